Source: an optimization exercise on an open RTL-to-GDS flow (aim: small area, a short achievable clock period and few clock cycles per item). Production flows keep margins and buffers that such runs may drop. At most, simulation tests tie the RTL to the original design; equivalence was not proved. The runs stand in the order in which they began. Some may have run side by side, so a run need not build on the results above it, and the first need not be the original design. Not every run is shown, and edits may drop behaviour that the tests do not exercise. For runs 1 to 10, 13 to 18, 26, 29 to 33, 36 and 38, only the layout was checked, not whether the RTL still works.

[flow/design.v]
module Mult (MultStart, out_A, out_B, rst, clk, HI, LOW, EndMult);
	input wire MultStart;
	input wire [31:0] out_A;
	input wire [31:0] out_B;
	output reg [31:0] HI;
	output reg [31:0] LOW;
	input wire rst;
	input wire clk;
	output reg EndMult;
	wire signed [63:0] p = $signed(out_A) * $signed(out_B);
	always @(posedge clk) begin
		{HI, LOW} <= p;
		EndMult <= ~rst & MultStart;
	end
endmodule
[flow/run.sh]
#!/bin/bash
# synth_recipe.tcl (not shown) runs the flow's synth.tcl, then flattens the netlist and writes it again
# the make line also repeats each setting of config.mk as NAME=value (left out here)
make -C /OpenROAD-flow-scripts/flow DESIGN_CONFIG=/design/flow/config.mk WORK_HOME=/design/flow/orfs CLKGATE_MAP_FILE= SYNTH_SCRIPT=/design/flow/synth_recipe.tcl finish
[flow/config.mk]
export PLATFORM = sky130hd
export DESIGN_NAME = Mult
export DESIGN_NICKNAME = Mult
export VERILOG_FILES = /design/flow/design.v
export SDC_FILE = /design/flow/constraint.sdc
export NUM_CORES = 4
export LEC_CHECK = 0
export CAP_MARGIN = 20
export CORE_MARGIN = 2
export CORE_UTILIZATION = 40
export SLEW_MARGIN = 20
[flow/constraint.sdc]
create_clock -name core_clock -period 6.5 [get_ports {clk}]
set_input_delay 1.3000 -clock core_clock [delete_from_list [all_inputs] [get_ports {clk}]]
set_output_delay 1.3000 -clock core_clock [all_outputs]
set_load 0.01 [all_outputs]
==> results of run 1 <==
==> through the flow <==
step,TNS (ns),cell area [µm²],instances,util
floorplan,-36.88,38200,3935,-
finish,-51.06,49900,5826,0.536
global route,-58.15,49900,5825,0.536
global placement,-93.70,44600,5598,0.479
detailed placement,-96.31,44600,5598,0.479
CTS,-52.33,48800,5793,0.524
==> logic make-up after synthesis <==
| logic type | after synthesis | synth area share |
|---|---|---|
| AOI/OAI and AO/OA | 209 | 0.0379 |
| and+or+nand+nor | 1162 | 0.156 |
| buffers and inverters | 1161 | 0.117 |
| adders and majority gates | 1266 | 0.638 |
| xor gates and xnor gates | 72 | 0.0168 |
| DFF | 65 | 0.0347 |
==> layout make-up <==
type,instances,share of cell area
Clock buffer,9,0.00451
Tap cell,1254,0.0314
Antenna cell,1,0.0000501
Inverter,952,0.0718
Timing Repair Buffer,829,0.184
Multi-Input combinational cell,2709,0.680
Sequential cell,65,0.0261
Clock inverter,7,0.00216
==> worst paths after layout <==
| check | endpoint | slack [ns] | depth (start not counted) |
|---|---|---|---|
| worst min-delay path | EndMult$_DFF_P_ | 1.48 | 2 |
| worst max-delay path | HI[26]$_DFF_P_ | -1.59 | 28 |
==> routing by layer <==
layer,wire length [µm],vias to the layer above,part of all wire,GRT usage
met5,47,-,0.00039,0
met4,7100,4,0.059,0.117
met3,6480,312,0.054,0.0313
met2,62800,938,0.52,0.462
met1,44200,15300,0.37,0.308
li1,-,12500,-,-
==> registers in the layout, indices dropped and copies added, names as in the netlist <==
name,cells
HI,32
LOW,32
EndMult,1
==> critical path: cells and delay by family <==
kind                       cells  cell delay (ns)
AOI/OAI and AO/OA              5             0.92
xor gates and xnor gates       1             0.15
adders and majority gates      9             4.41
buffers and inverters          8             0.79
and+or+nand+nor                5             0.77
==> cells in the final DEF (no fill, tap or decap), drive strengths merged, types with 3 or more instances in the layout <==
cell           synthesis  layout
and3                   9       9
and2                 515     515
clkbuf               198      23
clkdlybuf4s50          0      67
nand2                521     521
o22ai                  3       3
nand2b                15      15
nor3                   6       6
nor2b                  9       9
nand3                 10      10
dfxtp                 65      65
fa                  1082    1082
buf                   11     719
o21a                  13      13
bufbuf                 0      23
a21boi                 3       3
a21o                  27      27
xnor2                 42      42
nor2                  52      52
a31oi                  5       5
o21ai                 42      42
nand4                 10      10
and4                   3       3
xor2                  30      30
ha                   184     184
a21oi                 63      63
clkdlybuf4s15          0       3
a211oi                 9       9
clkinvlp               0       3
o21bai                10      10
o211ai                 7       7
or3                    5       5
inv                  952     954
==> timing repair <==
| item | CTS | global route |
|---|---|---|
| pin swaps | 239 | 216 |
| setup buffers | 128 | 42 |
| endpoints found under the setup margin | 55 | 54 |
| cloned | 54 | 3 |
| gates resized for setup | 639 | 355 |
==> results.py, run 1 <==
metrics = {
    "status": {
        "outcome": "finished with violations",
        "violatedChecks": "setup timing",
    },
    "detailed_routing": {
        "viasPerCell": 5.00,
        "via_count": 29100,
        "routedWlPerCell_um": 20.7,
        "antenna_left": 0,
        "tritonroute_pass_1_iters": 6,
        "drt_drc_violations_left": 0,
        "dr.first_iter.drc_count": 1605,
        "wirelength_mm": 121,
    },
    "setup_path": {
        "cp_max_fo": 7,
        "path_class": "in2reg",
        "slowest_delay_ns": 0.57,
        "critPathSlowestCell": "sky130_fd_sc_hd__fa_2",
        "start_kind": "primary input",
        "critical_path_arrival_ns": 8.37,
        "critical_path.endpoint_type": "flip-flop",
        "setup.worst_path.start": "out_B[11]",
        "timing.critical_path.required_ns": 6.77,
    },
    "logic_synthesis": {
        "synth.ff_latch_count": 65,
        "postSynth.asyncResetShare": 0,
        "synth_cell_type_count": 70,
        "cells_after_synthesis": 3935,
        "ys_flop_type": "sky130_fd_sc_hd__dfxtp_1",
        "post_synth_top_area_share": 0.577,
        "synth_warnings": 1,
        "syn_area_per_cell_um2": 9.54,
        "synth_area_leader_cell": "sky130_fd_sc_hd__fa_1",
        "synth_most_common_cell": "sky130_fd_sc_hd__fa_1",
        "synth.top_cells.by_area": "sky130_fd_sc_hd__fa_1 58%, sky130_fd_sc_hd__inv_1 9.5%, sky130_fd_sc_hd__and2_1 8.6%",
        "number_of_synthesized_flops_with_an_enable_pin": 0,
        "synth_area_um2": 37500,
        "synth_sequential_area_ratio": 0.0347,
        "synth.top_cells.by_count": "1082 x sky130_fd_sc_hd__fa_1, 952 x sky130_fd_sc_hd__inv_1, 521 x sky130_fd_sc_hd__nand2_1",
    },
    "grt": {
        "grt-ovfl-total": 0,
        "antenna_violations_before_repair": 6,
        "grt_pass1_wl_mm": 186,
        "first_global_vias": 32400,
        "grt_start_max_net_pins": 28,
        "track_usage": 0.257,
    },
    "layout": {
        "synthToLayoutAreaGrowth_pct": 33.0,
        "post_route_cells_drive_above_1_share": 0.284,
        "register_area_um2": 1300,
        "final.fill_count": 8212,
        "multi_input_logic_area_um2": 34000,
        "final_nets": 5899,
    },
    "sta": {
        "final.hold.worst_slack_ns": 1.48,
        "setup_violations": 51,
        "final_critical_path_setup_slack_ns": -1.59,
        "slew_viol_final": 0,
        "maxClockFrequency_ghz": 0.124,
        "timing_worst_slew_pin_value_ns": 0.429,
        "final-hold-violation-count": 0,
        "final.period_utilization": 1.25,
        "fin_crit_ns": 8.09,
        "grt_setup_unrepaired": "true",
        "timing.slew.headroom": 0.707,
    },
    "floorplanning": {
        "start_util": 0.403,
        "row_count": 112,
        "core-area_um2": 93200,
        "io_pins": 132,
        "dieArea_um2": 96300,
        "die_w_um": 310,
        "die_height_um": 310,
    },
    "cts": {
        "tritoncts": "done",
        "cts_made_buffers": 9,
        "ctsHtreeMaxLevel": 3,
        "cts_buffer_depth": 2,
        "ctsHoldBuffers": 0,
        "root_buffer_cell": "sky130_fd_sc_hd__clkbuf_16",
        "clock_transition_at_the_registers_of_the_reported_paths_ns": 0.06,
        "cts_sinks": 65,
    },
    "placed_design": {
        "io_buffer_count": 131,
        "global_placement_routability_congestion": 0.873,
        "pre_cts_slack_ns": -2.51,
        "detailed_place_hpwl_mm": 90.8,
    },
    "min_path": {
        "hold_sp": "rst",
        "worst_hold_path_class": "in2reg",
    },
    "job": {
        "max_cap_viol_count": 0,
    },
}
Power of run 1 is left out: the tool's default activity adds up to more than one toggle a clock period on the data nets, which glitch-free logic cannot reach.
==> run 2: changes to the inputs <==
==> flow/design.v (replaced) <==
module Mult (MultStart, out_A, out_B, rst, clk, HI, LOW, EndMult);
	input wire MultStart;
	input wire [31:0] out_A;
	input wire [31:0] out_B;
	output reg [31:0] HI;			 
	output reg [31:0] LOW;			 
	input wire rst;
	input wire clk;
	reg sinal;
	reg [65:0] A;
	reg [65:0] B;
	reg [65:0] negaA;
	reg [6:0] cont;
	output reg EndMult;
	always @(posedge clk) begin
		EndMult = 1'b0;
		if (rst) begin
			sinal = 0; A = 0; B = 0; negaA = 0; cont = 0;
		end else if (MultStart == 1'd1) begin
			if (cont == 7'd0) begin		 
				A = {out_A[31], out_A, 33'd0};			 
				negaA = {(~{out_A[31], out_A}) + 33'd1, 33'd0};	 
				B = {33'd0, out_B, 1'b0};	 
			end
			if (cont == 7'd32) begin		 
				HI = B [64:33];
				LOW = B [32:1];		 
				EndMult = 1'b1;
			end
			case (B[1:0])
				2'b01: begin
					B = B + A;		 
					sinal = B[65];		 
					B = (B >> 1);
				end
				2'b10: begin
					B = B + negaA;	 
					sinal = B[65];
					B = (B >> 1);
				end
				2'b00: begin			 
					sinal = B[65];		 
					B = (B >> 1);		 
				end
				2'b11: begin
					sinal = B[65];
					B = (B >> 1);
				end
			endcase
			B [65] = sinal;
			if (cont == 32) cont = 0;
			else cont = cont + 1;
		end  
	end		 
endmodule
==> run 2 against run 1 <==
Effect of this change: area after synthesis decreased by 46%; final cell count decreased by 42%; sequential share of layout area increased by 24 points; critical path type is now reg2reg; design area decreased by 54%; now clean on timing, DRC and antenna; flip-flop and latch count increased by 204; critical path depth decreased by 10; first-iteration DRC count increased by 14%; routed wire length decreased by 38%; die area decreased by 46%; hold slack got worse by 1.0 ns; critical endpoint is now B[49]$_SDFFE_PP0P_.
==> results.py, run 2 <==
metrics = {
    "detailed_routing": {
        "routedWlPerCell_um": 22.2,
        "antenna_left": 0,
        "wirelength_mm": 74.5,
        "tritonroute_pass_1_iters": 6,
        "viasPerCell": 5.92,
        "drt_drc_violations_left": 0,
        "via_count": 19900,
        "dr.first_iter.drc_count": 1831,
    },
    "cts": {
        "ctsHoldBuffers": 0,
        "clock_transition_at_the_registers_of_the_reported_paths_ns": 0.06,
        "clk-insertion-delay-late_ns": 0.57,
        "cts_made_buffers": 35,
        "ctsHtreeMaxLevel": 2,
        "root_buffer_cell": "sky130_fd_sc_hd__clkbuf_16",
        "postCtsResizedCells": 0,
        "cts_sinks": 269,
        "cts_buffer_depth": 3,
        "tritoncts": "done",
        "cts_setup_buffers": 0,
    },
    "floorplanning": {
        "row_count": 82,
        "io_pins": 132,
        "dieArea_um2": 52300,
        "core-area_um2": 50000,
        "die_height_um": 229,
        "die_w_um": 229,
        "start_util": 0.404,
    },
    "logic_synthesis": {
        "synth_cell_type_count": 91,
        "ys_flop_type": "sky130_fd_sc_hd__dfxtp_1",
        "post_synth_top_area_share": 0.203,
        "cells_after_synthesis": 2617,
        "synth_sequential_area_ratio": 0.298,
        "synth_area_um2": 20200,
        "syn_area_per_cell_um2": 7.72,
        "synth.top_cells.by_count": "484 x sky130_fd_sc_hd__nand2_1, 243 x sky130_fd_sc_hd__a21oi_1, 205 x sky130_fd_sc_hd__dfxtp_1",
        "synth_most_common_cell": "sky130_fd_sc_hd__nand2_1",
        "postSynth.asyncResetShare": 0,
        "synth.top_cells.by_area": "sky130_fd_sc_hd__dfxtp_1 20%, sky130_fd_sc_hd__edfxtp_1 9.5%, sky130_fd_sc_hd__nand2_1 9.0%",
        "synth.ff_latch_count": 269,
        "number_of_synthesized_flops_with_an_enable_pin": 64,
        "synth_area_leader_cell": "sky130_fd_sc_hd__dfxtp_1",
        "synth_warnings": 1,
    },
    "sta": {
        "final-hold-violation-count": 0,
        "sum_neg_setup_slack_ns": 0,
        "final.hold.worst_slack_ns": 0.454,
        "timing_worst_slew_pin_value_ns": 1.14,
        "timing.slew.headroom": 0.237,
        "slew_viol_final": 0,
        "grt_setup_unrepaired": "false",
        "maxClockFrequency_ghz": 0.171,
        "timing.clock.skew_ns": 0.0321,
        "final.period_utilization": 0.899,
        "setup_violations": 0,
        "fin_crit_ns": 5.84,
    },
    "layout": {
        "diodes": 0,
        "final_nets": 2855,
        "register_area_um2": 6030,
        "synthToLayoutAreaGrowth_pct": 14.1,
        "final_cell_count_no_fill": 3352,
        "final_cell_mix": "482 x sky130_fd_sc_hd__nand2_1, 243 x sky130_fd_sc_hd__a21oi_1, 205 x sky130_fd_sc_hd__dfxtp_1",
        "final_common_cell": "sky130_fd_sc_hd__nand2_1",
        "final.fill_count": 5012,
        "post_route_cells_drive_above_1_share": 0.0545,
        "post-route-util": 0.462,
        "multi_input_logic_area_um2": 13300,
    },
    "setup_path": {
        "critPathSlowestCell": "sky130_fd_sc_hd__a21oi_1",
        "cp_max_fo": 14,
        "path_class": "reg2reg",
        "critical_path_arrival_ns": 6.26,
        "start_kind": "flip-flop",
        "cp_cell_sequence": "inv_1 -> ha_1 -> nor2b_1 -> and2_4 -> mux2i_1 -> inv_1 -> fa_1 -> a21o_1 -> a221o_1 -> a21oi_1 -> o21ai_0 -> a21oi_1 -> o21bai_1 -> a21boi_0 -> buf_4 -> o31ai_1 -> xnor2_1 -> a2111oi_0",
        "critical_path.endpoint_type": "flip-flop",
        "slowest_delay_ns": 0.61,
        "timing.critical_path.required_ns": 6.92,
        "r2r_cells": 18,
    },
    "placed_design": {
        "global_placement_routability_congestion": 0.951,
        "detailed_place_hpwl_mm": 55.2,
        "io_buffer_count": 131,
        "placed_cells_incl_taps": 3288,
    },
    "grt": {
        "grt-ovfl-total": 0,
        "first_global_vias": 19000,
        "track_usage": 0.276,
        "antenna_violations_before_repair": 0,
        "grt_pass1_wl_mm": 114,
        "grt_start_max_net_pins": 65,
    },
    "job": {
        "max_cap_viol_count": 0,
    },
    "min_path": {
        "hold_path_depth": 2,
        "worst_hold_path_class": "reg2reg",
    },
    "status": {
        "outcome": "complete, no violations",
    },
}
-- run 2: worst paths after layout --
kind                                           start            endpoint  slack (ns)
worst min-delay path              A[33]$_SDFFE_PP0P_  A[33]$_SDFFE_PP0P_        0.45
worst max-delay path            cont[0]$_SDFFE_PP0P_  B[49]$_SDFFE_PP0P_        0.66
worst max register to register  cont[0]$_SDFFE_PP0P_  B[49]$_SDFFE_PP0P_        0.66
worst min register to register    A[33]$_SDFFE_PP0P_  A[33]$_SDFFE_PP0P_        0.45
-- run 2: layout make-up --
class / instances / share of cell area
well taps: 672 / 0.0365
clock buffers: 46 / 0.0406
flip-flops and latches: 269 / 0.261
repair buffers: 167 / 0.0689
inverters: 51 / 0.00830
multi-input cells: 2129 / 0.576
clock inverters: 18 / 0.00836
-- run 2: worst max-delay path: cells and delay by family, from the launching register on --
family / cells / cell delay (ns)
buffers and inverters: 3 / 0.50
flip-flops: 1 / 0.35
XOR/XNOR: 1 / 0.15
AO/OA/AOI/OAI: 9 / 2.82
adder cells (fa/ha/maj): 2 / 0.68
AND/OR/NAND/NOR: 2 / 0.74
multiplexers: 1 / 0.44
-- run 2: logic make-up after synthesis --
kind of cell | share of synthesized area
xor+xnor | 0.0602
mux | 0.0227
buf+inv | 0.0466
flops | 0.298
fa+ha+maj | 0.0843
simple gates | 0.253
compound gates | 0.235
-- run 2: layer usage --
layer,vias to the layer above,track usage,share of wire
li1,9474,-,-
met4,0,0.0917,0.031
met2,730,0.461,0.47
met5,-,0,0
met1,9541,0.369,0.44
met3,112,0.0306,0.062
-- run 2: through the flow --
| stage | worst slack, ns | instance area, µm² |
|---|---|---|
| 5_1_grt | 0.521 | 23100 |
| 6_report | 0.660 | 23100 |
| 2_1_floorplan | 1.43 | 20200 |
| 4_1_cts | 0.756 | 23100 |
| 3_5_place_dp | 0.470 | 21900 |
| 3_3_place_gp | 0.532 | 21900 |
Power of run 2 is not shown: the default activity estimate is doubtful for this run.
==> run 3: changes to the inputs <==
==> flow/design.v (replaced) <==
module Mult (MultStart, out_A, out_B, rst, clk, HI, LOW, EndMult);
	input wire MultStart;
	input wire [31:0] out_A;
	input wire [31:0] out_B;
	output wire [31:0] HI;
	output reg [31:0] LOW;
	input wire rst;
	input wire clk;
	output reg EndMult;
	reg [0:0] cnt;
	wire first = (cnt == 1'd0);
	always @(posedge clk) begin
		if (rst) begin
			cnt <= 1'd0;
			EndMult <= 1'b0;
		end else begin
			EndMult <= (cnt == 1'd1);
			if (!first || MultStart) cnt <= cnt + 1'd1;
		end
	end
	wire [16:0] bs;
	reg [16:0] bsr;
	always @(*) begin
		case (cnt)
		1'd0: bsr = {out_B[15:0], 1'b0};
		default: bsr = out_B[31:15];
		endcase
	end
	assign bs = bsr;
	wire [32:0] ax = {out_A[31], out_A};
	wire [32:0] ax1 = {out_A, 1'b0};
	wire neg0 = bs[2];
	wire one0 = bs[1] ^ bs[0];
	wire two0 = (bs[2] & ~bs[1] & ~bs[0]) | (~bs[2] & bs[1] & bs[0]);
	wire [32:0] pp0 = (({33{one0}} & ax) | ({33{two0}} & ax1)) ^ {33{neg0}};
	wire neg1 = bs[4];
	wire one1 = bs[3] ^ bs[2];
	wire two1 = (bs[4] & ~bs[3] & ~bs[2]) | (~bs[4] & bs[3] & bs[2]);
	wire [32:0] pp1 = (({33{one1}} & ax) | ({33{two1}} & ax1)) ^ {33{neg1}};
	wire neg2 = bs[6];
	wire one2 = bs[5] ^ bs[4];
	wire two2 = (bs[6] & ~bs[5] & ~bs[4]) | (~bs[6] & bs[5] & bs[4]);
	wire [32:0] pp2 = (({33{one2}} & ax) | ({33{two2}} & ax1)) ^ {33{neg2}};
	wire neg3 = bs[8];
	wire one3 = bs[7] ^ bs[6];
	wire two3 = (bs[8] & ~bs[7] & ~bs[6]) | (~bs[8] & bs[7] & bs[6]);
	wire [32:0] pp3 = (({33{one3}} & ax) | ({33{two3}} & ax1)) ^ {33{neg3}};
	wire neg4 = bs[10];
	wire one4 = bs[9] ^ bs[8];
	wire two4 = (bs[10] & ~bs[9] & ~bs[8]) | (~bs[10] & bs[9] & bs[8]);
	wire [32:0] pp4 = (({33{one4}} & ax) | ({33{two4}} & ax1)) ^ {33{neg4}};
	wire neg5 = bs[12];
	wire one5 = bs[11] ^ bs[10];
	wire two5 = (bs[12] & ~bs[11] & ~bs[10]) | (~bs[12] & bs[11] & bs[10]);
	wire [32:0] pp5 = (({33{one5}} & ax) | ({33{two5}} & ax1)) ^ {33{neg5}};
	wire neg6 = bs[14];
	wire one6 = bs[13] ^ bs[12];
	wire two6 = (bs[14] & ~bs[13] & ~bs[12]) | (~bs[14] & bs[13] & bs[12]);
	wire [32:0] pp6 = (({33{one6}} & ax) | ({33{two6}} & ax1)) ^ {33{neg6}};
	wire neg7 = bs[16];
	wire one7 = bs[15] ^ bs[14];
	wire two7 = (bs[16] & ~bs[15] & ~bs[14]) | (~bs[16] & bs[15] & bs[14]);
	wire [32:0] pp7 = (({33{one7}} & ax) | ({33{two7}} & ax1)) ^ {33{neg7}};
	reg [32:0] accS;
	reg [32:0] accC;
	wire [32:0] gS = accS & {33{~first}};
	wire [32:0] gC = accC & {33{~first}};
	wire s1 = gS[12] ^ gC[12];
	wire c2 = gS[12] & gC[12];
	wire s3 = gS[13] ^ gC[13] ^ pp0[13];
	wire c4 = (gS[13] & gC[13]) | (gS[13] & pp0[13]) | (gC[13] & pp0[13]);
	wire s5 = gS[14] ^ gC[14] ^ neg7;
	wire c6 = (gS[14] & gC[14]) | (gS[14] & neg7) | (gC[14] & neg7);
	wire s7 = pp0[14] ^ pp1[12] ^ pp2[10];
	wire c8 = (pp0[14] & pp1[12]) | (pp0[14] & pp2[10]) | (pp1[12] & pp2[10]);
	wire s9 = gS[15] ^ gC[15] ^ pp0[15];
	wire c10 = (gS[15] & gC[15]) | (gS[15] & pp0[15]) | (gC[15] & pp0[15]);
	wire s11 = pp1[13] ^ pp2[11] ^ pp3[9];
	wire c12 = (pp1[13] & pp2[11]) | (pp1[13] & pp3[9]) | (pp2[11] & pp3[9]);
	wire s13 = pp4[7] ^ pp5[5];
	wire c14 = pp4[7] & pp5[5];
	wire s15 = gS[16] ^ gC[16] ^ pp0[16];
	wire c16 = (gS[16] & gC[16]) | (gS[16] & pp0[16]) | (gC[16] & pp0[16]);
	wire s17 = pp1[14] ^ pp2[12] ^ pp3[10];
	wire c18 = (pp1[14] & pp2[12]) | (pp1[14] & pp3[10]) | (pp2[12] & pp3[10]);
	wire s19 = pp4[8] ^ pp5[6] ^ pp6[4];
	wire c20 = (pp4[8] & pp5[6]) | (pp4[8] & pp6[4]) | (pp5[6] & pp6[4]);
	wire s21 = gS[17] ^ gC[17] ^ pp0[17];
	wire c22 = (gS[17] & gC[17]) | (gS[17] & pp0[17]) | (gC[17] & pp0[17]);
	wire s23 = pp1[15] ^ pp2[13] ^ pp3[11];
	wire c24 = (pp1[15] & pp2[13]) | (pp1[15] & pp3[11]) | (pp2[13] & pp3[11]);
	wire s25 = pp4[9] ^ pp5[7] ^ pp6[5];
	wire c26 = (pp4[9] & pp5[7]) | (pp4[9] & pp6[5]) | (pp5[7] & pp6[5]);
	wire s27 = gS[18] ^ gC[18] ^ pp0[18];
	wire c28 = (gS[18] & gC[18]) | (gS[18] & pp0[18]) | (gC[18] & pp0[18]);
	wire s29 = pp1[16] ^ pp2[14] ^ pp3[12];
	wire c30 = (pp1[16] & pp2[14]) | (pp1[16] & pp3[12]) | (pp2[14] & pp3[12]);
	wire s31 = pp4[10] ^ pp5[8] ^ pp6[6];
	wire c32 = (pp4[10] & pp5[8]) | (pp4[10] & pp6[6]) | (pp5[8] & pp6[6]);
	wire s33 = gS[19] ^ gC[19] ^ pp0[19];
	wire c34 = (gS[19] & gC[19]) | (gS[19] & pp0[19]) | (gC[19] & pp0[19]);
	wire s35 = pp1[17] ^ pp2[15] ^ pp3[13];
	wire c36 = (pp1[17] & pp2[15]) | (pp1[17] & pp3[13]) | (pp2[15] & pp3[13]);
	wire s37 = pp4[11] ^ pp5[9] ^ pp6[7];
	wire c38 = (pp4[11] & pp5[9]) | (pp4[11] & pp6[7]) | (pp5[9] & pp6[7]);
	wire s39 = gS[20] ^ gC[20] ^ pp0[20];
	wire c40 = (gS[20] & gC[20]) | (gS[20] & pp0[20]) | (gC[20] & pp0[20]);
	wire s41 = pp1[18] ^ pp2[16] ^ pp3[14];
	wire c42 = (pp1[18] & pp2[16]) | (pp1[18] & pp3[14]) | (pp2[16] & pp3[14]);
	wire s43 = pp4[12] ^ pp5[10] ^ pp6[8];
	wire c44 = (pp4[12] & pp5[10]) | (pp4[12] & pp6[8]) | (pp5[10] & pp6[8]);
	wire s45 = gS[21] ^ gC[21] ^ pp0[21];
	wire c46 = (gS[21] & gC[21]) | (gS[21] & pp0[21]) | (gC[21] & pp0[21]);
	wire s47 = pp1[19] ^ pp2[17] ^ pp3[15];
	wire c48 = (pp1[19] & pp2[17]) | (pp1[19] & pp3[15]) | (pp2[17] & pp3[15]);
	wire s49 = pp4[13] ^ pp5[11] ^ pp6[9];
	wire c50 = (pp4[13] & pp5[11]) | (pp4[13] & pp6[9]) | (pp5[11] & pp6[9]);
	wire s51 = gS[22] ^ gC[22] ^ pp0[22];
	wire c52 = (gS[22] & gC[22]) | (gS[22] & pp0[22]) | (gC[22] & pp0[22]);
	wire s53 = pp1[20] ^ pp2[18] ^ pp3[16];
	wire c54 = (pp1[20] & pp2[18]) | (pp1[20] & pp3[16]) | (pp2[18] & pp3[16]);
	wire s55 = pp4[14] ^ pp5[12] ^ pp6[10];
	wire c56 = (pp4[14] & pp5[12]) | (pp4[14] & pp6[10]) | (pp5[12] & pp6[10]);
	wire s57 = gS[23] ^ gC[23] ^ pp0[23];
	wire c58 = (gS[23] & gC[23]) | (gS[23] & pp0[23]) | (gC[23] & pp0[23]);
	wire s59 = pp1[21] ^ pp2[19] ^ pp3[17];
	wire c60 = (pp1[21] & pp2[19]) | (pp1[21] & pp3[17]) | (pp2[19] & pp3[17]);
	wire s61 = pp4[15] ^ pp5[13] ^ pp6[11];
	wire c62 = (pp4[15] & pp5[13]) | (pp4[15] & pp6[11]) | (pp5[13] & pp6[11]);
	wire s63 = gS[24] ^ gC[24] ^ pp0[24];
	wire c64 = (gS[24] & gC[24]) | (gS[24] & pp0[24]) | (gC[24] & pp0[24]);
	wire s65 = pp1[22] ^ pp2[20] ^ pp3[18];
	wire c66 = (pp1[22] & pp2[20]) | (pp1[22] & pp3[18]) | (pp2[20] & pp3[18]);
	wire s67 = pp4[16] ^ pp5[14] ^ pp6[12];
	wire c68 = (pp4[16] & pp5[14]) | (pp4[16] & pp6[12]) | (pp5[14] & pp6[12]);
	wire s69 = gS[25] ^ gC[25] ^ pp0[25];
	wire c70 = (gS[25] & gC[25]) | (gS[25] & pp0[25]) | (gC[25] & pp0[25]);
	wire s71 = pp1[23] ^ pp2[21] ^ pp3[19];
	wire c72 = (pp1[23] & pp2[21]) | (pp1[23] & pp3[19]) | (pp2[21] & pp3[19]);
	wire s73 = pp4[17] ^ pp5[15] ^ pp6[13];
	wire c74 = (pp4[17] & pp5[15]) | (pp4[17] & pp6[13]) | (pp5[15] & pp6[13]);
	wire s75 = gS[26] ^ gC[26] ^ pp0[26];
	wire c76 = (gS[26] & gC[26]) | (gS[26] & pp0[26]) | (gC[26] & pp0[26]);
	wire s77 = pp1[24] ^ pp2[22] ^ pp3[20];
	wire c78 = (pp1[24] & pp2[22]) | (pp1[24] & pp3[20]) | (pp2[22] & pp3[20]);
	wire s79 = pp4[18] ^ pp5[16] ^ pp6[14];
	wire c80 = (pp4[18] & pp5[16]) | (pp4[18] & pp6[14]) | (pp5[16] & pp6[14]);
	wire s81 = gS[27] ^ gC[27] ^ pp0[27];
	wire c82 = (gS[27] & gC[27]) | (gS[27] & pp0[27]) | (gC[27] & pp0[27]);
	wire s83 = pp1[25] ^ pp2[23] ^ pp3[21];
	wire c84 = (pp1[25] & pp2[23]) | (pp1[25] & pp3[21]) | (pp2[23] & pp3[21]);
	wire s85 = pp4[19] ^ pp5[17] ^ pp6[15];
	wire c86 = (pp4[19] & pp5[17]) | (pp4[19] & pp6[15]) | (pp5[17] & pp6[15]);
	wire s87 = gS[28] ^ gC[28] ^ pp0[28];
	wire c88 = (gS[28] & gC[28]) | (gS[28] & pp0[28]) | (gC[28] & pp0[28]);
	wire s89 = pp1[26] ^ pp2[24] ^ pp3[22];
	wire c90 = (pp1[26] & pp2[24]) | (pp1[26] & pp3[22]) | (pp2[24] & pp3[22]);
	wire s91 = pp4[20] ^ pp5[18] ^ pp6[16];
	wire c92 = (pp4[20] & pp5[18]) | (pp4[20] & pp6[16]) | (pp5[18] & pp6[16]);
	wire s93 = gS[29] ^ gC[29] ^ pp0[29];
	wire c94 = (gS[29] & gC[29]) | (gS[29] & pp0[29]) | (gC[29] & pp0[29]);
	wire s95 = pp1[27] ^ pp2[25] ^ pp3[23];
	wire c96 = (pp1[27] & pp2[25]) | (pp1[27] & pp3[23]) | (pp2[25] & pp3[23]);
	wire s97 = pp4[21] ^ pp5[19] ^ pp6[17];
	wire c98 = (pp4[21] & pp5[19]) | (pp4[21] & pp6[17]) | (pp5[19] & pp6[17]);
	wire s99 = gS[30] ^ gC[30] ^ pp0[30];
	wire c100 = (gS[30] & gC[30]) | (gS[30] & pp0[30]) | (gC[30] & pp0[30]);
	wire s101 = pp1[28] ^ pp2[26] ^ pp3[24];
	wire c102 = (pp1[28] & pp2[26]) | (pp1[28] & pp3[24]) | (pp2[26] & pp3[24]);
	wire s103 = pp4[22] ^ pp5[20] ^ pp6[18];
	wire c104 = (pp4[22] & pp5[20]) | (pp4[22] & pp6[18]) | (pp5[20] & pp6[18]);
	wire s105 = gS[31] ^ gC[31] ^ pp0[31];
	wire c106 = (gS[31] & gC[31]) | (gS[31] & pp0[31]) | (gC[31] & pp0[31]);
	wire s107 = pp1[29] ^ pp2[27] ^ pp3[25];
	wire c108 = (pp1[29] & pp2[27]) | (pp1[29] & pp3[25]) | (pp2[27] & pp3[25]);
	wire s109 = pp4[23] ^ pp5[21] ^ pp6[19];
	wire c110 = (pp4[23] & pp5[21]) | (pp4[23] & pp6[19]) | (pp5[21] & pp6[19]);
	wire s111 = first ^ gS[32] ^ gC[32];
	wire c112 = (first & gS[32]) | (first & gC[32]) | (gS[32] & gC[32]);
	wire s113 = ~pp0[32] ^ pp1[30] ^ pp2[28];
	wire c114 = (~pp0[32] & pp1[30]) | (~pp0[32] & pp2[28]) | (pp1[30] & pp2[28]);
	wire s115 = pp3[26] ^ pp4[24] ^ pp5[22];
	wire c116 = (pp3[26] & pp4[24]) | (pp3[26] & pp5[22]) | (pp4[24] & pp5[22]);
	wire s117 = pp6[20] ^ pp7[18];
	wire c118 = pp6[20] & pp7[18];
	wire s119 = 1'b1 ^ pp1[31] ^ pp2[29];
	wire c120 = (1'b1 & pp1[31]) | (1'b1 & pp2[29]) | (pp1[31] & pp2[29]);
	wire s121 = pp3[27] ^ pp4[25] ^ pp5[23];
	wire c122 = (pp3[27] & pp4[25]) | (pp3[27] & pp5[23]) | (pp4[25] & pp5[23]);
	wire s123 = pp6[21] ^ pp7[19];
	wire c124 = pp6[21] & pp7[19];
	wire s125 = ~pp1[32] ^ pp2[30] ^ pp3[28];
	wire c126 = (~pp1[32] & pp2[30]) | (~pp1[32] & pp3[28]) | (pp2[30] & pp3[28]);
	wire s127 = pp4[26] ^ pp5[24] ^ pp6[22];
	wire c128 = (pp4[26] & pp5[24]) | (pp4[26] & pp6[22]) | (pp5[24] & pp6[22]);
	wire s129 = 1'b1 ^ pp2[31] ^ pp3[29];
	wire c130 = (1'b1 & pp2[31]) | (1'b1 & pp3[29]) | (pp2[31] & pp3[29]);
	wire s131 = gS[6] ^ gC[6];
	wire c132 = gS[6] & gC[6];
	wire s133 = gS[7] ^ gC[7] ^ pp0[7];
	wire c134 = (gS[7] & gC[7]) | (gS[7] & pp0[7]) | (gC[7] & pp0[7]);
	wire s135 = gS[8] ^ gC[8] ^ neg4;
	wire c136 = (gS[8] & gC[8]) | (gS[8] & neg4) | (gC[8] & neg4);
	wire s137 = pp0[8] ^ pp1[6] ^ pp2[4];
	wire c138 = (pp0[8] & pp1[6]) | (pp0[8] & pp2[4]) | (pp1[6] & pp2[4]);
	wire s139 = gS[9] ^ gC[9] ^ pp0[9];
	wire c140 = (gS[9] & gC[9]) | (gS[9] & pp0[9]) | (gC[9] & pp0[9]);
	wire s141 = pp1[7] ^ pp2[5] ^ pp3[3];
	wire c142 = (pp1[7] & pp2[5]) | (pp1[7] & pp3[3]) | (pp2[5] & pp3[3]);
	wire s143 = gS[10] ^ gC[10] ^ neg5;
	wire c144 = (gS[10] & gC[10]) | (gS[10] & neg5) | (gC[10] & neg5);
	wire s145 = pp0[10] ^ pp1[8] ^ pp2[6];
	wire c146 = (pp0[10] & pp1[8]) | (pp0[10] & pp2[6]) | (pp1[8] & pp2[6]);
	wire s147 = pp3[4] ^ pp4[2] ^ pp5[0];
	wire c148 = (pp3[4] & pp4[2]) | (pp3[4] & pp5[0]) | (pp4[2] & pp5[0]);
	wire s149 = gS[11] ^ gC[11] ^ pp0[11];
	wire c150 = (gS[11] & gC[11]) | (gS[11] & pp0[11]) | (gC[11] & pp0[11]);
	wire s151 = pp1[9] ^ pp2[7] ^ pp3[5];
	wire c152 = (pp1[9] & pp2[7]) | (pp1[9] & pp3[5]) | (pp2[7] & pp3[5]);
	wire s153 = pp4[3] ^ pp5[1];
	wire c154 = pp4[3] & pp5[1];
	wire s155 = s1 ^ neg6 ^ pp0[12];
	wire c156 = (s1 & neg6) | (s1 & pp0[12]) | (neg6 & pp0[12]);
	wire s157 = pp1[10] ^ pp2[8] ^ pp3[6];
	wire c158 = (pp1[10] & pp2[8]) | (pp1[10] & pp3[6]) | (pp2[8] & pp3[6]);
	wire s159 = pp4[4] ^ pp5[2] ^ pp6[0];
	wire c160 = (pp4[4] & pp5[2]) | (pp4[4] & pp6[0]) | (pp5[2] & pp6[0]);
	wire s161 = c2 ^ pp1[11] ^ pp2[9];
	wire c162 = (c2 & pp1[11]) | (c2 & pp2[9]) | (pp1[11] & pp2[9]);
	wire s163 = pp3[7] ^ pp4[5] ^ pp5[3];
	wire c164 = (pp3[7] & pp4[5]) | (pp3[7] & pp5[3]) | (pp4[5] & pp5[3]);
	wire s165 = pp6[1] ^ s3;
	wire c166 = pp6[1] & s3;
	wire s167 = pp3[8] ^ pp4[6] ^ pp5[4];
	wire c168 = (pp3[8] & pp4[6]) | (pp3[8] & pp5[4]) | (pp4[6] & pp5[4]);
	wire s169 = pp6[2] ^ pp7[0] ^ s5;
	wire c170 = (pp6[2] & pp7[0]) | (pp6[2] & s5) | (pp7[0] & s5);
	wire s171 = c4 ^ s7;
	wire c172 = c4 & s7;
	wire s173 = pp6[3] ^ pp7[1] ^ c6;
	wire c174 = (pp6[3] & pp7[1]) | (pp6[3] & c6) | (pp7[1] & c6);
	wire s175 = s13 ^ c8 ^ s9;
	wire c176 = (s13 & c8) | (s13 & s9) | (c8 & s9);
	wire s177 = pp7[2] ^ c14 ^ c10;
	wire c178 = (pp7[2] & c14) | (pp7[2] & c10) | (c14 & c10);
	wire s179 = c12 ^ s15 ^ s17;
	wire c180 = (c12 & s15) | (c12 & s17) | (s15 & s17);
	wire s181 = pp7[3] ^ c16 ^ c18;
	wire c182 = (pp7[3] & c16) | (pp7[3] & c18) | (c16 & c18);
	wire s183 = c20 ^ s21 ^ s23;
	wire c184 = (c20 & s21) | (c20 & s23) | (s21 & s23);
	wire s185 = pp7[4] ^ c22 ^ c24;
	wire c186 = (pp7[4] & c22) | (pp7[4] & c24) | (c22 & c24);
	wire s187 = c26 ^ s27 ^ s29;
	wire c188 = (c26 & s27) | (c26 & s29) | (s27 & s29);
	wire s189 = pp7[5] ^ c28 ^ c30;
	wire c190 = (pp7[5] & c28) | (pp7[5] & c30) | (c28 & c30);
	wire s191 = c32 ^ s33 ^ s35;
	wire c192 = (c32 & s33) | (c32 & s35) | (s33 & s35);
	wire s193 = pp7[6] ^ c34 ^ c36;
	wire c194 = (pp7[6] & c34) | (pp7[6] & c36) | (c34 & c36);
	wire s195 = c38 ^ s39 ^ s41;
	wire c196 = (c38 & s39) | (c38 & s41) | (s39 & s41);
	wire s197 = pp7[7] ^ c40 ^ c42;
	wire c198 = (pp7[7] & c40) | (pp7[7] & c42) | (c40 & c42);
	wire s199 = c44 ^ s45 ^ s47;
	wire c200 = (c44 & s45) | (c44 & s47) | (s45 & s47);
	wire s201 = pp7[8] ^ c46 ^ c48;
	wire c202 = (pp7[8] & c46) | (pp7[8] & c48) | (c46 & c48);
	wire s203 = c50 ^ s51 ^ s53;
	wire c204 = (c50 & s51) | (c50 & s53) | (s51 & s53);
	wire s205 = pp7[9] ^ c52 ^ c54;
	wire c206 = (pp7[9] & c52) | (pp7[9] & c54) | (c52 & c54);
	wire s207 = c56 ^ s57 ^ s59;
	wire c208 = (c56 & s57) | (c56 & s59) | (s57 & s59);
	wire s209 = pp7[10] ^ c58 ^ c60;
	wire c210 = (pp7[10] & c58) | (pp7[10] & c60) | (c58 & c60);
	wire s211 = c62 ^ s63 ^ s65;
	wire c212 = (c62 & s63) | (c62 & s65) | (s63 & s65);
	wire s213 = pp7[11] ^ c64 ^ c66;
	wire c214 = (pp7[11] & c64) | (pp7[11] & c66) | (c64 & c66);
	wire s215 = c68 ^ s69 ^ s71;
	wire c216 = (c68 & s69) | (c68 & s71) | (s69 & s71);
	wire s217 = pp7[12] ^ c70 ^ c72;
	wire c218 = (pp7[12] & c70) | (pp7[12] & c72) | (c70 & c72);
	wire s219 = c74 ^ s75 ^ s77;
	wire c220 = (c74 & s75) | (c74 & s77) | (s75 & s77);
	wire s221 = pp7[13] ^ c76 ^ c78;
	wire c222 = (pp7[13] & c76) | (pp7[13] & c78) | (c76 & c78);
	wire s223 = c80 ^ s81 ^ s83;
	wire c224 = (c80 & s81) | (c80 & s83) | (s81 & s83);
	wire s225 = pp7[14] ^ c82 ^ c84;
	wire c226 = (pp7[14] & c82) | (pp7[14] & c84) | (c82 & c84);
	wire s227 = c86 ^ s87 ^ s89;
	wire c228 = (c86 & s87) | (c86 & s89) | (s87 & s89);
	wire s229 = pp7[15] ^ c88 ^ c90;
	wire c230 = (pp7[15] & c88) | (pp7[15] & c90) | (c88 & c90);
	wire s231 = c92 ^ s93 ^ s95;
	wire c232 = (c92 & s93) | (c92 & s95) | (s93 & s95);
	wire s233 = pp7[16] ^ c94 ^ c96;
	wire c234 = (pp7[16] & c94) | (pp7[16] & c96) | (c94 & c96);
	wire s235 = c98 ^ s99 ^ s101;
	wire c236 = (c98 & s99) | (c98 & s101) | (s99 & s101);
	wire s237 = pp7[17] ^ c100 ^ c102;
	wire c238 = (pp7[17] & c100) | (pp7[17] & c102) | (c100 & c102);
	wire s239 = c104 ^ s105 ^ s107;
	wire c240 = (c104 & s105) | (c104 & s107) | (s105 & s107);
	wire s241 = s111 ^ s117 ^ c106;
	wire c242 = (s111 & s117) | (s111 & c106) | (s117 & c106);
	wire s243 = c108 ^ c110 ^ s113;
	wire c244 = (c108 & c110) | (c108 & s113) | (c110 & s113);
	wire s245 = c112 ^ c118 ^ s123;
	wire c246 = (c112 & c118) | (c112 & s123) | (c118 & s123);
	wire s247 = c114 ^ c116 ^ s119;
	wire c248 = (c114 & c116) | (c114 & s119) | (c116 & s119);
	wire s249 = pp7[20] ^ c124 ^ c120;
	wire c250 = (pp7[20] & c124) | (pp7[20] & c120) | (c124 & c120);
	wire s251 = c122 ^ s125 ^ s127;
	wire c252 = (c122 & s125) | (c122 & s127) | (s125 & s127);
	wire s253 = pp4[27] ^ pp5[25] ^ pp6[23];
	wire c254 = (pp4[27] & pp5[25]) | (pp4[27] & pp6[23]) | (pp5[25] & pp6[23]);
	wire s255 = pp7[21] ^ c126 ^ c128;
	wire c256 = (pp7[21] & c126) | (pp7[21] & c128) | (c126 & c128);
	wire s257 = ~pp2[32] ^ pp3[30] ^ pp4[28];
	wire c258 = (~pp2[32] & pp3[30]) | (~pp2[32] & pp4[28]) | (pp3[30] & pp4[28]);
	wire s259 = pp5[26] ^ pp6[24] ^ pp7[22];
	wire c260 = (pp5[26] & pp6[24]) | (pp5[26] & pp7[22]) | (pp6[24] & pp7[22]);
	wire s261 = 1'b1 ^ pp3[31] ^ pp4[29];
	wire c262 = (1'b1 & pp3[31]) | (1'b1 & pp4[29]) | (pp3[31] & pp4[29]);
	wire s263 = pp5[27] ^ pp6[25] ^ pp7[23];
	wire c264 = (pp5[27] & pp6[25]) | (pp5[27] & pp7[23]) | (pp6[25] & pp7[23]);
	wire s265 = ~pp3[32] ^ pp4[30] ^ pp5[28];
	wire c266 = (~pp3[32] & pp4[30]) | (~pp3[32] & pp5[28]) | (pp4[30] & pp5[28]);
	wire s267 = pp6[26] ^ pp7[24];
	wire c268 = pp6[26] & pp7[24];
	wire s269 = 1'b1 ^ pp4[31] ^ pp5[29];
	wire c270 = (1'b1 & pp4[31]) | (1'b1 & pp5[29]) | (pp4[31] & pp5[29]);
	wire s271 = pp6[27] ^ pp7[25];
	wire c272 = pp6[27] & pp7[25];
	wire s273 = ~pp4[32] ^ pp5[30] ^ pp6[28];
	wire c274 = (~pp4[32] & pp5[30]) | (~pp4[32] & pp6[28]) | (pp5[30] & pp6[28]);
	wire s275 = gS[2] ^ gC[2];
	wire c276 = gS[2] & gC[2];
	wire s277 = gS[3] ^ gC[3] ^ pp0[3];
	wire c278 = (gS[3] & gC[3]) | (gS[3] & pp0[3]) | (gC[3] & pp0[3]);
	wire s279 = gS[4] ^ gC[4] ^ neg2;
	wire c280 = (gS[4] & gC[4]) | (gS[4] & neg2) | (gC[4] & neg2);
	wire s281 = pp0[4] ^ pp1[2] ^ pp2[0];
	wire c282 = (pp0[4] & pp1[2]) | (pp0[4] & pp2[0]) | (pp1[2] & pp2[0]);
	wire s283 = gS[5] ^ gC[5] ^ pp0[5];
	wire c284 = (gS[5] & gC[5]) | (gS[5] & pp0[5]) | (gC[5] & pp0[5]);
	wire s285 = pp1[3] ^ pp2[1];
	wire c286 = pp1[3] & pp2[1];
	wire s287 = s131 ^ neg3 ^ pp0[6];
	wire c288 = (s131 & neg3) | (s131 & pp0[6]) | (neg3 & pp0[6]);
	wire s289 = pp1[4] ^ pp2[2] ^ pp3[0];
	wire c290 = (pp1[4] & pp2[2]) | (pp1[4] & pp3[0]) | (pp2[2] & pp3[0]);
	wire s291 = c132 ^ pp1[5] ^ pp2[3];
	wire c292 = (c132 & pp1[5]) | (c132 & pp2[3]) | (pp1[5] & pp2[3]);
	wire s293 = pp3[1] ^ s133;
	wire c294 = pp3[1] & s133;
	wire s295 = pp3[2] ^ pp4[0] ^ s135;
	wire c296 = (pp3[2] & pp4[0]) | (pp3[2] & s135) | (pp4[0] & s135);
	wire s297 = c134 ^ s137;
	wire c298 = c134 & s137;
	wire s299 = pp4[1] ^ c136 ^ c138;
	wire c300 = (pp4[1] & c136) | (pp4[1] & c138) | (c136 & c138);
	wire s301 = s139 ^ s141;
	wire c302 = s139 & s141;
	wire s303 = s143 ^ c140 ^ c142;
	wire c304 = (s143 & c140) | (s143 & c142) | (c140 & c142);
	wire s305 = s145 ^ s147;
	wire c306 = s145 & s147;
	wire s307 = c144 ^ s153 ^ c146;
	wire c308 = (c144 & s153) | (c144 & c146) | (s153 & c146);
	wire s309 = c148 ^ s149 ^ s151;
	wire c310 = (c148 & s149) | (c148 & s151) | (s149 & s151);
	wire s311 = c154 ^ c150 ^ c152;
	wire c312 = (c154 & c150) | (c154 & c152) | (c150 & c152);
	wire s313 = s155 ^ s157 ^ s159;
	wire c314 = (s155 & s157) | (s155 & s159) | (s157 & s159);
	wire s315 = c156 ^ c158 ^ c160;
	wire c316 = (c156 & c158) | (c156 & c160) | (c158 & c160);
	wire s317 = s161 ^ s163 ^ s165;
	wire c318 = (s161 & s163) | (s161 & s165) | (s163 & s165);
	wire s319 = c162 ^ c164 ^ s167;
	wire c320 = (c162 & c164) | (c162 & s167) | (c164 & s167);
	wire s321 = s169 ^ c166 ^ s171;
	wire c322 = (s169 & c166) | (s169 & s171) | (c166 & s171);
	wire s323 = c168 ^ s11 ^ c170;
	wire c324 = (c168 & s11) | (c168 & c170) | (s11 & c170);
	wire s325 = s173 ^ c172 ^ s175;
	wire c326 = (s173 & c172) | (s173 & s175) | (c172 & s175);
	wire s327 = s19 ^ c174 ^ c176;
	wire c328 = (s19 & c174) | (s19 & c176) | (c174 & c176);
	wire s329 = s177 ^ s179;
	wire c330 = s177 & s179;
	wire s331 = s25 ^ c178 ^ c180;
	wire c332 = (s25 & c178) | (s25 & c180) | (c178 & c180);
	wire s333 = s181 ^ s183;
	wire c334 = s181 & s183;
	wire s335 = s31 ^ c182 ^ c184;
	wire c336 = (s31 & c182) | (s31 & c184) | (c182 & c184);
	wire s337 = s185 ^ s187;
	wire c338 = s185 & s187;
	wire s339 = s37 ^ c186 ^ c188;
	wire c340 = (s37 & c186) | (s37 & c188) | (c186 & c188);
	wire s341 = s189 ^ s191;
	wire c342 = s189 & s191;
	wire s343 = s43 ^ c190 ^ c192;
	wire c344 = (s43 & c190) | (s43 & c192) | (c190 & c192);
	wire s345 = s193 ^ s195;
	wire c346 = s193 & s195;
	wire s347 = s49 ^ c194 ^ c196;
	wire c348 = (s49 & c194) | (s49 & c196) | (c194 & c196);
	wire s349 = s197 ^ s199;
	wire c350 = s197 & s199;
	wire s351 = s55 ^ c198 ^ c200;
	wire c352 = (s55 & c198) | (s55 & c200) | (c198 & c200);
	wire s353 = s201 ^ s203;
	wire c354 = s201 & s203;
	wire s355 = s61 ^ c202 ^ c204;
	wire c356 = (s61 & c202) | (s61 & c204) | (c202 & c204);
	wire s357 = s205 ^ s207;
	wire c358 = s205 & s207;
	wire s359 = s67 ^ c206 ^ c208;
	wire c360 = (s67 & c206) | (s67 & c208) | (c206 & c208);
	wire s361 = s209 ^ s211;
	wire c362 = s209 & s211;
	wire s363 = s73 ^ c210 ^ c212;
	wire c364 = (s73 & c210) | (s73 & c212) | (c210 & c212);
	wire s365 = s213 ^ s215;
	wire c366 = s213 & s215;
	wire s367 = s79 ^ c214 ^ c216;
	wire c368 = (s79 & c214) | (s79 & c216) | (c214 & c216);
	wire s369 = s217 ^ s219;
	wire c370 = s217 & s219;
	wire s371 = s85 ^ c218 ^ c220;
	wire c372 = (s85 & c218) | (s85 & c220) | (c218 & c220);
	wire s373 = s221 ^ s223;
	wire c374 = s221 & s223;
	wire s375 = s91 ^ c222 ^ c224;
	wire c376 = (s91 & c222) | (s91 & c224) | (c222 & c224);
	wire s377 = s225 ^ s227;
	wire c378 = s225 & s227;
	wire s379 = s97 ^ c226 ^ c228;
	wire c380 = (s97 & c226) | (s97 & c228) | (c226 & c228);
	wire s381 = s229 ^ s231;
	wire c382 = s229 & s231;
	wire s383 = s103 ^ c230 ^ c232;
	wire c384 = (s103 & c230) | (s103 & c232) | (c230 & c232);
	wire s385 = s233 ^ s235;
	wire c386 = s233 & s235;
	wire s387 = s109 ^ c234 ^ c236;
	wire c388 = (s109 & c234) | (s109 & c236) | (c234 & c236);
	wire s389 = s237 ^ s239;
	wire c390 = s237 & s239;
	wire s391 = s115 ^ c238 ^ c240;
	wire c392 = (s115 & c238) | (s115 & c240) | (c238 & c240);
	wire s393 = s241 ^ s243;
	wire c394 = s241 & s243;
	wire s395 = s121 ^ s245 ^ c242;
	wire c396 = (s121 & s245) | (s121 & c242) | (s245 & c242);
	wire s397 = c244 ^ s247;
	wire c398 = c244 & s247;
	wire s399 = c246 ^ c248 ^ s249;
	wire c400 = (c246 & c248) | (c246 & s249) | (c248 & s249);
	wire s401 = s253 ^ s129 ^ c250;
	wire c402 = (s253 & s129) | (s253 & c250) | (s129 & c250);
	wire s403 = c252 ^ s255;
	wire c404 = c252 & s255;
	wire s405 = c254 ^ s257 ^ s259;
	wire c406 = (c254 & s257) | (c254 & s259) | (s257 & s259);
	wire s407 = c130 ^ c256;
	wire c408 = c130 & c256;
	wire s409 = c258 ^ c260 ^ s261;
	wire c410 = (c258 & c260) | (c258 & s261) | (c260 & s261);
	wire s411 = s267 ^ c262 ^ c264;
	wire c412 = (s267 & c262) | (s267 & c264) | (c262 & c264);
	wire s413 = c268 ^ s271 ^ c266;
	wire c414 = (c268 & s271) | (c268 & c266) | (s271 & c266);
	wire s415 = pp7[26] ^ c272 ^ c270;
	wire c416 = (pp7[26] & c272) | (pp7[26] & c270) | (c272 & c270);
	wire s417 = 1'b1 ^ pp5[31] ^ pp6[29];
	wire c418 = (1'b1 & pp5[31]) | (1'b1 & pp6[29]) | (pp5[31] & pp6[29]);
	wire s419 = pp7[27] ^ c274;
	wire c420 = pp7[27] & c274;
	wire s421 = ~pp5[32] ^ pp6[30] ^ pp7[28];
	wire c422 = (~pp5[32] & pp6[30]) | (~pp5[32] & pp7[28]) | (pp6[30] & pp7[28]);
	wire s423 = 1'b1 ^ pp6[31];
	wire c424 = 1'b1 & pp6[31];
	wire s425 = gS[0] ^ gC[0];
	wire c426 = gS[0] & gC[0];
	wire s427 = gS[1] ^ gC[1] ^ pp0[1];
	wire c428 = (gS[1] & gC[1]) | (gS[1] & pp0[1]) | (gC[1] & pp0[1]);
	wire s429 = s275 ^ neg1 ^ pp0[2];
	wire c430 = (s275 & neg1) | (s275 & pp0[2]) | (neg1 & pp0[2]);
	wire s431 = c276 ^ pp1[1] ^ s277;
	wire c432 = (c276 & pp1[1]) | (c276 & s277) | (pp1[1] & s277);
	wire s433 = s279 ^ c278 ^ s281;
	wire c434 = (s279 & c278) | (s279 & s281) | (c278 & s281);
	wire s435 = c280 ^ s285 ^ c282;
	wire c436 = (c280 & s285) | (c280 & c282) | (s285 & c282);
	wire s437 = c286 ^ c284 ^ s287;
	wire c438 = (c286 & c284) | (c286 & s287) | (c284 & s287);
	wire s439 = c288 ^ c290 ^ s291;
	wire c440 = (c288 & c290) | (c288 & s291) | (c290 & s291);
	wire s441 = c292 ^ s295 ^ c294;
	wire c442 = (c292 & s295) | (c292 & c294) | (s295 & c294);
	wire s443 = c296 ^ c298 ^ s301;
	wire c444 = (c296 & c298) | (c296 & s301) | (c298 & s301);
	wire s445 = c302 ^ s305 ^ c300;
	wire c446 = (c302 & s305) | (c302 & c300) | (s305 & c300);
	wire s447 = c306 ^ c304 ^ s307;
	wire c448 = (c306 & c304) | (c306 & s307) | (c304 & s307);
	wire s449 = c308 ^ c310 ^ s311;
	wire c450 = (c308 & c310) | (c308 & s311) | (c310 & s311);
	wire s451 = c312 ^ c314 ^ s315;
	wire c452 = (c312 & c314) | (c312 & s315) | (c314 & s315);
	wire s453 = c316 ^ s319 ^ c318;
	wire c454 = (c316 & s319) | (c316 & c318) | (s319 & c318);
	wire s455 = c320 ^ s323 ^ c322;
	wire c456 = (c320 & s323) | (c320 & c322) | (s323 & c322);
	wire s457 = c324 ^ s329 ^ c326;
	wire c458 = (c324 & s329) | (c324 & c326) | (s329 & c326);
	wire s459 = c330 ^ s333 ^ c328;
	wire c460 = (c330 & s333) | (c330 & c328) | (s333 & c328);
	wire s461 = c334 ^ s337 ^ c332;
	wire c462 = (c334 & s337) | (c334 & c332) | (s337 & c332);
	wire s463 = c338 ^ s341 ^ c336;
	wire c464 = (c338 & s341) | (c338 & c336) | (s341 & c336);
	wire s465 = c342 ^ s345 ^ c340;
	wire c466 = (c342 & s345) | (c342 & c340) | (s345 & c340);
	wire s467 = c346 ^ s349 ^ c344;
	wire c468 = (c346 & s349) | (c346 & c344) | (s349 & c344);
	wire s469 = c350 ^ s353 ^ c348;
	wire c470 = (c350 & s353) | (c350 & c348) | (s353 & c348);
	wire s471 = c354 ^ s357 ^ c352;
	wire c472 = (c354 & s357) | (c354 & c352) | (s357 & c352);
	wire s473 = c358 ^ s361 ^ c356;
	wire c474 = (c358 & s361) | (c358 & c356) | (s361 & c356);
	wire s475 = c362 ^ s365 ^ c360;
	wire c476 = (c362 & s365) | (c362 & c360) | (s365 & c360);
	wire s477 = c366 ^ s369 ^ c364;
	wire c478 = (c366 & s369) | (c366 & c364) | (s369 & c364);
	wire s479 = c370 ^ s373 ^ c368;
	wire c480 = (c370 & s373) | (c370 & c368) | (s373 & c368);
	wire s481 = c374 ^ s377 ^ c372;
	wire c482 = (c374 & s377) | (c374 & c372) | (s377 & c372);
	wire s483 = c378 ^ s381 ^ c376;
	wire c484 = (c378 & s381) | (c378 & c376) | (s381 & c376);
	wire s485 = c382 ^ s385 ^ c380;
	wire c486 = (c382 & s385) | (c382 & c380) | (s385 & c380);
	wire s487 = c386 ^ s389 ^ c384;
	wire c488 = (c386 & s389) | (c386 & c384) | (s389 & c384);
	wire s489 = c390 ^ s393 ^ c388;
	wire c490 = (c390 & s393) | (c390 & c388) | (s393 & c388);
	wire s491 = c394 ^ s397 ^ c392;
	wire c492 = (c394 & s397) | (c394 & c392) | (s397 & c392);
	wire s493 = s251 ^ c398 ^ c396;
	wire c494 = (s251 & c398) | (s251 & c396) | (c398 & c396);
	wire s495 = s403 ^ c400 ^ s401;
	wire c496 = (s403 & c400) | (s403 & s401) | (c400 & s401);
	wire s497 = s405 ^ c404 ^ s407;
	wire c498 = (s405 & c404) | (s405 & s407) | (c404 & s407);
	wire s499 = s263 ^ c406 ^ s409;
	wire c500 = (s263 & c406) | (s263 & s409) | (c406 & s409);
	wire s501 = s265 ^ c410 ^ s411;
	wire c502 = (s265 & c410) | (s265 & s411) | (c410 & s411);
	wire s503 = s269 ^ c412 ^ s413;
	wire c504 = (s269 & c412) | (s269 & s413) | (c412 & s413);
	wire s505 = s273 ^ c414 ^ s415;
	wire c506 = (s273 & c414) | (s273 & s415) | (c414 & s415);
	wire s507 = s417 ^ s419 ^ c416;
	wire c508 = (s417 & s419) | (s417 & c416) | (s419 & c416);
	wire s509 = c418 ^ s421 ^ c420;
	wire c510 = (c418 & s421) | (c418 & c420) | (s421 & c420);
	wire s511 = pp7[29] ^ s423 ^ c422;
	wire c512 = (pp7[29] & s423) | (pp7[29] & c422) | (s423 & c422);
	wire s513 = ~pp6[32] ^ pp7[30] ^ c424;
	wire c514 = (~pp6[32] & pp7[30]) | (~pp6[32] & c424) | (pp7[30] & c424);
	wire s515 = 1'b1 ^ pp7[31];
	wire c516 = 1'b1 & pp7[31];
	wire s517 = s425 ^ neg0;
	wire c518 = s425 & neg0;
	wire s519 = c426 ^ s427;
	wire c520 = c426 & s427;
	wire s521 = pp1[0] ^ c428 ^ s429;
	wire c522 = (pp1[0] & c428) | (pp1[0] & s429) | (c428 & s429);
	wire s523 = c430 ^ s431;
	wire c524 = c430 & s431;
	wire s525 = c432 ^ s433;
	wire c526 = c432 & s433;
	wire s527 = s283 ^ c434 ^ s435;
	wire c528 = (s283 & c434) | (s283 & s435) | (c434 & s435);
	wire s529 = s289 ^ c436 ^ s437;
	wire c530 = (s289 & c436) | (s289 & s437) | (c436 & s437);
	wire s531 = s293 ^ c438 ^ s439;
	wire c532 = (s293 & c438) | (s293 & s439) | (c438 & s439);
	wire s533 = s297 ^ c440 ^ s441;
	wire c534 = (s297 & c440) | (s297 & s441) | (c440 & s441);
	wire s535 = s299 ^ c442 ^ s443;
	wire c536 = (s299 & c442) | (s299 & s443) | (c442 & s443);
	wire s537 = s303 ^ c444 ^ s445;
	wire c538 = (s303 & c444) | (s303 & s445) | (c444 & s445);
	wire s539 = s309 ^ c446 ^ s447;
	wire c540 = (s309 & c446) | (s309 & s447) | (c446 & s447);
	wire s541 = s313 ^ c448 ^ s449;
	wire c542 = (s313 & c448) | (s313 & s449) | (c448 & s449);
	wire s543 = s317 ^ c450 ^ s451;
	wire c544 = (s317 & c450) | (s317 & s451) | (c450 & s451);
	wire s545 = s321 ^ c452 ^ s453;
	wire c546 = (s321 & c452) | (s321 & s453) | (c452 & s453);
	wire s547 = s325 ^ c454 ^ s455;
	wire c548 = (s325 & c454) | (s325 & s455) | (c454 & s455);
	wire s549 = s327 ^ c456 ^ s457;
	wire c550 = (s327 & c456) | (s327 & s457) | (c456 & s457);
	wire s551 = s331 ^ c458 ^ s459;
	wire c552 = (s331 & c458) | (s331 & s459) | (c458 & s459);
	wire s553 = s335 ^ c460 ^ s461;
	wire c554 = (s335 & c460) | (s335 & s461) | (c460 & s461);
	wire s555 = s339 ^ c462 ^ s463;
	wire c556 = (s339 & c462) | (s339 & s463) | (c462 & s463);
	wire s557 = s343 ^ c464 ^ s465;
	wire c558 = (s343 & c464) | (s343 & s465) | (c464 & s465);
	wire s559 = s347 ^ c466 ^ s467;
	wire c560 = (s347 & c466) | (s347 & s467) | (c466 & s467);
	wire s561 = s351 ^ c468 ^ s469;
	wire c562 = (s351 & c468) | (s351 & s469) | (c468 & s469);
	wire s563 = s355 ^ c470 ^ s471;
	wire c564 = (s355 & c470) | (s355 & s471) | (c470 & s471);
	wire s565 = s359 ^ c472 ^ s473;
	wire c566 = (s359 & c472) | (s359 & s473) | (c472 & s473);
	wire s567 = s363 ^ c474 ^ s475;
	wire c568 = (s363 & c474) | (s363 & s475) | (c474 & s475);
	wire s569 = s367 ^ c476 ^ s477;
	wire c570 = (s367 & c476) | (s367 & s477) | (c476 & s477);
	wire s571 = s371 ^ c478 ^ s479;
	wire c572 = (s371 & c478) | (s371 & s479) | (c478 & s479);
	wire s573 = s375 ^ c480 ^ s481;
	wire c574 = (s375 & c480) | (s375 & s481) | (c480 & s481);
	wire s575 = s379 ^ c482 ^ s483;
	wire c576 = (s379 & c482) | (s379 & s483) | (c482 & s483);
	wire s577 = s383 ^ c484 ^ s485;
	wire c578 = (s383 & c484) | (s383 & s485) | (c484 & s485);
	wire s579 = s387 ^ c486 ^ s487;
	wire c580 = (s387 & c486) | (s387 & s487) | (c486 & s487);
	wire s581 = s391 ^ c488 ^ s489;
	wire c582 = (s391 & c488) | (s391 & s489) | (c488 & s489);
	wire s583 = s395 ^ c490 ^ s491;
	wire c584 = (s395 & c490) | (s395 & s491) | (c490 & s491);
	wire s585 = s399 ^ c492 ^ s493;
	wire c586 = (s399 & c492) | (s399 & s493) | (c492 & s493);
	wire s587 = c494 ^ s495;
	wire c588 = c494 & s495;
	wire s589 = c402 ^ s497 ^ c496;
	wire c590 = (c402 & s497) | (c402 & c496) | (s497 & c496);
	wire s591 = c408 ^ s499 ^ c498;
	wire c592 = (c408 & s499) | (c408 & c498) | (s499 & c498);
	wire s593 = c500 ^ s501;
	wire c594 = c500 & s501;
	wire s595 = c502 ^ s503;
	wire c596 = c502 & s503;
	wire s597 = c504 ^ s505;
	wire c598 = c504 & s505;
	wire s599 = c506 ^ s507;
	wire c600 = c506 & s507;
	wire s601 = s509 ^ c508;
	wire c602 = s509 & c508;
	wire s603 = s511 ^ c510;
	wire c604 = s511 & c510;
	wire s605 = s513 ^ c512;
	wire c606 = s513 & c512;
	wire s607 = s515 ^ c514;
	wire c608 = s515 & c514;
	wire s609 = ~pp7[32] ^ c516;
	wire c610 = ~pp7[32] & c516;
	reg cf;
	wire [15:0] lo_s = {c546, c544, c542, c540, c538, c536, c534, c532, c530, c528, c526, c524, c522, c520, c518, s517};
	wire [15:0] lo_c = {s547, s545, s543, s541, s539, s537, s535, s533, s531, s529, s527, s525, s523, s521, s519, pp0[0]};
	wire [17:0] lo_sum = {1'b0, lo_s, 1'b1} + {1'b0, lo_c, cf & ~first};
	always @(posedge clk) begin
		cf <= lo_sum[17];
		LOW <= {lo_sum[16:1], LOW[31:16]};
		accS[0] <= c548;
		accC[0] <= s549;
		accS[1] <= c550;
		accC[1] <= s551;
		accS[2] <= c552;
		accC[2] <= s553;
		accS[3] <= c554;
		accC[3] <= s555;
		accS[4] <= c556;
		accC[4] <= s557;
		accS[5] <= c558;
		accC[5] <= s559;
		accS[6] <= c560;
		accC[6] <= s561;
		accS[7] <= c562;
		accC[7] <= s563;
		accS[8] <= c564;
		accC[8] <= s565;
		accS[9] <= c566;
		accC[9] <= s567;
		accS[10] <= c568;
		accC[10] <= s569;
		accS[11] <= c570;
		accC[11] <= s571;
		accS[12] <= c572;
		accC[12] <= s573;
		accS[13] <= c574;
		accC[13] <= s575;
		accS[14] <= c576;
		accC[14] <= s577;
		accS[15] <= c578;
		accC[15] <= s579;
		accS[16] <= c580;
		accC[16] <= s581;
		accS[17] <= c582;
		accC[17] <= s583;
		accS[18] <= c584;
		accC[18] <= s585;
		accS[19] <= c586;
		accC[19] <= s587;
		accS[20] <= c588;
		accC[20] <= s589;
		accS[21] <= c590;
		accC[21] <= s591;
		accS[22] <= c592;
		accC[22] <= s593;
		accS[23] <= c594;
		accC[23] <= s595;
		accS[24] <= c596;
		accC[24] <= s597;
		accS[25] <= c598;
		accC[25] <= s599;
		accS[26] <= c600;
		accC[26] <= s601;
		accS[27] <= c602;
		accC[27] <= s603;
		accS[28] <= c604;
		accC[28] <= s605;
		accS[29] <= c606;
		accC[29] <= s607;
		accS[30] <= c608;
		accC[30] <= s609;
		accS[31] <= c610;
		accC[31] <= 1'b1;
		accS[32] <= 1'b0;
		accC[32] <= 1'b0;
	end
	wire [32:0] hi_sum = {accS[31:0], 1'b1} + {accC[31:0], cf};
	assign HI = hi_sum[32:1];
endmodule
==> run 3 against run 2 <==
Effect of this change: synthesized cell count decreased by 2.6%; sequential share of layout area decreased by 17 points; routed wire length decreased by 4.6%; design area decreased by 7.4%; via count decreased by 5.6%; non-clock buffer count increased by 96; die area decreased by 6.4%; final cell count decreased by 5.3%.
==> results.py, run 3 <==
metrics = {
    "setup_path": {
        "timing.critical_path.required_ns": 6.75,
        "critPathSlowestCell": "sky130_fd_sc_hd__fa_1",
        "critical_path_arrival_ns": 6.44,
        "cp_cell_sequence": "clkdlybuf4s50_1 -> mux2i_2 -> xnor2_1 -> nor2_2 -> a22oi_1 -> o21ai_0 -> buf_4 -> fa_1 -> inv_1 -> ha_1 -> fa_1 -> fa_1 -> ha_1 -> a21oi_1 -> o21ai_0 -> o41ai_2 -> o221ai_1 -> a21oi_1 -> o21ai_0",
        "cp_max_fo": 5,
        "top_delay_family_on_crit_path": "adder cells",
        "slowest_delay_ns": 0.53,
        "timing.critical_path.buf_inv": 3,
        "start_kind": "primary input",
        "path_class": "in2reg",
        "critical_path.endpoint_type": "flip-flop",
    },
    "layout": {
        "diodes": 0,
        "final_cell_mix": "544 x sky130_fd_sc_hd__nor2_1, 244 x sky130_fd_sc_hd__fa_1, 221 x sky130_fd_sc_hd__inv_1",
        "synthToLayoutAreaGrowth_pct": 13.0,
        "post_route_cells_drive_above_1_share": 0.0733,
        "final_std_cell_area_no_fill_um2": 21300,
        "final_common_cell": "sky130_fd_sc_hd__nor2_1",
        "post-route-util": 0.459,
        "final_cell_count_no_fill": 3173,
        "final_nets": 2978,
    },
    "cts": {
        "cts_made_buffers": 9,
        "cts_setup_buffers": 0,
        "ctsHtreeMaxLevel": 3,
        "cts_buffer_depth": 2,
        "postCtsResizedCells": 0,
        "tritoncts": "done",
        "root_buffer_cell": "sky130_fd_sc_hd__clkbuf_16",
        "clk-insertion-delay-late_ns": 0.39,
        "clock_transition_at_the_registers_of_the_reported_paths_ns": 0.07,
        "ctsHoldBuffers": 0,
        "cts_sinks": 98,
    },
    "placed_design": {
        "detailed_place_hpwl_mm": 55.3,
        "io_buffer_count": 131,
        "placed_cells_incl_taps": 3157,
        "global_placement_routability_congestion": 0.957,
        "post_dp_cell_area_um2": 21000,
    },
    "sta": {
        "final.period_utilization": 0.952,
        "final-hold-violation-count": 0,
        "final.hold.worst_slack_ns": 0.350,
        "slew_viol_final": 0,
        "timing_worst_slew_pin_value_ns": 0.820,
        "grt_setup_unrepaired": "false",
        "setup_violations": 0,
        "fin_crit_ns": 6.19,
        "maxClockFrequency_ghz": 0.162,
        "timing.clock.skew_ns": 0.0117,
        "timing.slew.headroom": 0.449,
    },
    "detailed_routing": {
        "tritonroute_pass_1_iters": 6,
        "via_count": 18800,
        "drt_drc_violations_left": 0,
        "antenna_left": 0,
        "viasPerCell": 5.91,
        "routedWlPerCell_um": 22.4,
        "dr.first_iter.drc_count": 2208,
        "wirelength_mm": 71.0,
    },
    "logic_synthesis": {
        "cells_after_synthesis": 2549,
        "syn_area_per_cell_um2": 7.41,
        "synth_area_um2": 18900,
        "synth_most_common_cell": "sky130_fd_sc_hd__nor2_1",
        "synth.top_cells.by_area": "sky130_fd_sc_hd__fa_1 26%, sky130_fd_sc_hd__nor2_1 11%, sky130_fd_sc_hd__dfxtp_1 10%",
        "post_synth_top_area_share": 0.259,
        "synth.top_cells.by_count": "553 x sky130_fd_sc_hd__nor2_1, 244 x sky130_fd_sc_hd__fa_1, 221 x sky130_fd_sc_hd__inv_1",
        "synth_warnings": 1,
        "number_of_synthesized_flops_with_an_enable_pin": 0,
        "synth.ff_latch_count": 98,
        "synth_sequential_area_ratio": 0.104,
        "postSynth.asyncResetShare": 0,
        "ys_flop_type": "sky130_fd_sc_hd__dfxtp_1",
        "synth_area_leader_cell": "sky130_fd_sc_hd__fa_1",
        "synth_cell_type_count": 66,
    },
    "status": {
        "outcome": "complete, no violations",
    },
    "floorplanning": {
        "row_count": 79,
        "die_w_um": 221,
        "io_pins": 132,
        "dieArea_um2": 49000,
        "die_height_um": 221,
        "core-area_um2": 46600,
        "start_util": 0.406,
    },
    "grt": {
        "track_usage": 0.289,
        "antenna_violations_before_repair": 1,
        "grt-ovfl-total": 0,
        "grt_start_max_net_pins": 73,
        "grt_pass1_wl_mm": 110,
        "first_global_vias": 18300,
    },
    "job": {
        "max_cap_viol_count": 0,
    },
    "min_path": {
        "worst_hold_path_class": "reg2reg",
    },
}
-- run 3: cell types whose count changed after synthesis, sizes merged, moves of 84 or more --
cell | before | now
and3 | 91 | 7
nor2 | 196 | 554
a221oi | 35 | 136
fa | 2 | 244
dfxtp | 205 | 98
a22oi | 15 | 113
nand2 | 485 | 156
nor3 | 39 | 163
a21oi | 243 | 81
inv | 51 | 223
-- run 3: cells by family (layout without fill, tap and decap cells) --
kind of cell,Yosys count,after routing,synth area share
muxes,19,19,0.0108
xor gates and xnor gates,85,85,0.0394
buffers and inverters,485,502,0.101
and+or+nand+nor,959,959,0.214
AOI/OAI and AO/OA,553,553,0.202
adders and majority gates,350,350,0.329
DFF,98,98,0.104
-- run 3: final timing paths --
check                                      start             end  slack, ns  depth (start not counted)
worst max register to register  cnt$_SDFFE_PP0P_      cf$_DFF_P_       0.93                         18
worst min-delay path             LOW[23]$_DFF_P_  LOW[7]$_DFF_P_       0.35                          0
worst min register to register   LOW[23]$_DFF_P_  LOW[7]$_DFF_P_       0.35                          0
worst max-delay path                    out_B[5]      cf$_DFF_P_       0.31                         19
-- run 3: metrics by stage --
stage | setup TNS (ns) | worst slack (ns)
after floorplan | 0 | 0.433
after global placement | -0.0391 | -0.0376
after detailed placement | -0.419 | -0.179
after CTS | 0 | 0.208
after global routing | 0 | 0.0322
final | 0 | 0.311
-- run 3: cell type report --
| cell class | count | area [µm²] |
|---|---|---|
| inverter | 223 | 837 |
| clock inverter | 6 | 76.3 |
| multi-input combinational | 1966 | 15100 |
| tap | 607 | 759 |
| fill | 4666 | 25200 |
| timing repair buffer | 263 | 2330 |
| clock buffer | 10 | 250 |
| sequential | 98 | 1970 |
-- run 3: routing by layer --
metal,track usage,vias up,share of wire
li1,-,8554,-
met1,0.388,9080,0.42
met2,0.451,956,0.44
met3,0.0430,161,0.082
met4,0.153,2,0.056
met5,0,-,0.00014
Power of run 3 is not shown: the default activity estimate is doubtful for this run.
--- run 4: outline of the changes from run 3 ---
flow/design.v: 754 -> 1242 lines; modules unchanged: 0
  Mult: edited, 754 -> 1242 lines, shown in part
==> module Mult, changes in run 4, first 46 of 1920 lines <==
@@ -4,28 +4,11 @@
 	input wire [31:0] out_B;
 	output wire [31:0] HI;
-	output reg [31:0] LOW;
+	output wire [31:0] LOW;
 	input wire rst;
 	input wire clk;
 	output reg EndMult;
-	reg [0:0] cnt;
-	wire first = (cnt == 1'd0);
-	always @(posedge clk) begin
-		if (rst) begin
-			cnt <= 1'd0;
-			EndMult <= 1'b0;
-		end else begin
-			EndMult <= (cnt == 1'd1);
-			if (!first || MultStart) cnt <= cnt + 1'd1;
-		end
-	end
-	wire [16:0] bs;
-	reg [16:0] bsr;
-	always @(*) begin
-		case (cnt)
-		1'd0: bsr = {out_B[15:0], 1'b0};
-		default: bsr = out_B[31:15];
-		endcase
-	end
-	assign bs = bsr;
+	always @(posedge clk) EndMult <= ~rst & MultStart;
+	wire [32:0] bs;
+	assign bs = {out_B, 1'b0};
 	wire [32:0] ax = {out_A[31], out_A};
 	wire [32:0] ax1 = {out_A, 1'b0};
@@ -62,693 +45,1198 @@
 	wire two7 = (bs[16] & ~bs[15] & ~bs[14]) | (~bs[16] & bs[15] & bs[14]);
 	wire [32:0] pp7 = (({33{one7}} & ax) | ({33{two7}} & ax1)) ^ {33{neg7}};
-	reg [32:0] accS;
-	reg [32:0] accC;
-	wire [32:0] gS = accS & {33{~first}};
-	wire [32:0] gC = accC & {33{~first}};
-	wire s1 = gS[12] ^ gC[12];
-	wire c2 = gS[12] & gC[12];
-	wire s3 = gS[13] ^ gC[13] ^ pp0[13];
-	wire c4 = (gS[13] & gC[13]) | (gS[13] & pp0[13]) | (gC[13] & pp0[13]);
-	wire s5 = gS[14] ^ gC[14] ^ neg7;
-	wire c6 = (gS[14] & gC[14]) | (gS[14] & neg7) | (gC[14] & neg7);
==> run 4 against run 3 <==
Effect of this change: still clean; core utilization is 1.8 points lower; synthesized cell count up 97%; via count up 97%; routed wire length up 100%; area after synthesis rose by 90%; critical path depth shrank 8; hold slack improved by 1.1 ns; design area up 83%; critical path type is now reg2out.
==> results.py, run 4 <==
metrics = {
    "floorplanning": {
        "dieArea_um2": 91900,
        "core-area_um2": 88500,
        "start_util": 0.405,
        "die_w_um": 303,
        "io_pins": 132,
        "die_height_um": 303,
        "row_count": 109,
    },
    "setup_path": {
        "timing.critical_path.buf_inv": 1,
        "critPathSlowestCell": "sky130_fd_sc_hd__o21ai_0",
        "cp_max_fo": 8,
        "start_kind": "flip-flop",
        "timing.critical_path.required_ns": 5.20,
        "critical_path_arrival_ns": 4.76,
        "slowest_delay_ns": 0.72,
        "path_class": "reg2out",
        "critical_path.endpoint_type": "primary output",
        "top_delay_family_on_crit_path": "compound AO/OA/AOI/OAI gates",
        "critical_path.most_common_cell": "sky130_fd_sc_hd__a31oi_1",
        "cp_cell_sequence": "ha_1 -> a21oi_1 -> o22ai_1 -> o21ai_0 -> a31oi_1 -> o211ai_1 -> nand4b_1 -> a31oi_1 -> nor4_1 -> nor3_1 -> clkdlybuf4s50_1",
    },
    "sta": {
        "timing_worst_slew_pin_value_ns": 1.01,
        "final-hold-violation-count": 0,
        "timing.slew.headroom": 0.327,
        "final_critical_path_setup_slack_ns": 0.443,
        "fin_crit_ns": 6.06,
        "final.period_utilization": 0.932,
        "setup_violations": 0,
        "grt_setup_unrepaired": "false",
        "slew_viol_final": 0,
        "maxClockFrequency_ghz": 0.165,
        "sum_neg_setup_slack_ns": 0,
    },
    "logic_synthesis": {
        "syn_area_per_cell_um2": 7.13,
        "number_of_synthesized_flops_with_an_enable_pin": 0,
        "synth_warnings": 1,
        "synth.ff_latch_count": 127,
        "post_synth_top_area_share": 0.235,
        "synth.top_cells.by_area": "sky130_fd_sc_hd__fa_1 23%, sky130_fd_sc_hd__nand2_1 9.0%, sky130_fd_sc_hd__dfxtp_1 7.1%",
        "synthMuxAreaShare": 0.0129,
        "synth_adder_area_share": 0.340,
        "post_synth_xor_area_fraction": 0.0220,
        "synth_area_leader_cell": "sky130_fd_sc_hd__fa_1",
        "synth_most_common_cell": "sky130_fd_sc_hd__nand2_1",
        "synth.top_cells.by_count": "855 x sky130_fd_sc_hd__nand2_1, 510 x sky130_fd_sc_hd__clkbuf_1, 495 x sky130_fd_sc_hd__a21oi_1",
        "synth_cell_type_count": 69,
        "postSynth.asyncResetShare": 0,
        "dominant_combinational_cell_family_by_area_after_synthesis": "adder cells",
        "synth_sequential_area_ratio": 0.0710,
        "synth_compound_area_frac": 0.296,
        "cells_after_synthesis": 5024,
        "ys_flop_type": "sky130_fd_sc_hd__dfxtp_1",
        "synth_area_um2": 35800,
        "synthSimpleGateAreaFrac": 0.142,
    },
    "job": {
        "max_cap_viol_count": 0,
    },
    "layout": {
        "registers.top_by_ff_count": "S",
        "final_nets": 5477,
        "final.fill_count": 8986,
        "synthToLayoutAreaGrowth_pct": 8.93,
        "final_cell_count_no_fill": 6015,
        "register_area_um2": 2540,
        "multi_input_logic_area_um2": 29100,
        "post_route_cells_drive_above_1_share": 0.0801,
        "largest_register_ff_count": 64,
        "final_cell_mix": "855 x sky130_fd_sc_hd__nand2_1, 495 x sky130_fd_sc_hd__a21oi_1, 476 x sky130_fd_sc_hd__inv_1",
        "final_common_cell": "sky130_fd_sc_hd__nand2_1",
    },
    "min_path": {
        "worst_hold_path_class": "in2reg",
        "worstHoldEndpoint": "EndMult$_DFF_P_",
        "hold_sp": "rst",
        "hold_path_depth": 2,
    },
    "detailed_routing": {
        "viasPerCell": 6.14,
        "routedWlPerCell_um": 24.0,
        "antenna_left": 0,
        "tritonroute_pass_1_iters": 7,
        "dr.first_iter.drc_count": 5596,
        "via_count": 37000,
        "drt_drc_violations_left": 0,
        "wirelength_mm": 144,
    },
    "cts": {
        "cts_made_buffers": 17,
        "clock_transition_at_the_registers_of_the_reported_paths_ns": 0.06,
        "ctsHtreeMaxLevel": 4,
        "postCtsResizedCells": 0,
        "root_buffer_cell": "sky130_fd_sc_hd__clkbuf_16",
        "tritoncts": "done",
        "cts_buffer_depth": 2,
        "ctsHoldBuffers": 0,
        "cts_setup_buffers": 0,
        "cts_sinks": 127,
    },
    "status": {
        "outcome": "complete, no violations",
    },
    "grt": {
        "antenna_violations_before_repair": 5,
        "track_usage": 0.310,
        "grt_start_max_net_pins": 84,
        "first_global_vias": 33600,
        "grt_pass1_wl_mm": 217,
        "grt-ovfl-total": 0,
    },
    "placed_design": {
        "pre_cts_slack_ns": 0.258,
        "io_buffer_count": 131,
        "placed_cells_incl_taps": 5980,
        "global_placement_routability_congestion": 0.975,
        "detailed_place_hpwl_mm": 113,
    },
}
## run 4: metrics by stage
| stage | util | cell area (µm²) | hold slack [ns] |
|---|---|---|---|
| 2_1_floorplan | - | 35800 | 1.33 |
| 3_3_place_gp | 0.434 | 38400 | 1.87 |
| 3_5_place_dp | 0.434 | 38400 | 1.87 |
| 4_1_cts | 0.441 | 39000 | 1.38 |
| 5_1_grt | 0.441 | 39000 | 1.42 |
| 6_report | 0.441 | 39000 | 1.40 |
## run 4: logic make-up (layout without fill, tap and decap cells)
group | Yosys count | after routing
AO/OA/AOI/OAI | 1654 | 1654
AND/OR/NAND/NOR | 1238 | 1238
adder cells (fa/ha/maj) | 757 | 757
other | 0 | 4
multiplexers | 46 | 46
buffers and inverters | 1112 | 934
XOR/XNOR | 90 | 90
flip-flops | 127 | 127
## run 4: cell type report
cell class / count / share of cell area
flip-flops and latches: 127 / 0.0652
multi-input cells: 3785 / 0.747
diodes: 4 / 0.000257
inverters: 481 / 0.0463
repair buffers: 422 / 0.0890
clock buffers: 20 / 0.0120
well taps: 1165 / 0.0374
clock inverters: 11 / 0.00279
## run 4: worst max-delay path by stage
stage / cells after the start / endpoint / from / slack [ns]
3_5_place_dp: 16 / C[34]$_DFF_P_ / out_B[20] / 0.26
6_report: 11 / HI[31] / C[12]$_DFF_P_ / 0.44
5_1_grt: 11 / HI[31] / C[13]$_DFF_P_ / 0.19
2_1_floorplan: 16 / C[35]$_DFF_P_ / out_B[10] / 0.72
3_3_place_gp: 16 / C[34]$_DFF_P_ / out_B[20] / 0.26
4_1_cts: 11 / HI[31] / C[12]$_DFF_P_ / 0.41
## run 4: routing by layer
layer  routed length [µm]  global-route usage
met5                   46                   0
met4                 3640              0.0755
met3                19100              0.0914
met2                59000               0.441
met1                62400               0.455
Power of run 4 is not shown: the default activity estimate is doubtful for this run.
==> run 5: changes to the inputs <==
==> flow/design.v: back to that of run 3 <==
--- a/flow/config.mk
+++ b/flow/config.mk
@@ -9,3 +9,4 @@
 export CORE_MARGIN = 2
 export CORE_UTILIZATION = 40
+export SETUP_SLACK_MARGIN = 1.0
 export SLEW_MARGIN = 20
==> run 5 against run 4 <==
Effect of this change: flip-flop and latch count shrank 29; hold slack lost 1.0 ns; fmax grew 10%; global-route usage shrank 1.4 points; first-iteration DRC count shrank 59%; highest routed layer is now met4.
==> results.py, run 5 <==
metrics = {
    "status": {
        "outcome": "complete, no violations",
    },
    "logic_synthesis": {
        "number_of_synthesized_flops_with_an_enable_pin": 0,
        "synth_sequential_area_ratio": 0.104,
        "synth_most_common_cell": "sky130_fd_sc_hd__nor2_1",
        "synth.ff_latch_count": 98,
        "synth_area_um2": 18900,
        "synth_cell_type_count": 66,
        "post_synth_top_area_share": 0.259,
        "syn_area_per_cell_um2": 7.41,
        "cells_after_synthesis": 2549,
        "synth.top_cells.by_area": "sky130_fd_sc_hd__fa_1 26%, sky130_fd_sc_hd__nor2_1 11%, sky130_fd_sc_hd__dfxtp_1 10%",
        "synth.top_cells.by_count": "553 x sky130_fd_sc_hd__nor2_1, 244 x sky130_fd_sc_hd__fa_1, 221 x sky130_fd_sc_hd__inv_1",
        "ys_flop_type": "sky130_fd_sc_hd__dfxtp_1",
        "postSynth.asyncResetShare": 0,
        "synth_area_leader_cell": "sky130_fd_sc_hd__fa_1",
        "synth_warnings": 1,
    },
    "detailed_routing": {
        "antenna_left": 0,
        "via_count": 19200,
        "tritonroute_pass_1_iters": 6,
        "drt_drc_violations_left": 0,
        "routedWlPerCell_um": 22.9,
        "wirelength_mm": 73.9,
        "dr.first_iter.drc_count": 2271,
        "viasPerCell": 5.95,
    },
    "min_path": {
        "worst_hold_path_class": "reg2reg",
    },
    "grt": {
        "first_global_vias": 18200,
        "grt_start_max_net_pins": 72,
        "grt-ovfl-total": 0,
        "grt_pass1_wl_mm": 112,
        "track_usage": 0.296,
        "antenna_violations_before_repair": 6,
    },
    "cts": {
        "clk-insertion-delay-late_ns": 0.38,
        "cts_buffer_depth": 2,
        "root_buffer_cell": "sky130_fd_sc_hd__clkbuf_16",
        "cts_made_buffers": 9,
        "cts_sinks": 98,
        "clock_transition_at_the_registers_of_the_reported_paths_ns": 0.07,
        "ctsHtreeMaxLevel": 3,
        "tritoncts": "done",
    },
    "sta": {
        "setup_violations": 0,
        "final.period_utilization": 0.844,
        "sum_neg_setup_slack_ns": 0,
        "slew_viol_final": 0,
        "fin_crit_ns": 5.49,
        "final-hold-violation-count": 0,
        "maxClockFrequency_ghz": 0.182,
        "timing_worst_slew_pin_value_ns": 0.871,
        "grt_setup_unrepaired": "true",
        "timing.slew.headroom": 0.418,
        "timing.clock.skew_ns": 0.0109,
    },
    "floorplanning": {
        "io_pins": 132,
        "start_util": 0.406,
        "dieArea_um2": 49000,
        "core-area_um2": 46600,
        "row_count": 79,
        "die_w_um": 221,
        "die_height_um": 221,
    },
    "setup_path": {
        "start_kind": "primary input",
        "timing.critical_path.buf_inv": 6,
        "slowest_delay_ns": 0.57,
        "critical_path.endpoint_type": "flip-flop",
        "top_delay_family_on_crit_path": "adder cells",
        "path_class": "in2reg",
        "cp_cell_sequence": "clkdlybuf4s50_1 -> mux2i_4 -> buf_12 -> buf_4 -> buf_4 -> nand2_1 -> nor2_1 -> nor3_1 -> o21ai_1 -> ha_4 -> fa_2 -> fa_1 -> inv_1 -> fa_1 -> inv_1 -> ha_4 -> nand3_1 -> nand2_1 -> a211oi_2 -> xnor2_1",
        "critPathSlowestCell": "sky130_fd_sc_hd__fa_1",
        "cp_max_fo": 11,
        "timing.critical_path.required_ns": 6.80,
        "critical_path_arrival_ns": 5.79,
    },
    "job": {
        "max_cap_viol_count": 0,
    },
    "placed_design": {
        "io_buffer_count": 131,
        "detailed_place_hpwl_mm": 56.9,
        "post_dp_cell_area_um2": 21200,
        "global_placement_routability_congestion": 0.971,
    },
    "layout": {
        "post-route-util": 0.483,
        "final.fill_count": 4523,
        "final_std_cell_area_no_fill_um2": 22500,
        "final_nets": 3027,
        "final_common_cell": "sky130_fd_sc_hd__nor2_1",
        "synthToLayoutAreaGrowth_pct": 19.0,
        "final_cell_mix": "541 x sky130_fd_sc_hd__nor2_1, 238 x sky130_fd_sc_hd__fa_1, 219 x sky130_fd_sc_hd__inv_1",
        "post_route_cells_drive_above_1_share": 0.124,
    },
}
-- run 5: changes by cell type after synthesis, moves of 133 or more --
| cell | before | now |
|---|---|---|
| sky130_fd_sc_hd__a21oi_1 | 495 | 80 |
| sky130_fd_sc_hd__a22oi_1 | 289 | 113 |
| sky130_fd_sc_hd__clkbuf_1 | 510 | 203 |
| sky130_fd_sc_hd__fa_1 | 420 | 244 |
| sky130_fd_sc_hd__inv_1 | 476 | 221 |
| sky130_fd_sc_hd__maj3_1 | 181 | 0 |
| sky130_fd_sc_hd__nand2_1 | 855 | 156 |
| sky130_fd_sc_hd__nor2_1 | 203 | 553 |
| sky130_fd_sc_hd__nor3_1 | 14 | 163 |
| sky130_fd_sc_hd__o21ai_0 | 324 | 137 |
| sky130_fd_sc_hd__o22ai_1 | 133 | 0 |
-- run 5: routing by layer --
layer,wire length [µm],vias to the layer above,global-route usage
met5,0,-,0
met4,3320,0,0.123
met3,7530,163,0.0527
met2,32500,1114,0.455
met1,30600,9238,0.409
li1,-,8663,-
-- run 5: timing repair --
action	CTS	global route
pin swaps	25	50
setup buffers	35	15
endpoints found under the setup margin	31	39
resized for setup	86	85
cloned	0	1
hold buffers	0	0
endpoints found under the hold margin	0	0
-- run 5: stage by stage --
stage,instances,hold WS (ns),setup slack (ns)
2_1_floorplan,2549,0.382,1.01
3_3_place_gp,3155,0.334,0.239
3_5_place_dp,3155,0.339,0.194
4_1_cts,3206,0.353,0.999
5_1_grt,3222,0.358,0.924
6_report,3223,0.352,1.01
-- run 5: final timing paths --
check,from,endpoint,slack (ns),depth (start not counted)
max,out_B[11],LOW[31]$_DFF_P_,1.01,20
min,LOW[20]$_DFF_P_,LOW[4]$_DFF_P_,0.35,0
max reg2reg,cnt$_SDFFE_PP0P_,LOW[31]$_DFF_P_,1.35,20
min reg2reg,LOW[20]$_DFF_P_,LOW[4]$_DFF_P_,0.35,0
-- run 5: area by class of cell --
| cell class | instances | area (µm²) | area share |
|---|---|---|---|
| Clock buffer | 11 | 243 | 0.0108 |
| Timing Repair Buffer | 312 | 2880 | 0.128 |
| Multi-Input combinational cell | 1966 | 15700 | 0.700 |
| Sequential cell | 98 | 1970 | 0.0875 |
| Antenna cell | 1 | 2.50 | 0.000111 |
| Inverter | 223 | 848 | 0.0377 |
| Tap cell | 607 | 759 | 0.0338 |
| Clock inverter | 5 | 38.8 | 0.00173 |
-- run 5: kinds of logic after synthesis --
logic type | Yosys count | synth area share
AO/OA/AOI/OAI | 553 | 0.202
XOR/XNOR | 85 | 0.0394
adder cells (fa/ha/maj) | 350 | 0.329
buffers and inverters | 485 | 0.101
flip-flops | 98 | 0.104
multiplexers | 19 | 0.0108
AND/OR/NAND/NOR | 959 | 0.214
Power of run 5 is not shown: the default activity estimate is doubtful for this run.
--- run 6: outline of the changes from run 5 ---
flow/design.v: 754 -> 800 lines; modules unchanged: 0
  Mult: edited, 754 -> 778 lines, not shown
  BoothSel: new, 5 lines
  BoothSelN: new, 5 lines, not shown
  FA: new, 6 lines
  HA: new, 6 lines
==> module BoothSel as of run 6 <==
module BoothSel (one, two, neg, a, a1, p);
	input wire one, two, neg, a, a1;
	output wire p;
	assign p = ((one & a) | (two & a1)) ^ neg;
endmodule
==> module FA as of run 6 <==
module FA (a, b, c, s, co);
	input wire a, b, c;
	output wire s, co;
	assign s = a ^ b ^ c;
	assign co = (a & b) | (a & c) | (b & c);
endmodule
==> module HA as of run 6 <==
module HA (a, b, s, co);
	input wire a, b;
	output wire s, co;
	assign s = a ^ b;
	assign co = a & b;
endmodule
--- a/flow/config.mk
+++ b/flow/config.mk
@@ -11,2 +11,4 @@
 export SETUP_SLACK_MARGIN = 1.0
 export SLEW_MARGIN = 20
+export SYNTH_HIERARCHICAL = 1
+export SYNTH_MINIMUM_KEEP_SIZE = 0
==> run 6 against run 5 <==
Effect of this change: first-iteration DRC count down 65%; hold slack worse by 0.0035 ns; global-route usage down 3.8 points; worst setup slack worse by 0.059 ns; flip-flop and latch count unchanged; synthesized cell count down 44%; core utilization up 4.6 points; area after synthesis down 12%; critical endpoint is now cf$_DFF_P_; highest routed layer unchanged.
==> results.py, run 6 <==
metrics = {
    "sta": {
        "final.period_utilization": 0.853,
        "maxClockFrequency_ghz": 0.180,
        "timing.slew.headroom": 0.388,
        "grt_setup_unrepaired": "true",
        "setup_violations": 0,
        "slew_viol_final": 0,
        "timing.clock.skew_ns": 0.00696,
        "sum_neg_setup_slack_ns": 0,
        "final-hold-violation-count": 0,
        "timing_worst_slew_pin_value_ns": 0.916,
        "fin_crit_ns": 5.55,
    },
    "floorplanning": {
        "start_util": 0.406,
        "die_w_um": 208,
        "row_count": 74,
        "io_pins": 132,
        "die_height_um": 208,
        "core-area_um2": 40900,
        "dieArea_um2": 43200,
    },
    "setup_path": {
        "timing.critical_path.required_ns": 6.77,
        "cp_cell_sequence": "dlygate4sd2_1 -> mux2i_4 -> clkinvlp_4 -> xnor2_4 -> buf_6 -> buf_16 -> a22oi_2 -> xnor2_2 -> fa_1 -> fa_1 -> fa_1 -> fa_2 -> ha_4 -> and3_1 -> a221o_1 -> a21o_1",
        "start_kind": "primary input",
        "cp_max_fo": 5,
        "critical_path.most_common_cell": "sky130_fd_sc_hd__fa_1",
        "critPathSlowestCell": "sky130_fd_sc_hd__fa_2",
        "critical_path_arrival_ns": 5.82,
        "slowest_delay_ns": 0.60,
        "critical_path.endpoint_type": "flip-flop",
        "path_class": "in2reg",
        "flop2flop_setup_slack_ns": 1.22,
    },
    "logic_synthesis": {
        "synth_compound_area_frac": 0.262,
        "synth_most_common_cell": "sky130_fd_sc_hd__xnor2_1",
        "synth_warnings": 7,
        "synthSimpleGateAreaFrac": 0.0569,
        "post_synth_xor_area_fraction": 0.163,
        "dominant_combinational_cell_family_by_area_after_synthesis": "adder cells",
        "number_of_synthesized_flops_with_an_enable_pin": 0,
        "syn_area_per_cell_um2": 11.7,
        "cells_after_synthesis": 1421,
        "postSynth.asyncResetShare": 0,
        "synth_sequential_area_ratio": 0.118,
        "synthMuxAreaShare": 0.00910,
        "synth_area_um2": 16600,
        "synth.top_cells.by_count": "292 x sky130_fd_sc_hd__xnor2_1, 264 x sky130_fd_sc_hd__a22oi_2, 253 x sky130_fd_sc_hd__fa_1",
        "synth.ff_latch_count": 98,
        "synth.top_cells.by_area": "sky130_fd_sc_hd__fa_1 30%, sky130_fd_sc_hd__a22oi_2 20%, sky130_fd_sc_hd__xnor2_1 15%",
        "ys_flop_type": "sky130_fd_sc_hd__dfxtp_1",
        "synth_adder_area_share": 0.380,
        "synth_cell_type_count": 59,
        "post_synth_top_area_share": 0.304,
        "synth_area_leader_cell": "sky130_fd_sc_hd__fa_1",
    },
    "placed_design": {
        "detailed_place_hpwl_mm": 42.0,
        "placed_cells_incl_taps": 2175,
        "io_buffer_count": 131,
        "global_placement_routability_congestion": 0.901,
    },
    "cts": {
        "cts_sinks": 98,
        "root_buffer_cell": "sky130_fd_sc_hd__clkbuf_16",
        "clk-insertion-delay-late_ns": 0.37,
        "clock_transition_at_the_registers_of_the_reported_paths_ns": 0.08,
        "cts_made_buffers": 9,
        "ctsHtreeMaxLevel": 3,
        "tritoncts": "done",
        "cts_buffer_depth": 2,
    },
    "layout": {
        "diodes": 0,
        "final.fill_count": 3561,
        "post_route_cells_drive_above_1_share": 0.374,
        "final_nets": 2155,
        "final_cell_count_no_fill": 2271,
        "multi_input_logic_area_um2": 15700,
        "final_cell_mix": "267 x sky130_fd_sc_hd__xnor2_1, 264 x sky130_fd_sc_hd__a22oi_2, 168 x sky130_fd_sc_hd__fa_1",
        "register_area_um2": 1960,
        "final_common_cell": "sky130_fd_sc_hd__xnor2_1",
        "synthToLayoutAreaGrowth_pct": 30.0,
    },
    "grt": {
        "antenna_violations_before_repair": 0,
        "grt-ovfl-total": 0,
        "grt_start_max_net_pins": 66,
        "track_usage": 0.257,
        "grt_pass1_wl_mm": 85.2,
        "first_global_vias": 14000,
    },
    "detailed_routing": {
        "drt_drc_violations_left": 0,
        "dr.first_iter.drc_count": 800,
        "routedWlPerCell_um": 24.3,
        "via_count": 12900,
        "tritonroute_pass_1_iters": 5,
        "wirelength_mm": 55.1,
        "viasPerCell": 5.69,
        "antenna_left": 0,
    },
    "job": {
        "max_cap_viol_count": 0,
    },
    "status": {
        "outcome": "complete, no violations",
    },
    "min_path": {
        "worst_hold_path_class": "reg2reg",
    },
}
[run 6: changes by cell type after synthesis, moves of 123 or more]
cell                       previous run  this run
sky130_fd_sc_hd__nor2_1             553        27
sky130_fd_sc_hd__a22oi_2              0       264
sky130_fd_sc_hd__xnor2_1             71       292
sky130_fd_sc_hd__inv_1              221        23
sky130_fd_sc_hd__clkbuf_1           203        15
sky130_fd_sc_hd__nor3_1             163         7
sky130_fd_sc_hd__a221oi_1           135         3
sky130_fd_sc_hd__nand2_1            156        33
[run 6: area by class of cell]
cell class,count,share of cell area
Clock buffer,9,0.0104
Sequential cell,98,0.0908
Multi-Input combinational cell,1296,0.724
Inverter,23,0.00486
Timing Repair Buffer,306,0.136
Clock inverter,7,0.00324
Tap cell,532,0.0308
[run 6: Yosys stat by module (local to each module, per instance)]
module     cells  cell area, µm²  times used  flops+latches
BoothSel       2            21.3         256              0
BoothSelN      2            21.3           8              0
FA             1            20.0         251              0
HA             1            12.5          54              0
Mult         588            5320           1             98
[run 6: critical path, delay by kind of cell]
family | cells | cell delay [ns]
multiplexers | 1 | 0.24
adder cells (fa/ha/maj) | 5 | 2.27
AND/OR/NAND/NOR | 1 | 0.15
buffers and inverters | 4 | 0.79
XOR/XNOR | 2 | 0.35
AO/OA/AOI/OAI | 3 | 0.70
[run 6: routing by layer]
metal,track usage,vias up,routed length [µm]
met5,0,-,0
met4,0.105,0,2430
met3,0.0340,107,2640
met2,0.464,387,28100
met1,0.308,6645,21900
li1,-,5788,-
[run 6: worst paths after layout]
path | startpoint | end | cells past startpoint
max reg2reg | cnt$_SDFFE_PP0P_ | cf$_DFF_P_ | 16
min | LOW[24]$_DFF_P_ | LOW[8]$_DFF_P_ | 0
min reg2reg | LOW[24]$_DFF_P_ | LOW[8]$_DFF_P_ | 0
max | out_B[5] | cf$_DFF_P_ | 16
[run 6: cell families after synthesis]
group / count (synthesis)
compound gates: 423
xor+xnor: 309
fa+ha+maj: 354
buf+inv: 43
flops: 98
mux: 15
other cells: 2
simple gates: 177
[run 6: repair_timing]
item / CTS / global route
buffers inserted: 54 / 22
pin swaps: 48 / 40
resized for setup: 60 / 51
setup endpoints to repair: 16 / 12
hold buffers: 0 / 0
gates cloned: 3 / 1
[run 6: per-stage QoR]
step	hold WS [ns]	instance area, µm²	util	setup WS [ns]
floorplan	0.382	17400	-	-0.155
global placement	0.333	20100	0.490	0.262
detailed placement	0.335	20100	0.490	0.170
CTS	0.351	21200	0.519	1.01
global route	0.361	21600	0.529	0.841
finish	0.349	21600	0.529	0.953
Power of run 6 is not shown: the default activity estimate is doubtful for this run.
==> run 7: too many edits to list; what changed since run 6 <==
flow/design.v: 800 -> 1312 lines; modules unchanged: 4
  Mult: edited, 778 -> 1290 lines, shown in part
==> module Mult, changes in run 7, first 46 of 1639 lines <==
@@ -4,28 +4,11 @@
 	input wire [31:0] out_B;
 	output wire [31:0] HI;
-	output reg [31:0] LOW;
+	output wire [31:0] LOW;
 	input wire rst;
 	input wire clk;
 	output reg EndMult;
-	reg [0:0] cnt;
-	wire first = (cnt == 1'd0);
-	always @(posedge clk) begin
-		if (rst) begin
-			cnt <= 1'd0;
-			EndMult <= 1'b0;
-		end else begin
-			EndMult <= (cnt == 1'd1);
-			if (!first || MultStart) cnt <= cnt + 1'd1;
-		end
-	end
-	wire [16:0] bs;
-	reg [16:0] bsr;
-	always @(*) begin
-		case (cnt)
-		1'd0: bsr = {out_B[15:0], 1'b0};
-		default: bsr = out_B[31:15];
-		endcase
-	end
-	assign bs = bsr;
+	always @(posedge clk) EndMult <= ~rst & MultStart;
+	wire [32:0] bs;
+	assign bs = {out_B, 1'b0};
 	wire [32:0] ax = {out_A[31], out_A};
 	wire [32:0] ax1 = {out_A, 1'b0};
@@ -86,693 +69,1222 @@
 	BoothSel bsel7 [31:0] (.one(one7), .two(two7), .neg(neg7), .a(out_A), .a1(ax1[31:0]), .p(pp7));
 	BoothSelN bseln7 (.one(one7), .two(two7), .neg(neg7), .a(out_A[31]), .a1(out_A[31]), .pn(pn7));
-	reg [32:0] accS;
-	reg [32:0] accC;
-	wire [32:0] gS = accS & {33{~first}};
-	wire [32:0] gC = accC & {33{~first}};
+	wire neg8 = bs[18];
+	wire one8 = bs[17] ^ bs[16];
+	wire two8 = (bs[18] & ~bs[17] & ~bs[16]) | (~bs[18] & bs[17] & bs[16]);
+	wire [31:0] pp8;
+	wire pn8;
+	BoothSel bsel8 [31:0] (.one(one8), .two(two8), .neg(neg8), .a(out_A), .a1(ax1[31:0]), .p(pp8));
==> run 7 against run 6 <==
Effect of this change: die area rose by 65%; final cell count rose by 59%; still clean; routed wire length rose by 86%; worst setup slack improved by 0.098 ns; hold slack improved by 1.0 ns; flip-flop and latch count rose by 29; core utilization fell by 4.7 points; design area rose by 53%; fmax rose by 1.8%; via count rose by 70%; clock-buffer cell count rose by 9; global-route usage rose by 2.8 points.
==> results.py, run 7 <==
metrics = {
    "status": {
        "outcome": "complete, no violations",
    },
    "detailed_routing": {
        "viasPerCell": 6.11,
        "routedWlPerCell_um": 28.3,
        "drt_drc_violations_left": 0,
        "via_count": 22000,
        "dr.first_iter.drc_count": 1945,
        "tritonroute_pass_1_iters": 5,
        "antenna_left": 0,
        "wirelength_mm": 102,
    },
    "sta": {
        "maxClockFrequency_ghz": 0.184,
        "final-hold-violation-count": 0,
        "sum_neg_setup_slack_ns": 0,
        "slew_viol_final": 0,
        "grt_setup_unrepaired": "true",
        "final.period_utilization": 0.838,
        "timing.slew.headroom": 0.329,
        "fin_crit_ns": 5.45,
        "timing_worst_slew_pin_value_ns": 1.01,
        "setup_violations": 0,
    },
    "grt": {
        "first_global_vias": 23100,
        "grt_start_max_net_pins": 35,
        "antenna_violations_before_repair": 2,
        "grt-ovfl-total": 0,
        "grt_pass1_wl_mm": 153,
        "track_usage": 0.285,
    },
    "floorplanning": {
        "die_height_um": 267,
        "start_util": 0.404,
        "die_w_um": 267,
        "row_count": 96,
        "dieArea_um2": 71400,
        "io_pins": 132,
        "core-area_um2": 68600,
    },
    "placed_design": {
        "detailed_place_hpwl_mm": 76.4,
        "io_buffer_count": 131,
        "global_placement_routability_congestion": 0.913,
    },
    "logic_synthesis": {
        "synth_cell_type_count": 63,
        "synth_area_um2": 27700,
        "synth_area_leader_cell": "sky130_fd_sc_hd__fa_1",
        "syn_area_per_cell_um2": 11.9,
        "synth.top_cells.by_area": "sky130_fd_sc_hd__fa_1 31%, sky130_fd_sc_hd__a22oi_2 24%, sky130_fd_sc_hd__xnor2_1 17%",
        "synth.ff_latch_count": 127,
        "ys_flop_type": "sky130_fd_sc_hd__dfxtp_1",
        "cells_after_synthesis": 2324,
        "synth.top_cells.by_count": "545 x sky130_fd_sc_hd__xnor2_1, 528 x sky130_fd_sc_hd__a22oi_2, 434 x sky130_fd_sc_hd__fa_1",
        "synth_most_common_cell": "sky130_fd_sc_hd__xnor2_1",
        "number_of_synthesized_flops_with_an_enable_pin": 0,
        "synth_sequential_area_ratio": 0.0917,
        "synth_warnings": 7,
        "post_synth_top_area_share": 0.313,
        "postSynth.asyncResetShare": 0,
    },
    "cts": {
        "tritoncts": "done",
        "cts_sinks": 127,
        "ctsHoldBuffers": 0,
        "root_buffer_cell": "sky130_fd_sc_hd__clkbuf_16",
        "clock_transition_at_the_registers_of_the_reported_paths_ns": 0.07,
        "ctsHtreeMaxLevel": 4,
        "cts_buffer_depth": 2,
        "cts_made_buffers": 17,
    },
    "setup_path": {
        "top_delay_family_on_crit_path": "adder cells",
        "path_class": "in2reg",
        "critical_path.most_common_cell": "sky130_fd_sc_hd__fa_1",
        "critical_path_arrival_ns": 5.73,
        "cp_max_fo": 16,
        "slowest_delay_ns": 0.59,
        "critPathSlowestCell": "sky130_fd_sc_hd__clkdlybuf4s50_1",
        "critical_path.endpoint_type": "flip-flop",
        "start_kind": "primary input",
        "cp_cell_sequence": "clkdlybuf4s50_1 -> xor2_4 -> buf_4 -> a22oi_2 -> xnor2_1 -> fa_1 -> fa_1 -> fa_1 -> fa_1 -> fa_1",
        "timing.critical_path.buf_inv": 2,
        "timing.critical_path.required_ns": 6.78,
    },
    "layout": {
        "post_route_cells_drive_above_1_share": 0.321,
        "diodes": 0,
        "synthToLayoutAreaGrowth_pct": 19.1,
        "final_nets": 3309,
        "final_cell_mix": "534 x sky130_fd_sc_hd__xnor2_1, 529 x sky130_fd_sc_hd__a22oi_2, 430 x sky130_fd_sc_hd__fa_1",
        "final_common_cell": "sky130_fd_sc_hd__xnor2_1",
        "registers.top_by_ff_count": "S",
        "largest_register_ff_count": 64,
    },
    "min_path": {
        "hold_path_depth": 2,
        "worst_hold_path_class": "in2reg",
        "worstHoldEndpoint": "EndMult$_DFF_P_",
        "hold_sp": "rst",
    },
    "job": {
        "max_cap_viol_count": 0,
    },
}
-- run 7: changes by cell type after synthesis, moves of 14 or more --
cell                       delta
sky130_fd_sc_hd__xnor2_1    +253
sky130_fd_sc_hd__and2_1      -62
sky130_fd_sc_hd__xor2_1      +40
sky130_fd_sc_hd__a21o_1      +23
sky130_fd_sc_hd__nand2b_1    +14
sky130_fd_sc_hd__dfxtp_1     +29
sky130_fd_sc_hd__fa_1       +181
sky130_fd_sc_hd__nand2_1     +29
sky130_fd_sc_hd__a21oi_1     +34
sky130_fd_sc_hd__o21ai_0     +19
sky130_fd_sc_hd__a22oi_2    +264
sky130_fd_sc_hd__mux2i_1     -14
sky130_fd_sc_hd__ha_1        +43
-- run 7: final cells by class --
type / count / area [µm²]
clock inverters: 14 / 204
clock buffers: 18 / 439
flip-flops and latches: 127 / 2540
repair buffers: 319 / 2910
inverters: 15 / 56.3
well taps: 931 / 1160
fillers: 6138 / 35600
multi-input cells: 2184 / 25700
-- run 7: kinds of logic (layout without fill, tap and decap cells) --
family / Yosys count / count (layout) / share of synthesized area
AOI/OAI and AO/OA: 775 / 775 / 0.297
xor gates and xnor gates: 602 / 602 / 0.190
adders and majority gates: 578 / 578 / 0.378
and+or+nand+nor: 197 / 197 / 0.0367
DFF: 127 / 127 / 0.0917
buffers and inverters: 43 / 366 / 0.00587
other: 2 / 32 / 0.000271
-- run 7: worst max-delay path by stage --
stage | from | to | slack (ns) | cells past startpoint
2_1_floorplan | out_B[6] | C[33]$_DFF_P_ | 1.09 | 10
3_5_place_dp | out_B[6] | C[29]$_DFF_P_ | 0.37 | 12
3_3_place_gp | out_B[6] | C[38]$_DFF_P_ | 0.39 | 12
5_1_grt | C[2]$_DFF_P_ | HI[31] | 0.91 | 12
6_report | out_B[28] | C[45]$_DFF_P_ | 1.05 | 10
4_1_cts | C[2]$_DFF_P_ | HI[31] | 0.91 | 12
-- run 7: per-stage QoR --
step	hold WS (ns)	util	worst slack, ns	area (µm²)	std cells
2_1_floorplan	1.33	-	1.09	28300	2354
3_3_place_gp	1.82	0.460	0.387	31600	3520
3_5_place_dp	1.84	0.460	0.366	31600	3520
4_1_cts	1.37	0.475	0.910	32600	3584
5_1_grt	1.38	0.481	0.907	33000	3608
6_report	1.39	0.481	1.05	33000	3608
-- run 7: Yosys stat by module (local to each module, per instance) --
module     area (µm²)  cells  times used  flip-flops and latches
Mult             6790    753           1                     127
BoothSel         21.3      2         512                       0
BoothSelN        21.3      2          16                       0
FA               20.0      1         434                       0
HA               12.5      1          81                       0
-- run 7: metal layers --
layer	global-route usage	routed length (µm)	up-vias
li1	-	-	9255
met1	0.411	44800	11600
met2	0.438	46000	1063
met3	0.0576	8860	151
met4	0.0694	2450	2
met5	0	12	-
-- run 7: what timing repair did --
item | 4_1_cts | 5_1_grt
pin swaps | 10 | 11
gates cloned | 1 | 5
setup endpoints to repair | 44 | 38
resized for setup | 9 | 24
buffers inserted | 31 | 19
Power of run 7 is not shown: the default activity estimate is doubtful for this run.
==> run 8: changes to the inputs <==
--- a/flow/design.v
+++ b/flow/design.v
@@ -13,116 +13,116 @@
 	wire [32:0] ax = {out_A[31], out_A};
 	wire [32:0] ax1 = {out_A, 1'b0};
-	wire neg0 = bs[2];
+	wire neg0, pn0;
+	wire [31:0] pp0;
 	wire one0 = bs[1] ^ bs[0];
 	wire two0 = (bs[2] & ~bs[1] & ~bs[0]) | (~bs[2] & bs[1] & bs[0]);
-	wire [31:0] pp0;
-	wire pn0;
-	BoothSel bsel0 [31:0] (.one(one0), .two(two0), .neg(neg0), .a(out_A), .a1(ax1[31:0]), .p(pp0));
-	BoothSelN bseln0 (.one(one0), .two(two0), .neg(neg0), .a(out_A[31]), .a1(out_A[31]), .pn(pn0));
-	wire neg1 = bs[4];
+	assign neg0 = bs[2];
+	BoothRow row0 (.one(one0), .two(two0), .neg(neg0), .a(out_A), .p(pp0));
+	assign pn0 = ~(((one0 | two0) & out_A[31]) ^ neg0);
+	wire neg1, pn1;
+	wire [31:0] pp1;
 	wire one1 = bs[3] ^ bs[2];
 	wire two1 = (bs[4] & ~bs[3] & ~bs[2]) | (~bs[4] & bs[3] & bs[2]);
-	wire [31:0] pp1;
-	wire pn1;
-	BoothSel bsel1 [31:0] (.one(one1), .two(two1), .neg(neg1), .a(out_A), .a1(ax1[31:0]), .p(pp1));
-	BoothSelN bseln1 (.one(one1), .two(two1), .neg(neg1), .a(out_A[31]), .a1(out_A[31]), .pn(pn1));
-	wire neg2 = bs[6];
+	assign neg1 = bs[4];
+	BoothRow row1 (.one(one1), .two(two1), .neg(neg1), .a(out_A), .p(pp1));
+	assign pn1 = ~(((one1 | two1) & out_A[31]) ^ neg1);
+	wire neg2, pn2;
+	wire [31:0] pp2;
 	wire one2 = bs[5] ^ bs[4];
 	wire two2 = (bs[6] & ~bs[5] & ~bs[4]) | (~bs[6] & bs[5] & bs[4]);
-	wire [31:0] pp2;
-	wire pn2;
-	BoothSel bsel2 [31:0] (.one(one2), .two(two2), .neg(neg2), .a(out_A), .a1(ax1[31:0]), .p(pp2));
-	BoothSelN bseln2 (.one(one2), .two(two2), .neg(neg2), .a(out_A[31]), .a1(out_A[31]), .pn(pn2));
-	wire neg3 = bs[8];
+	assign neg2 = bs[6];
+	BoothRow row2 (.one(one2), .two(two2), .neg(neg2), .a(out_A), .p(pp2));
+	assign pn2 = ~(((one2 | two2) & out_A[31]) ^ neg2);
+	wire neg3, pn3;
+	wire [31:0] pp3;
 	wire one3 = bs[7] ^ bs[6];
 	wire two3 = (bs[8] & ~bs[7] & ~bs[6]) | (~bs[8] & bs[7] & bs[6]);
-	wire [31:0] pp3;
-	wire pn3;
-	BoothSel bsel3 [31:0] (.one(one3), .two(two3), .neg(neg3), .a(out_A), .a1(ax1[31:0]), .p(pp3));
-	BoothSelN bseln3 (.one(one3), .two(two3), .neg(neg3), .a(out_A[31]), .a1(out_A[31]), .pn(pn3));
-	wire neg4 = bs[10];
+	assign neg3 = bs[8];
+	BoothRow row3 (.one(one3), .two(two3), .neg(neg3), .a(out_A), .p(pp3));
+	assign pn3 = ~(((one3 | two3) & out_A[31]) ^ neg3);
+	wire neg4, pn4;
+	wire [31:0] pp4;
 	wire one4 = bs[9] ^ bs[8];
 	wire two4 = (bs[10] & ~bs[9] & ~bs[8]) | (~bs[10] & bs[9] & bs[8]);
-	wire [31:0] pp4;
-	wire pn4;
-	BoothSel bsel4 [31:0] (.one(one4), .two(two4), .neg(neg4), .a(out_A), .a1(ax1[31:0]), .p(pp4));
-	BoothSelN bseln4 (.one(one4), .two(two4), .neg(neg4), .a(out_A[31]), .a1(out_A[31]), .pn(pn4));
-	wire neg5 = bs[12];
+	assign neg4 = bs[10];
+	BoothRow row4 (.one(one4), .two(two4), .neg(neg4), .a(out_A), .p(pp4));
+	assign pn4 = ~(((one4 | two4) & out_A[31]) ^ neg4);
+	wire neg5, pn5;
+	wire [31:0] pp5;
 	wire one5 = bs[11] ^ bs[10];
 	wire two5 = (bs[12] & ~bs[11] & ~bs[10]) | (~bs[12] & bs[11] & bs[10]);
-	wire [31:0] pp5;
-	wire pn5;
-	BoothSel bsel5 [31:0] (.one(one5), .two(two5), .neg(neg5), .a(out_A), .a1(ax1[31:0]), .p(pp5));
-	BoothSelN bseln5 (.one(one5), .two(two5), .neg(neg5), .a(out_A[31]), .a1(out_A[31]), .pn(pn5));
-	wire neg6 = bs[14];
+	assign neg5 = bs[12];
+	BoothRow row5 (.one(one5), .two(two5), .neg(neg5), .a(out_A), .p(pp5));
+	assign pn5 = ~(((one5 | two5) & out_A[31]) ^ neg5);
+	wire neg6, pn6;
+	wire [31:0] pp6;
 	wire one6 = bs[13] ^ bs[12];
 	wire two6 = (bs[14] & ~bs[13] & ~bs[12]) | (~bs[14] & bs[13] & bs[12]);
-	wire [31:0] pp6;
-	wire pn6;
-	BoothSel bsel6 [31:0] (.one(one6), .two(two6), .neg(neg6), .a(out_A), .a1(ax1[31:0]), .p(pp6));
-	BoothSelN bseln6 (.one(one6), .two(two6), .neg(neg6), .a(out_A[31]), .a1(out_A[31]), .pn(pn6));
-	wire neg7 = bs[16];
+	assign neg6 = bs[14];
+	BoothRow row6 (.one(one6), .two(two6), .neg(neg6), .a(out_A), .p(pp6));
+	assign pn6 = ~(((one6 | two6) & out_A[31]) ^ neg6);
+	wire neg7, pn7;
+	wire [31:0] pp7;
 	wire one7 = bs[15] ^ bs[14];
 	wire two7 = (bs[16] & ~bs[15] & ~bs[14]) | (~bs[16] & bs[15] & bs[14]);
-	wire [31:0] pp7;
-	wire pn7;
-	BoothSel bsel7 [31:0] (.one(one7), .two(two7), .neg(neg7), .a(out_A), .a1(ax1[31:0]), .p(pp7));
-	BoothSelN bseln7 (.one(one7), .two(two7), .neg(neg7), .a(out_A[31]), .a1(out_A[31]), .pn(pn7));
-	wire neg8 = bs[18];
+	assign neg7 = bs[16];
+	BoothRow row7 (.one(one7), .two(two7), .neg(neg7), .a(out_A), .p(pp7));
+	assign pn7 = ~(((one7 | two7) & out_A[31]) ^ neg7);
+	wire neg8, pn8;
+	wire [31:0] pp8;
 	wire one8 = bs[17] ^ bs[16];
 	wire two8 = (bs[18] & ~bs[17] & ~bs[16]) | (~bs[18] & bs[17] & bs[16]);
-	wire [31:0] pp8;
-	wire pn8;
-	BoothSel bsel8 [31:0] (.one(one8), .two(two8), .neg(neg8), .a(out_A), .a1(ax1[31:0]), .p(pp8));
-	BoothSelN bseln8 (.one(one8), .two(two8), .neg(neg8), .a(out_A[31]), .a1(out_A[31]), .pn(pn8));
-	wire neg9 = bs[20];
+	assign neg8 = bs[18];
+	BoothRow row8 (.one(one8), .two(two8), .neg(neg8), .a(out_A), .p(pp8));
+	assign pn8 = ~(((one8 | two8) & out_A[31]) ^ neg8);
+	wire neg9, pn9;
+	wire [31:0] pp9;
 	wire one9 = bs[19] ^ bs[18];
 	wire two9 = (bs[20] & ~bs[19] & ~bs[18]) | (~bs[20] & bs[19] & bs[18]);
-	wire [31:0] pp9;
-	wire pn9;
-	BoothSel bsel9 [31:0] (.one(one9), .two(two9), .neg(neg9), .a(out_A), .a1(ax1[31:0]), .p(pp9));
-	BoothSelN bseln9 (.one(one9), .two(two9), .neg(neg9), .a(out_A[31]), .a1(out_A[31]), .pn(pn9));
-	wire neg10 = bs[22];
+	assign neg9 = bs[20];
+	BoothRow row9 (.one(one9), .two(two9), .neg(neg9), .a(out_A), .p(pp9));
+	assign pn9 = ~(((one9 | two9) & out_A[31]) ^ neg9);
+	wire neg10, pn10;
+	wire [31:0] pp10;
 	wire one10 = bs[21] ^ bs[20];
 	wire two10 = (bs[22] & ~bs[21] & ~bs[20]) | (~bs[22] & bs[21] & bs[20]);
-	wire [31:0] pp10;
-	wire pn10;
-	BoothSel bsel10 [31:0] (.one(one10), .two(two10), .neg(neg10), .a(out_A), .a1(ax1[31:0]), .p(pp10));
-	BoothSelN bseln10 (.one(one10), .two(two10), .neg(neg10), .a(out_A[31]), .a1(out_A[31]), .pn(pn10));
-	wire neg11 = bs[24];
+	assign neg10 = bs[22];
+	BoothRow row10 (.one(one10), .two(two10), .neg(neg10), .a(out_A), .p(pp10));
+	assign pn10 = ~(((one10 | two10) & out_A[31]) ^ neg10);
+	wire neg11, pn11;
+	wire [31:0] pp11;
 	wire one11 = bs[23] ^ bs[22];
 	wire two11 = (bs[24] & ~bs[23] & ~bs[22]) | (~bs[24] & bs[23] & bs[22]);
-	wire [31:0] pp11;
-	wire pn11;
-	BoothSel bsel11 [31:0] (.one(one11), .two(two11), .neg(neg11), .a(out_A), .a1(ax1[31:0]), .p(pp11));
-	BoothSelN bseln11 (.one(one11), .two(two11), .neg(neg11), .a(out_A[31]), .a1(out_A[31]), .pn(pn11));
-	wire neg12 = bs[26];
+	assign neg11 = bs[24];
+	BoothRow row11 (.one(one11), .two(two11), .neg(neg11), .a(out_A), .p(pp11));
+	assign pn11 = ~(((one11 | two11) & out_A[31]) ^ neg11);
+	wire neg12, pn12;
+	wire [31:0] pp12;
 	wire one12 = bs[25] ^ bs[24];
 	wire two12 = (bs[26] & ~bs[25] & ~bs[24]) | (~bs[26] & bs[25] & bs[24]);
-	wire [31:0] pp12;
-	wire pn12;
-	BoothSel bsel12 [31:0] (.one(one12), .two(two12), .neg(neg12), .a(out_A), .a1(ax1[31:0]), .p(pp12));
-	BoothSelN bseln12 (.one(one12), .two(two12), .neg(neg12), .a(out_A[31]), .a1(out_A[31]), .pn(pn12));
-	wire neg13 = bs[28];
+	assign neg12 = bs[26];
+	BoothRow row12 (.one(one12), .two(two12), .neg(neg12), .a(out_A), .p(pp12));
+	assign pn12 = ~(((one12 | two12) & out_A[31]) ^ neg12);
+	wire neg13, pn13;
+	wire [31:0] pp13;
 	wire one13 = bs[27] ^ bs[26];
 	wire two13 = (bs[28] & ~bs[27] & ~bs[26]) | (~bs[28] & bs[27] & bs[26]);
-	wire [31:0] pp13;
-	wire pn13;
-	BoothSel bsel13 [31:0] (.one(one13), .two(two13), .neg(neg13), .a(out_A), .a1(ax1[31:0]), .p(pp13));
-	BoothSelN bseln13 (.one(one13), .two(two13), .neg(neg13), .a(out_A[31]), .a1(out_A[31]), .pn(pn13));
-	wire neg14 = bs[30];
+	assign neg13 = bs[28];
+	BoothRow row13 (.one(one13), .two(two13), .neg(neg13), .a(out_A), .p(pp13));
+	assign pn13 = ~(((one13 | two13) & out_A[31]) ^ neg13);
+	wire neg14, pn14;
+	wire [31:0] pp14;
 	wire one14 = bs[29] ^ bs[28];
 	wire two14 = (bs[30] & ~bs[29] & ~bs[28]) | (~bs[30] & bs[29] & bs[28]);
-	wire [31:0] pp14;
-	wire pn14;
-	BoothSel bsel14 [31:0] (.one(one14), .two(two14), .neg(neg14), .a(out_A), .a1(ax1[31:0]), .p(pp14));
-	BoothSelN bseln14 (.one(one14), .two(two14), .neg(neg14), .a(out_A[31]), .a1(out_A[31]), .pn(pn14));
-	wire neg15 = bs[32];
+	assign neg14 = bs[30];
+	BoothRow row14 (.one(one14), .two(two14), .neg(neg14), .a(out_A), .p(pp14));
+	assign pn14 = ~(((one14 | two14) & out_A[31]) ^ neg14);
+	wire neg15, pn15;
+	wire [31:0] pp15;
 	wire one15 = bs[31] ^ bs[30];
 	wire two15 = (bs[32] & ~bs[31] & ~bs[30]) | (~bs[32] & bs[31] & bs[30]);
-	wire [31:0] pp15;
-	wire pn15;
-	BoothSel bsel15 [31:0] (.one(one15), .two(two15), .neg(neg15), .a(out_A), .a1(ax1[31:0]), .p(pp15));
-	BoothSelN bseln15 (.one(one15), .two(two15), .neg(neg15), .a(out_A[31]), .a1(out_A[31]), .pn(pn15));
+	assign neg15 = bs[32];
+	BoothRow row15 (.one(one15), .two(two15), .neg(neg15), .a(out_A), .p(pp15));
+	assign pn15 = ~(((one15 | two15) & out_A[31]) ^ neg15);
 	wire s1, c2;
 	HA ha_s1 (.a(neg12), .b(pp0[24]), .s(s1), .co(c2));
@@ -1289,13 +1289,9 @@
 	assign {HI, LOW} = S + C;
 endmodule
-module BoothSel (one, two, neg, a, a1, p);
-	input wire one, two, neg, a, a1;
-	output wire p;
-	assign p = ((one & a) | (two & a1)) ^ neg;
-endmodule
-module BoothSelN (one, two, neg, a, a1, pn);
-	input wire one, two, neg, a, a1;
-	output wire pn;
-	assign pn = ~(((one & a) | (two & a1)) ^ neg);
+module BoothRow (one, two, neg, a, p);
+	input wire one, two, neg;
+	input wire [31:0] a;
+	output wire [31:0] p;
+	assign p = (({32{one}} & a) | ({32{two}} & {a[30:0], 1'b0})) ^ {32{neg}};
 endmodule
 module FA (a, b, c, s, co);
==> run 8 against run 7 <==
Effect of this change: still clean on timing, DRC and antenna; critical path depth unchanged; non-clock buffer count down 5; hold slack worse by 0.022 ns; global-route usage down 0.60 points; routed wire length down 7.1%; first-iteration DRC count up 26%; synthesized cell count up 8.4%; area after synthesis down 5.1%; clock-buffer cell count up 2; die area down 5.0%; worst setup slack worse by 0.014 ns; highest routed layer unchanged.
==> results.py, run 8 <==
metrics = {
    "setup_path": {
        "cp_max_fo": 16,
        "critical_path.most_common_cell": "sky130_fd_sc_hd__fa_1",
        "critical_path_arrival_ns": 5.78,
        "critPathSlowestCell": "sky130_fd_sc_hd__clkdlybuf4s50_1",
        "cp_cell_sequence": "clkdlybuf4s50_1 -> buf_4 -> buf_4 -> a22oi_1 -> xnor2_1 -> fa_1 -> fa_1 -> fa_1 -> fa_1 -> fa_1",
        "slowest_delay_ns": 0.95,
        "path_class": "in2reg",
        "critical_path.endpoint_type": "flip-flop",
        "timing.critical_path.required_ns": 6.82,
        "start_kind": "primary input",
        "timing.critical_path.buf_inv": 3,
        "top_delay_family_on_crit_path": "adder cells",
    },
    "layout": {
        "final_cell_mix": "543 x sky130_fd_sc_hd__xnor2_1, 496 x sky130_fd_sc_hd__a22oi_1, 423 x sky130_fd_sc_hd__fa_1",
        "final_common_cell": "sky130_fd_sc_hd__xnor2_1",
        "largest_register_ff_count": 64,
        "final_nets": 3316,
        "post_route_cells_drive_above_1_share": 0.115,
        "registers.top_by_ff_count": "S",
        "final.fill_count": 6205,
        "synthToLayoutAreaGrowth_pct": 14.0,
    },
    "detailed_routing": {
        "via_count": 21800,
        "viasPerCell": 6.15,
        "antenna_left": 0,
        "dr.first_iter.drc_count": 2441,
        "wirelength_mm": 94.9,
        "routedWlPerCell_um": 26.7,
        "drt_drc_violations_left": 0,
        "tritonroute_pass_1_iters": 8,
    },
    "logic_synthesis": {
        "synth_cell_type_count": 68,
        "number_of_synthesized_flops_with_an_enable_pin": 0,
        "synth.ff_latch_count": 127,
        "synth_area_leader_cell": "sky130_fd_sc_hd__fa_1",
        "synth_warnings": 7,
        "synth_sequential_area_ratio": 0.0966,
        "synth_area_um2": 26300,
        "cells_after_synthesis": 2519,
        "post_synth_top_area_share": 0.330,
        "postSynth.asyncResetShare": 0,
        "ys_flop_type": "sky130_fd_sc_hd__dfxtp_1",
        "synth.top_cells.by_count": "546 x sky130_fd_sc_hd__xnor2_1, 497 x sky130_fd_sc_hd__a22oi_1, 434 x sky130_fd_sc_hd__fa_1",
        "synth.top_cells.by_area": "sky130_fd_sc_hd__fa_1 33%, sky130_fd_sc_hd__xnor2_1 18%, sky130_fd_sc_hd__a22oi_1 14%",
        "synth_most_common_cell": "sky130_fd_sc_hd__xnor2_1",
        "syn_area_per_cell_um2": 10.4,
    },
    "grt": {
        "grt_pass1_wl_mm": 143,
        "track_usage": 0.279,
        "grt-ovfl-total": 0,
        "grt_start_max_net_pins": 35,
        "antenna_violations_before_repair": 3,
        "first_global_vias": 22400,
    },
    "placed_design": {
        "global_placement_routability_congestion": 0.954,
        "detailed_place_hpwl_mm": 73.7,
        "io_buffer_count": 131,
    },
    "sta": {
        "timing.slew.headroom": 0.283,
        "fin_crit_ns": 5.46,
        "timing_worst_slew_pin_value_ns": 1.07,
        "maxClockFrequency_ghz": 0.183,
        "sum_neg_setup_slack_ns": 0,
        "final.period_utilization": 0.841,
        "final-hold-violation-count": 0,
        "setup_violations": 0,
        "slew_viol_final": 0,
        "grt_setup_unrepaired": "true",
    },
    "floorplanning": {
        "core-area_um2": 65400,
        "row_count": 94,
        "io_pins": 132,
        "dieArea_um2": 67800,
        "die_height_um": 260,
        "start_util": 0.402,
        "die_w_um": 260,
    },
    "cts": {
        "ctsHoldBuffers": 0,
        "tritoncts": "done",
        "cts_buffer_depth": 2,
        "ctsHtreeMaxLevel": 4,
        "cts_made_buffers": 17,
        "clock_transition_at_the_registers_of_the_reported_paths_ns": 0.06,
        "root_buffer_cell": "sky130_fd_sc_hd__clkbuf_16",
        "cts_sinks": 127,
    },
    "min_path": {
        "hold_sp": "rst",
        "worstHoldEndpoint": "EndMult$_DFF_P_",
        "hold_path_depth": 2,
        "worst_hold_path_class": "in2reg",
    },
    "job": {
        "max_cap_viol_count": 0,
    },
    "status": {
        "outcome": "complete, no violations",
    },
}
-- run 8: changes by cell type after synthesis, moves of 16 or more --
cell	previous run	this run
sky130_fd_sc_hd__buf_4	0	16
sky130_fd_sc_hd__inv_1	15	34
sky130_fd_sc_hd__clkbuf_4	0	16
sky130_fd_sc_hd__buf_6	0	48
sky130_fd_sc_hd__buf_2	1	80
sky130_fd_sc_hd__xor2_1	57	40
sky130_fd_sc_hd__a22oi_2	528	0
sky130_fd_sc_hd__a22oi_1	1	497
-- run 8: per-stage QoR --
stage               utilization  setup WS, ns  std cells  hold WS [ns]  instance area, µm²
detailed placement        0.441         0.443       3496          1.82               28800
global route              0.459         0.973       3549          1.38               30000
floorplan                     -          1.24       2534          1.33               26400
finish                    0.459          1.04       3549          1.37               30000
CTS                       0.451         0.935       3529          1.34               29500
global placement          0.441         0.431       3496          1.82               28800
-- run 8: how the worst max path moves through the flow --
stage	from	to	slack, ns	cells after the start
2_1_floorplan	out_B[13]	C[34]$_DFF_P_	1.24	12
3_5_place_dp	out_B[16]	C[35]$_DFF_P_	0.44	13
5_1_grt	out_B[8]	C[32]$_DFF_P_	0.97	13
4_1_cts	C[2]$_DFF_P_	HI[13]	0.93	11
6_report	out_A[27]	C[44]$_DFF_P_	1.04	10
3_3_place_gp	out_B[8]	C[32]$_DFF_P_	0.43	13
-- run 8: logic make-up (layout without fill, tap and decap cells) --
group                      Yosys count  in the layout  synth area share
adders and majority gates          585            585             0.401
xor gates and xnor gates           586            586             0.195
AOI/OAI and AO/OA                  756            757             0.207
buffers and inverters              231            380            0.0550
DFF                                127            127            0.0966
and+or+nand+nor                    225            225            0.0418
muxes                                8              8           0.00309
other                                1             17          0.000143
-- run 8: final cells by class --
class	count	area, µm²	share of cell area
multi-input combinational	2177	22800	0.759
timing repair buffer	314	2870	0.0956
sequential	127	2540	0.0848
tap	864	1080	0.0360
clock buffer	20	457	0.0152
clock inverter	12	136	0.00455
inverter	34	128	0.00425
antenna	1	2.50	0.0000834
-- run 8: metal layers --
metal  global-route usage  vias up  routed length [µm]
met3               0.0510      200                9490
met4                0.118        4                4460
li1                     -     9252                   -
met5                    0        -                  28
met2                0.434     1302               42700
met1                0.383    11100               38300
-- run 8: Yosys stat by module, one instance, submodules excluded --
module    copies in the design  area (µm²)
BoothRow                    16         591
FA                         434        20.0
HA                          81        12.5
Mult                         1        7160
-- run 8: what timing repair did --
item / 4_1_cts / 5_1_grt
resized for setup: 11 / 60
pin swaps: 1 / 20
setup buffers: 1 / 15
endpoints found under the hold margin: 0 / 0
cloned: 0 / 4
endpoints found under the setup margin: 19 / 50
Power of run 8 is not shown: the default activity estimate is doubtful for this run.
==> run 9: changes to the inputs <==
--- a/flow/config.mk
+++ b/flow/config.mk
@@ -9,5 +9,5 @@
 export CORE_MARGIN = 2
 export CORE_UTILIZATION = 40
-export SETUP_SLACK_MARGIN = 1.0
+export SETUP_SLACK_MARGIN = 1.6
 export SLEW_MARGIN = 20
 export SYNTH_HIERARCHICAL = 1
==> run 9 against run 8 <==
Effect of this change: critical path type unchanged; flip-flop and latch count unchanged; design area up 11%; worst setup slack better by 0.45 ns; still clean on timing, DRC and antenna; routed wire length up 13%; die area unchanged; final cell count up 2.5%; largest cell class unchanged; first-iteration DRC count up 32%; hold slack worse by 0.29 ns.
==> results.py, run 9 <==
metrics = {
    "cts": {
        "cts_made_buffers": 17,
        "cts_buffer_depth": 2,
        "root_buffer_cell": "sky130_fd_sc_hd__clkbuf_16",
        "ctsHtreeMaxLevel": 4,
        "ctsHoldBuffers": 0,
        "clock_transition_at_the_registers_of_the_reported_paths_ns": 0.06,
        "tritoncts": "done",
        "cts_sinks": 127,
    },
    "placed_design": {
        "global_placement_routability_congestion": 0.959,
        "pre_cts_slack_ns": 0.377,
        "detailed_place_hpwl_mm": 71.2,
        "io_buffer_count": 131,
    },
    "sta": {
        "final.period_utilization": 0.772,
        "final-hold-violation-count": 0,
        "timing_worst_slew_pin_value_ns": 0.846,
        "setup_violations": 0,
        "grt_setup_unrepaired": "true",
        "maxClockFrequency_ghz": 0.199,
        "sum_neg_setup_slack_ns": 0,
        "final.hold.worst_slack_ns": 1.08,
        "timing.slew.headroom": 0.433,
        "slew_viol_final": 0,
        "final_critical_path_setup_slack_ns": 1.48,
        "fin_crit_ns": 5.02,
    },
    "floorplanning": {
        "row_count": 94,
        "die_w_um": 260,
        "die_height_um": 260,
        "io_pins": 132,
        "dieArea_um2": 67800,
        "core-area_um2": 65400,
        "start_util": 0.402,
    },
    "grt": {
        "track_usage": 0.306,
        "antenna_violations_before_repair": 1,
        "grt_pass1_wl_mm": 155,
        "grt_start_max_net_pins": 36,
        "grt-ovfl-total": 0,
        "first_global_vias": 23800,
    },
    "detailed_routing": {
        "drt_drc_violations_left": 0,
        "tritonroute_pass_1_iters": 8,
        "viasPerCell": 6.35,
        "wirelength_mm": 107,
        "antenna_left": 0,
        "routedWlPerCell_um": 29.5,
        "dr.first_iter.drc_count": 3233,
        "via_count": 23100,
    },
    "logic_synthesis": {
        "syn_area_per_cell_um2": 10.4,
        "synth_most_common_cell": "sky130_fd_sc_hd__xnor2_1",
        "synth_area_um2": 26300,
        "synth.top_cells.by_area": "sky130_fd_sc_hd__fa_1 33%, sky130_fd_sc_hd__xnor2_1 18%, sky130_fd_sc_hd__a22oi_1 14%",
        "synth_area_leader_cell": "sky130_fd_sc_hd__fa_1",
        "ys_flop_type": "sky130_fd_sc_hd__dfxtp_1",
        "synth_sequential_area_ratio": 0.0966,
        "postSynth.asyncResetShare": 0,
        "synth.top_cells.by_count": "546 x sky130_fd_sc_hd__xnor2_1, 497 x sky130_fd_sc_hd__a22oi_1, 434 x sky130_fd_sc_hd__fa_1",
        "synth_cell_type_count": 68,
        "post_synth_top_area_share": 0.330,
        "number_of_synthesized_flops_with_an_enable_pin": 0,
        "synth.ff_latch_count": 127,
        "cells_after_synthesis": 2519,
        "synth_warnings": 7,
    },
    "setup_path": {
        "critical_path.endpoint_type": "flip-flop",
        "path_class": "in2reg",
        "critical_path_arrival_ns": 5.39,
        "timing.critical_path.required_ns": 6.88,
        "critPathCapture": "C[45]$_DFF_P_",
        "setup.worst_path.start": "out_B[19]",
        "cp_max_fo": 5,
        "start_kind": "primary input",
    },
    "layout": {
        "final_common_cell": "sky130_fd_sc_hd__xnor2_1",
        "final_nets": 3404,
        "final_cell_mix": "520 x sky130_fd_sc_hd__xnor2_1, 462 x sky130_fd_sc_hd__a22oi_1, 301 x sky130_fd_sc_hd__fa_1",
        "registers.top_by_ff_count": "S",
        "post-route-util": 0.510,
        "synthToLayoutAreaGrowth_pct": 26.6,
        "post_route_cells_drive_above_1_share": 0.252,
        "largest_register_ff_count": 64,
    },
    "status": {
        "outcome": "complete, no violations",
    },
    "min_path": {
        "worst_hold_path_class": "in2reg",
        "hold_path_depth": 2,
    },
    "job": {
        "max_cap_viol_count": 0,
    },
}
==> run 9: cell counts after synthesis <==
No cell type changed its count.
==> run 9: worst min path at each step <==
stage / slack (ns) / to / start
2_1_floorplan: 1.33 / S[0]$_DFF_P_ / out_B[1]
3_3_place_gp: 1.67 / C[2]$_DFF_P_ / out_B[3]
3_5_place_dp: 1.67 / C[2]$_DFF_P_ / out_B[3]
4_1_cts: 1.10 / C[2]$_DFF_P_ / out_B[3]
5_1_grt: 1.08 / S[2]$_DFF_P_ / out_B[3]
6_report: 1.08 / S[2]$_DFF_P_ / out_B[3]
==> run 9: kinds of logic after synthesis <==
logic type / share of synthesized area
compound gates: 0.207
xor+xnor: 0.195
fa+ha+maj: 0.401
buf+inv: 0.0550
simple gates: 0.0418
flops: 0.0966
mux: 0.00309
other cells: 0.000143
==> run 9: per-module statistics from Yosys, one instance, submodules excluded <==
module	area [µm²]	cells	copies in the design	flip-flops and latches
Mult	7160	820	1	127
FA	20.0	1	434	0
BoothRow	591	74	16	0
HA	12.5	1	81	0
==> run 9: stage by stage <==
step | cells | cell area [µm²]
2_1_floorplan | 2534 | 26800
3_3_place_gp | 3457 | 28800
3_5_place_dp | 3457 | 28800
4_1_cts | 3584 | 32000
5_1_grt | 3635 | 33300
6_report | 3637 | 33300
==> run 9: repair_timing <==
item                                    in CTS  in global routing
resized for setup                          361                207
pin swaps                                  145                191
endpoints found under the setup margin     110                 70
cloned                                      19                  9
setup buffers                               77                 42
==> run 9: layout make-up <==
cell class / count / area [µm²]
Sequential cell: 127 / 2550
Tap cell: 864 / 1080
Antenna cell: 2 / 5.00
Clock buffer: 18 / 439
Timing Repair Buffer: 401 / 4790
Multi-Input combinational cell: 2178 / 24200
Clock inverter: 13 / 129
Fill cell: 5785 / 32100
Inverter: 34 / 148
==> run 9: metal layers <==
metal | share of wire | wire length, µm | GRT usage | vias up
met1 | 0.38 | 40900 | 0.394 | 11700
met5 | 0.00012 | 13 | 0 | -
li1 | - | - | - | 9456
met2 | 0.44 | 47400 | 0.466 | 1568
met3 | 0.12 | 12900 | 0.0944 | 382
met4 | 0.057 | 6110 | 0.153 | 2
==> run 9: worst max-delay path: stages <==
cell,delay [ns]
sky130_fd_sc_hd__buf_12,0.12
sky130_fd_sc_hd__inv_6,0.04
sky130_fd_sc_hd__or3_4,0.38
sky130_fd_sc_hd__o21ai_4,0.10
sky130_fd_sc_hd__buf_12,0.14
sky130_fd_sc_hd__buf_12,0.10
sky130_fd_sc_hd__buf_16,0.12
sky130_fd_sc_hd__buf_6,0.09
sky130_fd_sc_hd__a22oi_2,0.05
sky130_fd_sc_hd__xnor2_2,0.17
sky130_fd_sc_hd__fa_2,0.60
sky130_fd_sc_hd__fa_1,0.46
sky130_fd_sc_hd__fa_2,0.62
sky130_fd_sc_hd__fa_1,0.45
sky130_fd_sc_hd__fa_2,0.64
Power of run 9 is not shown: the default activity estimate is doubtful for this run.
==> run 10: changes to the inputs <==
==> flow/flow/run.sh (new file) <==
#!/bin/bash
# The standard layout (standard.sh: ORFS synthesis to finish), except that
# the port buffers are sky130_fd_sc_hd__buf_4 rather than the delay-cell buffer
# that buffer_ports picks by default. The make output goes to standard.log; ORFS
# keeps each step's own log under orfs/logs/.
set -uo pipefail
bash standard.sh "BUFFER_PORTS_ARGS=-buffer_cell sky130_fd_sc_hd__buf_4" finish > standard.log 2>&1
==> flow/standard.sh (new file) <==
#!/bin/bash
# synth_recipe.tcl (not shown) runs the flow's synth.tcl, then flattens the netlist and writes it again
# the make line also repeats each setting of config.mk as NAME=value (left out here)
make -C /OpenROAD-flow-scripts/flow DESIGN_CONFIG=/design/flow/config.mk WORK_HOME=/design/flow/orfs CLKGATE_MAP_FILE= SYNTH_SCRIPT=/design/flow/synth_recipe.tcl "${@:-finish}"
--- a/flow/config.mk
+++ b/flow/config.mk
@@ -9,5 +9,5 @@
 export CORE_MARGIN = 2
 export CORE_UTILIZATION = 40
-export SETUP_SLACK_MARGIN = 1.6
+export SETUP_SLACK_MARGIN = 1.0
 export SLEW_MARGIN = 20
 export SYNTH_HIERARCHICAL = 1
removed: flow/run.sh
==> run 10 against run 9 <==
Effect of this change: worst setup slack got worse by 0.37 ns; core utilization fell by 7.3 points; routed wire length fell by 14%; area after synthesis did not move; synthesized cell count did not move; fmax fell by 6.8%; hold slack got worse by 0.10 ns; design area fell by 14%.
==> results.py, run 10 <==
metrics = {
    "placed_design": {
        "detailed_place_hpwl_mm": 68.0,
        "global_placement_routability_congestion": 0.913,
        "io_buffer_count": 131,
    },
    "layout": {
        "final.fill_count": 6288,
        "largest_register_ff_count": 64,
        "final_cell_mix": "546 x sky130_fd_sc_hd__xnor2_1, 497 x sky130_fd_sc_hd__a22oi_1, 434 x sky130_fd_sc_hd__fa_1",
        "final_common_cell": "sky130_fd_sc_hd__xnor2_1",
        "final_nets": 3207,
        "synthToLayoutAreaGrowth_pct": 8.42,
        "post_route_cells_drive_above_1_share": 0.114,
        "registers.top_by_ff_count": "S",
    },
    "logic_synthesis": {
        "cells_after_synthesis": 2519,
        "synth.ff_latch_count": 127,
        "synth_area_leader_cell": "sky130_fd_sc_hd__fa_1",
        "post_synth_top_area_share": 0.330,
        "synth.top_cells.by_count": "546 x sky130_fd_sc_hd__xnor2_1, 497 x sky130_fd_sc_hd__a22oi_1, 434 x sky130_fd_sc_hd__fa_1",
        "number_of_synthesized_flops_with_an_enable_pin": 0,
        "syn_area_per_cell_um2": 10.4,
        "synth_area_um2": 26300,
        "ys_flop_type": "sky130_fd_sc_hd__dfxtp_1",
        "synth_most_common_cell": "sky130_fd_sc_hd__xnor2_1",
        "synth_warnings": 7,
        "synth_cell_type_count": 68,
        "synth.top_cells.by_area": "sky130_fd_sc_hd__fa_1 33%, sky130_fd_sc_hd__xnor2_1 18%, sky130_fd_sc_hd__a22oi_1 14%",
        "postSynth.asyncResetShare": 0,
        "synth_sequential_area_ratio": 0.0966,
    },
    "cts": {
        "root_buffer_cell": "sky130_fd_sc_hd__clkbuf_16",
        "ctsHoldBuffers": 0,
        "cts_setup_buffers": 0,
        "cts_sinks": 127,
        "tritoncts": "done",
        "cts_made_buffers": 17,
        "cts_buffer_depth": 2,
        "clock_transition_at_the_registers_of_the_reported_paths_ns": 0.07,
        "ctsHtreeMaxLevel": 4,
    },
    "grt": {
        "grt-ovfl-total": 0,
        "track_usage": 0.276,
        "grt_start_max_net_pins": 42,
        "grt_pass1_wl_mm": 141,
        "first_global_vias": 22600,
        "antenna_violations_before_repair": 5,
    },
    "sta": {
        "setup_violations": 0,
        "maxClockFrequency_ghz": 0.186,
        "grt_setup_unrepaired": "false",
        "timing.slew.headroom": 0.328,
        "fin_crit_ns": 5.38,
        "timing_worst_slew_pin_value_ns": 1.01,
        "final.period_utilization": 0.828,
        "final-hold-violation-count": 0,
        "sum_neg_setup_slack_ns": 0,
        "slew_viol_final": 0,
    },
    "floorplanning": {
        "dieArea_um2": 67800,
        "core-area_um2": 65400,
        "row_count": 94,
        "io_pins": 132,
        "start_util": 0.402,
        "die_w_um": 260,
        "die_height_um": 260,
    },
    "setup_path": {
        "timing.critical_path.required_ns": 6.81,
        "slowest_delay_ns": 0.78,
        "critPathSlowestCell": "sky130_fd_sc_hd__o21ai_2",
        "critical_path.endpoint_type": "flip-flop",
        "setup.worst_path.start": "out_B[29]",
        "critical_path.most_common_cell": "sky130_fd_sc_hd__fa_1",
        "cp_max_fo": 17,
        "path_class": "in2reg",
        "start_kind": "primary input",
        "cp_cell_sequence": "buf_4 -> nand2b_1 -> o21ai_2 -> a22oi_1 -> xnor2_1 -> fa_1 -> fa_1 -> fa_1 -> fa_1 -> fa_1 -> fa_1",
        "critical_path_arrival_ns": 5.70,
    },
    "job": {
        "max_cap_viol_count": 0,
    },
    "detailed_routing": {
        "wirelength_mm": 92.8,
        "routedWlPerCell_um": 27.0,
        "dr.first_iter.drc_count": 2512,
        "tritonroute_pass_1_iters": 7,
        "via_count": 21600,
        "viasPerCell": 6.28,
        "antenna_left": 0,
        "drt_drc_violations_left": 0,
    },
    "status": {
        "outcome": "complete, no violations",
    },
    "min_path": {
        "worst_hold_path_class": "in2reg",
        "hold_sp": "rst",
        "hold_path_depth": 2,
        "worstHoldEndpoint": "EndMult$_DFF_P_",
    },
}
run 10: worst max path at each step:
| stage | end | slack, ns | cells past startpoint |
|---|---|---|---|
| 2_1_floorplan | C[34]$_DFF_P_ | 1.24 | 12 |
| 4_1_cts | C[28]$_DFF_P_ | 1.15 | 13 |
| 3_3_place_gp | C[28]$_DFF_P_ | 0.68 | 13 |
| 5_1_grt | C[29]$_DFF_P_ | 1.03 | 13 |
| 6_report | C[37]$_DFF_P_ | 1.12 | 11 |
| 3_5_place_dp | C[28]$_DFF_P_ | 0.66 | 13 |
run 10: cell type report:
type / count / area [µm²] / area share
inverter: 34 / 128 / 0.00447
tap: 864 / 1080 / 0.0379
timing repair buffer: 206 / 1590 / 0.0557
clock buffer: 18 / 429 / 0.0150
clock inverter: 14 / 183 / 0.00640
multi-input combinational: 2176 / 22600 / 0.791
antenna: 2 / 5.00 / 0.000175
sequential: 127 / 2540 / 0.0891
run 10: per-module statistics from Yosys (local to each module, per instance):
module,flip-flops and latches,cells,copies in the design
Mult,127,820,1
FA,0,1,434
HA,0,1,81
BoothRow,0,74,16
run 10: cell families after synthesis:
group                    Yosys count  share of synthesized area
AO/OA/AOI/OAI                    756                      0.207
XOR/XNOR                         586                      0.195
adder cells (fa/ha/maj)          585                      0.401
buffers and inverters            231                     0.0550
flip-flops                       127                     0.0966
multiplexers                       8                    0.00309
other                              1                   0.000143
AND/OR/NAND/NOR                  225                     0.0418
run 10: worst max-delay path: cells and delay by family:
| kind | cells | cell delay (ns) |
|---|---|---|
| AO/OA/AOI/OAI | 2 | 0.97 |
| XOR/XNOR | 1 | 0.20 |
| adder cells (fa/ha/maj) | 6 | 2.83 |
| buffers and inverters | 1 | 0.27 |
| AND/OR/NAND/NOR | 1 | 0.12 |
run 10: per-layer routing:
metal	wire length, µm	vias to the layer above	track usage
li1	-	9038	-
met1	36800	10900	0.366
met2	42300	1371	0.435
met3	9180	273	0.0522
met4	4570	2	0.131
met5	13	-	0
run 10: repair_timing:
item | 4_1_cts | 5_1_grt
gates resized for setup | 0 | 2
endpoints found under the hold margin | 0 | 0
setup endpoints to repair | 0 | 4
run 10: metrics by stage:
| stage | cell area (µm²) | utilization | hold slack (ns) | std cells | worst slack, ns |
|---|---|---|---|---|---|
| floorplan | 26400 | - | 1.33 | 2534 | 1.24 |
| global placement | 27900 | 0.427 | 1.45 | 3407 | 0.683 |
| detailed placement | 27900 | 0.427 | 1.46 | 3407 | 0.660 |
| CTS | 28500 | 0.436 | 0.957 | 3439 | 1.15 |
| global route | 28500 | 0.436 | 0.980 | 3441 | 1.03 |
| finish | 28500 | 0.436 | 0.980 | 3441 | 1.12 |
Power of run 10 is not shown: the default activity estimate is doubtful for this run.
==> run 11: changes to the inputs <==
--- a/flow/design.v
+++ b/flow/design.v
@@ -1155,137 +1155,143 @@
 	wire s1029, c1030;
 	HA ha_s1029 (.a(pn15), .b(c908), .s(s1029), .co(c1030));
-	reg [63:0] S;
-	reg [63:0] C;
+	wire [7:0] lb;
+	wire rc1031;
+	HA ha_rc1031 (.a(neg0), .b(pp0[0]), .s(lb[0]), .co(rc1031));
+	wire rc1032;
+	HA ha_rc1032 (.a(pp0[1]), .b(rc1031), .s(lb[1]), .co(rc1032));
+	wire rc1033;
+	FA fa_rc1033 (.a(s909), .b(pp1[0]), .c(rc1032), .s(lb[2]), .co(rc1033));
+	wire rc1034;
+	FA fa_rc1034 (.a(c910), .b(s911), .c(rc1033), .s(lb[3]), .co(rc1034));
+	wire rc1035;
+	FA fa_rc1035 (.a(c912), .b(s913), .c(rc1034), .s(lb[4]), .co(rc1035));
+	wire rc1036;
+	FA fa_rc1036 (.a(c914), .b(s915), .c(rc1035), .s(lb[5]), .co(rc1036));
+	wire rc1037;
+	FA fa_rc1037 (.a(c916), .b(s917), .c(rc1036), .s(lb[6]), .co(rc1037));
+	wire rc1038;
+	FA fa_rc1038 (.a(c918), .b(s919), .c(rc1037), .s(lb[7]), .co(rc1038));
+	reg [55:0] S;
+	reg [55:0] C;
+	reg [7:0] LB;
+	reg CI;
 	always @(posedge clk) begin
-		S[0] <= neg0;
-		C[0] <= pp0[0];
-		S[1] <= pp0[1];
-		C[1] <= 1'b0;
-		S[2] <= s909;
-		C[2] <= pp1[0];
-		S[3] <= c910;
-		C[3] <= s911;
-		S[4] <= c912;
-		C[4] <= s913;
-		S[5] <= c914;
-		C[5] <= s915;
-		S[6] <= c916;
-		C[6] <= s917;
-		S[7] <= c918;
-		C[7] <= s919;
-		S[8] <= c920;
-		C[8] <= s921;
-		S[9] <= c922;
-		C[9] <= s923;
-		S[10] <= c924;
-		C[10] <= s925;
-		S[11] <= c926;
-		C[11] <= s927;
-		S[12] <= c928;
-		C[12] <= s929;
-		S[13] <= c930;
-		C[13] <= s931;
-		S[14] <= c932;
-		C[14] <= s933;
-		S[15] <= c934;
-		C[15] <= s935;
-		S[16] <= c936;
-		C[16] <= s937;
-		S[17] <= c938;
-		C[17] <= s939;
-		S[18] <= c940;
-		C[18] <= s941;
-		S[19] <= c942;
-		C[19] <= s943;
-		S[20] <= c944;
-		C[20] <= s945;
-		S[21] <= c946;
-		C[21] <= s947;
-		S[22] <= c948;
-		C[22] <= s949;
-		S[23] <= c950;
-		C[23] <= s951;
-		S[24] <= c952;
-		C[24] <= s953;
-		S[25] <= c954;
-		C[25] <= s955;
-		S[26] <= c956;
-		C[26] <= s957;
-		S[27] <= c958;
-		C[27] <= s959;
-		S[28] <= c960;
-		C[28] <= s961;
-		S[29] <= c962;
-		C[29] <= s963;
-		S[30] <= c964;
-		C[30] <= s965;
-		S[31] <= c966;
-		C[31] <= s967;
-		S[32] <= c968;
-		C[32] <= s969;
-		S[33] <= c970;
-		C[33] <= s971;
-		S[34] <= c972;
-		C[34] <= s973;
-		S[35] <= c974;
-		C[35] <= s975;
-		S[36] <= c976;
-		C[36] <= s977;
-		S[37] <= c978;
-		C[37] <= s979;
-		S[38] <= c980;
-		C[38] <= s981;
-		S[39] <= c982;
-		C[39] <= s983;
-		S[40] <= c984;
-		C[40] <= s985;
-		S[41] <= c986;
-		C[41] <= s987;
-		S[42] <= c988;
-		C[42] <= s989;
-		S[43] <= c990;
-		C[43] <= s991;
-		S[44] <= c992;
-		C[44] <= s993;
-		S[45] <= c994;
-		C[45] <= s995;
-		S[46] <= c996;
-		C[46] <= s997;
-		S[47] <= c998;
-		C[47] <= s999;
-		S[48] <= c1000;
-		C[48] <= s1001;
-		S[49] <= c1002;
-		C[49] <= s1003;
-		S[50] <= c1004;
-		C[50] <= s1005;
-		S[51] <= c1006;
-		C[51] <= s1007;
-		S[52] <= c1008;
-		C[52] <= s1009;
-		S[53] <= c1010;
-		C[53] <= s1011;
-		S[54] <= c1012;
-		C[54] <= s1013;
-		S[55] <= c1014;
-		C[55] <= s1015;
-		S[56] <= c1016;
-		C[56] <= s1017;
-		S[57] <= c1018;
-		C[57] <= s1019;
-		S[58] <= c1020;
-		C[58] <= s1021;
-		S[59] <= c1022;
-		C[59] <= s1023;
-		S[60] <= c1024;
-		C[60] <= s1025;
-		S[61] <= c1026;
-		C[61] <= s1027;
-		S[62] <= c1028;
-		C[62] <= s1029;
-		S[63] <= c1030;
-		C[63] <= 1'b1;
+		LB <= lb;
+		CI <= rc1038;
+		S[0] <= c920;
+		C[0] <= s921;
+		S[1] <= c922;
+		C[1] <= s923;
+		S[2] <= c924;
+		C[2] <= s925;
+		S[3] <= c926;
+		C[3] <= s927;
+		S[4] <= c928;
+		C[4] <= s929;
+		S[5] <= c930;
+		C[5] <= s931;
+		S[6] <= c932;
+		C[6] <= s933;
+		S[7] <= c934;
+		C[7] <= s935;
+		S[8] <= c936;
+		C[8] <= s937;
+		S[9] <= c938;
+		C[9] <= s939;
+		S[10] <= c940;
+		C[10] <= s941;
+		S[11] <= c942;
+		C[11] <= s943;
+		S[12] <= c944;
+		C[12] <= s945;
+		S[13] <= c946;
+		C[13] <= s947;
+		S[14] <= c948;
+		C[14] <= s949;
+		S[15] <= c950;
+		C[15] <= s951;
+		S[16] <= c952;
+		C[16] <= s953;
+		S[17] <= c954;
+		C[17] <= s955;
+		S[18] <= c956;
+		C[18] <= s957;
+		S[19] <= c958;
+		C[19] <= s959;
+		S[20] <= c960;
+		C[20] <= s961;
+		S[21] <= c962;
+		C[21] <= s963;
+		S[22] <= c964;
+		C[22] <= s965;
+		S[23] <= c966;
+		C[23] <= s967;
+		S[24] <= c968;
+		C[24] <= s969;
+		S[25] <= c970;
+		C[25] <= s971;
+		S[26] <= c972;
+		C[26] <= s973;
+		S[27] <= c974;
+		C[27] <= s975;
+		S[28] <= c976;
+		C[28] <= s977;
+		S[29] <= c978;
+		C[29] <= s979;
+		S[30] <= c980;
+		C[30] <= s981;
+		S[31] <= c982;
+		C[31] <= s983;
+		S[32] <= c984;
+		C[32] <= s985;
+		S[33] <= c986;
+		C[33] <= s987;
+		S[34] <= c988;
+		C[34] <= s989;
+		S[35] <= c990;
+		C[35] <= s991;
+		S[36] <= c992;
+		C[36] <= s993;
+		S[37] <= c994;
+		C[37] <= s995;
+		S[38] <= c996;
+		C[38] <= s997;
+		S[39] <= c998;
+		C[39] <= s999;
+		S[40] <= c1000;
+		C[40] <= s1001;
+		S[41] <= c1002;
+		C[41] <= s1003;
+		S[42] <= c1004;
+		C[42] <= s1005;
+		S[43] <= c1006;
+		C[43] <= s1007;
+		S[44] <= c1008;
+		C[44] <= s1009;
+		S[45] <= c1010;
+		C[45] <= s1011;
+		S[46] <= c1012;
+		C[46] <= s1013;
+		S[47] <= c1014;
+		C[47] <= s1015;
+		S[48] <= c1016;
+		C[48] <= s1017;
+		S[49] <= c1018;
+		C[49] <= s1019;
+		S[50] <= c1020;
+		C[50] <= s1021;
+		S[51] <= c1022;
+		C[51] <= s1023;
+		S[52] <= c1024;
+		C[52] <= s1025;
+		S[53] <= c1026;
+		C[53] <= s1027;
+		S[54] <= c1028;
+		C[54] <= s1029;
+		S[55] <= c1030;
+		C[55] <= 1'b1;
 	end
-	assign {HI, LOW} = S + C;
+	wire [56:0] hs = {S, 1'b1} + {C, CI};
+	assign {HI, LOW} = {hs[56:1], LB};
 endmodule
 module BoothRow (one, two, neg, a, p);
--- a/flow/config.mk
+++ b/flow/config.mk
@@ -9,5 +9,5 @@
 export CORE_MARGIN = 2
 export CORE_UTILIZATION = 40
-export SETUP_SLACK_MARGIN = 1.0
+export SETUP_SLACK_MARGIN = 2.0
 export SLEW_MARGIN = 20
 export SYNTH_HIERARCHICAL = 1
==> run 11 against run 10 <==
Effect of this change: non-clock buffer count up 178; design area up 14%; critical path depth is 3 higher; clock-buffer cell count decreased by 1; die area down 1.9%; first-iteration DRC count grew 0.44%; highest routed layer is now met4; critical endpoint is now C[36]$_DFF_P_; largest cell class unchanged; core utilization grew 7.2 points; worst setup slack better by 0.47 ns.
==> results.py, run 11 <==
metrics = {
    "floorplanning": {
        "core-area_um2": 64100,
        "dieArea_um2": 66500,
        "row_count": 93,
        "start_util": 0.402,
        "io_pins": 132,
        "die_w_um": 258,
        "die_height_um": 258,
    },
    "layout": {
        "largest_register_ff_count": 56,
        "final_common_cell": "sky130_fd_sc_hd__xnor2_1",
        "registers.top_by_ff_count": "S",
        "synthToLayoutAreaGrowth_pct": 26.4,
        "final_nets": 3314,
        "post_route_cells_drive_above_1_share": 0.325,
        "final_cell_mix": "513 x sky130_fd_sc_hd__xnor2_1, 453 x sky130_fd_sc_hd__a22oi_1, 261 x sky130_fd_sc_hd__buf_4",
    },
    "logic_synthesis": {
        "syn_area_per_cell_um2": 10.6,
        "postSynth.asyncResetShare": 0,
        "cells_after_synthesis": 2438,
        "synth_cell_type_count": 62,
        "ys_flop_type": "sky130_fd_sc_hd__dfxtp_1",
        "synth_most_common_cell": "sky130_fd_sc_hd__xnor2_1",
        "number_of_synthesized_flops_with_an_enable_pin": 0,
        "synth_sequential_area_ratio": 0.0939,
        "post_synth_top_area_share": 0.342,
        "synth_area_leader_cell": "sky130_fd_sc_hd__fa_1",
        "synth_area_um2": 25800,
        "synth_warnings": 7,
        "synth.top_cells.by_count": "548 x sky130_fd_sc_hd__xnor2_1, 496 x sky130_fd_sc_hd__a22oi_1, 441 x sky130_fd_sc_hd__fa_1",
        "synth.top_cells.by_area": "sky130_fd_sc_hd__fa_1 34%, sky130_fd_sc_hd__xnor2_1 19%, sky130_fd_sc_hd__a22oi_1 14%",
        "synth.ff_latch_count": 121,
    },
    "placed_design": {
        "io_buffer_count": 131,
        "global_placement_routability_congestion": 0.908,
        "detailed_place_hpwl_mm": 68.1,
    },
    "cts": {
        "cts_buffer_depth": 2,
        "cts_sinks": 121,
        "ctsHoldBuffers": 0,
        "cts_made_buffers": 17,
        "ctsHtreeMaxLevel": 4,
        "clock_transition_at_the_registers_of_the_reported_paths_ns": 0.07,
        "root_buffer_cell": "sky130_fd_sc_hd__clkbuf_16",
        "tritoncts": "done",
    },
    "sta": {
        "maxClockFrequency_ghz": 0.204,
        "grt_setup_unrepaired": "true",
        "final.period_utilization": 0.756,
        "sum_neg_setup_slack_ns": 0,
        "timing_worst_slew_pin_value_ns": 0.868,
        "setup_violations": 0,
        "slew_viol_final": 0,
        "timing.slew.headroom": 0.418,
        "final-hold-violation-count": 0,
        "fin_crit_ns": 4.91,
    },
    "detailed_routing": {
        "drt_drc_violations_left": 0,
        "wirelength_mm": 102,
        "antenna_left": 0,
        "routedWlPerCell_um": 28.8,
        "dr.first_iter.drc_count": 2523,
        "viasPerCell": 6.33,
        "tritonroute_pass_1_iters": 7,
        "via_count": 22400,
    },
    "setup_path": {
        "cp_max_fo": 7,
        "critical_path.endpoint_type": "flip-flop",
        "critical_path_arrival_ns": 5.30,
        "start_kind": "primary input",
        "timing.critical_path.required_ns": 6.89,
        "path_class": "in2reg",
    },
    "grt": {
        "grt_pass1_wl_mm": 150,
        "antenna_violations_before_repair": 0,
        "grt_start_max_net_pins": 42,
        "first_global_vias": 23300,
        "grt-ovfl-total": 0,
        "track_usage": 0.300,
    },
    "status": {
        "outcome": "complete, no violations",
    },
    "job": {
        "max_cap_viol_count": 0,
    },
    "min_path": {
        "worst_hold_path_class": "in2reg",
    },
}
[run 11: layer usage]
layer,up-vias,track usage,part of all wire
li1,9093,-,-
met4,0,0.163,0.062
met2,1599,0.460,0.44
met1,11400,0.389,0.38
met5,-,0,0
met3,347,0.0754,0.11
[run 11: what timing repair did]
action / 4_1_cts / 5_1_grt
pin swaps: 221 / 103
endpoints found under the setup margin: 124 / 94
cloned: 10 / 2
buffers inserted: 129 / 39
resized for setup: 398 / 129
[run 11: path summary, 6_finish.rpt]
| kind | from | end | slack [ns] | cells past startpoint |
|---|---|---|---|---|
| setup / recovery | out_B[19] | C[36]$_DFF_P_ | 1.59 | 14 |
| hold / removal | rst | EndMult$_DFF_P_ | 0.97 | 2 |
[run 11: Yosys stat by module (local to each module, per instance)]
module	cell area, µm²	flops+latches	copies in the design	cells inside
Mult	6500	121	1	731
BoothRow	591	0	16	74
FA	20.0	0	440	1
HA	12.5	0	83	1
[run 11: area by class of cell]
| type | count | area, µm² |
|---|---|---|
| diodes | 2 | 5.00 |
| clock buffers | 17 | 425 |
| clock inverters | 15 | 150 |
| fillers | 5520 | 31500 |
| inverters | 32 | 143 |
| multi-input cells | 2112 | 24300 |
| flip-flops and latches | 121 | 2430 |
| well taps | 855 | 1070 |
| repair buffers | 384 | 4050 |
[run 11: cell families (layout without fill, tap and decap cells)]
group | count (synthesis) | after routing | share of synthesized area
AO/OA/AOI/OAI | 719 | 720 | 0.199
XOR/XNOR | 582 | 582 | 0.198
adder cells (fa/ha/maj) | 586 | 586 | 0.412
buffers and inverters | 221 | 448 | 0.0579
flip-flops | 121 | 121 | 0.0939
multiplexers | 8 | 8 | 0.00315
other | 1 | 18 | 0.000145
AND/OR/NAND/NOR | 200 | 200 | 0.0370
[run 11: worst max-delay path, cell delays in order]
cell and delay [ns]:
sky130_fd_sc_hd__buf_16 0.09, sky130_fd_sc_hd__inv_6 0.03, sky130_fd_sc_hd__or3_4 0.38, sky130_fd_sc_hd__o21ai_4 0.13
sky130_fd_sc_hd__buf_12 0.15, sky130_fd_sc_hd__buf_16 0.13, sky130_fd_sc_hd__buf_4 0.12, sky130_fd_sc_hd__a22oi_1 0.07
sky130_fd_sc_hd__xnor2_1 0.18, sky130_fd_sc_hd__fa_2 0.58, sky130_fd_sc_hd__fa_2 0.46, sky130_fd_sc_hd__fa_2 0.60
sky130_fd_sc_hd__fa_2 0.45, sky130_fd_sc_hd__fa_2 0.62
[run 11: per-stage QoR]
stage                     cells  worst slack [ns]   util  cell area, µm²  hold slack [ns]
after floorplan            2453              1.45      -           26500             1.37
after global placement     3324             0.264  0.433           27700             1.45
after detailed placement   3324             0.214  0.433           27700             1.46
after CTS                  3495              1.58  0.494           31700            0.960
after global routing       3536              1.53  0.508           32600            0.975
final                      3538              1.59  0.508           32600            0.970
Testbench counts for the RTL of run 11, summed over its fixed seeds: cycles 960, items 960.
Power of run 11 is not shown: the default activity estimate is doubtful for this run.
==> run 12: changes to the inputs <==
--- a/flow/config.mk
+++ b/flow/config.mk
@@ -9,5 +9,5 @@
 export CORE_MARGIN = 2
 export CORE_UTILIZATION = 40
-export SETUP_SLACK_MARGIN = 2.0
+export SETUP_SLACK_MARGIN = 1.5
 export SLEW_MARGIN = 20
 export SYNTH_HIERARCHICAL = 1
==> run 12 against run 11 <==
Effect of this change: first-iteration DRC count is 2.2% higher; via count is 4.7% lower; clock-buffer cell count is 1 higher; hold slack better by 0.0059 ns; design area is 9.9% lower; core utilization is 5.0 points lower; worst setup slack worse by 0.033 ns; critical path type unchanged.
==> results.py, run 12 <==
metrics = {
    "detailed_routing": {
        "drt_drc_violations_left": 0,
        "via_count": 21400,
        "routedWlPerCell_um": 27.6,
        "wirelength_mm": 94.6,
        "antenna_left": 0,
        "dr.first_iter.drc_count": 2579,
        "viasPerCell": 6.24,
        "tritonroute_pass_1_iters": 9,
    },
    "logic_synthesis": {
        "ys_flop_type": "sky130_fd_sc_hd__dfxtp_1",
        "synth.top_cells.by_area": "sky130_fd_sc_hd__fa_1 34%, sky130_fd_sc_hd__xnor2_1 19%, sky130_fd_sc_hd__a22oi_1 14%",
        "synth_sequential_area_ratio": 0.0939,
        "syn_area_per_cell_um2": 10.6,
        "synth.top_cells.by_count": "548 x sky130_fd_sc_hd__xnor2_1, 496 x sky130_fd_sc_hd__a22oi_1, 441 x sky130_fd_sc_hd__fa_1",
        "cells_after_synthesis": 2438,
        "number_of_synthesized_flops_with_an_enable_pin": 0,
        "synth_most_common_cell": "sky130_fd_sc_hd__xnor2_1",
        "post_synth_top_area_share": 0.342,
        "synth_area_um2": 25800,
        "synth.ff_latch_count": 121,
        "synth_warnings": 7,
        "synth_area_leader_cell": "sky130_fd_sc_hd__fa_1",
        "postSynth.asyncResetShare": 0,
        "synth_cell_type_count": 62,
    },
    "sta": {
        "sum_neg_setup_slack_ns": 0,
        "final.hold.worst_slack_ns": 0.976,
        "setup_violations": 0,
        "slew_viol_final": 0,
        "maxClockFrequency_ghz": 0.202,
        "final-hold-violation-count": 0,
        "timing.slew.headroom": 0.435,
        "grt_setup_unrepaired": "true",
        "fin_crit_ns": 4.95,
        "final.period_utilization": 0.761,
        "timing_worst_slew_pin_value_ns": 0.848,
    },
    "setup_path": {
        "cp_max_fo": 18,
        "top_delay_family_on_crit_path": "adder cells",
        "critPathSlowestCell": "sky130_fd_sc_hd__fa_2",
        "critical_path.most_common_cell": "sky130_fd_sc_hd__fa_1",
        "timing.critical_path.required_ns": 6.85,
        "critical_path_arrival_ns": 5.30,
        "slowest_delay_ns": 0.63,
        "critical_path.endpoint_type": "flip-flop",
        "path_class": "in2reg",
        "timing.critical_path.buf_inv": 2,
        "cp_cell_sequence": "buf_6 -> or3_4 -> o21ai_4 -> buf_4 -> a22oi_1 -> xnor2_1 -> fa_1 -> fa_2 -> ha_4 -> fa_2 -> fa_1 -> fa_1",
        "start_kind": "primary input",
    },
    "status": {
        "outcome": "complete, no violations",
    },
    "layout": {
        "final_cell_mix": "541 x sky130_fd_sc_hd__xnor2_1, 493 x sky130_fd_sc_hd__a22oi_1, 401 x sky130_fd_sc_hd__fa_1",
        "largest_register_ff_count": 56,
        "post_route_cells_drive_above_1_share": 0.168,
        "post-route-util": 0.458,
        "registers.top_by_ff_count": "S",
        "final_nets": 3199,
        "synthToLayoutAreaGrowth_pct": 13.9,
        "final_cell_count_no_fill": 3422,
        "final.fill_count": 5939,
        "final_common_cell": "sky130_fd_sc_hd__xnor2_1",
    },
    "floorplanning": {
        "die_height_um": 258,
        "dieArea_um2": 66500,
        "start_util": 0.402,
        "die_w_um": 258,
        "core-area_um2": 64100,
        "row_count": 93,
        "io_pins": 132,
    },
    "grt": {
        "grt_start_max_net_pins": 42,
        "antenna_violations_before_repair": 2,
        "track_usage": 0.281,
        "grt_busiest_layer": "met2",
        "groute.layer.met1.usage": 0.365,
        "grt_pass1_wl_mm": 142,
        "grt.met3_usage": 0.0809,
        "first_global_vias": 22500,
        "grt-ovfl-total": 0,
        "met2_usage": 0.436,
    },
    "placed_design": {
        "detailed_place_hpwl_mm": 65.6,
        "placed_cells_incl_taps": 3326,
        "global_placement_routability_congestion": 0.903,
        "io_buffer_count": 131,
    },
    "min_path": {
        "worst_hold_path_class": "in2reg",
    },
    "cts": {
        "ctsHoldBuffers": 0,
        "ctsHtreeMaxLevel": 4,
        "cts_made_buffers": 17,
        "cts_buffer_depth": 2,
        "root_buffer_cell": "sky130_fd_sc_hd__clkbuf_16",
        "clock_transition_at_the_registers_of_the_reported_paths_ns": 0.07,
        "cts_sinks": 121,
        "tritoncts": "done",
    },
    "job": {
        "max_cap_viol_count": 0,
    },
}
[run 12: cell counts after synthesis]
Identical to the previous run, type by type.
[run 12: final cells by class]
class,count,area (µm²),area share
sequential,121,2420,0.0825
multi-input combinational,2114,22700,0.772
tap,855,1070,0.0364
inverter,32,120,0.00409
clock inverter,14,185,0.00630
timing repair buffer,267,2460,0.0837
antenna,1,2.50,0.0000852
clock buffer,18,439,0.0149
[run 12: path summary, 6_finish.rpt]
path                     endpoint       from  slack [ns]  cells after the start
setup / recovery    C[26]$_DFF_P_  out_B[21]        1.55                     12
hold / removal    EndMult$_DFF_P_        rst        0.98                      2
[run 12: through the flow]
| step | instance area (µm²) | setup slack, ns |
|---|---|---|
| floorplan | 26100 | 1.44 |
| global placement | 27400 | 0.552 |
| detailed placement | 27400 | 0.566 |
| CTS | 28700 | 1.49 |
| global route | 29400 | 1.46 |
| finish | 29400 | 1.55 |
[run 12: per-layer routing]
layer  routed length (µm)  share of wire
met1                36900           0.39
met2                42900           0.45
met3                10900           0.11
met4                 3930          0.042
met5                   27        0.00029
[run 12: modules after synthesis (local to each module, per instance)]
module    copies in the design  cells
Mult                         1    731
BoothRow                    16     74
HA                          83      1
FA                         440      1
[run 12: repair_timing]
item	CTS	global route
gates resized for setup	71	79
buffers inserted	18	39
cloned	3	3
hold endpoints to repair	0	0
pin swaps	19	53
endpoints found under the setup margin	73	60
[run 12: logic make-up after synthesis]
kind of cell	after synthesis	share of synthesized area
simple gates	200	0.0370
buf+inv	221	0.0579
compound gates	719	0.199
other cells	1	0.000145
xor+xnor	582	0.198
flops	121	0.0939
fa+ha+maj	586	0.412
mux	8	0.00315
Power of run 12 is not shown: the default activity estimate is doubtful for this run.
==> run 13: changes to the inputs <==
--- a/flow/design.v
+++ b/flow/design.v
@@ -13,116 +13,100 @@
 	wire [32:0] ax = {out_A[31], out_A};
 	wire [32:0] ax1 = {out_A, 1'b0};
-	wire neg0, pn0;
-	wire [31:0] pp0;
 	wire one0 = bs[1] ^ bs[0];
 	wire two0 = (bs[2] & ~bs[1] & ~bs[0]) | (~bs[2] & bs[1] & bs[0]);
-	assign neg0 = bs[2];
-	BoothRow row0 (.one(one0), .two(two0), .neg(neg0), .a(out_A), .p(pp0));
-	assign pn0 = ~(((one0 | two0) & out_A[31]) ^ neg0);
-	wire neg1, pn1;
-	wire [31:0] pp1;
+	wire neg0 = bs[2] | (~bs[1] & ~bs[0]);
+	wire [31:0] pp0;
+	wire pn0;
+	BoothRowX row0 (.one(one0), .two(two0), .nx(bs[2]), .a(out_A), .p(pp0), .pn(pn0));
 	wire one1 = bs[3] ^ bs[2];
 	wire two1 = (bs[4] & ~bs[3] & ~bs[2]) | (~bs[4] & bs[3] & bs[2]);
-	assign neg1 = bs[4];
-	BoothRow row1 (.one(one1), .two(two1), .neg(neg1), .a(out_A), .p(pp1));
-	assign pn1 = ~(((one1 | two1) & out_A[31]) ^ neg1);
-	wire neg2, pn2;
-	wire [31:0] pp2;
+	wire neg1 = bs[4] | (~bs[3] & ~bs[2]);
+	wire [31:0] pp1;
+	wire pn1;
+	BoothRowX row1 (.one(one1), .two(two1), .nx(bs[4]), .a(out_A), .p(pp1), .pn(pn1));
 	wire one2 = bs[5] ^ bs[4];
 	wire two2 = (bs[6] & ~bs[5] & ~bs[4]) | (~bs[6] & bs[5] & bs[4]);
-	assign neg2 = bs[6];
-	BoothRow row2 (.one(one2), .two(two2), .neg(neg2), .a(out_A), .p(pp2));
-	assign pn2 = ~(((one2 | two2) & out_A[31]) ^ neg2);
-	wire neg3, pn3;
-	wire [31:0] pp3;
+	wire neg2 = bs[6] | (~bs[5] & ~bs[4]);
+	wire [31:0] pp2;
+	wire pn2;
+	BoothRowX row2 (.one(one2), .two(two2), .nx(bs[6]), .a(out_A), .p(pp2), .pn(pn2));
 	wire one3 = bs[7] ^ bs[6];
 	wire two3 = (bs[8] & ~bs[7] & ~bs[6]) | (~bs[8] & bs[7] & bs[6]);
-	assign neg3 = bs[8];
-	BoothRow row3 (.one(one3), .two(two3), .neg(neg3), .a(out_A), .p(pp3));
-	assign pn3 = ~(((one3 | two3) & out_A[31]) ^ neg3);
-	wire neg4, pn4;
-	wire [31:0] pp4;
+	wire neg3 = bs[8] | (~bs[7] & ~bs[6]);
+	wire [31:0] pp3;
+	wire pn3;
+	BoothRowX row3 (.one(one3), .two(two3), .nx(bs[8]), .a(out_A), .p(pp3), .pn(pn3));
 	wire one4 = bs[9] ^ bs[8];
 	wire two4 = (bs[10] & ~bs[9] & ~bs[8]) | (~bs[10] & bs[9] & bs[8]);
-	assign neg4 = bs[10];
-	BoothRow row4 (.one(one4), .two(two4), .neg(neg4), .a(out_A), .p(pp4));
-	assign pn4 = ~(((one4 | two4) & out_A[31]) ^ neg4);
-	wire neg5, pn5;
-	wire [31:0] pp5;
+	wire neg4 = bs[10] | (~bs[9] & ~bs[8]);
+	wire [31:0] pp4;
+	wire pn4;
+	BoothRowX row4 (.one(one4), .two(two4), .nx(bs[10]), .a(out_A), .p(pp4), .pn(pn4));
 	wire one5 = bs[11] ^ bs[10];
 	wire two5 = (bs[12] & ~bs[11] & ~bs[10]) | (~bs[12] & bs[11] & bs[10]);
-	assign neg5 = bs[12];
-	BoothRow row5 (.one(one5), .two(two5), .neg(neg5), .a(out_A), .p(pp5));
-	assign pn5 = ~(((one5 | two5) & out_A[31]) ^ neg5);
-	wire neg6, pn6;
-	wire [31:0] pp6;
+	wire neg5 = bs[12] | (~bs[11] & ~bs[10]);
+	wire [31:0] pp5;
+	wire pn5;
+	BoothRowX row5 (.one(one5), .two(two5), .nx(bs[12]), .a(out_A), .p(pp5), .pn(pn5));
 	wire one6 = bs[13] ^ bs[12];
 	wire two6 = (bs[14] & ~bs[13] & ~bs[12]) | (~bs[14] & bs[13] & bs[12]);
-	assign neg6 = bs[14];
-	BoothRow row6 (.one(one6), .two(two6), .neg(neg6), .a(out_A), .p(pp6));
-	assign pn6 = ~(((one6 | two6) & out_A[31]) ^ neg6);
-	wire neg7, pn7;
-	wire [31:0] pp7;
+	wire neg6 = bs[14] | (~bs[13] & ~bs[12]);
+	wire [31:0] pp6;
+	wire pn6;
+	BoothRowX row6 (.one(one6), .two(two6), .nx(bs[14]), .a(out_A), .p(pp6), .pn(pn6));
 	wire one7 = bs[15] ^ bs[14];
 	wire two7 = (bs[16] & ~bs[15] & ~bs[14]) | (~bs[16] & bs[15] & bs[14]);
-	assign neg7 = bs[16];
-	BoothRow row7 (.one(one7), .two(two7), .neg(neg7), .a(out_A), .p(pp7));
-	assign pn7 = ~(((one7 | two7) & out_A[31]) ^ neg7);
-	wire neg8, pn8;
-	wire [31:0] pp8;
+	wire neg7 = bs[16] | (~bs[15] & ~bs[14]);
+	wire [31:0] pp7;
+	wire pn7;
+	BoothRowX row7 (.one(one7), .two(two7), .nx(bs[16]), .a(out_A), .p(pp7), .pn(pn7));
 	wire one8 = bs[17] ^ bs[16];
 	wire two8 = (bs[18] & ~bs[17] & ~bs[16]) | (~bs[18] & bs[17] & bs[16]);
-	assign neg8 = bs[18];
-	BoothRow row8 (.one(one8), .two(two8), .neg(neg8), .a(out_A), .p(pp8));
-	assign pn8 = ~(((one8 | two8) & out_A[31]) ^ neg8);
-	wire neg9, pn9;
-	wire [31:0] pp9;
+	wire neg8 = bs[18] | (~bs[17] & ~bs[16]);
+	wire [31:0] pp8;
+	wire pn8;
+	BoothRowX row8 (.one(one8), .two(two8), .nx(bs[18]), .a(out_A), .p(pp8), .pn(pn8));
 	wire one9 = bs[19] ^ bs[18];
 	wire two9 = (bs[20] & ~bs[19] & ~bs[18]) | (~bs[20] & bs[19] & bs[18]);
-	assign neg9 = bs[20];
-	BoothRow row9 (.one(one9), .two(two9), .neg(neg9), .a(out_A), .p(pp9));
-	assign pn9 = ~(((one9 | two9) & out_A[31]) ^ neg9);
-	wire neg10, pn10;
-	wire [31:0] pp10;
+	wire neg9 = bs[20] | (~bs[19] & ~bs[18]);
+	wire [31:0] pp9;
+	wire pn9;
+	BoothRowX row9 (.one(one9), .two(two9), .nx(bs[20]), .a(out_A), .p(pp9), .pn(pn9));
 	wire one10 = bs[21] ^ bs[20];
 	wire two10 = (bs[22] & ~bs[21] & ~bs[20]) | (~bs[22] & bs[21] & bs[20]);
-	assign neg10 = bs[22];
-	BoothRow row10 (.one(one10), .two(two10), .neg(neg10), .a(out_A), .p(pp10));
-	assign pn10 = ~(((one10 | two10) & out_A[31]) ^ neg10);
-	wire neg11, pn11;
-	wire [31:0] pp11;
+	wire neg10 = bs[22] | (~bs[21] & ~bs[20]);
+	wire [31:0] pp10;
+	wire pn10;
+	BoothRowX row10 (.one(one10), .two(two10), .nx(bs[22]), .a(out_A), .p(pp10), .pn(pn10));
 	wire one11 = bs[23] ^ bs[22];
 	wire two11 = (bs[24] & ~bs[23] & ~bs[22]) | (~bs[24] & bs[23] & bs[22]);
-	assign neg11 = bs[24];
-	BoothRow row11 (.one(one11), .two(two11), .neg(neg11), .a(out_A), .p(pp11));
-	assign pn11 = ~(((one11 | two11) & out_A[31]) ^ neg11);
-	wire neg12, pn12;
-	wire [31:0] pp12;
+	wire neg11 = bs[24] | (~bs[23] & ~bs[22]);
+	wire [31:0] pp11;
+	wire pn11;
+	BoothRowX row11 (.one(one11), .two(two11), .nx(bs[24]), .a(out_A), .p(pp11), .pn(pn11));
 	wire one12 = bs[25] ^ bs[24];
 	wire two12 = (bs[26] & ~bs[25] & ~bs[24]) | (~bs[26] & bs[25] & bs[24]);
-	assign neg12 = bs[26];
-	BoothRow row12 (.one(one12), .two(two12), .neg(neg12), .a(out_A), .p(pp12));
-	assign pn12 = ~(((one12 | two12) & out_A[31]) ^ neg12);
-	wire neg13, pn13;
-	wire [31:0] pp13;
+	wire neg12 = bs[26] | (~bs[25] & ~bs[24]);
+	wire [31:0] pp12;
+	wire pn12;
+	BoothRowX row12 (.one(one12), .two(two12), .nx(bs[26]), .a(out_A), .p(pp12), .pn(pn12));
 	wire one13 = bs[27] ^ bs[26];
 	wire two13 = (bs[28] & ~bs[27] & ~bs[26]) | (~bs[28] & bs[27] & bs[26]);
-	assign neg13 = bs[28];
-	BoothRow row13 (.one(one13), .two(two13), .neg(neg13), .a(out_A), .p(pp13));
-	assign pn13 = ~(((one13 | two13) & out_A[31]) ^ neg13);
-	wire neg14, pn14;
-	wire [31:0] pp14;
+	wire neg13 = bs[28] | (~bs[27] & ~bs[26]);
+	wire [31:0] pp13;
+	wire pn13;
+	BoothRowX row13 (.one(one13), .two(two13), .nx(bs[28]), .a(out_A), .p(pp13), .pn(pn13));
 	wire one14 = bs[29] ^ bs[28];
 	wire two14 = (bs[30] & ~bs[29] & ~bs[28]) | (~bs[30] & bs[29] & bs[28]);
-	assign neg14 = bs[30];
-	BoothRow row14 (.one(one14), .two(two14), .neg(neg14), .a(out_A), .p(pp14));
-	assign pn14 = ~(((one14 | two14) & out_A[31]) ^ neg14);
-	wire neg15, pn15;
-	wire [31:0] pp15;
+	wire neg14 = bs[30] | (~bs[29] & ~bs[28]);
+	wire [31:0] pp14;
+	wire pn14;
+	BoothRowX row14 (.one(one14), .two(two14), .nx(bs[30]), .a(out_A), .p(pp14), .pn(pn14));
 	wire one15 = bs[31] ^ bs[30];
 	wire two15 = (bs[32] & ~bs[31] & ~bs[30]) | (~bs[32] & bs[31] & bs[30]);
-	assign neg15 = bs[32];
-	BoothRow row15 (.one(one15), .two(two15), .neg(neg15), .a(out_A), .p(pp15));
-	assign pn15 = ~(((one15 | two15) & out_A[31]) ^ neg15);
+	wire neg15 = bs[32] | (~bs[31] & ~bs[30]);
+	wire [31:0] pp15;
+	wire pn15;
+	BoothRowX row15 (.one(one15), .two(two15), .nx(bs[32]), .a(out_A), .p(pp15), .pn(pn15));
 	wire s1, c2;
 	HA ha_s1 (.a(neg12), .b(pp0[24]), .s(s1), .co(c2));
@@ -1295,9 +1279,13 @@
 	assign {HI, LOW} = {hs[56:1], LB};
 endmodule
-module BoothRow (one, two, neg, a, p);
-	input wire one, two, neg;
+module BoothRowX (one, two, nx, a, p, pn);
+	input wire one, two, nx;
 	input wire [31:0] a;
 	output wire [31:0] p;
-	assign p = (({32{one}} & a) | ({32{two}} & {a[30:0], 1'b0})) ^ {32{neg}};
+	output wire pn;
+	wire [31:0] q = ~(a ^ {32{nx}});
+	wire [31:0] q1 = {q[30:0], ~nx};
+	assign p = ~(({32{one}} & q) | ({32{two}} & q1));
+	assign pn = (one | two) & q[31];
 endmodule
 module FA (a, b, c, s, co);
==> run 13 against run 12 <==
Effect of this change: design area down 2.8%; worst setup slack better by 0.011 ns; global-route usage down 1.2 points; clock-buffer cell count down 1; non-clock buffer count down 62; fmax up 0.22%; flip-flop and latch count unchanged; largest cell class unchanged; sequential share of layout area up 0.24 points; die area up 2.5%; critical path type unchanged; synthesized cell count up 3.2%.
==> results.py, run 13 <==
metrics = {
    "status": {
        "outcome": "complete, no violations",
    },
    "cts": {
        "ctsHtreeMaxLevel": 4,
        "tritoncts": "done",
        "root_buffer_cell": "sky130_fd_sc_hd__clkbuf_16",
        "cts_made_buffers": 17,
        "cts_sinks": 121,
        "cts_buffer_depth": 2,
        "clock_transition_at_the_registers_of_the_reported_paths_ns": 0.07,
    },
    "layout": {
        "synthToLayoutAreaGrowth_pct": 7.91,
        "registers.top_by_ff_count": "S",
        "final_common_cell": "sky130_fd_sc_hd__xnor2_1",
        "post_route_cells_drive_above_1_share": 0.120,
        "final_cell_mix": "533 x sky130_fd_sc_hd__xnor2_1, 475 x sky130_fd_sc_hd__a22oi_1, 441 x sky130_fd_sc_hd__fa_1",
        "final_std_cell_area_no_fill_um2": 28600,
        "final_nets": 3223,
        "largest_register_ff_count": 56,
    },
    "logic_synthesis": {
        "synth_sequential_area_ratio": 0.0915,
        "synth_area_leader_cell": "sky130_fd_sc_hd__fa_1",
        "synth.top_cells.by_count": "533 x sky130_fd_sc_hd__xnor2_1, 481 x sky130_fd_sc_hd__a22oi_1, 441 x sky130_fd_sc_hd__fa_1",
        "number_of_synthesized_flops_with_an_enable_pin": 0,
        "cells_after_synthesis": 2516,
        "ys_flop_type": "sky130_fd_sc_hd__dfxtp_1",
        "synth_cell_type_count": 67,
        "synth_warnings": 7,
        "synth.top_cells.by_area": "sky130_fd_sc_hd__fa_1 33%, sky130_fd_sc_hd__xnor2_1 18%, sky130_fd_sc_hd__a22oi_1 14%",
        "synth_most_common_cell": "sky130_fd_sc_hd__xnor2_1",
        "synth.ff_latch_count": 121,
        "postSynth.asyncResetShare": 0,
        "syn_area_per_cell_um2": 10.5,
        "post_synth_top_area_share": 0.334,
        "synth_area_um2": 26500,
    },
    "detailed_routing": {
        "drt_drc_violations_left": 0,
        "viasPerCell": 6.09,
        "dr.first_iter.drc_count": 2174,
        "wirelength_mm": 91.0,
        "tritonroute_pass_1_iters": 6,
        "via_count": 21000,
        "routedWlPerCell_um": 26.5,
        "antenna_left": 0,
    },
    "grt": {
        "grt-ovfl-total": 0,
        "track_usage": 0.269,
        "antenna_violations_before_repair": 2,
        "first_global_vias": 21600,
        "grt_start_max_net_pins": 39,
        "grt_pass1_wl_mm": 137,
    },
    "floorplanning": {
        "die_w_um": 261,
        "dieArea_um2": 68200,
        "core-area_um2": 65600,
        "io_pins": 132,
        "start_util": 0.403,
        "die_height_um": 261,
        "row_count": 94,
    },
    "sta": {
        "timing_worst_slew_pin_value_ns": 0.877,
        "maxClockFrequency_ghz": 0.203,
        "fin_crit_ns": 4.94,
        "final.period_utilization": 0.759,
        "setup_violations": 0,
        "grt_setup_unrepaired": "true",
        "final-hold-violation-count": 0,
        "slew_viol_final": 0,
        "sum_neg_setup_slack_ns": 0,
        "timing.slew.headroom": 0.414,
    },
    "placed_design": {
        "post_dp_cell_area_um2": 27400,
        "io_buffer_count": 131,
        "detailed_place_hpwl_mm": 71.9,
        "global_placement_routability_congestion": 0.945,
    },
    "setup_path": {
        "path_class": "in2reg",
        "critical_path.endpoint_type": "flip-flop",
        "start_kind": "primary input",
        "critical_path_arrival_ns": 5.28,
        "timing.critical_path.required_ns": 6.84,
        "cp_max_fo": 9,
    },
    "min_path": {
        "worst_hold_path_class": "in2reg",
        "worstHoldEndpoint": "EndMult$_DFF_P_",
        "hold_sp": "rst",
        "hold_path_depth": 2,
    },
    "job": {
        "max_cap_viol_count": 0,
    },
}
==> run 13: changes by cell type in the layout (fill, tap and decap cells not counted), moves of 16 or more <==
cell | previous run | this run
sky130_fd_sc_hd__o2bb2a_1 | 0 | 16
sky130_fd_sc_hd__a22oi_1 | 493 | 475
sky130_fd_sc_hd__buf_4 | 219 | 175
sky130_fd_sc_hd__fa_2 | 40 | 0
sky130_fd_sc_hd__nor2_1 | 33 | 68
sky130_fd_sc_hd__a21oi_1 | 71 | 91
sky130_fd_sc_hd__inv_1 | 28 | 64
sky130_fd_sc_hd__fa_1 | 401 | 441
==> run 13: kinds of logic (layout without fill, tap and decap cells) <==
logic type                 Yosys count  count (layout)  share of synthesized area
AOI/OAI and AO/OA                  730             730                      0.197
and+or+nand+nor                    247             247                     0.0459
xor gates and xnor gates           564             564                      0.187
muxes                                1               1                   0.000378
buffers and inverters              258             302                     0.0726
adders and majority gates          594             594                      0.406
DFF                                121             121                     0.0915
other                                1              17                   0.000142
==> run 13: worst max-delay path by stage <==
stage	startpoint	cells after the start	end
after detailed placement	out_B[11]	11	C[27]$_DFF_P_
after CTS	out_B[1]	11	C[27]$_DFF_P_
final	out_B[19]	11	C[27]$_DFF_P_
after floorplan	out_B[13]	11	C[26]$_DFF_P_
after global routing	out_B[27]	10	C[27]$_DFF_P_
after global placement	out_B[19]	11	C[22]$_DFF_P_
==> run 13: final cells by class <==
class	count	area [µm²]
tap	864	1080
fill	6272	37100
timing repair buffer	205	1710
multi-input combinational	2152	22500
sequential	121	2420
clock inverter	15	179
antenna	1	2.50
inverter	65	248
clock buffer	17	425
==> run 13: what timing repair did <==
action | in CTS | in global routing
endpoints found under the setup margin | 43 | 50
buffers inserted | 0 | 18
hold buffers | 0 | 0
resized for setup | 32 | 47
pin swaps | 0 | 7
==> run 13: per-stage QoR <==
step | std cells | worst slack, ns | hold slack [ns] | utilization
after floorplan | 2531 | 1.49 | 1.37 | -
after global placement | 3389 | 0.698 | 1.46 | 0.417
after detailed placement | 3389 | 0.652 | 1.46 | 0.417
after CTS | 3421 | 1.48 | 0.924 | 0.429
after global routing | 3439 | 1.50 | 0.941 | 0.435
final | 3440 | 1.56 | 0.963 | 0.435
==> run 13: per-module statistics from Yosys, one instance, submodules excluded <==
module / times used / area (µm²) / flops+latches
Mult: 1 / 6400 / 121
BoothRowX: 16 / 638 / 0
FA: 440 / 20.0 / 0
HA: 83 / 12.5 / 0
==> run 13: per-layer routing <==
| metal | GRT usage | vias to the layer above | share of wire |
|---|---|---|---|
| li1 | - | 9009 | - |
| met1 | 0.351 | 10600 | 0.41 |
| met2 | 0.428 | 1107 | 0.46 |
| met3 | 0.0587 | 224 | 0.085 |
| met4 | 0.125 | 0 | 0.051 |
| met5 | 0 | - | 0 |
==> run 13: critical path: stages <==
cell	delay [ns]
sky130_fd_sc_hd__buf_6	0.18
sky130_fd_sc_hd__clkinvlp_4	0.24
sky130_fd_sc_hd__ha_4	0.41
sky130_fd_sc_hd__clkbuf_4	0.24
sky130_fd_sc_hd__a22oi_1	0.14
sky130_fd_sc_hd__fa_1	0.42
sky130_fd_sc_hd__fa_1	0.47
sky130_fd_sc_hd__fa_1	0.41
sky130_fd_sc_hd__fa_1	0.48
sky130_fd_sc_hd__fa_1	0.54
sky130_fd_sc_hd__fa_1	0.42
Power of run 13 is not shown: the default activity estimate is doubtful for this run.
==> run 14: changes to the inputs <==
--- a/flow/design.v
+++ b/flow/design.v
@@ -13,97 +13,81 @@
 	wire [32:0] ax = {out_A[31], out_A};
 	wire [32:0] ax1 = {out_A, 1'b0};
-	wire one0 = bs[1] ^ bs[0];
-	wire two0 = (bs[2] & ~bs[1] & ~bs[0]) | (~bs[2] & bs[1] & bs[0]);
-	wire neg0 = bs[2] | (~bs[1] & ~bs[0]);
+	wire one0, two0, neg0;
+	BoothEnc enc0 (.b(bs[2:0]), .one(one0), .two(two0), .c(neg0));
 	wire [31:0] pp0;
 	wire pn0;
 	BoothRowX row0 (.one(one0), .two(two0), .nx(bs[2]), .a(out_A), .p(pp0), .pn(pn0));
-	wire one1 = bs[3] ^ bs[2];
-	wire two1 = (bs[4] & ~bs[3] & ~bs[2]) | (~bs[4] & bs[3] & bs[2]);
-	wire neg1 = bs[4] | (~bs[3] & ~bs[2]);
+	wire one1, two1, neg1;
+	BoothEnc enc1 (.b(bs[4:2]), .one(one1), .two(two1), .c(neg1));
 	wire [31:0] pp1;
 	wire pn1;
 	BoothRowX row1 (.one(one1), .two(two1), .nx(bs[4]), .a(out_A), .p(pp1), .pn(pn1));
-	wire one2 = bs[5] ^ bs[4];
-	wire two2 = (bs[6] & ~bs[5] & ~bs[4]) | (~bs[6] & bs[5] & bs[4]);
-	wire neg2 = bs[6] | (~bs[5] & ~bs[4]);
+	wire one2, two2, neg2;
+	BoothEnc enc2 (.b(bs[6:4]), .one(one2), .two(two2), .c(neg2));
 	wire [31:0] pp2;
 	wire pn2;
 	BoothRowX row2 (.one(one2), .two(two2), .nx(bs[6]), .a(out_A), .p(pp2), .pn(pn2));
-	wire one3 = bs[7] ^ bs[6];
-	wire two3 = (bs[8] & ~bs[7] & ~bs[6]) | (~bs[8] & bs[7] & bs[6]);
-	wire neg3 = bs[8] | (~bs[7] & ~bs[6]);
+	wire one3, two3, neg3;
+	BoothEnc enc3 (.b(bs[8:6]), .one(one3), .two(two3), .c(neg3));
 	wire [31:0] pp3;
 	wire pn3;
 	BoothRowX row3 (.one(one3), .two(two3), .nx(bs[8]), .a(out_A), .p(pp3), .pn(pn3));
-	wire one4 = bs[9] ^ bs[8];
-	wire two4 = (bs[10] & ~bs[9] & ~bs[8]) | (~bs[10] & bs[9] & bs[8]);
-	wire neg4 = bs[10] | (~bs[9] & ~bs[8]);
+	wire one4, two4, neg4;
+	BoothEnc enc4 (.b(bs[10:8]), .one(one4), .two(two4), .c(neg4));
 	wire [31:0] pp4;
 	wire pn4;
 	BoothRowX row4 (.one(one4), .two(two4), .nx(bs[10]), .a(out_A), .p(pp4), .pn(pn4));
-	wire one5 = bs[11] ^ bs[10];
-	wire two5 = (bs[12] & ~bs[11] & ~bs[10]) | (~bs[12] & bs[11] & bs[10]);
-	wire neg5 = bs[12] | (~bs[11] & ~bs[10]);
+	wire one5, two5, neg5;
+	BoothEnc enc5 (.b(bs[12:10]), .one(one5), .two(two5), .c(neg5));
 	wire [31:0] pp5;
 	wire pn5;
 	BoothRowX row5 (.one(one5), .two(two5), .nx(bs[12]), .a(out_A), .p(pp5), .pn(pn5));
-	wire one6 = bs[13] ^ bs[12];
-	wire two6 = (bs[14] & ~bs[13] & ~bs[12]) | (~bs[14] & bs[13] & bs[12]);
-	wire neg6 = bs[14] | (~bs[13] & ~bs[12]);
+	wire one6, two6, neg6;
+	BoothEnc enc6 (.b(bs[14:12]), .one(one6), .two(two6), .c(neg6));
 	wire [31:0] pp6;
 	wire pn6;
 	BoothRowX row6 (.one(one6), .two(two6), .nx(bs[14]), .a(out_A), .p(pp6), .pn(pn6));
-	wire one7 = bs[15] ^ bs[14];
-	wire two7 = (bs[16] & ~bs[15] & ~bs[14]) | (~bs[16] & bs[15] & bs[14]);
-	wire neg7 = bs[16] | (~bs[15] & ~bs[14]);
+	wire one7, two7, neg7;
+	BoothEnc enc7 (.b(bs[16:14]), .one(one7), .two(two7), .c(neg7));
 	wire [31:0] pp7;
 	wire pn7;
 	BoothRowX row7 (.one(one7), .two(two7), .nx(bs[16]), .a(out_A), .p(pp7), .pn(pn7));
-	wire one8 = bs[17] ^ bs[16];
-	wire two8 = (bs[18] & ~bs[17] & ~bs[16]) | (~bs[18] & bs[17] & bs[16]);
-	wire neg8 = bs[18] | (~bs[17] & ~bs[16]);
+	wire one8, two8, neg8;
+	BoothEnc enc8 (.b(bs[18:16]), .one(one8), .two(two8), .c(neg8));
 	wire [31:0] pp8;
 	wire pn8;
 	BoothRowX row8 (.one(one8), .two(two8), .nx(bs[18]), .a(out_A), .p(pp8), .pn(pn8));
-	wire one9 = bs[19] ^ bs[18];
-	wire two9 = (bs[20] & ~bs[19] & ~bs[18]) | (~bs[20] & bs[19] & bs[18]);
-	wire neg9 = bs[20] | (~bs[19] & ~bs[18]);
+	wire one9, two9, neg9;
+	BoothEnc enc9 (.b(bs[20:18]), .one(one9), .two(two9), .c(neg9));
 	wire [31:0] pp9;
 	wire pn9;
 	BoothRowX row9 (.one(one9), .two(two9), .nx(bs[20]), .a(out_A), .p(pp9), .pn(pn9));
-	wire one10 = bs[21] ^ bs[20];
-	wire two10 = (bs[22] & ~bs[21] & ~bs[20]) | (~bs[22] & bs[21] & bs[20]);
-	wire neg10 = bs[22] | (~bs[21] & ~bs[20]);
+	wire one10, two10, neg10;
+	BoothEnc enc10 (.b(bs[22:20]), .one(one10), .two(two10), .c(neg10));
 	wire [31:0] pp10;
 	wire pn10;
 	BoothRowX row10 (.one(one10), .two(two10), .nx(bs[22]), .a(out_A), .p(pp10), .pn(pn10));
-	wire one11 = bs[23] ^ bs[22];
-	wire two11 = (bs[24] & ~bs[23] & ~bs[22]) | (~bs[24] & bs[23] & bs[22]);
-	wire neg11 = bs[24] | (~bs[23] & ~bs[22]);
+	wire one11, two11, neg11;
+	BoothEnc enc11 (.b(bs[24:22]), .one(one11), .two(two11), .c(neg11));
 	wire [31:0] pp11;
 	wire pn11;
 	BoothRowX row11 (.one(one11), .two(two11), .nx(bs[24]), .a(out_A), .p(pp11), .pn(pn11));
-	wire one12 = bs[25] ^ bs[24];
-	wire two12 = (bs[26] & ~bs[25] & ~bs[24]) | (~bs[26] & bs[25] & bs[24]);
-	wire neg12 = bs[26] | (~bs[25] & ~bs[24]);
+	wire one12, two12, neg12;
+	BoothEnc enc12 (.b(bs[26:24]), .one(one12), .two(two12), .c(neg12));
 	wire [31:0] pp12;
 	wire pn12;
 	BoothRowX row12 (.one(one12), .two(two12), .nx(bs[26]), .a(out_A), .p(pp12), .pn(pn12));
-	wire one13 = bs[27] ^ bs[26];
-	wire two13 = (bs[28] & ~bs[27] & ~bs[26]) | (~bs[28] & bs[27] & bs[26]);
-	wire neg13 = bs[28] | (~bs[27] & ~bs[26]);
+	wire one13, two13, neg13;
+	BoothEnc enc13 (.b(bs[28:26]), .one(one13), .two(two13), .c(neg13));
 	wire [31:0] pp13;
 	wire pn13;
 	BoothRowX row13 (.one(one13), .two(two13), .nx(bs[28]), .a(out_A), .p(pp13), .pn(pn13));
-	wire one14 = bs[29] ^ bs[28];
-	wire two14 = (bs[30] & ~bs[29] & ~bs[28]) | (~bs[30] & bs[29] & bs[28]);
-	wire neg14 = bs[30] | (~bs[29] & ~bs[28]);
+	wire one14, two14, neg14;
+	BoothEnc enc14 (.b(bs[30:28]), .one(one14), .two(two14), .c(neg14));
 	wire [31:0] pp14;
 	wire pn14;
 	BoothRowX row14 (.one(one14), .two(two14), .nx(bs[30]), .a(out_A), .p(pp14), .pn(pn14));
-	wire one15 = bs[31] ^ bs[30];
-	wire two15 = (bs[32] & ~bs[31] & ~bs[30]) | (~bs[32] & bs[31] & bs[30]);
-	wire neg15 = bs[32] | (~bs[31] & ~bs[30]);
+	wire one15, two15, neg15;
+	BoothEnc enc15 (.b(bs[32:30]), .one(one15), .two(two15), .c(neg15));
 	wire [31:0] pp15;
 	wire pn15;
@@ -1156,8 +1140,8 @@
 	wire rc1038;
 	FA fa_rc1038 (.a(c918), .b(s919), .c(rc1037), .s(lb[7]), .co(rc1038));
-	reg [55:0] S;
-	reg [55:0] C;
 	reg [7:0] LB;
 	reg CI;
+	reg [55:0] S;
+	reg [55:0] C;
 	always @(posedge clk) begin
 		LB <= lb;
@@ -1276,6 +1260,16 @@
 		C[55] <= 1'b1;
 	end
-	wire [56:0] hs = {S, 1'b1} + {C, CI};
-	assign {HI, LOW} = {hs[56:1], LB};
+	wire [55:0] G = S & C;
+	wire [55:0] P = S ^ C;
+	wire [55:0] hs;
+	PrefixAdd padd (.g(G), .p(P), .ci(CI), .s(hs));
+	assign {HI, LOW} = {hs, LB};
+endmodule
+module BoothEnc (b, one, two, c);
+	input wire [2:0] b;
+	output wire one, two, c;
+	assign one = b[1] ^ b[0];
+	assign two = (b[2] ^ b[1]) & ~(b[1] ^ b[0]);
+	assign c = b[2] | ~(b[1] | b[0]);
 endmodule
 module BoothRowX (one, two, nx, a, p, pn);
@@ -1289,4 +1283,218 @@
 	assign pn = (one | two) & q[31];
 endmodule
+module PrefixAdd (g, p, ci, s);
+	input wire [55:0] g;
+	input wire [55:0] p;
+	input wire ci;
+	output wire [55:0] s;
+	wire G1 = g[0] | (p[0] & ci);
+	wire G2 = g[2] | (p[2] & g[1]);
+	wire P2 = p[2] & p[1];
+	wire G3 = g[4] | (p[4] & g[3]);
+	wire P3 = p[4] & p[3];
+	wire G4 = g[6] | (p[6] & g[5]);
+	wire P4 = p[6] & p[5];
+	wire G5 = g[8] | (p[8] & g[7]);
+	wire P5 = p[8] & p[7];
+	wire G6 = g[10] | (p[10] & g[9]);
+	wire P6 = p[10] & p[9];
+	wire G7 = g[12] | (p[12] & g[11]);
+	wire P7 = p[12] & p[11];
+	wire G8 = g[14] | (p[14] & g[13]);
+	wire P8 = p[14] & p[13];
+	wire G9 = g[16] | (p[16] & g[15]);
+	wire P9 = p[16] & p[15];
+	wire G10 = g[18] | (p[18] & g[17]);
+	wire P10 = p[18] & p[17];
+	wire G11 = g[20] | (p[20] & g[19]);
+	wire P11 = p[20] & p[19];
+	wire G12 = g[22] | (p[22] & g[21]);
+	wire P12 = p[22] & p[21];
+	wire G13 = g[24] | (p[24] & g[23]);
+	wire P13 = p[24] & p[23];
+	wire G14 = g[26] | (p[26] & g[25]);
+	wire P14 = p[26] & p[25];
+	wire G15 = g[28] | (p[28] & g[27]);
+	wire P15 = p[28] & p[27];
+	wire G16 = g[30] | (p[30] & g[29]);
+	wire P16 = p[30] & p[29];
+	wire G17 = g[32] | (p[32] & g[31]);
+	wire P17 = p[32] & p[31];
+	wire G18 = g[34] | (p[34] & g[33]);
+	wire P18 = p[34] & p[33];
+	wire G19 = g[36] | (p[36] & g[35]);
+	wire P19 = p[36] & p[35];
+	wire G20 = g[38] | (p[38] & g[37]);
+	wire P20 = p[38] & p[37];
+	wire G21 = g[40] | (p[40] & g[39]);
+	wire P21 = p[40] & p[39];
+	wire G22 = g[42] | (p[42] & g[41]);
+	wire P22 = p[42] & p[41];
+	wire G23 = g[44] | (p[44] & g[43]);
+	wire P23 = p[44] & p[43];
+	wire G24 = g[46] | (p[46] & g[45]);
+	wire P24 = p[46] & p[45];
+	wire G25 = g[48] | (p[48] & g[47]);
+	wire P25 = p[48] & p[47];
+	wire G26 = g[50] | (p[50] & g[49]);
+	wire P26 = p[50] & p[49];
+	wire G27 = g[52] | (p[52] & g[51]);
+	wire P27 = p[52] & p[51];
+	wire G28 = g[54] | (p[54] & g[53]);
+	wire P28 = p[54] & p[53];
+	wire G29 = G2 | (P2 & G1);
+	wire G30 = G4 | (P4 & G3);
+	wire P30 = P4 & P3;
+	wire G31 = G6 | (P6 & G5);
+	wire P31 = P6 & P5;
+	wire G32 = G8 | (P8 & G7);
+	wire P32 = P8 & P7;
+	wire G33 = G10 | (P10 & G9);
+	wire P33 = P10 & P9;
+	wire G34 = G12 | (P12 & G11);
+	wire P34 = P12 & P11;
+	wire G35 = G14 | (P14 & G13);
+	wire P35 = P14 & P13;
+	wire G36 = G16 | (P16 & G15);
+	wire P36 = P16 & P15;
+	wire G37 = G18 | (P18 & G17);
+	wire P37 = P18 & P17;
+	wire G38 = G20 | (P20 & G19);
+	wire P38 = P20 & P19;
+	wire G39 = G22 | (P22 & G21);
+	wire P39 = P22 & P21;
+	wire G40 = G24 | (P24 & G23);
+	wire P40 = P24 & P23;
+	wire G41 = G26 | (P26 & G25);
+	wire P41 = P26 & P25;
+	wire G42 = G28 | (P28 & G27);
+	wire P42 = P28 & P27;
+	wire G43 = G30 | (P30 & G29);
+	wire G44 = G32 | (P32 & G31);
+	wire P44 = P32 & P31;
+	wire G45 = G34 | (P34 & G33);
+	wire P45 = P34 & P33;
+	wire G46 = G36 | (P36 & G35);
+	wire P46 = P36 & P35;
+	wire G47 = G38 | (P38 & G37);
+	wire P47 = P38 & P37;
+	wire G48 = G40 | (P40 & G39);
+	wire P48 = P40 & P39;
+	wire G49 = G42 | (P42 & G41);
+	wire P49 = P42 & P41;
+	wire G50 = G44 | (P44 & G43);
+	wire G51 = G46 | (P46 & G45);
+	wire P51 = P46 & P45;
+	wire G52 = G48 | (P48 & G47);
+	wire P52 = P48 & P47;
+	wire G53 = G51 | (P51 & G50);
+	wire G54 = G52 | (P52 & G53);
+	wire G55 = G45 | (P45 & G50);
+	wire G56 = G47 | (P47 & G53);
+	wire G57 = G49 | (P49 & G54);
+	wire G58 = G31 | (P31 & G43);
+	wire G59 = G33 | (P33 & G50);
+	wire G60 = G35 | (P35 & G55);
+	wire G61 = G37 | (P37 & G53);
+	wire G62 = G39 | (P39 & G56);
+	wire G63 = G41 | (P41 & G54);
+	wire G64 = G3 | (P3 & G29);
+	wire G65 = G5 | (P5 & G43);
+	wire G66 = G7 | (P7 & G58);
+	wire G67 = G9 | (P9 & G50);
+	wire G68 = G11 | (P11 & G59);
+	wire G69 = G13 | (P13 & G55);
+	wire G70 = G15 | (P15 & G60);
+	wire G71 = G17 | (P17 & G53);
+	wire G72 = G19 | (P19 & G61);
+	wire G73 = G21 | (P21 & G56);
+	wire G74 = G23 | (P23 & G62);
+	wire G75 = G25 | (P25 & G54);
+	wire G76 = G27 | (P27 & G63);
+	wire G77 = g[1] | (p[1] & G1);
+	wire G78 = g[3] | (p[3] & G29);
+	wire G79 = g[5] | (p[5] & G64);
+	wire G80 = g[7] | (p[7] & G43);
+	wire G81 = g[9] | (p[9] & G65);
+	wire G82 = g[11] | (p[11] & G58);
+	wire G83 = g[13] | (p[13] & G66);
+	wire G84 = g[15] | (p[15] & G50);
+	wire G85 = g[17] | (p[17] & G67);
+	wire G86 = g[19] | (p[19] & G59);
+	wire G87 = g[21] | (p[21] & G68);
+	wire G88 = g[23] | (p[23] & G55);
+	wire G89 = g[25] | (p[25] & G69);
+	wire G90 = g[27] | (p[27] & G60);
+	wire G91 = g[29] | (p[29] & G70);
+	wire G92 = g[31] | (p[31] & G53);
+	wire G93 = g[33] | (p[33] & G71);
+	wire G94 = g[35] | (p[35] & G61);
+	wire G95 = g[37] | (p[37] & G72);
+	wire G96 = g[39] | (p[39] & G56);
+	wire G97 = g[41] | (p[41] & G73);
+	wire G98 = g[43] | (p[43] & G62);
+	wire G99 = g[45] | (p[45] & G74);
+	wire G100 = g[47] | (p[47] & G54);
+	wire G101 = g[49] | (p[49] & G75);
+	wire G102 = g[51] | (p[51] & G63);
+	wire G103 = g[53] | (p[53] & G76);
+	wire G104 = g[55] | (p[55] & G57);
+	assign s[0] = p[0] ^ ci;
+	assign s[1] = p[1] ^ G1;
+	assign s[2] = p[2] ^ G77;
+	assign s[3] = p[3] ^ G29;
+	assign s[4] = p[4] ^ G78;
+	assign s[5] = p[5] ^ G64;
+	assign s[6] = p[6] ^ G79;
+	assign s[7] = p[7] ^ G43;
+	assign s[8] = p[8] ^ G80;
+	assign s[9] = p[9] ^ G65;
+	assign s[10] = p[10] ^ G81;
+	assign s[11] = p[11] ^ G58;
+	assign s[12] = p[12] ^ G82;
+	assign s[13] = p[13] ^ G66;
+	assign s[14] = p[14] ^ G83;
+	assign s[15] = p[15] ^ G50;
+	assign s[16] = p[16] ^ G84;
+	assign s[17] = p[17] ^ G67;
+	assign s[18] = p[18] ^ G85;
+	assign s[19] = p[19] ^ G59;
+	assign s[20] = p[20] ^ G86;
+	assign s[21] = p[21] ^ G68;
+	assign s[22] = p[22] ^ G87;
+	assign s[23] = p[23] ^ G55;
+	assign s[24] = p[24] ^ G88;
+	assign s[25] = p[25] ^ G69;
+	assign s[26] = p[26] ^ G89;
+	assign s[27] = p[27] ^ G60;
+	assign s[28] = p[28] ^ G90;
+	assign s[29] = p[29] ^ G70;
+	assign s[30] = p[30] ^ G91;
+	assign s[31] = p[31] ^ G53;
+	assign s[32] = p[32] ^ G92;
+	assign s[33] = p[33] ^ G71;
+	assign s[34] = p[34] ^ G93;
+	assign s[35] = p[35] ^ G61;
+	assign s[36] = p[36] ^ G94;
+	assign s[37] = p[37] ^ G72;
+	assign s[38] = p[38] ^ G95;
+	assign s[39] = p[39] ^ G56;
+	assign s[40] = p[40] ^ G96;
+	assign s[41] = p[41] ^ G73;
+	assign s[42] = p[42] ^ G97;
+	assign s[43] = p[43] ^ G62;
+	assign s[44] = p[44] ^ G98;
+	assign s[45] = p[45] ^ G74;
+	assign s[46] = p[46] ^ G99;
+	assign s[47] = p[47] ^ G54;
+	assign s[48] = p[48] ^ G100;
+	assign s[49] = p[49] ^ G75;
+	assign s[50] = p[50] ^ G101;
+	assign s[51] = p[51] ^ G63;
+	assign s[52] = p[52] ^ G102;
+	assign s[53] = p[53] ^ G76;
+	assign s[54] = p[54] ^ G103;
+	assign s[55] = p[55] ^ G57;
+endmodule
 module FA (a, b, c, s, co);
 	input wire a, b, c;
==> run 14 against run 13 <==
Effect of this change: clock-buffer cell count rose by 1; flip-flop and latch count did not move; design area fell by 1.7%; via count fell by 8.4%; routed wire length fell by 12%; critical path depth rose by 9; critical path type is now reg2out; die area fell by 4.4%; non-clock buffer count rose by 36; sequential share of layout area rose by 0.20 points; final cell count fell by 6.1%.
==> results.py, run 14 <==
metrics = {
    "status": {
        "outcome": "complete, no violations",
    },
    "logic_synthesis": {
        "synth.top_cells.by_area": "sky130_fd_sc_hd__fa_1 35%, sky130_fd_sc_hd__xnor2_1 19%, sky130_fd_sc_hd__a22oi_1 14%",
        "cells_after_synthesis": 2273,
        "number_of_synthesized_flops_with_an_enable_pin": 0,
        "post_synth_top_area_share": 0.349,
        "synth.ff_latch_count": 121,
        "syn_area_per_cell_um2": 11.1,
        "synth.top_cells.by_count": "539 x sky130_fd_sc_hd__xnor2_1, 480 x sky130_fd_sc_hd__a22oi_1, 440 x sky130_fd_sc_hd__fa_1",
        "synth_area_leader_cell": "sky130_fd_sc_hd__fa_1",
        "synth_cell_type_count": 48,
        "synth_most_common_cell": "sky130_fd_sc_hd__xnor2_1",
        "ys_flop_type": "sky130_fd_sc_hd__dfxtp_1",
        "synth_sequential_area_ratio": 0.0959,
        "synth_area_um2": 25300,
        "postSynth.asyncResetShare": 0,
        "synth_warnings": 7,
    },
    "detailed_routing": {
        "antenna_left": 0,
        "routedWlPerCell_um": 24.8,
        "drt_drc_violations_left": 0,
        "viasPerCell": 5.94,
        "wirelength_mm": 80.2,
        "tritonroute_pass_1_iters": 5,
        "via_count": 19200,
        "dr.first_iter.drc_count": 1746,
    },
    "floorplanning": {
        "row_count": 92,
        "core-area_um2": 62700,
        "die_w_um": 255,
        "die_height_um": 255,
        "start_util": 0.403,
        "io_pins": 132,
        "dieArea_um2": 65200,
    },
    "cts": {
        "tritoncts": "done",
        "clock_transition_at_the_registers_of_the_reported_paths_ns": 0.06,
        "ctsHtreeMaxLevel": 4,
        "ctsHoldBuffers": 0,
        "cts_made_buffers": 17,
        "cts_sinks": 121,
        "root_buffer_cell": "sky130_fd_sc_hd__clkbuf_16",
        "cts_buffer_depth": 2,
    },
    "setup_path": {
        "timing.critical_path.required_ns": 5.20,
        "cp_max_fo": 3,
        "critical_path_arrival_ns": 3.79,
        "critical_path.endpoint_type": "primary output",
        "start_kind": "flip-flop",
        "path_class": "reg2out",
    },
    "grt": {
        "first_global_vias": 20600,
        "grt_busiest_layer": "met2",
        "grt.met3_usage": 0.0479,
        "track_usage": 0.249,
        "grt_start_max_net_pins": 35,
        "grt-ovfl-total": 0,
        "grt_pass1_wl_mm": 124,
        "groute.layer.met1.usage": 0.312,
        "met2_usage": 0.406,
        "antenna_violations_before_repair": 1,
    },
    "sta": {
        "final.period_utilization": 0.782,
        "timing_worst_slew_pin_value_ns": 0.604,
        "grt_setup_unrepaired": "true",
        "sum_neg_setup_slack_ns": 0,
        "timing.slew.headroom": 0.598,
        "maxClockFrequency_ghz": 0.197,
        "slew_viol_final": 0,
        "final-hold-violation-count": 0,
        "fin_crit_ns": 5.09,
        "setup_violations": 0,
    },
    "min_path": {
        "worst_hold_path_class": "in2reg",
    },
    "layout": {
        "final_cell_mix": "535 x sky130_fd_sc_hd__xnor2_1, 471 x sky130_fd_sc_hd__a22oi_1, 435 x sky130_fd_sc_hd__fa_1",
        "final_nets": 3061,
        "largest_register_ff_count": 56,
        "post-route-util": 0.448,
        "final_common_cell": "sky130_fd_sc_hd__xnor2_1",
        "diodes": 0,
        "post_route_cells_drive_above_1_share": 0.161,
        "registers.top_by_ff_count": "S",
        "synthToLayoutAreaGrowth_pct": 11.1,
    },
    "placed_design": {
        "detailed_place_hpwl_mm": 61.9,
        "io_buffer_count": 131,
        "global_placement_routability_congestion": 0.944,
    },
    "job": {
        "max_cap_viol_count": 0,
    },
}
==> run 14: Yosys stat by module, one instance, submodules excluded <==
module,area (µm²),times used
BoothRowX,638,16
Mult,3140,1
FA,20.0,440
HA,12.5,83
PrefixAdd,1460,1
BoothEnc,38.8,16
==> run 14: critical path: stages (launching register included) <==
cell and delay (ns):
sky130_fd_sc_hd__dfxtp_2 0.33, sky130_fd_sc_hd__ha_4 0.25, sky130_fd_sc_hd__a21oi_4 0.19, sky130_fd_sc_hd__o21ai_2 0.08
sky130_fd_sc_hd__a221oi_2 0.29, sky130_fd_sc_hd__buf_4 0.21, sky130_fd_sc_hd__o221ai_2 0.11, sky130_fd_sc_hd__buf_6 0.17
sky130_fd_sc_hd__a21oi_4 0.25, sky130_fd_sc_hd__buf_6 0.15, sky130_fd_sc_hd__buf_6 0.08, sky130_fd_sc_hd__buf_6 0.09
sky130_fd_sc_hd__buf_12 0.11, sky130_fd_sc_hd__o21ai_4 0.05, sky130_fd_sc_hd__a21oi_2 0.15, sky130_fd_sc_hd__o21ba_4 0.16
sky130_fd_sc_hd__o21ai_2 0.07, sky130_fd_sc_hd__ha_4 0.17, sky130_fd_sc_hd__nor2_2 0.10, sky130_fd_sc_hd__xnor2_1 0.12
sky130_fd_sc_hd__buf_4 0.14
==> run 14: final cells by class <==
cell class | count | area, µm²
clock buffers | 18 | 429
clock inverters | 14 | 150
fillers | 5902 | 34700
inverters | 62 | 233
multi-input cells | 1929 | 21700
flip-flops and latches | 121 | 2440
well taps | 846 | 1060
repair buffers | 241 | 2080
==> run 14: final timing paths <==
path                       from               to  slack [ns]  cells past startpoint
hold / removal              rst  EndMult$_DFF_P_        0.96                      2
setup / recovery  S[16]$_DFF_P_           HI[14]        1.41                     20
==> run 14: cells by family after synthesis <==
| logic type | Yosys count | share of synthesized area |
|---|---|---|
| compound gates | 583 | 0.172 |
| xor+xnor | 556 | 0.193 |
| fa+ha+maj | 622 | 0.439 |
| buf+inv | 238 | 0.0726 |
| flops | 121 | 0.0959 |
| other cells | 2 | 0.000297 |
| simple gates | 151 | 0.0279 |
==> run 14: routing by layer <==
| layer | vias to the layer above | routed length [µm] |
|---|---|---|
| met5 | - | 13 |
| met4 | 2 | 4590 |
| met3 | 223 | 5800 |
| met2 | 907 | 38400 |
| met1 | 9885 | 31500 |
| li1 | 8174 | - |
==> run 14: through the flow <==
step / cell area [µm²] / setup WS (ns) / hold WS, ns / cells
after CTS: 27500 / 1.29 / 0.913 / 3213
after global routing: 28100 / 1.25 / 0.944 / 3231
after detailed placement: 26300 / 0.608 / 1.47 / 3156
after global placement: 26300 / 0.681 / 1.47 / 3156
after floorplan: 25400 / 1.48 / 1.36 / 2288
final: 28100 / 1.41 / 0.964 / 3231
==> run 14: repair_timing <==
item                                    in CTS  in global routing
cloned                                       0                  2
gates resized for setup                     77                 90
endpoints found under the setup margin      60                 65
buffers inserted                            25                 16
pin swaps                                   44                 41
Power of run 14 is not shown: the default activity estimate is doubtful for this run.
==> run 15: changes to the inputs <==
--- a/flow/design.v
+++ b/flow/design.v
@@ -1343,157 +1343,267 @@
 	wire G28 = g[54] | (p[54] & g[53]);
 	wire P28 = p[54] & p[53];
-	wire G29 = G2 | (P2 & G1);
-	wire G30 = G4 | (P4 & G3);
-	wire P30 = P4 & P3;
-	wire G31 = G6 | (P6 & G5);
-	wire P31 = P6 & P5;
-	wire G32 = G8 | (P8 & G7);
-	wire P32 = P8 & P7;
-	wire G33 = G10 | (P10 & G9);
-	wire P33 = P10 & P9;
-	wire G34 = G12 | (P12 & G11);
-	wire P34 = P12 & P11;
-	wire G35 = G14 | (P14 & G13);
-	wire P35 = P14 & P13;
-	wire G36 = G16 | (P16 & G15);
-	wire P36 = P16 & P15;
-	wire G37 = G18 | (P18 & G17);
-	wire P37 = P18 & P17;
-	wire G38 = G20 | (P20 & G19);
-	wire P38 = P20 & P19;
-	wire G39 = G22 | (P22 & G21);
-	wire P39 = P22 & P21;
-	wire G40 = G24 | (P24 & G23);
-	wire P40 = P24 & P23;
-	wire G41 = G26 | (P26 & G25);
-	wire P41 = P26 & P25;
-	wire G42 = G28 | (P28 & G27);
-	wire P42 = P28 & P27;
-	wire G43 = G30 | (P30 & G29);
-	wire G44 = G32 | (P32 & G31);
-	wire P44 = P32 & P31;
-	wire G45 = G34 | (P34 & G33);
-	wire P45 = P34 & P33;
-	wire G46 = G36 | (P36 & G35);
-	wire P46 = P36 & P35;
-	wire G47 = G38 | (P38 & G37);
-	wire P47 = P38 & P37;
-	wire G48 = G40 | (P40 & G39);
-	wire P48 = P40 & P39;
-	wire G49 = G42 | (P42 & G41);
-	wire P49 = P42 & P41;
-	wire G50 = G44 | (P44 & G43);
-	wire G51 = G46 | (P46 & G45);
-	wire P51 = P46 & P45;
-	wire G52 = G48 | (P48 & G47);
-	wire P52 = P48 & P47;
-	wire G53 = G51 | (P51 & G50);
-	wire G54 = G52 | (P52 & G53);
-	wire G55 = G45 | (P45 & G50);
-	wire G56 = G47 | (P47 & G53);
-	wire G57 = G49 | (P49 & G54);
-	wire G58 = G31 | (P31 & G43);
-	wire G59 = G33 | (P33 & G50);
-	wire G60 = G35 | (P35 & G55);
-	wire G61 = G37 | (P37 & G53);
-	wire G62 = G39 | (P39 & G56);
-	wire G63 = G41 | (P41 & G54);
-	wire G64 = G3 | (P3 & G29);
-	wire G65 = G5 | (P5 & G43);
-	wire G66 = G7 | (P7 & G58);
-	wire G67 = G9 | (P9 & G50);
-	wire G68 = G11 | (P11 & G59);
-	wire G69 = G13 | (P13 & G55);
-	wire G70 = G15 | (P15 & G60);
-	wire G71 = G17 | (P17 & G53);
-	wire G72 = G19 | (P19 & G61);
-	wire G73 = G21 | (P21 & G56);
-	wire G74 = G23 | (P23 & G62);
-	wire G75 = G25 | (P25 & G54);
-	wire G76 = G27 | (P27 & G63);
-	wire G77 = g[1] | (p[1] & G1);
-	wire G78 = g[3] | (p[3] & G29);
-	wire G79 = g[5] | (p[5] & G64);
-	wire G80 = g[7] | (p[7] & G43);
-	wire G81 = g[9] | (p[9] & G65);
-	wire G82 = g[11] | (p[11] & G58);
-	wire G83 = g[13] | (p[13] & G66);
-	wire G84 = g[15] | (p[15] & G50);
-	wire G85 = g[17] | (p[17] & G67);
-	wire G86 = g[19] | (p[19] & G59);
-	wire G87 = g[21] | (p[21] & G68);
-	wire G88 = g[23] | (p[23] & G55);
-	wire G89 = g[25] | (p[25] & G69);
-	wire G90 = g[27] | (p[27] & G60);
-	wire G91 = g[29] | (p[29] & G70);
-	wire G92 = g[31] | (p[31] & G53);
-	wire G93 = g[33] | (p[33] & G71);
-	wire G94 = g[35] | (p[35] & G61);
-	wire G95 = g[37] | (p[37] & G72);
-	wire G96 = g[39] | (p[39] & G56);
-	wire G97 = g[41] | (p[41] & G73);
-	wire G98 = g[43] | (p[43] & G62);
-	wire G99 = g[45] | (p[45] & G74);
-	wire G100 = g[47] | (p[47] & G54);
-	wire G101 = g[49] | (p[49] & G75);
-	wire G102 = g[51] | (p[51] & G63);
-	wire G103 = g[53] | (p[53] & G76);
-	wire G104 = g[55] | (p[55] & G57);
+	wire G29 = g[1] | (p[1] & G1);
+	wire G30 = G2 | (P2 & G1);
+	wire G31 = g[5] | (p[5] & G3);
+	wire P31 = p[5] & P3;
+	wire G32 = G4 | (P4 & G3);
+	wire P32 = P4 & P3;
+	wire G33 = g[9] | (p[9] & G5);
+	wire P33 = p[9] & P5;
+	wire G34 = G6 | (P6 & G5);
+	wire P34 = P6 & P5;
+	wire G35 = g[13] | (p[13] & G7);
+	wire P35 = p[13] & P7;
+	wire G36 = G8 | (P8 & G7);
+	wire P36 = P8 & P7;
+	wire G37 = g[17] | (p[17] & G9);
+	wire P37 = p[17] & P9;
+	wire G38 = G10 | (P10 & G9);
+	wire P38 = P10 & P9;
+	wire G39 = g[21] | (p[21] & G11);
+	wire P39 = p[21] & P11;
+	wire G40 = G12 | (P12 & G11);
+	wire P40 = P12 & P11;
+	wire G41 = g[25] | (p[25] & G13);
+	wire P41 = p[25] & P13;
+	wire G42 = G14 | (P14 & G13);
+	wire P42 = P14 & P13;
+	wire G43 = g[29] | (p[29] & G15);
+	wire P43 = p[29] & P15;
+	wire G44 = G16 | (P16 & G15);
+	wire P44 = P16 & P15;
+	wire G45 = g[33] | (p[33] & G17);
+	wire P45 = p[33] & P17;
+	wire G46 = G18 | (P18 & G17);
+	wire P46 = P18 & P17;
+	wire G47 = g[37] | (p[37] & G19);
+	wire P47 = p[37] & P19;
+	wire G48 = G20 | (P20 & G19);
+	wire P48 = P20 & P19;
+	wire G49 = g[41] | (p[41] & G21);
+	wire P49 = p[41] & P21;
+	wire G50 = G22 | (P22 & G21);
+	wire P50 = P22 & P21;
+	wire G51 = g[45] | (p[45] & G23);
+	wire P51 = p[45] & P23;
+	wire G52 = G24 | (P24 & G23);
+	wire P52 = P24 & P23;
+	wire G53 = g[49] | (p[49] & G25);
+	wire P53 = p[49] & P25;
+	wire G54 = G26 | (P26 & G25);
+	wire P54 = P26 & P25;
+	wire G55 = g[53] | (p[53] & G27);
+	wire P55 = p[53] & P27;
+	wire G56 = G28 | (P28 & G27);
+	wire P56 = P28 & P27;
+	wire G57 = g[3] | (p[3] & G30);
+	wire G58 = G3 | (P3 & G30);
+	wire G59 = G31 | (P31 & G30);
+	wire G60 = G32 | (P32 & G30);
+	wire G61 = g[11] | (p[11] & G34);
+	wire P61 = p[11] & P34;
+	wire G62 = G7 | (P7 & G34);
+	wire P62 = P7 & P34;
+	wire G63 = G35 | (P35 & G34);
+	wire P63 = P35 & P34;
+	wire G64 = G36 | (P36 & G34);
+	wire P64 = P36 & P34;
+	wire G65 = g[19] | (p[19] & G38);
+	wire P65 = p[19] & P38;
+	wire G66 = G11 | (P11 & G38);
+	wire P66 = P11 & P38;
+	wire G67 = G39 | (P39 & G38);
+	wire P67 = P39 & P38;
+	wire G68 = G40 | (P40 & G38);
+	wire P68 = P40 & P38;
+	wire G69 = g[27] | (p[27] & G42);
+	wire P69 = p[27] & P42;
+	wire G70 = G15 | (P15 & G42);
+	wire P70 = P15 & P42;
+	wire G71 = G43 | (P43 & G42);
+	wire P71 = P43 & P42;
+	wire G72 = G44 | (P44 & G42);
+	wire P72 = P44 & P42;
+	wire G73 = g[35] | (p[35] & G46);
+	wire P73 = p[35] & P46;
+	wire G74 = G19 | (P19 & G46);
+	wire P74 = P19 & P46;
+	wire G75 = G47 | (P47 & G46);
+	wire P75 = P47 & P46;
+	wire G76 = G48 | (P48 & G46);
+	wire P76 = P48 & P46;
+	wire G77 = g[43] | (p[43] & G50);
+	wire P77 = p[43] & P50;
+	wire G78 = G23 | (P23 & G50);
+	wire P78 = P23 & P50;
+	wire G79 = G51 | (P51 & G50);
+	wire P79 = P51 & P50;
+	wire G80 = G52 | (P52 & G50);
+	wire P80 = P52 & P50;
+	wire G81 = g[51] | (p[51] & G54);
+	wire P81 = p[51] & P54;
+	wire G82 = G27 | (P27 & G54);
+	wire P82 = P27 & P54;
+	wire G83 = G55 | (P55 & G54);
+	wire P83 = P55 & P54;
+	wire G84 = G56 | (P56 & G54);
+	wire P84 = P56 & P54;
+	wire G85 = g[7] | (p[7] & G60);
+	wire G86 = G5 | (P5 & G60);
+	wire G87 = G33 | (P33 & G60);
+	wire G88 = G34 | (P34 & G60);
+	wire G89 = G61 | (P61 & G60);
+	wire G90 = G62 | (P62 & G60);
+	wire G91 = G63 | (P63 & G60);
+	wire G92 = G64 | (P64 & G60);
+	wire G93 = g[23] | (p[23] & G68);
+	wire P93 = p[23] & P68;
+	wire G94 = G13 | (P13 & G68);
+	wire P94 = P13 & P68;
+	wire G95 = G41 | (P41 & G68);
+	wire P95 = P41 & P68;
+	wire G96 = G42 | (P42 & G68);
+	wire P96 = P42 & P68;
+	wire G97 = G69 | (P69 & G68);
+	wire P97 = P69 & P68;
+	wire G98 = G70 | (P70 & G68);
+	wire P98 = P70 & P68;
+	wire G99 = G71 | (P71 & G68);
+	wire P99 = P71 & P68;
+	wire G100 = G72 | (P72 & G68);
+	wire P100 = P72 & P68;
+	wire G101 = g[39] | (p[39] & G76);
+	wire P101 = p[39] & P76;
+	wire G102 = G21 | (P21 & G76);
+	wire P102 = P21 & P76;
+	wire G103 = G49 | (P49 & G76);
+	wire P103 = P49 & P76;
+	wire G104 = G50 | (P50 & G76);
+	wire P104 = P50 & P76;
+	wire G105 = G77 | (P77 & G76);
+	wire P105 = P77 & P76;
+	wire G106 = G78 | (P78 & G76);
+	wire P106 = P78 & P76;
+	wire G107 = G79 | (P79 & G76);
+	wire P107 = P79 & P76;
+	wire G108 = G80 | (P80 & G76);
+	wire P108 = P80 & P76;
+	wire G109 = g[55] | (p[55] & G84);
+	wire P109 = p[55] & P84;
+	wire G110 = g[15] | (p[15] & G92);
+	wire G111 = G9 | (P9 & G92);
+	wire G112 = G37 | (P37 & G92);
+	wire G113 = G38 | (P38 & G92);
+	wire G114 = G65 | (P65 & G92);
+	wire G115 = G66 | (P66 & G92);
+	wire G116 = G67 | (P67 & G92);
+	wire G117 = G68 | (P68 & G92);
+	wire G118 = G93 | (P93 & G92);
+	wire G119 = G94 | (P94 & G92);
+	wire G120 = G95 | (P95 & G92);
+	wire G121 = G96 | (P96 & G92);
+	wire G122 = G97 | (P97 & G92);
+	wire G123 = G98 | (P98 & G92);
+	wire G124 = G99 | (P99 & G92);
+	wire G125 = G100 | (P100 & G92);
+	wire G126 = g[47] | (p[47] & G108);
+	wire P126 = p[47] & P108;
+	wire G127 = G25 | (P25 & G108);
+	wire P127 = P25 & P108;
+	wire G128 = G53 | (P53 & G108);
+	wire P128 = P53 & P108;
+	wire G129 = G54 | (P54 & G108);
+	wire P129 = P54 & P108;
+	wire G130 = G81 | (P81 & G108);
+	wire P130 = P81 & P108;
+	wire G131 = G82 | (P82 & G108);
+	wire P131 = P82 & P108;
+	wire G132 = G83 | (P83 & G108);
+	wire P132 = P83 & P108;
+	wire G133 = G84 | (P84 & G108);
+	wire P133 = P84 & P108;
+	wire G134 = G109 | (P109 & G108);
+	wire P134 = P109 & P108;
+	wire G135 = g[31] | (p[31] & G125);
+	wire G136 = G17 | (P17 & G125);
+	wire G137 = G45 | (P45 & G125);
+	wire G138 = G46 | (P46 & G125);
+	wire G139 = G73 | (P73 & G125);
+	wire G140 = G74 | (P74 & G125);
+	wire G141 = G75 | (P75 & G125);
+	wire G142 = G76 | (P76 & G125);
+	wire G143 = G101 | (P101 & G125);
+	wire G144 = G102 | (P102 & G125);
+	wire G145 = G103 | (P103 & G125);
+	wire G146 = G104 | (P104 & G125);
+	wire G147 = G105 | (P105 & G125);
+	wire G148 = G106 | (P106 & G125);
+	wire G149 = G107 | (P107 & G125);
+	wire G150 = G108 | (P108 & G125);
+	wire G151 = G126 | (P126 & G125);
+	wire G152 = G127 | (P127 & G125);
+	wire G153 = G128 | (P128 & G125);
+	wire G154 = G129 | (P129 & G125);
+	wire G155 = G130 | (P130 & G125);
+	wire G156 = G131 | (P131 & G125);
+	wire G157 = G132 | (P132 & G125);
+	wire G158 = G133 | (P133 & G125);
+	wire G159 = G134 | (P134 & G125);
 	assign s[0] = p[0] ^ ci;
 	assign s[1] = p[1] ^ G1;
-	assign s[2] = p[2] ^ G77;
-	assign s[3] = p[3] ^ G29;
-	assign s[4] = p[4] ^ G78;
-	assign s[5] = p[5] ^ G64;
-	assign s[6] = p[6] ^ G79;
-	assign s[7] = p[7] ^ G43;
-	assign s[8] = p[8] ^ G80;
-	assign s[9] = p[9] ^ G65;
-	assign s[10] = p[10] ^ G81;
-	assign s[11] = p[11] ^ G58;
-	assign s[12] = p[12] ^ G82;
-	assign s[13] = p[13] ^ G66;
-	assign s[14] = p[14] ^ G83;
-	assign s[15] = p[15] ^ G50;
-	assign s[16] = p[16] ^ G84;
-	assign s[17] = p[17] ^ G67;
-	assign s[18] = p[18] ^ G85;
-	assign s[19] = p[19] ^ G59;
-	assign s[20] = p[20] ^ G86;
-	assign s[21] = p[21] ^ G68;
-	assign s[22] = p[22] ^ G87;
-	assign s[23] = p[23] ^ G55;
-	assign s[24] = p[24] ^ G88;
-	assign s[25] = p[25] ^ G69;
-	assign s[26] = p[26] ^ G89;
-	assign s[27] = p[27] ^ G60;
-	assign s[28] = p[28] ^ G90;
-	assign s[29] = p[29] ^ G70;
-	assign s[30] = p[30] ^ G91;
-	assign s[31] = p[31] ^ G53;
-	assign s[32] = p[32] ^ G92;
-	assign s[33] = p[33] ^ G71;
-	assign s[34] = p[34] ^ G93;
-	assign s[35] = p[35] ^ G61;
-	assign s[36] = p[36] ^ G94;
-	assign s[37] = p[37] ^ G72;
-	assign s[38] = p[38] ^ G95;
-	assign s[39] = p[39] ^ G56;
-	assign s[40] = p[40] ^ G96;
-	assign s[41] = p[41] ^ G73;
-	assign s[42] = p[42] ^ G97;
-	assign s[43] = p[43] ^ G62;
-	assign s[44] = p[44] ^ G98;
-	assign s[45] = p[45] ^ G74;
-	assign s[46] = p[46] ^ G99;
-	assign s[47] = p[47] ^ G54;
-	assign s[48] = p[48] ^ G100;
-	assign s[49] = p[49] ^ G75;
-	assign s[50] = p[50] ^ G101;
-	assign s[51] = p[51] ^ G63;
-	assign s[52] = p[52] ^ G102;
-	assign s[53] = p[53] ^ G76;
-	assign s[54] = p[54] ^ G103;
-	assign s[55] = p[55] ^ G57;
+	assign s[2] = p[2] ^ G29;
+	assign s[3] = p[3] ^ G30;
+	assign s[4] = p[4] ^ G57;
+	assign s[5] = p[5] ^ G58;
+	assign s[6] = p[6] ^ G59;
+	assign s[7] = p[7] ^ G60;
+	assign s[8] = p[8] ^ G85;
+	assign s[9] = p[9] ^ G86;
+	assign s[10] = p[10] ^ G87;
+	assign s[11] = p[11] ^ G88;
+	assign s[12] = p[12] ^ G89;
+	assign s[13] = p[13] ^ G90;
+	assign s[14] = p[14] ^ G91;
+	assign s[15] = p[15] ^ G92;
+	assign s[16] = p[16] ^ G110;
+	assign s[17] = p[17] ^ G111;
+	assign s[18] = p[18] ^ G112;
+	assign s[19] = p[19] ^ G113;
+	assign s[20] = p[20] ^ G114;
+	assign s[21] = p[21] ^ G115;
+	assign s[22] = p[22] ^ G116;
+	assign s[23] = p[23] ^ G117;
+	assign s[24] = p[24] ^ G118;
+	assign s[25] = p[25] ^ G119;
+	assign s[26] = p[26] ^ G120;
+	assign s[27] = p[27] ^ G121;
+	assign s[28] = p[28] ^ G122;
+	assign s[29] = p[29] ^ G123;
+	assign s[30] = p[30] ^ G124;
+	assign s[31] = p[31] ^ G125;
+	assign s[32] = p[32] ^ G135;
+	assign s[33] = p[33] ^ G136;
+	assign s[34] = p[34] ^ G137;
+	assign s[35] = p[35] ^ G138;
+	assign s[36] = p[36] ^ G139;
+	assign s[37] = p[37] ^ G140;
+	assign s[38] = p[38] ^ G141;
+	assign s[39] = p[39] ^ G142;
+	assign s[40] = p[40] ^ G143;
+	assign s[41] = p[41] ^ G144;
+	assign s[42] = p[42] ^ G145;
+	assign s[43] = p[43] ^ G146;
+	assign s[44] = p[44] ^ G147;
+	assign s[45] = p[45] ^ G148;
+	assign s[46] = p[46] ^ G149;
+	assign s[47] = p[47] ^ G150;
+	assign s[48] = p[48] ^ G151;
+	assign s[49] = p[49] ^ G152;
+	assign s[50] = p[50] ^ G153;
+	assign s[51] = p[51] ^ G154;
+	assign s[52] = p[52] ^ G155;
+	assign s[53] = p[53] ^ G156;
+	assign s[54] = p[54] ^ G157;
+	assign s[55] = p[55] ^ G158;
 endmodule
 module FA (a, b, c, s, co);
==> run 15 against run 14 <==
Effect of this change: still clean on timing, DRC and antenna; global-route usage rose by 0.082 points; synthesized cell count increased by 2.2%; final cell count grew 0.68%; core utilization decreased by 0.51 points; first-iteration DRC count down 7.4%; die area up 0.93%.
==> results.py, run 15 <==
metrics = {
    "layout": {
        "registers.top_by_ff_count": "S",
        "final_common_cell": "sky130_fd_sc_hd__xnor2_1",
        "final_cell_mix": "540 x sky130_fd_sc_hd__xnor2_1, 468 x sky130_fd_sc_hd__a22oi_1, 427 x sky130_fd_sc_hd__fa_1",
        "diodes": 0,
        "largest_register_ff_count": 56,
        "multi_input_logic_area_um2": 21600,
        "synthToLayoutAreaGrowth_pct": 9.38,
        "register_area_um2": 2420,
        "final_nets": 3061,
        "final.fill_count": 6014,
        "post-route-util": 0.442,
        "post_route_cells_drive_above_1_share": 0.133,
    },
    "floorplanning": {
        "die_w_um": 257,
        "io_pins": 132,
        "core-area_um2": 63100,
        "dieArea_um2": 65800,
        "die_height_um": 257,
        "start_util": 0.404,
        "row_count": 92,
    },
    "setup_path": {
        "timing.critical_path.required_ns": 6.85,
        "critPathCapture": "C[21]$_DFF_P_",
        "setup.worst_path.start": "out_B[7]",
        "path_class": "in2reg",
        "critical_path_arrival_ns": 5.32,
        "critical_path.endpoint_type": "flip-flop",
        "start_kind": "primary input",
        "cp_max_fo": 20,
    },
    "sta": {
        "sum_neg_setup_slack_ns": 0,
        "setup_violations": 0,
        "grt_setup_unrepaired": "true",
        "timing.slew.headroom": 0.573,
        "slew_viol_final": 0,
        "fin_crit_ns": 4.97,
        "maxClockFrequency_ghz": 0.201,
        "timing_worst_slew_pin_value_ns": 0.641,
        "final-hold-violation-count": 0,
        "final.hold.worst_slack_ns": 0.971,
        "final_critical_path_setup_slack_ns": 1.53,
        "final.period_utilization": 0.765,
    },
    "cts": {
        "tritoncts": "done",
        "cts_buffer_depth": 2,
        "ctsHtreeMaxLevel": 4,
        "cts_made_buffers": 17,
        "cts_sinks": 121,
        "root_buffer_cell": "sky130_fd_sc_hd__clkbuf_16",
        "clock_transition_at_the_registers_of_the_reported_paths_ns": 0.06,
    },
    "detailed_routing": {
        "viasPerCell": 5.93,
        "wirelength_mm": 81.1,
        "dr.first_iter.drc_count": 1616,
        "drt_drc_violations_left": 0,
        "antenna_left": 0,
        "tritonroute_pass_1_iters": 6,
        "via_count": 19300,
        "routedWlPerCell_um": 24.9,
    },
    "grt": {
        "grt_pass1_wl_mm": 125,
        "antenna_violations_before_repair": 1,
        "grt_start_max_net_pins": 35,
        "track_usage": 0.250,
        "grt-ovfl-total": 0,
        "first_global_vias": 20900,
    },
    "logic_synthesis": {
        "ys_flop_type": "sky130_fd_sc_hd__dfxtp_1",
        "synth_warnings": 7,
        "synth.top_cells.by_area": "sky130_fd_sc_hd__fa_1 35%, sky130_fd_sc_hd__xnor2_1 19%, sky130_fd_sc_hd__a22oi_1 14%",
        "synth_area_um2": 25500,
        "synth_sequential_area_ratio": 0.0949,
        "postSynth.asyncResetShare": 0,
        "post_synth_top_area_share": 0.345,
        "syn_area_per_cell_um2": 11.0,
        "synth_area_leader_cell": "sky130_fd_sc_hd__fa_1",
        "cells_after_synthesis": 2323,
        "synth_cell_type_count": 66,
        "synth_most_common_cell": "sky130_fd_sc_hd__xnor2_1",
        "synth.top_cells.by_count": "540 x sky130_fd_sc_hd__xnor2_1, 480 x sky130_fd_sc_hd__a22oi_1, 440 x sky130_fd_sc_hd__fa_1",
        "number_of_synthesized_flops_with_an_enable_pin": 0,
        "synth.ff_latch_count": 121,
    },
    "placed_design": {
        "io_buffer_count": 131,
        "global_placement_routability_congestion": 0.959,
        "detailed_place_hpwl_mm": 64.6,
        "pre_cts_slack_ns": 0.693,
    },
    "min_path": {
        "worst_hold_path_class": "in2reg",
    },
    "job": {
        "max_cap_viol_count": 0,
    },
    "status": {
        "outcome": "complete, no violations",
    },
}
run 15: changes by cell type after synthesis, sizes merged, moves of 4 or more:
cell    delta
a31oi      +4
o211ai     +4
ha        -22
and3       +5
o311ai     +4
nand2      +5
nor3       +8
a21oi     +12
nand4      -4
xor2       +8
run 15: how the worst min path moves through the flow:
| stage | start | endpoint | cells past startpoint |
|---|---|---|---|
| after global routing | rst | EndMult$_DFF_P_ | 2 |
| after detailed placement | rst | EndMult$_DFF_P_ | 2 |
| final | rst | EndMult$_DFF_P_ | 2 |
| after floorplan | rst | EndMult$_DFF_P_ | 1 |
| after global placement | rst | EndMult$_DFF_P_ | 2 |
| after CTS | rst | EndMult$_DFF_P_ | 2 |
run 15: layer usage:
metal	GRT usage	up-vias	wire length, µm
li1	-	8320	-
met1	0.310	9853	31600
met2	0.417	888	39600
met3	0.0495	224	6070
met4	0.119	0	3870
met5	0	-	0
run 15: per-stage QoR:
stage,std cells,area (µm²)
5_1_grt,3253,27900
2_1_floorplan,2338,25600
6_report,3253,27900
3_3_place_gp,3202,26500
4_1_cts,3239,27400
3_5_place_dp,3202,26500
run 15: cell families after synthesis:
logic type	after synthesis	synth area share
compound gates	611	0.179
xor+xnor	565	0.194
fa+ha+maj	600	0.424
buf+inv	236	0.0716
flops	121	0.0949
mux	1	0.000392
other cells	2	0.000294
simple gates	187	0.0360
run 15: critical path, stage by stage:
cell                      delay, ns
sky130_fd_sc_hd__buf_12        0.16
sky130_fd_sc_hd__inv_1         0.10
sky130_fd_sc_hd__ha_4          0.26
sky130_fd_sc_hd__buf_12        0.16
sky130_fd_sc_hd__nor2_4        0.23
sky130_fd_sc_hd__buf_12        0.17
sky130_fd_sc_hd__a22oi_1       0.09
sky130_fd_sc_hd__fa_1          0.61
sky130_fd_sc_hd__fa_2          0.48
sky130_fd_sc_hd__ha_1          0.32
sky130_fd_sc_hd__fa_1          0.41
sky130_fd_sc_hd__fa_2          0.54
sky130_fd_sc_hd__fa_1          0.46
run 15: final cells by class:
type / count / area share
multi-input combinational: 1981 / 0.775
sequential: 121 / 0.0868
timing repair buffer: 213 / 0.0704
tap: 846 / 0.0379
clock buffer: 19 / 0.0159
inverter: 60 / 0.00807
clock inverter: 13 / 0.00601
run 15: modules after synthesis, one instance, submodules excluded:
module / cells / area [µm²] / flip-flops and latches / times used
PrefixAdd: 260 / 1700 / 0 / 1
HA: 1 / 12.5 / 0 / 83
FA: 1 / 20.0 / 0 / 440
BoothRowX: 79 / 638 / 0 / 16
Mult: 180 / 3140 / 121 / 1
BoothEnc: 6 / 38.8 / 0 / 16
run 15: what timing repair did:
item                       4_1_cts  5_1_grt
pin swaps                        7       16
setup buffers                    5       10
hold buffers                     0        0
resized for setup               48       77
setup endpoints to repair       63       41
gates cloned                     0        4
Power of run 15 is not shown: the default activity estimate is doubtful for this run.
==> run 16: changes to the inputs <==
--- a/flow/config.mk
+++ b/flow/config.mk
@@ -9,5 +9,5 @@
 export CORE_MARGIN = 2
 export CORE_UTILIZATION = 40
-export SETUP_SLACK_MARGIN = 1.5
+export SETUP_SLACK_MARGIN = 1.8
 export SLEW_MARGIN = 20
 export SYNTH_HIERARCHICAL = 1
==> run 16 against run 15 <==
Effect of this change: die area did not move; fmax increased by 5.6%; clock-buffer cell count shrank 1; area after synthesis stayed put; critical endpoint is now C[29]$_DFF_P_; design area up 7.7%; core utilization rose by 3.4 points; synthesized cell count unchanged.
==> results.py, run 16 <==
metrics = {
    "detailed_routing": {
        "drt_drc_violations_left": 0,
        "tritonroute_pass_1_iters": 7,
        "antenna_left": 0,
        "routedWlPerCell_um": 25.8,
        "via_count": 19800,
        "viasPerCell": 5.97,
        "dr.first_iter.drc_count": 1665,
        "wirelength_mm": 85.8,
    },
    "layout": {
        "final_common_cell": "sky130_fd_sc_hd__xnor2_1",
        "final_nets": 3131,
        "final_cell_mix": "518 x sky130_fd_sc_hd__xnor2_1, 378 x sky130_fd_sc_hd__fa_1, 372 x sky130_fd_sc_hd__a22oi_1",
        "synthToLayoutAreaGrowth_pct": 17.8,
        "largest_register_ff_count": 56,
        "post_route_cells_drive_above_1_share": 0.256,
        "final.fill_count": 5877,
        "post-route-util": 0.476,
        "diodes": 0,
        "registers.top_by_ff_count": "S",
    },
    "logic_synthesis": {
        "synth.top_cells.by_count": "540 x sky130_fd_sc_hd__xnor2_1, 480 x sky130_fd_sc_hd__a22oi_1, 440 x sky130_fd_sc_hd__fa_1",
        "synth_warnings": 7,
        "ys_flop_type": "sky130_fd_sc_hd__dfxtp_1",
        "synth.ff_latch_count": 121,
        "synth.top_cells.by_area": "sky130_fd_sc_hd__fa_1 35%, sky130_fd_sc_hd__xnor2_1 19%, sky130_fd_sc_hd__a22oi_1 14%",
        "synth_area_leader_cell": "sky130_fd_sc_hd__fa_1",
        "dominant_combinational_cell_family_by_area_after_synthesis": "adder cells",
        "synth_most_common_cell": "sky130_fd_sc_hd__xnor2_1",
        "synth_sequential_area_ratio": 0.0949,
        "cells_after_synthesis": 2323,
        "syn_area_per_cell_um2": 11.0,
        "number_of_synthesized_flops_with_an_enable_pin": 0,
        "synth_cell_type_count": 66,
        "synth_compound_area_frac": 0.179,
        "synthSimpleGateAreaFrac": 0.0360,
        "post_synth_xor_area_fraction": 0.194,
        "post_synth_top_area_share": 0.345,
        "synth_adder_area_share": 0.424,
        "postSynth.asyncResetShare": 0,
        "synthMuxAreaShare": 0.000392,
        "synth_area_um2": 25500,
    },
    "sta": {
        "grt_setup_unrepaired": "true",
        "sum_neg_setup_slack_ns": 0,
        "final.period_utilization": 0.724,
        "setup_violations": 0,
        "final-hold-violation-count": 0,
        "timing.slew.headroom": 0.529,
        "fin_crit_ns": 4.71,
        "slew_viol_final": 0,
        "maxClockFrequency_ghz": 0.212,
        "final.hold.worst_slack_ns": 0.966,
        "timing_worst_slew_pin_value_ns": 0.707,
    },
    "setup_path": {
        "critical_path_arrival_ns": 5.07,
        "start_kind": "primary input",
        "critPathCapture": "C[29]$_DFF_P_",
        "timing.critical_path.required_ns": 6.86,
        "setup.worst_path.start": "out_B[9]",
        "critical_path.endpoint_type": "flip-flop",
        "cp_max_fo": 6,
        "path_class": "in2reg",
    },
    "floorplanning": {
        "dieArea_um2": 65800,
        "die_w_um": 257,
        "core-area_um2": 63100,
        "die_height_um": 257,
        "row_count": 92,
        "io_pins": 132,
        "start_util": 0.404,
    },
    "min_path": {
        "hold_path_depth": 2,
        "worst_hold_path_class": "in2reg",
    },
    "cts": {
        "cts_sinks": 121,
        "ctsHtreeMaxLevel": 4,
        "tritoncts": "done",
        "cts_made_buffers": 17,
        "ctsHoldBuffers": 0,
        "root_buffer_cell": "sky130_fd_sc_hd__clkbuf_16",
        "clock_transition_at_the_registers_of_the_reported_paths_ns": 0.06,
        "cts_buffer_depth": 2,
    },
    "grt": {
        "grt-ovfl-total": 0,
        "track_usage": 0.262,
        "antenna_violations_before_repair": 0,
        "grt_start_max_net_pins": 36,
        "grt_pass1_wl_mm": 130,
        "first_global_vias": 21800,
    },
    "status": {
        "outcome": "complete, no violations",
    },
    "placed_design": {
        "detailed_place_hpwl_mm": 64.5,
        "global_placement_routability_congestion": 0.913,
        "io_buffer_count": 131,
    },
    "job": {
        "max_cap_viol_count": 0,
    },
}
run 16: cells by family (layout without fill, tap and decap cells):
logic type | Yosys count | after routing
AOI/OAI and AO/OA | 611 | 611
xor gates and xnor gates | 565 | 565
and+or+nand+nor | 187 | 189
adders and majority gates | 600 | 600
other | 2 | 17
muxes | 1 | 1
DFF | 121 | 121
buffers and inverters | 236 | 373
run 16: layer usage:
metal / track usage / vias up / wire (µm)
li1: - / 8473 / -
met2: 0.437 / 914 / 41100
met3: 0.0555 / 284 / 5940
met4: 0.152 / 0 / 5200
met1: 0.314 / 10200 / 33600
met5: 0 / - / 0
run 16: repair_timing:
item,in CTS,in global routing
pin swaps,35,69
endpoints found under the setup margin,99,63
resized for setup,82,141
setup buffers,59,30
gates cloned,2,2
run 16: final cells by class:
type                    count  area [µm²]  share of cell area
clock buffers              18         439              0.0146
repair buffers            281        2700              0.0898
inverters                  60         243             0.00808
well taps                 846        1060              0.0352
flip-flops and latches    121        2430              0.0809
clock inverters            14         208             0.00691
multi-input cells        1983       23000               0.764
run 16: worst max-delay path: stages:
cell and delay (ns):
sky130_fd_sc_hd__buf_4 0.11, sky130_fd_sc_hd__inv_2 0.05, sky130_fd_sc_hd__ha_4 0.27, sky130_fd_sc_hd__nor2_4 0.22, sky130_fd_sc_hd__buf_4 0.18, sky130_fd_sc_hd__a22oi_2 0.08, sky130_fd_sc_hd__fa_1 0.49, sky130_fd_sc_hd__fa_1 0.57
sky130_fd_sc_hd__fa_1 0.46, sky130_fd_sc_hd__ha_1 0.35, sky130_fd_sc_hd__fa_1 0.56, sky130_fd_sc_hd__fa_1 0.43
run 16: how the worst min path moves through the flow:
| stage | start | end | slack, ns |
|---|---|---|---|
| 6_report | rst | EndMult$_DFF_P_ | 0.97 |
| 4_1_cts | rst | EndMult$_DFF_P_ | 0.93 |
| 5_1_grt | rst | EndMult$_DFF_P_ | 0.95 |
| 2_1_floorplan | rst | EndMult$_DFF_P_ | 1.36 |
| 3_3_place_gp | rst | EndMult$_DFF_P_ | 1.47 |
| 3_5_place_dp | rst | EndMult$_DFF_P_ | 1.47 |
run 16: stage by stage:
stage / worst slack, ns / cells / area (µm²)
finish: 1.79 / 3323 / 30000
global route: 1.73 / 3323 / 30000
CTS: 1.76 / 3291 / 29000
detailed placement: 0.586 / 3198 / 27400
global placement: 0.673 / 3198 / 27400
floorplan: 1.71 / 2338 / 27100
run 16: per-module statistics from Yosys (local to each module, per instance):
module,cells,flip-flops and latches
BoothRowX,79,0
FA,1,0
PrefixAdd,260,0
HA,1,0
Mult,180,121
BoothEnc,6,0
Power of run 16 is not shown: the default activity estimate is doubtful for this run.
==> run 17: changes to the inputs <==
--- a/flow/config.mk
+++ b/flow/config.mk
@@ -9,5 +9,5 @@
 export CORE_MARGIN = 2
 export CORE_UTILIZATION = 40
-export SETUP_SLACK_MARGIN = 1.8
+export SETUP_SLACK_MARGIN = 1.2
 export SLEW_MARGIN = 20
 export SYNTH_HIERARCHICAL = 1
==> run 17 against run 16 <==
Effect of this change: design area shrank 9.6%; core utilization shrank 4.6 points; final cell count shrank 2.7%; non-clock buffer count shrank 87; die area is the same; sequential share of layout area grew 0.83 points; worst setup slack lost 0.52 ns.
==> results.py, run 17 <==
metrics = {
    "status": {
        "outcome": "complete, no violations",
    },
    "logic_synthesis": {
        "ys_flop_type": "sky130_fd_sc_hd__dfxtp_1",
        "synth.ff_latch_count": 121,
        "number_of_synthesized_flops_with_an_enable_pin": 0,
        "cells_after_synthesis": 2323,
        "synth_sequential_area_ratio": 0.0949,
        "syn_area_per_cell_um2": 11.0,
        "synth_cell_type_count": 66,
        "synth.top_cells.by_count": "540 x sky130_fd_sc_hd__xnor2_1, 480 x sky130_fd_sc_hd__a22oi_1, 440 x sky130_fd_sc_hd__fa_1",
        "synth_area_leader_cell": "sky130_fd_sc_hd__fa_1",
        "postSynth.asyncResetShare": 0,
        "synth_most_common_cell": "sky130_fd_sc_hd__xnor2_1",
        "synth.top_cells.by_area": "sky130_fd_sc_hd__fa_1 35%, sky130_fd_sc_hd__xnor2_1 19%, sky130_fd_sc_hd__a22oi_1 14%",
        "synth_area_um2": 25500,
        "post_synth_top_area_share": 0.345,
        "synth_warnings": 7,
    },
    "floorplanning": {
        "die_height_um": 257,
        "row_count": 92,
        "die_w_um": 257,
        "core-area_um2": 63100,
        "start_util": 0.404,
        "io_pins": 132,
        "dieArea_um2": 65800,
    },
    "cts": {
        "cts_buffer_depth": 2,
        "cts_made_buffers": 17,
        "root_buffer_cell": "sky130_fd_sc_hd__clkbuf_16",
        "cts_sinks": 121,
        "clock_transition_at_the_registers_of_the_reported_paths_ns": 0.07,
        "tritoncts": "done",
        "ctsHtreeMaxLevel": 4,
    },
    "layout": {
        "final_cell_mix": "540 x sky130_fd_sc_hd__xnor2_1, 480 x sky130_fd_sc_hd__a22oi_1, 440 x sky130_fd_sc_hd__fa_1",
        "diodes": 0,
        "post_route_cells_drive_above_1_share": 0.108,
        "final_common_cell": "sky130_fd_sc_hd__xnor2_1",
        "synthToLayoutAreaGrowth_pct": 6.50,
        "final_cell_count_no_fill": 3234,
        "final.fill_count": 6118,
        "largest_register_ff_count": 56,
        "registers.top_by_ff_count": "S",
        "final_nets": 3042,
    },
    "sta": {
        "fin_crit_ns": 5.23,
        "grt_setup_unrepaired": "true",
        "timing_worst_slew_pin_value_ns": 0.728,
        "maxClockFrequency_ghz": 0.191,
        "slew_viol_final": 0,
        "setup_violations": 0,
        "final-hold-violation-count": 0,
        "final.period_utilization": 0.804,
        "sum_neg_setup_slack_ns": 0,
        "timing.slew.headroom": 0.514,
    },
    "setup_path": {
        "setup.worst_path.start": "out_B[11]",
        "timing.critical_path.required_ns": 6.87,
        "path_class": "in2reg",
        "cp_max_fo": 33,
        "critical_path_arrival_ns": 5.60,
        "start_kind": "primary input",
        "critical_path.endpoint_type": "flip-flop",
    },
    "detailed_routing": {
        "antenna_left": 0,
        "routedWlPerCell_um": 25.0,
        "dr.first_iter.drc_count": 1431,
        "wirelength_mm": 80.8,
        "via_count": 19100,
        "drt_drc_violations_left": 0,
        "tritonroute_pass_1_iters": 6,
        "viasPerCell": 5.90,
    },
    "grt": {
        "antenna_violations_before_repair": 0,
        "grt-ovfl-total": 0,
        "grt_busiest_layer": "met2",
        "grt_pass1_wl_mm": 125,
        "grt_start_max_net_pins": 37,
        "track_usage": 0.250,
        "first_global_vias": 21000,
        "grt.met3_usage": 0.0569,
        "met2_usage": 0.426,
        "groute.layer.met1.usage": 0.303,
    },
    "placed_design": {
        "global_placement_routability_congestion": 0.917,
        "placed_cells_incl_taps": 3201,
        "detailed_place_hpwl_mm": 64.5,
        "io_buffer_count": 131,
    },
    "min_path": {
        "hold_sp": "rst",
        "hold_path_depth": 2,
        "worst_hold_path_class": "in2reg",
    },
    "job": {
        "max_cap_viol_count": 0,
    },
}
## run 17: cell counts after synthesis
No cell type changed its count.
## run 17: layer usage
layer,routed length [µm],share of wire,vias to the layer above
met3,6130,0.076,207
met4,3370,0.042,0
met2,39700,0.49,789
met5,0,0,-
met1,31600,0.39,9805
li1,-,-,8270
## run 17: stage by stage
step | worst slack (ns) | cell area (µm²) | util | hold slack [ns]
4_1_cts | 1.20 | 27100 | 0.430 | 0.932
3_3_place_gp | 0.591 | 26500 | 0.421 | 1.47
5_1_grt | 1.12 | 27200 | 0.431 | 0.951
3_5_place_dp | 0.571 | 26500 | 0.421 | 1.47
2_1_floorplan | 1.36 | 25600 | - | 1.36
6_report | 1.27 | 27200 | 0.431 | 0.968
## run 17: final timing paths
kind | to
setup / recovery | C[26]$_DFF_P_
hold / removal | EndMult$_DFF_P_
## run 17: worst max-delay path, cell delays in order
cell and delay [ns]:
sky130_fd_sc_hd__buf_4 0.30, sky130_fd_sc_hd__inv_1 0.08, sky130_fd_sc_hd__ha_1 0.35, sky130_fd_sc_hd__buf_4 0.44, sky130_fd_sc_hd__a22oi_1 0.21, sky130_fd_sc_hd__fa_1 0.54, sky130_fd_sc_hd__fa_1 0.49, sky130_fd_sc_hd__fa_1 0.45
sky130_fd_sc_hd__fa_1 0.46, sky130_fd_sc_hd__fa_1 0.53, sky130_fd_sc_hd__fa_1 0.43
## run 17: kinds of logic (layout without fill, tap and decap cells)
logic type / Yosys count / count (layout) / synth area share
other cells: 2 / 17 / 0.000294
fa+ha+maj: 600 / 600 / 0.424
buf+inv: 236 / 286 / 0.0716
flops: 121 / 121 / 0.0949
simple gates: 187 / 187 / 0.0360
compound gates: 611 / 611 / 0.179
xor+xnor: 565 / 565 / 0.194
mux: 1 / 1 / 0.000392
## run 17: timing repair
action | CTS | global route
hold endpoints to repair | 0 | 0
resized for setup | 2 | 7
pin swaps | 1 | 0
hold buffers | 0 | 0
setup endpoints to repair | 18 | 20
setup buffers | 1 | 0
## run 17: area by class of cell
type	instances	area (µm²)	share of cell area
inverters	60	225	0.00829
multi-input cells	1981	21400	0.787
clock inverters	10	119	0.00437
well taps	846	1060	0.0390
repair buffers	194	1490	0.0547
clock buffers	22	464	0.0171
flip-flops and latches	121	2420	0.0892
## run 17: modules after synthesis (local to each module, per instance)
module     cell area [µm²]  times used
BoothEnc              38.8          16
FA                    20.0         440
PrefixAdd             1700           1
Mult                  3140           1
BoothRowX              638          16
HA                    12.5          83
Power of run 17 is not shown: the default activity estimate is doubtful for this run.
==> run 18: too many edits to list; what changed since run 17 <==
flow/design.v: 1620 -> 1875 lines; modules unchanged: 3
  Mult: edited, 1267 -> 1283 lines, not shown
  BoothEnc: edited, 7 -> 6 lines
  PrefixAdd: edited, 324 -> 564 lines, shown in part
==> module BoothEnc as of run 18 <==
module BoothEnc (b, one, two);
	input wire [2:0] b;
	output wire one, two;
	assign one = b[1] ^ b[0];
	assign two = (b[2] ^ b[1]) & ~(b[1] ^ b[0]);
endmodule
==> module PrefixAdd as of run 18, first 29 of 564 lines <==
module PrefixAdd (g, p, ci, s);
	input wire [55:0] g;
	input wire [55:0] p;
	input wire ci;
	output wire [55:0] s;
	wire G1 = g[55] | (p[55] & g[54]);
	wire P1 = p[55] & p[54];
	wire G2 = g[54] | (p[54] & g[53]);
	wire P2 = p[54] & p[53];
	wire G3 = g[53] | (p[53] & g[52]);
	wire P3 = p[53] & p[52];
	wire G4 = g[52] | (p[52] & g[51]);
	wire P4 = p[52] & p[51];
	wire G5 = g[51] | (p[51] & g[50]);
	wire P5 = p[51] & p[50];
	wire G6 = g[50] | (p[50] & g[49]);
	wire P6 = p[50] & p[49];
	wire G7 = g[49] | (p[49] & g[48]);
	wire P7 = p[49] & p[48];
	wire G8 = g[48] | (p[48] & g[47]);
	wire P8 = p[48] & p[47];
	wire G9 = g[47] | (p[47] & g[46]);
	wire P9 = p[47] & p[46];
	wire G10 = g[46] | (p[46] & g[45]);
	wire P10 = p[46] & p[45];
	wire G11 = g[45] | (p[45] & g[44]);
	wire P11 = p[45] & p[44];
	wire G12 = g[44] | (p[44] & g[43]);
	wire P12 = p[44] & p[43];
--- a/flow/config.mk
+++ b/flow/config.mk
@@ -9,5 +9,5 @@
 export CORE_MARGIN = 2
 export CORE_UTILIZATION = 40
-export SETUP_SLACK_MARGIN = 1.2
+export SETUP_SLACK_MARGIN = 1.5
 export SLEW_MARGIN = 20
 export SYNTH_HIERARCHICAL = 1
==> run 18 against run 17 <==
Effect of this change: still clean on timing, DRC and antenna; design area is 5.5% higher; hold slack got worse by 0.0066 ns; worst setup slack gained 0.24 ns; routed wire length increased by 5.7%; critical path depth is 1 higher; clock-buffer cell count down 1; die area is 3.5% higher; fmax is 4.9% higher; flip-flop and latch count is the same; first-iteration DRC count up 53%; area after synthesis rose by 3.6%; global-route usage grew 0.43 points.
==> results.py, run 18 <==
metrics = {
    "logic_synthesis": {
        "synthSimpleGateAreaFrac": 0.0426,
        "synth_most_common_cell": "sky130_fd_sc_hd__xnor2_1",
        "dominant_combinational_cell_family_by_area_after_synthesis": "adder cells",
        "synth_cell_type_count": 60,
        "postSynth.asyncResetShare": 0,
        "synth.ff_latch_count": 121,
        "ys_flop_type": "sky130_fd_sc_hd__dfxtp_1",
        "synth_sequential_area_ratio": 0.0917,
        "synthMuxAreaShare": 0,
        "syn_area_per_cell_um2": 10.7,
        "post_synth_xor_area_fraction": 0.192,
        "cells_after_synthesis": 2481,
        "synth_adder_area_share": 0.399,
        "synth_area_um2": 26400,
        "synth_area_leader_cell": "sky130_fd_sc_hd__fa_1",
        "post_synth_top_area_share": 0.333,
        "synth.top_cells.by_area": "sky130_fd_sc_hd__fa_1 33%, sky130_fd_sc_hd__xnor2_1 18%, sky130_fd_sc_hd__a22oi_1 14%",
        "number_of_synthesized_flops_with_an_enable_pin": 0,
        "synth.top_cells.by_count": "531 x sky130_fd_sc_hd__xnor2_1, 481 x sky130_fd_sc_hd__a22oi_1, 440 x sky130_fd_sc_hd__fa_1",
        "synth_compound_area_frac": 0.206,
        "synth_warnings": 7,
    },
    "detailed_routing": {
        "wl_met2_mm": 40.3,
        "wirelength_mm": 85.3,
        "antenna_left": 0,
        "viasPerCell": 6.04,
        "routedWlPerCell_um": 25.0,
        "highest-signal-layer": "met4",
        "drt_drc_violations_left": 0,
        "dr.first_iter.drc_count": 2183,
        "route.met3.wl_mm": 6.54,
        "routed_metal_1_wirelength_mm": 35.5,
        "via_count": 20600,
        "tritonroute_pass_1_iters": 7,
    },
    "cts": {
        "root_buffer_cell": "sky130_fd_sc_hd__clkbuf_16",
        "cts_buffer_depth": 2,
        "clock_transition_at_the_registers_of_the_reported_paths_ns": 0.06,
        "ctsHtreeMaxLevel": 4,
        "cts_made_buffers": 17,
        "cts_sinks": 121,
        "ctsHoldBuffers": 0,
        "tritoncts": "done",
    },
    "grt": {
        "first_global_vias": 21500,
        "grt_start_max_net_pins": 41,
        "antenna_violations_before_repair": 0,
        "grt_pass1_wl_mm": 131,
        "grt-ovfl-total": 0,
        "track_usage": 0.255,
    },
    "floorplanning": {
        "die_height_um": 261,
        "core-area_um2": 65600,
        "die_w_um": 261,
        "row_count": 94,
        "io_pins": 132,
        "start_util": 0.403,
        "dieArea_um2": 68100,
    },
    "layout": {
        "final_cell_mix": "531 x sky130_fd_sc_hd__xnor2_1, 481 x sky130_fd_sc_hd__a22oi_1, 440 x sky130_fd_sc_hd__fa_1",
        "synthToLayoutAreaGrowth_pct": 8.44,
        "registers.top_by_ff_count": "S",
        "largest_register_ff_count": 56,
        "register_area_um2": 2420,
        "final.fill_count": 6278,
        "post_route_cells_drive_above_1_share": 0.128,
        "final_common_cell": "sky130_fd_sc_hd__xnor2_1",
        "final_nets": 3187,
        "multi_input_logic_area_um2": 22700,
        "final_std_cell_area_no_fill_um2": 28700,
    },
    "setup_path": {
        "critical_path.endpoint_type": "primary output",
        "start_kind": "flip-flop",
        "critical_path_arrival_ns": 3.68,
        "path_class": "reg2out",
        "timing.critical_path.required_ns": 5.20,
        "cp_max_fo": 3,
    },
    "min_path": {
        "hold_sp": "rst",
        "worst_hold_path_class": "in2reg",
        "hold_path_depth": 2,
        "worstHoldEndpoint": "EndMult$_DFF_P_",
    },
    "sta": {
        "final-hold-violation-count": 0,
        "maxClockFrequency_ghz": 0.201,
        "grt_setup_unrepaired": "true",
        "slew_viol_final": 0,
        "timing_worst_slew_pin_value_ns": 0.850,
        "setup_violations": 0,
        "fin_crit_ns": 4.98,
        "timing.slew.headroom": 0.429,
        "sum_neg_setup_slack_ns": 0,
        "final.period_utilization": 0.766,
    },
    "placed_design": {
        "post_dp_cell_area_um2": 27500,
        "global_placement_routability_congestion": 0.916,
        "detailed_place_hpwl_mm": 68.7,
        "io_buffer_count": 131,
    },
    "job": {
        "max_cap_viol_count": 0,
    },
    "status": {
        "outcome": "complete, no violations",
    },
}
-- run 18: logic make-up after synthesis --
| logic type | count (synthesis) |
|---|---|
| AND/OR/NAND/NOR | 225 |
| other | 2 |
| adder cells (fa/ha/maj) | 579 |
| flip-flops | 121 |
| XOR/XNOR | 580 |
| AO/OA/AOI/OAI | 745 |
| buffers and inverters | 229 |
-- run 18: per-stage QoR --
stage / hold WS (ns) / setup slack, ns / utilization / std cells
after floorplan: 1.37 / 1.59 / - / 2498
after global placement: 1.46 / 0.758 / 0.419 / 3366
after detailed placement: 1.46 / 0.688 / 0.419 / 3366
after CTS: 0.911 / 1.32 / 0.432 / 3406
after global routing: 0.937 / 1.41 / 0.437 / 3418
final: 0.961 / 1.52 / 0.437 / 3419
-- run 18: timing repair --
action,CTS,global route
cloned,0,1
resized for setup,37,48
pin swaps,14,23
setup endpoints to repair,55,50
setup buffers,8,11
hold endpoints to repair,0,0
-- run 18: layout make-up --
class	count	area share
clock buffer	21	0.0164
clock inverter	11	0.00301
multi-input combinational	2149	0.791
timing repair buffer	221	0.0630
sequential	121	0.0846
tap	864	0.0377
inverter	31	0.00406
antenna	1	0.0000873
-- run 18: worst max path at each step --
stage	depth (start not counted)	startpoint	end
2_1_floorplan	10	out_B[3]	C[25]$_DFF_P_
3_3_place_gp	10	out_B[13]	C[26]$_DFF_P_
4_1_cts	12	S[0]$_DFF_P_	HI[31]
6_report	12	C[0]$_DFF_P_	HI[31]
3_5_place_dp	10	out_B[13]	C[28]$_DFF_P_
5_1_grt	12	C[0]$_DFF_P_	HI[31]
-- run 18: metal layers --
metal,GRT usage,vias to the layer above
li1,-,8947
met1,0.336,10500
met2,0.418,1053
met3,0.0470,181
met4,0.0945,0
met5,0,-
-- run 18: modules after synthesis, one instance, submodules excluded --
| module | flops+latches | cell area [µm²] | cells inside | copies in the design |
|---|---|---|---|---|
| Mult | 121 | 3250 | 196 | 1 |
| PrefixAdd | 0 | 2620 | 434 | 1 |
| BoothRowX | 0 | 638 | 79 | 16 |
| BoothEnc | 0 | 31.3 | 4 | 16 |
| FA | 0 | 20.0 | 1 | 440 |
| HA | 0 | 12.5 | 1 | 83 |
-- run 18: critical path, cell delays in order (launching register included) --
cell and delay [ns]:
sky130_fd_sc_hd__dfxtp_2 0.33, sky130_fd_sc_hd__ha_4 0.25, sky130_fd_sc_hd__ha_4 0.15, sky130_fd_sc_hd__o211ai_1 0.31, sky130_fd_sc_hd__a21oi_2 0.13, sky130_fd_sc_hd__and4bb_4 0.41, sky130_fd_sc_hd__o21ai_4 0.08, sky130_fd_sc_hd__a311o_2 0.47
sky130_fd_sc_hd__a2111oi_4 0.38, sky130_fd_sc_hd__nor3_2 0.12, sky130_fd_sc_hd__a2111o_1 0.39, sky130_fd_sc_hd__nand3_2 0.07, sky130_fd_sc_hd__buf_6 0.10
Power of run 18 is not shown: the default activity estimate is doubtful for this run.
==> run 19: too many edits to list; what changed since run 18 <==
flow/design.v: 1875 -> 1635 lines; modules unchanged: 5
  PrefixAdd: edited, 564 -> 324 lines, not shown
--- a/flow/config.mk
+++ b/flow/config.mk
@@ -9,4 +9,5 @@
 export CORE_MARGIN = 2
 export CORE_UTILIZATION = 40
+export CTS_BUF_LIST = sky130_fd_sc_hd__clkbuf_4 sky130_fd_sc_hd__clkbuf_8
 export SETUP_SLACK_MARGIN = 1.5
 export SLEW_MARGIN = 20
==> run 19 against run 18 <==
Effect of this change: clock-buffer cell count grew 3; core utilization is essentially flat; worst setup slack gained 0.049 ns; routed wire length shrank 5.8%; fmax up 0.99%; global-route usage decreased by 0.57 points; final cell count decreased by 5.4%; via count down 7.0%.
==> results.py, run 19 <==
metrics = {
    "logic_synthesis": {
        "synth_area_um2": 25500,
        "number_of_synthesized_flops_with_an_enable_pin": 0,
        "syn_area_per_cell_um2": 11.1,
        "synth.top_cells.by_area": "sky130_fd_sc_hd__fa_1 35%, sky130_fd_sc_hd__xnor2_1 18%, sky130_fd_sc_hd__a22oi_1 14%",
        "synth_sequential_area_ratio": 0.0950,
        "synth_cell_type_count": 65,
        "synth_warnings": 7,
        "cells_after_synthesis": 2307,
        "synth.ff_latch_count": 121,
        "synth.top_cells.by_count": "524 x sky130_fd_sc_hd__xnor2_1, 480 x sky130_fd_sc_hd__a22oi_1, 440 x sky130_fd_sc_hd__fa_1",
        "synth_area_leader_cell": "sky130_fd_sc_hd__fa_1",
        "ys_flop_type": "sky130_fd_sc_hd__dfxtp_1",
        "post_synth_top_area_share": 0.345,
        "synth_most_common_cell": "sky130_fd_sc_hd__xnor2_1",
        "postSynth.asyncResetShare": 0,
    },
    "sta": {
        "slew_viol_final": 0,
        "sum_neg_setup_slack_ns": 0,
        "maxClockFrequency_ghz": 0.203,
        "final.hold.worst_slack_ns": 0.893,
        "final-hold-violation-count": 0,
        "grt_setup_unrepaired": "true",
        "timing.slew.headroom": 0.436,
        "final.period_utilization": 0.759,
        "setup_violations": 0,
        "timing_worst_slew_pin_value_ns": 0.846,
        "fin_crit_ns": 4.93,
    },
    "min_path": {
        "worst_hold_path_class": "in2reg",
    },
    "detailed_routing": {
        "wirelength_mm": 80.4,
        "tritonroute_pass_1_iters": 5,
        "drt_drc_violations_left": 0,
        "via_count": 19200,
        "antenna_left": 0,
        "dr.first_iter.drc_count": 1753,
        "routedWlPerCell_um": 24.9,
        "viasPerCell": 5.94,
    },
    "floorplanning": {
        "die_w_um": 257,
        "row_count": 92,
        "dieArea_um2": 65800,
        "io_pins": 132,
        "die_height_um": 257,
        "core-area_um2": 63100,
        "start_util": 0.404,
    },
    "cts": {
        "ctsHtreeMaxLevel": 4,
        "cts_sinks": 121,
        "root_buffer_cell": "sky130_fd_sc_hd__clkbuf_8",
        "ctsHoldBuffers": 0,
        "cts_buffer_depth": 2,
        "tritoncts": "done",
        "clock_transition_at_the_registers_of_the_reported_paths_ns": 0.07,
        "cts_made_buffers": 17,
    },
    "layout": {
        "final_nets": 3024,
        "final_common_cell": "sky130_fd_sc_hd__xnor2_1",
        "final.fill_count": 6057,
        "final_std_cell_area_no_fill_um2": 27500,
        "registers.top_by_ff_count": "S",
        "final_cell_mix": "524 x sky130_fd_sc_hd__xnor2_1, 480 x sky130_fd_sc_hd__a22oi_1, 440 x sky130_fd_sc_hd__fa_1",
        "synthToLayoutAreaGrowth_pct": 7.89,
        "largest_register_ff_count": 56,
        "post_route_cells_drive_above_1_share": 0.127,
    },
    "grt": {
        "grt_start_max_net_pins": 41,
        "track_usage": 0.249,
        "grt-ovfl-total": 0,
        "antenna_violations_before_repair": 2,
        "first_global_vias": 20800,
        "grt_pass1_wl_mm": 124,
    },
    "job": {
        "max_cap_viol_count": 0,
    },
    "status": {
        "outcome": "complete, no violations",
    },
    "placed_design": {
        "global_placement_routability_congestion": 0.935,
        "detailed_place_hpwl_mm": 64.3,
        "io_buffer_count": 131,
        "post_dp_cell_area_um2": 26600,
    },
    "setup_path": {
        "critical_path.most_common_cell": "sky130_fd_sc_hd__fa_1",
        "path_class": "in2reg",
        "slowest_delay_ns": 0.58,
        "critPathSlowestCell": "sky130_fd_sc_hd__fa_1",
        "cp_max_fo": 40,
        "start_kind": "primary input",
        "critical_path_arrival_ns": 5.37,
        "critical_path.endpoint_type": "flip-flop",
        "timing.critical_path.required_ns": 6.93,
        "cp_cell_sequence": "buf_6 -> nand2b_1 -> o21ai_2 -> o2bb2a_1 -> fa_1 -> fa_1 -> fa_1 -> fa_1 -> fa_1 -> fa_1",
    },
}
run 19: final timing paths:
path / slack, ns / to / depth (start not counted) / startpoint
setup / recovery: 1.57 / C[28]$_DFF_P_ / 10 / out_B[5]
hold / removal: 0.89 / EndMult$_DFF_P_ / 2 / rst
run 19: kinds of logic after synthesis:
family,after synthesis,share of synthesized area
buffers and inverters,204,0.0669
xor gates and xnor gates,565,0.194
DFF,121,0.0950
muxes,1,0.000392
and+or+nand+nor,188,0.0383
adders and majority gates,584,0.416
other,2,0.000294
AOI/OAI and AO/OA,642,0.189
run 19: routing by layer:
layer	up-vias	track usage	part of all wire
met4	2	0.128	0.051
met2	881	0.419	0.49
li1	8318	-	-
met5	-	0	0.00020
met1	9772	0.303	0.39
met3	231	0.0505	0.074
run 19: Yosys stat by module, one instance, submodules excluded:
module / times used / area (µm²)
BoothEnc: 16 / 31.3
FA: 440 / 20.0
PrefixAdd: 1 / 1700
HA: 83 / 12.5
BoothRowX: 16 / 638
Mult: 1 / 3250
run 19: layout make-up:
type,instances,area [µm²],area share
multi-input combinational,1999,21900,0.794
sequential,121,2420,0.0880
timing repair buffer,206,1620,0.0588
tap,846,1060,0.0385
clock buffer,24,312,0.0113
clock inverter,8,140,0.00509
inverter,28,105,0.00382
antenna,1,2.50,0.0000909
run 19: metrics by stage:
step | util | setup slack, ns | cells
after detailed placement | 0.422 | 0.697 | 3192
final | 0.436 | 1.57 | 3233
after floorplan | - | 1.59 | 2324
after global routing | 0.436 | 1.46 | 3233
after CTS | 0.431 | 1.51 | 3226
after global placement | 0.422 | 0.758 | 3192
run 19: worst max-delay path, delay by kind of cell:
kind | cells | cell delay [ns]
fa+ha+maj | 6 | 2.85
compound gates | 2 | 0.69
buf+inv | 1 | 0.35
simple gates | 1 | 0.13
run 19: timing repair:
| item | in CTS | in global routing |
|---|---|---|
| gates resized for setup | 19 | 35 |
| buffers inserted | 2 | 6 |
| setup endpoints to repair | 55 | 52 |
| pin swaps | 2 | 9 |
Testbench counts for the RTL of run 19, summed over its fixed seeds: cycles 960, items 960.
Power of run 19 is not shown: the default activity estimate is doubtful for this run.
==> run 20: changes to the inputs <==
--- a/flow/config.mk
+++ b/flow/config.mk
@@ -9,6 +9,5 @@
 export CORE_MARGIN = 2
 export CORE_UTILIZATION = 40
-export CTS_BUF_LIST = sky130_fd_sc_hd__clkbuf_4 sky130_fd_sc_hd__clkbuf_8
-export SETUP_SLACK_MARGIN = 1.5
+export SETUP_SLACK_MARGIN = 1.7
 export SLEW_MARGIN = 20
 export SYNTH_HIERARCHICAL = 1
==> run 20 against run 19 <==
Effect of this change: core utilization up 2.3 points; design area increased by 5.3%; area after synthesis did not move; sequential share of layout area decreased by 0.42 points; die area did not move; worst setup slack better by 0.13 ns; global-route usage up 0.99 points.
==> results.py, run 20 <==
metrics = {
    "logic_synthesis": {
        "synth.top_cells.by_area": "sky130_fd_sc_hd__fa_1 35%, sky130_fd_sc_hd__xnor2_1 18%, sky130_fd_sc_hd__a22oi_1 14%",
        "ys_flop_type": "sky130_fd_sc_hd__dfxtp_1",
        "synth_most_common_cell": "sky130_fd_sc_hd__xnor2_1",
        "synth_sequential_area_ratio": 0.0950,
        "postSynth.asyncResetShare": 0,
        "synth_cell_type_count": 65,
        "synth.ff_latch_count": 121,
        "post_synth_top_area_share": 0.345,
        "synth.top_cells.by_count": "524 x sky130_fd_sc_hd__xnor2_1, 480 x sky130_fd_sc_hd__a22oi_1, 440 x sky130_fd_sc_hd__fa_1",
        "synth_warnings": 7,
        "synth_area_leader_cell": "sky130_fd_sc_hd__fa_1",
        "synth_area_um2": 25500,
        "cells_after_synthesis": 2307,
        "syn_area_per_cell_um2": 11.1,
        "number_of_synthesized_flops_with_an_enable_pin": 0,
    },
    "sta": {
        "grt_setup_unrepaired": "true",
        "fin_crit_ns": 4.80,
        "sum_neg_setup_slack_ns": 0,
        "slew_viol_final": 0,
        "final-hold-violation-count": 0,
        "maxClockFrequency_ghz": 0.208,
        "timing.slew.headroom": 0.585,
        "final_critical_path_setup_slack_ns": 1.70,
        "timing_worst_slew_pin_value_ns": 0.621,
        "setup_violations": 0,
        "final.period_utilization": 0.738,
    },
    "layout": {
        "final_cell_mix": "524 x sky130_fd_sc_hd__xnor2_1, 464 x sky130_fd_sc_hd__a22oi_1, 429 x sky130_fd_sc_hd__fa_1",
        "synthToLayoutAreaGrowth_pct": 13.6,
        "registers.top_by_ff_count": "S",
        "largest_register_ff_count": 56,
        "final_nets": 3081,
        "final_common_cell": "sky130_fd_sc_hd__xnor2_1",
        "final.fill_count": 5888,
        "post_route_cells_drive_above_1_share": 0.171,
        "diodes": 0,
        "final_cell_count_no_fill": 3289,
    },
    "detailed_routing": {
        "wirelength_mm": 85.1,
        "via_count": 19700,
        "wl_met2_mm": 41.3,
        "highest-signal-layer": "met4",
        "routed_metal_1_wirelength_mm": 32.8,
        "routedWlPerCell_um": 25.9,
        "dr.first_iter.drc_count": 1983,
        "route.met3.wl_mm": 6.01,
        "viasPerCell": 5.98,
        "antenna_left": 0,
        "drt_drc_violations_left": 0,
        "tritonroute_pass_1_iters": 8,
    },
    "floorplanning": {
        "core-area_um2": 63100,
        "start_util": 0.404,
        "dieArea_um2": 65800,
        "io_pins": 132,
        "row_count": 92,
        "die_height_um": 257,
        "die_w_um": 257,
    },
    "cts": {
        "cts_sinks": 121,
        "cts_made_buffers": 17,
        "ctsHtreeMaxLevel": 4,
        "ctsHoldBuffers": 0,
        "root_buffer_cell": "sky130_fd_sc_hd__clkbuf_16",
        "cts_buffer_depth": 2,
        "clock_transition_at_the_registers_of_the_reported_paths_ns": 0.06,
        "tritoncts": "done",
    },
    "setup_path": {
        "critical_path_arrival_ns": 3.50,
        "critical_path.endpoint_type": "primary output",
        "start_kind": "flip-flop",
        "cp_max_fo": 4,
        "timing.critical_path.required_ns": 5.20,
        "path_class": "reg2out",
    },
    "grt": {
        "grt-ovfl-total": 0,
        "grt_start_max_net_pins": 41,
        "antenna_violations_before_repair": 0,
        "track_usage": 0.259,
        "first_global_vias": 20800,
        "grt_pass1_wl_mm": 128,
    },
    "placed_design": {
        "detailed_place_hpwl_mm": 66.7,
        "pre_cts_slack_ns": 0.591,
        "placed_cells_incl_taps": 3199,
        "global_placement_routability_congestion": 0.971,
        "io_buffer_count": 131,
    },
    "min_path": {
        "hold_path_depth": 2,
        "worst_hold_path_class": "in2reg",
    },
    "status": {
        "outcome": "complete, no violations",
    },
    "job": {
        "max_cap_viol_count": 0,
    },
}
## run 20: per-module statistics from Yosys, one instance, submodules excluded
module | flops+latches | times used | cells | cell area [µm²]
PrefixAdd | 0 | 1 | 260 | 1700
BoothRowX | 0 | 16 | 79 | 638
HA | 0 | 83 | 1 | 12.5
Mult | 121 | 1 | 196 | 3250
BoothEnc | 0 | 16 | 4 | 31.3
FA | 0 | 440 | 1 | 20.0
## run 20: worst max-delay path: stages, from the launching register on
cell	delay [ns]
sky130_fd_sc_hd__dfxtp_2	0.33
sky130_fd_sc_hd__ha_4	0.25
sky130_fd_sc_hd__a211oi_4	0.28
sky130_fd_sc_hd__nor3b_4	0.08
sky130_fd_sc_hd__or4_4	0.44
sky130_fd_sc_hd__a221oi_4	0.34
sky130_fd_sc_hd__a21oi_4	0.22
sky130_fd_sc_hd__o211ai_2	0.26
sky130_fd_sc_hd__a21oi_2	0.09
sky130_fd_sc_hd__or2_1	0.26
sky130_fd_sc_hd__o311ai_2	0.27
sky130_fd_sc_hd__buf_4	0.17
## run 20: worst paths after layout
kind,to,from
max,HI[27],C[24]$_DFF_P_
min,EndMult$_DFF_P_,rst
## run 20: per-layer routing
layer / GRT usage / up-vias
met5: 0 / -
met3: 0.0392 / 228
met1: 0.319 / 10000
met4: 0.143 / 0
li1: - / 8431
met2: 0.436 / 1008
## run 20: timing repair
item,CTS,global route
setup buffers,25,24
resized for setup,91,115
setup endpoints to repair,83,56
cloned,2,7
pin swaps,24,43
## run 20: logic make-up after synthesis
logic type      share of synthesized area
compound gates                      0.189
fa+ha+maj                           0.416
xor+xnor                            0.194
buf+inv                            0.0669
simple gates                       0.0383
flops                              0.0950
other cells                      0.000294
mux                              0.000392
## run 20: per-stage QoR
stage	utilization	hold WS, ns	area (µm²)
after CTS	0.445	0.910	28000
after global routing	0.459	0.945	29000
final	0.459	0.956	29000
after detailed placement	0.424	1.46	26700
after floorplan	-	1.37	25600
after global placement	0.424	1.46	26700
## run 20: final cells by class
| cell class | count | area, µm² | share of cell area |
|---|---|---|---|
| clock buffer | 21 | 470 | 0.0162 |
| clock inverter | 11 | 121 | 0.00419 |
| inverter | 28 | 105 | 0.00363 |
| multi-input combinational | 2000 | 22200 | 0.767 |
| sequential | 121 | 2430 | 0.0838 |
| tap | 846 | 1060 | 0.0366 |
| timing repair buffer | 262 | 2570 | 0.0887 |
Power of run 20 is not shown: the default activity estimate is doubtful for this run.
==> run 21: changes to the inputs <==
--- a/flow/config.mk
+++ b/flow/config.mk
@@ -9,5 +9,5 @@
 export CORE_MARGIN = 2
 export CORE_UTILIZATION = 40
-export SETUP_SLACK_MARGIN = 1.7
+export SETUP_SLACK_MARGIN = 1.5
 export SLEW_MARGIN = 20
 export SYNTH_HIERARCHICAL = 1
==> run 21 against run 20 <==
Effect of this change: via count fell by 2.0%; largest cell class unchanged; die area did not move; routed wire length shrank 5.1%; final cell count down 1.6%; non-clock buffer count is 51 lower; critical path type is now in2reg; critical path depth stayed put.
==> results.py, run 21 <==
metrics = {
    "cts": {
        "ctsHtreeMaxLevel": 4,
        "tritoncts": "done",
        "cts_sinks": 121,
        "cts_made_buffers": 17,
        "cts_buffer_depth": 2,
        "clock_transition_at_the_registers_of_the_reported_paths_ns": 0.06,
        "root_buffer_cell": "sky130_fd_sc_hd__clkbuf_16",
    },
    "sta": {
        "sum_neg_setup_slack_ns": 0,
        "setup_violations": 0,
        "final-hold-violation-count": 0,
        "fin_crit_ns": 4.91,
        "timing.slew.headroom": 0.448,
        "slew_viol_final": 0,
        "timing_worst_slew_pin_value_ns": 0.828,
        "maxClockFrequency_ghz": 0.204,
        "final.period_utilization": 0.756,
        "grt_setup_unrepaired": "false",
    },
    "logic_synthesis": {
        "post_synth_top_area_share": 0.345,
        "ys_flop_type": "sky130_fd_sc_hd__dfxtp_1",
        "cells_after_synthesis": 2307,
        "synth_area_leader_cell": "sky130_fd_sc_hd__fa_1",
        "synth.ff_latch_count": 121,
        "synth.top_cells.by_area": "sky130_fd_sc_hd__fa_1 35%, sky130_fd_sc_hd__xnor2_1 18%, sky130_fd_sc_hd__a22oi_1 14%",
        "postSynth.asyncResetShare": 0,
        "synth_warnings": 7,
        "synth_cell_type_count": 65,
        "number_of_synthesized_flops_with_an_enable_pin": 0,
        "synth_area_um2": 25500,
        "syn_area_per_cell_um2": 11.1,
        "synth_most_common_cell": "sky130_fd_sc_hd__xnor2_1",
        "synth_sequential_area_ratio": 0.0950,
        "synth.top_cells.by_count": "524 x sky130_fd_sc_hd__xnor2_1, 480 x sky130_fd_sc_hd__a22oi_1, 440 x sky130_fd_sc_hd__fa_1",
    },
    "floorplanning": {
        "start_util": 0.404,
        "die_height_um": 257,
        "io_pins": 132,
        "die_w_um": 257,
        "dieArea_um2": 65800,
        "row_count": 92,
        "core-area_um2": 63100,
    },
    "layout": {
        "largest_register_ff_count": 56,
        "final_common_cell": "sky130_fd_sc_hd__xnor2_1",
        "final_cell_mix": "524 x sky130_fd_sc_hd__xnor2_1, 480 x sky130_fd_sc_hd__a22oi_1, 440 x sky130_fd_sc_hd__fa_1",
        "diodes": 0,
        "synthToLayoutAreaGrowth_pct": 8.77,
        "registers.top_by_ff_count": "S",
        "post_route_cells_drive_above_1_share": 0.124,
        "final_nets": 3030,
        "final_cell_count_no_fill": 3238,
    },
    "detailed_routing": {
        "antenna_left": 0,
        "tritonroute_pass_1_iters": 6,
        "dr.first_iter.drc_count": 1613,
        "drt_drc_violations_left": 0,
        "wirelength_mm": 80.7,
        "routedWlPerCell_um": 24.9,
        "via_count": 19300,
        "viasPerCell": 5.95,
    },
    "grt": {
        "grt_start_max_net_pins": 41,
        "antenna_violations_before_repair": 1,
        "track_usage": 0.250,
        "grt-ovfl-total": 0,
        "first_global_vias": 20800,
        "grt_pass1_wl_mm": 125,
    },
    "job": {
        "max_cap_viol_count": 0,
    },
    "setup_path": {
        "timing.critical_path.required_ns": 6.88,
        "start_kind": "primary input",
        "critical_path_arrival_ns": 5.29,
        "cp_max_fo": 33,
        "path_class": "in2reg",
        "critical_path.endpoint_type": "flip-flop",
    },
    "placed_design": {
        "global_placement_routability_congestion": 0.935,
        "detailed_place_hpwl_mm": 64.3,
        "io_buffer_count": 131,
        "placed_cells_incl_taps": 3192,
    },
    "min_path": {
        "worst_hold_path_class": "in2reg",
        "hold_path_depth": 2,
    },
    "status": {
        "outcome": "complete, no violations",
    },
}
-- run 21: cell counts after synthesis --
No cell type changed its count.
-- run 21: worst paths after layout --
kind	startpoint	slack (ns)	to
max	out_B[9]	1.59	C[32]$_DFF_P_
min	rst	0.96	EndMult$_DFF_P_
-- run 21: cell families (layout without fill, tap and decap cells) --
logic type	Yosys count	after routing	share of synthesized area
compound gates	642	643	0.189
fa+ha+maj	584	584	0.416
xor+xnor	565	565	0.194
buf+inv	204	271	0.0669
simple gates	188	188	0.0383
flops	121	121	0.0950
other cells	2	19	0.000294
mux	1	1	0.000392
-- run 21: area by class of cell --
type / count / area, µm²
Fill cell: 6046 / 35300
Timing Repair Buffer: 211 / 1730
Clock inverter: 8 / 140
Sequential cell: 121 / 2420
Inverter: 28 / 105
Tap cell: 846 / 1060
Clock buffer: 24 / 492
Multi-Input combinational cell: 2000 / 21800
-- run 21: worst max-delay path, cell delays in order --
cell and delay (ns):
sky130_fd_sc_hd__buf_4 0.29, sky130_fd_sc_hd__nand2b_1 0.11, sky130_fd_sc_hd__o21ai_2 0.15, sky130_fd_sc_hd__buf_8 0.23, sky130_fd_sc_hd__o2bb2a_1 0.27, sky130_fd_sc_hd__fa_1 0.63, sky130_fd_sc_hd__fa_1 0.48, sky130_fd_sc_hd__fa_1 0.43
sky130_fd_sc_hd__fa_1 0.49, sky130_fd_sc_hd__fa_1 0.59, sky130_fd_sc_hd__ha_1 0.26
-- run 21: through the flow --
stage / util / instance area (µm²) / hold slack, ns / setup slack, ns
3_5_place_dp: 0.422 / 26600 / 1.46 / 0.697
3_3_place_gp: 0.422 / 26600 / 1.46 / 0.758
6_report: 0.440 / 27700 / 0.962 / 1.59
2_1_floorplan: - / 25600 / 1.37 / 1.59
4_1_cts: 0.435 / 27400 / 0.936 / 1.51
5_1_grt: 0.440 / 27700 / 0.950 / 1.50
-- run 21: modules after synthesis (local to each module, per instance) --
module,times used,cells
BoothEnc,16,4
BoothRowX,16,79
FA,440,1
HA,83,1
Mult,1,196
PrefixAdd,1,260
-- run 21: layer usage --
metal  wire length [µm]  track usage
met1              31700        0.305
met4               4360        0.131
met2              38900        0.420
met5                  0            0
met3               5830       0.0480
-- run 21: timing repair --
action | CTS | global route
pin swaps | 2 | 9
cloned | 0 | 1
hold buffers | 0 | 0
endpoints found under the setup margin | 64 | 52
resized for setup | 19 | 41
buffers inserted | 5 | 8
Power of run 21 is not shown: the default activity estimate is doubtful for this run.
==> run 22: changes to the inputs <==
--- a/flow/config.mk
+++ b/flow/config.mk
@@ -8,5 +8,5 @@
 export CAP_MARGIN = 20
 export CORE_MARGIN = 2
-export CORE_UTILIZATION = 40
+export CORE_UTILIZATION = 60
 export SETUP_SLACK_MARGIN = 1.5
 export SLEW_MARGIN = 20
==> run 22 against run 21 <==
Effect of this change: still clean; area after synthesis is the same; core utilization grew 21 points; hold slack gained 0.018 ns; flip-flop and latch count is the same; sequential share of layout area grew 0.17 points; via count grew 0.64%; final cell count shrank 9.7%; routed wire length shrank 2.4%; design area shrank 1.9%; highest routed layer unchanged.
==> results.py, run 22 <==
metrics = {
    "setup_path": {
        "top_delay_family_on_crit_path": "adder cells",
        "critical_path.most_common_cell": "sky130_fd_sc_hd__fa_1",
        "cp_cell_sequence": "buf_4 -> buf_6 -> xnor2_1 -> a22oi_1 -> fa_1 -> fa_1 -> fa_1 -> fa_1 -> fa_1 -> fa_1",
        "path_class": "in2reg",
        "slowest_delay_ns": 0.53,
        "start_kind": "primary input",
        "critical_path_depth": 10,
        "cp_max_fo": 21,
        "critPathSlowestCell": "sky130_fd_sc_hd__fa_1",
        "timing.critical_path.required_ns": 6.85,
        "critical_path.endpoint_type": "flip-flop",
        "timing.critical_path.buf_inv": 2,
        "critical_path_arrival_ns": 5.30,
    },
    "floorplanning": {
        "core-area_um2": 41900,
        "die_height_um": 210,
        "row_count": 75,
        "dieArea_um2": 44200,
        "io_pins": 132,
        "die_w_um": 210,
        "start_util": 0.608,
    },
    "layout": {
        "post_route_cells_drive_above_1_share": 0.124,
        "final.fill_count": 3474,
        "registers.top_by_ff_count": "S",
        "final_common_cell": "sky130_fd_sc_hd__xnor2_1",
        "synthToLayoutAreaGrowth_pct": 6.65,
        "multi_input_logic_area_um2": 21700,
        "register_area_um2": 2420,
        "final_nets": 3024,
        "final_cell_mix": "524 x sky130_fd_sc_hd__xnor2_1, 478 x sky130_fd_sc_hd__a22oi_1, 440 x sky130_fd_sc_hd__fa_1",
        "diodes": 0,
        "largest_register_ff_count": 56,
    },
    "grt": {
        "grt-ovfl-total": 0,
        "grt_pass1_wl_mm": 121,
        "track_usage": 0.369,
        "first_global_vias": 20700,
        "antenna_violations_before_repair": 0,
        "grt_start_max_net_pins": 35,
    },
    "detailed_routing": {
        "tritonroute_pass_1_iters": 6,
        "dr.first_iter.drc_count": 1745,
        "wirelength_mm": 78.8,
        "antenna_left": 0,
        "viasPerCell": 6.63,
        "routedWlPerCell_um": 26.9,
        "via_count": 19400,
        "drt_drc_violations_left": 0,
    },
    "logic_synthesis": {
        "synth.top_cells.by_count": "524 x sky130_fd_sc_hd__xnor2_1, 480 x sky130_fd_sc_hd__a22oi_1, 440 x sky130_fd_sc_hd__fa_1",
        "synthMuxAreaShare": 0.000392,
        "synth_adder_area_share": 0.416,
        "synth_area_um2": 25500,
        "syn_area_per_cell_um2": 11.1,
        "synth_warnings": 7,
        "synth.top_cells.by_area": "sky130_fd_sc_hd__fa_1 35%, sky130_fd_sc_hd__xnor2_1 18%, sky130_fd_sc_hd__a22oi_1 14%",
        "cells_after_synthesis": 2307,
        "synth_area_leader_cell": "sky130_fd_sc_hd__fa_1",
        "synth_cell_type_count": 65,
        "synth.ff_latch_count": 121,
        "post_synth_xor_area_fraction": 0.194,
        "synth_compound_area_frac": 0.189,
        "ys_flop_type": "sky130_fd_sc_hd__dfxtp_1",
        "synth_sequential_area_ratio": 0.0950,
        "synth_most_common_cell": "sky130_fd_sc_hd__xnor2_1",
        "number_of_synthesized_flops_with_an_enable_pin": 0,
        "synthSimpleGateAreaFrac": 0.0383,
        "dominant_combinational_cell_family_by_area_after_synthesis": "adder cells",
        "postSynth.asyncResetShare": 0,
        "post_synth_top_area_share": 0.345,
    },
    "sta": {
        "timing_worst_slew_pin_value_ns": 0.767,
        "sum_neg_setup_slack_ns": 0,
        "grt_setup_unrepaired": "true",
        "maxClockFrequency_ghz": 0.202,
        "final.period_utilization": 0.762,
        "setup_violations": 0,
        "timing.slew.headroom": 0.488,
        "final-hold-violation-count": 0,
        "slew_viol_final": 0,
        "fin_crit_ns": 4.95,
    },
    "min_path": {
        "worstHoldEndpoint": "EndMult$_DFF_P_",
        "hold_path_depth": 2,
        "hold_sp": "rst",
        "worst_hold_path_class": "in2reg",
    },
    "cts": {
        "tritoncts": "done",
        "ctsHoldBuffers": 0,
        "clock_transition_at_the_registers_of_the_reported_paths_ns": 0.06,
        "cts_sinks": 121,
        "cts_made_buffers": 17,
        "root_buffer_cell": "sky130_fd_sc_hd__clkbuf_16",
        "cts_buffer_depth": 2,
        "ctsHtreeMaxLevel": 4,
    },
    "placed_design": {
        "io_buffer_count": 131,
        "detailed_place_hpwl_mm": 61.3,
        "global_placement_routability_congestion": 0.963,
    },
    "job": {
        "max_cap_viol_count": 0,
    },
    "status": {
        "outcome": "complete, no violations",
    },
}
## run 22: modules after synthesis, one instance, submodules excluded
module / area [µm²] / copies in the design / flip-flops and latches / cells inside
FA: 20.0 / 440 / 0 / 1
PrefixAdd: 1700 / 1 / 0 / 260
BoothRowX: 638 / 16 / 0 / 79
Mult: 3250 / 1 / 121 / 196
BoothEnc: 31.3 / 16 / 0 / 4
HA: 12.5 / 83 / 0 / 1
## run 22: area by class of cell
class | count | area share
repair buffers | 206 | 0.0611
clock inverters | 12 | 0.00524
clock buffers | 20 | 0.0168
flip-flops and latches | 121 | 0.0891
multi-input cells | 1999 | 0.799
inverters | 28 | 0.00386
well taps | 539 | 0.0248
## run 22: what timing repair did
item	CTS	global route
setup endpoints to repair	55	49
cloned	0	0
pin swaps	2	11
buffers inserted	0	9
resized for setup	12	38
## run 22: worst max-delay path by stage
stage / end / from / slack, ns
after floorplan: C[25]$_DFF_P_ / out_B[3] / 1.59
after global placement: C[24]$_DFF_P_ / out_B[15] / 0.82
after detailed placement: C[24]$_DFF_P_ / out_B[15] / 0.77
after CTS: HI[27] / C[24]$_DFF_P_ / 1.47
after global routing: LOW[24] / C[0]$_DFF_P_ / 1.46
final: C[24]$_DFF_P_ / out_B[13] / 1.55
## run 22: logic make-up (layout without fill, tap and decap cells)
| kind of cell | after synthesis | after routing |
|---|---|---|
| AOI/OAI and AO/OA | 642 | 642 |
| xor gates and xnor gates | 565 | 565 |
| adders and majority gates | 584 | 584 |
| buffers and inverters | 204 | 266 |
| DFF | 121 | 121 |
| muxes | 1 | 1 |
| other | 2 | 19 |
| and+or+nand+nor | 188 | 188 |
## run 22: metrics by stage
step,worst slack (ns),hold WS (ns),instance area [µm²],cells,utilization
finish,1.55,0.980,27200,2925,0.648
global route,1.46,0.963,27200,2925,0.648
CTS,1.47,0.950,26900,2916,0.642
detailed placement,0.771,1.46,26300,2884,0.626
global placement,0.821,1.46,26300,2884,0.626
floorplan,1.59,1.37,25600,2324,-
## run 22: per-layer routing
layer	routed length (µm)	share of wire	vias up	global-route usage
met5	0	0	-	0
met4	4730	0.060	0	0.199
met3	6200	0.079	235	0.0758
met2	37800	0.48	924	0.617
met1	30100	0.38	9918	0.450
li1	-	-	8315	-
Power of run 22 is not shown: the default activity estimate is doubtful for this run.
==> run 23: changes to the inputs <==
==> flow/flow/run.sh (replaced) <==
#!/bin/bash
# The standard layout (standard.sh: ORFS synthesis to finish), except that
# the port buffers are sky130_fd_sc_hd__buf_2 rather than the delay-cell buffer
# that buffer_ports picks by default. The make output goes to standard.log; ORFS
# keeps each step's own log under orfs/logs/.
set -uo pipefail
bash standard.sh "BUFFER_PORTS_ARGS=-buffer_cell sky130_fd_sc_hd__buf_2" finish > standard.log 2>&1
--- a/flow/config.mk
+++ b/flow/config.mk
@@ -8,5 +8,5 @@
 export CAP_MARGIN = 20
 export CORE_MARGIN = 2
-export CORE_UTILIZATION = 60
+export CORE_UTILIZATION = 40
 export SETUP_SLACK_MARGIN = 1.5
 export SLEW_MARGIN = 20
==> run 23 against run 22 <==
Effect of this change: core utilization decreased by 21 points; still clean on timing, DRC and antenna; area after synthesis unchanged; critical path type unchanged; final cell count increased by 11%; largest cell class unchanged; critical path depth decreased by 1; hold slack got worse by 0.018 ns; design area increased by 0.92%; critical endpoint is now C[25]$_DFF_P_.
==> results.py, run 23 <==
metrics = {
    "layout": {
        "final_nets": 3049,
        "registers.top_by_ff_count": "S",
        "final_cell_mix": "524 x sky130_fd_sc_hd__xnor2_1, 479 x sky130_fd_sc_hd__a22oi_1, 440 x sky130_fd_sc_hd__fa_1",
        "largest_register_ff_count": 56,
        "final_common_cell": "sky130_fd_sc_hd__xnor2_1",
        "post_route_cells_drive_above_1_share": 0.132,
        "synthToLayoutAreaGrowth_pct": 7.64,
        "diodes": 0,
    },
    "logic_synthesis": {
        "synth_area_um2": 25500,
        "post_synth_top_area_share": 0.345,
        "synthSimpleGateAreaFrac": 0.0383,
        "synth_cell_type_count": 65,
        "synth_area_leader_cell": "sky130_fd_sc_hd__fa_1",
        "synth.top_cells.by_count": "524 x sky130_fd_sc_hd__xnor2_1, 480 x sky130_fd_sc_hd__a22oi_1, 440 x sky130_fd_sc_hd__fa_1",
        "postSynth.asyncResetShare": 0,
        "synth.top_cells.by_area": "sky130_fd_sc_hd__fa_1 35%, sky130_fd_sc_hd__xnor2_1 18%, sky130_fd_sc_hd__a22oi_1 14%",
        "ys_flop_type": "sky130_fd_sc_hd__dfxtp_1",
        "synth_adder_area_share": 0.416,
        "synth.ff_latch_count": 121,
        "syn_area_per_cell_um2": 11.1,
        "number_of_synthesized_flops_with_an_enable_pin": 0,
        "cells_after_synthesis": 2307,
        "post_synth_xor_area_fraction": 0.194,
        "synth_warnings": 7,
        "synth_compound_area_frac": 0.189,
        "dominant_combinational_cell_family_by_area_after_synthesis": "adder cells",
        "synth_sequential_area_ratio": 0.0950,
        "synthMuxAreaShare": 0.000392,
        "synth_most_common_cell": "sky130_fd_sc_hd__xnor2_1",
    },
    "cts": {
        "ctsHtreeMaxLevel": 4,
        "tritoncts": "done",
        "cts_made_buffers": 17,
        "root_buffer_cell": "sky130_fd_sc_hd__clkbuf_16",
        "clock_transition_at_the_registers_of_the_reported_paths_ns": 0.06,
        "cts_sinks": 121,
        "ctsHoldBuffers": 0,
        "cts_buffer_depth": 2,
    },
    "detailed_routing": {
        "tritonroute_pass_1_iters": 6,
        "viasPerCell": 5.98,
        "via_count": 19500,
        "antenna_left": 0,
        "routedWlPerCell_um": 25.1,
        "drt_drc_violations_left": 0,
        "dr.first_iter.drc_count": 1731,
        "wirelength_mm": 81.9,
    },
    "placed_design": {
        "io_buffer_count": 131,
        "detailed_place_hpwl_mm": 66.2,
        "global_placement_routability_congestion": 0.968,
    },
    "job": {
        "max_cap_viol_count": 0,
    },
    "grt": {
        "track_usage": 0.254,
        "grt_start_max_net_pins": 36,
        "grt-ovfl-total": 0,
        "first_global_vias": 20900,
        "antenna_violations_before_repair": 3,
        "grt_pass1_wl_mm": 127,
    },
    "setup_path": {
        "timing.critical_path.required_ns": 6.86,
        "cp_max_fo": 9,
        "path_class": "in2reg",
        "critical_path.endpoint_type": "flip-flop",
        "critical_path_arrival_ns": 5.30,
        "start_kind": "primary input",
    },
    "min_path": {
        "hold_path_depth": 2,
        "worstHoldEndpoint": "EndMult$_DFF_P_",
        "worst_hold_path_class": "in2reg",
        "hold_sp": "rst",
    },
    "sta": {
        "final-hold-violation-count": 0,
        "sum_neg_setup_slack_ns": 0,
        "timing_worst_slew_pin_value_ns": 0.777,
        "maxClockFrequency_ghz": 0.202,
        "timing.slew.headroom": 0.482,
        "grt_setup_unrepaired": "true",
        "slew_viol_final": 0,
        "final.period_utilization": 0.760,
        "setup_violations": 0,
        "fin_crit_ns": 4.94,
    },
    "floorplanning": {
        "die_w_um": 257,
        "die_height_um": 257,
        "row_count": 92,
        "start_util": 0.404,
        "io_pins": 132,
        "core-area_um2": 63100,
        "dieArea_um2": 65800,
    },
    "status": {
        "outcome": "complete, no violations",
    },
}
## run 23: cell counts after synthesis
Identical to the previous run, type by type.
## run 23: area by class of cell
class,instances,area [µm²]
multi-input combinational,1999,21800
sequential,121,2420
clock buffer,24,472
timing repair buffer,231,1510
clock inverter,8,95.1
inverter,28,105
fill,6115,35600
tap,846,1060
## run 23: logic make-up after synthesis
kind of cell               Yosys count
AOI/OAI and AO/OA                  642
xor gates and xnor gates           565
adders and majority gates          584
buffers and inverters              204
DFF                                121
muxes                                1
other                                2
and+or+nand+nor                    188
## run 23: critical path, stage by stage
cell                      delay (ns)
sky130_fd_sc_hd__buf_2          0.36
sky130_fd_sc_hd__xnor2_1        0.18
sky130_fd_sc_hd__a22oi_1        0.58
sky130_fd_sc_hd__fa_1           0.56
sky130_fd_sc_hd__fa_1           0.46
sky130_fd_sc_hd__fa_1           0.46
sky130_fd_sc_hd__fa_1           0.45
sky130_fd_sc_hd__fa_1           0.53
sky130_fd_sc_hd__fa_1           0.40
## run 23: repair_timing
| item | in CTS | in global routing |
|---|---|---|
| buffers inserted | 5 | 8 |
| setup endpoints to repair | 62 | 50 |
| hold endpoints to repair | 0 | 0 |
| pin swaps | 2 | 10 |
| resized for setup | 12 | 45 |
## run 23: Yosys stat by module, one instance, submodules excluded
module,area [µm²],cells inside
Mult,3250,196
PrefixAdd,1700,260
BoothRowX,638,79
BoothEnc,31.3,4
FA,20.0,1
HA,12.5,1
## run 23: how the worst max path moves through the flow
| stage | slack [ns] | end | cells past startpoint | from |
|---|---|---|---|---|
| floorplan | 1.59 | C[25]$_DFF_P_ | 10 | out_B[3] |
| global placement | 0.71 | C[22]$_DFF_P_ | 12 | out_B[21] |
| detailed placement | 0.67 | C[22]$_DFF_P_ | 12 | out_B[21] |
| CTS | 1.50 | C[24]$_DFF_P_ | 10 | out_B[5] |
| global route | 1.47 | LOW[24] | 15 | C[0]$_DFF_P_ |
| finish | 1.56 | C[25]$_DFF_P_ | 9 | out_A[29] |
## run 23: per-stage QoR
stage	utilization	area, µm²	worst slack, ns	cells	hold WS (ns)
3_3_place_gp	0.419	26500	0.710	3212	1.46
4_1_cts	0.430	27100	1.50	3249	0.932
2_1_floorplan	-	25600	1.59	2324	1.37
3_5_place_dp	0.419	26500	0.674	3212	1.47
5_1_grt	0.435	27500	1.47	3257	0.955
6_report	0.435	27500	1.56	3257	0.961
## run 23: metal layers
layer,global-route usage,up-vias,routed length [µm]
met2,0.436,867,39900
met1,0.304,9997,31600
li1,-,8351,-
met5,0,-,32
met4,0.133,6,4570
met3,0.0468,242,5780
Power of run 23 is not shown: the default activity estimate is doubtful for this run.
==> run 24: changes to the inputs <==
==> flow/flow/run.sh (replaced) <==
#!/bin/bash
# The standard layout (standard.sh: ORFS synthesis to finish), except that
# the port buffers are sky130_fd_sc_hd__buf_4 rather than the delay-cell buffer
# that buffer_ports picks by default. The make output goes to standard.log; ORFS
# keeps each step's own log under orfs/logs/.
set -uo pipefail
bash standard.sh "BUFFER_PORTS_ARGS=-buffer_cell sky130_fd_sc_hd__buf_4" finish > standard.log 2>&1
--- a/flow/config.mk
+++ b/flow/config.mk
@@ -9,5 +9,5 @@
 export CORE_MARGIN = 2
 export CORE_UTILIZATION = 40
-export SETUP_SLACK_MARGIN = 1.5
+export SETUP_SLACK_MARGIN = 1.6
 export SLEW_MARGIN = 20
 export SYNTH_HIERARCHICAL = 1
==> run 24 against run 23 <==
Effect of this change: die area unchanged; final cell count is essentially flat; hold slack better by 0.0066 ns; still clean on timing, DRC and antenna.
==> results.py, run 24 <==
metrics = {
    "cts": {
        "root_buffer_cell": "sky130_fd_sc_hd__clkbuf_16",
        "clock_transition_at_the_registers_of_the_reported_paths_ns": 0.06,
        "ctsHtreeMaxLevel": 4,
        "ctsHoldBuffers": 0,
        "tritoncts": "done",
        "cts_buffer_depth": 2,
        "cts_sinks": 121,
        "cts_made_buffers": 17,
    },
    "logic_synthesis": {
        "synth.ff_latch_count": 121,
        "synth_cell_type_count": 65,
        "dominant_combinational_cell_family_by_area_after_synthesis": "adder cells",
        "number_of_synthesized_flops_with_an_enable_pin": 0,
        "synth_sequential_area_ratio": 0.0950,
        "syn_area_per_cell_um2": 11.1,
        "cells_after_synthesis": 2307,
        "ys_flop_type": "sky130_fd_sc_hd__dfxtp_1",
        "post_synth_top_area_share": 0.345,
        "synthSimpleGateAreaFrac": 0.0383,
        "synth_adder_area_share": 0.416,
        "postSynth.asyncResetShare": 0,
        "synth_area_leader_cell": "sky130_fd_sc_hd__fa_1",
        "synth_warnings": 7,
        "synth.top_cells.by_count": "524 x sky130_fd_sc_hd__xnor2_1, 480 x sky130_fd_sc_hd__a22oi_1, 440 x sky130_fd_sc_hd__fa_1",
        "synth_area_um2": 25500,
        "synth_most_common_cell": "sky130_fd_sc_hd__xnor2_1",
        "synth_compound_area_frac": 0.189,
        "synthMuxAreaShare": 0.000392,
        "post_synth_xor_area_fraction": 0.194,
        "synth.top_cells.by_area": "sky130_fd_sc_hd__fa_1 35%, sky130_fd_sc_hd__xnor2_1 18%, sky130_fd_sc_hd__a22oi_1 14%",
    },
    "setup_path": {
        "critPathSlowestCell": "sky130_fd_sc_hd__fa_1",
        "critical_path.most_common_cell": "sky130_fd_sc_hd__fa_1",
        "cp_cell_sequence": "buf_4 -> nand2b_4 -> o21ai_4 -> buf_12 -> a22oi_1 -> fa_1 -> fa_1 -> fa_1 -> fa_1 -> fa_1 -> fa_1",
        "path_class": "in2reg",
        "timing.critical_path.required_ns": 6.85,
        "slowest_delay_ns": 0.52,
        "cp_max_fo": 17,
        "start_kind": "primary input",
        "critical_path_arrival_ns": 5.20,
        "critical_path.endpoint_type": "flip-flop",
    },
    "status": {
        "outcome": "complete, no violations",
    },
    "sta": {
        "timing.slew.headroom": 0.595,
        "final_critical_path_setup_slack_ns": 1.65,
        "sum_neg_setup_slack_ns": 0,
        "final-hold-violation-count": 0,
        "setup_violations": 0,
        "fin_crit_ns": 4.85,
        "slew_viol_final": 0,
        "grt_setup_unrepaired": "true",
        "timing_worst_slew_pin_value_ns": 0.606,
        "maxClockFrequency_ghz": 0.206,
        "final.period_utilization": 0.746,
    },
    "detailed_routing": {
        "dr.first_iter.drc_count": 1772,
        "highest-signal-layer": "met4",
        "wirelength_mm": 82.6,
        "route.met3.wl_mm": 6.41,
        "viasPerCell": 5.97,
        "wl_met2_mm": 38.4,
        "via_count": 19400,
        "routed_metal_1_wirelength_mm": 32.6,
        "routedWlPerCell_um": 25.4,
        "drt_drc_violations_left": 0,
        "antenna_left": 0,
        "tritonroute_pass_1_iters": 6,
    },
    "placed_design": {
        "post_dp_cell_area_um2": 26600,
        "io_buffer_count": 131,
        "pre_cts_slack_ns": 0.656,
        "detailed_place_hpwl_mm": 64.7,
        "global_placement_routability_congestion": 0.979,
    },
    "grt": {
        "first_global_vias": 20700,
        "track_usage": 0.253,
        "grt-ovfl-total": 0,
        "grt_start_max_net_pins": 41,
        "antenna_violations_before_repair": 0,
        "grt_pass1_wl_mm": 125,
    },
    "floorplanning": {
        "row_count": 92,
        "core-area_um2": 63100,
        "die_w_um": 257,
        "start_util": 0.404,
        "dieArea_um2": 65800,
        "die_height_um": 257,
        "io_pins": 132,
    },
    "layout": {
        "final_nets": 3047,
        "synthToLayoutAreaGrowth_pct": 10.4,
        "final_std_cell_area_no_fill_um2": 28100,
        "registers.top_by_ff_count": "S",
        "diodes": 0,
        "largest_register_ff_count": 56,
        "post_route_cells_drive_above_1_share": 0.140,
        "final_common_cell": "sky130_fd_sc_hd__xnor2_1",
        "final.fill_count": 6009,
        "post-route-util": 0.446,
        "multi_input_logic_area_um2": 22000,
        "register_area_um2": 2420,
        "final_cell_mix": "524 x sky130_fd_sc_hd__xnor2_1, 476 x sky130_fd_sc_hd__a22oi_1, 435 x sky130_fd_sc_hd__fa_1",
    },
    "min_path": {
        "worst_hold_path_class": "in2reg",
    },
    "job": {
        "max_cap_viol_count": 0,
    },
}
[run 24: cell counts after synthesis]
Identical to the previous run, type by type.
[run 24: timing repair]
item                                    4_1_cts  5_1_grt
setup buffers                                10       17
cloned                                        0        3
gates resized for setup                      47       70
endpoints found under the setup margin       79       49
pin swaps                                     7       22
[run 24: final timing paths]
| check | start | slack [ns] | cells after the start | end |
|---|---|---|---|---|
| max | out_B[3] | 1.65 | 11 | C[29]$_DFF_P_ |
| min | rst | 0.97 | 2 | EndMult$_DFF_P_ |
[run 24: per-stage QoR]
stage	hold WS, ns	cells
6_report	0.968	3255
5_1_grt	0.954	3255
4_1_cts	0.925	3235
3_5_place_dp	1.46	3193
3_3_place_gp	1.46	3193
2_1_floorplan	1.37	2324
[run 24: logic make-up (layout without fill, tap and decap cells)]
family                   count (synthesis)  after routing
AO/OA/AOI/OAI                          642            643
XOR/XNOR                               565            565
adder cells (fa/ha/maj)                584            584
buffers and inverters                  204            288
flip-flops                             121            121
multiplexers                             1              1
other                                    2             19
AND/OR/NAND/NOR                        188            188
[run 24: critical path: cells and delay by family]
family,cells,cell delay (ns)
buffers and inverters,2,0.42
adder cells (fa/ha/maj),6,2.79
AND/OR/NAND/NOR,1,0.20
AO/OA/AOI/OAI,2,0.47
[run 24: final cells by class]
class	count	area share
timing repair buffer	228	0.0718
clock inverter	8	0.00338
multi-input combinational	2000	0.781
tap	846	0.0376
clock buffer	24	0.0168
inverter	28	0.00373
sequential	121	0.0861
[run 24: per-layer routing]
metal,up-vias,GRT usage
li1,8348,-
met2,911,0.410
met5,-,0
met4,0,0.147
met3,212,0.0468
met1,9965,0.315
[run 24: Yosys stat by module (local to each module, per instance)]
module	flip-flops and latches	copies in the design	area, µm²	cells inside
FA	0	440	20.0	1
HA	0	83	12.5	1
PrefixAdd	0	1	1700	260
BoothRowX	0	16	638	79
Mult	121	1	3250	196
BoothEnc	0	16	31.3	4
Power of run 24 is not shown: the default activity estimate is doubtful for this run.
==> run 25: changes to the inputs <==
==> flow/flow/run.sh (replaced) <==
#!/bin/bash
# The standard layout (standard.sh: ORFS synthesis to finish), except that
# the port buffers are sky130_fd_sc_hd__buf_1 rather than the delay-cell buffer
# that buffer_ports picks by default. The make output goes to standard.log; ORFS
# keeps each step's own log under orfs/logs/.
set -uo pipefail
bash standard.sh "BUFFER_PORTS_ARGS=-buffer_cell sky130_fd_sc_hd__buf_1" finish > standard.log 2>&1
--- a/flow/config.mk
+++ b/flow/config.mk
@@ -9,5 +9,5 @@
 export CORE_MARGIN = 2
 export CORE_UTILIZATION = 40
-export SETUP_SLACK_MARGIN = 1.6
+export SETUP_SLACK_MARGIN = 1.5
 export SLEW_MARGIN = 20
 export SYNTH_HIERARCHICAL = 1
==> run 25 against run 24 <==
Effect of this change: still clean; core utilization decreased by 0.41 points; synthesized cell count is the same; final cell count increased by 1.3%; sequential share of layout area grew 0.081 points; critical path depth decreased by 1; fmax is 2.1% lower; clock-buffer cell count increased by 1; hold slack is essentially flat; global-route usage grew 0.61 points; first-iteration DRC count rose by 0.96%; area after synthesis did not move; worst setup slack lost 0.10 ns; critical endpoint is now C[28]$_DFF_P_.
==> results.py, run 25 <==
metrics = {
    "grt": {
        "groute.layer.met1.usage": 0.315,
        "first_global_vias": 21300,
        "grt_busiest_layer": "met2",
        "grt.met3_usage": 0.0562,
        "antenna_violations_before_repair": 0,
        "grt_start_max_net_pins": 35,
        "track_usage": 0.259,
        "met2_usage": 0.429,
        "grt_pass1_wl_mm": 129,
        "grt-ovfl-total": 0,
    },
    "cts": {
        "ctsHtreeMaxLevel": 4,
        "cts_sinks": 121,
        "cts_made_buffers": 17,
        "clock_transition_at_the_registers_of_the_reported_paths_ns": 0.06,
        "tritoncts": "done",
        "root_buffer_cell": "sky130_fd_sc_hd__clkbuf_16",
        "cts_buffer_depth": 2,
        "ctsHoldBuffers": 0,
    },
    "status": {
        "outcome": "complete, no violations",
    },
    "logic_synthesis": {
        "synth_most_common_cell": "sky130_fd_sc_hd__xnor2_1",
        "number_of_synthesized_flops_with_an_enable_pin": 0,
        "postSynth.asyncResetShare": 0,
        "cells_after_synthesis": 2307,
        "synth_area_um2": 25500,
        "synth.top_cells.by_area": "sky130_fd_sc_hd__fa_1 35%, sky130_fd_sc_hd__xnor2_1 18%, sky130_fd_sc_hd__a22oi_1 14%",
        "synth_area_leader_cell": "sky130_fd_sc_hd__fa_1",
        "synth_warnings": 7,
        "synth.top_cells.by_count": "524 x sky130_fd_sc_hd__xnor2_1, 480 x sky130_fd_sc_hd__a22oi_1, 440 x sky130_fd_sc_hd__fa_1",
        "synth_sequential_area_ratio": 0.0950,
        "ys_flop_type": "sky130_fd_sc_hd__dfxtp_1",
        "synth.ff_latch_count": 121,
        "syn_area_per_cell_um2": 11.1,
        "synth_cell_type_count": 65,
        "post_synth_top_area_share": 0.345,
    },
    "floorplanning": {
        "io_pins": 132,
        "die_height_um": 257,
        "dieArea_um2": 65800,
        "core-area_um2": 63100,
        "die_w_um": 257,
        "row_count": 92,
        "start_util": 0.404,
    },
    "sta": {
        "final.period_utilization": 0.761,
        "setup_violations": 0,
        "grt_setup_unrepaired": "true",
        "slew_viol_final": 0,
        "sum_neg_setup_slack_ns": 0,
        "fin_crit_ns": 4.95,
        "timing.slew.headroom": 0.348,
        "timing_worst_slew_pin_value_ns": 0.978,
        "final-hold-violation-count": 0,
        "maxClockFrequency_ghz": 0.202,
    },
    "layout": {
        "final_common_cell": "sky130_fd_sc_hd__xnor2_1",
        "synthToLayoutAreaGrowth_pct": 9.35,
        "largest_register_ff_count": 56,
        "final_nets": 3088,
        "final.fill_count": 6022,
        "post-route-util": 0.442,
        "final_cell_mix": "524 x sky130_fd_sc_hd__xnor2_1, 479 x sky130_fd_sc_hd__a22oi_1, 440 x sky130_fd_sc_hd__fa_1",
        "register_area_um2": 2420,
        "multi_input_logic_area_um2": 21900,
        "post_route_cells_drive_above_1_share": 0.106,
        "registers.top_by_ff_count": "S",
    },
    "placed_design": {
        "global_placement_routability_congestion": 0.992,
        "io_buffer_count": 131,
        "detailed_place_hpwl_mm": 67.6,
    },
    "detailed_routing": {
        "dr.first_iter.drc_count": 1789,
        "routedWlPerCell_um": 25.4,
        "via_count": 19800,
        "tritonroute_pass_1_iters": 6,
        "viasPerCell": 6.00,
        "antenna_left": 0,
        "wirelength_mm": 83.9,
        "drt_drc_violations_left": 0,
    },
    "setup_path": {
        "timing.critical_path.required_ns": 6.86,
        "path_class": "in2reg",
        "critical_path_arrival_ns": 5.31,
        "critical_path.endpoint_type": "flip-flop",
        "start_kind": "primary input",
        "cp_max_fo": 15,
    },
    "min_path": {
        "worst_hold_path_class": "in2reg",
    },
    "job": {
        "max_cap_viol_count": 0,
    },
}
==> run 25: cell types whose count changed in the layout (fill, tap and decap cells not counted), moves of 4 or more <==
| cell | change |
|---|---|
| sky130_fd_sc_hd__fa_1 | +5 |
| sky130_fd_sc_hd__ha_1 | +5 |
| sky130_fd_sc_hd__ha_4 | -5 |
| sky130_fd_sc_hd__buf_2 | +7 |
| sky130_fd_sc_hd__clkbuf_4 | +4 |
| sky130_fd_sc_hd__fa_2 | -5 |
| sky130_fd_sc_hd__buf_6 | -6 |
| sky130_fd_sc_hd__o21ai_2 | -6 |
| sky130_fd_sc_hd__buf_4 | -79 |
| sky130_fd_sc_hd__buf_1 | +98 |
| sky130_fd_sc_hd__clkbuf_2 | +20 |
==> run 25: area by class of cell <==
| cell class | instances | area share |
|---|---|---|
| multi-input cells | 1999 | 0.784 |
| flip-flops and latches | 121 | 0.0870 |
| repair buffers | 270 | 0.0648 |
| well taps | 846 | 0.0380 |
| clock buffers | 25 | 0.0178 |
| clock inverters | 7 | 0.00494 |
| inverters | 28 | 0.00377 |
| diodes | 1 | 0.0000897 |
==> run 25: final timing paths <==
check	from	cells after the start	endpoint
min	rst	2	EndMult$_DFF_P_
max	out_B[15]	10	C[28]$_DFF_P_
==> run 25: cells by family (layout without fill, tap and decap cells) <==
family / after synthesis / after routing / share of synthesized area
fa+ha+maj: 584 / 584 / 0.416
other cells: 2 / 20 / 0.000294
xor+xnor: 565 / 565 / 0.194
buf+inv: 204 / 330 / 0.0669
compound gates: 642 / 642 / 0.189
flops: 121 / 121 / 0.0950
simple gates: 188 / 188 / 0.0383
mux: 1 / 1 / 0.000392
==> run 25: what timing repair did <==
item	4_1_cts	5_1_grt
gates resized for setup	39	71
buffers inserted	7	11
pin swaps	4	12
endpoints found under the setup margin	68	62
==> run 25: worst max-delay path, cell delays in order <==
cell and delay [ns]:
sky130_fd_sc_hd__clkbuf_4 0.30, sky130_fd_sc_hd__xor2_4 0.38, sky130_fd_sc_hd__buf_4 0.33, sky130_fd_sc_hd__a22oi_1 0.17
sky130_fd_sc_hd__fa_1 0.51, sky130_fd_sc_hd__fa_1 0.43, sky130_fd_sc_hd__fa_1 0.53, sky130_fd_sc_hd__fa_1 0.40
sky130_fd_sc_hd__fa_1 0.53, sky130_fd_sc_hd__fa_1 0.41
==> run 25: per-layer routing <==
| layer | vias up | share of wire |
|---|---|---|
| met5 | - | 0 |
| met4 | 0 | 0.056 |
| met3 | 223 | 0.081 |
| met2 | 968 | 0.47 |
| met1 | 10100 | 0.39 |
| li1 | 8449 | - |
==> run 25: metrics by stage <==
step | std cells | worst slack, ns | hold slack (ns) | cell area (µm²)
after detailed placement | 3246 | 0.653 | 1.47 | 26600
after global routing | 3296 | 1.42 | 0.955 | 27900
after floorplan | 2324 | 1.59 | 1.37 | 25600
after CTS | 3285 | 1.50 | 0.930 | 27500
after global placement | 3246 | 0.655 | 1.46 | 26600
final | 3297 | 1.55 | 0.968 | 27900
==> run 25: per-module statistics from Yosys, one instance, submodules excluded <==
module	flops+latches	cells	area, µm²	copies in the design
HA	0	1	12.5	83
BoothEnc	0	4	31.3	16
PrefixAdd	0	260	1700	1
Mult	121	196	3250	1
FA	0	1	20.0	440
BoothRowX	0	79	638	16
Power of run 25 is not shown: the default activity estimate is doubtful for this run.
==> run 26: changes to the inputs <==
--- a/flow/design.v
+++ b/flow/design.v
@@ -1625,6 +1625,18 @@
 	input wire a, b, c;
 	output wire s, co;
-	assign s = a ^ b ^ c;
-	assign co = (a & b) | (a & c) | (b & c);
+	wire t;
+	XOR2 x0 (.a(a), .b(b), .y(t));
+	XOR2 x1 (.a(t), .b(c), .y(s));
+	MAJ3 m0 (.a(a), .b(b), .c(c), .y(co));
+endmodule
+module XOR2 (a, b, y);
+	input wire a, b;
+	output wire y;
+	assign y = a ^ b;
+endmodule
+module MAJ3 (a, b, c, y);
+	input wire a, b, c;
+	output wire y;
+	assign y = (a & b) | (a & c) | (b & c);
 endmodule
 module HA (a, b, s, co);
==> flow/flow/run.sh (replaced) <==
#!/bin/bash
# The standard layout (standard.sh: ORFS synthesis to finish), except that
# the port buffers are sky130_fd_sc_hd__buf_2 rather than the delay-cell buffer
# that buffer_ports picks by default. The make output goes to standard.log; ORFS
# keeps each step's own log under orfs/logs/.
set -uo pipefail
bash standard.sh "BUFFER_PORTS_ARGS=-buffer_cell sky130_fd_sc_hd__buf_2" finish > standard.log 2>&1
==> run 26 against run 25 <==
Effect of this change: die area rose by 15%; fmax rose by 1.6%; core utilization fell by 1.5 points; clock-buffer cell count fell by 4; area after synthesis rose by 15%; synthesized cell count rose by 38%; routed wire length rose by 5.9%; critical path depth rose by 5; hold slack got worse by 0.030 ns; final cell count rose by 29%; critical path type is now reg2out.
==> results.py, run 26 <==
metrics = {
    "sta": {
        "setup_violations": 0,
        "slew_viol_final": 0,
        "final-hold-violation-count": 0,
        "grt_setup_unrepaired": "true",
        "fin_crit_ns": 4.87,
        "sum_neg_setup_slack_ns": 0,
        "final.period_utilization": 0.749,
        "maxClockFrequency_ghz": 0.205,
        "timing.slew.headroom": 0.339,
        "timing_worst_slew_pin_value_ns": 0.991,
    },
    "logic_synthesis": {
        "ys_flop_type": "sky130_fd_sc_hd__dfxtp_1",
        "postSynth.asyncResetShare": 0,
        "synth.ff_latch_count": 121,
        "synth.top_cells.by_area": "sky130_fd_sc_hd__xor2_1 27%, sky130_fd_sc_hd__maj3_2 17%, sky130_fd_sc_hd__xnor2_1 16%",
        "synth_most_common_cell": "sky130_fd_sc_hd__xor2_1",
        "synth_cell_type_count": 65,
        "synth_warnings": 7,
        "synth_area_um2": 29400,
        "number_of_synthesized_flops_with_an_enable_pin": 0,
        "synth_area_leader_cell": "sky130_fd_sc_hd__xor2_1",
        "cells_after_synthesis": 3187,
        "synth_sequential_area_ratio": 0.0825,
        "syn_area_per_cell_um2": 9.21,
        "post_synth_top_area_share": 0.275,
        "synth.top_cells.by_count": "921 x sky130_fd_sc_hd__xor2_1, 524 x sky130_fd_sc_hd__xnor2_1, 480 x sky130_fd_sc_hd__a22oi_1",
    },
    "min_path": {
        "hold_path_depth": 2,
        "worst_hold_path_class": "in2reg",
        "worstHoldEndpoint": "EndMult$_DFF_P_",
        "hold_sp": "rst",
    },
    "detailed_routing": {
        "routedWlPerCell_um": 20.9,
        "dr.first_iter.drc_count": 1652,
        "wirelength_mm": 88.8,
        "drt_drc_violations_left": 0,
        "via_count": 23900,
        "antenna_left": 0,
        "viasPerCell": 5.63,
        "tritonroute_pass_1_iters": 5,
    },
    "status": {
        "outcome": "complete, no violations",
    },
    "floorplanning": {
        "core-area_um2": 72800,
        "die_height_um": 275,
        "row_count": 99,
        "io_pins": 132,
        "dieArea_um2": 75600,
        "start_util": 0.403,
        "die_w_um": 275,
    },
    "grt": {
        "track_usage": 0.231,
        "first_global_vias": 23400,
        "grt_pass1_wl_mm": 134,
        "grt-ovfl-total": 0,
        "antenna_violations_before_repair": 5,
        "grt_start_max_net_pins": 35,
    },
    "setup_path": {
        "cp_max_fo": 5,
        "critical_path.endpoint_type": "primary output",
        "slowest_delay_ns": 0.34,
        "critPathSlowestCell": "sky130_fd_sc_hd__a31o_2",
        "cp_cell_sequence": "ha_1 -> ha_1 -> o21ai_1 -> nand2_1 -> a31o_2 -> a21oi_2 -> o21ai_1 -> a22o_1 -> o21a_1 -> o21ai_1 -> nand2b_1 -> ha_1 -> nor2_1 -> xnor2_1 -> buf_2",
        "critical_path_arrival_ns": 3.57,
        "start_kind": "flip-flop",
        "timing.critical_path.required_ns": 5.20,
        "top_delay_family_on_crit_path": "compound AO/OA/AOI/OAI gates",
        "timing.critical_path.buf_inv": 1,
        "path_class": "reg2out",
    },
    "layout": {
        "final_nets": 3473,
        "post_route_cells_drive_above_1_share": 0.221,
        "final_cell_mix": "905 x sky130_fd_sc_hd__xor2_1, 524 x sky130_fd_sc_hd__xnor2_1, 480 x sky130_fd_sc_hd__a22oi_1",
        "final_common_cell": "sky130_fd_sc_hd__xor2_1",
        "largest_register_ff_count": 56,
        "synthToLayoutAreaGrowth_pct": 5.98,
        "registers.top_by_ff_count": "S",
        "final.fill_count": 7403,
    },
    "cts": {
        "cts_made_buffers": 17,
        "tritoncts": "done",
        "root_buffer_cell": "sky130_fd_sc_hd__clkbuf_16",
        "cts_sinks": 121,
        "ctsHoldBuffers": 0,
        "clock_transition_at_the_registers_of_the_reported_paths_ns": 0.08,
        "ctsHtreeMaxLevel": 4,
        "cts_buffer_depth": 2,
    },
    "placed_design": {
        "detailed_place_hpwl_mm": 70.1,
        "io_buffer_count": 131,
        "global_placement_routability_congestion": 0.886,
    },
    "job": {
        "max_cap_viol_count": 0,
    },
}
run 26: cell types whose count changed after synthesis:
cell and delta:
sky130_fd_sc_hd__xor2_1 +880, sky130_fd_sc_hd__fa_1 -440, sky130_fd_sc_hd__maj3_2 +440
run 26: modules after synthesis, one instance, submodules excluded, excerpt:
module     cell area, µm²  times used
MAJ3                 11.3         440
HA                   12.5          83
BoothRowX             638          16
XOR2                 8.76         880
Mult                 3250           1
BoothEnc             31.3          16
run 26: logic make-up after synthesis:
family | Yosys count | share of synthesized area
buffers and inverters | 204 | 0.0581
flip-flops | 121 | 0.0825
AND/OR/NAND/NOR | 188 | 0.0333
AO/OA/AOI/OAI | 642 | 0.164
other | 2 | 0.000256
adder cells (fa/ha/maj) | 584 | 0.230
multiplexers | 1 | 0.000341
XOR/XNOR | 1445 | 0.431
run 26: how the worst max path moves through the flow:
stage	start	to	slack, ns	cells past startpoint
CTS	C[0]$_DFF_P_	LOW[24]	1.50	15
global placement	out_B[17]	C[25]$_DFF_P_	1.23	12
detailed placement	out_B[5]	C[22]$_DFF_P_	1.18	14
finish	C[0]$_DFF_P_	LOW[24]	1.63	15
floorplan	out_B[0]	CI$_DFF_P_	2.14	12
global route	C[0]$_DFF_P_	LOW[24]	1.42	15
run 26: repair_timing:
item / in CTS / in global routing
setup buffers: 2 / 1
setup endpoints to repair: 19 / 29
gates resized for setup: 8 / 8
endpoints found under the hold margin: 0 / 0
pin swaps: 2 / 1
run 26: metrics by stage:
stage          cells   util  cell area (µm²)  hold slack, ns  worst slack (ns)
2_1_floorplan   3218      -            29500            1.37              2.14
3_3_place_gp    4199  0.417            30400            1.46              1.23
3_5_place_dp    4199  0.417            30400            1.46              1.18
4_1_cts         4233  0.426            31000           0.907              1.50
5_1_grt         4236  0.427            31100           0.940              1.42
6_report        4238  0.427            31100           0.938              1.63
run 26: final cells by class:
type                       instances  area (µm²)  share of cell area
antenna                            4        10.0            0.000322
clock buffer                      21         480              0.0154
clock inverter                    11         135             0.00434
inverter                          28         105             0.00338
multi-input combinational       2893       25500               0.820
sequential                       121        2420              0.0779
tap                              959        1200              0.0386
timing repair buffer             201        1230              0.0397
run 26: layer usage:
metal	global-route usage	vias up	part of all wire
met5	0	-	0.00030
met4	0.0953	4	0.036
met3	0.0271	188	0.054
met2	0.409	714	0.49
met1	0.284	11500	0.42
li1	-	11500	-
Power of run 26 is not shown: the default activity estimate is doubtful for this run.
==> run 27: changes to the inputs <==
--- a/flow/design.v
+++ b/flow/design.v
@@ -1625,18 +1625,6 @@
 	input wire a, b, c;
 	output wire s, co;
-	wire t;
-	XOR2 x0 (.a(a), .b(b), .y(t));
-	XOR2 x1 (.a(t), .b(c), .y(s));
-	MAJ3 m0 (.a(a), .b(b), .c(c), .y(co));
-endmodule
-module XOR2 (a, b, y);
-	input wire a, b;
-	output wire y;
-	assign y = a ^ b;
-endmodule
-module MAJ3 (a, b, c, y);
-	input wire a, b, c;
-	output wire y;
-	assign y = (a & b) | (a & c) | (b & c);
+	assign s = a ^ b ^ c;
+	assign co = (a & b) | (a & c) | (b & c);
 endmodule
 module HA (a, b, s, co);
--- a/flow/config.mk
+++ b/flow/config.mk
@@ -13,2 +13,3 @@
 export SYNTH_HIERARCHICAL = 1
 export SYNTH_MINIMUM_KEEP_SIZE = 0
+export TNS_END_PERCENT = 0
==> run 27 against run 26 <==
Effect of this change: synthesized cell count down 28%; fmax decreased by 2.0%; non-clock buffer count grew 25; highest routed layer unchanged; clock-buffer cell count up 3; worst setup slack lost 0.10 ns; routed wire length shrank 8.1%; flip-flop and latch count did not move; global-route usage rose by 2.3 points; sequential share of layout area rose by 1.1 points; design area down 12%.
==> results.py, run 27 <==
metrics = {
    "status": {
        "outcome": "complete, no violations",
    },
    "placed_design": {
        "io_buffer_count": 131,
        "detailed_place_hpwl_mm": 66.2,
        "post_dp_cell_area_um2": 26500,
        "global_placement_routability_congestion": 0.968,
    },
    "setup_path": {
        "start_kind": "primary input",
        "timing.critical_path.required_ns": 6.86,
        "top_delay_family_on_crit_path": "adder cells",
        "cp_max_fo": 23,
        "critical_path.endpoint_type": "flip-flop",
        "path_class": "in2reg",
        "setup.worst_path.start": "out_B[29]",
        "timing.critical_path.buf_inv": 2,
        "cp_cell_sequence": "buf_2 -> xor2_2 -> buf_4 -> a22oi_1 -> fa_1 -> fa_1 -> fa_1 -> fa_1 -> fa_1",
        "critical_path_arrival_ns": 5.33,
        "critPathSlowestCell": "sky130_fd_sc_hd__fa_1",
        "critical_path.most_common_cell": "sky130_fd_sc_hd__fa_1",
        "slowest_delay_ns": 0.58,
    },
    "detailed_routing": {
        "antenna_left": 0,
        "viasPerCell": 5.95,
        "routedWlPerCell_um": 25.1,
        "tritonroute_pass_1_iters": 6,
        "wirelength_mm": 81.6,
        "drt_drc_violations_left": 0,
        "dr.first_iter.drc_count": 1583,
        "via_count": 19400,
    },
    "grt": {
        "first_global_vias": 20900,
        "grt_start_max_net_pins": 36,
        "grt-ovfl-total": 0,
        "track_usage": 0.254,
        "antenna_violations_before_repair": 3,
        "grt_pass1_wl_mm": 126,
    },
    "logic_synthesis": {
        "synth.top_cells.by_count": "524 x sky130_fd_sc_hd__xnor2_1, 480 x sky130_fd_sc_hd__a22oi_1, 440 x sky130_fd_sc_hd__fa_1",
        "postSynth.asyncResetShare": 0,
        "synth.ff_latch_count": 121,
        "post_synth_top_area_share": 0.345,
        "synth_cell_type_count": 65,
        "ys_flop_type": "sky130_fd_sc_hd__dfxtp_1",
        "synth_warnings": 7,
        "synth_sequential_area_ratio": 0.0950,
        "synth.top_cells.by_area": "sky130_fd_sc_hd__fa_1 35%, sky130_fd_sc_hd__xnor2_1 18%, sky130_fd_sc_hd__a22oi_1 14%",
        "cells_after_synthesis": 2307,
        "synth_area_leader_cell": "sky130_fd_sc_hd__fa_1",
        "synth_most_common_cell": "sky130_fd_sc_hd__xnor2_1",
        "syn_area_per_cell_um2": 11.1,
        "number_of_synthesized_flops_with_an_enable_pin": 0,
        "synth_area_um2": 25500,
    },
    "layout": {
        "final_std_cell_area_no_fill_um2": 27300,
        "final_cell_mix": "524 x sky130_fd_sc_hd__xnor2_1, 480 x sky130_fd_sc_hd__a22oi_1, 440 x sky130_fd_sc_hd__fa_1",
        "diodes": 0,
        "registers.top_by_ff_count": "S",
        "final_common_cell": "sky130_fd_sc_hd__xnor2_1",
        "post_route_cells_drive_above_1_share": 0.127,
        "largest_register_ff_count": 56,
        "synthToLayoutAreaGrowth_pct": 7.18,
        "final_nets": 3044,
    },
    "min_path": {
        "worstHoldEndpoint": "EndMult$_DFF_P_",
        "worst_hold_path_class": "in2reg",
        "hold_path_depth": 2,
        "hold_sp": "rst",
    },
    "sta": {
        "fin_crit_ns": 4.97,
        "maxClockFrequency_ghz": 0.201,
        "final.period_utilization": 0.765,
        "final-hold-violation-count": 0,
        "slew_viol_final": 0,
        "grt_setup_unrepaired": "true",
        "timing_worst_slew_pin_value_ns": 0.762,
        "setup_violations": 0,
        "sum_neg_setup_slack_ns": 0,
        "timing.slew.headroom": 0.492,
    },
    "floorplanning": {
        "io_pins": 132,
        "row_count": 92,
        "die_height_um": 257,
        "die_w_um": 257,
        "start_util": 0.404,
        "dieArea_um2": 65800,
        "core-area_um2": 63100,
    },
    "cts": {
        "tritoncts": "done",
        "cts_made_buffers": 17,
        "root_buffer_cell": "sky130_fd_sc_hd__clkbuf_16",
        "ctsHoldBuffers": 0,
        "cts_sinks": 121,
        "clock_transition_at_the_registers_of_the_reported_paths_ns": 0.06,
        "cts_buffer_depth": 2,
        "ctsHtreeMaxLevel": 4,
    },
    "job": {
        "max_cap_viol_count": 0,
    },
}
==> run 27: per-stage QoR <==
stage	utilization	cells	setup WS, ns	hold WS (ns)
finish	0.433	3252	1.53	0.963
global route	0.433	3252	1.44	0.955
CTS	0.429	3246	1.40	0.932
detailed placement	0.419	3212	0.674	1.47
global placement	0.419	3212	0.710	1.46
floorplan	-	2324	1.59	1.37
==> run 27: kinds of logic (layout without fill, tap and decap cells) <==
family | count (synthesis) | after routing | share of synthesized area
AOI/OAI and AO/OA | 642 | 642 | 0.189
adders and majority gates | 584 | 584 | 0.416
xor gates and xnor gates | 565 | 565 | 0.194
buffers and inverters | 204 | 286 | 0.0669
and+or+nand+nor | 188 | 188 | 0.0383
DFF | 121 | 121 | 0.0950
other | 2 | 19 | 0.000294
muxes | 1 | 1 | 0.000392
==> run 27: timing repair <==
action                     4_1_cts  5_1_grt
resized for setup                5       36
buffers inserted                 2        6
setup endpoints to repair       62       68
pin swaps                        1        9
==> run 27: worst max path at each step <==
stage / end / depth (start not counted)
after detailed placement: C[22]$_DFF_P_ / 12
after global placement: C[22]$_DFF_P_ / 12
after global routing: HI[14] / 13
after CTS: C[22]$_DFF_P_ / 12
final: C[38]$_DFF_P_ / 9
after floorplan: C[25]$_DFF_P_ / 10
==> run 27: final cells by class <==
cell class,count,area (µm²)
well taps,846,1060
multi-input cells,1999,21700
clock inverters,8,95.1
clock buffers,24,472
flip-flops and latches,121,2420
fillers,6117,35700
inverters,28,105
repair buffers,226,1450
==> run 27: metal layers <==
| layer | up-vias | global-route usage | wire (µm) |
|---|---|---|---|
| met3 | 214 | 0.0423 | 5720 |
| met2 | 839 | 0.437 | 40100 |
| li1 | 8346 | - | - |
| met5 | - | 0 | 33 |
| met4 | 6 | 0.130 | 4300 |
| met1 | 9950 | 0.307 | 31500 |
==> run 27: per-module statistics from Yosys (local to each module, per instance) <==
module	cells inside	flip-flops and latches
Mult	196	121
PrefixAdd	260	0
BoothRowX	79	0
BoothEnc	4	0
FA	1	0
HA	1	0
Testbench counts for the RTL of run 27, summed over its fixed seeds: cycles 960, items 960.
Power of run 27 is not shown: the default activity estimate is doubtful for this run.
==> run 28: changes to the inputs <==
--- a/flow/config.mk
+++ b/flow/config.mk
@@ -13,3 +13,3 @@
 export SYNTH_HIERARCHICAL = 1
 export SYNTH_MINIMUM_KEEP_SIZE = 0
-export TNS_END_PERCENT = 0
+export TNS_END_PERCENT = 20
==> run 28 against run 27 <==
Effect of this change: non-clock buffer count unchanged; via count decreased by 0.17%; clock-buffer cell count unchanged; worst setup slack improved by 0.028 ns; die area unchanged; fmax increased by 0.56%; still clean; core utilization increased by 0.053 points; hold slack improved by 0.00071 ns; sequential share of layout area about the same; critical endpoint is now C[25]$_DFF_P_; final cell count unchanged.
==> results.py, run 28 <==
metrics = {
    "detailed_routing": {
        "drt_drc_violations_left": 0,
        "antenna_left": 0,
        "routedWlPerCell_um": 25.1,
        "wl_met2_mm": 40.0,
        "dr.first_iter.drc_count": 1652,
        "wirelength_mm": 81.7,
        "via_count": 19300,
        "viasPerCell": 5.94,
        "highest-signal-layer": "met5",
        "route.met3.wl_mm": 5.61,
        "tritonroute_pass_1_iters": 7,
        "routed_metal_1_wirelength_mm": 31.6,
    },
    "setup_path": {
        "critical_path_arrival_ns": 5.31,
        "timing.critical_path.buf_inv": 1,
        "cp_cell_sequence": "buf_2 -> xnor2_1 -> a22oi_1 -> fa_1 -> fa_1 -> fa_1 -> fa_1 -> fa_1 -> fa_1",
        "critical_path.endpoint_type": "flip-flop",
        "start_kind": "primary input",
        "slowest_delay_ns": 0.59,
        "critical_path.most_common_cell": "sky130_fd_sc_hd__fa_1",
        "timing.critical_path.required_ns": 6.87,
        "top_delay_family_on_crit_path": "adder cells",
        "path_class": "in2reg",
        "cp_max_fo": 9,
        "critPathSlowestCell": "sky130_fd_sc_hd__a22oi_1",
    },
    "floorplanning": {
        "die_height_um": 257,
        "row_count": 92,
        "io_pins": 132,
        "core-area_um2": 63100,
        "die_w_um": 257,
        "start_util": 0.404,
        "dieArea_um2": 65800,
    },
    "sta": {
        "final.period_utilization": 0.761,
        "maxClockFrequency_ghz": 0.202,
        "timing_worst_slew_pin_value_ns": 0.778,
        "final-hold-violation-count": 0,
        "setup_violations": 0,
        "timing.slew.headroom": 0.481,
        "fin_crit_ns": 4.94,
        "sum_neg_setup_slack_ns": 0,
        "slew_viol_final": 0,
        "grt_setup_unrepaired": "true",
    },
    "logic_synthesis": {
        "synth_warnings": 7,
        "synth_most_common_cell": "sky130_fd_sc_hd__xnor2_1",
        "post_synth_top_area_share": 0.345,
        "synth_cell_type_count": 65,
        "cells_after_synthesis": 2307,
        "synth_sequential_area_ratio": 0.0950,
        "syn_area_per_cell_um2": 11.1,
        "synth_area_leader_cell": "sky130_fd_sc_hd__fa_1",
        "synth.ff_latch_count": 121,
        "synth_area_um2": 25500,
        "synth.top_cells.by_count": "524 x sky130_fd_sc_hd__xnor2_1, 480 x sky130_fd_sc_hd__a22oi_1, 440 x sky130_fd_sc_hd__fa_1",
        "postSynth.asyncResetShare": 0,
        "number_of_synthesized_flops_with_an_enable_pin": 0,
        "synth.top_cells.by_area": "sky130_fd_sc_hd__fa_1 35%, sky130_fd_sc_hd__xnor2_1 18%, sky130_fd_sc_hd__a22oi_1 14%",
        "ys_flop_type": "sky130_fd_sc_hd__dfxtp_1",
    },
    "grt": {
        "antenna_violations_before_repair": 3,
        "track_usage": 0.254,
        "grt_pass1_wl_mm": 126,
        "grt_start_max_net_pins": 36,
        "grt-ovfl-total": 0,
        "first_global_vias": 20900,
    },
    "layout": {
        "final_nets": 3044,
        "registers.top_by_ff_count": "S",
        "final_cell_mix": "524 x sky130_fd_sc_hd__xnor2_1, 479 x sky130_fd_sc_hd__a22oi_1, 440 x sky130_fd_sc_hd__fa_1",
        "post_route_cells_drive_above_1_share": 0.127,
        "final_common_cell": "sky130_fd_sc_hd__xnor2_1",
        "diodes": 0,
        "final_cell_count_no_fill": 3252,
        "largest_register_ff_count": 56,
        "synthToLayoutAreaGrowth_pct": 7.31,
        "final_std_cell_area_no_fill_um2": 27400,
    },
    "cts": {
        "ctsHtreeMaxLevel": 4,
        "cts_buffer_depth": 2,
        "ctsHoldBuffers": 0,
        "root_buffer_cell": "sky130_fd_sc_hd__clkbuf_16",
        "cts_made_buffers": 17,
        "cts_sinks": 121,
        "clock_transition_at_the_registers_of_the_reported_paths_ns": 0.06,
        "tritoncts": "done",
    },
    "placed_design": {
        "global_placement_routability_congestion": 0.968,
        "placed_cells_incl_taps": 3212,
        "detailed_place_hpwl_mm": 66.2,
        "post_dp_cell_area_um2": 26500,
        "io_buffer_count": 131,
    },
    "job": {
        "max_cap_viol_count": 0,
    },
    "min_path": {
        "worst_hold_path_class": "in2reg",
    },
    "status": {
        "outcome": "complete, no violations",
    },
}
run 28: cell counts after synthesis:
Identical to the previous run, type by type.
run 28: Yosys stat by module, one instance, submodules excluded:
module / flip-flops and latches / times used
PrefixAdd: 0 / 1
Mult: 121 / 1
BoothEnc: 0 / 16
FA: 0 / 440
BoothRowX: 0 / 16
HA: 0 / 83
run 28: routing by layer:
metal / up-vias / GRT usage
met3: 222 / 0.0423
met2: 830 / 0.437
met4: 6 / 0.130
li1: 8349 / -
met5: - / 0
met1: 9915 / 0.307
run 28: cell families after synthesis:
logic type / Yosys count / synth area share
xor gates and xnor gates: 565 / 0.194
other: 2 / 0.000294
DFF: 121 / 0.0950
and+or+nand+nor: 188 / 0.0383
muxes: 1 / 0.000392
AOI/OAI and AO/OA: 642 / 0.189
adders and majority gates: 584 / 0.416
buffers and inverters: 204 / 0.0669
run 28: cell type report:
class	instances	area, µm²
Clock buffer	24	472
Clock inverter	8	95.1
Fill cell	6117	35700
Inverter	28	105
Multi-Input combinational cell	1999	21700
Sequential cell	121	2420
Tap cell	846	1060
Timing Repair Buffer	226	1480
run 28: repair_timing:
| item | CTS | global route |
|---|---|---|
| pin swaps | 1 | 9 |
| endpoints found under the setup margin | 62 | 62 |
| gates resized for setup | 6 | 46 |
| hold endpoints to repair | 0 | 0 |
| setup buffers | 2 | 6 |
run 28: final timing paths:
path                  slack [ns]         endpoint  startpoint  cells after the start
worst max-delay path        1.56    C[25]$_DFF_P_   out_A[29]                      9
worst min-delay path        0.96  EndMult$_DFF_P_         rst                      2
run 28: per-stage QoR:
step	util	setup slack, ns	hold WS, ns
3_3_place_gp	0.419	0.710	1.46
4_1_cts	0.429	1.40	0.932
6_report	0.434	1.56	0.964
3_5_place_dp	0.419	0.674	1.47
5_1_grt	0.434	1.44	0.955
2_1_floorplan	-	1.59	1.37
Power of run 28 is not shown: the default activity estimate is doubtful for this run.
--- run 29: outline of the changes from run 28 ---
flow/design.v: 1635 -> 1782 lines; modules unchanged: 5
  Mult: edited, 1283 -> 1430 lines, shown in part
==> module Mult, changes in run 29, first 33 of 617 lines <==
@@ -899,6 +899,6 @@
 	wire s789, c790;
 	FA fa_s789 (.a(pn13), .b(pp14[30]), .c(pp15[28]), .s(s789), .co(c790));
-	wire s791, c792;
-	HA ha_s791 (.a(1'b1), .b(pp14[31]), .s(s791), .co(c792));
+	wire s791 = ~pp14[31];
+	wire c792 = pp14[31];
 	wire s793, c794;
 	HA ha_s793 (.a(neg2), .b(pp0[4]), .s(s793), .co(c794));
@@ -1015,6 +1015,6 @@
 	wire s905, c906;
 	FA fa_s905 (.a(pn14), .b(pp15[30]), .c(c792), .s(s905), .co(c906));
-	wire s907, c908;
-	HA ha_s907 (.a(1'b1), .b(pp15[31]), .s(s907), .co(c908));
+	wire s907 = ~pp15[31];
+	wire c908 = pp15[31];
 	wire s909, c910;
 	HA ha_s909 (.a(neg1), .b(pp0[2]), .s(s909), .co(c910));
@@ -1029,253 +1029,400 @@
 	wire s919, c920;
 	HA ha_s919 (.a(c798), .b(s799), .s(s919), .co(c920));
-	wire s921, c922;
-	HA ha_s921 (.a(c800), .b(s801), .s(s921), .co(c922));
-	wire s923, c924;
-	FA fa_s923 (.a(s617), .b(c802), .c(s803), .s(s923), .co(c924));
-	wire s925, c926;
-	FA fa_s925 (.a(s623), .b(c804), .c(s805), .s(s925), .co(c926));
-	wire s927, c928;
-	FA fa_s927 (.a(s627), .b(c806), .c(s807), .s(s927), .co(c928));
+	wire [7:0] lb;
+	wire rc921;
+	HA ha_rc921 (.a(neg0), .b(pp0[0]), .s(lb[0]), .co(rc921));
+	wire rc922;
--- a/flow/config.mk
+++ b/flow/config.mk
@@ -13,3 +13,2 @@
 export SYNTH_HIERARCHICAL = 1
 export SYNTH_MINIMUM_KEEP_SIZE = 0
-export TNS_END_PERCENT = 20
==> run 29 against run 28 <==
Effect of this change: via count is 2.5% higher; global-route usage is 0.32 points higher; sequential share of layout area is 2.3 points higher; core utilization is 0.66 points higher; synthesized cell count is 1.6% higher; die area is 2.8% higher; first-iteration DRC count is 10% higher; hold slack worse by 0.0012 ns; final cell count is 1.9% higher; clock-buffer cell count is 7 lower; area after synthesis is 2.8% higher; flip-flop and latch count is 37 higher; largest cell class unchanged.
==> results.py, run 29 <==
metrics = {
    "grt": {
        "grt-ovfl-total": 0,
        "grt_start_max_net_pins": 35,
        "first_global_vias": 21500,
        "grt_pass1_wl_mm": 130,
        "antenna_violations_before_repair": 2,
        "track_usage": 0.257,
    },
    "setup_path": {
        "critical_path.endpoint_type": "primary output",
        "critPathSlowestCell": "sky130_fd_sc_hd__fa_1",
        "critical_path_arrival_ns": 3.95,
        "top_delay_family_on_crit_path": "compound AO/OA/AOI/OAI gates",
        "slowest_delay_ns": 0.57,
        "cp_cell_sequence": "fa_1 -> ha_4 -> a211oi_2 -> nor3b_2 -> or4_4 -> a221oi_4 -> a21oi_4 -> o311ai_4 -> a21boi_2 -> nor4_1 -> a311o_1 -> buf_2",
        "start_kind": "flip-flop",
        "path_class": "reg2out",
        "timing.critical_path.buf_inv": 1,
        "timing.critical_path.required_ns": 5.20,
        "setup.worst_path.start": "RB[72]$_DFF_P_",
        "cp_max_fo": 4,
    },
    "detailed_routing": {
        "routedWlPerCell_um": 25.5,
        "route.met3.wl_mm": 6.01,
        "tritonroute_pass_1_iters": 7,
        "dr.first_iter.drc_count": 1817,
        "viasPerCell": 5.97,
        "drt_drc_violations_left": 0,
        "wl_met2_mm": 41.2,
        "via_count": 19800,
        "wirelength_mm": 84.6,
        "routed_metal_1_wirelength_mm": 32.8,
        "highest-signal-layer": "met4",
        "antenna_left": 0,
    },
    "floorplanning": {
        "io_pins": 132,
        "start_util": 0.405,
        "die_height_um": 260,
        "dieArea_um2": 67600,
        "die_w_um": 260,
        "row_count": 93,
        "core-area_um2": 64700,
    },
    "min_path": {
        "worst_hold_path_class": "in2reg",
        "worstHoldEndpoint": "EndMult$_DFF_P_",
        "hold_path_depth": 2,
        "hold_sp": "rst",
    },
    "logic_synthesis": {
        "postSynth.asyncResetShare": 0,
        "number_of_synthesized_flops_with_an_enable_pin": 0,
        "cells_after_synthesis": 2344,
        "synth.ff_latch_count": 158,
        "synth_area_leader_cell": "sky130_fd_sc_hd__fa_1",
        "syn_area_per_cell_um2": 11.2,
        "synth_sequential_area_ratio": 0.121,
        "synth_warnings": 7,
        "synth_cell_type_count": 65,
        "synth.top_cells.by_count": "524 x sky130_fd_sc_hd__xnor2_1, 480 x sky130_fd_sc_hd__a22oi_1, 440 x sky130_fd_sc_hd__fa_1",
        "post_synth_top_area_share": 0.336,
        "synth.top_cells.by_area": "sky130_fd_sc_hd__fa_1 34%, sky130_fd_sc_hd__xnor2_1 17%, sky130_fd_sc_hd__a22oi_1 14%",
        "synth_area_um2": 26200,
        "synth_most_common_cell": "sky130_fd_sc_hd__xnor2_1",
        "ys_flop_type": "sky130_fd_sc_hd__dfxtp_1",
    },
    "sta": {
        "timing.slew.headroom": 0.341,
        "fin_crit_ns": 5.25,
        "grt_setup_unrepaired": "true",
        "final.period_utilization": 0.808,
        "final_critical_path_setup_slack_ns": 1.25,
        "setup_violations": 0,
        "sum_neg_setup_slack_ns": 0,
        "timing_worst_slew_pin_value_ns": 0.989,
        "final-hold-violation-count": 0,
        "maxClockFrequency_ghz": 0.190,
        "slew_viol_final": 0,
    },
    "placed_design": {
        "global_placement_routability_congestion": 0.926,
        "detailed_place_hpwl_mm": 66.7,
        "pre_cts_slack_ns": 1.07,
        "io_buffer_count": 131,
    },
    "layout": {
        "largest_register_ff_count": 148,
        "final_cell_mix": "522 x sky130_fd_sc_hd__xnor2_1, 480 x sky130_fd_sc_hd__a22oi_1, 440 x sky130_fd_sc_hd__fa_1",
        "registers.top_by_ff_count": "RB",
        "synthToLayoutAreaGrowth_pct": 8.66,
        "final.fill_count": 6180,
        "final_nets": 3092,
        "final_common_cell": "sky130_fd_sc_hd__xnor2_1",
        "post_route_cells_drive_above_1_share": 0.158,
    },
    "cts": {
        "cts_sinks": 158,
        "ctsHtreeMaxLevel": 4,
        "root_buffer_cell": "sky130_fd_sc_hd__clkbuf_16",
        "tritoncts": "done",
        "cts_made_buffers": 17,
        "cts_buffer_depth": 2,
        "clock_transition_at_the_registers_of_the_reported_paths_ns": 0.07,
    },
    "status": {
        "outcome": "complete, no violations",
    },
    "job": {
        "max_cap_viol_count": 0,
    },
}
run 29: through the flow:
step	cell area [µm²]	instances	hold slack, ns	util
global route	28500	3313	0.956	0.440
floorplan	26300	2359	1.37	-
finish	28500	3314	0.962	0.440
detailed placement	27100	3247	1.49	0.419
CTS	28200	3294	0.935	0.436
global placement	27100	3247	1.48	0.419
run 29: logic make-up (layout without fill, tap and decap cells):
group / Yosys count / after routing / share of synthesized area
other: 2 / 20 / 0.000286
AND/OR/NAND/NOR: 188 / 188 / 0.0373
adder cells (fa/ha/maj): 582 / 582 / 0.404
XOR/XNOR: 565 / 565 / 0.189
AO/OA/AOI/OAI: 642 / 642 / 0.184
multiplexers: 1 / 1 / 0.000382
buffers and inverters: 206 / 303 / 0.0654
flip-flops: 158 / 158 / 0.121
run 29: cell type report:
class	count	area [µm²]	area share
Multi-Input combinational cell	1995	22000	0.772
Inverter	30	113	0.00395
Antenna cell	3	7.51	0.000263
Timing Repair Buffer	241	1530	0.0535
Sequential cell	158	3170	0.111
Tap cell	855	1070	0.0375
Clock buffer	17	425	0.0149
Clock inverter	15	198	0.00694
run 29: what timing repair did:
action | CTS | global route
resized for setup | 60 | 41
hold buffers | 0 | 0
setup buffers | 15 | 17
endpoints found under the setup margin | 36 | 36
pin swaps | 32 | 49
run 29: Yosys stat by module (local to each module, per instance):
| module | cells inside | cell area, µm² |
|---|---|---|
| BoothRowX | 79 | 638 |
| Mult | 235 | 4000 |
| HA | 1 | 12.5 |
| PrefixAdd | 260 | 1700 |
| FA | 1 | 20.0 |
| BoothEnc | 4 | 31.3 |
run 29: metal layers:
metal / GRT usage / vias up
met5: 0 / -
met4: 0.138 / 0
met3: 0.0453 / 220
met2: 0.438 / 878
met1: 0.310 / 10200
li1: - / 8508
run 29: worst max path at each step:
stage / to / slack [ns] / cells past startpoint
after floorplan: LB[7]$_DFF_P_ / 1.74 / 11
after CTS: HI[14] / 1.21 / 11
after global routing: HI[14] / 1.10 / 14
after global placement: RB[103]$_DFF_P_ / 1.13 / 10
final: HI[14] / 1.25 / 12
after detailed placement: RB[101]$_DFF_P_ / 1.07 / 8
Power of run 29 is not shown: the default activity estimate is doubtful for this run.
## Run 30: large edit since run 29, in outline
flow/design.v: 1782 -> 2054 lines; modules unchanged: 5
  PrefixAdd: edited, 324 -> 586 lines, not shown
  AO21: new, 5 lines
  AND2: new, 5 lines
==> module AO21 as of run 30 <==
module AO21 (a, b, c, y);
	input wire a, b, c;
	output wire y;
	assign y = a | (b & c);
endmodule
==> module AND2 as of run 30 <==
module AND2 (a, b, y);
	input wire a, b;
	output wire y;
	assign y = a & b;
endmodule
--- a/flow/config.mk
+++ b/flow/config.mk
@@ -13,2 +13,3 @@
 export SYNTH_HIERARCHICAL = 1
 export SYNTH_MINIMUM_KEEP_SIZE = 0
+export TNS_END_PERCENT = 20
==> run 30 against run 29 <==
Effect of this change: critical path type unchanged; hold slack worse by 0.015 ns; core utilization is 1.2 points lower; die area is 2.2% higher; area after synthesis is 2.3% higher; design area is 0.63% lower; largest cell class unchanged; non-clock buffer count is 35 lower; worst setup slack better by 0.41 ns; critical endpoint is now HI[16].
==> results.py, run 30 <==
metrics = {
    "detailed_routing": {
        "drt_drc_violations_left": 0,
        "tritonroute_pass_1_iters": 6,
        "viasPerCell": 5.89,
        "antenna_left": 0,
        "via_count": 19700,
        "routedWlPerCell_um": 24.8,
        "dr.first_iter.drc_count": 1619,
        "wirelength_mm": 82.7,
    },
    "logic_synthesis": {
        "synth.top_cells.by_area": "sky130_fd_sc_hd__fa_1 33%, sky130_fd_sc_hd__xnor2_1 16%, sky130_fd_sc_hd__a22oi_1 13%",
        "postSynth.asyncResetShare": 0,
        "synth_cell_type_count": 22,
        "synth_area_leader_cell": "sky130_fd_sc_hd__fa_1",
        "synth_warnings": 7,
        "synth_sequential_area_ratio": 0.118,
        "synth.ff_latch_count": 158,
        "post_synth_top_area_share": 0.328,
        "synth_most_common_cell": "sky130_fd_sc_hd__xnor2_1",
        "cells_after_synthesis": 2397,
        "synth.top_cells.by_count": "496 x sky130_fd_sc_hd__xnor2_1, 480 x sky130_fd_sc_hd__a22oi_1, 440 x sky130_fd_sc_hd__fa_1",
        "syn_area_per_cell_um2": 11.2,
        "number_of_synthesized_flops_with_an_enable_pin": 0,
        "ys_flop_type": "sky130_fd_sc_hd__dfxtp_1",
        "synth_area_um2": 26800,
    },
    "setup_path": {
        "top_delay_family_on_crit_path": "compound AO/OA/AOI/OAI gates",
        "critical_path_depth": 10,
        "slowest_delay_ns": 0.61,
        "critical_path_arrival_ns": 3.54,
        "critPathSlowestCell": "sky130_fd_sc_hd__fa_2",
        "timing.critical_path.required_ns": 5.20,
        "cp_cell_sequence": "fa_2 -> ha_4 -> and2_1 -> a21o_2 -> a21o_4 -> a21o_4 -> a21o_4 -> a21o_1 -> xor2_1 -> buf_2",
        "cp_max_fo": 9,
        "timing.critical_path.buf_inv": 1,
        "start_kind": "flip-flop",
        "critical_path.endpoint_type": "primary output",
        "critical_path.most_common_cell": "sky130_fd_sc_hd__a21o_4",
        "path_class": "reg2out",
    },
    "min_path": {
        "hold_path_depth": 2,
        "worst_hold_path_class": "in2reg",
    },
    "layout": {
        "post_route_cells_drive_above_1_share": 0.111,
        "synthToLayoutAreaGrowth_pct": 5.58,
        "final_nets": 3106,
        "final_cell_mix": "496 x sky130_fd_sc_hd__xnor2_1, 480 x sky130_fd_sc_hd__a22oi_1, 439 x sky130_fd_sc_hd__fa_1",
        "final_common_cell": "sky130_fd_sc_hd__xnor2_1",
        "final_cell_count_no_fill": 3338,
        "final_std_cell_area_no_fill_um2": 28300,
        "registers.top_by_ff_count": "RB",
        "largest_register_ff_count": 148,
    },
    "sta": {
        "final.period_utilization": 0.744,
        "final-hold-violation-count": 0,
        "timing_worst_slew_pin_value_ns": 0.919,
        "timing.slew.headroom": 0.387,
        "maxClockFrequency_ghz": 0.207,
        "sum_neg_setup_slack_ns": 0,
        "setup_violations": 0,
        "final.hold.worst_slack_ns": 0.947,
        "grt_setup_unrepaired": "false",
        "slew_viol_final": 0,
        "fin_crit_ns": 4.84,
    },
    "placed_design": {
        "detailed_place_hpwl_mm": 65.1,
        "global_placement_routability_congestion": 0.921,
        "placed_cells_incl_taps": 3306,
        "post_dp_cell_area_um2": 27700,
        "io_buffer_count": 131,
    },
    "floorplanning": {
        "core-area_um2": 66100,
        "row_count": 94,
        "start_util": 0.406,
        "die_w_um": 263,
        "die_height_um": 263,
        "dieArea_um2": 69100,
        "io_pins": 132,
    },
    "status": {
        "outcome": "complete, no violations",
    },
    "job": {
        "max_cap_viol_count": 0,
    },
    "cts": {
        "ctsHtreeMaxLevel": 4,
        "tritoncts": "done",
        "ctsHoldBuffers": 0,
        "cts_buffer_depth": 2,
        "root_buffer_cell": "sky130_fd_sc_hd__clkbuf_16",
        "cts_made_buffers": 17,
        "clock_transition_at_the_registers_of_the_reported_paths_ns": 0.07,
        "cts_setup_buffers": 0,
        "cts_sinks": 158,
    },
    "grt": {
        "track_usage": 0.243,
        "grt_start_max_net_pins": 36,
        "antenna_violations_before_repair": 2,
        "first_global_vias": 21200,
        "grt_pass1_wl_mm": 128,
        "grt-ovfl-total": 0,
    },
}
==> run 30: changes by cell type in the layout (fill, tap and decap cells not counted), moves of 8 or more <==
cell | previous run | this run
sky130_fd_sc_hd__a21o_1 | 14 | 151
sky130_fd_sc_hd__and2_1 | 2 | 98
sky130_fd_sc_hd__xor2_1 | 23 | 72
sky130_fd_sc_hd__buf_4 | 104 | 73
sky130_fd_sc_hd__nor2_1 | 58 | 32
sky130_fd_sc_hd__xnor2_1 | 522 | 496
sky130_fd_sc_hd__nand2_1 | 18 | 0
sky130_fd_sc_hd__a21oi_1 | 33 | 16
sky130_fd_sc_hd__a21oi_2 | 13 | 0
sky130_fd_sc_hd__inv_1 | 30 | 19
sky130_fd_sc_hd__ha_4 | 10 | 1
sky130_fd_sc_hd__nor2_2 | 8 | 0
==> run 30: logic make-up after synthesis <==
| kind of cell | Yosys count | share of synthesized area |
|---|---|---|
| AND/OR/NAND/NOR | 183 | 0.0404 |
| buffers and inverters | 195 | 0.0624 |
| XOR/XNOR | 584 | 0.191 |
| adder cells (fa/ha/maj) | 576 | 0.392 |
| AO/OA/AOI/OAI | 699 | 0.196 |
| flip-flops | 158 | 0.118 |
| other | 2 | 0.000280 |
==> run 30: worst paths after layout <==
kind	from	to
setup / recovery	RB[7]$_DFF_P_	HI[16]
hold / removal	rst	EndMult$_DFF_P_
==> run 30: area by class of cell <==
cell class	count	area, µm²
repair buffers	206	1240
well taps	864	1080
multi-input cells	2061	22200
clock buffers	21	450
flip-flops and latches	158	3160
fillers	6354	37800
clock inverters	7	68.8
diodes	2	5.00
inverters	19	71.3
==> run 30: Yosys stat by module (local to each module, per instance), excerpt <==
module | cells inside | times used
BoothRowX | 79 | 16
BoothEnc | 4 | 16
FA | 1 | 440
AO21 | 1 | 156
Mult | 235 | 1
HA | 1 | 81
==> run 30: layer usage <==
layer / routed length (µm) / track usage / up-vias
li1: - / - / 8549
met1: 34500 / 0.314 / 10000
met2: 39100 / 0.400 / 912
met3: 5960 / 0.0483 / 179
met4: 3220 / 0.0993 / 0
met5: 0 / 0 / -
==> run 30: timing repair <==
action	CTS	global route
cloned	2	0
endpoints found under the setup margin	40	25
resized for setup	9	6
endpoints found under the hold margin	0	0
pin swaps	1	1
==> run 30: metrics by stage <==
step                      worst slack [ns]  utilization
after floorplan                       1.74            -
after global routing                  1.50        0.428
after detailed placement              1.24        0.419
after global placement                1.34        0.419
after CTS                             1.49        0.428
final                                 1.66        0.428
Power of run 30 is not shown: the default activity estimate is doubtful for this run.
==> run 31: changes to the inputs <==
--- a/flow/design.v
+++ b/flow/design.v
@@ -1029,400 +1029,253 @@
 	wire s919, c920;
 	HA ha_s919 (.a(c798), .b(s799), .s(s919), .co(c920));
-	wire [7:0] lb;
-	wire rc921;
-	HA ha_rc921 (.a(neg0), .b(pp0[0]), .s(lb[0]), .co(rc921));
-	wire rc922;
-	HA ha_rc922 (.a(pp0[1]), .b(rc921), .s(lb[1]), .co(rc922));
-	wire rc923;
-	FA fa_rc923 (.a(s909), .b(pp1[0]), .c(rc922), .s(lb[2]), .co(rc923));
-	wire rc924;
-	FA fa_rc924 (.a(c910), .b(s911), .c(rc923), .s(lb[3]), .co(rc924));
-	wire rc925;
-	FA fa_rc925 (.a(c912), .b(s913), .c(rc924), .s(lb[4]), .co(rc925));
-	wire rc926;
-	FA fa_rc926 (.a(c914), .b(s915), .c(rc925), .s(lb[5]), .co(rc926));
-	wire rc927;
-	FA fa_rc927 (.a(c916), .b(s917), .c(rc926), .s(lb[6]), .co(rc927));
-	wire rc928;
-	FA fa_rc928 (.a(c918), .b(s919), .c(rc927), .s(lb[7]), .co(rc928));
-	reg [7:0] LB;
-	reg CI;
-	reg [148:0] RB;
-	always @(posedge clk) begin
-		LB <= lb;
-		CI <= rc928;
-		RB[0] <= c920;
-		RB[1] <= c800;
-		RB[2] <= s801;
-		RB[3] <= s617;
-		RB[4] <= c802;
-		RB[5] <= s803;
-		RB[6] <= s623;
-		RB[7] <= c804;
-		RB[8] <= s805;
-		RB[9] <= s627;
-		RB[10] <= c806;
-		RB[11] <= s807;
-		RB[12] <= s629;
-		RB[13] <= c808;
-		RB[14] <= s809;
-		RB[15] <= s633;
-		RB[16] <= c810;
-		RB[17] <= s811;
-		RB[18] <= s637;
-		RB[19] <= c812;
-		RB[20] <= s813;
-		RB[21] <= s643;
-		RB[22] <= c814;
-		RB[23] <= s815;
-		RB[24] <= s647;
-		RB[25] <= c816;
-		RB[26] <= s817;
-		RB[27] <= s651;
-		RB[28] <= c818;
-		RB[29] <= s819;
-		RB[30] <= s655;
-		RB[31] <= c820;
-		RB[32] <= s821;
-		RB[33] <= s659;
-		RB[34] <= c822;
-		RB[35] <= s823;
-		RB[36] <= s661;
-		RB[37] <= c824;
-		RB[38] <= s825;
-		RB[39] <= s665;
-		RB[40] <= c826;
-		RB[41] <= s827;
-		RB[42] <= s671;
-		RB[43] <= c828;
-		RB[44] <= s829;
-		RB[45] <= s675;
-		RB[46] <= c830;
-		RB[47] <= s831;
-		RB[48] <= s679;
-		RB[49] <= c832;
-		RB[50] <= s833;
-		RB[51] <= s683;
-		RB[52] <= c834;
-		RB[53] <= s835;
-		RB[54] <= s687;
-		RB[55] <= c836;
-		RB[56] <= s837;
-		RB[57] <= s691;
-		RB[58] <= c838;
-		RB[59] <= s839;
-		RB[60] <= s695;
-		RB[61] <= c840;
-		RB[62] <= s841;
-		RB[63] <= s699;
-		RB[64] <= c842;
-		RB[65] <= s843;
-		RB[66] <= s701;
-		RB[67] <= c844;
-		RB[68] <= s845;
-		RB[69] <= s705;
-		RB[70] <= c846;
-		RB[71] <= s847;
-		RB[72] <= s711;
-		RB[73] <= c848;
-		RB[74] <= s849;
-		RB[75] <= s715;
-		RB[76] <= c850;
-		RB[77] <= s851;
-		RB[78] <= s719;
-		RB[79] <= c852;
-		RB[80] <= s853;
-		RB[81] <= s723;
-		RB[82] <= c854;
-		RB[83] <= s855;
-		RB[84] <= s725;
-		RB[85] <= c856;
-		RB[86] <= s857;
-		RB[87] <= s729;
-		RB[88] <= c858;
-		RB[89] <= s859;
-		RB[90] <= s733;
-		RB[91] <= c860;
-		RB[92] <= s861;
-		RB[93] <= s737;
-		RB[94] <= c862;
-		RB[95] <= s863;
-		RB[96] <= c864;
-		RB[97] <= s865;
-		RB[98] <= c866;
-		RB[99] <= s867;
-		RB[100] <= c868;
-		RB[101] <= s869;
-		RB[102] <= c870;
-		RB[103] <= s871;
-		RB[104] <= c746;
-		RB[105] <= s873;
-		RB[106] <= c872;
-		RB[107] <= s755;
-		RB[108] <= c874;
-		RB[109] <= s875;
-		RB[110] <= c756;
-		RB[111] <= s877;
-		RB[112] <= c876;
-		RB[113] <= c760;
-		RB[114] <= s879;
-		RB[115] <= c878;
-		RB[116] <= c880;
-		RB[117] <= s881;
-		RB[118] <= c882;
-		RB[119] <= s883;
-		RB[120] <= c884;
-		RB[121] <= s885;
-		RB[122] <= c886;
-		RB[123] <= s887;
-		RB[124] <= c770;
-		RB[125] <= s889;
-		RB[126] <= c888;
-		RB[127] <= c776;
-		RB[128] <= s891;
-		RB[129] <= c890;
-		RB[130] <= c892;
-		RB[131] <= s893;
-		RB[132] <= c894;
-		RB[133] <= s895;
-		RB[134] <= c896;
-		RB[135] <= s897;
-		RB[136] <= c898;
-		RB[137] <= s899;
-		RB[138] <= s901;
-		RB[139] <= c900;
-		RB[140] <= s903;
-		RB[141] <= c902;
-		RB[142] <= s905;
-		RB[143] <= c904;
-		RB[144] <= s907;
-		RB[145] <= c906;
-		RB[146] <= pn15;
-		RB[147] <= c908;
-		RB[148] <= 1'b1;
-	end
+	wire s921, c922;
+	HA ha_s921 (.a(c800), .b(s801), .s(s921), .co(c922));
+	wire s923, c924;
+	FA fa_s923 (.a(s617), .b(c802), .c(s803), .s(s923), .co(c924));
+	wire s925, c926;
+	FA fa_s925 (.a(s623), .b(c804), .c(s805), .s(s925), .co(c926));
+	wire s927, c928;
+	FA fa_s927 (.a(s627), .b(c806), .c(s807), .s(s927), .co(c928));
 	wire s929, c930;
-	HA ha_s929 (.a(RB[0]), .b(RB[1]), .s(s929), .co(c930));
+	FA fa_s929 (.a(s629), .b(c808), .c(s809), .s(s929), .co(c930));
 	wire s931, c932;
-	FA fa_s931 (.a(RB[3]), .b(RB[4]), .c(RB[5]), .s(s931), .co(c932));
+	FA fa_s931 (.a(s633), .b(c810), .c(s811), .s(s931), .co(c932));
 	wire s933, c934;
-	FA fa_s933 (.a(RB[6]), .b(RB[7]), .c(RB[8]), .s(s933), .co(c934));
+	FA fa_s933 (.a(s637), .b(c812), .c(s813), .s(s933), .co(c934));
 	wire s935, c936;
-	FA fa_s935 (.a(RB[9]), .b(RB[10]), .c(RB[11]), .s(s935), .co(c936));
+	FA fa_s935 (.a(s643), .b(c814), .c(s815), .s(s935), .co(c936));
 	wire s937, c938;
-	FA fa_s937 (.a(RB[12]), .b(RB[13]), .c(RB[14]), .s(s937), .co(c938));
+	FA fa_s937 (.a(s647), .b(c816), .c(s817), .s(s937), .co(c938));
 	wire s939, c940;
-	FA fa_s939 (.a(RB[15]), .b(RB[16]), .c(RB[17]), .s(s939), .co(c940));
+	FA fa_s939 (.a(s651), .b(c818), .c(s819), .s(s939), .co(c940));
 	wire s941, c942;
-	FA fa_s941 (.a(RB[18]), .b(RB[19]), .c(RB[20]), .s(s941), .co(c942));
+	FA fa_s941 (.a(s655), .b(c820), .c(s821), .s(s941), .co(c942));
 	wire s943, c944;
-	FA fa_s943 (.a(RB[21]), .b(RB[22]), .c(RB[23]), .s(s943), .co(c944));
+	FA fa_s943 (.a(s659), .b(c822), .c(s823), .s(s943), .co(c944));
 	wire s945, c946;
-	FA fa_s945 (.a(RB[24]), .b(RB[25]), .c(RB[26]), .s(s945), .co(c946));
+	FA fa_s945 (.a(s661), .b(c824), .c(s825), .s(s945), .co(c946));
 	wire s947, c948;
-	FA fa_s947 (.a(RB[27]), .b(RB[28]), .c(RB[29]), .s(s947), .co(c948));
+	FA fa_s947 (.a(s665), .b(c826), .c(s827), .s(s947), .co(c948));
 	wire s949, c950;
-	FA fa_s949 (.a(RB[30]), .b(RB[31]), .c(RB[32]), .s(s949), .co(c950));
+	FA fa_s949 (.a(s671), .b(c828), .c(s829), .s(s949), .co(c950));
 	wire s951, c952;
-	FA fa_s951 (.a(RB[33]), .b(RB[34]), .c(RB[35]), .s(s951), .co(c952));
+	FA fa_s951 (.a(s675), .b(c830), .c(s831), .s(s951), .co(c952));
 	wire s953, c954;
-	FA fa_s953 (.a(RB[36]), .b(RB[37]), .c(RB[38]), .s(s953), .co(c954));
+	FA fa_s953 (.a(s679), .b(c832), .c(s833), .s(s953), .co(c954));
 	wire s955, c956;
-	FA fa_s955 (.a(RB[39]), .b(RB[40]), .c(RB[41]), .s(s955), .co(c956));
+	FA fa_s955 (.a(s683), .b(c834), .c(s835), .s(s955), .co(c956));
 	wire s957, c958;
-	FA fa_s957 (.a(RB[42]), .b(RB[43]), .c(RB[44]), .s(s957), .co(c958));
+	FA fa_s957 (.a(s687), .b(c836), .c(s837), .s(s957), .co(c958));
 	wire s959, c960;
-	FA fa_s959 (.a(RB[45]), .b(RB[46]), .c(RB[47]), .s(s959), .co(c960));
+	FA fa_s959 (.a(s691), .b(c838), .c(s839), .s(s959), .co(c960));
 	wire s961, c962;
-	FA fa_s961 (.a(RB[48]), .b(RB[49]), .c(RB[50]), .s(s961), .co(c962));
+	FA fa_s961 (.a(s695), .b(c840), .c(s841), .s(s961), .co(c962));
 	wire s963, c964;
-	FA fa_s963 (.a(RB[51]), .b(RB[52]), .c(RB[53]), .s(s963), .co(c964));
+	FA fa_s963 (.a(s699), .b(c842), .c(s843), .s(s963), .co(c964));
 	wire s965, c966;
-	FA fa_s965 (.a(RB[54]), .b(RB[55]), .c(RB[56]), .s(s965), .co(c966));
+	FA fa_s965 (.a(s701), .b(c844), .c(s845), .s(s965), .co(c966));
 	wire s967, c968;
-	FA fa_s967 (.a(RB[57]), .b(RB[58]), .c(RB[59]), .s(s967), .co(c968));
+	FA fa_s967 (.a(s705), .b(c846), .c(s847), .s(s967), .co(c968));
 	wire s969, c970;
-	FA fa_s969 (.a(RB[60]), .b(RB[61]), .c(RB[62]), .s(s969), .co(c970));
+	FA fa_s969 (.a(s711), .b(c848), .c(s849), .s(s969), .co(c970));
 	wire s971, c972;
-	FA fa_s971 (.a(RB[63]), .b(RB[64]), .c(RB[65]), .s(s971), .co(c972));
+	FA fa_s971 (.a(s715), .b(c850), .c(s851), .s(s971), .co(c972));
 	wire s973, c974;
-	FA fa_s973 (.a(RB[66]), .b(RB[67]), .c(RB[68]), .s(s973), .co(c974));
+	FA fa_s973 (.a(s719), .b(c852), .c(s853), .s(s973), .co(c974));
 	wire s975, c976;
-	FA fa_s975 (.a(RB[69]), .b(RB[70]), .c(RB[71]), .s(s975), .co(c976));
+	FA fa_s975 (.a(s723), .b(c854), .c(s855), .s(s975), .co(c976));
 	wire s977, c978;
-	FA fa_s977 (.a(RB[72]), .b(RB[73]), .c(RB[74]), .s(s977), .co(c978));
+	FA fa_s977 (.a(s725), .b(c856), .c(s857), .s(s977), .co(c978));
 	wire s979, c980;
-	FA fa_s979 (.a(RB[75]), .b(RB[76]), .c(RB[77]), .s(s979), .co(c980));
+	FA fa_s979 (.a(s729), .b(c858), .c(s859), .s(s979), .co(c980));
 	wire s981, c982;
-	FA fa_s981 (.a(RB[78]), .b(RB[79]), .c(RB[80]), .s(s981), .co(c982));
+	FA fa_s981 (.a(s733), .b(c860), .c(s861), .s(s981), .co(c982));
 	wire s983, c984;
-	FA fa_s983 (.a(RB[81]), .b(RB[82]), .c(RB[83]), .s(s983), .co(c984));
+	FA fa_s983 (.a(s737), .b(c862), .c(s863), .s(s983), .co(c984));
 	wire s985, c986;
-	FA fa_s985 (.a(RB[84]), .b(RB[85]), .c(RB[86]), .s(s985), .co(c986));
+	HA ha_s985 (.a(c864), .b(s865), .s(s985), .co(c986));
 	wire s987, c988;
-	FA fa_s987 (.a(RB[87]), .b(RB[88]), .c(RB[89]), .s(s987), .co(c988));
+	HA ha_s987 (.a(c866), .b(s867), .s(s987), .co(c988));
 	wire s989, c990;
-	FA fa_s989 (.a(RB[90]), .b(RB[91]), .c(RB[92]), .s(s989), .co(c990));
+	HA ha_s989 (.a(c868), .b(s869), .s(s989), .co(c990));
 	wire s991, c992;
-	FA fa_s991 (.a(RB[93]), .b(RB[94]), .c(RB[95]), .s(s991), .co(c992));
+	HA ha_s991 (.a(c870), .b(s871), .s(s991), .co(c992));
 	wire s993, c994;
-	HA ha_s993 (.a(RB[96]), .b(RB[97]), .s(s993), .co(c994));
+	FA fa_s993 (.a(c746), .b(s873), .c(c872), .s(s993), .co(c994));
 	wire s995, c996;
-	HA ha_s995 (.a(RB[98]), .b(RB[99]), .s(s995), .co(c996));
+	FA fa_s995 (.a(s755), .b(c874), .c(s875), .s(s995), .co(c996));
 	wire s997, c998;
-	HA ha_s997 (.a(RB[100]), .b(RB[101]), .s(s997), .co(c998));
+	FA fa_s997 (.a(c756), .b(s877), .c(c876), .s(s997), .co(c998));
 	wire s999, c1000;
-	HA ha_s999 (.a(RB[102]), .b(RB[103]), .s(s999), .co(c1000));
+	FA fa_s999 (.a(c760), .b(s879), .c(c878), .s(s999), .co(c1000));
 	wire s1001, c1002;
-	FA fa_s1001 (.a(RB[104]), .b(RB[105]), .c(RB[106]), .s(s1001), .co(c1002));
+	HA ha_s1001 (.a(c880), .b(s881), .s(s1001), .co(c1002));
 	wire s1003, c1004;
-	FA fa_s1003 (.a(RB[107]), .b(RB[108]), .c(RB[109]), .s(s1003), .co(c1004));
+	HA ha_s1003 (.a(c882), .b(s883), .s(s1003), .co(c1004));
 	wire s1005, c1006;
-	FA fa_s1005 (.a(RB[110]), .b(RB[111]), .c(RB[112]), .s(s1005), .co(c1006));
+	HA ha_s1005 (.a(c884), .b(s885), .s(s1005), .co(c1006));
 	wire s1007, c1008;
-	FA fa_s1007 (.a(RB[113]), .b(RB[114]), .c(RB[115]), .s(s1007), .co(c1008));
+	HA ha_s1007 (.a(c886), .b(s887), .s(s1007), .co(c1008));
 	wire s1009, c1010;
-	HA ha_s1009 (.a(RB[116]), .b(RB[117]), .s(s1009), .co(c1010));
+	FA fa_s1009 (.a(c770), .b(s889), .c(c888), .s(s1009), .co(c1010));
 	wire s1011, c1012;
-	HA ha_s1011 (.a(RB[118]), .b(RB[119]), .s(s1011), .co(c1012));
+	FA fa_s1011 (.a(c776), .b(s891), .c(c890), .s(s1011), .co(c1012));
 	wire s1013, c1014;
-	HA ha_s1013 (.a(RB[120]), .b(RB[121]), .s(s1013), .co(c1014));
+	HA ha_s1013 (.a(c892), .b(s893), .s(s1013), .co(c1014));
 	wire s1015, c1016;
-	HA ha_s1015 (.a(RB[122]), .b(RB[123]), .s(s1015), .co(c1016));
+	HA ha_s1015 (.a(c894), .b(s895), .s(s1015), .co(c1016));
 	wire s1017, c1018;
-	FA fa_s1017 (.a(RB[124]), .b(RB[125]), .c(RB[126]), .s(s1017), .co(c1018));
+	HA ha_s1017 (.a(c896), .b(s897), .s(s1017), .co(c1018));
 	wire s1019, c1020;
-	FA fa_s1019 (.a(RB[127]), .b(RB[128]), .c(RB[129]), .s(s1019), .co(c1020));
+	HA ha_s1019 (.a(c898), .b(s899), .s(s1019), .co(c1020));
 	wire s1021, c1022;
-	HA ha_s1021 (.a(RB[130]), .b(RB[131]), .s(s1021), .co(c1022));
+	HA ha_s1021 (.a(s901), .b(c900), .s(s1021), .co(c1022));
 	wire s1023, c1024;
-	HA ha_s1023 (.a(RB[132]), .b(RB[133]), .s(s1023), .co(c1024));
+	HA ha_s1023 (.a(s903), .b(c902), .s(s1023), .co(c1024));
 	wire s1025, c1026;
-	HA ha_s1025 (.a(RB[134]), .b(RB[135]), .s(s1025), .co(c1026));
+	HA ha_s1025 (.a(s905), .b(c904), .s(s1025), .co(c1026));
 	wire s1027, c1028;
-	HA ha_s1027 (.a(RB[136]), .b(RB[137]), .s(s1027), .co(c1028));
+	HA ha_s1027 (.a(s907), .b(c906), .s(s1027), .co(c1028));
 	wire s1029, c1030;
-	HA ha_s1029 (.a(RB[138]), .b(RB[139]), .s(s1029), .co(c1030));
-	wire s1031, c1032;
-	HA ha_s1031 (.a(RB[140]), .b(RB[141]), .s(s1031), .co(c1032));
-	wire s1033, c1034;
-	HA ha_s1033 (.a(RB[142]), .b(RB[143]), .s(s1033), .co(c1034));
-	wire s1035, c1036;
-	HA ha_s1035 (.a(RB[144]), .b(RB[145]), .s(s1035), .co(c1036));
-	wire s1037, c1038;
-	HA ha_s1037 (.a(RB[146]), .b(RB[147]), .s(s1037), .co(c1038));
-	wire [55:0] G, P;
-	assign G[0] = s929 & RB[2];
-	assign P[0] = s929 ^ RB[2];
-	assign G[1] = c930 & s931;
-	assign P[1] = c930 ^ s931;
-	assign G[2] = c932 & s933;
-	assign P[2] = c932 ^ s933;
-	assign G[3] = c934 & s935;
-	assign P[3] = c934 ^ s935;
-	assign G[4] = c936 & s937;
-	assign P[4] = c936 ^ s937;
-	assign G[5] = c938 & s939;
-	assign P[5] = c938 ^ s939;
-	assign G[6] = c940 & s941;
-	assign P[6] = c940 ^ s941;
-	assign G[7] = c942 & s943;
-	assign P[7] = c942 ^ s943;
-	assign G[8] = c944 & s945;
-	assign P[8] = c944 ^ s945;
-	assign G[9] = c946 & s947;
-	assign P[9] = c946 ^ s947;
-	assign G[10] = c948 & s949;
-	assign P[10] = c948 ^ s949;
-	assign G[11] = c950 & s951;
-	assign P[11] = c950 ^ s951;
-	assign G[12] = c952 & s953;
-	assign P[12] = c952 ^ s953;
-	assign G[13] = c954 & s955;
-	assign P[13] = c954 ^ s955;
-	assign G[14] = c956 & s957;
-	assign P[14] = c956 ^ s957;
-	assign G[15] = c958 & s959;
-	assign P[15] = c958 ^ s959;
-	assign G[16] = c960 & s961;
-	assign P[16] = c960 ^ s961;
-	assign G[17] = c962 & s963;
-	assign P[17] = c962 ^ s963;
-	assign G[18] = c964 & s965;
-	assign P[18] = c964 ^ s965;
-	assign G[19] = c966 & s967;
-	assign P[19] = c966 ^ s967;
-	assign G[20] = c968 & s969;
-	assign P[20] = c968 ^ s969;
-	assign G[21] = c970 & s971;
-	assign P[21] = c970 ^ s971;
-	assign G[22] = c972 & s973;
-	assign P[22] = c972 ^ s973;
-	assign G[23] = c974 & s975;
-	assign P[23] = c974 ^ s975;
-	assign G[24] = c976 & s977;
-	assign P[24] = c976 ^ s977;
-	assign G[25] = c978 & s979;
-	assign P[25] = c978 ^ s979;
-	assign G[26] = c980 & s981;
-	assign P[26] = c980 ^ s981;
-	assign G[27] = c982 & s983;
-	assign P[27] = c982 ^ s983;
-	assign G[28] = c984 & s985;
-	assign P[28] = c984 ^ s985;
-	assign G[29] = c986 & s987;
-	assign P[29] = c986 ^ s987;
-	assign G[30] = c988 & s989;
-	assign P[30] = c988 ^ s989;
-	assign G[31] = c990 & s991;
-	assign P[31] = c990 ^ s991;
-	assign G[32] = c992 & s993;
-	assign P[32] = c992 ^ s993;
-	assign G[33] = c994 & s995;
-	assign P[33] = c994 ^ s995;
-	assign G[34] = c996 & s997;
-	assign P[34] = c996 ^ s997;
-	assign G[35] = c998 & s999;
-	assign P[35] = c998 ^ s999;
-	assign G[36] = c1000 & s1001;
-	assign P[36] = c1000 ^ s1001;
-	assign G[37] = c1002 & s1003;
-	assign P[37] = c1002 ^ s1003;
-	assign G[38] = c1004 & s1005;
-	assign P[38] = c1004 ^ s1005;
-	assign G[39] = c1006 & s1007;
-	assign P[39] = c1006 ^ s1007;
-	assign G[40] = c1008 & s1009;
-	assign P[40] = c1008 ^ s1009;
-	assign G[41] = c1010 & s1011;
-	assign P[41] = c1010 ^ s1011;
-	assign G[42] = c1012 & s1013;
-	assign P[42] = c1012 ^ s1013;
-	assign G[43] = c1014 & s1015;
-	assign P[43] = c1014 ^ s1015;
-	assign G[44] = c1016 & s1017;
-	assign P[44] = c1016 ^ s1017;
-	assign G[45] = c1018 & s1019;
-	assign P[45] = c1018 ^ s1019;
-	assign G[46] = c1020 & s1021;
-	assign P[46] = c1020 ^ s1021;
-	assign G[47] = c1022 & s1023;
-	assign P[47] = c1022 ^ s1023;
-	assign G[48] = c1024 & s1025;
-	assign P[48] = c1024 ^ s1025;
-	assign G[49] = c1026 & s1027;
-	assign P[49] = c1026 ^ s1027;
-	assign G[50] = c1028 & s1029;
-	assign P[50] = c1028 ^ s1029;
-	assign G[51] = c1030 & s1031;
-	assign P[51] = c1030 ^ s1031;
-	assign G[52] = c1032 & s1033;
-	assign P[52] = c1032 ^ s1033;
-	assign G[53] = c1034 & s1035;
-	assign P[53] = c1034 ^ s1035;
-	assign G[54] = c1036 & s1037;
-	assign P[54] = c1036 ^ s1037;
-	assign G[55] = c1038 & RB[148];
-	assign P[55] = c1038 ^ RB[148];
+	HA ha_s1029 (.a(pn15), .b(c908), .s(s1029), .co(c1030));
+	wire [7:0] lb;
+	wire rc1031;
+	HA ha_rc1031 (.a(neg0), .b(pp0[0]), .s(lb[0]), .co(rc1031));
+	wire rc1032;
+	HA ha_rc1032 (.a(pp0[1]), .b(rc1031), .s(lb[1]), .co(rc1032));
+	wire rc1033;
+	FA fa_rc1033 (.a(s909), .b(pp1[0]), .c(rc1032), .s(lb[2]), .co(rc1033));
+	wire rc1034;
+	FA fa_rc1034 (.a(c910), .b(s911), .c(rc1033), .s(lb[3]), .co(rc1034));
+	wire rc1035;
+	FA fa_rc1035 (.a(c912), .b(s913), .c(rc1034), .s(lb[4]), .co(rc1035));
+	wire rc1036;
+	FA fa_rc1036 (.a(c914), .b(s915), .c(rc1035), .s(lb[5]), .co(rc1036));
+	wire rc1037;
+	FA fa_rc1037 (.a(c916), .b(s917), .c(rc1036), .s(lb[6]), .co(rc1037));
+	wire rc1038;
+	FA fa_rc1038 (.a(c918), .b(s919), .c(rc1037), .s(lb[7]), .co(rc1038));
+	reg [7:0] LB;
+	reg CI;
+	reg [55:0] S;
+	reg [55:0] C;
+	always @(posedge clk) begin
+		LB <= lb;
+		CI <= rc1038;
+		S[0] <= c920;
+		C[0] <= s921;
+		S[1] <= c922;
+		C[1] <= s923;
+		S[2] <= c924;
+		C[2] <= s925;
+		S[3] <= c926;
+		C[3] <= s927;
+		S[4] <= c928;
+		C[4] <= s929;
+		S[5] <= c930;
+		C[5] <= s931;
+		S[6] <= c932;
+		C[6] <= s933;
+		S[7] <= c934;
+		C[7] <= s935;
+		S[8] <= c936;
+		C[8] <= s937;
+		S[9] <= c938;
+		C[9] <= s939;
+		S[10] <= c940;
+		C[10] <= s941;
+		S[11] <= c942;
+		C[11] <= s943;
+		S[12] <= c944;
+		C[12] <= s945;
+		S[13] <= c946;
+		C[13] <= s947;
+		S[14] <= c948;
+		C[14] <= s949;
+		S[15] <= c950;
+		C[15] <= s951;
+		S[16] <= c952;
+		C[16] <= s953;
+		S[17] <= c954;
+		C[17] <= s955;
+		S[18] <= c956;
+		C[18] <= s957;
+		S[19] <= c958;
+		C[19] <= s959;
+		S[20] <= c960;
+		C[20] <= s961;
+		S[21] <= c962;
+		C[21] <= s963;
+		S[22] <= c964;
+		C[22] <= s965;
+		S[23] <= c966;
+		C[23] <= s967;
+		S[24] <= c968;
+		C[24] <= s969;
+		S[25] <= c970;
+		C[25] <= s971;
+		S[26] <= c972;
+		C[26] <= s973;
+		S[27] <= c974;
+		C[27] <= s975;
+		S[28] <= c976;
+		C[28] <= s977;
+		S[29] <= c978;
+		C[29] <= s979;
+		S[30] <= c980;
+		C[30] <= s981;
+		S[31] <= c982;
+		C[31] <= s983;
+		S[32] <= c984;
+		C[32] <= s985;
+		S[33] <= c986;
+		C[33] <= s987;
+		S[34] <= c988;
+		C[34] <= s989;
+		S[35] <= c990;
+		C[35] <= s991;
+		S[36] <= c992;
+		C[36] <= s993;
+		S[37] <= c994;
+		C[37] <= s995;
+		S[38] <= c996;
+		C[38] <= s997;
+		S[39] <= c998;
+		C[39] <= s999;
+		S[40] <= c1000;
+		C[40] <= s1001;
+		S[41] <= c1002;
+		C[41] <= s1003;
+		S[42] <= c1004;
+		C[42] <= s1005;
+		S[43] <= c1006;
+		C[43] <= s1007;
+		S[44] <= c1008;
+		C[44] <= s1009;
+		S[45] <= c1010;
+		C[45] <= s1011;
+		S[46] <= c1012;
+		C[46] <= s1013;
+		S[47] <= c1014;
+		C[47] <= s1015;
+		S[48] <= c1016;
+		C[48] <= s1017;
+		S[49] <= c1018;
+		C[49] <= s1019;
+		S[50] <= c1020;
+		C[50] <= s1021;
+		S[51] <= c1022;
+		C[51] <= s1023;
+		S[52] <= c1024;
+		C[52] <= s1025;
+		S[53] <= c1026;
+		C[53] <= s1027;
+		S[54] <= c1028;
+		C[54] <= s1029;
+		S[55] <= c1030;
+		C[55] <= 1'b1;
+	end
+	wire [55:0] G = S & C;
+	wire [55:0] P = S ^ C;
 	wire [55:0] hs;
 	PrefixAdd padd (.g(G), .p(P), .ci(CI), .s(hs));
==> run 31 against run 30 <==
Effect of this change: still clean on timing, DRC and antenna; critical path depth shrank 1; fmax decreased by 4.4%; flip-flop and latch count fell by 37; first-iteration DRC count is 10% higher; final cell count down 0.72%; area after synthesis is 2.8% lower; worst setup slack worse by 0.22 ns; synthesized cell count fell by 1.5%; hold slack improved by 0.038 ns; critical endpoint is now C[28]$_DFF_P_; largest cell class unchanged.
==> results.py, run 31 <==
metrics = {
    "grt": {
        "antenna_violations_before_repair": 2,
        "groute.layer.met1.usage": 0.307,
        "track_usage": 0.250,
        "first_global_vias": 21100,
        "grt.met3_usage": 0.0430,
        "grt_busiest_layer": "met2",
        "grt_pass1_wl_mm": 127,
        "grt_start_max_net_pins": 36,
        "met2_usage": 0.432,
        "grt-ovfl-total": 0,
    },
    "detailed_routing": {
        "via_count": 19900,
        "drt_drc_violations_left": 0,
        "viasPerCell": 5.99,
        "dr.first_iter.drc_count": 1786,
        "wirelength_mm": 82.6,
        "routedWlPerCell_um": 24.9,
        "tritonroute_pass_1_iters": 9,
        "antenna_left": 0,
    },
    "setup_path": {
        "critical_path.most_common_cell": "sky130_fd_sc_hd__fa_1",
        "critical_path_depth": 9,
        "slowest_delay_ns": 0.68,
        "critPathSlowestCell": "sky130_fd_sc_hd__buf_2",
        "critical_path.endpoint_type": "flip-flop",
        "timing.critical_path.required_ns": 6.83,
        "cp_max_fo": 16,
        "path_class": "in2reg",
        "timing.critical_path.buf_inv": 1,
        "critical_path_arrival_ns": 5.40,
        "start_kind": "primary input",
        "top_delay_family_on_crit_path": "adder cells",
        "cp_cell_sequence": "buf_2 -> xnor2_1 -> a22oi_1 -> fa_1 -> fa_1 -> fa_1 -> fa_1 -> fa_1 -> fa_1",
    },
    "floorplanning": {
        "dieArea_um2": 67300,
        "core-area_um2": 64500,
        "row_count": 93,
        "die_w_um": 259,
        "die_height_um": 259,
        "io_pins": 132,
        "start_util": 0.405,
    },
    "sta": {
        "grt_setup_unrepaired": "true",
        "setup_violations": 0,
        "timing.slew.headroom": 0.385,
        "fin_crit_ns": 5.06,
        "maxClockFrequency_ghz": 0.198,
        "final.period_utilization": 0.779,
        "timing_worst_slew_pin_value_ns": 0.922,
        "final-hold-violation-count": 0,
        "sum_neg_setup_slack_ns": 0,
        "final.hold.worst_slack_ns": 0.985,
        "slew_viol_final": 0,
    },
    "layout": {
        "final_cell_mix": "496 x sky130_fd_sc_hd__xnor2_1, 479 x sky130_fd_sc_hd__a22oi_1, 440 x sky130_fd_sc_hd__fa_1",
        "largest_register_ff_count": 56,
        "final_cell_count_no_fill": 3314,
        "post-route-util": 0.433,
        "post_route_cells_drive_above_1_share": 0.118,
        "final_nets": 3087,
        "synthToLayoutAreaGrowth_pct": 7.09,
        "final_common_cell": "sky130_fd_sc_hd__xnor2_1",
        "registers.top_by_ff_count": "S",
    },
    "logic_synthesis": {
        "synth_area_leader_cell": "sky130_fd_sc_hd__fa_1",
        "ys_flop_type": "sky130_fd_sc_hd__dfxtp_1",
        "syn_area_per_cell_um2": 11.1,
        "synth.top_cells.by_count": "496 x sky130_fd_sc_hd__xnor2_1, 480 x sky130_fd_sc_hd__a22oi_1, 440 x sky130_fd_sc_hd__fa_1",
        "post_synth_top_area_share": 0.338,
        "synth.ff_latch_count": 121,
        "synth_area_um2": 26100,
        "number_of_synthesized_flops_with_an_enable_pin": 0,
        "post_synth_xor_area_fraction": 0.196,
        "synthMuxAreaShare": 0,
        "synth.top_cells.by_area": "sky130_fd_sc_hd__fa_1 34%, sky130_fd_sc_hd__xnor2_1 17%, sky130_fd_sc_hd__a22oi_1 14%",
        "cells_after_synthesis": 2360,
        "postSynth.asyncResetShare": 0,
        "synth_adder_area_share": 0.403,
        "synth_most_common_cell": "sky130_fd_sc_hd__xnor2_1",
        "dominant_combinational_cell_family_by_area_after_synthesis": "adder cells",
        "synth_compound_area_frac": 0.202,
        "synthSimpleGateAreaFrac": 0.0416,
        "synth_sequential_area_ratio": 0.0929,
        "synth_warnings": 7,
        "synth_cell_type_count": 22,
    },
    "cts": {
        "cts_made_buffers": 17,
        "tritoncts": "done",
        "cts_buffer_depth": 2,
        "ctsHoldBuffers": 0,
        "clock_transition_at_the_registers_of_the_reported_paths_ns": 0.06,
        "root_buffer_cell": "sky130_fd_sc_hd__clkbuf_16",
        "ctsHtreeMaxLevel": 4,
        "cts_sinks": 121,
    },
    "placed_design": {
        "detailed_place_hpwl_mm": 65.0,
        "global_placement_routability_congestion": 0.929,
        "placed_cells_incl_taps": 3272,
        "io_buffer_count": 131,
    },
    "min_path": {
        "hold_path_depth": 2,
        "worst_hold_path_class": "in2reg",
    },
    "status": {
        "outcome": "complete, no violations",
    },
    "job": {
        "max_cap_viol_count": 0,
    },
}
## run 31: cell types whose count changed after synthesis
cell                      before  now
sky130_fd_sc_hd__dfxtp_1     158  121
## run 31: logic make-up after synthesis
kind of cell	Yosys count
other	2
buffers and inverters	195
AND/OR/NAND/NOR	183
flip-flops	121
AO/OA/AOI/OAI	699
XOR/XNOR	584
adder cells (fa/ha/maj)	576
## run 31: layer usage
metal	up-vias	part of all wire
met2	952	0.50
li1	8469	-
met1	10200	0.39
met5	-	0
met3	231	0.071
met4	0	0.045
## run 31: worst paths after layout
path / endpoint / slack [ns] / startpoint
setup / recovery: C[28]$_DFF_P_ / 1.44 / out_A[15]
hold / removal: EndMult$_DFF_P_ / 0.99 / rst
## run 31: layout make-up
class	count	area [µm²]
fillers	6197	36500
multi-input cells	2060	22300
flip-flops and latches	121	2420
repair buffers	225	1520
well taps	855	1070
clock buffers	17	425
clock inverters	15	145
inverters	19	71.3
diodes	2	5.00
## run 31: what timing repair did
| action | CTS | global route |
|---|---|---|
| gates resized for setup | 19 | 31 |
| pin swaps | 0 | 4 |
| endpoints found under the hold margin | 0 | 0 |
| endpoints found under the setup margin | 36 | 30 |
| buffers inserted | 0 | 7 |
| gates cloned | 0 | 1 |
## run 31: per-module statistics from Yosys, one instance, submodules excluded, a selection
module     copies in the design  flip-flops and latches  cells
PrefixAdd                     1                       0     56
BoothEnc                     16                       0      4
HA                           81                       0      1
AND2                        101                       0      1
BoothRowX                    16                       0     79
FA                          440                       0      1
## run 31: stage by stage
| step | area [µm²] | worst slack (ns) |
|---|---|---|
| CTS | 27700 | 1.44 |
| detailed placement | 27000 | 0.711 |
| floorplan | 26100 | 1.59 |
| global route | 27900 | 1.44 |
| finish | 27900 | 1.44 |
| global placement | 27000 | 0.843 |
Power of run 31 is not shown: the default activity estimate is doubtful for this run.
==> run 32: changes to the inputs <==
==> flow/design.v: back to that of run 30 <==
--- a/flow/config.mk
+++ b/flow/config.mk
@@ -9,5 +9,5 @@
 export CORE_MARGIN = 2
 export CORE_UTILIZATION = 40
-export SETUP_SLACK_MARGIN = 1.5
+export SETUP_SLACK_MARGIN = 1.9
 export SLEW_MARGIN = 20
 export SYNTH_HIERARCHICAL = 1
==> run 32 against run 31 <==
Effect of this change: area after synthesis grew 2.8%; clock-buffer cell count is 6 higher; worst setup slack improved by 0.33 ns; largest cell class unchanged; non-clock buffer count increased by 14; sequential share of layout area rose by 2.2 points; critical path depth up 1; routed wire length grew 2.8%; core utilization rose by 0.72 points; design area up 4.2%; critical path type is now reg2out.
==> results.py, run 32 <==
metrics = {
    "detailed_routing": {
        "drt_drc_violations_left": 0,
        "wirelength_mm": 84.9,
        "dr.first_iter.drc_count": 1829,
        "viasPerCell": 5.94,
        "antenna_left": 0,
        "routedWlPerCell_um": 25.2,
        "tritonroute_pass_1_iters": 6,
        "via_count": 20000,
    },
    "layout": {
        "final.fill_count": 6324,
        "final_common_cell": "sky130_fd_sc_hd__xnor2_1",
        "final_nets": 3139,
        "synthToLayoutAreaGrowth_pct": 8.55,
        "registers.top_by_ff_count": "RB",
        "final_std_cell_area_no_fill_um2": 29100,
        "largest_register_ff_count": 148,
        "post_route_cells_drive_above_1_share": 0.132,
        "final_cell_mix": "496 x sky130_fd_sc_hd__xnor2_1, 480 x sky130_fd_sc_hd__a22oi_1, 436 x sky130_fd_sc_hd__fa_1",
    },
    "setup_path": {
        "start_kind": "flip-flop",
        "timing.critical_path.required_ns": 5.20,
        "critical_path.endpoint_type": "primary output",
        "cp_max_fo": 16,
        "critical_path_arrival_ns": 3.43,
        "path_class": "reg2out",
    },
    "logic_synthesis": {
        "syn_area_per_cell_um2": 11.2,
        "synth_cell_type_count": 22,
        "synth_most_common_cell": "sky130_fd_sc_hd__xnor2_1",
        "post_synth_top_area_share": 0.328,
        "synth.ff_latch_count": 158,
        "synth.top_cells.by_area": "sky130_fd_sc_hd__fa_1 33%, sky130_fd_sc_hd__xnor2_1 16%, sky130_fd_sc_hd__a22oi_1 13%",
        "synth_warnings": 7,
        "synth.top_cells.by_count": "496 x sky130_fd_sc_hd__xnor2_1, 480 x sky130_fd_sc_hd__a22oi_1, 440 x sky130_fd_sc_hd__fa_1",
        "cells_after_synthesis": 2397,
        "synth_area_um2": 26800,
        "postSynth.asyncResetShare": 0,
        "synth_area_leader_cell": "sky130_fd_sc_hd__fa_1",
        "synth_sequential_area_ratio": 0.118,
        "ys_flop_type": "sky130_fd_sc_hd__dfxtp_1",
        "number_of_synthesized_flops_with_an_enable_pin": 0,
    },
    "sta": {
        "timing_worst_slew_pin_value_ns": 0.809,
        "grt_setup_unrepaired": "true",
        "maxClockFrequency_ghz": 0.211,
        "final_critical_path_setup_slack_ns": 1.77,
        "final.hold.worst_slack_ns": 0.931,
        "sum_neg_setup_slack_ns": 0,
        "final-hold-violation-count": 0,
        "fin_crit_ns": 4.73,
        "final.period_utilization": 0.728,
        "timing.slew.headroom": 0.461,
        "slew_viol_final": 0,
        "setup_violations": 0,
    },
    "cts": {
        "ctsHoldBuffers": 0,
        "tritoncts": "done",
        "cts_made_buffers": 17,
        "cts_sinks": 158,
        "ctsHtreeMaxLevel": 4,
        "clock_transition_at_the_registers_of_the_reported_paths_ns": 0.07,
        "root_buffer_cell": "sky130_fd_sc_hd__clkbuf_16",
        "cts_buffer_depth": 2,
    },
    "grt": {
        "track_usage": 0.249,
        "antenna_violations_before_repair": 1,
        "grt_pass1_wl_mm": 131,
        "grt_start_max_net_pins": 37,
        "grt-ovfl-total": 0,
        "first_global_vias": 21500,
    },
    "min_path": {
        "worst_hold_path_class": "in2reg",
    },
    "status": {
        "outcome": "complete, no violations",
    },
    "floorplanning": {
        "start_util": 0.406,
        "row_count": 94,
        "core-area_um2": 66100,
        "die_height_um": 263,
        "dieArea_um2": 69100,
        "die_w_um": 263,
        "io_pins": 132,
    },
    "placed_design": {
        "pre_cts_slack_ns": 1.06,
        "global_placement_routability_congestion": 0.901,
        "io_buffer_count": 131,
        "detailed_place_hpwl_mm": 66.3,
        "post_dp_cell_area_um2": 27700,
    },
    "job": {
        "max_cap_viol_count": 0,
    },
}
## run 32: layer usage
metal  track usage  part of all wire
met1         0.320              0.40
met3        0.0475             0.072
met2         0.404              0.47
met4         0.122             0.050
met5             0                 0
## run 32: final timing paths
path / start / end / slack, ns / cells after the start
worst max-delay path: RB[8]$_DFF_P_ / HI[4] / 1.77 / 10
worst min-delay path: rst / EndMult$_DFF_P_ / 0.93 / 2
## run 32: metrics by stage
stage,util,instances
2_1_floorplan,-,2412
3_3_place_gp,0.420,3308
3_5_place_dp,0.420,3308
4_1_cts,0.431,3344
5_1_grt,0.440,3373
6_report,0.440,3373
## run 32: per-module statistics from Yosys (local to each module, per instance)
module / cell area, µm² / times used / flip-flops and latches
BoothRowX: 638 / 16 / 0
AND2: 6.26 / 101 / 0
PrefixAdd: 490 / 1 / 0
FA: 20.0 / 440 / 0
HA: 12.5 / 81 / 0
BoothEnc: 31.3 / 16 / 0
Mult: 4000 / 1 / 158
AO21: 7.51 / 156 / 0
## run 32: area by class of cell
type                       instances  area (µm²)  area share
inverter                          19        71.3     0.00245
timing repair buffer             239        1660      0.0571
tap                              864        1080      0.0371
clock buffer                      23         488      0.0168
clock inverter                     8        82.6     0.00284
sequential                       158        3170       0.109
antenna                            1        2.50   0.0000860
multi-input combinational       2061       22600       0.775
## run 32: cell families after synthesis
family,count (synthesis),share of synthesized area
simple gates,183,0.0404
fa+ha+maj,576,0.392
compound gates,699,0.196
buf+inv,195,0.0624
flops,158,0.118
xor+xnor,584,0.191
other cells,2,0.000280
## run 32: critical path, stage by stage (launching register included)
cell                      delay (ns)
sky130_fd_sc_hd__dfxtp_2        0.32
sky130_fd_sc_hd__fa_2           0.61
sky130_fd_sc_hd__ha_4           0.22
sky130_fd_sc_hd__a21o_1         0.17
sky130_fd_sc_hd__a21o_4         0.21
sky130_fd_sc_hd__a21o_4         0.24
sky130_fd_sc_hd__a21o_4         0.28
sky130_fd_sc_hd__buf_4          0.24
sky130_fd_sc_hd__a21o_1         0.19
sky130_fd_sc_hd__xor2_1         0.24
sky130_fd_sc_hd__buf_2          0.19
## run 32: what timing repair did
item,4_1_cts,5_1_grt
gates resized for setup,24,66
setup buffers,3,28
endpoints found under the hold margin,0,0
gates cloned,2,0
pin swaps,18,19
endpoints found under the setup margin,77,99
Power of run 32 is not shown: the default activity estimate is doubtful for this run.
==> run 33: changes to the inputs <==
--- a/flow/config.mk
+++ b/flow/config.mk
@@ -9,5 +9,5 @@
 export CORE_MARGIN = 2
 export CORE_UTILIZATION = 40
-export SETUP_SLACK_MARGIN = 1.9
+export SETUP_SLACK_MARGIN = 2.2
 export SLEW_MARGIN = 20
 export SYNTH_HIERARCHICAL = 1
==> run 33 against run 32 <==
Effect of this change: clock-buffer cell count is 3 lower; worst setup slack worse by 0.10 ns; still clean; critical path depth is 2 higher.
==> results.py, run 33 <==
metrics = {
    "status": {
        "outcome": "complete, no violations",
    },
    "logic_synthesis": {
        "dominant_combinational_cell_family_by_area_after_synthesis": "adder cells",
        "synth.top_cells.by_count": "496 x sky130_fd_sc_hd__xnor2_1, 480 x sky130_fd_sc_hd__a22oi_1, 440 x sky130_fd_sc_hd__fa_1",
        "synth.ff_latch_count": 158,
        "synthMuxAreaShare": 0,
        "synth_warnings": 7,
        "synth_area_um2": 26800,
        "post_synth_xor_area_fraction": 0.191,
        "syn_area_per_cell_um2": 11.2,
        "synth_most_common_cell": "sky130_fd_sc_hd__xnor2_1",
        "synthSimpleGateAreaFrac": 0.0404,
        "synth_adder_area_share": 0.392,
        "number_of_synthesized_flops_with_an_enable_pin": 0,
        "synth.top_cells.by_area": "sky130_fd_sc_hd__fa_1 33%, sky130_fd_sc_hd__xnor2_1 16%, sky130_fd_sc_hd__a22oi_1 13%",
        "synth_area_leader_cell": "sky130_fd_sc_hd__fa_1",
        "post_synth_top_area_share": 0.328,
        "synth_sequential_area_ratio": 0.118,
        "ys_flop_type": "sky130_fd_sc_hd__dfxtp_1",
        "postSynth.asyncResetShare": 0,
        "synth_cell_type_count": 22,
        "cells_after_synthesis": 2397,
        "synth_compound_area_frac": 0.196,
    },
    "layout": {
        "post-route-util": 0.468,
        "final_std_cell_area_no_fill_um2": 30900,
        "post_route_cells_drive_above_1_share": 0.187,
        "final_cell_count_no_fill": 3436,
        "final_nets": 3201,
        "final_cell_mix": "485 x sky130_fd_sc_hd__xnor2_1, 445 x sky130_fd_sc_hd__a22oi_1, 401 x sky130_fd_sc_hd__fa_1",
        "final.fill_count": 6041,
        "final_common_cell": "sky130_fd_sc_hd__xnor2_1",
        "largest_register_ff_count": 148,
        "synthToLayoutAreaGrowth_pct": 15.4,
        "registers.top_by_ff_count": "RB",
    },
    "floorplanning": {
        "row_count": 94,
        "die_w_um": 263,
        "start_util": 0.406,
        "dieArea_um2": 69100,
        "die_height_um": 263,
        "io_pins": 132,
        "core-area_um2": 66100,
    },
    "cts": {
        "cts_sinks": 158,
        "clock_transition_at_the_registers_of_the_reported_paths_ns": 0.07,
        "ctsHoldBuffers": 0,
        "tritoncts": "done",
        "cts_buffer_depth": 2,
        "ctsHtreeMaxLevel": 4,
        "cts_made_buffers": 17,
        "root_buffer_cell": "sky130_fd_sc_hd__clkbuf_16",
    },
    "setup_path": {
        "critical_path.most_common_cell": "sky130_fd_sc_hd__a21o_1",
        "timing.critical_path.buf_inv": 3,
        "path_class": "reg2out",
        "critical_path.endpoint_type": "primary output",
        "critPathSlowestCell": "sky130_fd_sc_hd__fa_1",
        "slowest_delay_ns": 0.60,
        "cp_cell_sequence": "fa_1 -> ha_4 -> and2_1 -> a21o_4 -> a21o_4 -> a21o_1 -> buf_12 -> a21o_1 -> buf_12 -> a21o_1 -> xor2_1 -> buf_2",
        "timing.critical_path.required_ns": 5.20,
        "top_delay_family_on_crit_path": "compound AO/OA/AOI/OAI gates",
        "start_kind": "flip-flop",
        "critical_path_arrival_ns": 3.53,
        "cp_max_fo": 25,
    },
    "sta": {
        "timing.slew.headroom": 0.517,
        "timing_worst_slew_pin_value_ns": 0.724,
        "setup_violations": 0,
        "final.period_utilization": 0.744,
        "slew_viol_final": 0,
        "final-hold-violation-count": 0,
        "grt_setup_unrepaired": "true",
        "maxClockFrequency_ghz": 0.207,
        "sum_neg_setup_slack_ns": 0,
        "fin_crit_ns": 4.83,
    },
    "min_path": {
        "hold_path_depth": 2,
        "worstHoldEndpoint": "EndMult$_DFF_P_",
        "worst_hold_path_class": "in2reg",
        "hold_sp": "rst",
    },
    "detailed_routing": {
        "wirelength_mm": 89.8,
        "antenna_left": 0,
        "tritonroute_pass_1_iters": 8,
        "viasPerCell": 5.95,
        "dr.first_iter.drc_count": 2217,
        "routedWlPerCell_um": 26.1,
        "via_count": 20500,
        "drt_drc_violations_left": 0,
    },
    "grt": {
        "antenna_violations_before_repair": 4,
        "first_global_vias": 21000,
        "grt-ovfl-total": 0,
        "grt_start_max_net_pins": 40,
        "grt_pass1_wl_mm": 130,
        "track_usage": 0.247,
    },
    "placed_design": {
        "detailed_place_hpwl_mm": 65.6,
        "placed_cells_incl_taps": 3304,
        "io_buffer_count": 131,
        "post_dp_cell_area_um2": 27800,
        "global_placement_routability_congestion": 0.923,
    },
    "job": {
        "max_cap_viol_count": 0,
    },
}
[run 33: cell types whose count changed in the layout (fill, tap and decap cells not counted), moves of 11 or more]
cell / previous run / this run
sky130_fd_sc_hd__fa_1: 436 / 401
sky130_fd_sc_hd__fa_2: 4 / 39
sky130_fd_sc_hd__a22oi_2: 0 / 35
sky130_fd_sc_hd__clkbuf_4: 5 / 28
sky130_fd_sc_hd__xnor2_1: 496 / 485
sky130_fd_sc_hd__buf_12: 10 / 44
sky130_fd_sc_hd__clkbuf_16: 17 / 36
sky130_fd_sc_hd__xnor2_2: 0 / 11
sky130_fd_sc_hd__a22oi_1: 480 / 445
sky130_fd_sc_hd__buf_2: 125 / 94
[run 33: timing repair]
| item | in CTS | in global routing |
|---|---|---|
| gates resized for setup | 16 | 268 |
| pin swaps | 3 | 56 |
| gates cloned | 0 | 24 |
| setup endpoints to repair | 117 | 130 |
| setup buffers | 1 | 74 |
| hold endpoints to repair | 0 | 0 |
[run 33: per-layer routing]
metal,GRT usage,vias to the layer above,wire length (µm)
li1,-,8750,-
met1,0.325,10400,36800
met2,0.399,1055,41600
met3,0.0437,228,7160
met4,0.109,6,4200
met5,0,-,39
[run 33: kinds of logic (layout without fill, tap and decap cells)]
kind of cell | count (synthesis) | after routing
compound gates | 699 | 701
xor+xnor | 584 | 585
fa+ha+maj | 576 | 576
buf+inv | 195 | 351
flops | 158 | 158
other cells | 2 | 18
simple gates | 183 | 183
[run 33: stage by stage]
step                      worst slack, ns  hold WS (ns)
after floorplan                      2.09          1.37
after global placement               1.01          1.45
final                                1.67         0.951
after detailed placement            0.965          1.46
after global routing                 1.58         0.943
after CTS                            1.64         0.910
[run 33: modules after synthesis, one instance, submodules excluded]
module     flops+latches  cell area [µm²]  cells inside  copies in the design
AND2                   0             6.26             1                   101
AO21                   0             7.51             1                   156
BoothEnc               0             31.3             4                    16
BoothRowX              0              638            79                    16
FA                     0             20.0             1                   440
HA                     0             12.5             1                    81
Mult                 158             4000           235                     1
PrefixAdd              0              490            56                     1
[run 33: worst max-delay path by stage]
| stage | from | endpoint | cells after the start |
|---|---|---|---|
| CTS | RB[8]$_DFF_P_ | HI[16] | 12 |
| global placement | out_B[29] | RB[97]$_DFF_P_ | 9 |
| floorplan | out_B[13] | RB[80]$_DFF_P_ | 9 |
| finish | RB[8]$_DFF_P_ | HI[16] | 12 |
| global route | RB[8]$_DFF_P_ | HI[29] | 12 |
| detailed placement | out_B[29] | RB[97]$_DFF_P_ | 9 |
[run 33: area by class of cell]
| class | instances | area (µm²) | area share |
|---|---|---|---|
| Timing Repair Buffer | 300 | 3000 | 0.0970 |
| Sequential cell | 158 | 3160 | 0.102 |
| Multi-Input combinational cell | 2062 | 23000 | 0.743 |
| Tap cell | 864 | 1080 | 0.0349 |
| Inverter | 19 | 71.3 | 0.00230 |
| Antenna cell | 1 | 2.50 | 0.0000809 |
| Clock buffer | 20 | 467 | 0.0151 |
| Clock inverter | 12 | 159 | 0.00513 |
Power of run 33 is not shown: the default activity estimate is doubtful for this run.
==> run 34: changes to the inputs <==
==> flow/design.v: back to that of run 19 <==
--- a/flow/config.mk
+++ b/flow/config.mk
@@ -9,5 +9,6 @@
 export CORE_MARGIN = 2
 export CORE_UTILIZATION = 40
-export SETUP_SLACK_MARGIN = 2.2
+export CTS_BUF_LIST = sky130_fd_sc_hd__clkbuf_4 sky130_fd_sc_hd__clkbuf_8
+export SETUP_SLACK_MARGIN = 1.7
 export SLEW_MARGIN = 20
 export SYNTH_HIERARCHICAL = 1
==> run 34 against run 33 <==
Effect of this change: non-clock buffer count shrank 38; global-route usage rose by 0.87 points; final cell count fell by 4.3%; critical endpoint is now HI[27].
==> results.py, run 34 <==
metrics = {
    "status": {
        "outcome": "complete, no violations",
    },
    "sta": {
        "timing.slew.headroom": 0.522,
        "final.hold.worst_slack_ns": 0.889,
        "fin_crit_ns": 4.82,
        "grt_setup_unrepaired": "true",
        "sum_neg_setup_slack_ns": 0,
        "timing_worst_slew_pin_value_ns": 0.717,
        "final.period_utilization": 0.742,
        "slew_viol_final": 0,
        "setup_violations": 0,
        "final-hold-violation-count": 0,
        "maxClockFrequency_ghz": 0.207,
    },
    "grt": {
        "first_global_vias": 21400,
        "antenna_violations_before_repair": 2,
        "grt_start_max_net_pins": 36,
        "grt_pass1_wl_mm": 128,
        "grt-ovfl-total": 0,
        "track_usage": 0.256,
    },
    "layout": {
        "post_route_cells_drive_above_1_share": 0.164,
        "final_std_cell_area_no_fill_um2": 28100,
        "final.fill_count": 5985,
        "registers.top_by_ff_count": "S",
        "final_cell_mix": "522 x sky130_fd_sc_hd__xnor2_1, 477 x sky130_fd_sc_hd__a22oi_1, 438 x sky130_fd_sc_hd__fa_1",
        "final_common_cell": "sky130_fd_sc_hd__xnor2_1",
        "multi_input_logic_area_um2": 22200,
        "final_nets": 3080,
        "synthToLayoutAreaGrowth_pct": 10.2,
        "largest_register_ff_count": 56,
        "register_area_um2": 2430,
        "post-route-util": 0.446,
    },
    "floorplanning": {
        "start_util": 0.404,
        "core-area_um2": 63100,
        "dieArea_um2": 65800,
        "row_count": 92,
        "io_pins": 132,
        "die_height_um": 257,
        "die_w_um": 257,
    },
    "detailed_routing": {
        "routedWlPerCell_um": 25.1,
        "viasPerCell": 5.96,
        "tritonroute_pass_1_iters": 8,
        "wirelength_mm": 82.7,
        "dr.first_iter.drc_count": 1744,
        "antenna_left": 0,
        "drt_drc_violations_left": 0,
        "via_count": 19600,
    },
    "setup_path": {
        "timing.critical_path.required_ns": 5.20,
        "cp_max_fo": 4,
        "critical_path.endpoint_type": "primary output",
        "path_class": "reg2out",
        "start_kind": "flip-flop",
        "critical_path_arrival_ns": 3.52,
    },
    "logic_synthesis": {
        "synth_area_leader_cell": "sky130_fd_sc_hd__fa_1",
        "number_of_synthesized_flops_with_an_enable_pin": 0,
        "synth_cell_type_count": 65,
        "post_synth_top_area_share": 0.345,
        "synth_area_um2": 25500,
        "cells_after_synthesis": 2307,
        "synth_sequential_area_ratio": 0.0950,
        "syn_area_per_cell_um2": 11.1,
        "synth_most_common_cell": "sky130_fd_sc_hd__xnor2_1",
        "synth.top_cells.by_count": "524 x sky130_fd_sc_hd__xnor2_1, 480 x sky130_fd_sc_hd__a22oi_1, 440 x sky130_fd_sc_hd__fa_1",
        "ys_flop_type": "sky130_fd_sc_hd__dfxtp_1",
        "synth.top_cells.by_area": "sky130_fd_sc_hd__fa_1 35%, sky130_fd_sc_hd__xnor2_1 18%, sky130_fd_sc_hd__a22oi_1 14%",
        "synth.ff_latch_count": 121,
        "synth_warnings": 7,
        "postSynth.asyncResetShare": 0,
    },
    "placed_design": {
        "global_placement_routability_congestion": 0.954,
        "io_buffer_count": 131,
        "post_dp_cell_area_um2": 26500,
        "detailed_place_hpwl_mm": 66.5,
    },
    "cts": {
        "tritoncts": "done",
        "ctsHtreeMaxLevel": 4,
        "clock_transition_at_the_registers_of_the_reported_paths_ns": 0.07,
        "cts_sinks": 121,
        "root_buffer_cell": "sky130_fd_sc_hd__clkbuf_8",
        "cts_buffer_depth": 2,
        "cts_made_buffers": 17,
    },
    "min_path": {
        "worst_hold_path_class": "in2reg",
    },
    "job": {
        "max_cap_viol_count": 0,
    },
}
[run 34: cell types whose count changed after synthesis, moves of 20 or more]
cell / delta
sky130_fd_sc_hd__a21o_1: -141
sky130_fd_sc_hd__and2_1: -98
sky130_fd_sc_hd__xor2_1: -47
sky130_fd_sc_hd__dfxtp_1: -37
sky130_fd_sc_hd__nor2_1: +34
sky130_fd_sc_hd__a21oi_1: +31
sky130_fd_sc_hd__xnor2_1: +28
sky130_fd_sc_hd__nand2_1: +20
[run 34: metrics by stage]
step,setup slack (ns),cells
after floorplan,1.70,2324
after global placement,0.788,3222
after detailed placement,0.720,3222
after CTS,1.62,3263
after global routing,1.56,3289
final,1.68,3289
[run 34: cell type report]
type / count / share of cell area
Inverter: 28 / 0.00374
Timing Repair Buffer: 262 / 0.0685
Tap cell: 846 / 0.0377
Antenna cell: 1 / 0.0000890
Clock buffer: 24 / 0.0109
Sequential cell: 121 / 0.0865
Clock inverter: 8 / 0.00418
Multi-Input combinational cell: 1999 / 0.788
[run 34: modules after synthesis (local to each module, per instance)]
module	copies in the design	flops+latches
HA	83	0
PrefixAdd	1	0
FA	440	0
Mult	1	121
BoothEnc	16	0
BoothRowX	16	0
[run 34: worst max-delay path, cell delays in order (launching register included)]
cell                       delay, ns
sky130_fd_sc_hd__dfxtp_2        0.33
sky130_fd_sc_hd__ha_4           0.24
sky130_fd_sc_hd__a211oi_2       0.21
sky130_fd_sc_hd__nor3b_2        0.10
sky130_fd_sc_hd__or4_4          0.44
sky130_fd_sc_hd__a221oi_4       0.42
sky130_fd_sc_hd__a21oi_4        0.23
sky130_fd_sc_hd__o211ai_2       0.23
sky130_fd_sc_hd__a21oi_1        0.11
sky130_fd_sc_hd__or2_1          0.25
sky130_fd_sc_hd__o311ai_2       0.22
sky130_fd_sc_hd__buf_2          0.17
[run 34: worst paths after layout]
kind | from | slack, ns | depth (start not counted) | to
min | rst | 0.89 | 2 | EndMult$_DFF_P_
max | C[24]$_DFF_P_ | 1.68 | 11 | HI[27]
[run 34: cells by family after synthesis]
logic type | count (synthesis) | synth area share
compound gates | 642 | 0.189
buf+inv | 204 | 0.0669
fa+ha+maj | 584 | 0.416
other cells | 2 | 0.000294
flops | 121 | 0.0950
xor+xnor | 565 | 0.194
simple gates | 188 | 0.0383
mux | 1 | 0.000392
[run 34: routing by layer]
layer,GRT usage,up-vias,wire length [µm]
met5,0,-,13
met4,0.134,2,4860
met3,0.0639,234,6380
met2,0.427,908,39500
met1,0.304,10000,31900
li1,-,8428,-
[run 34: what timing repair did]
| item | in CTS | in global routing |
|---|---|---|
| setup endpoints to repair | 89 | 75 |
| gates resized for setup | 54 | 106 |
| pin swaps | 21 | 46 |
| hold buffers | 0 | 0 |
| gates cloned | 0 | 1 |
| buffers inserted | 9 | 24 |
Testbench counts for the RTL of run 34, summed over its fixed seeds: cycles 960, items 960.
Power of run 34 is not shown: the default activity estimate is doubtful for this run.
==> run 35: changes to the inputs <==
--- a/flow/config.mk
+++ b/flow/config.mk
@@ -10,5 +10,5 @@
 export CORE_UTILIZATION = 40
 export CTS_BUF_LIST = sky130_fd_sc_hd__clkbuf_4 sky130_fd_sc_hd__clkbuf_8
-export SETUP_SLACK_MARGIN = 1.7
+export SETUP_SLACK_MARGIN = 1.5
 export SLEW_MARGIN = 20
 export SYNTH_HIERARCHICAL = 1
==> run 35 against run 34 <==
Effect of this change: via count shrank 1.5%; design area shrank 3.2%; area after synthesis stayed put; routed wire length is 1.0% lower; first-iteration DRC count is 3.6% lower.
==> results.py, run 35 <==
metrics = {
    "status": {
        "outcome": "complete, no violations",
    },
    "cts": {
        "root_buffer_cell": "sky130_fd_sc_hd__clkbuf_8",
        "clock_transition_at_the_registers_of_the_reported_paths_ns": 0.07,
        "cts_sinks": 121,
        "tritoncts": "done",
        "ctsHoldBuffers": 0,
        "ctsHtreeMaxLevel": 4,
        "cts_made_buffers": 17,
        "cts_buffer_depth": 2,
    },
    "layout": {
        "final_cell_mix": "524 x sky130_fd_sc_hd__xnor2_1, 480 x sky130_fd_sc_hd__a22oi_1, 440 x sky130_fd_sc_hd__fa_1",
        "synthToLayoutAreaGrowth_pct": 6.64,
        "largest_register_ff_count": 56,
        "final_nets": 3043,
        "final_common_cell": "sky130_fd_sc_hd__xnor2_1",
        "post_route_cells_drive_above_1_share": 0.134,
        "registers.top_by_ff_count": "S",
    },
    "detailed_routing": {
        "wirelength_mm": 81.8,
        "routedWlPerCell_um": 25.2,
        "viasPerCell": 5.94,
        "drt_drc_violations_left": 0,
        "tritonroute_pass_1_iters": 6,
        "dr.first_iter.drc_count": 1681,
        "antenna_left": 0,
        "via_count": 19300,
    },
    "sta": {
        "sum_neg_setup_slack_ns": 0,
        "setup_violations": 0,
        "maxClockFrequency_ghz": 0.203,
        "final-hold-violation-count": 0,
        "slew_viol_final": 0,
        "timing.slew.headroom": 0.370,
        "fin_crit_ns": 4.92,
        "grt_setup_unrepaired": "true",
        "timing_worst_slew_pin_value_ns": 0.944,
        "final.period_utilization": 0.758,
        "final.hold.worst_slack_ns": 0.891,
    },
    "setup_path": {
        "critical_path.endpoint_type": "flip-flop",
        "cp_max_fo": 33,
        "slowest_delay_ns": 0.54,
        "path_class": "in2reg",
        "critical_path_arrival_ns": 5.37,
        "critPathSlowestCell": "sky130_fd_sc_hd__fa_1",
        "critical_path.most_common_cell": "sky130_fd_sc_hd__fa_1",
        "cp_cell_sequence": "clkbuf_4 -> nand2b_1 -> o21ai_2 -> buf_4 -> a22oi_1 -> fa_1 -> fa_1 -> fa_1 -> fa_1 -> fa_1 -> fa_1",
        "timing.critical_path.required_ns": 6.94,
        "start_kind": "primary input",
    },
    "logic_synthesis": {
        "synth.ff_latch_count": 121,
        "synth_sequential_area_ratio": 0.0950,
        "ys_flop_type": "sky130_fd_sc_hd__dfxtp_1",
        "synth.top_cells.by_area": "sky130_fd_sc_hd__fa_1 35%, sky130_fd_sc_hd__xnor2_1 18%, sky130_fd_sc_hd__a22oi_1 14%",
        "syn_area_per_cell_um2": 11.1,
        "synth_cell_type_count": 65,
        "synth_most_common_cell": "sky130_fd_sc_hd__xnor2_1",
        "synth_area_um2": 25500,
        "post_synth_top_area_share": 0.345,
        "number_of_synthesized_flops_with_an_enable_pin": 0,
        "synth_warnings": 7,
        "postSynth.asyncResetShare": 0,
        "synth_area_leader_cell": "sky130_fd_sc_hd__fa_1",
        "synth.top_cells.by_count": "524 x sky130_fd_sc_hd__xnor2_1, 480 x sky130_fd_sc_hd__a22oi_1, 440 x sky130_fd_sc_hd__fa_1",
        "cells_after_synthesis": 2307,
    },
    "placed_design": {
        "detailed_place_hpwl_mm": 66.2,
        "io_buffer_count": 131,
        "global_placement_routability_congestion": 0.968,
    },
    "floorplanning": {
        "io_pins": 132,
        "die_height_um": 257,
        "start_util": 0.404,
        "core-area_um2": 63100,
        "row_count": 92,
        "dieArea_um2": 65800,
        "die_w_um": 257,
    },
    "grt": {
        "met2_usage": 0.433,
        "grt_pass1_wl_mm": 126,
        "groute.layer.met1.usage": 0.305,
        "antenna_violations_before_repair": 4,
        "track_usage": 0.254,
        "grt_start_max_net_pins": 36,
        "grt_busiest_layer": "met2",
        "first_global_vias": 21000,
        "grt-ovfl-total": 0,
        "grt.met3_usage": 0.0461,
    },
    "job": {
        "max_cap_viol_count": 0,
    },
    "min_path": {
        "worstHoldEndpoint": "EndMult$_DFF_P_",
        "hold_path_depth": 2,
        "worst_hold_path_class": "in2reg",
        "hold_sp": "rst",
    },
}
[run 35: cell counts after synthesis]
Identical to the previous run, type by type.
[run 35: final cells by class]
type                            instances  area (µm²)
Antenna cell                            1        2.50
Clock buffer                           24         299
Clock inverter                          8        95.1
Fill cell                            6141       35900
Inverter                               28         105
Multi-Input combinational cell       1999       21800
Sequential cell                       121        2420
Tap cell                              846        1060
Timing Repair Buffer                  225        1430
[run 35: worst max-delay path: cells and delay by family]
family,cells,cell delay [ns]
simple gates,1,0.24
buf+inv,2,0.68
fa+ha+maj,6,2.80
compound gates,2,0.30
[run 35: per-stage QoR]
stage / util / instance area [µm²] / worst slack (ns) / std cells
after floorplan: - / 25600 / 1.59 / 2324
after global placement: 0.419 / 26500 / 0.710 / 3212
after detailed placement: 0.419 / 26500 / 0.674 / 3212
after CTS: 0.427 / 26900 / 1.33 / 3246
after global routing: 0.431 / 27200 / 1.46 / 3252
final: 0.431 / 27200 / 1.58 / 3252
[run 35: worst max path at each step]
stage                                to    startpoint  slack [ns]  depth (start not counted)
after global routing      C[27]$_DFF_P_     out_B[17]        1.46                         11
after floorplan           C[25]$_DFF_P_      out_B[3]        1.59                         10
final                     C[27]$_DFF_P_     out_B[17]        1.58                         11
after detailed placement  C[22]$_DFF_P_     out_B[21]        0.67                         12
after global placement    C[22]$_DFF_P_     out_B[21]        0.71                         12
after CTS                       LOW[24]  C[0]$_DFF_P_        1.33                         15
[run 35: Yosys stat by module (local to each module, per instance)]
module / flops+latches / cells / cell area (µm²) / times used
BoothRowX: 0 / 79 / 638 / 16
PrefixAdd: 0 / 260 / 1700 / 1
FA: 0 / 1 / 20.0 / 440
Mult: 121 / 196 / 3250 / 1
BoothEnc: 0 / 4 / 31.3 / 16
HA: 0 / 1 / 12.5 / 83
[run 35: cells by family after synthesis]
group	count (synthesis)	share of synthesized area
other	2	0.000294
multiplexers	1	0.000392
AND/OR/NAND/NOR	188	0.0383
AO/OA/AOI/OAI	642	0.189
XOR/XNOR	565	0.194
flip-flops	121	0.0950
buffers and inverters	204	0.0669
adder cells (fa/ha/maj)	584	0.416
[run 35: repair_timing]
action                     4_1_cts  5_1_grt
pin swaps                        2       13
cloned                           0        0
setup buffers                    2        5
gates resized for setup          8       41
setup endpoints to repair       53       59
[run 35: layer usage]
metal  up-vias  wire (µm)
met1      9900      31600
li1       8339          -
met5         -         35
met2       834      39900
met4         6       4610
met3       240       5590
Power of run 35 is not shown: the default activity estimate is doubtful for this run.
## Run 36: large edit since run 35, in outline
flow/design.v: 1635 -> 1619 lines; modules unchanged: 4
  Mult: edited, 1283 -> 1283 lines, not shown
  PrefixAdd: edited, 324 -> 308 lines, not shown
==> run 36 against run 35 <==
Effect of this change: hold slack got worse by 0.023 ns; synthesized cell count shrank 0.52%; worst setup slack worse by 0.036 ns; critical path depth up 2; flip-flop and latch count shrank 2; core utilization is 0.052 points lower; global-route usage is 0.68 points lower; non-clock buffer count decreased by 12; area after synthesis fell by 0.18%; fmax down 0.73%; die area shrank 0.18%; design area down 0.30%; critical path type unchanged; critical endpoint is now LB[9]$_DFF_P_.
==> results.py, run 36 <==
metrics = {
    "status": {
        "outcome": "complete, no violations",
    },
    "cts": {
        "cts_sinks": 119,
        "cts_buffer_depth": 2,
        "clock_transition_at_the_registers_of_the_reported_paths_ns": 0.08,
        "ctsHtreeMaxLevel": 4,
        "tritoncts": "done",
        "root_buffer_cell": "sky130_fd_sc_hd__clkbuf_8",
        "cts_made_buffers": 17,
    },
    "logic_synthesis": {
        "ys_flop_type": "sky130_fd_sc_hd__dfxtp_1",
        "synth_most_common_cell": "sky130_fd_sc_hd__xnor2_1",
        "synth_cell_type_count": 64,
        "syn_area_per_cell_um2": 11.1,
        "synth_sequential_area_ratio": 0.0936,
        "synth.ff_latch_count": 119,
        "post_synth_top_area_share": 0.348,
        "cells_after_synthesis": 2295,
        "synth_warnings": 7,
        "synth.top_cells.by_area": "sky130_fd_sc_hd__fa_1 35%, sky130_fd_sc_hd__xnor2_1 18%, sky130_fd_sc_hd__a22oi_1 14%",
        "synth_area_um2": 25500,
        "postSynth.asyncResetShare": 0,
        "number_of_synthesized_flops_with_an_enable_pin": 0,
        "synth.top_cells.by_count": "525 x sky130_fd_sc_hd__xnor2_1, 480 x sky130_fd_sc_hd__a22oi_1, 442 x sky130_fd_sc_hd__fa_1",
        "synth_area_leader_cell": "sky130_fd_sc_hd__fa_1",
    },
    "setup_path": {
        "critical_path_arrival_ns": 5.40,
        "start_kind": "primary input",
        "critical_path.most_common_cell": "sky130_fd_sc_hd__fa_2",
        "cp_cell_sequence": "buf_2 -> buf_6 -> xnor2_1 -> a22oi_1 -> ha_1 -> fa_2 -> fa_2 -> fa_2 -> fa_2 -> fa_2 -> fa_2 -> fa_2 -> fa_1",
        "critPathSlowestCell": "sky130_fd_sc_hd__fa_1",
        "path_class": "in2reg",
        "timing.critical_path.required_ns": 6.94,
        "cp_max_fo": 31,
        "slowest_delay_ns": 0.43,
        "critical_path.endpoint_type": "flip-flop",
    },
    "floorplanning": {
        "die_height_um": 256,
        "io_pins": 132,
        "dieArea_um2": 65700,
        "start_util": 0.404,
        "row_count": 92,
        "core-area_um2": 63000,
        "die_w_um": 256,
    },
    "grt": {
        "antenna_violations_before_repair": 4,
        "grt_pass1_wl_mm": 124,
        "track_usage": 0.247,
        "grt-ovfl-total": 0,
        "grt_start_max_net_pins": 38,
        "first_global_vias": 20700,
    },
    "sta": {
        "timing_worst_slew_pin_value_ns": 0.786,
        "setup_violations": 0,
        "maxClockFrequency_ghz": 0.202,
        "grt_setup_unrepaired": "true",
        "fin_crit_ns": 4.96,
        "slew_viol_final": 0,
        "final.period_utilization": 0.763,
        "final.hold.worst_slack_ns": 0.867,
        "final-hold-violation-count": 0,
        "timing.slew.headroom": 0.476,
        "sum_neg_setup_slack_ns": 0,
    },
    "detailed_routing": {
        "highest-signal-layer": "met5",
        "wirelength_mm": 79.9,
        "routed_metal_1_wirelength_mm": 32.3,
        "viasPerCell": 6.01,
        "via_count": 19400,
        "tritonroute_pass_1_iters": 6,
        "wl_met2_mm": 36.5,
        "dr.first_iter.drc_count": 1883,
        "routedWlPerCell_um": 24.7,
        "route.met3.wl_mm": 7.52,
        "antenna_left": 0,
        "drt_drc_violations_left": 0,
    },
    "layout": {
        "synthToLayoutAreaGrowth_pct": 6.51,
        "final_cell_mix": "523 x sky130_fd_sc_hd__xnor2_1, 480 x sky130_fd_sc_hd__a22oi_1, 435 x sky130_fd_sc_hd__fa_1",
        "largest_register_ff_count": 54,
        "final_nets": 3018,
        "final_std_cell_area_no_fill_um2": 27100,
        "registers.top_by_ff_count": "S",
        "final_cell_count_no_fill": 3230,
        "post_route_cells_drive_above_1_share": 0.130,
        "final_common_cell": "sky130_fd_sc_hd__xnor2_1",
    },
    "placed_design": {
        "global_placement_routability_congestion": 0.952,
        "io_buffer_count": 131,
        "placed_cells_incl_taps": 3188,
        "detailed_place_hpwl_mm": 64.0,
        "post_dp_cell_area_um2": 26400,
    },
    "job": {
        "max_cap_viol_count": 0,
    },
    "min_path": {
        "hold_path_depth": 2,
        "worst_hold_path_class": "in2reg",
    },
}
[run 36: cell count changes after synthesis, sizes merged, moves of 4 or more]
cell    previous run  this run
o21bai            16        24
inv               28        34
a21o              15         6
o21ai             31        27
nand2             20        24
xor2              41        46
nor3               9         5
nor2              67        54
[run 36: final timing paths]
kind	from	endpoint	slack, ns
min	rst	EndMult$_DFF_P_	0.87
max	out_B[1]	LB[9]$_DFF_P_	1.54
[run 36: worst max-delay path, delay by kind of cell]
family	cells	cell delay, ns
adders and majority gates	9	3.23
buffers and inverters	2	0.58
xor gates and xnor gates	1	0.19
AOI/OAI and AO/OA	1	0.10
[run 36: layout make-up]
| class | instances | area (µm²) |
|---|---|---|
| Antenna cell | 4 | 10.0 |
| Tap cell | 846 | 1060 |
| Clock buffer | 18 | 248 |
| Timing Repair Buffer | 213 | 1370 |
| Clock inverter | 14 | 198 |
| Multi-Input combinational cell | 1982 | 21700 |
| Inverter | 34 | 128 |
| Fill cell | 6088 | 35900 |
| Sequential cell | 119 | 2380 |
[run 36: cell families (layout without fill, tap and decap cells)]
family | count (synthesis) | count (layout) | share of synthesized area
AOI/OAI and AO/OA | 635 | 635 | 0.189
xor gates and xnor gates | 571 | 571 | 0.196
buffers and inverters | 211 | 279 | 0.0684
other | 2 | 23 | 0.000295
and+or+nand+nor | 173 | 173 | 0.0353
adders and majority gates | 584 | 584 | 0.417
DFF | 119 | 119 | 0.0936
[run 36: modules after synthesis, one instance, submodules excluded]
module,times used,cell area [µm²],flip-flops and latches
BoothEnc,16,31.3,0
Mult,1,3180,119
FA,442,20.0,0
HA,83,12.5,0
PrefixAdd,1,1680,0
BoothRowX,16,638,0
[run 36: timing repair]
item / 4_1_cts / 5_1_grt
setup endpoints to repair: 38 / 62
cloned: 0 / 0
setup buffers: 1 / 5
hold buffers: 0 / 0
pin swaps: 2 / 5
gates resized for setup: 7 / 34
[run 36: metal layers]
metal,global-route usage,vias to the layer above
met5,0,-
met4,0.110,4
met3,0.0646,201
met2,0.393,1052
met1,0.315,9893
li1,-,8261
[run 36: metrics by stage]
stage          worst slack, ns   util
6_report                  1.54  0.431
5_1_grt                   1.36  0.431
4_1_cts                   1.46  0.427
3_5_place_dp             0.775  0.419
3_3_place_gp             0.790  0.419
2_1_floorplan             1.39      -
Power of run 36 is not shown: the default activity estimate is doubtful for this run.
==> run 37: changes to the inputs <==
==> flow/design.v: back to that of run 19 <==
--- a/flow/config.mk
+++ b/flow/config.mk
@@ -10,4 +10,5 @@
 export CORE_UTILIZATION = 40
 export CTS_BUF_LIST = sky130_fd_sc_hd__clkbuf_4 sky130_fd_sc_hd__clkbuf_8
+export PLACE_DENSITY = 0.8
 export SETUP_SLACK_MARGIN = 1.5
 export SLEW_MARGIN = 20
==> run 37 against run 36 <==
Effect of this change: first-iteration DRC count is 13% higher; routed wire length is 1.6% lower; design area grew 1.2%.
==> results.py, run 37 <==
metrics = {
    "sta": {
        "timing_worst_slew_pin_value_ns": 0.792,
        "timing.slew.headroom": 0.472,
        "sum_neg_setup_slack_ns": 0,
        "fin_crit_ns": 4.96,
        "final-hold-violation-count": 0,
        "slew_viol_final": 0,
        "grt_setup_unrepaired": "true",
        "final.period_utilization": 0.763,
        "maxClockFrequency_ghz": 0.202,
        "setup_violations": 0,
    },
    "floorplanning": {
        "die_w_um": 257,
        "core-area_um2": 63100,
        "dieArea_um2": 65800,
        "die_height_um": 257,
        "row_count": 92,
        "start_util": 0.404,
        "io_pins": 132,
    },
    "placed_design": {
        "detailed_place_hpwl_mm": 63.1,
        "global_placement_routability_congestion": 0.986,
        "io_buffer_count": 131,
    },
    "logic_synthesis": {
        "cells_after_synthesis": 2307,
        "ys_flop_type": "sky130_fd_sc_hd__dfxtp_1",
        "synth_sequential_area_ratio": 0.0950,
        "post_synth_top_area_share": 0.345,
        "synth.ff_latch_count": 121,
        "synth.top_cells.by_count": "524 x sky130_fd_sc_hd__xnor2_1, 480 x sky130_fd_sc_hd__a22oi_1, 440 x sky130_fd_sc_hd__fa_1",
        "synth_area_leader_cell": "sky130_fd_sc_hd__fa_1",
        "syn_area_per_cell_um2": 11.1,
        "synth_cell_type_count": 65,
        "postSynth.asyncResetShare": 0,
        "synth_most_common_cell": "sky130_fd_sc_hd__xnor2_1",
        "synth.top_cells.by_area": "sky130_fd_sc_hd__fa_1 35%, sky130_fd_sc_hd__xnor2_1 18%, sky130_fd_sc_hd__a22oi_1 14%",
        "synth_warnings": 7,
        "number_of_synthesized_flops_with_an_enable_pin": 0,
        "synth_area_um2": 25500,
    },
    "grt": {
        "track_usage": 0.242,
        "antenna_violations_before_repair": 5,
        "grt_pass1_wl_mm": 121,
        "first_global_vias": 20800,
        "grt_start_max_net_pins": 39,
        "grt-ovfl-total": 0,
    },
    "setup_path": {
        "top_delay_family_on_crit_path": "adder cells",
        "critical_path_arrival_ns": 5.41,
        "critical_path.most_common_cell": "sky130_fd_sc_hd__fa_1",
        "slowest_delay_ns": 0.58,
        "cp_max_fo": 16,
        "critPathSlowestCell": "sky130_fd_sc_hd__buf_2",
        "timing.critical_path.buf_inv": 1,
        "timing.critical_path.required_ns": 6.95,
        "start_kind": "primary input",
        "path_class": "in2reg",
        "cp_cell_sequence": "buf_2 -> xnor2_1 -> a22oi_1 -> fa_1 -> fa_1 -> fa_1 -> fa_1 -> fa_1 -> fa_1",
        "critical_path.endpoint_type": "flip-flop",
    },
    "layout": {
        "final_cell_mix": "524 x sky130_fd_sc_hd__xnor2_1, 480 x sky130_fd_sc_hd__a22oi_1, 440 x sky130_fd_sc_hd__fa_1",
        "largest_register_ff_count": 56,
        "post_route_cells_drive_above_1_share": 0.140,
        "register_area_um2": 2420,
        "final_common_cell": "sky130_fd_sc_hd__xnor2_1",
        "registers.top_by_ff_count": "S",
        "final_nets": 3058,
        "multi_input_logic_area_um2": 21900,
        "synthToLayoutAreaGrowth_pct": 7.64,
        "final.fill_count": 5930,
    },
    "cts": {
        "cts_buffer_depth": 2,
        "cts_made_buffers": 17,
        "ctsHtreeMaxLevel": 4,
        "root_buffer_cell": "sky130_fd_sc_hd__clkbuf_8",
        "tritoncts": "done",
        "ctsHoldBuffers": 0,
        "cts_sinks": 121,
        "clock_transition_at_the_registers_of_the_reported_paths_ns": 0.08,
    },
    "detailed_routing": {
        "via_count": 19900,
        "routedWlPerCell_um": 24.0,
        "antenna_left": 0,
        "tritonroute_pass_1_iters": 9,
        "route.met3.wl_mm": 9.17,
        "drt_drc_violations_left": 0,
        "highest-signal-layer": "met4",
        "viasPerCell": 6.07,
        "dr.first_iter.drc_count": 2136,
        "wirelength_mm": 78.6,
        "routed_metal_1_wirelength_mm": 28.4,
        "wl_met2_mm": 36.0,
    },
    "min_path": {
        "worst_hold_path_class": "in2reg",
    },
    "job": {
        "max_cap_viol_count": 0,
    },
    "status": {
        "outcome": "complete, no violations",
    },
}
-- run 37: cell types whose count changed in the layout (fill, tap and decap cells not counted), moves of 4 or more --
cell	change
sky130_fd_sc_hd__fa_1	+5
sky130_fd_sc_hd__o21bai_1	-7
sky130_fd_sc_hd__ha_1	-4
sky130_fd_sc_hd__inv_1	-6
sky130_fd_sc_hd__nand2_1	-6
sky130_fd_sc_hd__nand3_1	-4
sky130_fd_sc_hd__xor2_1	-5
sky130_fd_sc_hd__buf_4	+28
sky130_fd_sc_hd__o21ai_0	+4
sky130_fd_sc_hd__nor2_1	+10
sky130_fd_sc_hd__ha_4	+6
sky130_fd_sc_hd__fa_2	-7
sky130_fd_sc_hd__a21o_1	+10
sky130_fd_sc_hd__a31o_1	-4
-- run 37: through the flow --
| step | cells | worst slack [ns] | instance area (µm²) | utilization | hold slack [ns] |
|---|---|---|---|---|---|
| 6_report | 3271 | 1.54 | 27500 | 0.435 | 0.876 |
| 5_1_grt | 3269 | 1.38 | 27400 | 0.435 | 0.837 |
| 4_1_cts | 3257 | 1.46 | 27100 | 0.429 | 0.802 |
| 3_5_place_dp | 3222 | 0.628 | 26500 | 0.421 | 1.46 |
| 3_3_place_gp | 3222 | 0.743 | 26500 | 0.421 | 1.45 |
| 2_1_floorplan | 2324 | 1.59 | 25600 | - | 1.37 |
-- run 37: kinds of logic after synthesis --
family          after synthesis  share of synthesized area
simple gates                188                     0.0383
other cells                   2                   0.000294
xor+xnor                    565                      0.194
fa+ha+maj                   584                      0.416
flops                       121                     0.0950
buf+inv                     204                     0.0669
mux                           1                   0.000392
compound gates              642                      0.189
-- run 37: area by class of cell --
type                    instances  area share
multi-input cells            1999       0.796
well taps                     846      0.0386
clock inverters                11     0.00529
repair buffers                240      0.0571
inverters                      28     0.00383
clock buffers                  21      0.0101
diodes                          5    0.000456
flip-flops and latches        121      0.0883
-- run 37: timing repair --
action                                  4_1_cts  5_1_grt
resized for setup                            15       52
endpoints found under the setup margin       44       47
setup buffers                                 3        9
pin swaps                                     3       11
-- run 37: Yosys stat by module, one instance, submodules excluded --
module / flops+latches / cells
BoothEnc: 0 / 4
BoothRowX: 0 / 79
HA: 0 / 1
Mult: 121 / 196
FA: 0 / 1
PrefixAdd: 0 / 260
-- run 37: path summary, 6_finish.rpt --
kind / start / endpoint / slack [ns] / depth (start not counted)
hold / removal: rst / EndMult$_DFF_P_ / 0.88 / 2
setup / recovery: out_A[24] / C[27]$_DFF_P_ / 1.54 / 9
-- run 37: per-layer routing --
| metal | GRT usage | up-vias |
|---|---|---|
| li1 | - | 8377 |
| met1 | 0.288 | 9865 |
| met2 | 0.385 | 1280 |
| met3 | 0.0753 | 339 |
| met4 | 0.142 | 0 |
| met5 | 0 | - |
Testbench counts for the RTL of run 37, summed over its fixed seeds: cycles 960, items 960.
Power of run 37 is not shown: the default activity estimate is doubtful for this run.
==> run 38: changes to the inputs <==
--- a/flow/design.v
+++ b/flow/design.v
@@ -18,5 +18,8 @@
 	wire [31:0] pp0;
 	wire pn0;
-	BoothRowX row0 (.one(one0), .two(two0), .nx(bs[2]), .a(out_A), .p(pp0), .pn(pn0));
+	wire oneh0, twoh0;
+	BoothEnc ench0 (.b(bs[2:0]), .one(oneh0), .two(twoh0));
+	BoothHalfLo rowl0 (.one(one0), .two(two0), .nx(bs[2]), .a(out_A[15:0]), .p(pp0[15:0]));
+	BoothHalfHi rowh0 (.one(oneh0), .two(twoh0), .nx(bs[2]), .a(out_A[31:15]), .p(pp0[31:16]), .pn(pn0));
 	wire one1, two1;
 	BoothEnc enc1 (.b(bs[4:2]), .one(one1), .two(two1));
@@ -24,5 +27,8 @@
 	wire [31:0] pp1;
 	wire pn1;
-	BoothRowX row1 (.one(one1), .two(two1), .nx(bs[4]), .a(out_A), .p(pp1), .pn(pn1));
+	wire oneh1, twoh1;
+	BoothEnc ench1 (.b(bs[4:2]), .one(oneh1), .two(twoh1));
+	BoothHalfLo rowl1 (.one(one1), .two(two1), .nx(bs[4]), .a(out_A[15:0]), .p(pp1[15:0]));
+	BoothHalfHi rowh1 (.one(oneh1), .two(twoh1), .nx(bs[4]), .a(out_A[31:15]), .p(pp1[31:16]), .pn(pn1));
 	wire one2, two2;
 	BoothEnc enc2 (.b(bs[6:4]), .one(one2), .two(two2));
@@ -30,5 +36,8 @@
 	wire [31:0] pp2;
 	wire pn2;
-	BoothRowX row2 (.one(one2), .two(two2), .nx(bs[6]), .a(out_A), .p(pp2), .pn(pn2));
+	wire oneh2, twoh2;
+	BoothEnc ench2 (.b(bs[6:4]), .one(oneh2), .two(twoh2));
+	BoothHalfLo rowl2 (.one(one2), .two(two2), .nx(bs[6]), .a(out_A[15:0]), .p(pp2[15:0]));
+	BoothHalfHi rowh2 (.one(oneh2), .two(twoh2), .nx(bs[6]), .a(out_A[31:15]), .p(pp2[31:16]), .pn(pn2));
 	wire one3, two3;
 	BoothEnc enc3 (.b(bs[8:6]), .one(one3), .two(two3));
@@ -36,5 +45,8 @@
 	wire [31:0] pp3;
 	wire pn3;
-	BoothRowX row3 (.one(one3), .two(two3), .nx(bs[8]), .a(out_A), .p(pp3), .pn(pn3));
+	wire oneh3, twoh3;
+	BoothEnc ench3 (.b(bs[8:6]), .one(oneh3), .two(twoh3));
+	BoothHalfLo rowl3 (.one(one3), .two(two3), .nx(bs[8]), .a(out_A[15:0]), .p(pp3[15:0]));
+	BoothHalfHi rowh3 (.one(oneh3), .two(twoh3), .nx(bs[8]), .a(out_A[31:15]), .p(pp3[31:16]), .pn(pn3));
 	wire one4, two4;
 	BoothEnc enc4 (.b(bs[10:8]), .one(one4), .two(two4));
@@ -42,5 +54,8 @@
 	wire [31:0] pp4;
 	wire pn4;
-	BoothRowX row4 (.one(one4), .two(two4), .nx(bs[10]), .a(out_A), .p(pp4), .pn(pn4));
+	wire oneh4, twoh4;
+	BoothEnc ench4 (.b(bs[10:8]), .one(oneh4), .two(twoh4));
+	BoothHalfLo rowl4 (.one(one4), .two(two4), .nx(bs[10]), .a(out_A[15:0]), .p(pp4[15:0]));
+	BoothHalfHi rowh4 (.one(oneh4), .two(twoh4), .nx(bs[10]), .a(out_A[31:15]), .p(pp4[31:16]), .pn(pn4));
 	wire one5, two5;
 	BoothEnc enc5 (.b(bs[12:10]), .one(one5), .two(two5));
@@ -48,5 +63,8 @@
 	wire [31:0] pp5;
 	wire pn5;
-	BoothRowX row5 (.one(one5), .two(two5), .nx(bs[12]), .a(out_A), .p(pp5), .pn(pn5));
+	wire oneh5, twoh5;
+	BoothEnc ench5 (.b(bs[12:10]), .one(oneh5), .two(twoh5));
+	BoothHalfLo rowl5 (.one(one5), .two(two5), .nx(bs[12]), .a(out_A[15:0]), .p(pp5[15:0]));
+	BoothHalfHi rowh5 (.one(oneh5), .two(twoh5), .nx(bs[12]), .a(out_A[31:15]), .p(pp5[31:16]), .pn(pn5));
 	wire one6, two6;
 	BoothEnc enc6 (.b(bs[14:12]), .one(one6), .two(two6));
@@ -54,5 +72,8 @@
 	wire [31:0] pp6;
 	wire pn6;
-	BoothRowX row6 (.one(one6), .two(two6), .nx(bs[14]), .a(out_A), .p(pp6), .pn(pn6));
+	wire oneh6, twoh6;
+	BoothEnc ench6 (.b(bs[14:12]), .one(oneh6), .two(twoh6));
+	BoothHalfLo rowl6 (.one(one6), .two(two6), .nx(bs[14]), .a(out_A[15:0]), .p(pp6[15:0]));
+	BoothHalfHi rowh6 (.one(oneh6), .two(twoh6), .nx(bs[14]), .a(out_A[31:15]), .p(pp6[31:16]), .pn(pn6));
 	wire one7, two7;
 	BoothEnc enc7 (.b(bs[16:14]), .one(one7), .two(two7));
@@ -60,5 +81,8 @@
 	wire [31:0] pp7;
 	wire pn7;
-	BoothRowX row7 (.one(one7), .two(two7), .nx(bs[16]), .a(out_A), .p(pp7), .pn(pn7));
+	wire oneh7, twoh7;
+	BoothEnc ench7 (.b(bs[16:14]), .one(oneh7), .two(twoh7));
+	BoothHalfLo rowl7 (.one(one7), .two(two7), .nx(bs[16]), .a(out_A[15:0]), .p(pp7[15:0]));
+	BoothHalfHi rowh7 (.one(oneh7), .two(twoh7), .nx(bs[16]), .a(out_A[31:15]), .p(pp7[31:16]), .pn(pn7));
 	wire one8, two8;
 	BoothEnc enc8 (.b(bs[18:16]), .one(one8), .two(two8));
@@ -66,5 +90,8 @@
 	wire [31:0] pp8;
 	wire pn8;
-	BoothRowX row8 (.one(one8), .two(two8), .nx(bs[18]), .a(out_A), .p(pp8), .pn(pn8));
+	wire oneh8, twoh8;
+	BoothEnc ench8 (.b(bs[18:16]), .one(oneh8), .two(twoh8));
+	BoothHalfLo rowl8 (.one(one8), .two(two8), .nx(bs[18]), .a(out_A[15:0]), .p(pp8[15:0]));
+	BoothHalfHi rowh8 (.one(oneh8), .two(twoh8), .nx(bs[18]), .a(out_A[31:15]), .p(pp8[31:16]), .pn(pn8));
 	wire one9, two9;
 	BoothEnc enc9 (.b(bs[20:18]), .one(one9), .two(two9));
@@ -72,5 +99,8 @@
 	wire [31:0] pp9;
 	wire pn9;
-	BoothRowX row9 (.one(one9), .two(two9), .nx(bs[20]), .a(out_A), .p(pp9), .pn(pn9));
+	wire oneh9, twoh9;
+	BoothEnc ench9 (.b(bs[20:18]), .one(oneh9), .two(twoh9));
+	BoothHalfLo rowl9 (.one(one9), .two(two9), .nx(bs[20]), .a(out_A[15:0]), .p(pp9[15:0]));
+	BoothHalfHi rowh9 (.one(oneh9), .two(twoh9), .nx(bs[20]), .a(out_A[31:15]), .p(pp9[31:16]), .pn(pn9));
 	wire one10, two10;
 	BoothEnc enc10 (.b(bs[22:20]), .one(one10), .two(two10));
@@ -78,5 +108,8 @@
 	wire [31:0] pp10;
 	wire pn10;
-	BoothRowX row10 (.one(one10), .two(two10), .nx(bs[22]), .a(out_A), .p(pp10), .pn(pn10));
+	wire oneh10, twoh10;
+	BoothEnc ench10 (.b(bs[22:20]), .one(oneh10), .two(twoh10));
+	BoothHalfLo rowl10 (.one(one10), .two(two10), .nx(bs[22]), .a(out_A[15:0]), .p(pp10[15:0]));
+	BoothHalfHi rowh10 (.one(oneh10), .two(twoh10), .nx(bs[22]), .a(out_A[31:15]), .p(pp10[31:16]), .pn(pn10));
 	wire one11, two11;
 	BoothEnc enc11 (.b(bs[24:22]), .one(one11), .two(two11));
@@ -84,5 +117,8 @@
 	wire [31:0] pp11;
 	wire pn11;
-	BoothRowX row11 (.one(one11), .two(two11), .nx(bs[24]), .a(out_A), .p(pp11), .pn(pn11));
+	wire oneh11, twoh11;
+	BoothEnc ench11 (.b(bs[24:22]), .one(oneh11), .two(twoh11));
+	BoothHalfLo rowl11 (.one(one11), .two(two11), .nx(bs[24]), .a(out_A[15:0]), .p(pp11[15:0]));
+	BoothHalfHi rowh11 (.one(oneh11), .two(twoh11), .nx(bs[24]), .a(out_A[31:15]), .p(pp11[31:16]), .pn(pn11));
 	wire one12, two12;
 	BoothEnc enc12 (.b(bs[26:24]), .one(one12), .two(two12));
@@ -90,5 +126,8 @@
 	wire [31:0] pp12;
 	wire pn12;
-	BoothRowX row12 (.one(one12), .two(two12), .nx(bs[26]), .a(out_A), .p(pp12), .pn(pn12));
+	wire oneh12, twoh12;
+	BoothEnc ench12 (.b(bs[26:24]), .one(oneh12), .two(twoh12));
+	BoothHalfLo rowl12 (.one(one12), .two(two12), .nx(bs[26]), .a(out_A[15:0]), .p(pp12[15:0]));
+	BoothHalfHi rowh12 (.one(oneh12), .two(twoh12), .nx(bs[26]), .a(out_A[31:15]), .p(pp12[31:16]), .pn(pn12));
 	wire one13, two13;
 	BoothEnc enc13 (.b(bs[28:26]), .one(one13), .two(two13));
@@ -96,5 +135,8 @@
 	wire [31:0] pp13;
 	wire pn13;
-	BoothRowX row13 (.one(one13), .two(two13), .nx(bs[28]), .a(out_A), .p(pp13), .pn(pn13));
+	wire oneh13, twoh13;
+	BoothEnc ench13 (.b(bs[28:26]), .one(oneh13), .two(twoh13));
+	BoothHalfLo rowl13 (.one(one13), .two(two13), .nx(bs[28]), .a(out_A[15:0]), .p(pp13[15:0]));
+	BoothHalfHi rowh13 (.one(oneh13), .two(twoh13), .nx(bs[28]), .a(out_A[31:15]), .p(pp13[31:16]), .pn(pn13));
 	wire one14, two14;
 	BoothEnc enc14 (.b(bs[30:28]), .one(one14), .two(two14));
@@ -102,5 +144,8 @@
 	wire [31:0] pp14;
 	wire pn14;
-	BoothRowX row14 (.one(one14), .two(two14), .nx(bs[30]), .a(out_A), .p(pp14), .pn(pn14));
+	wire oneh14, twoh14;
+	BoothEnc ench14 (.b(bs[30:28]), .one(oneh14), .two(twoh14));
+	BoothHalfLo rowl14 (.one(one14), .two(two14), .nx(bs[30]), .a(out_A[15:0]), .p(pp14[15:0]));
+	BoothHalfHi rowh14 (.one(oneh14), .two(twoh14), .nx(bs[30]), .a(out_A[31:15]), .p(pp14[31:16]), .pn(pn14));
 	wire one15, two15;
 	BoothEnc enc15 (.b(bs[32:30]), .one(one15), .two(two15));
@@ -108,5 +153,8 @@
 	wire [31:0] pp15;
 	wire pn15;
-	BoothRowX row15 (.one(one15), .two(two15), .nx(bs[32]), .a(out_A), .p(pp15), .pn(pn15));
+	wire oneh15, twoh15;
+	BoothEnc ench15 (.b(bs[32:30]), .one(oneh15), .two(twoh15));
+	BoothHalfLo rowl15 (.one(one15), .two(two15), .nx(bs[32]), .a(out_A[15:0]), .p(pp15[15:0]));
+	BoothHalfHi rowh15 (.one(oneh15), .two(twoh15), .nx(bs[32]), .a(out_A[31:15]), .p(pp15[31:16]), .pn(pn15));
 	wire s1, c2;
 	HA ha_s1 (.a(neg12), .b(pp0[24]), .s(s1), .co(c2));
@@ -1622,4 +1670,21 @@
 	assign s[55] = p[55] ^ G158;
 endmodule
+module BoothHalfLo (one, two, nx, a, p);
+	input wire one, two, nx;
+	input wire [15:0] a;
+	output wire [15:0] p;
+	wire [15:0] q = ~(a ^ {16{nx}});
+	wire [15:0] q1 = {q[14:0], ~nx};
+	assign p = ~(({16{one}} & q) | ({16{two}} & q1));
+endmodule
+module BoothHalfHi (one, two, nx, a, p, pn);
+	input wire one, two, nx;
+	input wire [16:0] a;
+	output wire [15:0] p;
+	output wire pn;
+	wire [16:0] q = ~(a ^ {17{nx}});
+	assign p = ~(({16{one}} & q[16:1]) | ({16{two}} & q[15:0]));
+	assign pn = (one | two) & q[16];
+endmodule
 module FA (a, b, c, s, co);
 	input wire a, b, c;
--- a/flow/config.mk
+++ b/flow/config.mk
@@ -10,5 +10,4 @@
 export CORE_UTILIZATION = 40
 export CTS_BUF_LIST = sky130_fd_sc_hd__clkbuf_4 sky130_fd_sc_hd__clkbuf_8
-export PLACE_DENSITY = 0.8
 export SETUP_SLACK_MARGIN = 1.5
 export SLEW_MARGIN = 20
==> run 38 against run 37 <==
Effect of this change: first-iteration DRC count fell by 18%; hold slack lost 0.0088 ns; critical path depth grew 2; largest cell class unchanged; sequential share of layout area shrank 0.17 points; critical endpoint is now HI[11]; die area rose by 2.2%; final cell count up 2.8%; routed wire length rose by 7.1%; via count is 0.32% higher; worst setup slack got worse by 0.053 ns.
==> results.py, run 38 <==
metrics = {
    "status": {
        "outcome": "complete, no violations",
    },
    "logic_synthesis": {
        "synth_adder_area_share": 0.407,
        "synth_compound_area_frac": 0.190,
        "dominant_combinational_cell_family_by_area_after_synthesis": "adder cells",
        "synthMuxAreaShare": 0.000384,
        "synth_cell_type_count": 67,
        "postSynth.asyncResetShare": 0,
        "synth_sequential_area_ratio": 0.0929,
        "synth.top_cells.by_area": "sky130_fd_sc_hd__fa_1 34%, sky130_fd_sc_hd__xnor2_1 18%, sky130_fd_sc_hd__a22oi_1 14%",
        "synth_area_leader_cell": "sky130_fd_sc_hd__fa_1",
        "post_synth_top_area_share": 0.338,
        "synthSimpleGateAreaFrac": 0.0475,
        "post_synth_xor_area_fraction": 0.201,
        "synth.top_cells.by_count": "540 x sky130_fd_sc_hd__xnor2_1, 480 x sky130_fd_sc_hd__a22oi_1, 440 x sky130_fd_sc_hd__fa_1",
        "synth_area_um2": 26100,
        "ys_flop_type": "sky130_fd_sc_hd__dfxtp_1",
        "synth_most_common_cell": "sky130_fd_sc_hd__xnor2_1",
        "synth.ff_latch_count": 121,
        "number_of_synthesized_flops_with_an_enable_pin": 0,
        "synth_warnings": 7,
        "cells_after_synthesis": 2387,
        "syn_area_per_cell_um2": 10.9,
    },
    "placed_design": {
        "io_buffer_count": 131,
        "detailed_place_hpwl_mm": 68.8,
        "global_placement_routability_congestion": 0.940,
    },
    "cts": {
        "cts_buffer_depth": 2,
        "clock_transition_at_the_registers_of_the_reported_paths_ns": 0.08,
        "root_buffer_cell": "sky130_fd_sc_hd__clkbuf_8",
        "ctsHtreeMaxLevel": 4,
        "tritoncts": "done",
        "cts_sinks": 121,
        "cts_made_buffers": 17,
    },
    "setup_path": {
        "critical_path_arrival_ns": 3.72,
        "timing.critical_path.required_ns": 5.20,
        "path_class": "reg2out",
        "top_delay_family_on_crit_path": "compound AO/OA/AOI/OAI gates",
        "cp_cell_sequence": "ha_1 -> a211oi_2 -> nor3b_1 -> or4_1 -> a221oi_4 -> a21oi_4 -> buf_4 -> or3_1 -> a21oi_1 -> xnor2_1 -> buf_2",
        "cp_max_fo": 4,
        "critPathSlowestCell": "sky130_fd_sc_hd__or4_1",
        "critical_path.endpoint_type": "primary output",
        "slowest_delay_ns": 0.46,
        "start_kind": "flip-flop",
        "timing.critical_path.buf_inv": 2,
    },
    "floorplanning": {
        "die_height_um": 259,
        "core-area_um2": 64500,
        "row_count": 93,
        "die_w_um": 259,
        "io_pins": 132,
        "start_util": 0.404,
        "dieArea_um2": 67200,
    },
    "layout": {
        "synthToLayoutAreaGrowth_pct": 7.22,
        "final.fill_count": 6178,
        "final_nets": 3145,
        "final_common_cell": "sky130_fd_sc_hd__xnor2_1",
        "registers.top_by_ff_count": "S",
        "post_route_cells_drive_above_1_share": 0.140,
        "final_cell_mix": "540 x sky130_fd_sc_hd__xnor2_1, 479 x sky130_fd_sc_hd__a22oi_1, 440 x sky130_fd_sc_hd__fa_1",
        "register_area_um2": 2420,
        "multi_input_logic_area_um2": 22300,
        "largest_register_ff_count": 56,
    },
    "grt": {
        "track_usage": 0.256,
        "grt_start_max_net_pins": 42,
        "grt_pass1_wl_mm": 128,
        "first_global_vias": 20800,
        "antenna_violations_before_repair": 1,
        "grt-ovfl-total": 0,
    },
    "detailed_routing": {
        "via_count": 19900,
        "tritonroute_pass_1_iters": 5,
        "antenna_left": 0,
        "routedWlPerCell_um": 25.0,
        "wirelength_mm": 84.2,
        "viasPerCell": 5.93,
        "dr.first_iter.drc_count": 1744,
        "drt_drc_violations_left": 0,
    },
    "sta": {
        "timing_worst_slew_pin_value_ns": 0.864,
        "grt_setup_unrepaired": "true",
        "sum_neg_setup_slack_ns": 0,
        "fin_crit_ns": 5.02,
        "setup_violations": 0,
        "maxClockFrequency_ghz": 0.199,
        "timing.slew.headroom": 0.422,
        "final.period_utilization": 0.772,
        "final.hold.worst_slack_ns": 0.868,
        "final-hold-violation-count": 0,
        "slew_viol_final": 0,
    },
    "min_path": {
        "worst_hold_path_class": "in2reg",
    },
    "job": {
        "max_cap_viol_count": 0,
    },
}
-- run 38: cells by family (layout without fill, tap and decap cells) --
logic type / count (synthesis) / count (layout)
compound gates: 658 / 658
xor+xnor: 597 / 597
fa+ha+maj: 584 / 584
buf+inv: 204 / 303
flops: 121 / 121
mux: 1 / 1
other cells: 2 / 23
simple gates: 220 / 220
-- run 38: Yosys stat by module, one instance, submodules excluded --
| module | copies in the design | area (µm²) | cells inside |
|---|---|---|---|
| Mult | 1 | 3250 | 196 |
| PrefixAdd | 1 | 1700 | 260 |
| BoothHalfLo | 16 | 310 | 38 |
| HA | 83 | 12.5 | 1 |
| FA | 440 | 20.0 | 1 |
| BoothHalfHi | 16 | 332 | 42 |
| BoothEnc | 32 | 31.3 | 4 |
-- run 38: per-layer routing --
metal,vias to the layer above,GRT usage,part of all wire
li1,8643,-,-
met1,10200,0.349,0.43
met2,910,0.404,0.46
met3,167,0.0474,0.079
met4,0,0.0932,0.034
met5,-,0,0
-- run 38: per-stage QoR --
step	setup WS (ns)	util	instance area [µm²]	std cells
floorplan	1.56	-	26100	2407
global placement	0.844	0.421	27200	3322
detailed placement	0.692	0.421	27200	3322
CTS	1.47	0.430	27700	3354
global route	1.37	0.434	27900	3362
finish	1.48	0.434	27900	3362
-- run 38: repair_timing --
item,in CTS,in global routing
resized for setup,20,38
hold buffers,0,0
pin swaps,5,5
setup buffers,1,7
setup endpoints to repair,43,58
-- run 38: path summary, 6_finish.rpt --
check / from / to / cells past startpoint
worst min-delay path: rst / EndMult$_DFF_P_ / 2
worst max-delay path: C[24]$_DFF_P_ / HI[11] / 11
-- run 38: area by class of cell --
| cell class | count | area share |
|---|---|---|
| Multi-Input combinational cell | 2082 | 0.799 |
| Sequential cell | 121 | 0.0867 |
| Timing Repair Buffer | 244 | 0.0568 |
| Tap cell | 855 | 0.0383 |
| Clock buffer | 21 | 0.00989 |
| Clock inverter | 10 | 0.00510 |
| Inverter | 28 | 0.00376 |
| Antenna cell | 1 | 0.0000895 |
Power of run 38 is not shown: the default activity estimate is doubtful for this run.

-- what the ideal ports hide --
Ports are ideal in the flow. The routed layouts listed here were re-timed in OpenROAD. Step 1, drivers: a clkbuf_16 drives clk and a buf_2 each remaining input, both assumed. Step 2 adds t to the input delays and takes it off the output delays; t is the mean of the earliest and latest rising clock arrival at the registers after step 1. Input paths then give back, and output paths get back, about the clock's delay inside the block. Slacks: ideal / step 1 / step 2; pairs: ideal / step 1.
run	shift t [ns]	slack for setup (ns)	worst register clock-pin slew, ns
run 1	0.385	-1.594 / -1.596 / -1.981	0.06 / 0.06
run 2	0.611	0.660 / 0.660 / 0.345	0.06 / 0.06
run 3	0.436	0.311 / 0.335 / -0.101	0.08 / 0.08
run 4	0.498	0.443 / 0.388 / 0.189	0.07 / 0.07
run 5	0.423	1.012 / 1.043 / 0.620	0.08 / 0.08
run 6	0.419	0.953 / 0.985 / 0.566	0.08 / 0.08
run 7	0.486	1.051 / 1.041 / 0.554	0.07 / 0.07
run 8	0.508	1.036 / 1.063 / 0.554	0.08 / 0.08
run 9	0.513	1.485 / 1.472 / 0.959	0.07 / 0.07
run 10	0.517	1.116 / 1.105 / 0.588	0.07 / 0.07
run 11	0.527	1.587 / 1.472 / 0.945	0.08 / 0.08
run 12	0.526	1.554 / 1.476 / 0.951	0.07 / 0.07
run 13	0.532	1.565 / 1.525 / 1.007	0.07 / 0.07
run 14	0.554	1.415 / 1.355 / 0.971	0.07 / 0.07
run 15	0.544	1.529 / 1.502 / 0.958	0.07 / 0.07
run 16	0.553	1.792 / 1.793 / 1.242	0.07 / 0.07
run 17	0.547	1.274 / 1.297 / 0.750	0.07 / 0.07
run 18	0.546	1.518 / 1.454 / 1.021	0.07 / 0.07
run 19	0.614	1.567 / 1.547 / 0.970	0.09 / 0.09
run 20	0.554	1.701 / 1.640 / 1.109	0.07 / 0.07
run 21	0.554	1.589 / 1.606 / 1.074	0.06 / 0.06
run 22	0.529	1.550 / 1.545 / 1.024	0.07 / 0.07
run 23	0.548	1.559 / 1.597 / 1.049	0.06 / 0.06
run 24	0.548	1.653 / 1.656 / 1.114	0.06 / 0.06
run 25	0.550	1.550 / 1.573 / 1.023	0.06 / 0.06
run 26	0.553	1.629 / 1.569 / 1.231	0.08 / 0.08
run 27	0.546	1.527 / 1.538 / 0.992	0.06 / 0.06
run 28	0.546	1.555 / 1.586 / 1.043	0.06 / 0.06
run 29	0.557	1.247 / 1.187 / 1.087	0.08 / 0.08
run 30	0.554	1.661 / 1.602 / 1.168	0.07 / 0.07
run 31	0.518	1.438 / 1.466 / 0.948	0.07 / 0.07
run 32	0.564	1.771 / 1.710 / 1.446	0.07 / 0.07
run 33	0.554	1.666 / 1.605 / 1.555	0.08 / 0.08
run 34	0.620	1.679 / 1.619 / 1.145	0.08 / 0.08
run 35	0.621	1.576 / 1.584 / 0.975	0.08 / 0.08
run 36	0.629	1.540 / 1.513 / 0.927	0.09 / 0.09
run 37	0.621	1.538 / 1.538 / 0.946	0.09 / 0.09
run 38	0.621	1.485 / 1.431 / 0.938	0.08 / 0.08
Met with ideal ports but missed after step 2: setup timing in run 3. The setup slack of run 11, which loses most, moves by -0.115 ns with the drivers and by -0.642 ns with both steps.
